This is an optimization exercise on Yosys and OpenROAD, whose aim is small area, a short achievable clock period and few clock cycles per item, not a production implementation.
RTL that was checked went through simulation tests only; none was proved equivalent to the original.
Runs are listed by start time; runs that overlapped did not see each other's results, and the first one shown may already differ from the original design.
Some runs may be left out. An edit can pass the tests and still lose a function that they never use.
For runs 5 to 8 and 14 to 23, only the layout was checked, not whether the RTL still works.
No activity file was given, so power comes from the tool's default toggle rates.

[design/flow/run.sh]
#!/bin/bash
# synth_recipe.tcl (not shown) runs the flow's synth.tcl, then flattens the netlist and writes it again
# the make line also repeats each setting of config.mk as NAME=value (left out here)
make -C /OpenROAD-flow-scripts/flow DESIGN_CONFIG=/design/flow/config.mk WORK_HOME=/design/flow/orfs CLKGATE_MAP_FILE= SYNTH_SCRIPT=/design/flow/synth_recipe.tcl finish
[design/flow/config.mk]
export PLATFORM = sky130hd
export DESIGN_NAME = MyDesign
export DESIGN_NICKNAME = MyDesign
export VERILOG_FILES = /design/flow/design.v
export SDC_FILE = /design/flow/constraint.sdc
export NUM_CORES = 4
export LEC_CHECK = 0
export CAP_MARGIN = 20
export CORE_MARGIN = 2
export CORE_UTILIZATION = 40
export SLEW_MARGIN = 20
[design/flow/design.v]
module MyDesign(
    input logic reset_n,
    input logic clk,
    input logic dut_valid,
    output logic dut_ready,
    output logic dut__tb__sram_input_write_enable,
    output logic [16-1 : 0] dut__tb__sram_input_write_address,
    output logic [32-1 : 0] dut__tb__sram_input_write_data,
    output logic [16-1 : 0] dut__tb__sram_input_read_address,
    input logic [32-1 : 0] tb__dut__sram_input_read_data,     
    output logic dut__tb__sram_weight_write_enable,
    output logic [16-1 : 0] dut__tb__sram_weight_write_address,
    output logic [32-1 : 0] dut__tb__sram_weight_write_data,
    output logic [16-1 : 0] dut__tb__sram_weight_read_address,
    input logic [32-1 : 0] tb__dut__sram_weight_read_data,     
    output logic dut__tb__sram_result_write_enable,
    output logic [16-1 : 0] dut__tb__sram_result_write_address,
    output logic [32-1 : 0] dut__tb__sram_result_write_data,
    output logic [16-1 : 0] dut__tb__sram_result_read_address,
    input logic [32-1 : 0] tb__dut__sram_result_read_data,
    output logic dut__tb__sram_scratchpad_write_enable,
    output logic [16-1 : 0] dut__tb__sram_scratchpad_write_address,
    output logic [32-1 : 0] dut__tb__sram_scratchpad_write_data,
    output logic [16-1 : 0] dut__tb__sram_scratchpad_read_address,
    input logic [32-1 : 0] tb__dut__sram_scratchpad_read_data
);
typedef enum logic [2:0] {
    IDLE,
    READ_DIM,
    READ_INPUT,
    ACCUMULATE,
    WRITE_DATA,
    DONE
} state_t;
state_t current_state, next_state;
logic [31:0]  accum_result;
logic [31:0]  temp_result;
logic [31:0]  input_data;
logic [14:0] input_address;			 
logic [31:0]  weight_data;
logic [15:0] weight_address;
logic [13:0] matrix_a_rows;			 
logic [15:0] matrix_a_cols;
logic [13:0] matrix_b_cols;
logic [14:0] total_elements_b;			 
logic [13:0] total_writes;
logic [13:0] row_counter;
logic [15:0] a_column_counter;
logic [13:0] b_element_counter;
logic [13:0] b_column_counter;			 
logic [13:0] write_count;			 
logic [15:0] result_addr;
logic [13:0] scratchpad_addr;			 
logic first_write;				 
logic [15:0] col_dims;
logic set_dut_ready;
logic compute_complete;
logic read_addr_sel ;
logic write_enable_sel;
logic [2:0]done_count;
always @(posedge clk) begin : proc_current_state_fsm
  if(!reset_n) begin  
    current_state <= IDLE;
  end else begin
    current_state <= next_state;
  end
end
always @(posedge clk) begin : proc_compute_complete
  if(!reset_n) begin
    compute_complete <= 0;
  end else begin
    compute_complete <= (set_dut_ready) ? 1'b1 : 1'b0;
  end
end
assign dut_ready = compute_complete;
always @(posedge clk) begin : proc_matrix_size
  if(!reset_n) begin
    matrix_a_rows <= 0;
    matrix_a_cols <= 0;
    matrix_b_cols <= 0;
    dut__tb__sram_input_write_enable <= 0;
    dut__tb__sram_weight_write_enable <= 0;
  end else begin
   if (current_state==READ_DIM) begin
    matrix_a_rows <= tb__dut__sram_input_read_data[31:16];
    matrix_a_cols <= tb__dut__sram_input_read_data[15:0];
    matrix_b_cols <= tb__dut__sram_weight_read_data[15:0];
    total_elements_b <= tb__dut__sram_input_read_data[15:0] * tb__dut__sram_weight_read_data[15:0];
    total_writes <=tb__dut__sram_input_read_data[31:16]*tb__dut__sram_weight_read_data[15:0]; 
   end
  end
end
always @(posedge clk) begin
  if (!reset_n || current_state == IDLE) begin
    done_count <= 3'b000;
  end else if (current_state == DONE ) begin 
    done_count <= done_count + 1;
  end
end
assign col_dims = (done_count<3) ? matrix_a_cols : 
                  (done_count==3) ? matrix_b_cols : 
                  (done_count==4)  ? matrix_a_rows : 
                   0;
always @(posedge clk) begin  
  if(!reset_n) begin  
    first_write <= 0;
  end else begin
    if (current_state==DONE)
    	first_write <= 0;
    else if (current_state==WRITE_DATA)
    	first_write <= 1;
  end
end
always @(posedge clk) begin
    if (!reset_n|| current_state == IDLE) begin
      input_address  <= 1'b0;
      weight_address <= 1'b0;
      row_counter <= 1'b0;
      a_column_counter <= 1'b0;
      b_element_counter <= 1'b0;
      b_column_counter <= 1'b1;
      write_count <= 1'b0;
    end
    else begin
     if (done_count<3) begin
      if (read_addr_sel == 1'b0) begin
        input_address <= 1'b0;
	weight_address <= 1'b0;
        a_column_counter <= 1'b0;
        row_counter <= 1'b0;
        b_element_counter <= 1'b0;
      end
      else if (read_addr_sel == 1'b1) begin
      	input_address <= 12'h001  + (row_counter * matrix_a_cols) + a_column_counter;
        weight_address <= 12'h001 + b_element_counter + done_count * total_elements_b;
	if (a_column_counter == matrix_a_cols -1 && b_element_counter != total_elements_b -1) begin
                    a_column_counter <= 0;  
	            b_element_counter <= b_element_counter + 1;
        end else if (b_element_counter == total_elements_b-1) begin
	        row_counter <= row_counter + 1;  		 
	        a_column_counter <= 0;
		b_element_counter <= 0;
	    end 
            else if (a_column_counter < matrix_a_cols-1 && b_element_counter != total_elements_b -1 ) begin
	        a_column_counter <= a_column_counter + 1;
	        b_element_counter <= b_element_counter + 1; 
	    end 
     end	
    end
	else if (done_count==3) begin
      if (read_addr_sel == 1'b0) begin
        input_address <= 1'b0;
	weight_address <= 1'b0;
        a_column_counter <= 1'b0;
        row_counter <= 1'b0;
        b_element_counter <= 1'b0;
      end
      else if (read_addr_sel == 1'b1) begin
      	input_address <=  (row_counter * matrix_b_cols) + a_column_counter;
        weight_address <=  b_element_counter;
	if (a_column_counter == matrix_b_cols -1 && b_element_counter != total_writes -1) begin
                    a_column_counter <= 0;  
	            b_element_counter <= b_element_counter + 1;
        end else if (b_element_counter == total_writes-1) begin
	        row_counter <= row_counter + 1;  		 
	        a_column_counter <= 0;
		b_element_counter <= 0;
	    end 
            else if (a_column_counter < matrix_b_cols-1 && b_element_counter != total_writes -1 ) begin
	        a_column_counter <= a_column_counter + 1;
	        b_element_counter <= b_element_counter + 1; 
	    end 
     end	
    end
	else if (done_count ==4) begin
      if (read_addr_sel == 1'b0) begin
        input_address <= 1'b0;
	weight_address <= 1'b0;
        a_column_counter <= 1'b0;
        row_counter <= 1'b0;
        b_element_counter <= 1'b0;
	b_column_counter <= 1'b1;
      end
      else if (read_addr_sel == 1'b1) begin
      	input_address <=  (row_counter * matrix_a_rows) + a_column_counter + total_writes + total_writes +total_writes; 	 
        weight_address <=  b_element_counter + total_writes;
	if (a_column_counter == matrix_a_rows -1 && b_element_counter != total_writes -1) begin
                    a_column_counter <= 0;  
	            b_element_counter <= b_column_counter;
		    b_column_counter <= b_column_counter +1;
		    write_count <= write_count +1;
        end else if (b_element_counter == total_writes-1) begin
	        row_counter <= row_counter + 1;  		 
	        a_column_counter <= 0;
		b_element_counter <= 0;
		b_column_counter <= 1;
	    end 
            else if (a_column_counter < matrix_a_rows-1 && b_element_counter != total_writes -1 ) begin
	        a_column_counter <= a_column_counter + 1;
	        b_element_counter <= b_element_counter + matrix_b_cols; 
	    end 
     end	
end
    end
 end
assign dut__tb__sram_input_write_address = 0;
assign dut__tb__sram_input_write_data = 0;
assign dut__tb__sram_weight_write_address = 0;
assign dut__tb__sram_weight_write_data = 0;
assign dut__tb__sram_input_read_address = (done_count<3)? input_address : 0;
assign dut__tb__sram_weight_read_address = (done_count<3)? weight_address : 0;
assign dut__tb__sram_result_read_address = (done_count>2)? input_address : 0;
assign dut__tb__sram_scratchpad_read_address = (done_count>2)? weight_address : 0;
always @(posedge clk) begin : proc_accumulation
  if(!reset_n|| current_state == IDLE) begin
    input_data   <= 1'b0;
    weight_data  <= 1'b0;
    accum_result <= 1'b0;
  end else begin
    accum_result <= accum_result;
    if (done_count <3) begin
    	input_data <= tb__dut__sram_input_read_data;
    	weight_data <= tb__dut__sram_weight_read_data;
    end else if(done_count >2) begin
    	input_data <= tb__dut__sram_result_read_data;
    	weight_data <= tb__dut__sram_scratchpad_read_data;
    end
	if (current_state == WRITE_DATA) 
		accum_result <= 0;
	else 
		accum_result <= accum_result + temp_result;
   end
end
assign temp_result = input_data*weight_data;
always @(posedge clk) begin : proc_sram_write_address_r
  if(!reset_n || current_state == IDLE) begin
    result_addr <= 0;
    scratchpad_addr <= 0;
  end else begin
    result_addr <= write_enable_sel ? result_addr + 1 : result_addr; 
    if (done_count)	
	scratchpad_addr <= write_enable_sel ? scratchpad_addr + 1 : scratchpad_addr;
  end
end
 assign dut__tb__sram_result_write_enable = write_enable_sel;
 assign dut__tb__sram_result_write_address = result_addr;
 assign dut__tb__sram_result_write_data = write_enable_sel ? (accum_result + temp_result) : 0;
 assign dut__tb__sram_scratchpad_write_enable = write_enable_sel && (done_count==2 ||done_count ==1);
 assign dut__tb__sram_scratchpad_write_address = scratchpad_addr;
 assign	dut__tb__sram_scratchpad_write_data = write_enable_sel ? (accum_result + temp_result) : 0;
always @(*) begin : proc_next_state_fsm
  next_state          = IDLE;
  case (current_state)
    IDLE                    : begin
	if (dut_valid) begin
		set_dut_ready       = 1'b0;
        	read_addr_sel       = 1'b0;
        	write_enable_sel    = 1'b0;
        	next_state          = READ_DIM;
      	end
      	else begin
        	set_dut_ready       = 1'b1;
        	read_addr_sel       = 1'b0;
        	write_enable_sel    = 1'b0;
        	next_state          = IDLE;
      	end
    end
    READ_DIM  : begin
      set_dut_ready         = 1'b0;
      read_addr_sel         = 1'b0;  
      write_enable_sel      = 1'b0;
      next_state            = READ_INPUT;
    end 
    READ_INPUT: begin
      set_dut_ready         = 1'b0;
      read_addr_sel         = 1'b1;   
      write_enable_sel      = 1'b0;
      next_state            = ACCUMULATE;    
    end
    ACCUMULATE: begin
      set_dut_ready         = 1'b0;
      read_addr_sel         = 1'b1;   
      write_enable_sel      = 1'b0;
      if (a_column_counter !=1 && col_dims>1 )
      	next_state            = ACCUMULATE; 
      else 
	next_state = WRITE_DATA;   
    end
    WRITE_DATA: begin
      set_dut_ready         = 1'b0;
      read_addr_sel         = 1'b1;  
      write_enable_sel      = first_write? 1'b1: 1'b0;
      if (col_dims<2 ) begin
	if (write_count<total_writes+1)
		next_state = WRITE_DATA;
	else 
		next_state = DONE;
      end
      else begin
	if (done_count !=4) begin
      if (row_counter == matrix_a_rows && b_element_counter==2)			 
      	next_state = DONE;
      else 
		next_state = ACCUMULATE; 
      end
      else if (done_count ==4) begin
	if (write_count > total_writes)			 
      	next_state = DONE;
      else 
		next_state = ACCUMULATE; 
      end
	end
    end
    DONE: begin
      set_dut_ready         = 1'b0;
      read_addr_sel         = 1'b0;  
      write_enable_sel      = 1'b0;
      if (done_count ==4)
	next_state = IDLE;
      else   
	next_state = READ_INPUT;   
    end
    default                 :  begin
      set_dut_ready         = 1'b1;
      read_addr_sel         = 1'b0;  
      write_enable_sel      = 1'b0;
      next_state = IDLE;    
    end
endcase
end
endmodule
[design/flow/constraint.sdc]
create_clock -name core_clock -period 11.0 [get_ports {clk}]
set_input_delay 2.2000 -clock core_clock [delete_from_list [all_inputs] [get_ports {clk}]]
set_output_delay 2.2000 -clock core_clock [all_outputs]
set_load 0.01 [all_outputs]
==> summary.txt, run 1 <==
Status
  – Status: complete, no violations

Die
  – Die Span X: 378 um
  – Ports: 392
  – Die Area: 0.143 mm2
  – Initial core utilization: 40.2%
  – Die Y: 378 um
  – Core Rows: 137
  – Area of the core: 0.139 mm2

STA
  – Final number of max-transition violations: 0
  – Slew headroom: 27.1%
  – # setup viols final: 0
  – Setup Skew: 0.0406 ns
  – Tmin final: 10.61 ns
  – Fmax: 94.2 MHz
  – RSZ-0062 raised after global routing: no
  – Crit share post-route: 96.5%
  – Slew @ Worst Pin: 1.09 ns
  – Final hold violations: 0
  – TNS Setup: 0 ns

Route
  – Via-to-Cell Ratio: 5.23
  – DRT iter0 DRCs: 3597
  – Routed WL per cell: 20.8 um
  – Post-DRT Antenna Nets: 0
  – Pre-antenna DRT Iters: 7
  – Final WL: 181 mm
  – DRC viols: 0
  – Via count: 45500

Placed design
  – Final GP Congestion: 0.936
  – Port bufs: 289
  – DP HPWL: 142 mm

Setup path
  – Crit path launch: input_data[11]
  – WP data required: 8.80 ns
  – Worst Setup EP: dut__tb__sram_result_write_data[30]
  – Reg2Reg Depth: 25
  – Crit Path Category: reg -> out
  – Reg2reg start: input_data[11]
  – Arrival @ worst endpoint: 8.41 ns
  – Reg2reg end: accum_result[30]
  – Critical path capture point type: output pin
  – Crit path launch type: register
  – Setup slack, reg-to-reg: 3.61 ns
  – Worst-path fanout max: 13

Synthesis
  – Unique masters post-synth: 92
  – Post-synthesis adder-cell area fraction: 41.7%
  – Syn_area_per_cell: 8.35 um2
  – Post-synth ARST share: 0%
  – Seq/Total Area, Yosys: 11.6%
  – Ys Warns: 1
  – XOR/XNOR Fraction of Synth Area: 7.25%
  – Mux cell area share after synthesis: 0.288%
  – Largest family of logic cells by synthesized area: adder cells
  – Post-synth top flop: dfxtp_1
  – Syn Std Cell Area: 0.0560 mm2
  – Number of synthesized register bits: 310
  – Number of synthesized flops with an enable pin: 29
  – Cell count after synthesis: 6700
  – Compound-cell area share of the yosys netlist: 7.26%
  – Synth Area in Simple Gates: 20.3%

GRT
  – Global-route wire length before repair: 278 mm
  – GR Util All Layers: 25.5%
  – Global route total overflow: 0
  – Number of global-route vias before repair: 46000
  – Largest net degree at the start of global routing: 70
  – Antenna violations before repair: 8

Layout
  – Layout area overhead: 10.6%
  – Commonest non-fill, non-tap cell in the layout: inv_1
  – Final core utilization: 44.4%
  – # fillers: 13800
  – Layout Nets: 8254
  – Most frequent cells in the layout: 1080 x inv_1, 941 x nand2_1, 860 x fa_1
  – Layout cells sized above 1: 4.02%

CTS
  – Clock latency (worst-skew pair): 0.65 ns
  – Clock-pin slew on the worst setup and hold paths: 0.06 ns
  – Root buf cell: clkbuf_16
  – Clk buf depth: 3
  – TritonCTS clock tree: yes
  – TritonCTS Sinks: 310
  – Post-CTS setup repair buffer count: 0
  – CTS buffer count: 44
  – Htree depth: 2

Worst hold path
  – Worst hold path class: reg -> reg

Run
  – Max Cap Violations: 0

Pwr
  – Peak supply drop: 0.134 mV
  – Leak: 0.0288 uW
  – P per Cell Area: 123 mW/mm2
[synthesized netlist by cell type (45+ instances only)]
master    number  share of area, %
nand2_1      941               6.3
clkbuf_1     326               2.2
ha_1         488                11
and3_1        45              0.50
dfxtp_1      281                10
nor2_1       320               2.1
nor3_1        73              0.65
nand3_1      131               1.2
a21o_1        47              0.63
nor2b_1       57              0.64
and2_1       597               6.7
a21oi_1      209               1.9
buf_4        136               1.8
fa_1         860                31
inv_1       1080               7.2
o21ai_0      167               1.5
xnor2_1      332               5.2
xor2_1       131               2.1
[worst max-delay path, stage by stage (launching register included)]
cell	delay, ns
dfxtp_1	0.72
buf_4	0.31
and2_1	0.18
fa_1	0.39
inv_1	0.07
fa_1	0.44
fa_1	0.56
inv_1	0.06
fa_1	0.40
fa_1	0.47
fa_1	0.52
fa_1	0.50
inv_1	0.05
fa_1	0.47
inv_1	0.04
ha_1	0.33
a21o_1	0.19
a21o_1	0.18
a21o_1	0.19
a21oi_1	0.14
nor2b_1	0.06
a311o_1	0.35
a21o_1	0.19
a21oi_1	0.17
xor2_1	0.10
nor2_1	0.13
clkdlybuf4s50_1	0.56
[where the power goes]
part,internal [uW],switching [uW],leakage [uW]
logic,1770,2570,0.0255
clock network,972,636,0.000764
registers,1340,341,0.00255
[worst min path at each step]
| stage | start | end | slack [ns] | cells after the start |
|---|---|---|---|---|
| final | weight_address[1] | weight_address[1] | 0.46 | 2 |
| after global routing | matrix_a_cols[1] | matrix_a_cols[1] | 0.49 | 2 |
| after CTS | matrix_b_cols[2] | matrix_b_cols[2] | 0.46 | 2 |
| after detailed placement | matrix_b_cols[2] | matrix_b_cols[2] | 0.45 | 2 |
| after global placement | matrix_b_cols[2] | matrix_b_cols[2] | 0.45 | 2 |
| after floorplan | weight_address[15] | weight_address[15] | 0.44 | 2 |
[what timing repair did]
action / CTS / global route
hold buffers: 0 / 0
gates resized for setup: 0 / 20
setup endpoints to repair: 0 / 12
[registers in the layout, indices dropped and copies added (netlist names), 3 cells and up]
signal	cells
a_column_counter	16
matrix_a_rows	14
input_address	15
b_column_counter	14
current_state	3
weight_address	16
accum_result	32
b_element_counter	14
done_count	3
row_counter	14
write_count	14
result_addr	16
matrix_b_cols	14
weight_data	32
matrix_a_cols	16
scratchpad_addr	14
input_data	32
total_elements_b	15
total_writes	14
[layer usage]
layer | part of all wire (%) | up-vias | global-route usage (%)
li1 | - | 20600 | -
met1 | 43 | 22700 | 34.8
met2 | 45 | 1830 | 41.0
met3 | 8.5 | 290 | 4.44
met4 | 3.3 | 4 | 8.31
met5 | 0.013 | - | 0
[through the flow]
stage	instance area, um2	std cells	worst slack, ns	power [uW]	hold WS (ns)
5_1_grt	61900	8687	0.0278	8210	0.486
3_5_place_dp	60200	8605	0.834	5980	0.453
6_report	61900	8688	0.386	7630	0.461
4_1_cts	61800	8687	0.139	7620	0.462
2_1_floorplan	56300	6801	1.75	4630	0.436
3_3_place_gp	60200	8605	0.918	5910	0.447
[kinds of logic after synthesis]
family / count (synthesis)
simple gates: 2343
buf+inv: 1573
fa+ha+maj: 1348
compound gates: 646
xor+xnor: 463
flops: 310
mux: 16
other cells: 1
[layout make-up]
class | instances | area [um2] | area share [%]
Clock inverter | 30 | 407 | 0.657
Inverter | 1082 | 4060 | 6.57
Timing Repair Buffer | 419 | 3880 | 6.27
Clock buffer | 52 | 1190 | 1.93
Tap cell | 1876 | 2350 | 3.79
Multi-Input combinational cell | 4918 | 43400 | 70.2
Antenna cell | 1 | 2.50 | 0.00405
Sequential cell | 310 | 6530 | 10.5
Testbench counts, summed over its fixed seeds: cycles 312,606, items 48.
==> inputs of run 2 (changes only) <==
==> design/flow/design.v (replaced) <==
module MyDesign(
    input logic reset_n,
    input logic clk,
    input logic dut_valid,
    output logic dut_ready,
    output logic dut__tb__sram_input_write_enable,
    output logic [16-1 : 0] dut__tb__sram_input_write_address,
    output logic [32-1 : 0] dut__tb__sram_input_write_data,
    output logic [16-1 : 0] dut__tb__sram_input_read_address,
    input logic [32-1 : 0] tb__dut__sram_input_read_data,
    output logic dut__tb__sram_weight_write_enable,
    output logic [16-1 : 0] dut__tb__sram_weight_write_address,
    output logic [32-1 : 0] dut__tb__sram_weight_write_data,
    output logic [16-1 : 0] dut__tb__sram_weight_read_address,
    input logic [32-1 : 0] tb__dut__sram_weight_read_data,
    output logic dut__tb__sram_result_write_enable,
    output logic [16-1 : 0] dut__tb__sram_result_write_address,
    output logic [32-1 : 0] dut__tb__sram_result_write_data,
    output logic [16-1 : 0] dut__tb__sram_result_read_address,
    input logic [32-1 : 0] tb__dut__sram_result_read_data,
    output logic dut__tb__sram_scratchpad_write_enable,
    output logic [16-1 : 0] dut__tb__sram_scratchpad_write_address,
    output logic [32-1 : 0] dut__tb__sram_scratchpad_write_data,
    output logic [16-1 : 0] dut__tb__sram_scratchpad_read_address,
    input logic [32-1 : 0] tb__dut__sram_scratchpad_read_data
);
  logic        res_we, sp_we, w_spv, w_rowend, w_final;
  logic [11:0] res_wa;
  logic [9:0]  sp_wa, vt_row;
  logic        ready_r;
  logic        st_wait;       
  logic        st_dims;       
  logic        issuing;       
  logic [2:0]  ph;            
  logic [4:0]  k, c;
  logic [3:0]  r;
  logic [4:0]  kmax, cmax;
  logic [4:0]  dm1, em1;
  logic [3:0]  nm1;
  logic [10:0] a_addr, a_row;
  logic [11:0] b_addr, b_base;
  wire end_k  = (k == kmax);
  wire end_c  = (c == cmax);
  wire end_r  = (r == nm1);
  wire end_ph = end_k & end_c & end_r;
  wire [10:0] a_inc = a_addr + 11'd1;
  wire [11:0] b_inc = b_addr + 12'd1;
  always_ff @(posedge clk) begin
    if (!reset_n) begin
      ready_r <= 1'b1;
      st_wait <= 1'b0;
      st_dims <= 1'b0;
      issuing <= 1'b0;
    end else begin
      st_wait <= 1'b0;
      st_dims <= st_wait;
      if (ready_r && dut_valid) begin
        ready_r <= 1'b0;
        st_wait <= 1'b1;
      end
      if (st_dims)
        issuing <= 1'b1;
      else if (issuing && end_ph && ph == 3'd4)
        issuing <= 1'b0;
      if (w_final)
        ready_r <= 1'b1;
    end
  end
  always_ff @(posedge clk) begin
    if (ready_r) begin
      a_addr <= '0;
      b_addr <= '0;
    end else if (st_dims) begin
      nm1    <= tb__dut__sram_input_read_data[19:16] - 4'd1;
      dm1    <= tb__dut__sram_input_read_data[4:0] - 5'd1;
      em1    <= tb__dut__sram_weight_read_data[4:0] - 5'd1;
      kmax   <= tb__dut__sram_input_read_data[4:0] - 5'd1;
      cmax   <= tb__dut__sram_weight_read_data[4:0] - 5'd1;
      ph     <= 3'd0;
      k      <= '0;
      c      <= '0;
      r      <= '0;
      a_addr <= 11'd1;
      a_row  <= 11'd1;
      b_addr <= 12'd1;
      b_base <= 12'd1;
    end else if (issuing) begin
      if (!end_k) begin
        k      <= k + 5'd1;
        a_addr <= a_inc;
        b_addr <= b_inc;
      end else begin
        k <= '0;
        if (!end_c) begin
          c      <= c + 5'd1;
          a_addr <= a_row;
          b_addr <= b_inc;
        end else begin
          c <= '0;
          if (!end_r) begin
            r      <= r + 4'd1;
            a_addr <= a_inc;
            a_row  <= a_inc;
            b_addr <= b_base;
          end else begin
            r  <= '0;
            ph <= ph + 3'd1;
            case (ph)
              3'd0, 3'd1: begin             
                a_addr <= 11'd1;
                a_row  <= 11'd1;
                b_addr <= b_inc;
                b_base <= b_inc;
              end
              3'd2: begin                   
                a_addr <= '0;
                a_row  <= '0;
                b_addr <= '0;
                b_base <= '0;
                kmax   <= em1;
                cmax   <= {1'b0, nm1};
              end
              default: begin                
                a_addr <= a_inc + {a_inc[9:0], 1'b0};
                a_row  <= a_inc + {a_inc[9:0], 1'b0};
                b_addr <= b_inc;
                b_base <= b_inc;
                kmax   <= {1'b0, nm1};
                cmax   <= em1;
              end
            endcase
          end
        end
      end
    end
  end
  logic       t1_v, t2_v, t3_v;
  logic       t1_src;
  logic       t1_first, t2_first, t3_first;
  logic       t1_last, t2_last, t3_last;
  logic       t1_rowend, t2_rowend, t3_rowend;
  logic       t1_spk, t2_spk, t3_spk;        
  logic       t1_spv, t2_spv, t3_spv;        
  logic       t1_fin, t2_fin, t3_fin;
  always_ff @(posedge clk) begin
    if (!reset_n) begin
      t1_v <= 1'b0; t2_v <= 1'b0; t3_v <= 1'b0;
    end else begin
      t1_v <= issuing; t2_v <= t1_v; t3_v <= t2_v;
    end
  end
  always_ff @(posedge clk) begin
    t1_src    <= (ph == 3'd3) || (ph == 3'd4);
    t1_first  <= (k == 5'd0);
    t1_last   <= end_k;
    t1_rowend <= end_c;
    t1_spk    <= (ph == 3'd1);
    t1_spv    <= (ph == 3'd2);
    t1_fin    <= end_ph && (ph == 3'd4);
    t2_first  <= t1_first;  t3_first  <= t2_first;
    t2_last   <= t1_last;   t3_last   <= t2_last;
    t2_rowend <= t1_rowend; t3_rowend <= t2_rowend;
    t2_spk    <= t1_spk;    t3_spk    <= t2_spk;
    t2_spv    <= t1_spv;    t3_spv    <= t2_spv;
    t2_fin    <= t1_fin;    t3_fin    <= t2_fin;
  end
  logic [31:0] op_a, op_b;
  always_ff @(posedge clk) begin
    op_a <= t1_src ? tb__dut__sram_result_read_data     : tb__dut__sram_input_read_data;
    op_b <= t1_src ? tb__dut__sram_scratchpad_read_data : tb__dut__sram_weight_read_data;
  end
  logic [31:0] pp [0:16];
  logic [15:0] neg;
  always_comb begin
    logic [2:0]  bits;
    logic        one, two;
    logic [31:0] m;
    for (int i = 0; i < 16; i++) begin
      bits   = {op_b[2*i+1], op_b[2*i], (i == 0) ? 1'b0 : op_b[2*i-1]};
      one    = bits[1] ^ bits[0];
      two    = (bits == 3'b100) || (bits == 3'b011);
      neg[i] = bits[2];
      m      = ({32{one}} & op_a) | ({32{two}} & {op_a[30:0], 1'b0});
      if (bits[2]) m = ~m;
      pp[i]  = m << (2*i);
      if (i > 0) pp[i][2*i-2] = neg[i-1];
    end
    pp[16] = {1'b0, neg[15], 30'b0};
  end
  function automatic logic [63:0] csa(input logic [31:0] x, input logic [31:0] y, input logic [31:0] z);
    logic [31:0] s, cy;
    s  = x ^ y ^ z;
    cy = (x & y) | (x & z) | (y & z);
    csa = {cy[30:0], 1'b0, s};
  endfunction
  logic [31:0] l1 [0:11];
  logic [31:0] l2 [0:7];
  logic [31:0] l3 [0:5];
  logic [31:0] l4 [0:3];
  logic [31:0] l5 [0:2];
  always_comb begin
    logic [63:0] t;
    for (int i = 0; i < 5; i++) begin t = csa(pp[3*i], pp[3*i+1], pp[3*i+2]); l1[2*i] = t[31:0]; l1[2*i+1] = t[63:32]; end
    l1[10] = pp[15];
    l1[11] = pp[16];
    for (int i = 0; i < 4; i++) begin t = csa(l1[3*i], l1[3*i+1], l1[3*i+2]); l2[2*i] = t[31:0]; l2[2*i+1] = t[63:32]; end
    for (int i = 0; i < 2; i++) begin t = csa(l2[3*i], l2[3*i+1], l2[3*i+2]); l3[2*i] = t[31:0]; l3[2*i+1] = t[63:32]; end
    l3[4] = l2[6];
    l3[5] = l2[7];
    for (int i = 0; i < 2; i++) begin t = csa(l3[3*i], l3[3*i+1], l3[3*i+2]); l4[2*i] = t[31:0]; l4[2*i+1] = t[63:32]; end
    begin t = csa(l4[0], l4[1], l4[2]); l5[0] = t[31:0]; l5[1] = t[63:32]; end
    l5[2] = l4[3];
  end
  logic [31:0] p0, p1, p2;
  always_ff @(posedge clk) begin
    p0 <= l5[0];
    p1 <= l5[1];
    p2 <= l5[2];
  end
  logic [31:0] acc;
  always_ff @(posedge clk)
    acc <= (t3_first ? 32'd0 : acc) + p0 + p1 + p2;
  always_ff @(posedge clk) begin
    if (!reset_n) begin
      res_we  <= 1'b0;
      sp_we   <= 1'b0;
      w_final <= 1'b0;
    end else begin
      res_we  <= t3_v & t3_last;
      sp_we   <= t3_v & t3_last & (t3_spk | t3_spv);
      w_final <= t3_v & t3_last & t3_fin;
    end
  end
  always_ff @(posedge clk) begin
    w_spv    <= t3_spv;
    w_rowend <= t3_rowend;
  end
  always_ff @(posedge clk) begin
    if (st_dims) begin
      res_wa <= '0;
      sp_wa  <= '0;
    end else if (res_we) begin
      res_wa <= res_wa + 12'd1;
      if (sp_we) begin
        if (!w_spv) begin
          sp_wa  <= sp_wa + 10'd1;
          vt_row <= sp_wa + 10'd1;
        end else if (w_rowend) begin
          sp_wa  <= vt_row + 10'd1;
          vt_row <= vt_row + 10'd1;
        end else begin
          sp_wa  <= sp_wa + {6'd0, nm1} + 10'd1;
        end
      end
    end
  end
  assign dut_ready = ready_r;
  assign dut__tb__sram_input_write_enable   = 1'b0;
  assign dut__tb__sram_input_write_address  = '0;
  assign dut__tb__sram_input_write_data     = '0;
  assign dut__tb__sram_weight_write_enable  = 1'b0;
  assign dut__tb__sram_weight_write_address = '0;
  assign dut__tb__sram_weight_write_data    = '0;
  assign dut__tb__sram_input_read_address      = {5'd0, a_addr};
  assign dut__tb__sram_result_read_address     = {5'd0, a_addr};
  assign dut__tb__sram_weight_read_address     = {4'd0, b_addr};
  assign dut__tb__sram_scratchpad_read_address = {4'd0, b_addr};
  assign dut__tb__sram_result_write_enable      = res_we;
  assign dut__tb__sram_result_write_address     = {4'd0, res_wa};
  assign dut__tb__sram_result_write_data        = acc;
  assign dut__tb__sram_scratchpad_write_enable  = sp_we;
  assign dut__tb__sram_scratchpad_write_address = {6'd0, sp_wa};
  assign dut__tb__sram_scratchpad_write_data    = acc;
endmodule
==> summary.txt, run 2 <==
Status
  – Status: complete, no violations

STA
  – Final number of max-transition violations: 0 (unchanged)
  – Post-route setup slack: 4.33 ns (+3.94 ns)
  – Slew @ Worst Pin: 1.14 ns (+0.0490 ns)
  – Slew headroom: 24.2% (-2.9 points)
  – Final hold violations: 0 (unchanged)
  – Setup Skew: 0.0365 ns (-0.00408 ns)
  – TNS Setup: 0 ns (unchanged)
  – # setup viols final: 0 (unchanged)
  – Tmin final: 6.67 ns (-3.94 ns)
  – Fmax: 150 MHz (+59%)
  – RSZ-0062 raised after global routing: no
  – Crit share post-route: 60.6% (-36 points)

CTS
  – Post-CTS setup repair buffer count: 0 (unchanged)
  – Clock latency (worst-skew pair): 0.59 ns (-0.06 ns)
  – Post-CTS Resized: 0 (unchanged)
  – TritonCTS clock tree: yes
  – Clock-pin slew on the worst setup and hold paths: 0.06 ns (about the same)
  – Root buf cell: clkbuf_16
  – Clk buf depth: 3 (unchanged)
  – CTS buffer count: 38 (-14%)
  – TritonCTS Sinks: 304 (-1.9%)
  – Hold_buf cts: 0 (unchanged)
  – Htree depth: 2 (unchanged)

Synthesis
  – Largest cells by area after synthesis: dfxtp_1 17%, fa_1 17%, xnor2_1 10%
  – Number of synthesized flops with an enable pin: 69 (+140%)
  – Post-synth ARST share: 0% (unchanged)
  – Seq/Total Area, Yosys: 25.2% (+14 points)
  – Number of synthesized register bits: 304 (-1.9%)
  – Count leader, synth: xnor2_1
  – Ys Warns: 7 (+6)
  – Unique masters post-synth: 72 (-22%)
  – Syn_area_per_cell: 9.61 um2 (+15%)
  – Cell count after synthesis: 2800 (-58%)
  – Syn Std Cell Area: 0.0269 mm2 (-52%)
  – Area leader, netlist: dfxtp_1
  – Post-synth top cells: 316 x xnor2_1, 240 x inv_1, 235 x dfxtp_1, 234 x a22oi_1, 223 x fa_1
  – Post-synth top flop: dfxtp_1
  – Synth top area share: 17.5% (-13 points)

Layout
  – Layout cells sized above 1: 6.65% (+2.6 points)
  – Final core utilization: 45.7% (+1.3 points)
  – Final instance area: 0.0306 mm2 (-51%)
  – Most frequent cells in the layout: 316 x xnor2_1, 265 x clkdlybuf4s50_1, 240 x inv_1
  – Commonest non-fill, non-tap cell in the layout: xnor2_1
  – Layout Nets: 3415 (-59%)
  – Layout area overhead: 13.6%
  – Ant diodes: 0 (-1)

Route
  – Pre-antenna DRT Iters: 7 (unchanged)
  – DRT iter0 DRCs: 1606 (-55%)
  – DRC viols: 0 (unchanged)
  – Final WL: 72.1 mm (-60%)
  – Post-DRT Antenna Nets: 0 (unchanged)
  – Via-to-Cell Ratio: 5.26 (+0.59%)
  – Via count: 19900 (-56%)
  – Routed WL per cell: 19.0 um (-8.7%)

Setup path
  – Crit Path Category: reg -> reg
  – Critical path capture point type: register
  – CP Cell Sequence: inv_1, ha_1, a22oi_1, xnor2_1, fa_1, fa_1, inv_1, fa_1, fa_1, xnor2_1, xnor2_1, xnor2_1, xnor2_1, xnor2_1, xnor2_1, xnor2_1, xnor2_1
  – Crit path largest cell delay: 1.24 ns (+0.52 ns)
  – Crit path launch type: register
  – Top delay family on crit path: adder cells
  – Slowest stage cell, crit path: ha_1
  – Worst path most repeated cell: xnor2_1
  – Crit path buf inv count: 2 (-4)
  – WP data required: 11.52 ns (+2.72 ns)
  – Worst-path fanout max: 36 (+23)
  – Arrival @ worst endpoint: 7.19 ns (-1.22 ns)

Die
  – Die Area: 0.0694 mm2 (-51%)
  – Ports: 392 (unchanged)
  – Die Span X: 263 um (-30%)
  – Area of the core: 0.0669 mm2 (-52%)
  – Core Rows: 95 (-31%)
  – Die Y: 263 um (-30%)
  – Initial core utilization: 40.2% (about the same)

GRT
  – Global-route wire length before repair: 114 mm (-59%)
  – Largest net degree at the start of global routing: 71 (+1.4%)
  – Antenna violations before repair: 0 (-8)
  – Global route total overflow: 0 (unchanged)
  – GR Util All Layers: 20.4% (-5.1 points)
  – Number of global-route vias before repair: 20300 (-56%)

Pwr
  – Peak supply drop: 0.241 mV (+80%)
  – Overall power: 8770 uW (+15%)
  – Leak: 0.0125 uW (-57%)
  – P per Cell Area: 287 mW/mm2 (+130%)

Placed design
  – DP HPWL: 52.8 mm (-63%)
  – Port bufs: 265 (-8.3%)
  – Final GP Congestion: 0.845 (-9.7%)
  – Post-place setup slack: 4.34 ns (+3.51 ns)
  – Cell Area, Placed: 0.0293 mm2 (-51%)

Worst hold path
  – Worst hold path class: reg -> reg

Run
  – Max Cap Violations: 0 (unchanged)
-- run 2: cell families (layout without fill, tap and decap cells) --
group	Yosys count	after routing	share of synthesized area, %
AOI/OAI and AO/OA	533	533	13.9
xor gates and xnor gates	401	401	13.0
adders and majority gates	397	397	24.7
buffers and inverters	620	612	11.2
DFF	304	304	25.2
muxes	94	94	3.85
other	1	126	0.0139
and+or+nand+nor	450	450	8.11
-- run 2: cell type report --
cell class,count,area (um2)
clock buffers,52,1130
well taps,873,1090
repair buffers,290,2840
flip-flops and latches,304,6780
inverters,252,946
fillers,6311,36300
multi-input cells,2001,17600
clock inverters,18,200
-- run 2: final timing paths --
path / from / to / slack (ns) / depth (start not counted)
setup / recovery: op_b[1] / p0[31] / 4.33 / 17
hold / removal: t2_rowend / t3_rowend / 0.30 / 0
setup reg to reg: op_b[1] / p0[31] / 4.33 / 17
hold reg to reg: t2_rowend / t3_rowend / 0.30 / 0
-- run 2: per-stage QoR --
| step | std cells | hold WS, ns |
|---|---|---|
| after global placement | 3720 | 0.310 |
| after detailed placement | 3720 | 0.312 |
| after floorplan | 2925 | 0.310 |
| final | 3790 | 0.302 |
| after global routing | 3790 | 0.314 |
| after CTS | 3790 | 0.304 |
-- run 2: worst reg2reg max path: cells and delay by family (launching register included) --
kind            cells  cell delay, ns
compound gates      1            0.25
flops               1            0.97
xor+xnor            9            1.53
fa+ha+maj           5            3.05
buf+inv             2            0.81
-- run 2: per-layer routing --
layer	track usage, %	vias to the layer above	wire length [um]
li1	-	9318	-
met4	5.90	0	1710
met2	34.8	707	34800
met3	2.89	109	4340
met5	0	-	0
met1	27.0	9811	31300
-- run 2: power breakdown --
group,internal (uW),leakage (uW),switching [uW]
combinational,2690,0.00925,3150
sequential,1460,0.00258,162
clock,758,0.000644,542
total,4920,0.0125,3850
Testbench counts for the RTL of run 2, summed over its fixed seeds: cycles 307,764, items 48.
==> inputs of run 3 (changes only) <==
--- a/design/flow/design.v
+++ b/design/flow/design.v
@@ -164,28 +164,29 @@
     t2_spv    <= t1_spv;    t3_spv    <= t2_spv;
     t2_fin    <= t1_fin;    t3_fin    <= t2_fin;
   end
-  logic [31:0] op_a, op_b;
-  always_ff @(posedge clk) begin
-    op_a <= t1_src ? tb__dut__sram_result_read_data     : tb__dut__sram_input_read_data;
-    op_b <= t1_src ? tb__dut__sram_scratchpad_read_data : tb__dut__sram_weight_read_data;
+  logic [31:0] op_a;
+  logic [15:0] bt_one, bt_two, bt_neg;
+  wire  [31:0] in_b = t1_src ? tb__dut__sram_scratchpad_read_data : tb__dut__sram_weight_read_data;
+  always_ff @(posedge clk) begin
+    op_a <= t1_src ? tb__dut__sram_result_read_data : tb__dut__sram_input_read_data;
+    for (int i = 0; i < 16; i++) begin
+      logic [2:0] bits;
+      bits      = {in_b[2*i+1], in_b[2*i], (i == 0) ? 1'b0 : in_b[2*i-1]};
+      bt_one[i] <= bits[1] ^ bits[0];
+      bt_two[i] <= (bits == 3'b100) || (bits == 3'b011);
+      bt_neg[i] <= bits[2];
+    end
   end
   logic [31:0] pp [0:16];
-  logic [15:0] neg;
   always_comb begin
-    logic [2:0]  bits;
-    logic        one, two;
     logic [31:0] m;
     for (int i = 0; i < 16; i++) begin
-      bits   = {op_b[2*i+1], op_b[2*i], (i == 0) ? 1'b0 : op_b[2*i-1]};
-      one    = bits[1] ^ bits[0];
-      two    = (bits == 3'b100) || (bits == 3'b011);
-      neg[i] = bits[2];
-      m      = ({32{one}} & op_a) | ({32{two}} & {op_a[30:0], 1'b0});
-      if (bits[2]) m = ~m;
+      m      = ({32{bt_one[i]}} & op_a) | ({32{bt_two[i]}} & {op_a[30:0], 1'b0});
+      if (bt_neg[i]) m = ~m;
       pp[i]  = m << (2*i);
-      if (i > 0) pp[i][2*i-2] = neg[i-1];
-    end
-    pp[16] = {1'b0, neg[15], 30'b0};
+      if (i > 0) pp[i][2*i-2] = bt_neg[i-1];
+    end
+    pp[16] = {1'b0, bt_neg[15], 30'b0};
   end
   function automatic logic [63:0] csa(input logic [31:0] x, input logic [31:0] y, input logic [31:0] z);
     logic [31:0] s, cy;
@@ -197,7 +198,6 @@
   logic [31:0] l2 [0:7];
   logic [31:0] l3 [0:5];
   logic [31:0] l4 [0:3];
-  logic [31:0] l5 [0:2];
   always_comb begin
     logic [63:0] t;
     for (int i = 0; i < 5; i++) begin t = csa(pp[3*i], pp[3*i+1], pp[3*i+2]); l1[2*i] = t[31:0]; l1[2*i+1] = t[63:32]; end
@@ -208,18 +208,17 @@
     l3[4] = l2[6];
     l3[5] = l2[7];
     for (int i = 0; i < 2; i++) begin t = csa(l3[3*i], l3[3*i+1], l3[3*i+2]); l4[2*i] = t[31:0]; l4[2*i+1] = t[63:32]; end
-    begin t = csa(l4[0], l4[1], l4[2]); l5[0] = t[31:0]; l5[1] = t[63:32]; end
-    l5[2] = l4[3];
-  end
-  logic [31:0] p0, p1, p2;
-  always_ff @(posedge clk) begin
-    p0 <= l5[0];
-    p1 <= l5[1];
-    p2 <= l5[2];
+  end
+  logic [31:0] p0, p1, p2, p3;
+  always_ff @(posedge clk) begin
+    p0 <= l4[0];
+    p1 <= l4[1];
+    p2 <= l4[2];
+    p3 <= l4[3];
   end
   logic [31:0] acc;
   always_ff @(posedge clk)
-    acc <= (t3_first ? 32'd0 : acc) + p0 + p1 + p2;
+    acc <= (t3_first ? 32'd0 : acc) + p0 + p1 + p2 + p3;
   always_ff @(posedge clk) begin
     if (!reset_n) begin
       res_we  <= 1'b0;
==> summary.txt, run 3 <==
Layout
  – Most frequent cells in the layout: 308 x inv_1, 270 x a22oi_1, 265 x clkdlybuf4s50_1
  – Layout cells sized above 1: 5.69% (-0.96 points)
  – Register area: 0.00740 mm2 (+9.1%)
  – Commonest non-fill, non-tap cell in the layout: inv_1
  – # fillers: 6291 (-0.32%)
  – Area of the multi-input gates: 0.0173 mm2 (-1.9%)
  – Layout area overhead: 13.8%
  – Final instance area: 0.0312 mm2 (+2.0%)
  – Registers with the most flip-flops: acc: 32 flops, op_a: 32 flops, p0: 32 flops
  – Layout Nets: 3436 (+0.61%)

Synthesis
  – Number of synthesized register bits: 335 (+10%)
  – Post-synth top cells: 308 x inv_1, 270 x a22oi_1, 266 x dfxtp_1, 256 x xnor2_1, 225 x fa_1
  – Largest cells by area after synthesis: dfxtp_1 19%, fa_1 16%, xnor2_1 8.2%
  – Post-synth ARST share: 0% (unchanged)
  – Number of synthesized flops with an enable pin: 69 (unchanged)
  – Cell count after synthesis: 2812 (+0.43%)
  – Count leader, synth: inv_1
  – Ys Warns: 6 (-1)
  – Seq/Total Area, Yosys: 27.0% (+1.8 points)
  – Synth top area share: 19.4% (+2.0 points)
  – Syn_area_per_cell: 9.74 um2 (+1.3%)
  – Unique masters post-synth: 67 (-6.9%)
  – Post-synth top flop: dfxtp_1
  – Syn Std Cell Area: 0.0274 mm2 (+1.8%)
  – Area leader, netlist: dfxtp_1

Pwr
  – P per Cell Area: 311 mW/mm2 (+8.4%)
  – Peak supply drop: 0.374 mV (+55%)
  – Leak: 0.0131 uW (+4.7%)

Die
  – Ports: 392 (unchanged)
  – Area of the core: 0.0675 mm2 (+0.89%)
  – Die Y: 266 um (+0.87%)
  – Die Span X: 266 um (+0.87%)
  – Die Area: 0.0706 mm2 (+1.7%)
  – Initial core utilization: 40.6% (+0.35 points)
  – Core Rows: 95 (unchanged)

Route
  – Post-DRT Antenna Nets: 0 (unchanged)
  – Via-to-Cell Ratio: 5.17 (-1.8%)
  – DRT iter0 DRCs: 1415 (-12%)
  – Final WL: 68.5 mm (-5.1%)
  – Via count: 19700 (-1.2%)
  – Pre-antenna DRT Iters: 6 (-1)
  – Routed WL per cell: 18.0 um (-5.6%)
  – DRC viols: 0 (unchanged)

STA
  – Final number of max-transition violations: 0 (unchanged)
  – Fmax: 241 MHz (+61%)
  – Slew headroom: 25.0% (+0.87 points)
  – Crit share post-route: 37.7% (-23 points)
  – Setup Skew: 0.0284 ns (-0.00812 ns)
  – Final hold violations: 0 (unchanged)
  – Slew @ Worst Pin: 1.12 ns (-0.0130 ns)
  – RSZ-0062 raised after global routing: no
  – Post-route setup slack: 6.85 ns (+2.52 ns)
  – # setup viols final: 0 (unchanged)
  – TNS Setup: 0 ns (unchanged)
  – Tmin final: 4.15 ns (-2.52 ns)
  – Hold slack: 0.322 ns (+0.0199 ns)

CTS
  – TritonCTS clock tree: yes
  – CTS buffer count: 41 (+7.9%)
  – Hold_buf cts: 0 (unchanged)
  – Clk buf depth: 3 (unchanged)
  – Clock latency (worst-skew pair): 0.59 ns (about the same)
  – Clock-pin slew on the worst setup and hold paths: 0.06 ns (about the same)
  – Htree depth: 2 (unchanged)
  – Post-CTS Resized: 0 (unchanged)
  – Root buf cell: clkbuf_16
  – Post-CTS setup repair buffer count: 0 (unchanged)
  – TritonCTS Sinks: 335 (+10%)

Worst hold path
  – Worst Min Path Start: t1_first
  – Hold path endpoint: t2_first
  – Hold path cells: 0 (unchanged)
  – Worst hold path class: reg -> reg

GRT
  – Global-route wire length before repair: 110 mm (-3.2%)
  – Number of global-route vias before repair: 20200 (-0.54%)
  – Antenna violations before repair: 3 (+3)
  – Global route total overflow: 0 (unchanged)
  – GR Util All Layers: 19.3% (-1.1 points)
  – Largest net degree at the start of global routing: 80 (+13%)

Setup path
  – Crit path launch type: register
  – CP Cell Sequence: buf_4, nor2b_1, fa_1, ha_1, ha_1, ha_1, nand3_1, or3_1, o22ai_1, a211oi_2, o311ai_0, a21oi_1, xnor2_1
  – Slowest stage cell, crit path: o22ai_1
  – WP data required: 11.46 ns (-0.06 ns)
  – Reg2Reg Depth: 13 (-4)
  – Crit path launch: t3_first
  – Worst-path fanout max: 32 (-11%)
  – Critical path capture point type: register
  – Crit Path Category: reg -> reg
  – Reg2reg end: acc[28]
  – Crit path largest cell delay: 0.48 ns (-0.76 ns)
  – Worst path most repeated cell: ha_1
  – Reg2reg start: t3_first
  – Setup slack, reg-to-reg: 6.85 ns (+2.52 ns)
  – Arrival @ worst endpoint: 4.60 ns (-2.59 ns)

Placed design
  – Final GP Congestion: 0.838 (-0.89%)
  – Port bufs: 265 (unchanged)
  – Cell Area, Placed: 0.0298 mm2 (+1.7%)
  – Post-place setup slack: 6.86 ns (+2.51 ns)
  – DP HPWL: 52.3 mm (-1.0%)

Run
  – Max Cap Violations: 0 (unchanged)

Status
  – Status: complete, no violations
run 3: worst max-delay path by stage:
stage	end	depth (start not counted)
after floorplan	acc[30]	14
after global placement	acc[30]	13
after detailed placement	acc[28]	13
after CTS	acc[28]	13
after global routing	acc[30]	13
final	acc[28]	13
run 3: cells by family after synthesis:
kind of cell	share of synthesized area [%]
buffers and inverters	11.7
multiplexers	3.78
adder cells (fa/ha/maj)	24.4
AO/OA/AOI/OAI	12.7
XOR/XNOR	13.3
AND/OR/NAND/NOR	7.06
other	0.0137
flip-flops	27.0
run 3: where the power goes:
part	switching, uW	leakage (uW)	internal (uW)
sequential	222	0.00284	1620
clock	572	0.000696	814
combinational	3550	0.00953	2920
run 3: cell type report:
class	instances	share of cell area [%]
repair buffers	289	9.08
diodes	2	0.0160
flip-flops and latches	335	23.7
clock buffers	60	3.94
well taps	873	3.50
clock inverters	15	0.626
multi-input cells	1928	55.4
inverters	310	3.73
run 3: critical path: cells and delay by family (launching register included):
family,cells,cell delay [ns]
xor+xnor,1,0.13
buf+inv,1,0.31
simple gates,3,0.63
fa+ha+maj,4,1.40
compound gates,4,1.22
flops,1,0.31
run 3: per-layer routing:
metal	wire [um]	vias to the layer above	part of all wire (%)	GRT usage, %
li1	-	9234	-	-
met1	30600	9698	45	26.3
met2	33000	699	48	32.5
met3	3800	70	5.5	2.52
met4	1110	2	1.6	4.69
met5	13	-	0.019	0
run 3: through the flow:
| step | total power (uW) | utilization, % | cells |
|---|---|---|---|
| global placement | 8150 | 44.1 | 3735 |
| detailed placement | 8310 | 44.1 | 3735 |
| floorplan | 6640 | - | 2937 |
| CTS | 9770 | 46.2 | 3810 |
| finish | 9690 | 46.2 | 3812 |
| global route | 10700 | 46.2 | 3811 |
Testbench counts for the RTL of run 3, summed over its fixed seeds: cycles 307,764, items 48.
==> inputs of run 4 (changes only) <==
==> design/flow/flow/run.sh (new file) <==
#!/bin/bash
bash standard.sh SETUP_SLACK_MARGIN=7.5 ABC_CLOCK_PERIOD_IN_PS=3500 finish > standard.log 2>&1
==> design/flow/standard.sh (new file) <==
#!/bin/bash
# synth_recipe.tcl (not shown) runs the flow's synth.tcl, then flattens the netlist and writes it again
# the make line also repeats each setting of config.mk as NAME=value (left out here)
make -C /OpenROAD-flow-scripts/flow DESIGN_CONFIG=/design/flow/config.mk WORK_HOME=/design/flow/orfs CLKGATE_MAP_FILE= SYNTH_SCRIPT=/design/flow/synth_recipe.tcl "${@:-finish}"
removed: design/flow/run.sh
==> summary.txt, run 4 <==
Status
  – Status: complete, no violations

STA
  – Post-route setup slack: 7.24 ns (+0.391 ns)
  – Tmin final: 3.76 ns (-0.391 ns)
  – # setup viols final: 0 (unchanged)
  – RSZ-0062 raised after global routing: yes
  – Crit share post-route: 34.2% (-3.6 points)
  – Slew @ Worst Pin: 1.03 ns (-0.0884 ns)
  – Final hold violations: 0 (unchanged)
  – Setup Skew: 0.0436 ns (+0.0151 ns)
  – Final number of max-transition violations: 0 (unchanged)
  – Fmax: 266 MHz (+10%)
  – Hold slack: 0.326 ns (+0.00383 ns)
  – Slew headroom: 30.8% (+5.8 points)
  – TNS Setup: 0 ns (unchanged)

Placed design
  – Post-place setup slack: 6.74 ns (-0.115 ns)
  – DP HPWL: 51.9 mm (-0.76%)
  – Port bufs: 265 (unchanged)
  – Final GP Congestion: 0.849 (+1.4%)

GRT
  – Global-route wire length before repair: 112 mm (+1.3%)
  – Global route total overflow: 0 (unchanged)
  – GR Util All Layers: 19.6% (+0.28 points)
  – Largest net degree at the start of global routing: 80 (unchanged)
  – Number of global-route vias before repair: 20200 (+0.19%)
  – Antenna violations before repair: 1 (-2)

Layout
  – Final core utilization: 47.8% (+1.6 points)
  – # fillers: 6233 (-0.92%)
  – Most frequent cells in the layout: 307 x inv_1, 264 x a22oi_1, 254 x xnor2_1
  – Registers with the most flip-flops: acc: 32 flops, op_a: 32 flops, p0: 32 flops
  – Commonest non-fill, non-tap cell in the layout: inv_1
  – Area of the multi-input gates: 0.0179 mm2 (+3.6%)
  – Layout area overhead: 17.7%
  – Layout cells sized above 1: 12.9% (+7.2 points)
  – Register area: 0.00766 mm2 (+3.5%)
  – Layout Nets: 3469 (+0.96%)

Synthesis
  – Seq/Total Area, Yosys: 27.0% (unchanged)
  – Number of synthesized register bits: 335 (unchanged)
  – Post-synth top flop: dfxtp_1
  – Ys Warns: 6 (unchanged)
  – Unique masters post-synth: 67 (unchanged)
  – Largest cells by area after synthesis: dfxtp_1 19%, fa_1 16%, xnor2_1 8.2%
  – Synth top area share: 19.4% (unchanged)
  – Syn Std Cell Area: 0.0274 mm2 (unchanged)
  – Syn_area_per_cell: 9.74 um2 (unchanged)
  – Number of synthesized flops with an enable pin: 69 (unchanged)
  – Cell count after synthesis: 2812 (unchanged)
  – Area leader, netlist: dfxtp_1
  – Post-synth ARST share: 0% (unchanged)
  – Count leader, synth: inv_1
  – Post-synth top cells: 308 x inv_1, 270 x a22oi_1, 266 x dfxtp_1, 256 x xnor2_1, 225 x fa_1

Route
  – Routed WL per cell: 18.5 um (+2.9%)
  – DRT iter0 DRCs: 1350 (-4.6%)
  – Highest Signal Layer: met4
  – Via-to-Cell Ratio: 5.23 (+1.2%)
  – Met1 wire length: 31.0 mm (+1.3%)
  – Post-DRT Antenna Nets: 0 (unchanged)
  – Final WL: 71.0 mm (+3.7%)
  – Met3 wire length: 4.33 mm (+14%)
  – Pre-antenna DRT Iters: 6 (unchanged)
  – Met2 wire len: 34.2 mm (+3.7%)
  – Via count: 20100 (+2.0%)
  – DRC viols: 0 (unchanged)

Die
  – Initial core utilization: 40.6% (unchanged)
  – Die Area: 0.0706 mm2 (unchanged)
  – Ports: 392 (unchanged)
  – Die Span X: 266 um (unchanged)
  – Area of the core: 0.0675 mm2 (unchanged)
  – Core Rows: 95 (unchanged)
  – Die Y: 266 um (unchanged)

Setup path
  – Critical path capture point type: register
  – Worst-path fanout max: 6 (-81%)
  – Crit path launch type: register
  – WP data required: 11.49 ns (+0.03 ns)
  – Crit Path Category: reg -> reg
  – Worst path most repeated cell: ha_4
  – Arrival @ worst endpoint: 4.24 ns (-0.36 ns)
  – Slowest stage cell, crit path: fa_1
  – Crit path largest cell delay: 0.51 ns (+0.03 ns)
  – CP Cell Sequence: buf_6, nor2b_2, fa_2, fa_1, ha_4, ha_4, and3_4, a221o_1, o211ai_1, o21ai_2, a211oi_2, buf_4, o31ai_4, a311oi_2, xnor2_1

CTS
  – Clock-pin slew on the worst setup and hold paths: 0.06 ns (about the same)
  – TritonCTS Sinks: 335 (unchanged)
  – TritonCTS clock tree: yes
  – Hold_buf cts: 0 (unchanged)
  – CTS buffer count: 39 (-4.9%)
  – Clk buf depth: 3 (unchanged)
  – Htree depth: 2 (unchanged)
  – Clock latency (worst-skew pair): 0.60 ns (about the same)
  – Root buf cell: clkbuf_16

Run
  – Max Cap Violations: 0 (unchanged)

Worst hold path
  – Worst hold path class: reg -> reg
## run 4: cell counts after synthesis
Identical to the previous run, type by type.
## run 4: path summary, 6_finish.rpt
path / start / end / slack, ns / cells past startpoint
hold / removal: t2_last / t3_last / 0.33 / 0
hold reg to reg: t2_last / t3_last / 0.33 / 0
setup / recovery: t3_first / acc[30] / 7.24 / 15
setup reg to reg: t3_first / acc[30] / 7.24 / 15
## run 4: worst max-delay path: cells and delay by family, from the launching register on
family / cells / cell delay (ns)
AND/OR/NAND/NOR: 2 / 0.21
AO/OA/AOI/OAI: 6 / 1.23
adder cells (fa/ha/maj): 4 / 1.35
flip-flops: 1 / 0.42
XOR/XNOR: 1 / 0.14
buffers and inverters: 2 / 0.30
## run 4: cell families after synthesis
kind of cell    after synthesis  synth area share (%)
flops                       335                  27.0
simple gates                393                  7.06
other cells                   1                0.0137
mux                          97                  3.78
compound gates              497                  12.7
xor+xnor                    415                  13.3
fa+ha+maj                   400                  24.4
buf+inv                     674                  11.7
## run 4: layer usage
layer / vias to the layer above / global-route usage [%]
li1: 9318 / -
met1: 9875 / 26.9
met2: 778 / 32.6
met3: 118 / 2.50
met4: 0 / 5.16
met5: - / 0
## run 4: stage by stage
step / instances / instance area [um2]
CTS: 3821 / 31700
global placement: 3731 / 29800
floorplan: 2937 / 27900
global route: 3842 / 32300
detailed placement: 3732 / 29800
finish: 3842 / 32300
## run 4: cell type report
class | count | share of cell area [%]
multi-input cells | 1928 | 55.5
diodes | 1 | 0.00776
well taps | 873 | 3.39
clock inverters | 21 | 0.799
flip-flops and latches | 335 | 23.8
inverters | 310 | 3.61
clock buffers | 50 | 3.31
repair buffers | 324 | 9.67
## run 4: repair_timing
action	CTS	global route
pin swaps	22	26
endpoints found under the setup margin	203	43
buffers inserted	18	19
resized for setup	360	98
cloned	0	1
Power of run 4 is not shown: the default activity estimate is doubtful for this run.
==> inputs of run 5 (changes only) <==
--- a/design/flow/design.v
+++ b/design/flow/design.v
@@ -177,48 +177,24 @@
       bt_neg[i] <= bits[2];
     end
   end
-  logic [31:0] pp [0:16];
-  always_comb begin
-    logic [31:0] m;
-    for (int i = 0; i < 16; i++) begin
-      m      = ({32{bt_one[i]}} & op_a) | ({32{bt_two[i]}} & {op_a[30:0], 1'b0});
-      if (bt_neg[i]) m = ~m;
-      pp[i]  = m << (2*i);
-      if (i > 0) pp[i][2*i-2] = bt_neg[i-1];
-    end
-    pp[16] = {1'b0, bt_neg[15], 30'b0};
-  end
-  function automatic logic [63:0] csa(input logic [31:0] x, input logic [31:0] y, input logic [31:0] z);
-    logic [31:0] s, cy;
-    s  = x ^ y ^ z;
-    cy = (x & y) | (x & z) | (y & z);
-    csa = {cy[30:0], 1'b0, s};
-  endfunction
-  logic [31:0] l1 [0:11];
-  logic [31:0] l2 [0:7];
-  logic [31:0] l3 [0:5];
-  logic [31:0] l4 [0:3];
-  always_comb begin
-    logic [63:0] t;
-    for (int i = 0; i < 5; i++) begin t = csa(pp[3*i], pp[3*i+1], pp[3*i+2]); l1[2*i] = t[31:0]; l1[2*i+1] = t[63:32]; end
-    l1[10] = pp[15];
-    l1[11] = pp[16];
-    for (int i = 0; i < 4; i++) begin t = csa(l1[3*i], l1[3*i+1], l1[3*i+2]); l2[2*i] = t[31:0]; l2[2*i+1] = t[63:32]; end
-    for (int i = 0; i < 2; i++) begin t = csa(l2[3*i], l2[3*i+1], l2[3*i+2]); l3[2*i] = t[31:0]; l3[2*i+1] = t[63:32]; end
-    l3[4] = l2[6];
-    l3[5] = l2[7];
-    for (int i = 0; i < 2; i++) begin t = csa(l3[3*i], l3[3*i+1], l3[3*i+2]); l4[2*i] = t[31:0]; l4[2*i+1] = t[63:32]; end
-  end
-  logic [31:0] p0, p1, p2, p3;
+  logic [31:0] r0, r1, r2;
+  booth_tree u_booth (
+    .op_a(op_a), .one(bt_one), .two(bt_two), .neg(bt_neg),
+    .r0(r0), .r1(r1), .r2(r2)
+  );
+  logic [31:0] p0, p1, p2;
   always_ff @(posedge clk) begin
-    p0 <= l4[0];
-    p1 <= l4[1];
-    p2 <= l4[2];
-    p3 <= l4[3];
+    p0 <= r0;
+    p1 <= r1;
+    p2 <= r2;
   end
-  logic [31:0] acc;
+  logic [31:0] acc, y0, y1;
+  csa_tree u_csa (
+    .x0(p0), .x1(p1), .x2(p2), .x3(t3_first ? 32'd0 : acc),
+    .y0(y0), .y1(y1)
+  );
   always_ff @(posedge clk)
-    acc <= (t3_first ? 32'd0 : acc) + p0 + p1 + p2 + p3;
+    acc <= y0 + y1;
   always_ff @(posedge clk) begin
     if (!reset_n) begin
       res_we  <= 1'b0;
@@ -271,3 +247,829 @@
   assign dut__tb__sram_scratchpad_write_address = {6'd0, sp_wa};
   assign dut__tb__sram_scratchpad_write_data    = acc;
 endmodule
+module booth_tree (
+  input  logic [31:0] op_a,
+  input  logic [15:0] one, two, neg,
+  output logic [31:0] r0,
+  output logic [31:0] r1,
+  output logic [31:0] r2
+);
+  wire pp_0_0 = (one[0] & op_a[0]) ^ neg[0];
+  wire pp_0_1 = ((one[0] & op_a[1]) | (two[0] & op_a[0])) ^ neg[0];
+  wire pp_0_2 = ((one[0] & op_a[2]) | (two[0] & op_a[1])) ^ neg[0];
+  wire pp_0_3 = ((one[0] & op_a[3]) | (two[0] & op_a[2])) ^ neg[0];
+  wire pp_0_4 = ((one[0] & op_a[4]) | (two[0] & op_a[3])) ^ neg[0];
+  wire pp_0_5 = ((one[0] & op_a[5]) | (two[0] & op_a[4])) ^ neg[0];
+  wire pp_0_6 = ((one[0] & op_a[6]) | (two[0] & op_a[5])) ^ neg[0];
+  wire pp_0_7 = ((one[0] & op_a[7]) | (two[0] & op_a[6])) ^ neg[0];
+  wire pp_0_8 = ((one[0] & op_a[8]) | (two[0] & op_a[7])) ^ neg[0];
+  wire pp_0_9 = ((one[0] & op_a[9]) | (two[0] & op_a[8])) ^ neg[0];
+  wire pp_0_10 = ((one[0] & op_a[10]) | (two[0] & op_a[9])) ^ neg[0];
+  wire pp_0_11 = ((one[0] & op_a[11]) | (two[0] & op_a[10])) ^ neg[0];
+  wire pp_0_12 = ((one[0] & op_a[12]) | (two[0] & op_a[11])) ^ neg[0];
+  wire pp_0_13 = ((one[0] & op_a[13]) | (two[0] & op_a[12])) ^ neg[0];
+  wire pp_0_14 = ((one[0] & op_a[14]) | (two[0] & op_a[13])) ^ neg[0];
+  wire pp_0_15 = ((one[0] & op_a[15]) | (two[0] & op_a[14])) ^ neg[0];
+  wire pp_0_16 = ((one[0] & op_a[16]) | (two[0] & op_a[15])) ^ neg[0];
+  wire pp_0_17 = ((one[0] & op_a[17]) | (two[0] & op_a[16])) ^ neg[0];
+  wire pp_0_18 = ((one[0] & op_a[18]) | (two[0] & op_a[17])) ^ neg[0];
+  wire pp_0_19 = ((one[0] & op_a[19]) | (two[0] & op_a[18])) ^ neg[0];
+  wire pp_0_20 = ((one[0] & op_a[20]) | (two[0] & op_a[19])) ^ neg[0];
+  wire pp_0_21 = ((one[0] & op_a[21]) | (two[0] & op_a[20])) ^ neg[0];
+  wire pp_0_22 = ((one[0] & op_a[22]) | (two[0] & op_a[21])) ^ neg[0];
+  wire pp_0_23 = ((one[0] & op_a[23]) | (two[0] & op_a[22])) ^ neg[0];
+  wire pp_0_24 = ((one[0] & op_a[24]) | (two[0] & op_a[23])) ^ neg[0];
+  wire pp_0_25 = ((one[0] & op_a[25]) | (two[0] & op_a[24])) ^ neg[0];
+  wire pp_0_26 = ((one[0] & op_a[26]) | (two[0] & op_a[25])) ^ neg[0];
+  wire pp_0_27 = ((one[0] & op_a[27]) | (two[0] & op_a[26])) ^ neg[0];
+  wire pp_0_28 = ((one[0] & op_a[28]) | (two[0] & op_a[27])) ^ neg[0];
+  wire pp_0_29 = ((one[0] & op_a[29]) | (two[0] & op_a[28])) ^ neg[0];
+  wire pp_0_30 = ((one[0] & op_a[30]) | (two[0] & op_a[29])) ^ neg[0];
+  wire pp_0_31 = ((one[0] & op_a[31]) | (two[0] & op_a[30])) ^ neg[0];
+  wire pp_1_0 = (one[1] & op_a[0]) ^ neg[1];
+  wire pp_1_1 = ((one[1] & op_a[1]) | (two[1] & op_a[0])) ^ neg[1];
+  wire pp_1_2 = ((one[1] & op_a[2]) | (two[1] & op_a[1])) ^ neg[1];
+  wire pp_1_3 = ((one[1] & op_a[3]) | (two[1] & op_a[2])) ^ neg[1];
+  wire pp_1_4 = ((one[1] & op_a[4]) | (two[1] & op_a[3])) ^ neg[1];
+  wire pp_1_5 = ((one[1] & op_a[5]) | (two[1] & op_a[4])) ^ neg[1];
+  wire pp_1_6 = ((one[1] & op_a[6]) | (two[1] & op_a[5])) ^ neg[1];
+  wire pp_1_7 = ((one[1] & op_a[7]) | (two[1] & op_a[6])) ^ neg[1];
+  wire pp_1_8 = ((one[1] & op_a[8]) | (two[1] & op_a[7])) ^ neg[1];
+  wire pp_1_9 = ((one[1] & op_a[9]) | (two[1] & op_a[8])) ^ neg[1];
+  wire pp_1_10 = ((one[1] & op_a[10]) | (two[1] & op_a[9])) ^ neg[1];
+  wire pp_1_11 = ((one[1] & op_a[11]) | (two[1] & op_a[10])) ^ neg[1];
+  wire pp_1_12 = ((one[1] & op_a[12]) | (two[1] & op_a[11])) ^ neg[1];
+  wire pp_1_13 = ((one[1] & op_a[13]) | (two[1] & op_a[12])) ^ neg[1];
+  wire pp_1_14 = ((one[1] & op_a[14]) | (two[1] & op_a[13])) ^ neg[1];
+  wire pp_1_15 = ((one[1] & op_a[15]) | (two[1] & op_a[14])) ^ neg[1];
+  wire pp_1_16 = ((one[1] & op_a[16]) | (two[1] & op_a[15])) ^ neg[1];
+  wire pp_1_17 = ((one[1] & op_a[17]) | (two[1] & op_a[16])) ^ neg[1];
+  wire pp_1_18 = ((one[1] & op_a[18]) | (two[1] & op_a[17])) ^ neg[1];
+  wire pp_1_19 = ((one[1] & op_a[19]) | (two[1] & op_a[18])) ^ neg[1];
+  wire pp_1_20 = ((one[1] & op_a[20]) | (two[1] & op_a[19])) ^ neg[1];
+  wire pp_1_21 = ((one[1] & op_a[21]) | (two[1] & op_a[20])) ^ neg[1];
+  wire pp_1_22 = ((one[1] & op_a[22]) | (two[1] & op_a[21])) ^ neg[1];
+  wire pp_1_23 = ((one[1] & op_a[23]) | (two[1] & op_a[22])) ^ neg[1];
+  wire pp_1_24 = ((one[1] & op_a[24]) | (two[1] & op_a[23])) ^ neg[1];
+  wire pp_1_25 = ((one[1] & op_a[25]) | (two[1] & op_a[24])) ^ neg[1];
+  wire pp_1_26 = ((one[1] & op_a[26]) | (two[1] & op_a[25])) ^ neg[1];
+  wire pp_1_27 = ((one[1] & op_a[27]) | (two[1] & op_a[26])) ^ neg[1];
+  wire pp_1_28 = ((one[1] & op_a[28]) | (two[1] & op_a[27])) ^ neg[1];
+  wire pp_1_29 = ((one[1] & op_a[29]) | (two[1] & op_a[28])) ^ neg[1];
+  wire pp_2_0 = (one[2] & op_a[0]) ^ neg[2];
+  wire pp_2_1 = ((one[2] & op_a[1]) | (two[2] & op_a[0])) ^ neg[2];
+  wire pp_2_2 = ((one[2] & op_a[2]) | (two[2] & op_a[1])) ^ neg[2];
+  wire pp_2_3 = ((one[2] & op_a[3]) | (two[2] & op_a[2])) ^ neg[2];
+  wire pp_2_4 = ((one[2] & op_a[4]) | (two[2] & op_a[3])) ^ neg[2];
+  wire pp_2_5 = ((one[2] & op_a[5]) | (two[2] & op_a[4])) ^ neg[2];
+  wire pp_2_6 = ((one[2] & op_a[6]) | (two[2] & op_a[5])) ^ neg[2];
+  wire pp_2_7 = ((one[2] & op_a[7]) | (two[2] & op_a[6])) ^ neg[2];
+  wire pp_2_8 = ((one[2] & op_a[8]) | (two[2] & op_a[7])) ^ neg[2];
+  wire pp_2_9 = ((one[2] & op_a[9]) | (two[2] & op_a[8])) ^ neg[2];
+  wire pp_2_10 = ((one[2] & op_a[10]) | (two[2] & op_a[9])) ^ neg[2];
+  wire pp_2_11 = ((one[2] & op_a[11]) | (two[2] & op_a[10])) ^ neg[2];
+  wire pp_2_12 = ((one[2] & op_a[12]) | (two[2] & op_a[11])) ^ neg[2];
+  wire pp_2_13 = ((one[2] & op_a[13]) | (two[2] & op_a[12])) ^ neg[2];
+  wire pp_2_14 = ((one[2] & op_a[14]) | (two[2] & op_a[13])) ^ neg[2];
+  wire pp_2_15 = ((one[2] & op_a[15]) | (two[2] & op_a[14])) ^ neg[2];
+  wire pp_2_16 = ((one[2] & op_a[16]) | (two[2] & op_a[15])) ^ neg[2];
+  wire pp_2_17 = ((one[2] & op_a[17]) | (two[2] & op_a[16])) ^ neg[2];
+  wire pp_2_18 = ((one[2] & op_a[18]) | (two[2] & op_a[17])) ^ neg[2];
+  wire pp_2_19 = ((one[2] & op_a[19]) | (two[2] & op_a[18])) ^ neg[2];
+  wire pp_2_20 = ((one[2] & op_a[20]) | (two[2] & op_a[19])) ^ neg[2];
+  wire pp_2_21 = ((one[2] & op_a[21]) | (two[2] & op_a[20])) ^ neg[2];
+  wire pp_2_22 = ((one[2] & op_a[22]) | (two[2] & op_a[21])) ^ neg[2];
+  wire pp_2_23 = ((one[2] & op_a[23]) | (two[2] & op_a[22])) ^ neg[2];
+  wire pp_2_24 = ((one[2] & op_a[24]) | (two[2] & op_a[23])) ^ neg[2];
+  wire pp_2_25 = ((one[2] & op_a[25]) | (two[2] & op_a[24])) ^ neg[2];
+  wire pp_2_26 = ((one[2] & op_a[26]) | (two[2] & op_a[25])) ^ neg[2];
+  wire pp_2_27 = ((one[2] & op_a[27]) | (two[2] & op_a[26])) ^ neg[2];
+  wire pp_3_0 = (one[3] & op_a[0]) ^ neg[3];
+  wire pp_3_1 = ((one[3] & op_a[1]) | (two[3] & op_a[0])) ^ neg[3];
+  wire pp_3_2 = ((one[3] & op_a[2]) | (two[3] & op_a[1])) ^ neg[3];
+  wire pp_3_3 = ((one[3] & op_a[3]) | (two[3] & op_a[2])) ^ neg[3];
+  wire pp_3_4 = ((one[3] & op_a[4]) | (two[3] & op_a[3])) ^ neg[3];
+  wire pp_3_5 = ((one[3] & op_a[5]) | (two[3] & op_a[4])) ^ neg[3];
+  wire pp_3_6 = ((one[3] & op_a[6]) | (two[3] & op_a[5])) ^ neg[3];
+  wire pp_3_7 = ((one[3] & op_a[7]) | (two[3] & op_a[6])) ^ neg[3];
+  wire pp_3_8 = ((one[3] & op_a[8]) | (two[3] & op_a[7])) ^ neg[3];
+  wire pp_3_9 = ((one[3] & op_a[9]) | (two[3] & op_a[8])) ^ neg[3];
+  wire pp_3_10 = ((one[3] & op_a[10]) | (two[3] & op_a[9])) ^ neg[3];
+  wire pp_3_11 = ((one[3] & op_a[11]) | (two[3] & op_a[10])) ^ neg[3];
+  wire pp_3_12 = ((one[3] & op_a[12]) | (two[3] & op_a[11])) ^ neg[3];
+  wire pp_3_13 = ((one[3] & op_a[13]) | (two[3] & op_a[12])) ^ neg[3];
+  wire pp_3_14 = ((one[3] & op_a[14]) | (two[3] & op_a[13])) ^ neg[3];
+  wire pp_3_15 = ((one[3] & op_a[15]) | (two[3] & op_a[14])) ^ neg[3];
+  wire pp_3_16 = ((one[3] & op_a[16]) | (two[3] & op_a[15])) ^ neg[3];
+  wire pp_3_17 = ((one[3] & op_a[17]) | (two[3] & op_a[16])) ^ neg[3];
+  wire pp_3_18 = ((one[3] & op_a[18]) | (two[3] & op_a[17])) ^ neg[3];
+  wire pp_3_19 = ((one[3] & op_a[19]) | (two[3] & op_a[18])) ^ neg[3];
+  wire pp_3_20 = ((one[3] & op_a[20]) | (two[3] & op_a[19])) ^ neg[3];
+  wire pp_3_21 = ((one[3] & op_a[21]) | (two[3] & op_a[20])) ^ neg[3];
+  wire pp_3_22 = ((one[3] & op_a[22]) | (two[3] & op_a[21])) ^ neg[3];
+  wire pp_3_23 = ((one[3] & op_a[23]) | (two[3] & op_a[22])) ^ neg[3];
+  wire pp_3_24 = ((one[3] & op_a[24]) | (two[3] & op_a[23])) ^ neg[3];
+  wire pp_3_25 = ((one[3] & op_a[25]) | (two[3] & op_a[24])) ^ neg[3];
+  wire pp_4_0 = (one[4] & op_a[0]) ^ neg[4];
+  wire pp_4_1 = ((one[4] & op_a[1]) | (two[4] & op_a[0])) ^ neg[4];
+  wire pp_4_2 = ((one[4] & op_a[2]) | (two[4] & op_a[1])) ^ neg[4];
+  wire pp_4_3 = ((one[4] & op_a[3]) | (two[4] & op_a[2])) ^ neg[4];
+  wire pp_4_4 = ((one[4] & op_a[4]) | (two[4] & op_a[3])) ^ neg[4];
+  wire pp_4_5 = ((one[4] & op_a[5]) | (two[4] & op_a[4])) ^ neg[4];
+  wire pp_4_6 = ((one[4] & op_a[6]) | (two[4] & op_a[5])) ^ neg[4];
+  wire pp_4_7 = ((one[4] & op_a[7]) | (two[4] & op_a[6])) ^ neg[4];
+  wire pp_4_8 = ((one[4] & op_a[8]) | (two[4] & op_a[7])) ^ neg[4];
+  wire pp_4_9 = ((one[4] & op_a[9]) | (two[4] & op_a[8])) ^ neg[4];
+  wire pp_4_10 = ((one[4] & op_a[10]) | (two[4] & op_a[9])) ^ neg[4];
+  wire pp_4_11 = ((one[4] & op_a[11]) | (two[4] & op_a[10])) ^ neg[4];
+  wire pp_4_12 = ((one[4] & op_a[12]) | (two[4] & op_a[11])) ^ neg[4];
+  wire pp_4_13 = ((one[4] & op_a[13]) | (two[4] & op_a[12])) ^ neg[4];
+  wire pp_4_14 = ((one[4] & op_a[14]) | (two[4] & op_a[13])) ^ neg[4];
+  wire pp_4_15 = ((one[4] & op_a[15]) | (two[4] & op_a[14])) ^ neg[4];
+  wire pp_4_16 = ((one[4] & op_a[16]) | (two[4] & op_a[15])) ^ neg[4];
+  wire pp_4_17 = ((one[4] & op_a[17]) | (two[4] & op_a[16])) ^ neg[4];
+  wire pp_4_18 = ((one[4] & op_a[18]) | (two[4] & op_a[17])) ^ neg[4];
+  wire pp_4_19 = ((one[4] & op_a[19]) | (two[4] & op_a[18])) ^ neg[4];
+  wire pp_4_20 = ((one[4] & op_a[20]) | (two[4] & op_a[19])) ^ neg[4];
+  wire pp_4_21 = ((one[4] & op_a[21]) | (two[4] & op_a[20])) ^ neg[4];
+  wire pp_4_22 = ((one[4] & op_a[22]) | (two[4] & op_a[21])) ^ neg[4];
+  wire pp_4_23 = ((one[4] & op_a[23]) | (two[4] & op_a[22])) ^ neg[4];
+  wire pp_5_0 = (one[5] & op_a[0]) ^ neg[5];
+  wire pp_5_1 = ((one[5] & op_a[1]) | (two[5] & op_a[0])) ^ neg[5];
+  wire pp_5_2 = ((one[5] & op_a[2]) | (two[5] & op_a[1])) ^ neg[5];
+  wire pp_5_3 = ((one[5] & op_a[3]) | (two[5] & op_a[2])) ^ neg[5];
+  wire pp_5_4 = ((one[5] & op_a[4]) | (two[5] & op_a[3])) ^ neg[5];
+  wire pp_5_5 = ((one[5] & op_a[5]) | (two[5] & op_a[4])) ^ neg[5];
+  wire pp_5_6 = ((one[5] & op_a[6]) | (two[5] & op_a[5])) ^ neg[5];
+  wire pp_5_7 = ((one[5] & op_a[7]) | (two[5] & op_a[6])) ^ neg[5];
+  wire pp_5_8 = ((one[5] & op_a[8]) | (two[5] & op_a[7])) ^ neg[5];
+  wire pp_5_9 = ((one[5] & op_a[9]) | (two[5] & op_a[8])) ^ neg[5];
+  wire pp_5_10 = ((one[5] & op_a[10]) | (two[5] & op_a[9])) ^ neg[5];
+  wire pp_5_11 = ((one[5] & op_a[11]) | (two[5] & op_a[10])) ^ neg[5];
+  wire pp_5_12 = ((one[5] & op_a[12]) | (two[5] & op_a[11])) ^ neg[5];
+  wire pp_5_13 = ((one[5] & op_a[13]) | (two[5] & op_a[12])) ^ neg[5];
+  wire pp_5_14 = ((one[5] & op_a[14]) | (two[5] & op_a[13])) ^ neg[5];
+  wire pp_5_15 = ((one[5] & op_a[15]) | (two[5] & op_a[14])) ^ neg[5];
+  wire pp_5_16 = ((one[5] & op_a[16]) | (two[5] & op_a[15])) ^ neg[5];
+  wire pp_5_17 = ((one[5] & op_a[17]) | (two[5] & op_a[16])) ^ neg[5];
+  wire pp_5_18 = ((one[5] & op_a[18]) | (two[5] & op_a[17])) ^ neg[5];
+  wire pp_5_19 = ((one[5] & op_a[19]) | (two[5] & op_a[18])) ^ neg[5];
+  wire pp_5_20 = ((one[5] & op_a[20]) | (two[5] & op_a[19])) ^ neg[5];
+  wire pp_5_21 = ((one[5] & op_a[21]) | (two[5] & op_a[20])) ^ neg[5];
+  wire pp_6_0 = (one[6] & op_a[0]) ^ neg[6];
+  wire pp_6_1 = ((one[6] & op_a[1]) | (two[6] & op_a[0])) ^ neg[6];
+  wire pp_6_2 = ((one[6] & op_a[2]) | (two[6] & op_a[1])) ^ neg[6];
+  wire pp_6_3 = ((one[6] & op_a[3]) | (two[6] & op_a[2])) ^ neg[6];
+  wire pp_6_4 = ((one[6] & op_a[4]) | (two[6] & op_a[3])) ^ neg[6];
+  wire pp_6_5 = ((one[6] & op_a[5]) | (two[6] & op_a[4])) ^ neg[6];
+  wire pp_6_6 = ((one[6] & op_a[6]) | (two[6] & op_a[5])) ^ neg[6];
+  wire pp_6_7 = ((one[6] & op_a[7]) | (two[6] & op_a[6])) ^ neg[6];
+  wire pp_6_8 = ((one[6] & op_a[8]) | (two[6] & op_a[7])) ^ neg[6];
+  wire pp_6_9 = ((one[6] & op_a[9]) | (two[6] & op_a[8])) ^ neg[6];
+  wire pp_6_10 = ((one[6] & op_a[10]) | (two[6] & op_a[9])) ^ neg[6];
+  wire pp_6_11 = ((one[6] & op_a[11]) | (two[6] & op_a[10])) ^ neg[6];
+  wire pp_6_12 = ((one[6] & op_a[12]) | (two[6] & op_a[11])) ^ neg[6];
+  wire pp_6_13 = ((one[6] & op_a[13]) | (two[6] & op_a[12])) ^ neg[6];
+  wire pp_6_14 = ((one[6] & op_a[14]) | (two[6] & op_a[13])) ^ neg[6];
+  wire pp_6_15 = ((one[6] & op_a[15]) | (two[6] & op_a[14])) ^ neg[6];
+  wire pp_6_16 = ((one[6] & op_a[16]) | (two[6] & op_a[15])) ^ neg[6];
+  wire pp_6_17 = ((one[6] & op_a[17]) | (two[6] & op_a[16])) ^ neg[6];
+  wire pp_6_18 = ((one[6] & op_a[18]) | (two[6] & op_a[17])) ^ neg[6];
+  wire pp_6_19 = ((one[6] & op_a[19]) | (two[6] & op_a[18])) ^ neg[6];
+  wire pp_7_0 = (one[7] & op_a[0]) ^ neg[7];
+  wire pp_7_1 = ((one[7] & op_a[1]) | (two[7] & op_a[0])) ^ neg[7];
+  wire pp_7_2 = ((one[7] & op_a[2]) | (two[7] & op_a[1])) ^ neg[7];
+  wire pp_7_3 = ((one[7] & op_a[3]) | (two[7] & op_a[2])) ^ neg[7];
+  wire pp_7_4 = ((one[7] & op_a[4]) | (two[7] & op_a[3])) ^ neg[7];
+  wire pp_7_5 = ((one[7] & op_a[5]) | (two[7] & op_a[4])) ^ neg[7];
+  wire pp_7_6 = ((one[7] & op_a[6]) | (two[7] & op_a[5])) ^ neg[7];
+  wire pp_7_7 = ((one[7] & op_a[7]) | (two[7] & op_a[6])) ^ neg[7];
+  wire pp_7_8 = ((one[7] & op_a[8]) | (two[7] & op_a[7])) ^ neg[7];
+  wire pp_7_9 = ((one[7] & op_a[9]) | (two[7] & op_a[8])) ^ neg[7];
+  wire pp_7_10 = ((one[7] & op_a[10]) | (two[7] & op_a[9])) ^ neg[7];
+  wire pp_7_11 = ((one[7] & op_a[11]) | (two[7] & op_a[10])) ^ neg[7];
+  wire pp_7_12 = ((one[7] & op_a[12]) | (two[7] & op_a[11])) ^ neg[7];
+  wire pp_7_13 = ((one[7] & op_a[13]) | (two[7] & op_a[12])) ^ neg[7];
+  wire pp_7_14 = ((one[7] & op_a[14]) | (two[7] & op_a[13])) ^ neg[7];
+  wire pp_7_15 = ((one[7] & op_a[15]) | (two[7] & op_a[14])) ^ neg[7];
+  wire pp_7_16 = ((one[7] & op_a[16]) | (two[7] & op_a[15])) ^ neg[7];
+  wire pp_7_17 = ((one[7] & op_a[17]) | (two[7] & op_a[16])) ^ neg[7];
+  wire pp_8_0 = (one[8] & op_a[0]) ^ neg[8];
+  wire pp_8_1 = ((one[8] & op_a[1]) | (two[8] & op_a[0])) ^ neg[8];
+  wire pp_8_2 = ((one[8] & op_a[2]) | (two[8] & op_a[1])) ^ neg[8];
+  wire pp_8_3 = ((one[8] & op_a[3]) | (two[8] & op_a[2])) ^ neg[8];
+  wire pp_8_4 = ((one[8] & op_a[4]) | (two[8] & op_a[3])) ^ neg[8];
+  wire pp_8_5 = ((one[8] & op_a[5]) | (two[8] & op_a[4])) ^ neg[8];
+  wire pp_8_6 = ((one[8] & op_a[6]) | (two[8] & op_a[5])) ^ neg[8];
+  wire pp_8_7 = ((one[8] & op_a[7]) | (two[8] & op_a[6])) ^ neg[8];
+  wire pp_8_8 = ((one[8] & op_a[8]) | (two[8] & op_a[7])) ^ neg[8];
+  wire pp_8_9 = ((one[8] & op_a[9]) | (two[8] & op_a[8])) ^ neg[8];
+  wire pp_8_10 = ((one[8] & op_a[10]) | (two[8] & op_a[9])) ^ neg[8];
+  wire pp_8_11 = ((one[8] & op_a[11]) | (two[8] & op_a[10])) ^ neg[8];
+  wire pp_8_12 = ((one[8] & op_a[12]) | (two[8] & op_a[11])) ^ neg[8];
+  wire pp_8_13 = ((one[8] & op_a[13]) | (two[8] & op_a[12])) ^ neg[8];
+  wire pp_8_14 = ((one[8] & op_a[14]) | (two[8] & op_a[13])) ^ neg[8];
+  wire pp_8_15 = ((one[8] & op_a[15]) | (two[8] & op_a[14])) ^ neg[8];
+  wire pp_9_0 = (one[9] & op_a[0]) ^ neg[9];
+  wire pp_9_1 = ((one[9] & op_a[1]) | (two[9] & op_a[0])) ^ neg[9];
+  wire pp_9_2 = ((one[9] & op_a[2]) | (two[9] & op_a[1])) ^ neg[9];
+  wire pp_9_3 = ((one[9] & op_a[3]) | (two[9] & op_a[2])) ^ neg[9];
+  wire pp_9_4 = ((one[9] & op_a[4]) | (two[9] & op_a[3])) ^ neg[9];
+  wire pp_9_5 = ((one[9] & op_a[5]) | (two[9] & op_a[4])) ^ neg[9];
+  wire pp_9_6 = ((one[9] & op_a[6]) | (two[9] & op_a[5])) ^ neg[9];
+  wire pp_9_7 = ((one[9] & op_a[7]) | (two[9] & op_a[6])) ^ neg[9];
+  wire pp_9_8 = ((one[9] & op_a[8]) | (two[9] & op_a[7])) ^ neg[9];
+  wire pp_9_9 = ((one[9] & op_a[9]) | (two[9] & op_a[8])) ^ neg[9];
+  wire pp_9_10 = ((one[9] & op_a[10]) | (two[9] & op_a[9])) ^ neg[9];
+  wire pp_9_11 = ((one[9] & op_a[11]) | (two[9] & op_a[10])) ^ neg[9];
+  wire pp_9_12 = ((one[9] & op_a[12]) | (two[9] & op_a[11])) ^ neg[9];
+  wire pp_9_13 = ((one[9] & op_a[13]) | (two[9] & op_a[12])) ^ neg[9];
+  wire pp_10_0 = (one[10] & op_a[0]) ^ neg[10];
+  wire pp_10_1 = ((one[10] & op_a[1]) | (two[10] & op_a[0])) ^ neg[10];
+  wire pp_10_2 = ((one[10] & op_a[2]) | (two[10] & op_a[1])) ^ neg[10];
+  wire pp_10_3 = ((one[10] & op_a[3]) | (two[10] & op_a[2])) ^ neg[10];
+  wire pp_10_4 = ((one[10] & op_a[4]) | (two[10] & op_a[3])) ^ neg[10];
+  wire pp_10_5 = ((one[10] & op_a[5]) | (two[10] & op_a[4])) ^ neg[10];
+  wire pp_10_6 = ((one[10] & op_a[6]) | (two[10] & op_a[5])) ^ neg[10];
+  wire pp_10_7 = ((one[10] & op_a[7]) | (two[10] & op_a[6])) ^ neg[10];
+  wire pp_10_8 = ((one[10] & op_a[8]) | (two[10] & op_a[7])) ^ neg[10];
+  wire pp_10_9 = ((one[10] & op_a[9]) | (two[10] & op_a[8])) ^ neg[10];
+  wire pp_10_10 = ((one[10] & op_a[10]) | (two[10] & op_a[9])) ^ neg[10];
+  wire pp_10_11 = ((one[10] & op_a[11]) | (two[10] & op_a[10])) ^ neg[10];
+  wire pp_11_0 = (one[11] & op_a[0]) ^ neg[11];
+  wire pp_11_1 = ((one[11] & op_a[1]) | (two[11] & op_a[0])) ^ neg[11];
+  wire pp_11_2 = ((one[11] & op_a[2]) | (two[11] & op_a[1])) ^ neg[11];
+  wire pp_11_3 = ((one[11] & op_a[3]) | (two[11] & op_a[2])) ^ neg[11];
+  wire pp_11_4 = ((one[11] & op_a[4]) | (two[11] & op_a[3])) ^ neg[11];
+  wire pp_11_5 = ((one[11] & op_a[5]) | (two[11] & op_a[4])) ^ neg[11];
+  wire pp_11_6 = ((one[11] & op_a[6]) | (two[11] & op_a[5])) ^ neg[11];
+  wire pp_11_7 = ((one[11] & op_a[7]) | (two[11] & op_a[6])) ^ neg[11];
+  wire pp_11_8 = ((one[11] & op_a[8]) | (two[11] & op_a[7])) ^ neg[11];
+  wire pp_11_9 = ((one[11] & op_a[9]) | (two[11] & op_a[8])) ^ neg[11];
+  wire pp_12_0 = (one[12] & op_a[0]) ^ neg[12];
+  wire pp_12_1 = ((one[12] & op_a[1]) | (two[12] & op_a[0])) ^ neg[12];
+  wire pp_12_2 = ((one[12] & op_a[2]) | (two[12] & op_a[1])) ^ neg[12];
+  wire pp_12_3 = ((one[12] & op_a[3]) | (two[12] & op_a[2])) ^ neg[12];
+  wire pp_12_4 = ((one[12] & op_a[4]) | (two[12] & op_a[3])) ^ neg[12];
+  wire pp_12_5 = ((one[12] & op_a[5]) | (two[12] & op_a[4])) ^ neg[12];
+  wire pp_12_6 = ((one[12] & op_a[6]) | (two[12] & op_a[5])) ^ neg[12];
+  wire pp_12_7 = ((one[12] & op_a[7]) | (two[12] & op_a[6])) ^ neg[12];
+  wire pp_13_0 = (one[13] & op_a[0]) ^ neg[13];
+  wire pp_13_1 = ((one[13] & op_a[1]) | (two[13] & op_a[0])) ^ neg[13];
+  wire pp_13_2 = ((one[13] & op_a[2]) | (two[13] & op_a[1])) ^ neg[13];
+  wire pp_13_3 = ((one[13] & op_a[3]) | (two[13] & op_a[2])) ^ neg[13];
+  wire pp_13_4 = ((one[13] & op_a[4]) | (two[13] & op_a[3])) ^ neg[13];
+  wire pp_13_5 = ((one[13] & op_a[5]) | (two[13] & op_a[4])) ^ neg[13];
+  wire pp_14_0 = (one[14] & op_a[0]) ^ neg[14];
+  wire pp_14_1 = ((one[14] & op_a[1]) | (two[14] & op_a[0])) ^ neg[14];
+  wire pp_14_2 = ((one[14] & op_a[2]) | (two[14] & op_a[1])) ^ neg[14];
+  wire pp_14_3 = ((one[14] & op_a[3]) | (two[14] & op_a[2])) ^ neg[14];
+  wire pp_15_0 = (one[15] & op_a[0]) ^ neg[15];
+  wire pp_15_1 = ((one[15] & op_a[1]) | (two[15] & op_a[0])) ^ neg[15];
+  wire s0 = pp_0_24 ^ pp_1_22;
+  wire c0 = pp_0_24 & pp_1_22;
+  wire s1 = pp_0_25 ^ pp_1_23;
+  wire c1 = pp_0_25 & pp_1_23;
+  wire s2 = pp_0_26 ^ pp_1_24 ^ pp_2_22;
+  wire c2 = (pp_0_26 & pp_1_24) | (pp_0_26 & pp_2_22) | (pp_1_24 & pp_2_22);
+  wire s3 = pp_3_20 ^ pp_4_18;
+  wire c3 = pp_3_20 & pp_4_18;
+  wire s4 = pp_0_27 ^ pp_1_25 ^ pp_2_23;
+  wire c4 = (pp_0_27 & pp_1_25) | (pp_0_27 & pp_2_23) | (pp_1_25 & pp_2_23);
+  wire s5 = pp_3_21 ^ pp_4_19;
+  wire c5 = pp_3_21 & pp_4_19;
+  wire s6 = pp_0_28 ^ pp_1_26 ^ pp_2_24;
+  wire c6 = (pp_0_28 & pp_1_26) | (pp_0_28 & pp_2_24) | (pp_1_26 & pp_2_24);
+  wire s7 = pp_3_22 ^ pp_4_20 ^ pp_5_18;
+  wire c7 = (pp_3_22 & pp_4_20) | (pp_3_22 & pp_5_18) | (pp_4_20 & pp_5_18);
+  wire s8 = pp_6_16 ^ pp_7_14;
+  wire c8 = pp_6_16 & pp_7_14;
+  wire s9 = pp_0_29 ^ pp_1_27 ^ pp_2_25;
+  wire c9 = (pp_0_29 & pp_1_27) | (pp_0_29 & pp_2_25) | (pp_1_27 & pp_2_25);
+  wire s10 = pp_3_23 ^ pp_4_21 ^ pp_5_19;
+  wire c10 = (pp_3_23 & pp_4_21) | (pp_3_23 & pp_5_19) | (pp_4_21 & pp_5_19);
+  wire s11 = pp_6_17 ^ pp_7_15;
+  wire c11 = pp_6_17 & pp_7_15;
+  wire s12 = pp_0_30 ^ pp_1_28 ^ pp_2_26;
+  wire c12 = (pp_0_30 & pp_1_28) | (pp_0_30 & pp_2_26) | (pp_1_28 & pp_2_26);
+  wire s13 = pp_3_24 ^ pp_4_22 ^ pp_5_20;
+  wire c13 = (pp_3_24 & pp_4_22) | (pp_3_24 & pp_5_20) | (pp_4_22 & pp_5_20);
+  wire s14 = pp_6_18 ^ pp_7_16 ^ pp_8_14;
+  wire c14 = (pp_6_18 & pp_7_16) | (pp_6_18 & pp_8_14) | (pp_7_16 & pp_8_14);
+  wire s15 = pp_9_12 ^ pp_10_10;
+  wire c15 = pp_9_12 & pp_10_10;
+  wire s16 = pp_0_31 ^ pp_1_29 ^ pp_2_27;
+  wire s17 = pp_3_25 ^ pp_4_23 ^ pp_5_21;
+  wire s18 = pp_6_19 ^ pp_7_17 ^ pp_8_15;
+  wire s19 = pp_9_13 ^ pp_10_11;
+  wire s20 = pp_0_16 ^ pp_1_14;
+  wire c20 = pp_0_16 & pp_1_14;
+  wire s21 = pp_0_17 ^ pp_1_15;
+  wire c21 = pp_0_17 & pp_1_15;
+  wire s22 = pp_0_18 ^ pp_1_16 ^ pp_2_14;
+  wire c22 = (pp_0_18 & pp_1_16) | (pp_0_18 & pp_2_14) | (pp_1_16 & pp_2_14);
+  wire s23 = pp_3_12 ^ pp_4_10;
+  wire c23 = pp_3_12 & pp_4_10;
+  wire s24 = pp_0_19 ^ pp_1_17 ^ pp_2_15;
+  wire c24 = (pp_0_19 & pp_1_17) | (pp_0_19 & pp_2_15) | (pp_1_17 & pp_2_15);
+  wire s25 = pp_3_13 ^ pp_4_11;
+  wire c25 = pp_3_13 & pp_4_11;
+  wire s26 = pp_0_20 ^ pp_1_18 ^ pp_2_16;
+  wire c26 = (pp_0_20 & pp_1_18) | (pp_0_20 & pp_2_16) | (pp_1_18 & pp_2_16);
+  wire s27 = pp_3_14 ^ pp_4_12 ^ pp_5_10;
+  wire c27 = (pp_3_14 & pp_4_12) | (pp_3_14 & pp_5_10) | (pp_4_12 & pp_5_10);
+  wire s28 = pp_6_8 ^ pp_7_6;
+  wire c28 = pp_6_8 & pp_7_6;
+  wire s29 = pp_0_21 ^ pp_1_19 ^ pp_2_17;
+  wire c29 = (pp_0_21 & pp_1_19) | (pp_0_21 & pp_2_17) | (pp_1_19 & pp_2_17);
+  wire s30 = pp_3_15 ^ pp_4_13 ^ pp_5_11;
+  wire c30 = (pp_3_15 & pp_4_13) | (pp_3_15 & pp_5_11) | (pp_4_13 & pp_5_11);
+  wire s31 = pp_6_9 ^ pp_7_7;
+  wire c31 = pp_6_9 & pp_7_7;
+  wire s32 = pp_0_22 ^ pp_1_20 ^ pp_2_18;
+  wire c32 = (pp_0_22 & pp_1_20) | (pp_0_22 & pp_2_18) | (pp_1_20 & pp_2_18);
+  wire s33 = pp_3_16 ^ pp_4_14 ^ pp_5_12;
+  wire c33 = (pp_3_16 & pp_4_14) | (pp_3_16 & pp_5_12) | (pp_4_14 & pp_5_12);
+  wire s34 = pp_6_10 ^ pp_7_8 ^ pp_8_6;
+  wire c34 = (pp_6_10 & pp_7_8) | (pp_6_10 & pp_8_6) | (pp_7_8 & pp_8_6);
+  wire s35 = pp_9_4 ^ pp_10_2;
+  wire c35 = pp_9_4 & pp_10_2;
+  wire s36 = pp_0_23 ^ pp_1_21 ^ pp_2_19;
+  wire c36 = (pp_0_23 & pp_1_21) | (pp_0_23 & pp_2_19) | (pp_1_21 & pp_2_19);
+  wire s37 = pp_3_17 ^ pp_4_15 ^ pp_5_13;
+  wire c37 = (pp_3_17 & pp_4_15) | (pp_3_17 & pp_5_13) | (pp_4_15 & pp_5_13);
+  wire s38 = pp_6_11 ^ pp_7_9 ^ pp_8_7;
+  wire c38 = (pp_6_11 & pp_7_9) | (pp_6_11 & pp_8_7) | (pp_7_9 & pp_8_7);
+  wire s39 = pp_9_5 ^ pp_10_3;
+  wire c39 = pp_9_5 & pp_10_3;
+  wire s40 = s0 ^ pp_2_20 ^ pp_3_18;
+  wire c40 = (s0 & pp_2_20) | (s0 & pp_3_18) | (pp_2_20 & pp_3_18);
+  wire s41 = pp_4_16 ^ pp_5_14 ^ pp_6_12;
+  wire c41 = (pp_4_16 & pp_5_14) | (pp_4_16 & pp_6_12) | (pp_5_14 & pp_6_12);
+  wire s42 = pp_7_10 ^ pp_8_8 ^ pp_9_6;
+  wire c42 = (pp_7_10 & pp_8_8) | (pp_7_10 & pp_9_6) | (pp_8_8 & pp_9_6);
+  wire s43 = pp_10_4 ^ pp_11_2 ^ pp_12_0;
+  wire c43 = (pp_10_4 & pp_11_2) | (pp_10_4 & pp_12_0) | (pp_11_2 & pp_12_0);
+  wire s44 = s1 ^ pp_2_21 ^ pp_3_19;
+  wire c44 = (s1 & pp_2_21) | (s1 & pp_3_19) | (pp_2_21 & pp_3_19);
+  wire s45 = pp_4_17 ^ pp_5_15 ^ pp_6_13;
+  wire c45 = (pp_4_17 & pp_5_15) | (pp_4_17 & pp_6_13) | (pp_5_15 & pp_6_13);
+  wire s46 = pp_7_11 ^ pp_8_9 ^ pp_9_7;
+  wire c46 = (pp_7_11 & pp_8_9) | (pp_7_11 & pp_9_7) | (pp_8_9 & pp_9_7);
+  wire s47 = pp_10_5 ^ pp_11_3 ^ pp_12_1;
+  wire c47 = (pp_10_5 & pp_11_3) | (pp_10_5 & pp_12_1) | (pp_11_3 & pp_12_1);
+  wire s48 = s2 ^ s3 ^ pp_5_16;
+  wire c48 = (s2 & s3) | (s2 & pp_5_16) | (s3 & pp_5_16);
+  wire s49 = pp_6_14 ^ pp_7_12 ^ pp_8_10;
+  wire c49 = (pp_6_14 & pp_7_12) | (pp_6_14 & pp_8_10) | (pp_7_12 & pp_8_10);
+  wire s50 = pp_9_8 ^ pp_10_6 ^ pp_11_4;
+  wire c50 = (pp_9_8 & pp_10_6) | (pp_9_8 & pp_11_4) | (pp_10_6 & pp_11_4);
+  wire s51 = pp_12_2 ^ pp_13_0 ^ neg[13];
+  wire c51 = (pp_12_2 & pp_13_0) | (pp_12_2 & neg[13]) | (pp_13_0 & neg[13]);
+  wire s52 = s4 ^ s5 ^ pp_5_17;
+  wire c52 = (s4 & s5) | (s4 & pp_5_17) | (s5 & pp_5_17);
+  wire s53 = pp_6_15 ^ pp_7_13 ^ pp_8_11;
+  wire c53 = (pp_6_15 & pp_7_13) | (pp_6_15 & pp_8_11) | (pp_7_13 & pp_8_11);
+  wire s54 = pp_9_9 ^ pp_10_7 ^ pp_11_5;
+  wire c54 = (pp_9_9 & pp_10_7) | (pp_9_9 & pp_11_5) | (pp_10_7 & pp_11_5);
+  wire s55 = pp_12_3 ^ pp_13_1 ^ c2;
+  wire c55 = (pp_12_3 & pp_13_1) | (pp_12_3 & c2) | (pp_13_1 & c2);
+  wire s56 = s6 ^ s7 ^ s8;
+  wire c56 = (s6 & s7) | (s6 & s8) | (s7 & s8);
+  wire s57 = pp_8_12 ^ pp_9_10 ^ pp_10_8;
+  wire c57 = (pp_8_12 & pp_9_10) | (pp_8_12 & pp_10_8) | (pp_9_10 & pp_10_8);
+  wire s58 = pp_11_6 ^ pp_12_4 ^ pp_13_2;
+  wire c58 = (pp_11_6 & pp_12_4) | (pp_11_6 & pp_13_2) | (pp_12_4 & pp_13_2);
+  wire s59 = pp_14_0 ^ neg[14] ^ c4;
+  wire c59 = (pp_14_0 & neg[14]) | (pp_14_0 & c4) | (neg[14] & c4);
+  wire s60 = s9 ^ s10 ^ s11;
+  wire c60 = (s9 & s10) | (s9 & s11) | (s10 & s11);
+  wire s61 = pp_8_13 ^ pp_9_11 ^ pp_10_9;
+  wire c61 = (pp_8_13 & pp_9_11) | (pp_8_13 & pp_10_9) | (pp_9_11 & pp_10_9);
+  wire s62 = pp_11_7 ^ pp_12_5 ^ pp_13_3;
+  wire c62 = (pp_11_7 & pp_12_5) | (pp_11_7 & pp_13_3) | (pp_12_5 & pp_13_3);
+  wire s63 = pp_14_1 ^ c6 ^ c7;
+  wire c63 = (pp_14_1 & c6) | (pp_14_1 & c7) | (c6 & c7);
+  wire s64 = s12 ^ s13 ^ s14;
+  wire c64 = (s12 & s13) | (s12 & s14) | (s13 & s14);
+  wire s65 = s15 ^ pp_11_8 ^ pp_12_6;
+  wire c65 = (s15 & pp_11_8) | (s15 & pp_12_6) | (pp_11_8 & pp_12_6);
+  wire s66 = pp_13_4 ^ pp_14_2 ^ pp_15_0;
+  wire c66 = (pp_13_4 & pp_14_2) | (pp_13_4 & pp_15_0) | (pp_14_2 & pp_15_0);
+  wire s67 = neg[15] ^ c9 ^ c10;
+  wire c67 = (neg[15] & c9) | (neg[15] & c10) | (c9 & c10);
+  wire s68 = s16 ^ s17 ^ s18;
+  wire s69 = s19 ^ pp_11_9 ^ pp_12_7;
+  wire s70 = pp_13_5 ^ pp_14_3 ^ pp_15_1;
+  wire s71 = c12 ^ c13 ^ c14;
+  wire s72 = pp_0_10 ^ pp_1_8;
+  wire c72 = pp_0_10 & pp_1_8;
+  wire s73 = pp_0_11 ^ pp_1_9;
+  wire c73 = pp_0_11 & pp_1_9;
+  wire s74 = pp_0_12 ^ pp_1_10 ^ pp_2_8;
+  wire c74 = (pp_0_12 & pp_1_10) | (pp_0_12 & pp_2_8) | (pp_1_10 & pp_2_8);
+  wire s75 = pp_3_6 ^ pp_4_4;
+  wire c75 = pp_3_6 & pp_4_4;
+  wire s76 = pp_0_13 ^ pp_1_11 ^ pp_2_9;
+  wire c76 = (pp_0_13 & pp_1_11) | (pp_0_13 & pp_2_9) | (pp_1_11 & pp_2_9);
+  wire s77 = pp_3_7 ^ pp_4_5;
+  wire c77 = pp_3_7 & pp_4_5;
+  wire s78 = pp_0_14 ^ pp_1_12 ^ pp_2_10;
+  wire c78 = (pp_0_14 & pp_1_12) | (pp_0_14 & pp_2_10) | (pp_1_12 & pp_2_10);
+  wire s79 = pp_3_8 ^ pp_4_6 ^ pp_5_4;
+  wire c79 = (pp_3_8 & pp_4_6) | (pp_3_8 & pp_5_4) | (pp_4_6 & pp_5_4);
+  wire s80 = pp_6_2 ^ pp_7_0;
+  wire c80 = pp_6_2 & pp_7_0;
+  wire s81 = pp_0_15 ^ pp_1_13 ^ pp_2_11;
+  wire c81 = (pp_0_15 & pp_1_13) | (pp_0_15 & pp_2_11) | (pp_1_13 & pp_2_11);
+  wire s82 = pp_3_9 ^ pp_4_7 ^ pp_5_5;
+  wire c82 = (pp_3_9 & pp_4_7) | (pp_3_9 & pp_5_5) | (pp_4_7 & pp_5_5);
+  wire s83 = pp_6_3 ^ pp_7_1;
+  wire c83 = pp_6_3 & pp_7_1;
+  wire s84 = s20 ^ pp_2_12 ^ pp_3_10;
+  wire c84 = (s20 & pp_2_12) | (s20 & pp_3_10) | (pp_2_12 & pp_3_10);
+  wire s85 = pp_4_8 ^ pp_5_6 ^ pp_6_4;
+  wire c85 = (pp_4_8 & pp_5_6) | (pp_4_8 & pp_6_4) | (pp_5_6 & pp_6_4);
+  wire s86 = pp_7_2 ^ pp_8_0 ^ neg[8];
+  wire c86 = (pp_7_2 & pp_8_0) | (pp_7_2 & neg[8]) | (pp_8_0 & neg[8]);
+  wire s87 = s21 ^ pp_2_13 ^ pp_3_11;
+  wire c87 = (s21 & pp_2_13) | (s21 & pp_3_11) | (pp_2_13 & pp_3_11);
+  wire s88 = pp_4_9 ^ pp_5_7 ^ pp_6_5;
+  wire c88 = (pp_4_9 & pp_5_7) | (pp_4_9 & pp_6_5) | (pp_5_7 & pp_6_5);
+  wire s89 = pp_7_3 ^ pp_8_1 ^ c20;
+  wire c89 = (pp_7_3 & pp_8_1) | (pp_7_3 & c20) | (pp_8_1 & c20);
+  wire s90 = s22 ^ s23 ^ pp_5_8;
+  wire c90 = (s22 & s23) | (s22 & pp_5_8) | (s23 & pp_5_8);
+  wire s91 = pp_6_6 ^ pp_7_4 ^ pp_8_2;
+  wire c91 = (pp_6_6 & pp_7_4) | (pp_6_6 & pp_8_2) | (pp_7_4 & pp_8_2);
+  wire s92 = pp_9_0 ^ neg[9] ^ c21;
+  wire c92 = (pp_9_0 & neg[9]) | (pp_9_0 & c21) | (neg[9] & c21);
+  wire s93 = s24 ^ s25 ^ pp_5_9;
+  wire c93 = (s24 & s25) | (s24 & pp_5_9) | (s25 & pp_5_9);
+  wire s94 = pp_6_7 ^ pp_7_5 ^ pp_8_3;
+  wire c94 = (pp_6_7 & pp_7_5) | (pp_6_7 & pp_8_3) | (pp_7_5 & pp_8_3);
+  wire s95 = pp_9_1 ^ c22 ^ c23;
+  wire c95 = (pp_9_1 & c22) | (pp_9_1 & c23) | (c22 & c23);
+  wire s96 = s26 ^ s27 ^ s28;
+  wire c96 = (s26 & s27) | (s26 & s28) | (s27 & s28);
+  wire s97 = pp_8_4 ^ pp_9_2 ^ pp_10_0;
+  wire c97 = (pp_8_4 & pp_9_2) | (pp_8_4 & pp_10_0) | (pp_9_2 & pp_10_0);
+  wire s98 = neg[10] ^ c24 ^ c25;
+  wire c98 = (neg[10] & c24) | (neg[10] & c25) | (c24 & c25);
+  wire s99 = s29 ^ s30 ^ s31;
+  wire c99 = (s29 & s30) | (s29 & s31) | (s30 & s31);
+  wire s100 = pp_8_5 ^ pp_9_3 ^ pp_10_1;
+  wire c100 = (pp_8_5 & pp_9_3) | (pp_8_5 & pp_10_1) | (pp_9_3 & pp_10_1);
+  wire s101 = c26 ^ c27 ^ c28;
+  wire c101 = (c26 & c27) | (c26 & c28) | (c27 & c28);
+  wire s102 = s32 ^ s33 ^ s34;
+  wire c102 = (s32 & s33) | (s32 & s34) | (s33 & s34);
+  wire s103 = s35 ^ pp_11_0 ^ neg[11];
+  wire c103 = (s35 & pp_11_0) | (s35 & neg[11]) | (pp_11_0 & neg[11]);
+  wire s104 = c29 ^ c30 ^ c31;
+  wire c104 = (c29 & c30) | (c29 & c31) | (c30 & c31);
+  wire s105 = s36 ^ s37 ^ s38;
+  wire c105 = (s36 & s37) | (s36 & s38) | (s37 & s38);
+  wire s106 = s39 ^ pp_11_1 ^ c32;
+  wire c106 = (s39 & pp_11_1) | (s39 & c32) | (pp_11_1 & c32);
+  wire s107 = c33 ^ c34 ^ c35;
+  wire c107 = (c33 & c34) | (c33 & c35) | (c34 & c35);
+  wire s108 = s40 ^ s41 ^ s42;
+  wire c108 = (s40 & s41) | (s40 & s42) | (s41 & s42);
+  wire s109 = s43 ^ neg[12] ^ c36;
+  wire c109 = (s43 & neg[12]) | (s43 & c36) | (neg[12] & c36);
+  wire s110 = c37 ^ c38 ^ c39;
+  wire c110 = (c37 & c38) | (c37 & c39) | (c38 & c39);
+  wire s111 = s44 ^ s45 ^ s46;
+  wire c111 = (s44 & s45) | (s44 & s46) | (s45 & s46);
+  wire s112 = s47 ^ c0 ^ c40;
+  wire c112 = (s47 & c0) | (s47 & c40) | (c0 & c40);
+  wire s113 = c41 ^ c42 ^ c43;
+  wire c113 = (c41 & c42) | (c41 & c43) | (c42 & c43);
+  wire s114 = s48 ^ s49 ^ s50;
+  wire c114 = (s48 & s49) | (s48 & s50) | (s49 & s50);
+  wire s115 = s51 ^ c1 ^ c44;
+  wire c115 = (s51 & c1) | (s51 & c44) | (c1 & c44);
+  wire s116 = c45 ^ c46 ^ c47;
+  wire c116 = (c45 & c46) | (c45 & c47) | (c46 & c47);
+  wire s117 = s52 ^ s53 ^ s54;
+  wire c117 = (s52 & s53) | (s52 & s54) | (s53 & s54);
+  wire s118 = s55 ^ c3 ^ c48;
+  wire c118 = (s55 & c3) | (s55 & c48) | (c3 & c48);
+  wire s119 = c49 ^ c50 ^ c51;
+  wire c119 = (c49 & c50) | (c49 & c51) | (c50 & c51);
+  wire s120 = s56 ^ s57 ^ s58;
+  wire c120 = (s56 & s57) | (s56 & s58) | (s57 & s58);
+  wire s121 = s59 ^ c5 ^ c52;
+  wire c121 = (s59 & c5) | (s59 & c52) | (c5 & c52);
+  wire s122 = c53 ^ c54 ^ c55;
+  wire c122 = (c53 & c54) | (c53 & c55) | (c54 & c55);
+  wire s123 = s60 ^ s61 ^ s62;
+  wire c123 = (s60 & s61) | (s60 & s62) | (s61 & s62);
+  wire s124 = s63 ^ c8 ^ c56;
+  wire c124 = (s63 & c8) | (s63 & c56) | (c8 & c56);
+  wire s125 = c57 ^ c58 ^ c59;
+  wire c125 = (c57 & c58) | (c57 & c59) | (c58 & c59);
+  wire s126 = s64 ^ s65 ^ s66;
+  wire c126 = (s64 & s65) | (s64 & s66) | (s65 & s66);
+  wire s127 = s67 ^ c11 ^ c60;
+  wire c127 = (s67 & c11) | (s67 & c60) | (c11 & c60);
+  wire s128 = c61 ^ c62 ^ c63;
+  wire c128 = (c61 & c62) | (c61 & c63) | (c62 & c63);
+  wire s129 = s68 ^ s69 ^ s70;
+  wire s130 = s71 ^ c15 ^ c64;
+  wire s131 = c65 ^ c66 ^ c67;
+  wire s132 = pp_0_6 ^ pp_1_4;
+  wire c132 = pp_0_6 & pp_1_4;
+  wire s133 = pp_0_7 ^ pp_1_5;
+  wire c133 = pp_0_7 & pp_1_5;
+  wire s134 = pp_0_8 ^ pp_1_6 ^ pp_2_4;
+  wire c134 = (pp_0_8 & pp_1_6) | (pp_0_8 & pp_2_4) | (pp_1_6 & pp_2_4);
+  wire s135 = pp_3_2 ^ pp_4_0;
+  wire c135 = pp_3_2 & pp_4_0;
+  wire s136 = pp_0_9 ^ pp_1_7 ^ pp_2_5;
+  wire c136 = (pp_0_9 & pp_1_7) | (pp_0_9 & pp_2_5) | (pp_1_7 & pp_2_5);
+  wire s137 = pp_3_3 ^ pp_4_1;
+  wire c137 = pp_3_3 & pp_4_1;
+  wire s138 = s72 ^ pp_2_6 ^ pp_3_4;
+  wire c138 = (s72 & pp_2_6) | (s72 & pp_3_4) | (pp_2_6 & pp_3_4);
+  wire s139 = pp_4_2 ^ pp_5_0 ^ neg[5];
+  wire c139 = (pp_4_2 & pp_5_0) | (pp_4_2 & neg[5]) | (pp_5_0 & neg[5]);
+  wire s140 = s73 ^ pp_2_7 ^ pp_3_5;
+  wire c140 = (s73 & pp_2_7) | (s73 & pp_3_5) | (pp_2_7 & pp_3_5);
+  wire s141 = pp_4_3 ^ pp_5_1 ^ c72;
+  wire c141 = (pp_4_3 & pp_5_1) | (pp_4_3 & c72) | (pp_5_1 & c72);
+  wire s142 = s74 ^ s75 ^ pp_5_2;
+  wire c142 = (s74 & s75) | (s74 & pp_5_2) | (s75 & pp_5_2);
+  wire s143 = pp_6_0 ^ neg[6] ^ c73;
+  wire c143 = (pp_6_0 & neg[6]) | (pp_6_0 & c73) | (neg[6] & c73);
+  wire s144 = s76 ^ s77 ^ pp_5_3;
+  wire c144 = (s76 & s77) | (s76 & pp_5_3) | (s77 & pp_5_3);
+  wire s145 = pp_6_1 ^ c74 ^ c75;
+  wire c145 = (pp_6_1 & c74) | (pp_6_1 & c75) | (c74 & c75);
+  wire s146 = s78 ^ s79 ^ s80;
+  wire c146 = (s78 & s79) | (s78 & s80) | (s79 & s80);
+  wire s147 = neg[7] ^ c76 ^ c77;
+  wire c147 = (neg[7] & c76) | (neg[7] & c77) | (c76 & c77);
+  wire s148 = s81 ^ s82 ^ s83;
+  wire c148 = (s81 & s82) | (s81 & s83) | (s82 & s83);
+  wire s149 = c78 ^ c79 ^ c80;
+  wire c149 = (c78 & c79) | (c78 & c80) | (c79 & c80);
+  wire s150 = s84 ^ s85 ^ s86;
+  wire c150 = (s84 & s85) | (s84 & s86) | (s85 & s86);
+  wire s151 = c81 ^ c82 ^ c83;
+  wire c151 = (c81 & c82) | (c81 & c83) | (c82 & c83);
+  wire s152 = s87 ^ s88 ^ s89;
+  wire c152 = (s87 & s88) | (s87 & s89) | (s88 & s89);
+  wire s153 = c84 ^ c85 ^ c86;
+  wire c153 = (c84 & c85) | (c84 & c86) | (c85 & c86);
+  wire s154 = s90 ^ s91 ^ s92;
+  wire c154 = (s90 & s91) | (s90 & s92) | (s91 & s92);
+  wire s155 = c87 ^ c88 ^ c89;
+  wire c155 = (c87 & c88) | (c87 & c89) | (c88 & c89);
+  wire s156 = s93 ^ s94 ^ s95;
+  wire c156 = (s93 & s94) | (s93 & s95) | (s94 & s95);
+  wire s157 = c90 ^ c91 ^ c92;
+  wire c157 = (c90 & c91) | (c90 & c92) | (c91 & c92);
+  wire s158 = s96 ^ s97 ^ s98;
+  wire c158 = (s96 & s97) | (s96 & s98) | (s97 & s98);
+  wire s159 = c93 ^ c94 ^ c95;
+  wire c159 = (c93 & c94) | (c93 & c95) | (c94 & c95);
+  wire s160 = s99 ^ s100 ^ s101;
+  wire c160 = (s99 & s100) | (s99 & s101) | (s100 & s101);
+  wire s161 = c96 ^ c97 ^ c98;
+  wire c161 = (c96 & c97) | (c96 & c98) | (c97 & c98);
+  wire s162 = s102 ^ s103 ^ s104;
+  wire c162 = (s102 & s103) | (s102 & s104) | (s103 & s104);
+  wire s163 = c99 ^ c100 ^ c101;
+  wire c163 = (c99 & c100) | (c99 & c101) | (c100 & c101);
+  wire s164 = s105 ^ s106 ^ s107;
+  wire c164 = (s105 & s106) | (s105 & s107) | (s106 & s107);
+  wire s165 = c102 ^ c103 ^ c104;
+  wire c165 = (c102 & c103) | (c102 & c104) | (c103 & c104);
+  wire s166 = s108 ^ s109 ^ s110;
+  wire c166 = (s108 & s109) | (s108 & s110) | (s109 & s110);
+  wire s167 = c105 ^ c106 ^ c107;
+  wire c167 = (c105 & c106) | (c105 & c107) | (c106 & c107);
+  wire s168 = s111 ^ s112 ^ s113;
+  wire c168 = (s111 & s112) | (s111 & s113) | (s112 & s113);
+  wire s169 = c108 ^ c109 ^ c110;
+  wire c169 = (c108 & c109) | (c108 & c110) | (c109 & c110);
+  wire s170 = s114 ^ s115 ^ s116;
+  wire c170 = (s114 & s115) | (s114 & s116) | (s115 & s116);
+  wire s171 = c111 ^ c112 ^ c113;
+  wire c171 = (c111 & c112) | (c111 & c113) | (c112 & c113);
+  wire s172 = s117 ^ s118 ^ s119;
+  wire c172 = (s117 & s118) | (s117 & s119) | (s118 & s119);
+  wire s173 = c114 ^ c115 ^ c116;
+  wire c173 = (c114 & c115) | (c114 & c116) | (c115 & c116);
+  wire s174 = s120 ^ s121 ^ s122;
+  wire c174 = (s120 & s121) | (s120 & s122) | (s121 & s122);
+  wire s175 = c117 ^ c118 ^ c119;
+  wire c175 = (c117 & c118) | (c117 & c119) | (c118 & c119);
+  wire s176 = s123 ^ s124 ^ s125;
+  wire c176 = (s123 & s124) | (s123 & s125) | (s124 & s125);
+  wire s177 = c120 ^ c121 ^ c122;
+  wire c177 = (c120 & c121) | (c120 & c122) | (c121 & c122);
+  wire s178 = s126 ^ s127 ^ s128;
+  wire c178 = (s126 & s127) | (s126 & s128) | (s127 & s128);
+  wire s179 = c123 ^ c124 ^ c125;
+  wire c179 = (c123 & c124) | (c123 & c125) | (c124 & c125);
+  wire s180 = s129 ^ s130 ^ s131;
+  wire s181 = c126 ^ c127 ^ c128;
+  wire s182 = pp_0_4 ^ pp_1_2;
+  wire c182 = pp_0_4 & pp_1_2;
+  wire s183 = pp_0_5 ^ pp_1_3;
+  wire c183 = pp_0_5 & pp_1_3;
+  wire s184 = s132 ^ pp_2_2 ^ pp_3_0;
+  wire c184 = (s132 & pp_2_2) | (s132 & pp_3_0) | (pp_2_2 & pp_3_0);
+  wire s185 = s133 ^ pp_2_3 ^ pp_3_1;
+  wire c185 = (s133 & pp_2_3) | (s133 & pp_3_1) | (pp_2_3 & pp_3_1);
+  wire s186 = s134 ^ s135 ^ neg[4];
+  wire c186 = (s134 & s135) | (s134 & neg[4]) | (s135 & neg[4]);
+  wire s187 = s136 ^ s137 ^ c134;
+  wire c187 = (s136 & s137) | (s136 & c134) | (s137 & c134);
+  wire s188 = s138 ^ s139 ^ c136;
+  wire c188 = (s138 & s139) | (s138 & c136) | (s139 & c136);
+  wire s189 = s140 ^ s141 ^ c138;
+  wire c189 = (s140 & s141) | (s140 & c138) | (s141 & c138);
+  wire s190 = s142 ^ s143 ^ c140;
+  wire c190 = (s142 & s143) | (s142 & c140) | (s143 & c140);
+  wire s191 = s144 ^ s145 ^ c142;
+  wire c191 = (s144 & s145) | (s144 & c142) | (s145 & c142);
+  wire s192 = s146 ^ s147 ^ c144;
+  wire c192 = (s146 & s147) | (s146 & c144) | (s147 & c144);
+  wire s193 = s148 ^ s149 ^ c146;
+  wire c193 = (s148 & s149) | (s148 & c146) | (s149 & c146);
+  wire s194 = s150 ^ s151 ^ c148;
+  wire c194 = (s150 & s151) | (s150 & c148) | (s151 & c148);
+  wire s195 = s152 ^ s153 ^ c150;
+  wire c195 = (s152 & s153) | (s152 & c150) | (s153 & c150);
+  wire s196 = s154 ^ s155 ^ c152;
+  wire c196 = (s154 & s155) | (s154 & c152) | (s155 & c152);
+  wire s197 = s156 ^ s157 ^ c154;
+  wire c197 = (s156 & s157) | (s156 & c154) | (s157 & c154);
+  wire s198 = s158 ^ s159 ^ c156;
+  wire c198 = (s158 & s159) | (s158 & c156) | (s159 & c156);
+  wire s199 = s160 ^ s161 ^ c158;
+  wire c199 = (s160 & s161) | (s160 & c158) | (s161 & c158);
+  wire s200 = s162 ^ s163 ^ c160;
+  wire c200 = (s162 & s163) | (s162 & c160) | (s163 & c160);
+  wire s201 = s164 ^ s165 ^ c162;
+  wire c201 = (s164 & s165) | (s164 & c162) | (s165 & c162);
+  wire s202 = s166 ^ s167 ^ c164;
+  wire c202 = (s166 & s167) | (s166 & c164) | (s167 & c164);
+  wire s203 = s168 ^ s169 ^ c166;
+  wire c203 = (s168 & s169) | (s168 & c166) | (s169 & c166);
+  wire s204 = s170 ^ s171 ^ c168;
+  wire c204 = (s170 & s171) | (s170 & c168) | (s171 & c168);
+  wire s205 = s172 ^ s173 ^ c170;
+  wire c205 = (s172 & s173) | (s172 & c170) | (s173 & c170);
+  wire s206 = s174 ^ s175 ^ c172;
+  wire c206 = (s174 & s175) | (s174 & c172) | (s175 & c172);
+  wire s207 = s176 ^ s177 ^ c174;
+  wire c207 = (s176 & s177) | (s176 & c174) | (s177 & c174);
+  wire s208 = s178 ^ s179 ^ c176;
+  wire c208 = (s178 & s179) | (s178 & c176) | (s179 & c176);
+  wire s209 = s180 ^ s181 ^ c178;
+  assign r0 = {s209, s208, s207, s206, s205, s204, s203, s202, s201, s200, s199, s198, s197, s196, s195, s194, s193, s192, s191, s190, s189, s188, s187, s186, s185, s184, s183, s182, pp_0_3, pp_0_2, pp_0_1, pp_0_0};
+  assign r1 = {c179, c177, c175, c173, c171, c169, c167, c165, c163, c161, c159, c157, c155, c153, c151, c149, c147, c145, c143, c141, c139, c137, c135, c133, c132, neg[3], pp_2_1, pp_2_0, pp_1_1, pp_1_0, 1'b0, neg[0]};
+  assign r2 = {c208, c207, c206, c205, c204, c203, c202, c201, c200, c199, c198, c197, c196, c195, c194, c193, c192, c191, c190, c189, c188, c187, c186, c185, c184, c183, c182, neg[2], 1'b0, neg[1], 1'b0, 1'b0};
+endmodule
+module csa_tree (
+  input  logic [31:0] x0,
+  input  logic [31:0] x1,
+  input  logic [31:0] x2,
+  input  logic [31:0] x3,
+  output logic [31:0] y0,
+  output logic [31:0] y1
+);
+  wire s0 = x0[0] ^ x1[0];
+  wire c0 = x0[0] & x1[0];
+  wire s1 = x0[1] ^ x1[1] ^ x2[1];
+  wire c1 = (x0[1] & x1[1]) | (x0[1] & x2[1]) | (x1[1] & x2[1]);
+  wire s2 = x0[2] ^ x1[2] ^ x2[2];
+  wire c2 = (x0[2] & x1[2]) | (x0[2] & x2[2]) | (x1[2] & x2[2]);
+  wire s3 = x0[3] ^ x1[3] ^ x2[3];
+  wire c3 = (x0[3] & x1[3]) | (x0[3] & x2[3]) | (x1[3] & x2[3]);
+  wire s4 = x0[4] ^ x1[4] ^ x2[4];
+  wire c4 = (x0[4] & x1[4]) | (x0[4] & x2[4]) | (x1[4] & x2[4]);
+  wire s5 = x0[5] ^ x1[5] ^ x2[5];
+  wire c5 = (x0[5] & x1[5]) | (x0[5] & x2[5]) | (x1[5] & x2[5]);
+  wire s6 = x0[6] ^ x1[6] ^ x2[6];
+  wire c6 = (x0[6] & x1[6]) | (x0[6] & x2[6]) | (x1[6] & x2[6]);
+  wire s7 = x0[7] ^ x1[7] ^ x2[7];
+  wire c7 = (x0[7] & x1[7]) | (x0[7] & x2[7]) | (x1[7] & x2[7]);
+  wire s8 = x0[8] ^ x1[8] ^ x2[8];
+  wire c8 = (x0[8] & x1[8]) | (x0[8] & x2[8]) | (x1[8] & x2[8]);
+  wire s9 = x0[9] ^ x1[9] ^ x2[9];
+  wire c9 = (x0[9] & x1[9]) | (x0[9] & x2[9]) | (x1[9] & x2[9]);
+  wire s10 = x0[10] ^ x1[10] ^ x2[10];
+  wire c10 = (x0[10] & x1[10]) | (x0[10] & x2[10]) | (x1[10] & x2[10]);
+  wire s11 = x0[11] ^ x1[11] ^ x2[11];
+  wire c11 = (x0[11] & x1[11]) | (x0[11] & x2[11]) | (x1[11] & x2[11]);
+  wire s12 = x0[12] ^ x1[12] ^ x2[12];
+  wire c12 = (x0[12] & x1[12]) | (x0[12] & x2[12]) | (x1[12] & x2[12]);
+  wire s13 = x0[13] ^ x1[13] ^ x2[13];
+  wire c13 = (x0[13] & x1[13]) | (x0[13] & x2[13]) | (x1[13] & x2[13]);
+  wire s14 = x0[14] ^ x1[14] ^ x2[14];
+  wire c14 = (x0[14] & x1[14]) | (x0[14] & x2[14]) | (x1[14] & x2[14]);
+  wire s15 = x0[15] ^ x1[15] ^ x2[15];
+  wire c15 = (x0[15] & x1[15]) | (x0[15] & x2[15]) | (x1[15] & x2[15]);
+  wire s16 = x0[16] ^ x1[16] ^ x2[16];
+  wire c16 = (x0[16] & x1[16]) | (x0[16] & x2[16]) | (x1[16] & x2[16]);
+  wire s17 = x0[17] ^ x1[17] ^ x2[17];
+  wire c17 = (x0[17] & x1[17]) | (x0[17] & x2[17]) | (x1[17] & x2[17]);
+  wire s18 = x0[18] ^ x1[18] ^ x2[18];
+  wire c18 = (x0[18] & x1[18]) | (x0[18] & x2[18]) | (x1[18] & x2[18]);
+  wire s19 = x0[19] ^ x1[19] ^ x2[19];
+  wire c19 = (x0[19] & x1[19]) | (x0[19] & x2[19]) | (x1[19] & x2[19]);
+  wire s20 = x0[20] ^ x1[20] ^ x2[20];
+  wire c20 = (x0[20] & x1[20]) | (x0[20] & x2[20]) | (x1[20] & x2[20]);
+  wire s21 = x0[21] ^ x1[21] ^ x2[21];
+  wire c21 = (x0[21] & x1[21]) | (x0[21] & x2[21]) | (x1[21] & x2[21]);
+  wire s22 = x0[22] ^ x1[22] ^ x2[22];
+  wire c22 = (x0[22] & x1[22]) | (x0[22] & x2[22]) | (x1[22] & x2[22]);
+  wire s23 = x0[23] ^ x1[23] ^ x2[23];
+  wire c23 = (x0[23] & x1[23]) | (x0[23] & x2[23]) | (x1[23] & x2[23]);
+  wire s24 = x0[24] ^ x1[24] ^ x2[24];
+  wire c24 = (x0[24] & x1[24]) | (x0[24] & x2[24]) | (x1[24] & x2[24]);
+  wire s25 = x0[25] ^ x1[25] ^ x2[25];
+  wire c25 = (x0[25] & x1[25]) | (x0[25] & x2[25]) | (x1[25] & x2[25]);
+  wire s26 = x0[26] ^ x1[26] ^ x2[26];
+  wire c26 = (x0[26] & x1[26]) | (x0[26] & x2[26]) | (x1[26] & x2[26]);
+  wire s27 = x0[27] ^ x1[27] ^ x2[27];
+  wire c27 = (x0[27] & x1[27]) | (x0[27] & x2[27]) | (x1[27] & x2[27]);
+  wire s28 = x0[28] ^ x1[28] ^ x2[28];
+  wire c28 = (x0[28] & x1[28]) | (x0[28] & x2[28]) | (x1[28] & x2[28]);
+  wire s29 = x0[29] ^ x1[29] ^ x2[29];
+  wire c29 = (x0[29] & x1[29]) | (x0[29] & x2[29]) | (x1[29] & x2[29]);
+  wire s30 = x0[30] ^ x1[30] ^ x2[30];
+  wire c30 = (x0[30] & x1[30]) | (x0[30] & x2[30]) | (x1[30] & x2[30]);
+  wire s31 = x0[31] ^ x1[31] ^ x2[31];
+  wire s32 = s0 ^ x2[0];
+  wire c32 = s0 & x2[0];
+  wire s33 = s1 ^ x3[1] ^ c0;
+  wire c33 = (s1 & x3[1]) | (s1 & c0) | (x3[1] & c0);
+  wire s34 = s2 ^ x3[2] ^ c1;
+  wire c34 = (s2 & x3[2]) | (s2 & c1) | (x3[2] & c1);
+  wire s35 = s3 ^ x3[3] ^ c2;
+  wire c35 = (s3 & x3[3]) | (s3 & c2) | (x3[3] & c2);
+  wire s36 = s4 ^ x3[4] ^ c3;
+  wire c36 = (s4 & x3[4]) | (s4 & c3) | (x3[4] & c3);
+  wire s37 = s5 ^ x3[5] ^ c4;
+  wire c37 = (s5 & x3[5]) | (s5 & c4) | (x3[5] & c4);
+  wire s38 = s6 ^ x3[6] ^ c5;
+  wire c38 = (s6 & x3[6]) | (s6 & c5) | (x3[6] & c5);
+  wire s39 = s7 ^ x3[7] ^ c6;
+  wire c39 = (s7 & x3[7]) | (s7 & c6) | (x3[7] & c6);
+  wire s40 = s8 ^ x3[8] ^ c7;
+  wire c40 = (s8 & x3[8]) | (s8 & c7) | (x3[8] & c7);
+  wire s41 = s9 ^ x3[9] ^ c8;
+  wire c41 = (s9 & x3[9]) | (s9 & c8) | (x3[9] & c8);
+  wire s42 = s10 ^ x3[10] ^ c9;
+  wire c42 = (s10 & x3[10]) | (s10 & c9) | (x3[10] & c9);
+  wire s43 = s11 ^ x3[11] ^ c10;
+  wire c43 = (s11 & x3[11]) | (s11 & c10) | (x3[11] & c10);
+  wire s44 = s12 ^ x3[12] ^ c11;
+  wire c44 = (s12 & x3[12]) | (s12 & c11) | (x3[12] & c11);
+  wire s45 = s13 ^ x3[13] ^ c12;
+  wire c45 = (s13 & x3[13]) | (s13 & c12) | (x3[13] & c12);
+  wire s46 = s14 ^ x3[14] ^ c13;
+  wire c46 = (s14 & x3[14]) | (s14 & c13) | (x3[14] & c13);
+  wire s47 = s15 ^ x3[15] ^ c14;
+  wire c47 = (s15 & x3[15]) | (s15 & c14) | (x3[15] & c14);
+  wire s48 = s16 ^ x3[16] ^ c15;
+  wire c48 = (s16 & x3[16]) | (s16 & c15) | (x3[16] & c15);
+  wire s49 = s17 ^ x3[17] ^ c16;
+  wire c49 = (s17 & x3[17]) | (s17 & c16) | (x3[17] & c16);
+  wire s50 = s18 ^ x3[18] ^ c17;
+  wire c50 = (s18 & x3[18]) | (s18 & c17) | (x3[18] & c17);
+  wire s51 = s19 ^ x3[19] ^ c18;
+  wire c51 = (s19 & x3[19]) | (s19 & c18) | (x3[19] & c18);
+  wire s52 = s20 ^ x3[20] ^ c19;
+  wire c52 = (s20 & x3[20]) | (s20 & c19) | (x3[20] & c19);
+  wire s53 = s21 ^ x3[21] ^ c20;
+  wire c53 = (s21 & x3[21]) | (s21 & c20) | (x3[21] & c20);
+  wire s54 = s22 ^ x3[22] ^ c21;
+  wire c54 = (s22 & x3[22]) | (s22 & c21) | (x3[22] & c21);
+  wire s55 = s23 ^ x3[23] ^ c22;
+  wire c55 = (s23 & x3[23]) | (s23 & c22) | (x3[23] & c22);
+  wire s56 = s24 ^ x3[24] ^ c23;
+  wire c56 = (s24 & x3[24]) | (s24 & c23) | (x3[24] & c23);
+  wire s57 = s25 ^ x3[25] ^ c24;
+  wire c57 = (s25 & x3[25]) | (s25 & c24) | (x3[25] & c24);
+  wire s58 = s26 ^ x3[26] ^ c25;
+  wire c58 = (s26 & x3[26]) | (s26 & c25) | (x3[26] & c25);
+  wire s59 = s27 ^ x3[27] ^ c26;
+  wire c59 = (s27 & x3[27]) | (s27 & c26) | (x3[27] & c26);
+  wire s60 = s28 ^ x3[28] ^ c27;
+  wire c60 = (s28 & x3[28]) | (s28 & c27) | (x3[28] & c27);
+  wire s61 = s29 ^ x3[29] ^ c28;
+  wire c61 = (s29 & x3[29]) | (s29 & c28) | (x3[29] & c28);
+  wire s62 = s30 ^ x3[30] ^ c29;
+  wire c62 = (s30 & x3[30]) | (s30 & c29) | (x3[30] & c29);
+  wire s63 = s31 ^ x3[31] ^ c30;
+  assign y0 = {s63, s62, s61, s60, s59, s58, s57, s56, s55, s54, s53, s52, s51, s50, s49, s48, s47, s46, s45, s44, s43, s42, s41, s40, s39, s38, s37, s36, s35, s34, s33, s32};
+  assign y1 = {c62, c61, c60, c59, c58, c57, c56, c55, c54, c53, c52, c51, c50, c49, c48, c47, c46, c45, c44, c43, c42, c41, c40, c39, c38, c37, c36, c35, c34, c33, c32, x3[0]};
+endmodule
==> design/flow/flow/run.sh (replaced) <==
#!/bin/bash
set -euo pipefail
bash standard.sh SETUP_SLACK_MARGIN=7.5 finish > standard.log 2>&1
--- a/design/flow/config.mk
+++ b/design/flow/config.mk
@@ -5,6 +5,7 @@
 export SDC_FILE = /design/flow/constraint.sdc
 export NUM_CORES = 4
 export LEC_CHECK = 0
+export ABC_CLOCK_PERIOD_IN_PS = 3500
 export CAP_MARGIN = 20
 export CORE_MARGIN = 2
 export CORE_UTILIZATION = 40
==> summary.txt, run 5 <==
Status
  – Status: complete, no violations

Pwr
  – P per Cell Area: 317 mW/mm2
  – Peak supply drop: 0.317 mV
  – Int Pwr: 5810 uW
  – Clock Power Share: 14.2%
  – Leak: 0.0139 uW
  – Combinational power share: 67.9%
  – Sw Share: 44.3%
  – Seq pwr share: 17.9%
  – P_sw: 4620 uW

Layout
  – Final core utilization: 49.0% (+1.2 points)
  – # fillers: 6144 (-1.4%)
  – Layout cells sized above 1: 17.5% (+4.6 points)
  – Registers with the most flip-flops: acc: 32 flops, op_a: 32 flops, p0: 32 flops
  – Most frequent cells in the layout: 277 x inv_1, 236 x xnor2_1, 234 x a22oi_1
  – Commonest non-fill, non-tap cell in the layout: inv_1
  – Non-filler cells, final: 3899 (+1.5%)
  – Layout Nets: 3463 (-0.17%)
  – Layout area overhead: 21.3%
  – Final instance area: 0.0329 mm2 (+2.0%)

Placed design
  – Post-place setup slack: 6.53 ns (-0.216 ns)
  – Port bufs: 265 (unchanged)
  – Cell Area, Placed: 0.0296 mm2 (-0.47%)
  – Dpl cells: 3737 (+0.13%)
  – DP HPWL: 54.7 mm (+5.4%)
  – Final GP Congestion: 0.877 (+3.3%)

Synthesis
  – Count leader, synth: inv_1
  – Post-synth ARST share: 0% (unchanged)
  – Cell count after synthesis: 2808 (-0.14%)
  – Seq/Total Area, Yosys: 28.3% (+1.3 points)
  – Post-synth top flop: dfxtp_1
  – Largest cells by area after synthesis: dfxtp_1 21%, fa_1 16%, xnor2_1 8.0%
  – Ys Warns: 1 (-5)
  – Syn_area_per_cell: 9.66 um2 (-0.88%)
  – Synth top area share: 20.7% (+1.2 points)
  – Area leader, netlist: dfxtp_1
  – Number of synthesized flops with an enable pin: 69 (unchanged)
  – Unique masters post-synth: 74 (+10%)
  – Post-synth top cells: 306 x inv_1, 280 x dfxtp_1, 267 x a22oi_1, 249 x xnor2_1, 221 x fa_1
  – Syn Std Cell Area: 0.0271 mm2 (-1.0%)
  – Number of synthesized register bits: 349 (+4.2%)

Setup path
  – Critical path capture point type: register
  – Worst-path fanout max: 6 (unchanged)
  – Reg2reg start: bt_two[2]
  – WP data required: 11.51 ns (+0.02 ns)
  – Setup slack, reg-to-reg: 7.19 ns (-0.05 ns)
  – Arrival @ worst endpoint: 4.32 ns (+0.08 ns)
  – Crit path launch type: register
  – Crit Path Category: reg -> reg
  – Crit path launch: bt_two[2]

STA
  – Slew headroom: 33.0% (+2.2 points)
  – Final hold violations: 0 (unchanged)
  – Setup Skew: 0.0312 ns (-0.0124 ns)
  – Post-route setup slack: 7.19 ns (-0.0483 ns)
  – Fmax: 263 MHz (-1.3%)
  – # setup viols final: 0 (unchanged)
  – Slew @ Worst Pin: 0.996 ns (-0.0390 ns)
  – Crit share post-route: 34.6% (+0.44 points)
  – Tmin final: 3.81 ns (+0.0483 ns)
  – Final number of max-transition violations: 0 (unchanged)
  – TNS Setup: 0 ns (unchanged)
  – RSZ-0062 raised after global routing: yes

CTS
  – Clk buf depth: 3 (unchanged)
  – CTS buffer count: 40 (+2.6%)
  – Root buf cell: clkbuf_16
  – TritonCTS Sinks: 349 (+4.2%)
  – Hold_buf cts: 0 (unchanged)
  – Clock latency (worst-skew pair): 0.60 ns (about the same)
  – Clock-pin slew on the worst setup and hold paths: 0.07 ns (about the same)
  – Htree depth: 2 (unchanged)
  – TritonCTS clock tree: yes

Route
  – Final WL: 75.7 mm (+6.6%)
  – DRT iter0 DRCs: 1400 (+3.7%)
  – DRC viols: 0 (unchanged)
  – Routed WL per cell: 19.4 um (+5.1%)
  – Via-to-Cell Ratio: 5.22 (-0.23%)
  – Via count: 20300 (+1.3%)
  – Post-DRT Antenna Nets: 0 (unchanged)
  – Pre-antenna DRT Iters: 6 (unchanged)

Worst hold path
  – Worst Min Path Start: t1_first
  – Worst hold path class: reg -> reg

Die
  – Die Y: 264 um (-0.50%)
  – Die Span X: 264 um (-0.50%)
  – Initial core utilization: 40.4% (-0.20 points)
  – Die Area: 0.0699 mm2 (-1.0%)
  – Core Rows: 95 (unchanged)
  – Ports: 392 (unchanged)
  – Area of the core: 0.0672 mm2 (-0.53%)

GRT
  – Largest net degree at the start of global routing: 59 (-26%)
  – Global-route wire length before repair: 117 mm (+4.7%)
  – Number of global-route vias before repair: 20500 (+1.4%)
  – Global route total overflow: 0 (unchanged)
  – GR Util All Layers: 21.1% (+1.5 points)
  – Antenna violations before repair: 4 (+3)

Run
  – Max Cap Violations: 0 (unchanged)
==> run 5: changes by cell type after synthesis, sizes merged, moves of 8 or more <==
cell / change
ha: -56
o21ai: +20
dfxtp: +14
nand2: +12
o211ai: -10
nor2: +8
==> run 5: critical path, stage by stage (launching register included) <==
cell	delay, ns
dfxtp_4	0.35
buf_12	0.13
buf_4	0.12
buf_6	0.11
a22oi_2	0.21
xnor2_2	0.10
fa_1	0.56
inv_2	0.05
fa_1	0.51
inv_2	0.05
fa_1	0.49
inv_2	0.04
fa_1	0.48
inv_2	0.04
fa_2	0.50
==> run 5: power by group through the flow <==
stage	registers, uW	logic (uW)	clock network, uW
after floorplan	1830	4750	0
after global placement	1910	5920	0
after detailed placement	1920	6120	0
after CTS	1880	6560	1510
after global routing	1900	7940	1570
final	1860	7080	1480
==> run 5: what timing repair did <==
action,in CTS,in global routing
gates resized for setup,412,143
pin swaps,48,78
cloned,5,4
setup buffers,37,40
hold endpoints to repair,0,0
setup endpoints to repair,188,98
==> run 5: cell type report <==
type	count	area [um2]	area share, %
antenna	3	7.51	0.0228
clock buffer	44	1070	3.25
clock inverter	29	405	1.23
inverter	309	1160	3.54
multi-input combinational	1909	17400	52.9
sequential	349	7960	24.2
tap	873	1090	3.32
timing repair buffer	383	3810	11.6
==> run 5: path summary, 6_finish.rpt <==
kind	to	depth (start not counted)
setup / recovery	p0[26]	14
hold / removal	t2_first	0
setup reg to reg	p0[26]	14
hold reg to reg	t2_first	0
==> run 5: cell families (layout without fill, tap and decap cells) <==
kind of cell | Yosys count | after routing | synth area share, %
compound gates | 522 | 522 | 13.6
xor+xnor | 411 | 411 | 13.3
mux | 97 | 97 | 3.81
buf+inv | 675 | 765 | 11.9
fa+ha+maj | 340 | 340 | 21.8
flops | 349 | 349 | 28.3
other cells | 1 | 129 | 0.0138
simple gates | 413 | 413 | 7.36
==> run 5: through the flow <==
stage	hold WS (ns)	total power [uW]
CTS	0.321	9950
detailed placement	0.312	8030
global route	0.330	11400
finish	0.324	10400
global placement	0.310	7830
floorplan	0.310	6580
==> run 5: layer usage <==
metal  GRT usage, %  vias up  wire (um)
met5              0        -         13
met1           28.5    10000      32800
li1               -     9394          -
met4           7.68        2       2450
met3           3.37      137       4760
met2           34.2      806      35700
==> inputs of run 6 (changes only) <==
==> design/flow/flow/run.sh (replaced) <==
#!/bin/bash
set -euo pipefail
bash standard.sh SETUP_SLACK_MARGIN=7.5 "BUFFER_PORTS_ARGS=-buffer_cell sky130_fd_sc_hd__buf_1" finish > standard.log 2>&1
==> summary.txt, run 6 <==
GRT
  – GR Util All Layers: 20.1% (-0.96 points)
  – Antenna violations before repair: 5 (+1)
  – Global route total overflow: 0 (unchanged)
  – Global-route wire length before repair: 112 mm (-4.1%)
  – Number of global-route vias before repair: 19400 (-5.6%)
  – Largest net degree at the start of global routing: 57 (-3.4%)

CTS
  – Clock-pin slew on the worst setup and hold paths: 0.06 ns (about the same)
  – CTS buffer count: 42 (+5.0%)
  – Root buf cell: clkbuf_16
  – Htree depth: 2 (unchanged)
  – Clock latency (worst-skew pair): 0.62 ns (+0.02 ns)
  – Clk buf depth: 3 (unchanged)
  – Hold_buf cts: 0 (unchanged)
  – TritonCTS clock tree: yes
  – TritonCTS Sinks: 349 (unchanged)

Placed design
  – Cell Area, Placed: 0.0280 mm2 (-5.6%)
  – Final GP Congestion: 0.859 (-2.1%)
  – Dpl cells: 3736 (-0.027%)
  – DP HPWL: 51.9 mm (-5.0%)
  – Port bufs: 265 (unchanged)

Worst hold path
  – Hold path endpoint: t3_spk
  – Hold path cells: 0 (unchanged)
  – Worst Min Path Start: t2_spk
  – Worst hold path class: reg -> reg

Synthesis
  – Number of synthesized flops with an enable pin: 69 (unchanged)
  – Largest cells by area after synthesis: dfxtp_1 21%, fa_1 16%, xnor2_1 8.0%
  – Syn Std Cell Area: 0.0271 mm2 (unchanged)
  – Number of synthesized register bits: 349 (unchanged)
  – Seq/Total Area, Yosys: 28.3% (unchanged)
  – Synth top area share: 20.7% (unchanged)
  – Cell count after synthesis: 2808 (unchanged)
  – Area leader, netlist: dfxtp_1
  – Unique masters post-synth: 74 (unchanged)
  – Post-synth top cells: 306 x inv_1, 280 x dfxtp_1, 267 x a22oi_1, 249 x xnor2_1, 221 x fa_1
  – Post-synth ARST share: 0% (unchanged)
  – Ys Warns: 1 (unchanged)
  – Count leader, synth: inv_1
  – Post-synth top flop: dfxtp_1
  – Syn_area_per_cell: 9.66 um2 (unchanged)

Die
  – Ports: 392 (unchanged)
  – Area of the core: 0.0672 mm2 (unchanged)
  – Die Y: 264 um (unchanged)
  – Die Area: 0.0699 mm2 (unchanged)
  – Die Span X: 264 um (unchanged)
  – Initial core utilization: 40.4% (unchanged)
  – Core Rows: 95 (unchanged)

Layout
  – # fillers: 6326 (+3.0%)
  – Layout Nets: 3426 (-1.1%)
  – Final instance area: 0.0309 mm2 (-6.0%)
  – Most frequent cells in the layout: 281 x inv_1, 263 x buf_1, 236 x xnor2_1
  – Final core utilization: 46.0% (-2.9 points)
  – Registers with the most flip-flops: acc: 32 flops, op_a: 32 flops, p0: 32 flops
  – Non-filler cells, final: 3864 (-0.90%)
  – Layout area overhead: 14.0%
  – Commonest non-fill, non-tap cell in the layout: inv_1
  – Layout cells sized above 1: 14.4% (-3.0 points)

Setup path
  – Reg2Reg Depth: 14 (unchanged)
  – Reg2reg start: bt_one[1]
  – WP data required: 11.51 ns (about the same)
  – Arrival @ worst endpoint: 4.43 ns (+0.11 ns)
  – Reg2reg end: p0[26]
  – Crit path launch type: register
  – Critical path capture point type: register
  – Worst-path fanout max: 5 (-1)
  – Crit Path Category: reg -> reg
  – Setup slack, reg-to-reg: 7.09 ns (-0.11 ns)

Route
  – Via-to-Cell Ratio: 5.07 (-2.9%)
  – Pre-antenna DRT Iters: 6 (unchanged)
  – DRC viols: 0 (unchanged)
  – Via count: 19600 (-3.8%)
  – DRT iter0 DRCs: 1368 (-2.3%)
  – Post-DRT Antenna Nets: 0 (unchanged)
  – Routed WL per cell: 18.4 um (-5.2%)
  – Final WL: 71.1 mm (-6.1%)

Pwr
  – Sw Share: 44.4% (+0.11 points)
  – Peak supply drop: 0.274 mV (-14%)
  – Clock Power Share: 15.0% (+0.8 points)
  – P per Cell Area: 319 mW/mm2 (+0.66%)
  – Leak: 0.0127 uW (-8.1%)
  – Seq pwr share: 19.1% (+1.2 points)
  – Overall power: 9860 uW (-5.4%)
  – P_sw: 4380 uW (-5.2%)
  – Combinational power share: 65.9% (-2.0 points)
  – Int Pwr: 5490 uW (-5.6%)

STA
  – Slew headroom: 31.5% (-1.5 points)
  – RSZ-0062 raised after global routing: yes
  – Tmin final: 3.91 ns (+0.108 ns)
  – Final hold violations: 0 (unchanged)
  – Final number of max-transition violations: 0 (unchanged)
  – Setup Skew: 0.0565 ns (+0.0253 ns)
  – Slew @ Worst Pin: 1.02 ns (+0.0229 ns)
  – # setup viols final: 0 (unchanged)
  – Fmax: 256 MHz (-2.8%)
  – TNS Setup: 0 ns (unchanged)
  – Crit share post-route: 35.6% (+0.98 points)

Run
  – Max Cap Violations: 0 (unchanged)

Status
  – Status: complete, no violations
-- run 6: critical path, stage by stage (launching register included) --
cell     delay (ns)
dfxtp_4        0.35
buf_12         0.12
buf_12         0.12
buf_8          0.12
a22oi_2        0.20
xnor2_2        0.10
fa_1           0.58
inv_2          0.05
fa_1           0.58
inv_2          0.05
fa_1           0.47
inv_1          0.05
fa_1           0.47
inv_1          0.05
fa_2           0.50
-- run 6: power by group through the flow --
stage               sequential (uW)  clock, uW  combinational [uW]
floorplan                      1830          0                4750
global placement               1920          0                5750
detailed placement             1920          0                5880
CTS                            1890       1510                6270
global route                   1920       1570                7400
finish                         1880       1480                6500
-- run 6: worst max-delay path by stage --
stage | startpoint | end | slack [ns] | cells past startpoint
after global routing | bt_one[1] | p0[31] | 6.92 | 15
after CTS | p0[4] | acc[29] | 7.17 | 12
after detailed placement | bt_one[0] | p0[31] | 6.55 | 15
after global placement | bt_one[0] | p0[31] | 6.57 | 15
final | bt_one[1] | p0[26] | 7.09 | 14
after floorplan | op_a[14] | p0[31] | 7.23 | 16
-- run 6: layout make-up --
class | instances | area [um2] | area share (%)
Clock inverter | 21 | 283 | 0.915
Multi-Input combinational cell | 1909 | 17300 | 55.9
Timing Repair Buffer | 344 | 1990 | 6.43
Tap cell | 873 | 1090 | 3.53
Sequential cell | 349 | 7860 | 25.4
Antenna cell | 3 | 7.51 | 0.0243
Inverter | 309 | 1160 | 3.76
Clock buffer | 56 | 1230 | 3.97
-- run 6: cells by family (layout without fill, tap and decap cells) --
group | count (synthesis) | after routing | share of synthesized area, %
other cells | 1 | 129 | 0.0138
simple gates | 413 | 413 | 7.36
buf+inv | 675 | 730 | 11.9
xor+xnor | 411 | 411 | 13.3
flops | 349 | 349 | 28.3
mux | 97 | 97 | 3.81
compound gates | 522 | 522 | 13.6
fa+ha+maj | 340 | 340 | 21.8
-- run 6: stage by stage --
stage	setup slack [ns]	hold WS, ns
global route	6.92	0.325
CTS	7.17	0.321
detailed placement	6.55	0.312
finish	7.09	0.321
floorplan	7.23	0.310
global placement	6.57	0.310
-- run 6: per-layer routing --
layer / track usage, % / vias to the layer above / wire, um
li1: - / 9330 / -
met4: 5.99 / 4 / 1890
met5: 0 / - / 28
met2: 32.6 / 672 / 33100
met1: 28.0 / 9461 / 32000
met3: 2.81 / 110 / 4130
-- run 6: timing repair --
action,4_1_cts,5_1_grt
setup endpoints to repair,98,68
pin swaps,42,58
gates cloned,5,2
setup buffers,21,20
endpoints found under the hold margin,0,0
gates resized for setup,170,111
==> inputs of run 7 (changes only) <==
--- a/design/flow/design.v
+++ b/design/flow/design.v
@@ -177,20 +177,21 @@
       bt_neg[i] <= bits[2];
     end
   end
-  logic [31:0] r0, r1, r2;
+  logic [31:0] r0, r1, r2, r3;
   booth_tree u_booth (
     .op_a(op_a), .one(bt_one), .two(bt_two), .neg(bt_neg),
-    .r0(r0), .r1(r1), .r2(r2)
+    .r0(r0), .r1(r1), .r2(r2), .r3(r3)
   );
-  logic [31:0] p0, p1, p2;
+  logic [31:0] p0, p1, p2, p3;
   always_ff @(posedge clk) begin
     p0 <= r0;
     p1 <= r1;
     p2 <= r2;
+    p3 <= r3;
   end
   logic [31:0] acc, y0, y1;
   csa_tree u_csa (
-    .x0(p0), .x1(p1), .x2(p2), .x3(t3_first ? 32'd0 : acc),
+    .x0(p0), .x1(p1), .x2(p2), .x3(p3), .x4(t3_first ? 32'd0 : acc),
     .y0(y0), .y1(y1)
   );
   always_ff @(posedge clk)
@@ -252,7 +253,8 @@
   input  logic [15:0] one, two, neg,
   output logic [31:0] r0,
   output logic [31:0] r1,
-  output logic [31:0] r2
+  output logic [31:0] r2,
+  output logic [31:0] r3
 );
   wire pp_0_0 = (one[0] & op_a[0]) ^ neg[0];
   wire pp_0_1 = ((one[0] & op_a[1]) | (two[0] & op_a[0])) ^ neg[0];
@@ -877,70 +879,17 @@
   wire c179 = (c123 & c124) | (c123 & c125) | (c124 & c125);
   wire s180 = s129 ^ s130 ^ s131;
   wire s181 = c126 ^ c127 ^ c128;
-  wire s182 = pp_0_4 ^ pp_1_2;
-  wire c182 = pp_0_4 & pp_1_2;
-  wire s183 = pp_0_5 ^ pp_1_3;
-  wire c183 = pp_0_5 & pp_1_3;
-  wire s184 = s132 ^ pp_2_2 ^ pp_3_0;
-  wire c184 = (s132 & pp_2_2) | (s132 & pp_3_0) | (pp_2_2 & pp_3_0);
-  wire s185 = s133 ^ pp_2_3 ^ pp_3_1;
-  wire c185 = (s133 & pp_2_3) | (s133 & pp_3_1) | (pp_2_3 & pp_3_1);
-  wire s186 = s134 ^ s135 ^ neg[4];
-  wire c186 = (s134 & s135) | (s134 & neg[4]) | (s135 & neg[4]);
-  wire s187 = s136 ^ s137 ^ c134;
-  wire c187 = (s136 & s137) | (s136 & c134) | (s137 & c134);
-  wire s188 = s138 ^ s139 ^ c136;
-  wire c188 = (s138 & s139) | (s138 & c136) | (s139 & c136);
-  wire s189 = s140 ^ s141 ^ c138;
-  wire c189 = (s140 & s141) | (s140 & c138) | (s141 & c138);
-  wire s190 = s142 ^ s143 ^ c140;
-  wire c190 = (s142 & s143) | (s142 & c140) | (s143 & c140);
-  wire s191 = s144 ^ s145 ^ c142;
-  wire c191 = (s144 & s145) | (s144 & c142) | (s145 & c142);
-  wire s192 = s146 ^ s147 ^ c144;
-  wire c192 = (s146 & s147) | (s146 & c144) | (s147 & c144);
-  wire s193 = s148 ^ s149 ^ c146;
-  wire c193 = (s148 & s149) | (s148 & c146) | (s149 & c146);
-  wire s194 = s150 ^ s151 ^ c148;
-  wire c194 = (s150 & s151) | (s150 & c148) | (s151 & c148);
-  wire s195 = s152 ^ s153 ^ c150;
-  wire c195 = (s152 & s153) | (s152 & c150) | (s153 & c150);
-  wire s196 = s154 ^ s155 ^ c152;
-  wire c196 = (s154 & s155) | (s154 & c152) | (s155 & c152);
-  wire s197 = s156 ^ s157 ^ c154;
-  wire c197 = (s156 & s157) | (s156 & c154) | (s157 & c154);
-  wire s198 = s158 ^ s159 ^ c156;
-  wire c198 = (s158 & s159) | (s158 & c156) | (s159 & c156);
-  wire s199 = s160 ^ s161 ^ c158;
-  wire c199 = (s160 & s161) | (s160 & c158) | (s161 & c158);
-  wire s200 = s162 ^ s163 ^ c160;
-  wire c200 = (s162 & s163) | (s162 & c160) | (s163 & c160);
-  wire s201 = s164 ^ s165 ^ c162;
-  wire c201 = (s164 & s165) | (s164 & c162) | (s165 & c162);
-  wire s202 = s166 ^ s167 ^ c164;
-  wire c202 = (s166 & s167) | (s166 & c164) | (s167 & c164);
-  wire s203 = s168 ^ s169 ^ c166;
-  wire c203 = (s168 & s169) | (s168 & c166) | (s169 & c166);
-  wire s204 = s170 ^ s171 ^ c168;
-  wire c204 = (s170 & s171) | (s170 & c168) | (s171 & c168);
-  wire s205 = s172 ^ s173 ^ c170;
-  wire c205 = (s172 & s173) | (s172 & c170) | (s173 & c170);
-  wire s206 = s174 ^ s175 ^ c172;
-  wire c206 = (s174 & s175) | (s174 & c172) | (s175 & c172);
-  wire s207 = s176 ^ s177 ^ c174;
-  wire c207 = (s176 & s177) | (s176 & c174) | (s177 & c174);
-  wire s208 = s178 ^ s179 ^ c176;
-  wire c208 = (s178 & s179) | (s178 & c176) | (s179 & c176);
-  wire s209 = s180 ^ s181 ^ c178;
-  assign r0 = {s209, s208, s207, s206, s205, s204, s203, s202, s201, s200, s199, s198, s197, s196, s195, s194, s193, s192, s191, s190, s189, s188, s187, s186, s185, s184, s183, s182, pp_0_3, pp_0_2, pp_0_1, pp_0_0};
-  assign r1 = {c179, c177, c175, c173, c171, c169, c167, c165, c163, c161, c159, c157, c155, c153, c151, c149, c147, c145, c143, c141, c139, c137, c135, c133, c132, neg[3], pp_2_1, pp_2_0, pp_1_1, pp_1_0, 1'b0, neg[0]};
-  assign r2 = {c208, c207, c206, c205, c204, c203, c202, c201, c200, c199, c198, c197, c196, c195, c194, c193, c192, c191, c190, c189, c188, c187, c186, c185, c184, c183, c182, neg[2], 1'b0, neg[1], 1'b0, 1'b0};
+  assign r0 = {s180, s178, s176, s174, s172, s170, s168, s166, s164, s162, s160, s158, s156, s154, s152, s150, s148, s146, s144, s142, s140, s138, s136, s134, s133, s132, pp_0_5, pp_0_4, pp_0_3, pp_0_2, pp_0_1, pp_0_0};
+  assign r1 = {s181, s179, s177, s175, s173, s171, s169, s167, s165, s163, s161, s159, s157, s155, s153, s151, s149, s147, s145, s143, s141, s139, s137, s135, pp_2_3, pp_2_2, pp_1_3, pp_1_2, pp_1_1, pp_1_0, 1'b0, neg[0]};
+  assign r2 = {c178, c176, c174, c172, c170, c168, c166, c164, c162, c160, c158, c156, c154, c152, c150, c148, c146, c144, c142, c140, c138, c136, c134, neg[4], pp_3_1, pp_3_0, pp_2_1, pp_2_0, 1'b0, neg[1], 1'b0, 1'b0};
+  assign r3 = {c179, c177, c175, c173, c171, c169, c167, c165, c163, c161, c159, c157, c155, c153, c151, c149, c147, c145, c143, c141, c139, c137, c135, c133, c132, neg[3], 1'b0, neg[2], 1'b0, 1'b0, 1'b0, 1'b0};
 endmodule
 module csa_tree (
   input  logic [31:0] x0,
   input  logic [31:0] x1,
   input  logic [31:0] x2,
   input  logic [31:0] x3,
+  input  logic [31:0] x4,
   output logic [31:0] y0,
   output logic [31:0] y1
 );
@@ -1009,67 +958,130 @@
   wire s31 = x0[31] ^ x1[31] ^ x2[31];
   wire s32 = s0 ^ x2[0];
   wire c32 = s0 & x2[0];
-  wire s33 = s1 ^ x3[1] ^ c0;
-  wire c33 = (s1 & x3[1]) | (s1 & c0) | (x3[1] & c0);
-  wire s34 = s2 ^ x3[2] ^ c1;
-  wire c34 = (s2 & x3[2]) | (s2 & c1) | (x3[2] & c1);
-  wire s35 = s3 ^ x3[3] ^ c2;
-  wire c35 = (s3 & x3[3]) | (s3 & c2) | (x3[3] & c2);
-  wire s36 = s4 ^ x3[4] ^ c3;
-  wire c36 = (s4 & x3[4]) | (s4 & c3) | (x3[4] & c3);
-  wire s37 = s5 ^ x3[5] ^ c4;
-  wire c37 = (s5 & x3[5]) | (s5 & c4) | (x3[5] & c4);
-  wire s38 = s6 ^ x3[6] ^ c5;
-  wire c38 = (s6 & x3[6]) | (s6 & c5) | (x3[6] & c5);
-  wire s39 = s7 ^ x3[7] ^ c6;
-  wire c39 = (s7 & x3[7]) | (s7 & c6) | (x3[7] & c6);
-  wire s40 = s8 ^ x3[8] ^ c7;
-  wire c40 = (s8 & x3[8]) | (s8 & c7) | (x3[8] & c7);
-  wire s41 = s9 ^ x3[9] ^ c8;
-  wire c41 = (s9 & x3[9]) | (s9 & c8) | (x3[9] & c8);
-  wire s42 = s10 ^ x3[10] ^ c9;
-  wire c42 = (s10 & x3[10]) | (s10 & c9) | (x3[10] & c9);
-  wire s43 = s11 ^ x3[11] ^ c10;
-  wire c43 = (s11 & x3[11]) | (s11 & c10) | (x3[11] & c10);
-  wire s44 = s12 ^ x3[12] ^ c11;
-  wire c44 = (s12 & x3[12]) | (s12 & c11) | (x3[12] & c11);
-  wire s45 = s13 ^ x3[13] ^ c12;
-  wire c45 = (s13 & x3[13]) | (s13 & c12) | (x3[13] & c12);
-  wire s46 = s14 ^ x3[14] ^ c13;
-  wire c46 = (s14 & x3[14]) | (s14 & c13) | (x3[14] & c13);
-  wire s47 = s15 ^ x3[15] ^ c14;
-  wire c47 = (s15 & x3[15]) | (s15 & c14) | (x3[15] & c14);
-  wire s48 = s16 ^ x3[16] ^ c15;
-  wire c48 = (s16 & x3[16]) | (s16 & c15) | (x3[16] & c15);
-  wire s49 = s17 ^ x3[17] ^ c16;
-  wire c49 = (s17 & x3[17]) | (s17 & c16) | (x3[17] & c16);
-  wire s50 = s18 ^ x3[18] ^ c17;
-  wire c50 = (s18 & x3[18]) | (s18 & c17) | (x3[18] & c17);
-  wire s51 = s19 ^ x3[19] ^ c18;
-  wire c51 = (s19 & x3[19]) | (s19 & c18) | (x3[19] & c18);
-  wire s52 = s20 ^ x3[20] ^ c19;
-  wire c52 = (s20 & x3[20]) | (s20 & c19) | (x3[20] & c19);
-  wire s53 = s21 ^ x3[21] ^ c20;
-  wire c53 = (s21 & x3[21]) | (s21 & c20) | (x3[21] & c20);
-  wire s54 = s22 ^ x3[22] ^ c21;
-  wire c54 = (s22 & x3[22]) | (s22 & c21) | (x3[22] & c21);
-  wire s55 = s23 ^ x3[23] ^ c22;
-  wire c55 = (s23 & x3[23]) | (s23 & c22) | (x3[23] & c22);
-  wire s56 = s24 ^ x3[24] ^ c23;
-  wire c56 = (s24 & x3[24]) | (s24 & c23) | (x3[24] & c23);
-  wire s57 = s25 ^ x3[25] ^ c24;
-  wire c57 = (s25 & x3[25]) | (s25 & c24) | (x3[25] & c24);
-  wire s58 = s26 ^ x3[26] ^ c25;
-  wire c58 = (s26 & x3[26]) | (s26 & c25) | (x3[26] & c25);
-  wire s59 = s27 ^ x3[27] ^ c26;
-  wire c59 = (s27 & x3[27]) | (s27 & c26) | (x3[27] & c26);
-  wire s60 = s28 ^ x3[28] ^ c27;
-  wire c60 = (s28 & x3[28]) | (s28 & c27) | (x3[28] & c27);
-  wire s61 = s29 ^ x3[29] ^ c28;
-  wire c61 = (s29 & x3[29]) | (s29 & c28) | (x3[29] & c28);
-  wire s62 = s30 ^ x3[30] ^ c29;
-  wire c62 = (s30 & x3[30]) | (s30 & c29) | (x3[30] & c29);
-  wire s63 = s31 ^ x3[31] ^ c30;
-  assign y0 = {s63, s62, s61, s60, s59, s58, s57, s56, s55, s54, s53, s52, s51, s50, s49, s48, s47, s46, s45, s44, s43, s42, s41, s40, s39, s38, s37, s36, s35, s34, s33, s32};
-  assign y1 = {c62, c61, c60, c59, c58, c57, c56, c55, c54, c53, c52, c51, c50, c49, c48, c47, c46, c45, c44, c43, c42, c41, c40, c39, c38, c37, c36, c35, c34, c33, c32, x3[0]};
+  wire s33 = s1 ^ x3[1] ^ x4[1];
+  wire c33 = (s1 & x3[1]) | (s1 & x4[1]) | (x3[1] & x4[1]);
+  wire s34 = s2 ^ x3[2] ^ x4[2];
+  wire c34 = (s2 & x3[2]) | (s2 & x4[2]) | (x3[2] & x4[2]);
+  wire s35 = s3 ^ x3[3] ^ x4[3];
+  wire c35 = (s3 & x3[3]) | (s3 & x4[3]) | (x3[3] & x4[3]);
+  wire s36 = s4 ^ x3[4] ^ x4[4];
+  wire c36 = (s4 & x3[4]) | (s4 & x4[4]) | (x3[4] & x4[4]);
+  wire s37 = s5 ^ x3[5] ^ x4[5];
+  wire c37 = (s5 & x3[5]) | (s5 & x4[5]) | (x3[5] & x4[5]);
+  wire s38 = s6 ^ x3[6] ^ x4[6];
+  wire c38 = (s6 & x3[6]) | (s6 & x4[6]) | (x3[6] & x4[6]);
+  wire s39 = s7 ^ x3[7] ^ x4[7];
+  wire c39 = (s7 & x3[7]) | (s7 & x4[7]) | (x3[7] & x4[7]);
+  wire s40 = s8 ^ x3[8] ^ x4[8];
+  wire c40 = (s8 & x3[8]) | (s8 & x4[8]) | (x3[8] & x4[8]);
+  wire s41 = s9 ^ x3[9] ^ x4[9];
+  wire c41 = (s9 & x3[9]) | (s9 & x4[9]) | (x3[9] & x4[9]);
+  wire s42 = s10 ^ x3[10] ^ x4[10];
+  wire c42 = (s10 & x3[10]) | (s10 & x4[10]) | (x3[10] & x4[10]);
+  wire s43 = s11 ^ x3[11] ^ x4[11];
+  wire c43 = (s11 & x3[11]) | (s11 & x4[11]) | (x3[11] & x4[11]);
+  wire s44 = s12 ^ x3[12] ^ x4[12];
+  wire c44 = (s12 & x3[12]) | (s12 & x4[12]) | (x3[12] & x4[12]);
+  wire s45 = s13 ^ x3[13] ^ x4[13];
+  wire c45 = (s13 & x3[13]) | (s13 & x4[13]) | (x3[13] & x4[13]);
+  wire s46 = s14 ^ x3[14] ^ x4[14];
+  wire c46 = (s14 & x3[14]) | (s14 & x4[14]) | (x3[14] & x4[14]);
+  wire s47 = s15 ^ x3[15] ^ x4[15];
+  wire c47 = (s15 & x3[15]) | (s15 & x4[15]) | (x3[15] & x4[15]);
+  wire s48 = s16 ^ x3[16] ^ x4[16];
+  wire c48 = (s16 & x3[16]) | (s16 & x4[16]) | (x3[16] & x4[16]);
+  wire s49 = s17 ^ x3[17] ^ x4[17];
+  wire c49 = (s17 & x3[17]) | (s17 & x4[17]) | (x3[17] & x4[17]);
+  wire s50 = s18 ^ x3[18] ^ x4[18];
+  wire c50 = (s18 & x3[18]) | (s18 & x4[18]) | (x3[18] & x4[18]);
+  wire s51 = s19 ^ x3[19] ^ x4[19];
+  wire c51 = (s19 & x3[19]) | (s19 & x4[19]) | (x3[19] & x4[19]);
+  wire s52 = s20 ^ x3[20] ^ x4[20];
+  wire c52 = (s20 & x3[20]) | (s20 & x4[20]) | (x3[20] & x4[20]);
+  wire s53 = s21 ^ x3[21] ^ x4[21];
+  wire c53 = (s21 & x3[21]) | (s21 & x4[21]) | (x3[21] & x4[21]);
+  wire s54 = s22 ^ x3[22] ^ x4[22];
+  wire c54 = (s22 & x3[22]) | (s22 & x4[22]) | (x3[22] & x4[22]);
+  wire s55 = s23 ^ x3[23] ^ x4[23];
+  wire c55 = (s23 & x3[23]) | (s23 & x4[23]) | (x3[23] & x4[23]);
+  wire s56 = s24 ^ x3[24] ^ x4[24];
+  wire c56 = (s24 & x3[24]) | (s24 & x4[24]) | (x3[24] & x4[24]);
+  wire s57 = s25 ^ x3[25] ^ x4[25];
+  wire c57 = (s25 & x3[25]) | (s25 & x4[25]) | (x3[25] & x4[25]);
+  wire s58 = s26 ^ x3[26] ^ x4[26];
+  wire c58 = (s26 & x3[26]) | (s26 & x4[26]) | (x3[26] & x4[26]);
+  wire s59 = s27 ^ x3[27] ^ x4[27];
+  wire c59 = (s27 & x3[27]) | (s27 & x4[27]) | (x3[27] & x4[27]);
+  wire s60 = s28 ^ x3[28] ^ x4[28];
+  wire c60 = (s28 & x3[28]) | (s28 & x4[28]) | (x3[28] & x4[28]);
+  wire s61 = s29 ^ x3[29] ^ x4[29];
+  wire c61 = (s29 & x3[29]) | (s29 & x4[29]) | (x3[29] & x4[29]);
+  wire s62 = s30 ^ x3[30] ^ x4[30];
+  wire c62 = (s30 & x3[30]) | (s30 & x4[30]) | (x3[30] & x4[30]);
+  wire s63 = s31 ^ x3[31] ^ x4[31];
+  wire s64 = s32 ^ x3[0];
+  wire c64 = s32 & x3[0];
+  wire s65 = s33 ^ c0 ^ c32;
+  wire c65 = (s33 & c0) | (s33 & c32) | (c0 & c32);
+  wire s66 = s34 ^ c1 ^ c33;
+  wire c66 = (s34 & c1) | (s34 & c33) | (c1 & c33);
+  wire s67 = s35 ^ c2 ^ c34;
+  wire c67 = (s35 & c2) | (s35 & c34) | (c2 & c34);
+  wire s68 = s36 ^ c3 ^ c35;
+  wire c68 = (s36 & c3) | (s36 & c35) | (c3 & c35);
+  wire s69 = s37 ^ c4 ^ c36;
+  wire c69 = (s37 & c4) | (s37 & c36) | (c4 & c36);
+  wire s70 = s38 ^ c5 ^ c37;
+  wire c70 = (s38 & c5) | (s38 & c37) | (c5 & c37);
+  wire s71 = s39 ^ c6 ^ c38;
+  wire c71 = (s39 & c6) | (s39 & c38) | (c6 & c38);
+  wire s72 = s40 ^ c7 ^ c39;
+  wire c72 = (s40 & c7) | (s40 & c39) | (c7 & c39);
+  wire s73 = s41 ^ c8 ^ c40;
+  wire c73 = (s41 & c8) | (s41 & c40) | (c8 & c40);
+  wire s74 = s42 ^ c9 ^ c41;
+  wire c74 = (s42 & c9) | (s42 & c41) | (c9 & c41);
+  wire s75 = s43 ^ c10 ^ c42;
+  wire c75 = (s43 & c10) | (s43 & c42) | (c10 & c42);
+  wire s76 = s44 ^ c11 ^ c43;
+  wire c76 = (s44 & c11) | (s44 & c43) | (c11 & c43);
+  wire s77 = s45 ^ c12 ^ c44;
+  wire c77 = (s45 & c12) | (s45 & c44) | (c12 & c44);
+  wire s78 = s46 ^ c13 ^ c45;
+  wire c78 = (s46 & c13) | (s46 & c45) | (c13 & c45);
+  wire s79 = s47 ^ c14 ^ c46;
+  wire c79 = (s47 & c14) | (s47 & c46) | (c14 & c46);
+  wire s80 = s48 ^ c15 ^ c47;
+  wire c80 = (s48 & c15) | (s48 & c47) | (c15 & c47);
+  wire s81 = s49 ^ c16 ^ c48;
+  wire c81 = (s49 & c16) | (s49 & c48) | (c16 & c48);
+  wire s82 = s50 ^ c17 ^ c49;
+  wire c82 = (s50 & c17) | (s50 & c49) | (c17 & c49);
+  wire s83 = s51 ^ c18 ^ c50;
+  wire c83 = (s51 & c18) | (s51 & c50) | (c18 & c50);
+  wire s84 = s52 ^ c19 ^ c51;
+  wire c84 = (s52 & c19) | (s52 & c51) | (c19 & c51);
+  wire s85 = s53 ^ c20 ^ c52;
+  wire c85 = (s53 & c20) | (s53 & c52) | (c20 & c52);
+  wire s86 = s54 ^ c21 ^ c53;
+  wire c86 = (s54 & c21) | (s54 & c53) | (c21 & c53);
+  wire s87 = s55 ^ c22 ^ c54;
+  wire c87 = (s55 & c22) | (s55 & c54) | (c22 & c54);
+  wire s88 = s56 ^ c23 ^ c55;
+  wire c88 = (s56 & c23) | (s56 & c55) | (c23 & c55);
+  wire s89 = s57 ^ c24 ^ c56;
+  wire c89 = (s57 & c24) | (s57 & c56) | (c24 & c56);
+  wire s90 = s58 ^ c25 ^ c57;
+  wire c90 = (s58 & c25) | (s58 & c57) | (c25 & c57);
+  wire s91 = s59 ^ c26 ^ c58;
+  wire c91 = (s59 & c26) | (s59 & c58) | (c26 & c58);
+  wire s92 = s60 ^ c27 ^ c59;
+  wire c92 = (s60 & c27) | (s60 & c59) | (c27 & c59);
+  wire s93 = s61 ^ c28 ^ c60;
+  wire c93 = (s61 & c28) | (s61 & c60) | (c28 & c60);
+  wire s94 = s62 ^ c29 ^ c61;
+  wire c94 = (s62 & c29) | (s62 & c61) | (c29 & c61);
+  wire s95 = s63 ^ c30 ^ c62;
+  assign y0 = {s95, s94, s93, s92, s91, s90, s89, s88, s87, s86, s85, s84, s83, s82, s81, s80, s79, s78, s77, s76, s75, s74, s73, s72, s71, s70, s69, s68, s67, s66, s65, s64};
+  assign y1 = {c94, c93, c92, c91, c90, c89, c88, c87, c86, c85, c84, c83, c82, c81, c80, c79, c78, c77, c76, c75, c74, c73, c72, c71, c70, c69, c68, c67, c66, c65, c64, x4[0]};
 endmodule
--- a/design/flow/config.mk
+++ b/design/flow/config.mk
@@ -9,4 +9,5 @@
 export CAP_MARGIN = 20
 export CORE_MARGIN = 2
 export CORE_UTILIZATION = 40
+export CTS_BUF_LIST = sky130_fd_sc_hd__clkbuf_4 sky130_fd_sc_hd__clkbuf_8
 export SLEW_MARGIN = 20
==> summary.txt, run 7 <==
Status
  – Status: complete, no violations

Setup path
  – Critical path capture point type: register
  – Crit path launch type: register
  – Crit path largest cell delay: 0.54 ns (-0.04 ns)
  – Worst-path fanout max: 3 (-2)
  – CP Cell Sequence: inv_2, fa_1, inv_2, fa_1, inv_1, fa_1, inv_2, ha_4, nand2_4, nor3_4, o21a_1, o311ai_4, a211oi_4, buf_6, o21bai_4, and3_4, or3_1
  – Slowest stage cell, crit path: fa_1
  – Crit Path Category: reg -> reg
  – WP data required: 11.54 ns (+0.03 ns)
  – Arrival @ worst endpoint: 4.47 ns (+0.04 ns)

STA
  – Setup Skew: 0.0560 ns (-0.000515 ns)
  – Slew @ Worst Pin: 0.961 ns (-0.0571 ns)
  – TNS Setup: 0 ns (unchanged)
  – Final hold violations: 0 (unchanged)
  – RSZ-0062 raised after global routing: yes
  – Tmin final: 3.93 ns (+0.0118 ns)
  – # setup viols final: 0 (unchanged)
  – Final number of max-transition violations: 0 (unchanged)
  – Crit share post-route: 35.7% (+0.11 points)
  – Slew headroom: 35.8% (+4.3 points)
  – Fmax: 255 MHz (-0.30%)

Placed design
  – Port bufs: 265 (unchanged)
  – Final GP Congestion: 0.866 (+0.77%)
  – DP HPWL: 52.2 mm (+0.51%)

CTS
  – TritonCTS clock tree: yes
  – Htree depth: 3 (+1)
  – Hold_buf cts: 0 (unchanged)
  – TritonCTS Sinks: 376 (+7.7%)
  – Clock-pin slew on the worst setup and hold paths: 0.06 ns (about the same)
  – Clk buf depth: 3 (unchanged)
  – Clock latency (worst-skew pair): 0.70 ns (+0.08 ns)
  – Root buf cell: clkbuf_8
  – CTS buffer count: 66 (+57%)

Synthesis
  – Syn Std Cell Area: 0.0277 mm2 (+2.1%)
  – Unique masters post-synth: 77 (+4.1%)
  – Cell count after synthesis: 2825 (+0.61%)
  – Area leader, netlist: dfxtp_1
  – Count leader, synth: dfxtp_1
  – Post-synth top cells: 307 x dfxtp_1, 297 x inv_1, 273 x a22oi_1, 242 x xnor2_1, 221 x fa_1
  – Post-synth top flop: dfxtp_1
  – Largest cells by area after synthesis: dfxtp_1 22%, fa_1 16%, xnor2_1 7.7%
  – Post-synth ARST share: 0% (unchanged)
  – Ys Warns: 1 (unchanged)
  – Seq/Total Area, Yosys: 29.7% (+1.4 points)
  – Syn_area_per_cell: 9.80 um2 (+1.5%)
  – Synth top area share: 22.2% (+1.5 points)
  – Number of synthesized register bits: 376 (+7.7%)
  – Number of synthesized flops with an enable pin: 69 (unchanged)

Route
  – DRT iter0 DRCs: 1333 (-2.6%)
  – Via count: 19800 (+0.91%)
  – Via-to-Cell Ratio: 4.99 (-1.5%)
  – DRC viols: 0 (unchanged)
  – Post-DRT Antenna Nets: 0 (unchanged)
  – Routed WL per cell: 18.1 um (-1.5%)
  – Pre-antenna DRT Iters: 6 (unchanged)
  – Final WL: 71.8 mm (+1.0%)

GRT
  – GR Util All Layers: 20.1% (-0.022 points)
  – Antenna violations before repair: 1 (-4)
  – Largest net degree at the start of global routing: 62 (+8.8%)
  – Global-route wire length before repair: 112 mm (about the same)
  – Number of global-route vias before repair: 19400 (+0.12%)
  – Global route total overflow: 0 (unchanged)

Layout
  – Layout cells sized above 1: 14.6% (+0.21 points)
  – Layout Nets: 3453 (+0.79%)
  – Register area: 0.00840 mm2 (+6.9%)
  – Commonest non-fill, non-tap cell in the layout: inv_1
  – Most frequent cells in the layout: 287 x inv_1, 273 x a22oi_1, 241 x xnor2_1
  – Area of the multi-input gates: 0.0171 mm2 (-1.2%)
  – Registers with the most flip-flops: acc: 32 flops, op_a: 32 flops, p0: 32 flops
  – Layout area overhead: 11.3%
  – # fillers: 6617 (+4.6%)

Worst hold path
  – Worst hold path class: reg -> reg

Die
  – Area of the core: 0.0686 mm2 (+2.1%)
  – Core Rows: 96 (+1.1%)
  – Ports: 392 (unchanged)
  – Die Y: 267 um (+1.0%)
  – Die Span X: 267 um (+1.0%)
  – Die Area: 0.0713 mm2 (+2.1%)
  – Initial core utilization: 40.4% (about the same)

Run
  – Max Cap Violations: 0 (unchanged)
run 7: cell count changes after synthesis, sizes merged, moves of 9 or more:
| cell | before | now |
|---|---|---|
| clkbuf | 141 | 129 |
| nand2b | 20 | 36 |
| inv | 307 | 298 |
| a211oi | 16 | 25 |
| nand2 | 86 | 103 |
| buf | 225 | 238 |
| nor2b | 30 | 17 |
| dfxtp | 280 | 307 |
| o21ai | 77 | 59 |
| a21o | 17 | 29 |
run 7: kinds of logic (layout without fill, tap and decap cells):
kind of cell	Yosys count	in the layout	share of synthesized area, %
other	1	127	0.0135
buffers and inverters	665	743	11.6
xor gates and xnor gates	413	413	13.1
DFF	376	376	29.7
AOI/OAI and AO/OA	513	513	13.1
adders and majority gates	344	344	21.5
and+or+nand+nor	416	416	7.33
muxes	97	97	3.74
run 7: area by class of cell:
class / count / area share (%)
multi-input combinational: 1909 / 55.4
sequential: 376 / 27.2
timing repair buffer: 327 / 5.08
tap: 931 / 3.78
clock buffer: 92 / 3.74
inverter: 298 / 3.63
clock inverter: 26 / 1.10
antenna: 1 / 0.00812
run 7: worst paths after layout:
kind	startpoint	slack [ns]	cells past startpoint	endpoint
worst max-delay path	p2[4]	7.07	17	acc[28]
worst min-delay path	t1_fin	0.33	0	t2_fin
worst max register to register	p2[4]	7.07	17	acc[28]
worst min register to register	t1_fin	0.33	0	t2_fin
run 7: what timing repair did:
item                                    in CTS  in global routing
endpoints found under the setup margin     144                 51
pin swaps                                   45                 16
hold endpoints to repair                     0                  0
resized for setup                          169                 43
buffers inserted                            22                  5
run 7: metrics by stage:
step | utilization, % | std cells | hold slack (ns) | setup WS (ns) | instance area, um2
after global placement | 41.8 | 3814 | 0.310 | 6.57 | 28700
after CTS | 44.8 | 3954 | 0.326 | 6.92 | 30700
final | 44.9 | 3960 | 0.326 | 7.07 | 30800
after floorplan | - | 2950 | 0.310 | 7.28 | 28300
after detailed placement | 41.8 | 3814 | 0.312 | 6.49 | 28700
after global routing | 44.9 | 3960 | 0.331 | 6.92 | 30800
run 7: critical path, delay by kind of cell (launching register included):
| kind | cells | cell delay, ns |
|---|---|---|
| AND/OR/NAND/NOR | 4 | 0.70 |
| adder cells (fa/ha/maj) | 4 | 1.82 |
| AO/OA/AOI/OAI | 4 | 0.64 |
| flip-flops | 1 | 0.32 |
| buffers and inverters | 5 | 0.32 |
run 7: per-layer routing:
| layer | share of wire, % | track usage, % |
|---|---|---|
| met1 | 45 | 28.2 |
| met2 | 46 | 31.6 |
| met3 | 6.6 | 3.20 |
| met4 | 2.5 | 6.74 |
| met5 | 0 | 0 |
Power of run 7 is not shown: the default activity estimate is doubtful for this run.
==> inputs of run 8 (changes only) <==
--- a/design/flow/config.mk
+++ b/design/flow/config.mk
@@ -9,5 +9,4 @@
 export CAP_MARGIN = 20
 export CORE_MARGIN = 2
 export CORE_UTILIZATION = 40
-export CTS_BUF_LIST = sky130_fd_sc_hd__clkbuf_4 sky130_fd_sc_hd__clkbuf_8
 export SLEW_MARGIN = 20
==> summary.txt, run 8 <==
STA
  – # setup viols final: 0 (unchanged)
  – Final number of max-transition violations: 0 (unchanged)
  – Crit share post-route: 35.5% (-0.19 points)
  – Tmin final: 3.90 ns (-0.0207 ns)
  – Fmax: 256 MHz (+0.53%)
  – Final hold violations: 0 (unchanged)
  – Setup Skew: 0.0243 ns (-0.0317 ns)
  – RSZ-0062 raised after global routing: yes
  – TNS Setup: 0 ns (unchanged)
  – Slew headroom: 33.8% (-2.0 points)
  – Slew @ Worst Pin: 0.993 ns (+0.0320 ns)

Route
  – DRT iter0 DRCs: 1307 (-2.0%)
  – Final WL: 71.6 mm (-0.34%)
  – Pre-antenna DRT Iters: 7 (+1)
  – DRC viols: 0 (unchanged)
  – Via-to-Cell Ratio: 5.01 (+0.48%)
  – Post-DRT Antenna Nets: 0 (unchanged)
  – Via count: 19600 (-0.63%)
  – Routed WL per cell: 18.3 um (+0.78%)

Layout
  – Final core utilization: 44.7% (-0.23 points)
  – Non-filler cells, final: 3916 (-1.1%)
  – Most frequent cells in the layout: 287 x inv_1, 273 x a22oi_1, 265 x buf_1
  – Commonest non-fill, non-tap cell in the layout: inv_1
  – Registers with the most flip-flops: acc: 32 flops, op_a: 32 flops, p0: 32 flops
  – Layout Nets: 3427 (-0.75%)
  – Layout cells sized above 1: 10.9% (-3.8 points)
  – Layout area overhead: 10.8%
  – Ant diodes: 0 (-1)

Setup path
  – Crit Path Category: reg -> reg
  – Arrival @ worst endpoint: 4.37 ns (-0.10 ns)
  – Worst Setup EP: acc[28]
  – WP data required: 11.47 ns (-0.07 ns)
  – Reg2reg start: p2[4]
  – Setup slack, reg-to-reg: 7.10 ns (+0.02 ns)
  – Reg2reg end: acc[28]
  – Reg2Reg Depth: 17 (unchanged)
  – Critical path capture point type: register
  – Crit path launch type: register
  – Worst-path fanout max: 3 (unchanged)
  – Crit path launch: p2[4]

Placed design
  – Dpl cells: 3814 (unchanged)
  – Port bufs: 265 (unchanged)
  – Final GP Congestion: 0.866 (unchanged)
  – DP HPWL: 52.2 mm (unchanged)

Synthesis
  – Syn Std Cell Area: 0.0277 mm2 (unchanged)
  – Cell count after synthesis: 2825 (unchanged)
  – Post-synth top cells: 307 x dfxtp_1, 297 x inv_1, 273 x a22oi_1, 242 x xnor2_1, 221 x fa_1
  – Seq/Total Area, Yosys: 29.7% (unchanged)
  – Ys Warns: 1 (unchanged)
  – Area leader, netlist: dfxtp_1
  – Synth top area share: 22.2% (unchanged)
  – Unique masters post-synth: 77 (unchanged)
  – Syn_area_per_cell: 9.80 um2 (unchanged)
  – Number of synthesized register bits: 376 (unchanged)
  – Post-synth top flop: dfxtp_1
  – Count leader, synth: dfxtp_1
  – Post-synth ARST share: 0% (unchanged)
  – Number of synthesized flops with an enable pin: 69 (unchanged)
  – Largest cells by area after synthesis: dfxtp_1 22%, fa_1 16%, xnor2_1 7.7%

Die
  – Die Area: 0.0713 mm2 (unchanged)
  – Ports: 392 (unchanged)
  – Area of the core: 0.0686 mm2 (unchanged)
  – Core Rows: 96 (unchanged)
  – Initial core utilization: 40.4% (unchanged)
  – Die Y: 267 um (unchanged)
  – Die Span X: 267 um (unchanged)

GRT
  – M3 GR Usage: 3.20% (unchanged)
  – GR Util met1: 28.0% (-0.20 points)
  – GR Util All Layers: 20.0% (-0.16 points)
  – Largest net degree at the start of global routing: 62 (unchanged)
  – GR Util met2: 31.8% (+0.19 points)
  – Global-route wire length before repair: 111 mm (-0.44%)
  – Antenna violations before repair: 0 (-1)
  – Busiest grt layer: met2
  – Global route total overflow: 0 (unchanged)
  – Number of global-route vias before repair: 19200 (-0.96%)

CTS
  – Clock latency (worst-skew pair): 0.60 ns (-0.10 ns)
  – CTS buffer count: 43 (-35%)
  – TritonCTS clock tree: yes
  – Clk buf depth: 3 (unchanged)
  – Hold_buf cts: 0 (unchanged)
  – Htree depth: 2 (-1)
  – Clock-pin slew on the worst setup and hold paths: 0.06 ns (about the same)
  – TritonCTS Sinks: 376 (unchanged)
  – Root buf cell: clkbuf_16

Status
  – Status: complete, no violations

Worst hold path
  – Worst hold path class: reg -> reg

Run
  – Max Cap Violations: 0 (unchanged)
==> run 8: cell counts after synthesis <==
No cell type changed its count.
==> run 8: worst min path at each step <==
stage                    from         to  slack, ns  cells past startpoint
global placement    t2_rowend  t3_rowend       0.31                      0
finish              t2_rowend  t3_rowend       0.33                      0
detailed placement  t2_rowend  t3_rowend       0.31                      0
CTS                 t2_rowend  t3_rowend       0.33                      0
global route           t1_fin     t2_fin       0.33                      0
floorplan              t1_fin     t2_fin       0.31                      0
==> run 8: kinds of logic after synthesis <==
| group | Yosys count | share of synthesized area [%] |
|---|---|---|
| AO/OA/AOI/OAI | 513 | 13.1 |
| XOR/XNOR | 413 | 13.1 |
| adder cells (fa/ha/maj) | 344 | 21.5 |
| buffers and inverters | 665 | 11.6 |
| flip-flops | 376 | 29.7 |
| multiplexers | 97 | 3.74 |
| other | 1 | 0.0135 |
| AND/OR/NAND/NOR | 416 | 7.33 |
==> run 8: worst max-delay path, cell delays in order, from the launching register on <==
cell and delay, ns:
dfxtp_2 0.32, inv_2 0.03, fa_1 0.54, inv_2 0.04, fa_1 0.49, inv_1 0.05, fa_1 0.48, inv_2 0.05
ha_4 0.29, nand2_4 0.06, nor3_4 0.13, o21a_1 0.21, o311ai_4 0.13, a211oi_4 0.23, buf_6 0.15, o21bai_4 0.07
and3_1 0.18, or3_1 0.35
==> run 8: area by class of cell <==
cell class | count | area (um2)
sequential | 376 | 8300
clock buffer | 54 | 1180
tap | 931 | 1160
multi-input combinational | 1909 | 17100
clock inverter | 24 | 317
inverter | 298 | 1120
fill | 6632 | 37900
timing repair buffer | 324 | 1480
==> run 8: what timing repair did <==
item / in CTS / in global routing
pin swaps: 39 / 31
buffers inserted: 14 / 10
resized for setup: 68 / 51
setup endpoints to repair: 65 / 46
==> run 8: routing by layer <==
layer | share of wire [%] | vias up
met2 | 46 | 670
met1 | 46 | 9537
met3 | 6.2 | 108
li1 | - | 9315
met5 | 0 | -
met4 | 2.5 | 0
==> run 8: stage by stage <==
step / hold WS (ns) / worst slack [ns] / instance area [um2]
6_report: 0.325 / 7.10 / 30700
5_1_grt: 0.330 / 6.95 / 30700
4_1_cts: 0.326 / 6.92 / 30500
3_5_place_dp: 0.312 / 6.49 / 28700
3_3_place_gp: 0.310 / 6.57 / 28700
2_1_floorplan: 0.310 / 7.28 / 28300
Power of run 8 is not shown: the default activity estimate is doubtful for this run.
==> inputs of run 9 (changes only) <==
--- a/design/flow/design.v
+++ b/design/flow/design.v
@@ -24,6 +24,7 @@
     output logic [16-1 : 0] dut__tb__sram_scratchpad_read_address,
     input logic [32-1 : 0] tb__dut__sram_scratchpad_read_data
 );
+  logic        w4_we, w4_sp, w4_fin, w4_spv, w4_rowend;
   logic        res_we, sp_we, w_spv, w_rowend, w_final;
   logic [11:0] res_wa;
   logic [9:0]  sp_wa, vt_row;
@@ -189,27 +190,41 @@
     p2 <= r2;
     p3 <= r3;
   end
-  logic [31:0] acc, y0, y1;
+  logic [31:0] acc_s, acc_c, y0, y1;
   csa_tree u_csa (
-    .x0(p0), .x1(p1), .x2(p2), .x3(p3), .x4(t3_first ? 32'd0 : acc),
+    .x0(p0), .x1(p1), .x2(p2), .x3(p3),
+    .x4(t3_first ? 32'd0 : acc_s), .x5(t3_first ? 32'd0 : acc_c),
     .y0(y0), .y1(y1)
   );
+  always_ff @(posedge clk) begin
+    acc_s <= y0;
+    acc_c <= y1;
+  end
+  logic [31:0] wdata;
   always_ff @(posedge clk)
-    acc <= y0 + y1;
+    wdata <= acc_s + acc_c;
   always_ff @(posedge clk) begin
     if (!reset_n) begin
+      w4_we   <= 1'b0;
+      w4_sp   <= 1'b0;
+      w4_fin  <= 1'b0;
       res_we  <= 1'b0;
       sp_we   <= 1'b0;
       w_final <= 1'b0;
     end else begin
-      res_we  <= t3_v & t3_last;
-      sp_we   <= t3_v & t3_last & (t3_spk | t3_spv);
-      w_final <= t3_v & t3_last & t3_fin;
+      w4_we   <= t3_v & t3_last;
+      w4_sp   <= t3_v & t3_last & (t3_spk | t3_spv);
+      w4_fin  <= t3_v & t3_last & t3_fin;
+      res_we  <= w4_we;
+      sp_we   <= w4_sp;
+      w_final <= w4_fin;
     end
   end
   always_ff @(posedge clk) begin
-    w_spv    <= t3_spv;
-    w_rowend <= t3_rowend;
+    w4_spv    <= t3_spv;
+    w4_rowend <= t3_rowend;
+    w_spv     <= w4_spv;
+    w_rowend  <= w4_rowend;
   end
   always_ff @(posedge clk) begin
     if (st_dims) begin
@@ -243,10 +258,10 @@
   assign dut__tb__sram_scratchpad_read_address = {4'd0, b_addr};
   assign dut__tb__sram_result_write_enable      = res_we;
   assign dut__tb__sram_result_write_address     = {4'd0, res_wa};
-  assign dut__tb__sram_result_write_data        = acc;
+  assign dut__tb__sram_result_write_data        = wdata;
   assign dut__tb__sram_scratchpad_write_enable  = sp_we;
   assign dut__tb__sram_scratchpad_write_address = {6'd0, sp_wa};
-  assign dut__tb__sram_scratchpad_write_data    = acc;
+  assign dut__tb__sram_scratchpad_write_data    = wdata;
 endmodule
 module booth_tree (
   input  logic [31:0] op_a,
@@ -890,198 +905,260 @@
   input  logic [31:0] x2,
   input  logic [31:0] x3,
   input  logic [31:0] x4,
+  input  logic [31:0] x5,
   output logic [31:0] y0,
   output logic [31:0] y1
 );
-  wire s0 = x0[0] ^ x1[0];
-  wire c0 = x0[0] & x1[0];
+  wire s0 = x0[0] ^ x1[0] ^ x2[0];
+  wire c0 = (x0[0] & x1[0]) | (x0[0] & x2[0]) | (x1[0] & x2[0]);
   wire s1 = x0[1] ^ x1[1] ^ x2[1];
   wire c1 = (x0[1] & x1[1]) | (x0[1] & x2[1]) | (x1[1] & x2[1]);
-  wire s2 = x0[2] ^ x1[2] ^ x2[2];
-  wire c2 = (x0[2] & x1[2]) | (x0[2] & x2[2]) | (x1[2] & x2[2]);
-  wire s3 = x0[3] ^ x1[3] ^ x2[3];
-  wire c3 = (x0[3] & x1[3]) | (x0[3] & x2[3]) | (x1[3] & x2[3]);
-  wire s4 = x0[4] ^ x1[4] ^ x2[4];
-  wire c4 = (x0[4] & x1[4]) | (x0[4] & x2[4]) | (x1[4] & x2[4]);
-  wire s5 = x0[5] ^ x1[5] ^ x2[5];
-  wire c5 = (x0[5] & x1[5]) | (x0[5] & x2[5]) | (x1[5] & x2[5]);
-  wire s6 = x0[6] ^ x1[6] ^ x2[6];
-  wire c6 = (x0[6] & x1[6]) | (x0[6] & x2[6]) | (x1[6] & x2[6]);
-  wire s7 = x0[7] ^ x1[7] ^ x2[7];
-  wire c7 = (x0[7] & x1[7]) | (x0[7] & x2[7]) | (x1[7] & x2[7]);
-  wire s8 = x0[8] ^ x1[8] ^ x2[8];
-  wire c8 = (x0[8] & x1[8]) | (x0[8] & x2[8]) | (x1[8] & x2[8]);
-  wire s9 = x0[9] ^ x1[9] ^ x2[9];
-  wire c9 = (x0[9] & x1[9]) | (x0[9] & x2[9]) | (x1[9] & x2[9]);
-  wire s10 = x0[10] ^ x1[10] ^ x2[10];
-  wire c10 = (x0[10] & x1[10]) | (x0[10] & x2[10]) | (x1[10] & x2[10]);
-  wire s11 = x0[11] ^ x1[11] ^ x2[11];
-  wire c11 = (x0[11] & x1[11]) | (x0[11] & x2[11]) | (x1[11] & x2[11]);
-  wire s12 = x0[12] ^ x1[12] ^ x2[12];
-  wire c12 = (x0[12] & x1[12]) | (x0[12] & x2[12]) | (x1[12] & x2[12]);
-  wire s13 = x0[13] ^ x1[13] ^ x2[13];
-  wire c13 = (x0[13] & x1[13]) | (x0[13] & x2[13]) | (x1[13] & x2[13]);
-  wire s14 = x0[14] ^ x1[14] ^ x2[14];
-  wire c14 = (x0[14] & x1[14]) | (x0[14] & x2[14]) | (x1[14] & x2[14]);
-  wire s15 = x0[15] ^ x1[15] ^ x2[15];
-  wire c15 = (x0[15] & x1[15]) | (x0[15] & x2[15]) | (x1[15] & x2[15]);
-  wire s16 = x0[16] ^ x1[16] ^ x2[16];
-  wire c16 = (x0[16] & x1[16]) | (x0[16] & x2[16]) | (x1[16] & x2[16]);
-  wire s17 = x0[17] ^ x1[17] ^ x2[17];
-  wire c17 = (x0[17] & x1[17]) | (x0[17] & x2[17]) | (x1[17] & x2[17]);
-  wire s18 = x0[18] ^ x1[18] ^ x2[18];
-  wire c18 = (x0[18] & x1[18]) | (x0[18] & x2[18]) | (x1[18] & x2[18]);
-  wire s19 = x0[19] ^ x1[19] ^ x2[19];
-  wire c19 = (x0[19] & x1[19]) | (x0[19] & x2[19]) | (x1[19] & x2[19]);
-  wire s20 = x0[20] ^ x1[20] ^ x2[20];
-  wire c20 = (x0[20] & x1[20]) | (x0[20] & x2[20]) | (x1[20] & x2[20]);
-  wire s21 = x0[21] ^ x1[21] ^ x2[21];
-  wire c21 = (x0[21] & x1[21]) | (x0[21] & x2[21]) | (x1[21] & x2[21]);
-  wire s22 = x0[22] ^ x1[22] ^ x2[22];
-  wire c22 = (x0[22] & x1[22]) | (x0[22] & x2[22]) | (x1[22] & x2[22]);
-  wire s23 = x0[23] ^ x1[23] ^ x2[23];
-  wire c23 = (x0[23] & x1[23]) | (x0[23] & x2[23]) | (x1[23] & x2[23]);
-  wire s24 = x0[24] ^ x1[24] ^ x2[24];
-  wire c24 = (x0[24] & x1[24]) | (x0[24] & x2[24]) | (x1[24] & x2[24]);
-  wire s25 = x0[25] ^ x1[25] ^ x2[25];
-  wire c25 = (x0[25] & x1[25]) | (x0[25] & x2[25]) | (x1[25] & x2[25]);
-  wire s26 = x0[26] ^ x1[26] ^ x2[26];
-  wire c26 = (x0[26] & x1[26]) | (x0[26] & x2[26]) | (x1[26] & x2[26]);
-  wire s27 = x0[27] ^ x1[27] ^ x2[27];
-  wire c27 = (x0[27] & x1[27]) | (x0[27] & x2[27]) | (x1[27] & x2[27]);
-  wire s28 = x0[28] ^ x1[28] ^ x2[28];
-  wire c28 = (x0[28] & x1[28]) | (x0[28] & x2[28]) | (x1[28] & x2[28]);
-  wire s29 = x0[29] ^ x1[29] ^ x2[29];
-  wire c29 = (x0[29] & x1[29]) | (x0[29] & x2[29]) | (x1[29] & x2[29]);
-  wire s30 = x0[30] ^ x1[30] ^ x2[30];
-  wire c30 = (x0[30] & x1[30]) | (x0[30] & x2[30]) | (x1[30] & x2[30]);
-  wire s31 = x0[31] ^ x1[31] ^ x2[31];
-  wire s32 = s0 ^ x2[0];
-  wire c32 = s0 & x2[0];
-  wire s33 = s1 ^ x3[1] ^ x4[1];
-  wire c33 = (s1 & x3[1]) | (s1 & x4[1]) | (x3[1] & x4[1]);
-  wire s34 = s2 ^ x3[2] ^ x4[2];
-  wire c34 = (s2 & x3[2]) | (s2 & x4[2]) | (x3[2] & x4[2]);
-  wire s35 = s3 ^ x3[3] ^ x4[3];
-  wire c35 = (s3 & x3[3]) | (s3 & x4[3]) | (x3[3] & x4[3]);
-  wire s36 = s4 ^ x3[4] ^ x4[4];
-  wire c36 = (s4 & x3[4]) | (s4 & x4[4]) | (x3[4] & x4[4]);
-  wire s37 = s5 ^ x3[5] ^ x4[5];
-  wire c37 = (s5 & x3[5]) | (s5 & x4[5]) | (x3[5] & x4[5]);
-  wire s38 = s6 ^ x3[6] ^ x4[6];
-  wire c38 = (s6 & x3[6]) | (s6 & x4[6]) | (x3[6] & x4[6]);
-  wire s39 = s7 ^ x3[7] ^ x4[7];
-  wire c39 = (s7 & x3[7]) | (s7 & x4[7]) | (x3[7] & x4[7]);
-  wire s40 = s8 ^ x3[8] ^ x4[8];
-  wire c40 = (s8 & x3[8]) | (s8 & x4[8]) | (x3[8] & x4[8]);
-  wire s41 = s9 ^ x3[9] ^ x4[9];
-  wire c41 = (s9 & x3[9]) | (s9 & x4[9]) | (x3[9] & x4[9]);
-  wire s42 = s10 ^ x3[10] ^ x4[10];
-  wire c42 = (s10 & x3[10]) | (s10 & x4[10]) | (x3[10] & x4[10]);
-  wire s43 = s11 ^ x3[11] ^ x4[11];
-  wire c43 = (s11 & x3[11]) | (s11 & x4[11]) | (x3[11] & x4[11]);
-  wire s44 = s12 ^ x3[12] ^ x4[12];
-  wire c44 = (s12 & x3[12]) | (s12 & x4[12]) | (x3[12] & x4[12]);
-  wire s45 = s13 ^ x3[13] ^ x4[13];
-  wire c45 = (s13 & x3[13]) | (s13 & x4[13]) | (x3[13] & x4[13]);
-  wire s46 = s14 ^ x3[14] ^ x4[14];
-  wire c46 = (s14 & x3[14]) | (s14 & x4[14]) | (x3[14] & x4[14]);
-  wire s47 = s15 ^ x3[15] ^ x4[15];
-  wire c47 = (s15 & x3[15]) | (s15 & x4[15]) | (x3[15] & x4[15]);
-  wire s48 = s16 ^ x3[16] ^ x4[16];
-  wire c48 = (s16 & x3[16]) | (s16 & x4[16]) | (x3[16] & x4[16]);
-  wire s49 = s17 ^ x3[17] ^ x4[17];
-  wire c49 = (s17 & x3[17]) | (s17 & x4[17]) | (x3[17] & x4[17]);
-  wire s50 = s18 ^ x3[18] ^ x4[18];
-  wire c50 = (s18 & x3[18]) | (s18 & x4[18]) | (x3[18] & x4[18]);
-  wire s51 = s19 ^ x3[19] ^ x4[19];
-  wire c51 = (s19 & x3[19]) | (s19 & x4[19]) | (x3[19] & x4[19]);
-  wire s52 = s20 ^ x3[20] ^ x4[20];
-  wire c52 = (s20 & x3[20]) | (s20 & x4[20]) | (x3[20] & x4[20]);
-  wire s53 = s21 ^ x3[21] ^ x4[21];
-  wire c53 = (s21 & x3[21]) | (s21 & x4[21]) | (x3[21] & x4[21]);
-  wire s54 = s22 ^ x3[22] ^ x4[22];
-  wire c54 = (s22 & x3[22]) | (s22 & x4[22]) | (x3[22] & x4[22]);
-  wire s55 = s23 ^ x3[23] ^ x4[23];
-  wire c55 = (s23 & x3[23]) | (s23 & x4[23]) | (x3[23] & x4[23]);
-  wire s56 = s24 ^ x3[24] ^ x4[24];
-  wire c56 = (s24 & x3[24]) | (s24 & x4[24]) | (x3[24] & x4[24]);
-  wire s57 = s25 ^ x3[25] ^ x4[25];
-  wire c57 = (s25 & x3[25]) | (s25 & x4[25]) | (x3[25] & x4[25]);
-  wire s58 = s26 ^ x3[26] ^ x4[26];
-  wire c58 = (s26 & x3[26]) | (s26 & x4[26]) | (x3[26] & x4[26]);
-  wire s59 = s27 ^ x3[27] ^ x4[27];
-  wire c59 = (s27 & x3[27]) | (s27 & x4[27]) | (x3[27] & x4[27]);
-  wire s60 = s28 ^ x3[28] ^ x4[28];
-  wire c60 = (s28 & x3[28]) | (s28 & x4[28]) | (x3[28] & x4[28]);
-  wire s61 = s29 ^ x3[29] ^ x4[29];
-  wire c61 = (s29 & x3[29]) | (s29 & x4[29]) | (x3[29] & x4[29]);
-  wire s62 = s30 ^ x3[30] ^ x4[30];
-  wire c62 = (s30 & x3[30]) | (s30 & x4[30]) | (x3[30] & x4[30]);
-  wire s63 = s31 ^ x3[31] ^ x4[31];
-  wire s64 = s32 ^ x3[0];
-  wire c64 = s32 & x3[0];
-  wire s65 = s33 ^ c0 ^ c32;
-  wire c65 = (s33 & c0) | (s33 & c32) | (c0 & c32);
-  wire s66 = s34 ^ c1 ^ c33;
-  wire c66 = (s34 & c1) | (s34 & c33) | (c1 & c33);
-  wire s67 = s35 ^ c2 ^ c34;
-  wire c67 = (s35 & c2) | (s35 & c34) | (c2 & c34);
-  wire s68 = s36 ^ c3 ^ c35;
-  wire c68 = (s36 & c3) | (s36 & c35) | (c3 & c35);
-  wire s69 = s37 ^ c4 ^ c36;
-  wire c69 = (s37 & c4) | (s37 & c36) | (c4 & c36);
-  wire s70 = s38 ^ c5 ^ c37;
-  wire c70 = (s38 & c5) | (s38 & c37) | (c5 & c37);
-  wire s71 = s39 ^ c6 ^ c38;
-  wire c71 = (s39 & c6) | (s39 & c38) | (c6 & c38);
-  wire s72 = s40 ^ c7 ^ c39;
-  wire c72 = (s40 & c7) | (s40 & c39) | (c7 & c39);
-  wire s73 = s41 ^ c8 ^ c40;
-  wire c73 = (s41 & c8) | (s41 & c40) | (c8 & c40);
-  wire s74 = s42 ^ c9 ^ c41;
-  wire c74 = (s42 & c9) | (s42 & c41) | (c9 & c41);
-  wire s75 = s43 ^ c10 ^ c42;
-  wire c75 = (s43 & c10) | (s43 & c42) | (c10 & c42);
-  wire s76 = s44 ^ c11 ^ c43;
-  wire c76 = (s44 & c11) | (s44 & c43) | (c11 & c43);
-  wire s77 = s45 ^ c12 ^ c44;
-  wire c77 = (s45 & c12) | (s45 & c44) | (c12 & c44);
-  wire s78 = s46 ^ c13 ^ c45;
-  wire c78 = (s46 & c13) | (s46 & c45) | (c13 & c45);
-  wire s79 = s47 ^ c14 ^ c46;
-  wire c79 = (s47 & c14) | (s47 & c46) | (c14 & c46);
-  wire s80 = s48 ^ c15 ^ c47;
-  wire c80 = (s48 & c15) | (s48 & c47) | (c15 & c47);
-  wire s81 = s49 ^ c16 ^ c48;
-  wire c81 = (s49 & c16) | (s49 & c48) | (c16 & c48);
-  wire s82 = s50 ^ c17 ^ c49;
-  wire c82 = (s50 & c17) | (s50 & c49) | (c17 & c49);
-  wire s83 = s51 ^ c18 ^ c50;
-  wire c83 = (s51 & c18) | (s51 & c50) | (c18 & c50);
-  wire s84 = s52 ^ c19 ^ c51;
-  wire c84 = (s52 & c19) | (s52 & c51) | (c19 & c51);
-  wire s85 = s53 ^ c20 ^ c52;
-  wire c85 = (s53 & c20) | (s53 & c52) | (c20 & c52);
-  wire s86 = s54 ^ c21 ^ c53;
-  wire c86 = (s54 & c21) | (s54 & c53) | (c21 & c53);
-  wire s87 = s55 ^ c22 ^ c54;
-  wire c87 = (s55 & c22) | (s55 & c54) | (c22 & c54);
-  wire s88 = s56 ^ c23 ^ c55;
-  wire c88 = (s56 & c23) | (s56 & c55) | (c23 & c55);
-  wire s89 = s57 ^ c24 ^ c56;
-  wire c89 = (s57 & c24) | (s57 & c56) | (c24 & c56);
-  wire s90 = s58 ^ c25 ^ c57;
-  wire c90 = (s58 & c25) | (s58 & c57) | (c25 & c57);
-  wire s91 = s59 ^ c26 ^ c58;
-  wire c91 = (s59 & c26) | (s59 & c58) | (c26 & c58);
-  wire s92 = s60 ^ c27 ^ c59;
-  wire c92 = (s60 & c27) | (s60 & c59) | (c27 & c59);
-  wire s93 = s61 ^ c28 ^ c60;
-  wire c93 = (s61 & c28) | (s61 & c60) | (c28 & c60);
-  wire s94 = s62 ^ c29 ^ c61;
-  wire c94 = (s62 & c29) | (s62 & c61) | (c29 & c61);
-  wire s95 = s63 ^ c30 ^ c62;
-  assign y0 = {s95, s94, s93, s92, s91, s90, s89, s88, s87, s86, s85, s84, s83, s82, s81, s80, s79, s78, s77, s76, s75, s74, s73, s72, s71, s70, s69, s68, s67, s66, s65, s64};
-  assign y1 = {c94, c93, c92, c91, c90, c89, c88, c87, c86, c85, c84, c83, c82, c81, c80, c79, c78, c77, c76, c75, c74, c73, c72, c71, c70, c69, c68, c67, c66, c65, c64, x4[0]};
+  wire s2 = x3[1] ^ x4[1];
+  wire c2 = x3[1] & x4[1];
+  wire s3 = x0[2] ^ x1[2] ^ x2[2];
+  wire c3 = (x0[2] & x1[2]) | (x0[2] & x2[2]) | (x1[2] & x2[2]);
+  wire s4 = x3[2] ^ x4[2] ^ x5[2];
+  wire c4 = (x3[2] & x4[2]) | (x3[2] & x5[2]) | (x4[2] & x5[2]);
+  wire s5 = x0[3] ^ x1[3] ^ x2[3];
+  wire c5 = (x0[3] & x1[3]) | (x0[3] & x2[3]) | (x1[3] & x2[3]);
+  wire s6 = x3[3] ^ x4[3] ^ x5[3];
+  wire c6 = (x3[3] & x4[3]) | (x3[3] & x5[3]) | (x4[3] & x5[3]);
+  wire s7 = x0[4] ^ x1[4] ^ x2[4];
+  wire c7 = (x0[4] & x1[4]) | (x0[4] & x2[4]) | (x1[4] & x2[4]);
+  wire s8 = x3[4] ^ x4[4] ^ x5[4];
+  wire c8 = (x3[4] & x4[4]) | (x3[4] & x5[4]) | (x4[4] & x5[4]);
+  wire s9 = x0[5] ^ x1[5] ^ x2[5];
+  wire c9 = (x0[5] & x1[5]) | (x0[5] & x2[5]) | (x1[5] & x2[5]);
+  wire s10 = x3[5] ^ x4[5] ^ x5[5];
+  wire c10 = (x3[5] & x4[5]) | (x3[5] & x5[5]) | (x4[5] & x5[5]);
+  wire s11 = x0[6] ^ x1[6] ^ x2[6];
+  wire c11 = (x0[6] & x1[6]) | (x0[6] & x2[6]) | (x1[6] & x2[6]);
+  wire s12 = x3[6] ^ x4[6] ^ x5[6];
+  wire c12 = (x3[6] & x4[6]) | (x3[6] & x5[6]) | (x4[6] & x5[6]);
+  wire s13 = x0[7] ^ x1[7] ^ x2[7];
+  wire c13 = (x0[7] & x1[7]) | (x0[7] & x2[7]) | (x1[7] & x2[7]);
+  wire s14 = x3[7] ^ x4[7] ^ x5[7];
+  wire c14 = (x3[7] & x4[7]) | (x3[7] & x5[7]) | (x4[7] & x5[7]);
+  wire s15 = x0[8] ^ x1[8] ^ x2[8];
+  wire c15 = (x0[8] & x1[8]) | (x0[8] & x2[8]) | (x1[8] & x2[8]);
+  wire s16 = x3[8] ^ x4[8] ^ x5[8];
+  wire c16 = (x3[8] & x4[8]) | (x3[8] & x5[8]) | (x4[8] & x5[8]);
+  wire s17 = x0[9] ^ x1[9] ^ x2[9];
+  wire c17 = (x0[9] & x1[9]) | (x0[9] & x2[9]) | (x1[9] & x2[9]);
+  wire s18 = x3[9] ^ x4[9] ^ x5[9];
+  wire c18 = (x3[9] & x4[9]) | (x3[9] & x5[9]) | (x4[9] & x5[9]);
+  wire s19 = x0[10] ^ x1[10] ^ x2[10];
+  wire c19 = (x0[10] & x1[10]) | (x0[10] & x2[10]) | (x1[10] & x2[10]);
+  wire s20 = x3[10] ^ x4[10] ^ x5[10];
+  wire c20 = (x3[10] & x4[10]) | (x3[10] & x5[10]) | (x4[10] & x5[10]);
+  wire s21 = x0[11] ^ x1[11] ^ x2[11];
+  wire c21 = (x0[11] & x1[11]) | (x0[11] & x2[11]) | (x1[11] & x2[11]);
+  wire s22 = x3[11] ^ x4[11] ^ x5[11];
+  wire c22 = (x3[11] & x4[11]) | (x3[11] & x5[11]) | (x4[11] & x5[11]);
+  wire s23 = x0[12] ^ x1[12] ^ x2[12];
+  wire c23 = (x0[12] & x1[12]) | (x0[12] & x2[12]) | (x1[12] & x2[12]);
+  wire s24 = x3[12] ^ x4[12] ^ x5[12];
+  wire c24 = (x3[12] & x4[12]) | (x3[12] & x5[12]) | (x4[12] & x5[12]);
+  wire s25 = x0[13] ^ x1[13] ^ x2[13];
+  wire c25 = (x0[13] & x1[13]) | (x0[13] & x2[13]) | (x1[13] & x2[13]);
+  wire s26 = x3[13] ^ x4[13] ^ x5[13];
+  wire c26 = (x3[13] & x4[13]) | (x3[13] & x5[13]) | (x4[13] & x5[13]);
+  wire s27 = x0[14] ^ x1[14] ^ x2[14];
+  wire c27 = (x0[14] & x1[14]) | (x0[14] & x2[14]) | (x1[14] & x2[14]);
+  wire s28 = x3[14] ^ x4[14] ^ x5[14];
+  wire c28 = (x3[14] & x4[14]) | (x3[14] & x5[14]) | (x4[14] & x5[14]);
+  wire s29 = x0[15] ^ x1[15] ^ x2[15];
+  wire c29 = (x0[15] & x1[15]) | (x0[15] & x2[15]) | (x1[15] & x2[15]);
+  wire s30 = x3[15] ^ x4[15] ^ x5[15];
+  wire c30 = (x3[15] & x4[15]) | (x3[15] & x5[15]) | (x4[15] & x5[15]);
+  wire s31 = x0[16] ^ x1[16] ^ x2[16];
+  wire c31 = (x0[16] & x1[16]) | (x0[16] & x2[16]) | (x1[16] & x2[16]);
+  wire s32 = x3[16] ^ x4[16] ^ x5[16];
+  wire c32 = (x3[16] & x4[16]) | (x3[16] & x5[16]) | (x4[16] & x5[16]);
+  wire s33 = x0[17] ^ x1[17] ^ x2[17];
+  wire c33 = (x0[17] & x1[17]) | (x0[17] & x2[17]) | (x1[17] & x2[17]);
+  wire s34 = x3[17] ^ x4[17] ^ x5[17];
+  wire c34 = (x3[17] & x4[17]) | (x3[17] & x5[17]) | (x4[17] & x5[17]);
+  wire s35 = x0[18] ^ x1[18] ^ x2[18];
+  wire c35 = (x0[18] & x1[18]) | (x0[18] & x2[18]) | (x1[18] & x2[18]);
+  wire s36 = x3[18] ^ x4[18] ^ x5[18];
+  wire c36 = (x3[18] & x4[18]) | (x3[18] & x5[18]) | (x4[18] & x5[18]);
+  wire s37 = x0[19] ^ x1[19] ^ x2[19];
+  wire c37 = (x0[19] & x1[19]) | (x0[19] & x2[19]) | (x1[19] & x2[19]);
+  wire s38 = x3[19] ^ x4[19] ^ x5[19];
+  wire c38 = (x3[19] & x4[19]) | (x3[19] & x5[19]) | (x4[19] & x5[19]);
+  wire s39 = x0[20] ^ x1[20] ^ x2[20];
+  wire c39 = (x0[20] & x1[20]) | (x0[20] & x2[20]) | (x1[20] & x2[20]);
+  wire s40 = x3[20] ^ x4[20] ^ x5[20];
+  wire c40 = (x3[20] & x4[20]) | (x3[20] & x5[20]) | (x4[20] & x5[20]);
+  wire s41 = x0[21] ^ x1[21] ^ x2[21];
+  wire c41 = (x0[21] & x1[21]) | (x0[21] & x2[21]) | (x1[21] & x2[21]);
+  wire s42 = x3[21] ^ x4[21] ^ x5[21];
+  wire c42 = (x3[21] & x4[21]) | (x3[21] & x5[21]) | (x4[21] & x5[21]);
+  wire s43 = x0[22] ^ x1[22] ^ x2[22];
+  wire c43 = (x0[22] & x1[22]) | (x0[22] & x2[22]) | (x1[22] & x2[22]);
+  wire s44 = x3[22] ^ x4[22] ^ x5[22];
+  wire c44 = (x3[22] & x4[22]) | (x3[22] & x5[22]) | (x4[22] & x5[22]);
+  wire s45 = x0[23] ^ x1[23] ^ x2[23];
+  wire c45 = (x0[23] & x1[23]) | (x0[23] & x2[23]) | (x1[23] & x2[23]);
+  wire s46 = x3[23] ^ x4[23] ^ x5[23];
+  wire c46 = (x3[23] & x4[23]) | (x3[23] & x5[23]) | (x4[23] & x5[23]);
+  wire s47 = x0[24] ^ x1[24] ^ x2[24];
+  wire c47 = (x0[24] & x1[24]) | (x0[24] & x2[24]) | (x1[24] & x2[24]);
+  wire s48 = x3[24] ^ x4[24] ^ x5[24];
+  wire c48 = (x3[24] & x4[24]) | (x3[24] & x5[24]) | (x4[24] & x5[24]);
+  wire s49 = x0[25] ^ x1[25] ^ x2[25];
+  wire c49 = (x0[25] & x1[25]) | (x0[25] & x2[25]) | (x1[25] & x2[25]);
+  wire s50 = x3[25] ^ x4[25] ^ x5[25];
+  wire c50 = (x3[25] & x4[25]) | (x3[25] & x5[25]) | (x4[25] & x5[25]);
+  wire s51 = x0[26] ^ x1[26] ^ x2[26];
+  wire c51 = (x0[26] & x1[26]) | (x0[26] & x2[26]) | (x1[26] & x2[26]);
+  wire s52 = x3[26] ^ x4[26] ^ x5[26];
+  wire c52 = (x3[26] & x4[26]) | (x3[26] & x5[26]) | (x4[26] & x5[26]);
+  wire s53 = x0[27] ^ x1[27] ^ x2[27];
+  wire c53 = (x0[27] & x1[27]) | (x0[27] & x2[27]) | (x1[27] & x2[27]);
+  wire s54 = x3[27] ^ x4[27] ^ x5[27];
+  wire c54 = (x3[27] & x4[27]) | (x3[27] & x5[27]) | (x4[27] & x5[27]);
+  wire s55 = x0[28] ^ x1[28] ^ x2[28];
+  wire c55 = (x0[28] & x1[28]) | (x0[28] & x2[28]) | (x1[28] & x2[28]);
+  wire s56 = x3[28] ^ x4[28] ^ x5[28];
+  wire c56 = (x3[28] & x4[28]) | (x3[28] & x5[28]) | (x4[28] & x5[28]);
+  wire s57 = x0[29] ^ x1[29] ^ x2[29];
+  wire c57 = (x0[29] & x1[29]) | (x0[29] & x2[29]) | (x1[29] & x2[29]);
+  wire s58 = x3[29] ^ x4[29] ^ x5[29];
+  wire c58 = (x3[29] & x4[29]) | (x3[29] & x5[29]) | (x4[29] & x5[29]);
+  wire s59 = x0[30] ^ x1[30] ^ x2[30];
+  wire c59 = (x0[30] & x1[30]) | (x0[30] & x2[30]) | (x1[30] & x2[30]);
+  wire s60 = x3[30] ^ x4[30] ^ x5[30];
+  wire c60 = (x3[30] & x4[30]) | (x3[30] & x5[30]) | (x4[30] & x5[30]);
+  wire s61 = x0[31] ^ x1[31] ^ x2[31];
+  wire s62 = x3[31] ^ x4[31] ^ x5[31];
+  wire s63 = s0 ^ x3[0];
+  wire c63 = s0 & x3[0];
+  wire s64 = s1 ^ s2 ^ x5[1];
+  wire c64 = (s1 & s2) | (s1 & x5[1]) | (s2 & x5[1]);
+  wire s65 = s3 ^ s4 ^ c1;
+  wire c65 = (s3 & s4) | (s3 & c1) | (s4 & c1);
+  wire s66 = s5 ^ s6 ^ c3;
+  wire c66 = (s5 & s6) | (s5 & c3) | (s6 & c3);
+  wire s67 = s7 ^ s8 ^ c5;
+  wire c67 = (s7 & s8) | (s7 & c5) | (s8 & c5);
+  wire s68 = s9 ^ s10 ^ c7;
+  wire c68 = (s9 & s10) | (s9 & c7) | (s10 & c7);
+  wire s69 = s11 ^ s12 ^ c9;
+  wire c69 = (s11 & s12) | (s11 & c9) | (s12 & c9);
+  wire s70 = s13 ^ s14 ^ c11;
+  wire c70 = (s13 & s14) | (s13 & c11) | (s14 & c11);
+  wire s71 = s15 ^ s16 ^ c13;
+  wire c71 = (s15 & s16) | (s15 & c13) | (s16 & c13);
+  wire s72 = s17 ^ s18 ^ c15;
+  wire c72 = (s17 & s18) | (s17 & c15) | (s18 & c15);
+  wire s73 = s19 ^ s20 ^ c17;
+  wire c73 = (s19 & s20) | (s19 & c17) | (s20 & c17);
+  wire s74 = s21 ^ s22 ^ c19;
+  wire c74 = (s21 & s22) | (s21 & c19) | (s22 & c19);
+  wire s75 = s23 ^ s24 ^ c21;
+  wire c75 = (s23 & s24) | (s23 & c21) | (s24 & c21);
+  wire s76 = s25 ^ s26 ^ c23;
+  wire c76 = (s25 & s26) | (s25 & c23) | (s26 & c23);
+  wire s77 = s27 ^ s28 ^ c25;
+  wire c77 = (s27 & s28) | (s27 & c25) | (s28 & c25);
+  wire s78 = s29 ^ s30 ^ c27;
+  wire c78 = (s29 & s30) | (s29 & c27) | (s30 & c27);
+  wire s79 = s31 ^ s32 ^ c29;
+  wire c79 = (s31 & s32) | (s31 & c29) | (s32 & c29);
+  wire s80 = s33 ^ s34 ^ c31;
+  wire c80 = (s33 & s34) | (s33 & c31) | (s34 & c31);
+  wire s81 = s35 ^ s36 ^ c33;
+  wire c81 = (s35 & s36) | (s35 & c33) | (s36 & c33);
+  wire s82 = s37 ^ s38 ^ c35;
+  wire c82 = (s37 & s38) | (s37 & c35) | (s38 & c35);
+  wire s83 = s39 ^ s40 ^ c37;
+  wire c83 = (s39 & s40) | (s39 & c37) | (s40 & c37);
+  wire s84 = s41 ^ s42 ^ c39;
+  wire c84 = (s41 & s42) | (s41 & c39) | (s42 & c39);
+  wire s85 = s43 ^ s44 ^ c41;
+  wire c85 = (s43 & s44) | (s43 & c41) | (s44 & c41);
+  wire s86 = s45 ^ s46 ^ c43;
+  wire c86 = (s45 & s46) | (s45 & c43) | (s46 & c43);
+  wire s87 = s47 ^ s48 ^ c45;
+  wire c87 = (s47 & s48) | (s47 & c45) | (s48 & c45);
+  wire s88 = s49 ^ s50 ^ c47;
+  wire c88 = (s49 & s50) | (s49 & c47) | (s50 & c47);
+  wire s89 = s51 ^ s52 ^ c49;
+  wire c89 = (s51 & s52) | (s51 & c49) | (s52 & c49);
+  wire s90 = s53 ^ s54 ^ c51;
+  wire c90 = (s53 & s54) | (s53 & c51) | (s54 & c51);
+  wire s91 = s55 ^ s56 ^ c53;
+  wire c91 = (s55 & s56) | (s55 & c53) | (s56 & c53);
+  wire s92 = s57 ^ s58 ^ c55;
+  wire c92 = (s57 & s58) | (s57 & c55) | (s58 & c55);
+  wire s93 = s59 ^ s60 ^ c57;
+  wire c93 = (s59 & s60) | (s59 & c57) | (s60 & c57);
+  wire s94 = s61 ^ s62 ^ c59;
+  wire s95 = s63 ^ x4[0];
+  wire c95 = s63 & x4[0];
+  wire s96 = s64 ^ c0 ^ c63;
+  wire c96 = (s64 & c0) | (s64 & c63) | (c0 & c63);
+  wire s97 = s65 ^ c2 ^ c64;
+  wire c97 = (s65 & c2) | (s65 & c64) | (c2 & c64);
+  wire s98 = s66 ^ c4 ^ c65;
+  wire c98 = (s66 & c4) | (s66 & c65) | (c4 & c65);
+  wire s99 = s67 ^ c6 ^ c66;
+  wire c99 = (s67 & c6) | (s67 & c66) | (c6 & c66);
+  wire s100 = s68 ^ c8 ^ c67;
+  wire c100 = (s68 & c8) | (s68 & c67) | (c8 & c67);
+  wire s101 = s69 ^ c10 ^ c68;
+  wire c101 = (s69 & c10) | (s69 & c68) | (c10 & c68);
+  wire s102 = s70 ^ c12 ^ c69;
+  wire c102 = (s70 & c12) | (s70 & c69) | (c12 & c69);
+  wire s103 = s71 ^ c14 ^ c70;
+  wire c103 = (s71 & c14) | (s71 & c70) | (c14 & c70);
+  wire s104 = s72 ^ c16 ^ c71;
+  wire c104 = (s72 & c16) | (s72 & c71) | (c16 & c71);
+  wire s105 = s73 ^ c18 ^ c72;
+  wire c105 = (s73 & c18) | (s73 & c72) | (c18 & c72);
+  wire s106 = s74 ^ c20 ^ c73;
+  wire c106 = (s74 & c20) | (s74 & c73) | (c20 & c73);
+  wire s107 = s75 ^ c22 ^ c74;
+  wire c107 = (s75 & c22) | (s75 & c74) | (c22 & c74);
+  wire s108 = s76 ^ c24 ^ c75;
+  wire c108 = (s76 & c24) | (s76 & c75) | (c24 & c75);
+  wire s109 = s77 ^ c26 ^ c76;
+  wire c109 = (s77 & c26) | (s77 & c76) | (c26 & c76);
+  wire s110 = s78 ^ c28 ^ c77;
+  wire c110 = (s78 & c28) | (s78 & c77) | (c28 & c77);
+  wire s111 = s79 ^ c30 ^ c78;
+  wire c111 = (s79 & c30) | (s79 & c78) | (c30 & c78);
+  wire s112 = s80 ^ c32 ^ c79;
+  wire c112 = (s80 & c32) | (s80 & c79) | (c32 & c79);
+  wire s113 = s81 ^ c34 ^ c80;
+  wire c113 = (s81 & c34) | (s81 & c80) | (c34 & c80);
+  wire s114 = s82 ^ c36 ^ c81;
+  wire c114 = (s82 & c36) | (s82 & c81) | (c36 & c81);
+  wire s115 = s83 ^ c38 ^ c82;
+  wire c115 = (s83 & c38) | (s83 & c82) | (c38 & c82);
+  wire s116 = s84 ^ c40 ^ c83;
+  wire c116 = (s84 & c40) | (s84 & c83) | (c40 & c83);
+  wire s117 = s85 ^ c42 ^ c84;
+  wire c117 = (s85 & c42) | (s85 & c84) | (c42 & c84);
+  wire s118 = s86 ^ c44 ^ c85;
+  wire c118 = (s86 & c44) | (s86 & c85) | (c44 & c85);
+  wire s119 = s87 ^ c46 ^ c86;
+  wire c119 = (s87 & c46) | (s87 & c86) | (c46 & c86);
+  wire s120 = s88 ^ c48 ^ c87;
+  wire c120 = (s88 & c48) | (s88 & c87) | (c48 & c87);
+  wire s121 = s89 ^ c50 ^ c88;
+  wire c121 = (s89 & c50) | (s89 & c88) | (c50 & c88);
+  wire s122 = s90 ^ c52 ^ c89;
+  wire c122 = (s90 & c52) | (s90 & c89) | (c52 & c89);
+  wire s123 = s91 ^ c54 ^ c90;
+  wire c123 = (s91 & c54) | (s91 & c90) | (c54 & c90);
+  wire s124 = s92 ^ c56 ^ c91;
+  wire c124 = (s92 & c56) | (s92 & c91) | (c56 & c91);
+  wire s125 = s93 ^ c58 ^ c92;
+  wire c125 = (s93 & c58) | (s93 & c92) | (c58 & c92);
+  wire s126 = s94 ^ c60 ^ c93;
+  assign y0 = {s126, s125, s124, s123, s122, s121, s120, s119, s118, s117, s116, s115, s114, s113, s112, s111, s110, s109, s108, s107, s106, s105, s104, s103, s102, s101, s100, s99, s98, s97, s96, s95};
+  assign y1 = {c125, c124, c123, c122, c121, c120, c119, c118, c117, c116, c115, c114, c113, c112, c111, c110, c109, c108, c107, c106, c105, c104, c103, c102, c101, c100, c99, c98, c97, c96, c95, x5[0]};
 endmodule
==> summary.txt, run 9 <==
Status
  – Status: complete, no violations

Die
  – Die Span X: 275 um (+3.1%)
  – Ports: 392 (unchanged)
  – Core Rows: 99 (+3.1%)
  – Die Y: 275 um (+3.1%)
  – Die Area: 0.0759 mm2 (+6.3%)
  – Area of the core: 0.0730 mm2 (+6.4%)
  – Initial core utilization: 40.4% (about the same)

Route
  – Via-to-Cell Ratio: 5.04 (+0.60%)
  – Pre-antenna DRT Iters: 5 (-2)
  – Met2 wire len: 33.0 mm (+0.96%)
  – DRT iter0 DRCs: 1408 (+7.7%)
  – Via count: 20100 (+2.4%)
  – Final WL: 71.6 mm (about the same)
  – Highest Signal Layer: met4
  – Met3 wire length: 4.47 mm (+0.52%)
  – Post-DRT Antenna Nets: 0 (unchanged)
  – DRC viols: 0 (unchanged)
  – Routed WL per cell: 18.0 um (-1.7%)
  – Met1 wire length: 31.6 mm (-3.0%)

CTS
  – Clock-pin slew on the worst setup and hold paths: 0.07 ns (about the same)
  – Htree depth: 2 (unchanged)
  – Clk buf depth: 3 (unchanged)
  – Hold_buf cts: 0 (unchanged)
  – TritonCTS clock tree: yes
  – Root buf cell: clkbuf_16
  – TritonCTS Sinks: 444 (+18%)
  – Clock latency (worst-skew pair): 0.62 ns (+0.02 ns)
  – CTS buffer count: 50 (+16%)

Setup path
  – Crit path largest cell delay: 0.45 ns (-0.09 ns)
  – Arrival @ worst endpoint: 1.26 ns (-3.11 ns)
  – Slowest stage cell, crit path: dfxtp_4
  – WP data required: 8.80 ns (-2.67 ns)
  – Crit Path Category: reg -> out
  – Worst-path fanout max: 16 (+13)
  – Top delay family on crit path: flip-flops
  – Reg2Reg Depth: 7 (-10)
  – Reg2reg start: bt_one[7]
  – Critical path capture point type: output pin
  – Setup slack, reg-to-reg: 7.57 ns (+0.47 ns)
  – Crit path launch type: register
  – CP Cell Sequence: buf_2
  – Crit path buf inv count: 1 (-4)
  – Reg2reg end: p0[30]

Pwr
  – P per Cell Area: 248 mW/mm2
  – Leak: 0.0130 uW
  – Peak supply drop: 0.129 mV

STA
  – Final number of max-transition violations: 0 (unchanged)
  – Final hold violations: 0 (unchanged)
  – RSZ-0062 raised after global routing: no
  – Slew headroom: 34.3% (+0.57 points)
  – TNS Setup: 0 ns (unchanged)
  – Crit share post-route: 31.5% (-4.0 points)
  – Setup Skew: 0.0456 ns (+0.0213 ns)
  – Hold slack: 0.320 ns (-0.00494 ns)
  – Fmax: 289 MHz (+13%)
  – # setup viols final: 0 (unchanged)
  – Tmin final: 3.46 ns (-0.442 ns)
  – Slew @ Worst Pin: 0.984 ns (-0.00996 ns)

Worst hold path
  – Hold path cells: 0 (unchanged)
  – Hold path endpoint: t3_fin
  – Worst hold path class: reg -> reg
  – Worst Min Path Start: t2_fin

Synthesis
  – Largest cells by area after synthesis: dfxtp_1 25%, fa_1 17%, xnor2_1 8.0%
  – Compound-cell area share of the yosys netlist: 12.2% (-0.82 points)
  – Mux cell area share after synthesis: 3.41% (-0.33 points)
  – Cell count after synthesis: 2879 (+1.9%)
  – Area leader, netlist: dfxtp_1
  – Synth Area in Simple Gates: 7.69% (+0.36 points)
  – Unique masters post-synth: 75 (-2.6%)
  – Syn_area_per_cell: 10.2 um2 (+4.4%)
  – Seq/Total Area, Yosys: 32.5% (+2.8 points)
  – Synth top area share: 25.5% (+3.3 points)
  – Post-synth top flop: dfxtp_1
  – Largest family of logic cells by synthesized area: adder cells
  – Syn Std Cell Area: 0.0295 mm2 (+6.4%)
  – Post-synth top cells: 375 x dfxtp_1, 271 x a22oi_1, 268 x xnor2_1, 250 x fa_1, 202 x inv_1
  – Number of synthesized register bits: 444 (+18%)
  – Number of synthesized flops with an enable pin: 69 (unchanged)
  – XOR/XNOR Fraction of Synth Area: 12.2% (-0.88 points)
  – Ys Warns: 1 (unchanged)
  – Count leader, synth: dfxtp_1
  – Post-synthesis adder-cell area fraction: 22.2% (+0.62 points)
  – Post-synth ARST share: 0% (unchanged)

Layout
  – # fillers: 6896 (+4.0%)
  – Commonest non-fill, non-tap cell in the layout: dfxtp_1
  – Register area: 0.00966 mm2 (+16%)
  – Layout area overhead: 9.26%
  – Area of the multi-input gates: 0.0175 mm2 (+2.5%)
  – Final instance area: 0.0322 mm2 (+5.0%)
  – Layout Nets: 3485 (+1.7%)
  – Layout cells sized above 1: 8.20% (-2.7 points)
  – Most frequent cells in the layout: 326 x dfxtp_1, 271 x a22oi_1, 267 x xnor2_1

GRT
  – GR Util All Layers: 19.0% (-1.0 points)
  – Global-route wire length before repair: 113 mm (+1.5%)
  – Global route total overflow: 0 (unchanged)
  – Largest net degree at the start of global routing: 68 (+9.7%)
  – Antenna violations before repair: 2 (+2)
  – Number of global-route vias before repair: 19600 (+2.3%)

Placed design
  – Port bufs: 265 (unchanged)
  – DP HPWL: 52.4 mm (+0.47%)
  – Cell Area, Placed: 0.0303 mm2 (+5.8%)
  – Final GP Congestion: 0.874 (+0.96%)

Run
  – Max Cap Violations: 0 (unchanged)
==> run 9: cell types whose count changed in the layout (fill, tap and decap cells not counted), sizes merged, moves of 16 or more <==
cell / change
fa: +29
clkbuf: +16
dfxtp: +68
buf: -22
nor2b: +49
inv: -94
xor2: -27
nand2b: -25
xnor2: +25
==> run 9: what timing repair did <==
item	4_1_cts	5_1_grt
gates resized for setup	34	28
endpoints found under the setup margin	63	34
setup buffers	2	0
pin swaps	1	0
==> run 9: worst max-delay path by stage <==
| stage | from | to | slack, ns | depth (start not counted) |
|---|---|---|---|---|
| finish | a_addr[0] | dut__tb__sram_input_read_address[0] | 7.54 | 1 |
| CTS | a_addr[9] | dut__tb__sram_result_read_address[9] | 7.50 | 1 |
| global placement | k[0] | kmax[0] | 7.01 | 9 |
| detailed placement | k[0] | kmax[0] | 7.04 | 9 |
| global route | a_addr[0] | dut__tb__sram_input_read_address[0] | 7.50 | 1 |
| floorplan | bt_neg[3] | p0[28] | 7.59 | 8 |
==> run 9: area by class of cell <==
type / instances / area share (%)
clock inverters: 23 / 0.890
inverters: 206 / 2.41
multi-input cells: 1979 / 54.5
well taps: 959 / 3.73
repair buffers: 302 / 3.99
clock buffers: 70 / 4.49
flip-flops and latches: 444 / 30.0
diodes: 2 / 0.0155
==> run 9: power by group <==
| part | internal (uW) | switching (uW) | total, uW |
|---|---|---|---|
| sequential | 2160 | 269 | 2430 |
| combinational | 1760 | 2060 | 3830 |
| clock | 1020 | 713 | 1730 |
==> run 9: layer usage <==
layer | GRT usage (%) | vias to the layer above
li1 | - | 9575
met1 | 26.0 | 9685
met2 | 30.3 | 711
met3 | 2.85 | 124
met4 | 6.93 | 0
met5 | 0 | -
==> run 9: logic make-up (layout without fill, tap and decap cells) <==
kind of cell | after synthesis | count (layout)
muxes | 94 | 94
and+or+nand+nor | 457 | 457
xor gates and xnor gates | 411 | 411
DFF | 444 | 444
other | 1 | 128
adders and majority gates | 372 | 372
buffers and inverters | 581 | 601
AOI/OAI and AO/OA | 519 | 519
==> run 9: per-stage QoR <==
step | total power (uW) | utilization [%] | instances | setup WS [ns]
floorplan | 5440 | - | 3004 | 7.59
CTS | 8160 | 44.0 | 3983 | 7.50
global placement | 6280 | 41.6 | 3888 | 7.01
global route | 8880 | 44.1 | 3984 | 7.50
finish | 7990 | 44.1 | 3985 | 7.54
detailed placement | 6390 | 41.6 | 3888 | 7.04
Testbench counts for the RTL of run 9, summed over its fixed seeds: cycles 307,812, items 48.
==> inputs of run 10 (changes only) <==
--- a/design/flow/config.mk
+++ b/design/flow/config.mk
@@ -9,4 +9,6 @@
 export CAP_MARGIN = 20
 export CORE_MARGIN = 2
 export CORE_UTILIZATION = 40
+export CTS_CLUSTER_DIAMETER = 150
+export CTS_CLUSTER_SIZE = 30
 export SLEW_MARGIN = 20
==> summary.txt, run 10 <==
Status
  – Status: complete, no violations

Setup path
  – Arrival @ worst endpoint: 1.27 ns (about the same)
  – Crit path launch: a_addr[0]
  – Slowest stage cell, crit path: dfxtp_4
  – Worst-path fanout max: 16 (unchanged)
  – Top delay family on crit path: flip-flops
  – Reg2reg start: bt_one[7]
  – Crit path largest cell delay: 0.47 ns (+0.02 ns)
  – Crit path launch type: register
  – Crit Path Category: reg -> out
  – Critical path capture point type: output pin
  – Crit path buf inv count: 1 (unchanged)
  – WP data required: 8.80 ns (about the same)
  – CP Cell Sequence: buf_1

Layout
  – Layout area overhead: 5.01%
  – Final instance area: 0.0309 mm2 (-3.9%)
  – Most frequent cells in the layout: 332 x dfxtp_1, 271 x a22oi_1, 267 x xnor2_1
  – Commonest non-fill, non-tap cell in the layout: dfxtp_1
  – Layout Nets: 3452 (-0.95%)
  – # fillers: 6996 (+1.5%)
  – Layout cells sized above 1: 6.09% (-2.1 points)
  – Non-filler cells, final: 3918 (-1.7%)

Synthesis
  – Largest cells by area after synthesis: dfxtp_1 25%, fa_1 17%, xnor2_1 8.0%
  – Syn_area_per_cell: 10.2 um2 (unchanged)
  – Cell count after synthesis: 2879 (unchanged)
  – Synth top area share: 25.5% (unchanged)
  – Number of synthesized flops with an enable pin: 69 (unchanged)
  – Post-synth top flop: dfxtp_1
  – Seq/Total Area, Yosys: 32.5% (unchanged)
  – Count leader, synth: dfxtp_1
  – Ys Warns: 1 (unchanged)
  – Syn Std Cell Area: 0.0295 mm2 (unchanged)
  – Post-synth top cells: 375 x dfxtp_1, 271 x a22oi_1, 268 x xnor2_1, 250 x fa_1, 202 x inv_1
  – Post-synth ARST share: 0% (unchanged)
  – Unique masters post-synth: 75 (unchanged)
  – Number of synthesized register bits: 444 (unchanged)
  – Area leader, netlist: dfxtp_1

STA
  – Fmax: 288 MHz (-0.31%)
  – TNS Setup: 0 ns (unchanged)
  – Tmin final: 3.47 ns (+0.0107 ns)
  – Slew headroom: 34.0% (-0.30 points)
  – Slew @ Worst Pin: 0.988 ns (+0.00456 ns)
  – RSZ-0062 raised after global routing: yes
  – Post-route setup slack: 7.53 ns (-0.0107 ns)
  – Setup Skew: 0.0171 ns (-0.0285 ns)
  – Final number of max-transition violations: 0 (unchanged)
  – Final hold violations: 0 (unchanged)
  – Crit share post-route: 31.6% (+0.098 points)
  – # setup viols final: 0 (unchanged)

Placed design
  – Dpl cells: 3888 (unchanged)
  – Cell Area, Placed: 0.0303 mm2 (unchanged)
  – Post-place setup slack: 7.04 ns (unchanged)
  – Port bufs: 265 (unchanged)
  – Final GP Congestion: 0.874 (unchanged)
  – DP HPWL: 52.4 mm (unchanged)

Worst hold path
  – Worst Min Path Start: w4_rowend
  – Worst hold path class: reg -> reg

Die
  – Area of the core: 0.0730 mm2 (unchanged)
  – Die Span X: 275 um (unchanged)
  – Die Area: 0.0759 mm2 (unchanged)
  – Die Y: 275 um (unchanged)
  – Core Rows: 99 (unchanged)
  – Initial core utilization: 40.4% (unchanged)
  – Ports: 392 (unchanged)

CTS
  – TritonCTS Sinks: 444 (unchanged)
  – TritonCTS clock tree: yes
  – Root buf cell: clkbuf_16
  – Clock-pin slew on the worst setup and hold paths: 0.12 ns (+0.05 ns)
  – CTS buffer count: 18 (-64%)
  – Htree depth: 1 (-1)
  – Clk buf depth: 3 (unchanged)
  – Clock latency (worst-skew pair): 0.57 ns (-0.05 ns)

Route
  – Via-to-Cell Ratio: 5.06 (+0.33%)
  – Final WL: 70.5 mm (-1.5%)
  – Routed WL per cell: 18.0 um (+0.19%)
  – DRT iter0 DRCs: 1406 (-0.14%)
  – Pre-antenna DRT Iters: 6 (+1)
  – DRC viols: 0 (unchanged)
  – Via count: 19800 (-1.4%)
  – Post-DRT Antenna Nets: 0 (unchanged)

GRT
  – Global route total overflow: 0 (unchanged)
  – GR Util All Layers: 18.6% (-0.41 points)
  – Antenna violations before repair: 2 (unchanged)
  – Largest net degree at the start of global routing: 68 (unchanged)
  – Number of global-route vias before repair: 19200 (-2.0%)
  – Global-route wire length before repair: 111 mm (-1.6%)

Pwr
  – P per Cell Area: 229 mW/mm2 (-7.8%)
  – Peak supply drop: 0.162 mV (+26%)
  – Leak: 0.0124 uW (-4.7%)

Run
  – Max Cap Violations: 0 (unchanged)
run 10: cell count changes in the layout (fill, tap and decap cells not counted), sizes merged:
cell and delta:
inv -3, clkinv -10, buf -1, bufinv -4, clkinvlp -4, clkbuf -45
run 10: cell families after synthesis:
logic type	count (synthesis)	share of synthesized area, %
buffers and inverters	581	9.77
AOI/OAI and AO/OA	519	12.2
and+or+nand+nor	457	7.69
DFF	444	32.5
xor gates and xnor gates	411	12.2
adders and majority gates	372	22.2
muxes	94	3.41
other	1	0.0127
run 10: worst paths after layout:
check | slack (ns) | end | cells past startpoint
worst max-delay path | 7.53 | dut__tb__sram_input_read_address[0] | 1
worst min-delay path | 0.33 | w_rowend | 0
worst max register to register | 7.57 | p0[30] | 7
worst min register to register | 0.33 | w_rowend | 0
run 10: routing by layer:
layer,GRT usage [%],routed length (um),up-vias
li1,-,-,9459
met1,26.1,31700,9634
met2,30.2,32800,649
met3,2.05,3990,81
met4,5.41,1940,0
met5,0,0,-
run 10: what timing repair did:
action | in CTS | in global routing
setup endpoints to repair | 49 | 36
setup buffers | 1 | 0
hold endpoints to repair | 0 | 0
pin swaps | 1 | 0
resized for setup | 23 | 30
gates cloned | 0 | 0
hold buffers | 0 | 0
run 10: layout make-up:
class / instances / area (um2) / share of cell area (%)
diodes: 2 / 5.00 / 0.0162
clock buffers: 25 / 498 / 1.61
clock inverters: 2 / 10.0 / 0.0323
inverters: 206 / 777 / 2.51
multi-input cells: 1979 / 17500 / 56.7
flip-flops and latches: 444 / 9650 / 31.2
well taps: 959 / 1200 / 3.88
repair buffers: 301 / 1270 / 4.10
run 10: report_power, final:
group | switching [uW] | total, uW | internal [uW]
Clock | 515 | 838 | 323
Combinational | 2060 | 3810 | 1760
Sequential | 269 | 2430 | 2160
Total | 2840 | 7080 | 4240
run 10: stage by stage:
step                      hold slack [ns]  power, uW  util (%)
final                               0.328       7080      42.4
after global routing                0.329       7950      42.4
after CTS                           0.327       7240      42.3
after detailed placement            0.312       6390      41.6
after global placement              0.310       6280      41.6
after floorplan                     0.310       5440         -
==> inputs of run 11 (changes only) <==
--- a/design/flow/config.mk
+++ b/design/flow/config.mk
@@ -8,7 +8,5 @@
 export ABC_CLOCK_PERIOD_IN_PS = 3500
 export CAP_MARGIN = 20
 export CORE_MARGIN = 2
-export CORE_UTILIZATION = 40
-export CTS_CLUSTER_DIAMETER = 150
-export CTS_CLUSTER_SIZE = 30
+export CORE_UTILIZATION = 65
 export SLEW_MARGIN = 20
==> summary.txt, run 11 <==
Pwr
  – Leak: 0.0130 uW (+5.0%)
  – Peak supply drop: 0.205 mV (+26%)
  – P_sw: 3100 uW (+9.1%)
  – P per Cell Area: 256 mW/mm2 (+12%)
  – Int Pwr: 5030 uW (+19%)
  – Clock Power Share: 21.8% (+10 points)
  – Seq pwr share: 30.0% (-4.3 points)
  – Combinational power share: 48.2% (-5.7 points)
  – Sw Share: 38.1% (-2.0 points)

Setup path
  – Slowest stage cell, crit path: dfxtp_4
  – Crit path launch type: register
  – Crit path buf inv count: 1 (unchanged)
  – Worst-path fanout max: 16 (unchanged)
  – Top delay family on crit path: flip-flops
  – Arrival @ worst endpoint: 1.27 ns (about the same)
  – Critical path capture point type: output pin
  – Crit Path Category: reg -> out
  – WP data required: 8.80 ns (about the same)
  – CP Cell Sequence: buf_2
  – Crit path largest cell delay: 0.46 ns (about the same)

Synthesis
  – Area leader, netlist: dfxtp_1
  – Seq/Total Area, Yosys: 32.5% (unchanged)
  – Post-synth top flop: dfxtp_1
  – Compound-cell area share of the yosys netlist: 12.2% (unchanged)
  – Syn_area_per_cell: 10.2 um2 (unchanged)
  – Number of synthesized register bits: 444 (unchanged)
  – Post-synth top cells: 375 x dfxtp_1, 271 x a22oi_1, 268 x xnor2_1, 250 x fa_1, 202 x inv_1
  – Mux cell area share after synthesis: 3.41% (unchanged)
  – Syn Std Cell Area: 0.0295 mm2 (unchanged)
  – Ys Warns: 1 (unchanged)
  – Count leader, synth: dfxtp_1
  – Synth Area in Simple Gates: 7.69% (unchanged)
  – Post-synth ARST share: 0% (unchanged)
  – Unique masters post-synth: 75 (unchanged)
  – Synth top area share: 25.5% (unchanged)
  – Cell count after synthesis: 2879 (unchanged)
  – Largest cells by area after synthesis: dfxtp_1 25%, fa_1 17%, xnor2_1 8.0%
  – Number of synthesized flops with an enable pin: 69 (unchanged)
  – Largest family of logic cells by synthesized area: adder cells
  – XOR/XNOR Fraction of Synth Area: 12.2% (unchanged)
  – Post-synthesis adder-cell area fraction: 22.2% (unchanged)

STA
  – Setup Skew: 0.0337 ns (+0.0166 ns)
  – TNS Setup: 0 ns (unchanged)
  – Final number of max-transition violations: 0 (unchanged)
  – Slew @ Worst Pin: 1.02 ns (+0.0295 ns)
  – Tmin final: 3.47 ns (-0.00392 ns)
  – Fmax: 288 MHz (+0.11%)
  – RSZ-0062 raised after global routing: yes
  – Slew headroom: 32.1% (-2.0 points)
  – Crit share post-route: 31.5% (-0.036 points)
  – # setup viols final: 0 (unchanged)
  – Hold slack: 0.325 ns (-0.00256 ns)
  – Final hold violations: 0 (unchanged)

Route
  – DRC viols: 0 (unchanged)
  – Final WL: 72.3 mm (+2.5%)
  – Routed WL per cell: 20.0 um (+11%)
  – Via count: 21000 (+6.0%)
  – Post-DRT Antenna Nets: 0 (unchanged)
  – Pre-antenna DRT Iters: 7 (+1)
  – Via-to-Cell Ratio: 5.81 (+15%)
  – DRT iter0 DRCs: 1967 (+40%)

CTS
  – Hold_buf cts: 0 (unchanged)
  – CTS buffer count: 49 (+31)
  – TritonCTS Sinks: 444 (unchanged)
  – Clock-pin slew on the worst setup and hold paths: 0.07 ns (-0.05 ns)
  – TritonCTS clock tree: yes
  – Htree depth: 2 (+1)
  – Root buf cell: clkbuf_16
  – Clock latency (worst-skew pair): 0.61 ns (+0.04 ns)
  – Clk buf depth: 3 (unchanged)

Placed design
  – Cell Area, Placed: 0.0298 mm2 (-1.6%)
  – Final GP Congestion: 0.929 (+6.3%)
  – DP HPWL: 52.0 mm (-0.91%)
  – Port bufs: 265 (unchanged)

GRT
  – Number of global-route vias before repair: 21100 (+9.5%)
  – GR Util All Layers: 30.8% (+12 points)
  – Antenna violations before repair: 0 (-2)
  – Largest net degree at the start of global routing: 67 (-1.5%)
  – Global route total overflow: 0 (unchanged)
  – Global-route wire length before repair: 114 mm (+2.7%)

Die
  – Ports: 392 (unchanged)
  – Area of the core: 0.0451 mm2 (-38%)
  – Core Rows: 78 (-21%)
  – Die Span X: 217 um (-21%)
  – Initial core utilization: 65.4% (+25 points)
  – Die Area: 0.0471 mm2 (-38%)
  – Die Y: 217 um (-21%)

Layout
  – Final core utilization: 70.5% (+28 points)
  – Layout cells sized above 1: 8.03% (+1.9 points)
  – Final instance area: 0.0318 mm2 (+2.6%)
  – Layout Nets: 3477 (+0.72%)
  – Layout area overhead: 7.79%
  – Ant diodes: 0 (-2)
  – Commonest non-fill, non-tap cell in the layout: dfxtp_1
  – Most frequent cells in the layout: 325 x dfxtp_1, 271 x a22oi_1, 267 x xnor2_1
  – # fillers: 3491 (-50%)

Run
  – Max Cap Violations: 0 (unchanged)

Status
  – Status: complete, no violations

Worst hold path
  – Worst hold path class: reg -> reg
## run 11: cell counts after synthesis
Identical to the previous run, type by type.
## run 11: layer usage
layer | track usage [%] | routed length, um | vias to the layer above
li1 | - | - | 9547
met1 | 42.3 | 30500 | 10300
met2 | 49.1 | 33200 | 1003
met3 | 5.70 | 5910 | 158
met4 | 11.4 | 2640 | 0
met5 | 0 | 0 | -
## run 11: power by group through the flow
stage                     clock network (uW)  registers [uW]  logic (uW)
after floorplan                            0            2390        3050
final                                   1770            2440        3920
after global routing                    1870            2490        4530
after CTS                               1800            2440        3960
after detailed placement                   0            2470        3900
after global placement                     0            2460        3720
## run 11: final timing paths
path                  start                             endpoint  slack [ns]  cells after the start
hold / removal       t2_spk                               t3_spk        0.33                      0
setup / recovery  a_addr[0]  dut__tb__sram_input_read_address[0]        7.53                      1
hold reg to reg      t2_spk                               t3_spk        0.33                      0
setup reg to reg  a_addr[0]                            a_row[10]        7.62                     12
## run 11: cell type report
class                   instances  area, um2  share of cell area (%)
multi-input cells            1979      17600                    55.3
flip-flops and latches        444       9660                    30.4
clock buffers                  71       1480                    4.67
repair buffers                295       1260                    3.95
inverters                     206        773                    2.43
well taps                     600        751                    2.36
clock inverters                19        274                   0.863
## run 11: what timing repair did
item | in CTS | in global routing
resized for setup | 29 | 37
setup endpoints to repair | 73 | 35
pin swaps | 1 | 0
setup buffers | 1 | 1
cloned | 0 | 0
## run 11: cell families after synthesis
kind of cell,Yosys count
flops,444
buf+inv,581
compound gates,519
xor+xnor,411
mux,94
fa+ha+maj,372
other cells,1
simple gates,457
## run 11: through the flow
stage	setup WS (ns)	cells	total power, uW
finish	7.53	3614	8130
global route	7.47	3614	8880
CTS	7.50	3613	8200
detailed placement	6.91	3522	6380
global placement	7.08	3522	6180
floorplan	7.59	3004	5440
==> inputs of run 12 (changes only) <==
==> design/flow/config.mk (replaced) <==
export PLATFORM = sky130hd
export DESIGN_NAME = MyDesign
export DESIGN_NICKNAME = MyDesign
export VERILOG_FILES = /design/flow/design.v
export SDC_FILE = /design/flow/constraint.sdc
export NUM_CORES = 4
export LEC_CHECK = 0
export ABC_AREA = 1
export CAP_MARGIN = 20
export CORE_MARGIN = 2
export CORE_UTILIZATION = 40
export CTS_CLUSTER_DIAMETER = 100
export CTS_CLUSTER_SIZE = 20
export SLEW_MARGIN = 20
==> summary.txt, run 12 <==
Synthesis
  – Ys Warns: 1 (unchanged)
  – Area leader, netlist: dfxtp_1
  – Syn Std Cell Area: 0.0295 mm2 (+0.26%)
  – Syn_area_per_cell: 9.09 um2 (-11%)
  – Largest cells by area after synthesis: dfxtp_1 25%, fa_1 17%, xor2_1 9.9%
  – Post-synth top flop: dfxtp_1
  – Post-synth ARST share: 0% (unchanged)
  – Synth top area share: 25.4% (-0.067 points)
  – Number of synthesized flops with an enable pin: 69 (unchanged)
  – Cell count after synthesis: 3251 (+13%)
  – Count leader, synth: inv_1
  – Unique masters post-synth: 59 (-21%)
  – Seq/Total Area, Yosys: 32.4% (-0.085 points)
  – Number of synthesized register bits: 444 (unchanged)
  – Post-synth top cells: 439 x inv_1, 375 x dfxtp_1, 362 x nand2_1, 335 x xor2_1, 259 x o22ai_1

Route
  – Post-DRT Antenna Nets: 0 (unchanged)
  – Met2 wire len: 36.0 mm (+8.4%)
  – Met1 wire length: 32.2 mm (+5.5%)
  – Via count: 21200 (+1.1%)
  – Met3 wire length: 4.05 mm (-31%)
  – DRC viols: 0 (unchanged)
  – Pre-antenna DRT Iters: 16 (+9)
  – DRT iter0 DRCs: 1483 (-25%)
  – Final WL: 74.7 mm (+3.4%)
  – Routed WL per cell: 17.1 um (-14%)
  – Highest Signal Layer: met5
  – Via-to-Cell Ratio: 4.87 (-16%)

STA
  – TNS Setup: 0 ns (unchanged)
  – Final hold violations: 0 (unchanged)
  – Slew @ Worst Pin: 0.990 ns (-0.0273 ns)
  – Tmin final: 3.45 ns (-0.0169 ns)
  – Post-route setup slack: 7.55 ns (+0.0169 ns)
  – RSZ-0062 raised after global routing: yes
  – Crit share post-route: 31.4% (-0.15 points)
  – Fmax: 290 MHz (+0.49%)
  – Final number of max-transition violations: 0 (unchanged)
  – # setup viols final: 0 (unchanged)
  – Setup Skew: 0.0502 ns (+0.0165 ns)
  – Slew headroom: 33.6% (+1.5 points)

Die
  – Ports: 392 (unchanged)
  – Core Rows: 99 (+27%)
  – Initial core utilization: 40.4% (-25 points)
  – Die Y: 276 um (+27%)
  – Area of the core: 0.0731 mm2 (+62%)
  – Die Span X: 276 um (+27%)
  – Die Area: 0.0761 mm2 (+62%)

Placed design
  – Final GP Congestion: 0.882 (-5.0%)
  – Post-place setup slack: 7.22 ns (+0.306 ns)
  – Cell Area, Placed: 0.0304 mm2 (+2.0%)
  – Port bufs: 265 (unchanged)
  – DP HPWL: 57.1 mm (+10%)

GRT
  – Number of global-route vias before repair: 20700 (-1.7%)
  – Global route total overflow: 0 (unchanged)
  – GR Util All Layers: 19.4% (-11 points)
  – Largest net degree at the start of global routing: 66 (-1.5%)
  – Antenna violations before repair: 5 (+5)
  – Global-route wire length before repair: 116 mm (+1.8%)

CTS
  – Clock latency (worst-skew pair): 0.63 ns (+0.02 ns)
  – Htree depth: 1 (-1)
  – TritonCTS Sinks: 444 (unchanged)
  – Hold_buf cts: 0 (unchanged)
  – TritonCTS clock tree: yes
  – Clk buf depth: 3 (unchanged)
  – Clock-pin slew on the worst setup and hold paths: 0.09 ns (+0.02 ns)
  – Root buf cell: clkbuf_16
  – CTS buffer count: 28 (-43%)

Layout
  – Commonest non-fill, non-tap cell in the layout: inv_1
  – Most frequent cells in the layout: 428 x inv_1, 362 x nand2_1, 344 x dfxtp_1
  – Layout cells sized above 1: 6.73% (-1.3 points)
  – Layout area overhead: 6.97%
  – Final instance area: 0.0316 mm2 (-0.50%)
  – Layout Nets: 3889 (+12%)

Setup path
  – Crit path largest cell delay: 0.45 ns (about the same)
  – Top delay family on crit path: flip-flops
  – Slowest stage cell, crit path: dfxtp_4
  – Worst-path fanout max: 9 (-7)
  – Crit path buf inv count: 1 (unchanged)
  – Crit Path Category: reg -> out
  – CP Cell Sequence: buf_1
  – WP data required: 8.80 ns (about the same)
  – Arrival @ worst endpoint: 1.25 ns (-0.02 ns)
  – Critical path capture point type: output pin
  – Crit path launch type: register

Run
  – Max Cap Violations: 0 (unchanged)

Pwr
  – Overall power: 7100 uW (-13%)
  – Leak: 0.0140 uW (+7.8%)
  – Peak supply drop: 0.132 mV (-36%)
  – P per Cell Area: 225 mW/mm2 (-12%)

Worst hold path
  – Worst hold path class: reg -> reg

Status
  – Status: complete, no violations
==> run 12: through the flow <==
step / std cells / utilization, % / hold slack, ns
2_1_floorplan: 3376 / - / 0.310
3_3_place_gp: 4292 / 41.6 / 0.310
3_5_place_dp: 4292 / 41.6 / 0.312
4_1_cts: 4350 / 43.0 / 0.319
5_1_grt: 4365 / 43.2 / 0.319
6_report: 4365 / 43.2 / 0.318
==> run 12: worst register-to-register path: stages, from the launching register on <==
cell and delay (ns):
dfxtp_1 0.51, inv_1 0.40, xor2_1 0.29, fa_1 0.51
fa_1 0.53, inv_1 0.07, fa_1 0.50, fa_1 0.49
==> run 12: metal layers <==
| metal | vias up | GRT usage, % |
|---|---|---|
| li1 | 10400 | - |
| met1 | 10100 | 25.8 |
| met2 | 661 | 33.1 |
| met3 | 123 | 2.05 |
| met4 | 2 | 6.40 |
| met5 | - | 0 |
==> run 12: repair_timing <==
action / 4_1_cts / 5_1_grt
cloned: 5 / 2
pin swaps: 0 / 0
buffers inserted: 7 / 9
gates resized for setup: 42 / 25
hold endpoints to repair: 0 / 0
setup endpoints to repair: 58 / 23
==> run 12: report_power, final <==
group / switching, uW / internal (uW) / total [uW]
clock network: 594 / 502 / 1100
registers: 224 / 2140 / 2360
logic: 2100 / 1550 / 3640
==> run 12: path summary, 6_finish.rpt <==
path	startpoint	end	slack [ns]	cells past startpoint
worst max-delay path	a_addr[0]	dut__tb__sram_result_read_address[0]	7.55	1
worst min-delay path	t2_rowend	t3_rowend	0.32	0
worst max register to register	bt_neg[8]	p0[30]	7.62	7
worst min register to register	t2_rowend	t3_rowend	0.32	0
==> run 12: cell families (layout without fill, tap and decap cells) <==
| family | Yosys count | count (layout) | synth area share (%) |
|---|---|---|---|
| buffers and inverters | 808 | 835 | 12.7 |
| and+or+nand+nor | 666 | 666 | 9.52 |
| AOI/OAI and AO/OA | 551 | 551 | 10.9 |
| DFF | 444 | 444 | 32.4 |
| xor gates and xnor gates | 382 | 382 | 11.3 |
| adders and majority gates | 371 | 371 | 22.1 |
| muxes | 28 | 28 | 1.07 |
| other | 1 | 129 | 0.0127 |
==> run 12: layout make-up <==
| type | count | area [um2] |
|---|---|---|
| fillers | 7272 | 41500 |
| multi-input cells | 2124 | 16700 |
| flip-flops and latches | 444 | 9640 |
| inverters | 480 | 1870 |
| repair buffers | 302 | 1280 |
| well taps | 959 | 1200 |
| clock buffers | 38 | 769 |
| clock inverters | 8 | 98.8 |
| repair inverters | 7 | 35.0 |
| diodes | 3 | 7.51 |
==> inputs of run 13 (changes only) <==
--- a/design/flow/config.mk
+++ b/design/flow/config.mk
@@ -5,7 +5,7 @@
 export SDC_FILE = /design/flow/constraint.sdc
 export NUM_CORES = 4
 export LEC_CHECK = 0
-export ABC_AREA = 1
+export ABC_CLOCK_PERIOD_IN_PS = 3500
 export CAP_MARGIN = 20
 export CORE_MARGIN = 2
 export CORE_UTILIZATION = 40
==> summary.txt, run 13 <==
Synthesis
  – Synth top area share: 25.5% (+0.067 points)
  – Post-synth top cells: 375 x dfxtp_1, 271 x a22oi_1, 268 x xnor2_1, 250 x fa_1, 202 x inv_1
  – Ys Warns: 1 (unchanged)
  – Post-synth ARST share: 0% (unchanged)
  – Area leader, netlist: dfxtp_1
  – Syn_area_per_cell: 10.2 um2 (+13%)
  – Syn Std Cell Area: 0.0295 mm2 (-0.26%)
  – Number of synthesized flops with an enable pin: 69 (unchanged)
  – Post-synth top flop: dfxtp_1
  – Unique masters post-synth: 75 (+27%)
  – Largest cells by area after synthesis: dfxtp_1 25%, fa_1 17%, xnor2_1 8.0%
  – Seq/Total Area, Yosys: 32.5% (+0.085 points)
  – Count leader, synth: dfxtp_1
  – Number of synthesized register bits: 444 (unchanged)
  – Cell count after synthesis: 2879 (-11%)

Route
  – Post-DRT Antenna Nets: 0 (unchanged)
  – Via-to-Cell Ratio: 5.06 (+4.0%)
  – DRT iter0 DRCs: 1275 (-14%)
  – Via count: 19900 (-6.2%)
  – Routed WL per cell: 18.0 um (+5.1%)
  – DRC viols: 0 (unchanged)
  – Final WL: 70.8 mm (-5.2%)
  – Pre-antenna DRT Iters: 7 (-9)

CTS
  – CTS buffer count: 28 (unchanged)
  – Htree depth: 1 (unchanged)
  – Clock latency (worst-skew pair): 0.61 ns (-0.02 ns)
  – Root buf cell: clkbuf_16
  – Clock-pin slew on the worst setup and hold paths: 0.09 ns (about the same)
  – Clk buf depth: 3 (unchanged)
  – TritonCTS Sinks: 444 (unchanged)
  – TritonCTS clock tree: yes

Setup path
  – Setup slack, reg-to-reg: 7.61 ns (about the same)
  – Crit path buf inv count: 1 (unchanged)
  – Crit path launch: a_addr[0]
  – Worst-path fanout max: 16 (+7)
  – Reg2Reg Depth: 7 (unchanged)
  – Worst Setup EP: dut__tb__sram_input_read_address[0]
  – Crit Path Category: reg -> out
  – CP Cell Sequence: buf_2
  – WP data required: 8.80 ns (about the same)
  – Reg2reg end: p0[30]
  – Slowest stage cell, crit path: dfxtp_4
  – CP Depth: 1 (unchanged)
  – Critical path capture point type: output pin
  – Top delay family on crit path: flip-flops
  – Reg2reg start: bt_one[7]
  – Crit path largest cell delay: 0.46 ns (about the same)
  – Arrival @ worst endpoint: 1.26 ns (about the same)
  – Crit path launch type: register

STA
  – RSZ-0062 raised after global routing: yes
  – Final hold violations: 0 (unchanged)
  – Slew headroom: 33.2% (-0.37 points)
  – Setup Skew: 0.0301 ns (-0.0201 ns)
  – Fmax: 289 MHz (-0.29%)
  – Slew @ Worst Pin: 1.00 ns (+0.0103 ns)
  – Final number of max-transition violations: 0 (unchanged)
  – Hold slack: 0.330 ns (+0.0128 ns)
  – TNS Setup: 0 ns (unchanged)
  – Crit share post-route: 31.5% (+0.090 points)
  – Tmin final: 3.46 ns (+0.00994 ns)
  – # setup viols final: 0 (unchanged)

GRT
  – Global-route wire length before repair: 112 mm (-4.0%)
  – GR Util All Layers: 18.6% (-0.82 points)
  – Number of global-route vias before repair: 19300 (-6.6%)
  – Antenna violations before repair: 2 (-3)
  – Global route total overflow: 0 (unchanged)
  – Largest net degree at the start of global routing: 68 (+3.0%)

Placed design
  – Final GP Congestion: 0.874 (-0.94%)
  – DP HPWL: 52.4 mm (-8.2%)
  – Port bufs: 265 (unchanged)

Layout
  – Commonest non-fill, non-tap cell in the layout: dfxtp_1
  – # fillers: 6966 (-4.2%)
  – Most frequent cells in the layout: 325 x dfxtp_1, 271 x a22oi_1, 268 x xnor2_1
  – Layout area overhead: 6.16%
  – Area of the multi-input gates: 0.0175 mm2 (+5.0%)
  – Register area: 0.00966 mm2 (+0.25%)
  – Layout cells sized above 1: 6.86% (+0.13 points)
  – Layout Nets: 3463 (-11%)
  – Final core utilization: 42.9% (-0.37 points)

Status
  – Status: complete, no violations

Die
  – Die Area: 0.0759 mm2 (-0.26%)
  – Initial core utilization: 40.4% (about the same)
  – Area of the core: 0.0730 mm2 (-0.17%)
  – Die Span X: 275 um (-0.13%)
  – Ports: 392 (unchanged)
  – Core Rows: 99 (unchanged)
  – Die Y: 275 um (-0.13%)

Worst hold path
  – Worst Min Path Start: t2_first
  – Worst hold path class: reg -> reg

Pwr
  – Leak: 0.0125 uW (-10%)
  – Int Pwr: 4400 uW (+5.1%)
  – Sw Share: 39.8% (-1.2 points)
  – Overall power: 7310 uW (+2.9%)
  – Peak supply drop: 0.143 mV (+8.5%)
  – Seq pwr share: 33.2% (about the same)
  – Combinational power share: 52.2% (+0.9 points)
  – Clock Power Share: 14.6% (-0.8 points)
  – P_sw: 2910 uW (-0.22%)
  – P per Cell Area: 234 mW/mm2 (+4.0%)

Run
  – Max Cap Violations: 0 (unchanged)
run 13: changes by cell type after synthesis, sizes merged, moves of 193 or more:
cell and delta:
a22oi +268, inv -252, o22ai -255, xnor2 +222, nand2 -287, xor2 -193
run 13: metrics by stage:
step,setup slack [ns],area (um2),cells
CTS,7.50,31200,3934
floorplan,7.59,30000,3004
detailed placement,7.04,30300,3888
global route,7.49,31300,3935
global placement,7.01,30300,3888
finish,7.54,31300,3936
run 13: kinds of logic (layout without fill, tap and decap cells):
logic type	count (synthesis)	count (layout)	synth area share, %
buffers and inverters	581	552	9.77
AOI/OAI and AO/OA	519	519	12.2
and+or+nand+nor	457	457	7.69
DFF	444	444	32.5
xor gates and xnor gates	411	411	12.2
adders and majority gates	372	372	22.2
muxes	94	94	3.41
other	1	128	0.0127
run 13: worst min-delay path by stage:
| stage | end | cells after the start | slack [ns] |
|---|---|---|---|
| 6_report | t3_first | 0 | 0.33 |
| 5_1_grt | t3_first | 0 | 0.33 |
| 4_1_cts | t3_first | 0 | 0.33 |
| 3_5_place_dp | t3_rowend | 0 | 0.31 |
| 3_3_place_gp | w_spv | 0 | 0.31 |
| 2_1_floorplan | t2_fin | 0 | 0.31 |
run 13: area by class of cell:
cell class                 instances  area share (%)
clock inverter                     6           0.264
timing repair buffer             302            4.12
sequential                       444            30.9
clock buffer                      38            2.36
multi-input combinational       1979            56.0
inverter                         206            2.48
tap                              959            3.84
antenna                            2          0.0160
run 13: power by group through the flow:
stage | sequential [uW] | combinational, uW | clock, uW
final | 2430 | 3810 | 1070
after floorplan | 2390 | 3050 | 0
after detailed placement | 2470 | 3920 | 0
after global placement | 2470 | 3820 | 0
after CTS | 2430 | 3940 | 1100
after global routing | 2480 | 4550 | 1160
run 13: per-layer routing:
layer | up-vias | global-route usage, % | routed length, um
met3 | 98 | 2.25 | 4170
met2 | 669 | 30.1 | 32800
met4 | 0 | 5.95 | 2200
met1 | 9650 | 26.0 | 31600
met5 | - | 0 | 0
li1 | 9504 | - | -
run 13: timing repair:
item / CTS / global route
hold endpoints to repair: 0 / 0
gates resized for setup: 39 / 27
setup buffers: 2 / 0
setup endpoints to repair: 66 / 29
pin swaps: 1 / 0
hold buffers: 0 / 0
==> inputs of run 14 (changes only) <==
--- a/design/flow/design.v
+++ b/design/flow/design.v
@@ -68,7 +68,7 @@
     end
   end
   always_ff @(posedge clk) begin
-    if (ready_r) begin
+    if (ready_r || st_wait) begin
       a_addr <= '0;
       b_addr <= '0;
     end else if (st_dims) begin
@@ -85,7 +85,7 @@
       a_row  <= 11'd1;
       b_addr <= 12'd1;
       b_base <= 12'd1;
-    end else if (issuing) begin
+    end else begin
       if (!end_k) begin
         k      <= k + 5'd1;
         a_addr <= a_inc;
==> summary.txt, run 14 <==
Route
  – Final WL: 70.0 mm (-1.2%)
  – DRC viols: 0 (unchanged)
  – DRT iter0 DRCs: 1353 (+6.1%)
  – Post-DRT Antenna Nets: 0 (unchanged)
  – Via count: 19400 (-2.4%)
  – Pre-antenna DRT Iters: 6 (-1)
  – Routed WL per cell: 18.0 um (-0.11%)
  – Via-to-Cell Ratio: 4.99 (-1.4%)

STA
  – Final hold violations: 0 (unchanged)
  – Slew @ Worst Pin: 1.15 ns (+0.145 ns)
  – Tmin final: 3.44 ns (-0.0200 ns)
  – RSZ-0062 raised after global routing: yes
  – Fmax: 291 MHz (+0.58%)
  – TNS Setup: 0 ns (unchanged)
  – # setup viols final: 0 (unchanged)
  – Slew headroom: 23.5% (-9.7 points)
  – Final number of max-transition violations: 0 (unchanged)
  – Setup Skew: 0.0194 ns (-0.0107 ns)
  – Crit share post-route: 31.3% (-0.18 points)

Layout
  – Commonest non-fill, non-tap cell in the layout: dfxtp_1
  – Layout area overhead: 6.71%
  – Most frequent cells in the layout: 318 x dfxtp_1, 275 x a22oi_1, 262 x xnor2_1
  – Layout cells sized above 1: 6.92% (+0.059 points)
  – Layout Nets: 3420 (-1.2%)

Die
  – Ports: 392 (unchanged)
  – Initial core utilization: 40.3% (-0.14 points)
  – Die Y: 275 um (-0.33%)
  – Core Rows: 99 (unchanged)
  – Die Area: 0.0754 mm2 (-0.67%)
  – Die Span X: 275 um (-0.33%)
  – Area of the core: 0.0727 mm2 (-0.34%)

CTS
  – TritonCTS clock tree: yes
  – TritonCTS Sinks: 444 (unchanged)
  – CTS buffer count: 29 (+3.6%)
  – Htree depth: 1 (unchanged)
  – Root buf cell: clkbuf_16
  – Clk buf depth: 3 (unchanged)
  – Hold_buf cts: 0 (unchanged)
  – Clock-pin slew on the worst setup and hold paths: 0.10 ns (about the same)
  – Clock latency (worst-skew pair): 0.63 ns (+0.02 ns)

Setup path
  – Crit Path Category: reg -> out
  – WP data required: 8.80 ns (about the same)
  – Arrival @ worst endpoint: 1.24 ns (-0.02 ns)
  – Reg2reg start: bt_two[8]
  – Crit path launch type: register
  – Crit path largest cell delay: 0.44 ns (-0.02 ns)
  – Setup slack, reg-to-reg: 7.57 ns (-0.04 ns)
  – Reg2reg end: p0[30]
  – CP Depth: 1 (unchanged)
  – Reg2Reg Depth: 7 (unchanged)
  – Slowest stage cell, crit path: dfxtp_4
  – Crit path buf inv count: 1 (unchanged)
  – Critical path capture point type: output pin
  – CP Cell Sequence: buf_1
  – Worst-path fanout max: 13 (-3)
  – Top delay family on crit path: flip-flops

Synthesis
  – Syn_area_per_cell: 10.3 um2 (+0.87%)
  – Synth top area share: 25.6% (+0.17 points)
  – Post-synth ARST share: 0% (unchanged)
  – Ys Warns: 1 (unchanged)
  – Count leader, synth: dfxtp_1
  – Largest cells by area after synthesis: dfxtp_1 26%, fa_1 17%, xnor2_1 8.0%
  – Seq/Total Area, Yosys: 32.7% (+0.22 points)
  – Cell count after synthesis: 2835 (-1.5%)
  – Syn Std Cell Area: 0.0293 mm2 (-0.68%)
  – Area leader, netlist: dfxtp_1
  – Number of synthesized flops with an enable pin: 69 (unchanged)
  – Number of synthesized register bits: 444 (unchanged)
  – Post-synth top flop: dfxtp_1
  – Post-synth top cells: 375 x dfxtp_1, 275 x a22oi_1, 266 x xnor2_1, 250 x fa_1, 184 x inv_1
  – Unique masters post-synth: 81 (+8.0%)

Worst hold path
  – Hold path endpoint: t3_last
  – Hold path cells: 0 (unchanged)
  – Worst hold path class: reg -> reg
  – Worst Min Path Start: t2_last

Placed design
  – Port bufs: 265 (unchanged)
  – Final GP Congestion: 0.833 (-4.7%)
  – DP HPWL: 51.6 mm (-1.5%)

GRT
  – GR Util All Layers: 18.5% (-0.12 points)
  – Number of global-route vias before repair: 19100 (-1.2%)
  – Antenna violations before repair: 0 (-2)
  – Global route total overflow: 0 (unchanged)
  – Global-route wire length before repair: 111 mm (-0.96%)
  – Largest net degree at the start of global routing: 63 (-7.4%)

Status
  – Status: complete, no violations

Pwr
  – Overall power: 7450 uW (+2.0%)
  – P per Cell Area: 239 mW/mm2 (+2.2%)
  – Peak supply drop: 0.139 mV (-2.7%)
  – Leak: 0.0125 uW (-0.51%)

Run
  – Max Cap Violations: 0 (unchanged)
[run 14: timing repair]
item	in CTS	in global routing
setup buffers	0	13
resized for setup	44	35
pin swaps	1	8
endpoints found under the setup margin	66	35
[run 14: worst register-to-register path, stage by stage (launching register included)]
cell and delay, ns:
dfxtp_1 0.86, a22oi_1 0.18, xor2_1 0.25, fa_1 0.48, fa_1 0.49, inv_1 0.05
fa_1 0.51, fa_1 0.48
[run 14: how the worst max path moves through the flow]
stage                                           endpoint  slack, ns      start
2_1_floorplan                                     p0[28]       7.59  bt_neg[3]
3_3_place_gp                                      p0[26]       7.22  bt_two[0]
3_5_place_dp                                      p0[26]       7.15  bt_two[0]
4_1_cts        dut__tb__sram_scratchpad_write_address[7]       7.50   sp_wa[7]
5_1_grt                                        wdata[31]       7.45   acc_s[1]
6_report             dut__tb__sram_input_read_address[3]       7.56  a_addr[3]
[run 14: power breakdown]
group / switching [uW] / internal, uW / leakage, uW
Sequential: 290 / 2160 / 0.00378
Combinational: 2070 / 1810 / 0.00827
Clock: 610 / 515 / 0.000434
[run 14: routing by layer]
| metal | track usage (%) | up-vias | wire length [um] |
|---|---|---|---|
| met5 | 0 | - | 0 |
| met4 | 5.51 | 0 | 1830 |
| met3 | 2.14 | 101 | 3570 |
| met2 | 30.2 | 577 | 33000 |
| met1 | 25.8 | 9431 | 31600 |
| li1 | - | 9325 | - |
[run 14: per-stage QoR]
stage                     setup WS, ns  instances  util, %  area (um2)  hold WS, ns
after floorplan                   7.59       2960        -       29700        0.310
after global placement            7.22       3833     41.3       30100        0.310
after detailed placement          7.15       3833     41.3       30100        0.312
after CTS                         7.50       3881     42.7       31000        0.331
after global routing              7.45       3894     43.0       31200        0.338
final                             7.56       3895     43.0       31200        0.331
[run 14: logic make-up (layout without fill, tap and decap cells)]
logic type	after synthesis	count (layout)	share of synthesized area, %
AOI/OAI and AO/OA	502	502	12.0
adders and majority gates	372	372	22.3
buffers and inverters	565	540	9.58
other	1	127	0.0128
DFF	444	444	32.7
and+or+nand+nor	439	439	7.47
muxes	93	93	3.39
xor gates and xnor gates	419	419	12.5
[run 14: cell type report]
class,instances,area (um2)
Multi-Input combinational cell,1951,17400
Antenna cell,1,2.50
Inverter,188,707
Clock buffer,39,783
Tap cell,959,1200
Fill cell,7065,41500
Timing Repair Buffer,304,1290
Clock inverter,9,115
Sequential cell,444,9690
==> inputs of run 15 (changes only) <==
--- a/design/flow/config.mk
+++ b/design/flow/config.mk
@@ -5,7 +5,7 @@
 export SDC_FILE = /design/flow/constraint.sdc
 export NUM_CORES = 4
 export LEC_CHECK = 0
-export ABC_CLOCK_PERIOD_IN_PS = 3500
+export ABC_CLOCK_PERIOD_IN_PS = 2800
 export CAP_MARGIN = 20
 export CORE_MARGIN = 2
 export CORE_UTILIZATION = 40
==> summary.txt, run 15 <==
STA
  – Slew headroom: 23.5% (unchanged)
  – Hold slack: 0.331 ns (unchanged)
  – # setup viols final: 0 (unchanged)
  – Crit share post-route: 31.3% (unchanged)
  – Tmin final: 3.44 ns (unchanged)
  – RSZ-0062 raised after global routing: yes
  – TNS Setup: 0 ns (unchanged)
  – Fmax: 291 MHz (unchanged)
  – Final hold violations: 0 (unchanged)
  – Setup Skew: 0.0194 ns (unchanged)
  – Slew @ Worst Pin: 1.15 ns (unchanged)
  – Final number of max-transition violations: 0 (unchanged)

Setup path
  – Crit path buf inv count: 1 (unchanged)
  – Arrival @ worst endpoint: 1.24 ns (about the same)
  – Slowest stage cell, crit path: dfxtp_4
  – Reg2Reg Depth: 7 (unchanged)
  – Worst-path fanout max: 13 (unchanged)
  – Crit path launch type: register
  – CP Cell Sequence: buf_1
  – Crit path largest cell delay: 0.44 ns (about the same)
  – Critical path capture point type: output pin
  – Crit Path Category: reg -> out
  – Top delay family on crit path: flip-flops
  – WP data required: 8.80 ns (about the same)
  – CP Depth: 1 (unchanged)

Placed design
  – Dpl cells: 3833 (unchanged)
  – DP HPWL: 51.6 mm (unchanged)
  – Final GP Congestion: 0.833 (unchanged)
  – Port bufs: 265 (unchanged)

Synthesis
  – Syn_area_per_cell: 10.3 um2 (unchanged)
  – Count leader, synth: dfxtp_1
  – Largest cells by area after synthesis: dfxtp_1 26%, fa_1 17%, xnor2_1 8.0%
  – Cell count after synthesis: 2835 (unchanged)
  – Post-synth top cells: 375 x dfxtp_1, 275 x a22oi_1, 266 x xnor2_1, 250 x fa_1, 184 x inv_1
  – Seq/Total Area, Yosys: 32.7% (unchanged)
  – Syn Std Cell Area: 0.0293 mm2 (unchanged)
  – Number of synthesized register bits: 444 (unchanged)
  – Post-synth ARST share: 0% (unchanged)
  – Area leader, netlist: dfxtp_1
  – Ys Warns: 1 (unchanged)
  – Post-synth top flop: dfxtp_1
  – Synth top area share: 25.6% (unchanged)
  – Number of synthesized flops with an enable pin: 69 (unchanged)
  – Unique masters post-synth: 81 (unchanged)

Die
  – Die Area: 0.0754 mm2 (unchanged)
  – Initial core utilization: 40.3% (unchanged)
  – Die Y: 275 um (unchanged)
  – Ports: 392 (unchanged)
  – Die Span X: 275 um (unchanged)
  – Area of the core: 0.0727 mm2 (unchanged)
  – Core Rows: 99 (unchanged)

Route
  – DRT iter0 DRCs: 1353 (unchanged)
  – Via count: 19400 (unchanged)
  – Routed WL per cell: 18.0 um (unchanged)
  – Post-DRT Antenna Nets: 0 (unchanged)
  – Via-to-Cell Ratio: 4.99 (unchanged)
  – Pre-antenna DRT Iters: 6 (unchanged)
  – Final WL: 70.0 mm (unchanged)
  – DRC viols: 0 (unchanged)

GRT
  – GR Util All Layers: 18.5% (unchanged)
  – Number of global-route vias before repair: 19100 (unchanged)
  – Global route total overflow: 0 (unchanged)
  – Global-route wire length before repair: 111 mm (unchanged)
  – Largest net degree at the start of global routing: 63 (unchanged)
  – Antenna violations before repair: 0 (unchanged)

Layout
  – Most frequent cells in the layout: 318 x dfxtp_1, 275 x a22oi_1, 262 x xnor2_1
  – Non-filler cells, final: 3895 (unchanged)
  – Layout area overhead: 6.71% (unchanged)
  – Layout cells sized above 1: 6.92% (unchanged)
  – Layout Nets: 3420 (unchanged)
  – Final core utilization: 43.0% (unchanged)
  – Commonest non-fill, non-tap cell in the layout: dfxtp_1

Pwr
  – Leak: 0.0125 uW (unchanged)
  – Peak supply drop: 0.139 mV (unchanged)
  – P per Cell Area: 239 mW/mm2 (unchanged)

CTS
  – CTS buffer count: 29 (unchanged)
  – TritonCTS Sinks: 444 (unchanged)
  – Hold_buf cts: 0 (unchanged)
  – TritonCTS clock tree: yes
  – Clock-pin slew on the worst setup and hold paths: 0.10 ns (about the same)
  – Clk buf depth: 3 (unchanged)
  – Clock latency (worst-skew pair): 0.63 ns (about the same)
  – Root buf cell: clkbuf_16
  – Htree depth: 1 (unchanged)

Worst hold path
  – Worst hold path class: reg -> reg
  – Hold path cells: 0 (unchanged)

Status
  – Status: complete, no violations

Run
  – Max Cap Violations: 0 (unchanged)
## run 15: cell counts in the layout (fill, tap and decap cells not counted)
Identical to the previous run, type by type.
## run 15: cells by family after synthesis
group	count (synthesis)	synth area share [%]
simple gates	439	7.47
buf+inv	565	9.58
xor+xnor	419	12.5
flops	444	32.7
fa+ha+maj	372	22.3
compound gates	502	12.0
other cells	1	0.0128
mux	93	3.39
## run 15: final cells by class
cell class / count / area (um2)
Antenna cell: 1 / 2.50
Timing Repair Buffer: 304 / 1290
Fill cell: 7065 / 41500
Inverter: 188 / 707
Tap cell: 959 / 1200
Multi-Input combinational cell: 1951 / 17400
Clock buffer: 39 / 783
Sequential cell: 444 / 9690
Clock inverter: 9 / 115
## run 15: worst paths after layout
kind | endpoint | from | slack (ns)
max | dut__tb__sram_input_read_address[3] | a_addr[3] | 7.56
min | t3_last | t2_last | 0.33
max reg2reg | p0[30] | bt_two[8] | 7.57
min reg2reg | t3_last | t2_last | 0.33
## run 15: power by group
group	switching [uW]	internal [uW]	total [uW]	leakage, uW
clock	610	515	1120	0.000434
combinational	2070	1810	3880	0.00827
sequential	290	2160	2450	0.00378
total	2970	4480	7450	0.0125
## run 15: per-stage QoR
stage | setup WS [ns] | cell area, um2 | power [uW]
global route | 7.45 | 31200 | 8300
finish | 7.56 | 31200 | 7450
floorplan | 7.59 | 29700 | 5470
global placement | 7.22 | 30100 | 6290
CTS | 7.50 | 31000 | 7590
detailed placement | 7.15 | 30100 | 6450
## run 15: worst reg2reg max path: stages (launching register included)
cell     delay (ns)
dfxtp_1        0.86
a22oi_1        0.18
xor2_1         0.25
fa_1           0.48
fa_1           0.49
inv_1          0.05
fa_1           0.51
fa_1           0.48
## run 15: per-layer routing
| metal | routed length (um) | share of wire [%] | vias up | track usage, % |
|---|---|---|---|---|
| met4 | 1830 | 2.6 | 0 | 5.51 |
| met3 | 3570 | 5.1 | 101 | 2.14 |
| met5 | 0 | 0 | - | 0 |
| met2 | 33000 | 47 | 577 | 30.2 |
| met1 | 31600 | 45 | 9431 | 25.8 |
| li1 | - | - | 9325 | - |
## run 15: repair_timing
item / CTS / global route
endpoints found under the setup margin: 66 / 35
gates resized for setup: 44 / 35
setup buffers: 0 / 13
pin swaps: 1 / 8
==> inputs of run 16 (changes only) <==
==> design/flow/flow/run.sh (replaced) <==
#!/bin/bash
set -euo pipefail
bash standard.sh SETUP_SLACK_MARGIN=7.3 "BUFFER_PORTS_ARGS=-buffer_cell sky130_fd_sc_hd__buf_1" finish > standard.log 2>&1
--- a/design/flow/config.mk
+++ b/design/flow/config.mk
@@ -5,7 +5,7 @@
 export SDC_FILE = /design/flow/constraint.sdc
 export NUM_CORES = 4
 export LEC_CHECK = 0
-export ABC_CLOCK_PERIOD_IN_PS = 2800
+export ABC_CLOCK_PERIOD_IN_PS = 3500
 export CAP_MARGIN = 20
 export CORE_MARGIN = 2
 export CORE_UTILIZATION = 40
==> summary.txt, run 16 <==
Route
  – DRT iter0 DRCs: 1328 (-1.8%)
  – Via count: 19300 (-0.48%)
  – Pre-antenna DRT Iters: 6 (unchanged)
  – Final WL: 69.5 mm (-0.78%)
  – Via-to-Cell Ratio: 4.98 (-0.17%)
  – Routed WL per cell: 17.9 um (-0.48%)
  – DRC viols: 0 (unchanged)
  – Post-DRT Antenna Nets: 0 (unchanged)

Setup path
  – Crit Path Category: reg -> out
  – Worst Setup EP: dut__tb__sram_input_read_address[3]
  – Crit path launch: a_addr[3]
  – WP data required: 8.80 ns (about the same)
  – Setup slack, reg-to-reg: 7.44 ns (-0.13 ns)
  – Arrival @ worst endpoint: 1.44 ns (+0.20 ns)
  – Worst-path fanout max: 13 (unchanged)
  – Reg2Reg Depth: 7 (unchanged)
  – Critical path capture point type: output pin
  – Crit path launch type: register
  – CP Depth: 1 (unchanged)
  – Crit path buf inv count: 1 (unchanged)
  – Crit path largest cell delay: 0.61 ns (+0.17 ns)
  – CP Cell Sequence: buf_1
  – Reg2reg end: p0[30]
  – Reg2reg start: bt_two[6]
  – Slowest stage cell, crit path: dfxtp_1
  – Top delay family on crit path: flip-flops

Placed design
  – DP HPWL: 51.4 mm (-0.48%)
  – Final GP Congestion: 0.821 (-1.4%)
  – Port bufs: 265 (unchanged)

Synthesis
  – Syn_area_per_cell: 10.3 um2 (unchanged)
  – Post-synth ARST share: 0% (unchanged)
  – Seq/Total Area, Yosys: 32.7% (unchanged)
  – Ys Warns: 1 (unchanged)
  – Syn Std Cell Area: 0.0293 mm2 (unchanged)
  – Area leader, netlist: dfxtp_1
  – Number of synthesized flops with an enable pin: 69 (unchanged)
  – Post-synth top cells: 375 x dfxtp_1, 275 x a22oi_1, 266 x xnor2_1, 250 x fa_1, 184 x inv_1
  – Largest cells by area after synthesis: dfxtp_1 26%, fa_1 17%, xnor2_1 8.0%
  – Synth top area share: 25.6% (unchanged)
  – Unique masters post-synth: 81 (unchanged)
  – Post-synth top flop: dfxtp_1
  – Cell count after synthesis: 2835 (unchanged)
  – Number of synthesized register bits: 444 (unchanged)
  – Count leader, synth: dfxtp_1

Layout
  – Layout area overhead: 5.88%
  – Layout cells sized above 1: 4.79% (-2.1 points)
  – # fillers: 6987 (-1.1%)
  – Commonest non-fill, non-tap cell in the layout: dfxtp_1
  – Final core utilization: 42.6% (-0.34 points)
  – Most frequent cells in the layout: 357 x dfxtp_1, 275 x a22oi_1, 265 x buf_1
  – Layout Nets: 3408 (-0.35%)

Pwr
  – Peak supply drop: 0.134 mV (-3.5%)
  – P per Cell Area: 238 mW/mm2 (-0.36%)
  – Leak: 0.0124 uW (-0.99%)

CTS
  – Htree depth: 1 (unchanged)
  – Post-CTS setup repair buffer count: 0 (unchanged)
  – Clk buf depth: 3 (unchanged)
  – Root buf cell: clkbuf_16
  – CTS buffer count: 29 (unchanged)
  – Clock latency (worst-skew pair): 0.62 ns (about the same)
  – TritonCTS Sinks: 444 (unchanged)
  – Clock-pin slew on the worst setup and hold paths: 0.10 ns (about the same)
  – Hold_buf cts: 0 (unchanged)
  – TritonCTS clock tree: yes

STA
  – Crit share post-route: 33.1% (+1.8 points)
  – Final hold violations: 0 (unchanged)
  – TNS Setup: 0 ns (unchanged)
  – Slew @ Worst Pin: 1.06 ns (-0.0873 ns)
  – Slew headroom: 29.3% (+5.8 points)
  – Setup Skew: 0.0367 ns (+0.0173 ns)
  – Final number of max-transition violations: 0 (unchanged)
  – RSZ-0062 raised after global routing: yes
  – Tmin final: 3.64 ns (+0.203 ns)
  – # setup viols final: 0 (unchanged)
  – Fmax: 274 MHz (-5.6%)

Die
  – Ports: 392 (unchanged)
  – Die Y: 275 um (unchanged)
  – Die Span X: 275 um (unchanged)
  – Core Rows: 99 (unchanged)
  – Die Area: 0.0754 mm2 (unchanged)
  – Initial core utilization: 40.3% (unchanged)
  – Area of the core: 0.0727 mm2 (unchanged)

GRT
  – Global route total overflow: 0 (unchanged)
  – GR Util All Layers: 18.4% (-0.14 points)
  – Largest net degree at the start of global routing: 63 (unchanged)
  – Antenna violations before repair: 2 (+2)
  – Global-route wire length before repair: 109 mm (-1.2%)
  – Number of global-route vias before repair: 18900 (-1.3%)

Status
  – Status: complete, no violations

Worst hold path
  – Hold path cells: 0 (unchanged)
  – Worst hold path class: reg -> reg

Run
  – Max Cap Violations: 0 (unchanged)
-- run 16: per-layer routing --
layer / global-route usage (%) / up-vias / part of all wire [%]
li1: - / 9316 / -
met1: 25.3 / 9336 / 45
met2: 29.6 / 595 / 46
met3: 2.58 / 94 / 5.7
met4: 6.06 / 0 / 3.0
met5: 0 / - / 0
-- run 16: cell families after synthesis --
| logic type | share of synthesized area (%) |
|---|---|
| buf+inv | 9.58 |
| fa+ha+maj | 22.3 |
| flops | 32.7 |
| xor+xnor | 12.5 |
| other cells | 0.0128 |
| compound gates | 12.0 |
| simple gates | 7.47 |
| mux | 3.39 |
-- run 16: cell type report --
| class | count | area (um2) | share of cell area (%) |
|---|---|---|---|
| multi-input cells | 1951 | 17400 | 56.1 |
| diodes | 3 | 7.51 | 0.0242 |
| clock buffers | 37 | 756 | 2.44 |
| repair buffers | 292 | 1200 | 3.86 |
| flip-flops and latches | 444 | 9610 | 31.0 |
| clock inverters | 9 | 115 | 0.371 |
| well taps | 959 | 1200 | 3.87 |
| inverters | 188 | 707 | 2.28 |
-- run 16: repair_timing --
action / 4_1_cts / 5_1_grt
setup endpoints to repair: 24 / 15
resized for setup: 4 / 10
hold endpoints to repair: 0 / 0
-- run 16: worst min path at each step --
stage                     startpoint        to  slack (ns)
after global placement        t2_fin    t3_fin        0.31
final                        t1_last   t2_last        0.33
after global routing        t2_first  t3_first        0.34
after CTS                   t2_first  t3_first        0.33
after detailed placement      t2_spv    t3_spv        0.31
after floorplan               t1_fin    t2_fin        0.31
-- run 16: through the flow --
stage          setup WS, ns  instance area, um2  instances  hold slack [ns]  power [uW]
2_1_floorplan          7.44               29700       2960            0.310        5470
3_3_place_gp           7.19               30100       3834            0.310        6300
3_5_place_dp           7.14               30100       3834            0.312        6410
4_1_cts                7.34               30900       3880            0.330        7530
5_1_grt                7.25               31000       3882            0.335        8220
6_report               7.36               31000       3883            0.327        7370
-- run 16: power breakdown --
part / switching [uW] / total (uW) / internal, uW
clock: 605 / 1110 / 501
combinational: 2050 / 3810 / 1770
sequential: 290 / 2450 / 2160
total: 2940 / 7370 / 4430
==> inputs of run 17 (changes only) <==
--- a/design/flow/design.v
+++ b/design/flow/design.v
@@ -548,31 +548,31 @@
   wire s1 = pp_0_25 ^ pp_1_23;
   wire c1 = pp_0_25 & pp_1_23;
   wire s2 = pp_0_26 ^ pp_1_24 ^ pp_2_22;
-  wire c2 = (pp_0_26 & pp_1_24) | (pp_0_26 & pp_2_22) | (pp_1_24 & pp_2_22);
+  wire c2 = (pp_0_26 ^ pp_1_24) ? pp_2_22 : pp_0_26;
   wire s3 = pp_3_20 ^ pp_4_18;
   wire c3 = pp_3_20 & pp_4_18;
   wire s4 = pp_0_27 ^ pp_1_25 ^ pp_2_23;
-  wire c4 = (pp_0_27 & pp_1_25) | (pp_0_27 & pp_2_23) | (pp_1_25 & pp_2_23);
+  wire c4 = (pp_0_27 ^ pp_1_25) ? pp_2_23 : pp_0_27;
   wire s5 = pp_3_21 ^ pp_4_19;
   wire c5 = pp_3_21 & pp_4_19;
   wire s6 = pp_0_28 ^ pp_1_26 ^ pp_2_24;
-  wire c6 = (pp_0_28 & pp_1_26) | (pp_0_28 & pp_2_24) | (pp_1_26 & pp_2_24);
+  wire c6 = (pp_0_28 ^ pp_1_26) ? pp_2_24 : pp_0_28;
   wire s7 = pp_3_22 ^ pp_4_20 ^ pp_5_18;
-  wire c7 = (pp_3_22 & pp_4_20) | (pp_3_22 & pp_5_18) | (pp_4_20 & pp_5_18);
+  wire c7 = (pp_3_22 ^ pp_4_20) ? pp_5_18 : pp_3_22;
   wire s8 = pp_6_16 ^ pp_7_14;
   wire c8 = pp_6_16 & pp_7_14;
   wire s9 = pp_0_29 ^ pp_1_27 ^ pp_2_25;
-  wire c9 = (pp_0_29 & pp_1_27) | (pp_0_29 & pp_2_25) | (pp_1_27 & pp_2_25);
+  wire c9 = (pp_0_29 ^ pp_1_27) ? pp_2_25 : pp_0_29;
   wire s10 = pp_3_23 ^ pp_4_21 ^ pp_5_19;
-  wire c10 = (pp_3_23 & pp_4_21) | (pp_3_23 & pp_5_19) | (pp_4_21 & pp_5_19);
+  wire c10 = (pp_3_23 ^ pp_4_21) ? pp_5_19 : pp_3_23;
   wire s11 = pp_6_17 ^ pp_7_15;
   wire c11 = pp_6_17 & pp_7_15;
   wire s12 = pp_0_30 ^ pp_1_28 ^ pp_2_26;
-  wire c12 = (pp_0_30 & pp_1_28) | (pp_0_30 & pp_2_26) | (pp_1_28 & pp_2_26);
+  wire c12 = (pp_0_30 ^ pp_1_28) ? pp_2_26 : pp_0_30;
   wire s13 = pp_3_24 ^ pp_4_22 ^ pp_5_20;
-  wire c13 = (pp_3_24 & pp_4_22) | (pp_3_24 & pp_5_20) | (pp_4_22 & pp_5_20);
+  wire c13 = (pp_3_24 ^ pp_4_22) ? pp_5_20 : pp_3_24;
   wire s14 = pp_6_18 ^ pp_7_16 ^ pp_8_14;
-  wire c14 = (pp_6_18 & pp_7_16) | (pp_6_18 & pp_8_14) | (pp_7_16 & pp_8_14);
+  wire c14 = (pp_6_18 ^ pp_7_16) ? pp_8_14 : pp_6_18;
   wire s15 = pp_9_12 ^ pp_10_10;
   wire c15 = pp_9_12 & pp_10_10;
   wire s16 = pp_0_31 ^ pp_1_29 ^ pp_2_27;
@@ -584,97 +584,97 @@
   wire s21 = pp_0_17 ^ pp_1_15;
   wire c21 = pp_0_17 & pp_1_15;
   wire s22 = pp_0_18 ^ pp_1_16 ^ pp_2_14;
-  wire c22 = (pp_0_18 & pp_1_16) | (pp_0_18 & pp_2_14) | (pp_1_16 & pp_2_14);
+  wire c22 = (pp_0_18 ^ pp_1_16) ? pp_2_14 : pp_0_18;
   wire s23 = pp_3_12 ^ pp_4_10;
   wire c23 = pp_3_12 & pp_4_10;
   wire s24 = pp_0_19 ^ pp_1_17 ^ pp_2_15;
-  wire c24 = (pp_0_19 & pp_1_17) | (pp_0_19 & pp_2_15) | (pp_1_17 & pp_2_15);
+  wire c24 = (pp_0_19 ^ pp_1_17) ? pp_2_15 : pp_0_19;
   wire s25 = pp_3_13 ^ pp_4_11;
   wire c25 = pp_3_13 & pp_4_11;
   wire s26 = pp_0_20 ^ pp_1_18 ^ pp_2_16;
-  wire c26 = (pp_0_20 & pp_1_18) | (pp_0_20 & pp_2_16) | (pp_1_18 & pp_2_16);
+  wire c26 = (pp_0_20 ^ pp_1_18) ? pp_2_16 : pp_0_20;
   wire s27 = pp_3_14 ^ pp_4_12 ^ pp_5_10;
-  wire c27 = (pp_3_14 & pp_4_12) | (pp_3_14 & pp_5_10) | (pp_4_12 & pp_5_10);
+  wire c27 = (pp_3_14 ^ pp_4_12) ? pp_5_10 : pp_3_14;
   wire s28 = pp_6_8 ^ pp_7_6;
   wire c28 = pp_6_8 & pp_7_6;
   wire s29 = pp_0_21 ^ pp_1_19 ^ pp_2_17;
-  wire c29 = (pp_0_21 & pp_1_19) | (pp_0_21 & pp_2_17) | (pp_1_19 & pp_2_17);
+  wire c29 = (pp_0_21 ^ pp_1_19) ? pp_2_17 : pp_0_21;
   wire s30 = pp_3_15 ^ pp_4_13 ^ pp_5_11;
-  wire c30 = (pp_3_15 & pp_4_13) | (pp_3_15 & pp_5_11) | (pp_4_13 & pp_5_11);
+  wire c30 = (pp_3_15 ^ pp_4_13) ? pp_5_11 : pp_3_15;
   wire s31 = pp_6_9 ^ pp_7_7;
   wire c31 = pp_6_9 & pp_7_7;
   wire s32 = pp_0_22 ^ pp_1_20 ^ pp_2_18;
-  wire c32 = (pp_0_22 & pp_1_20) | (pp_0_22 & pp_2_18) | (pp_1_20 & pp_2_18);
+  wire c32 = (pp_0_22 ^ pp_1_20) ? pp_2_18 : pp_0_22;
   wire s33 = pp_3_16 ^ pp_4_14 ^ pp_5_12;
-  wire c33 = (pp_3_16 & pp_4_14) | (pp_3_16 & pp_5_12) | (pp_4_14 & pp_5_12);
+  wire c33 = (pp_3_16 ^ pp_4_14) ? pp_5_12 : pp_3_16;
   wire s34 = pp_6_10 ^ pp_7_8 ^ pp_8_6;
-  wire c34 = (pp_6_10 & pp_7_8) | (pp_6_10 & pp_8_6) | (pp_7_8 & pp_8_6);
+  wire c34 = (pp_6_10 ^ pp_7_8) ? pp_8_6 : pp_6_10;
   wire s35 = pp_9_4 ^ pp_10_2;
   wire c35 = pp_9_4 & pp_10_2;
   wire s36 = pp_0_23 ^ pp_1_21 ^ pp_2_19;
-  wire c36 = (pp_0_23 & pp_1_21) | (pp_0_23 & pp_2_19) | (pp_1_21 & pp_2_19);
+  wire c36 = (pp_0_23 ^ pp_1_21) ? pp_2_19 : pp_0_23;
   wire s37 = pp_3_17 ^ pp_4_15 ^ pp_5_13;
-  wire c37 = (pp_3_17 & pp_4_15) | (pp_3_17 & pp_5_13) | (pp_4_15 & pp_5_13);
+  wire c37 = (pp_3_17 ^ pp_4_15) ? pp_5_13 : pp_3_17;
   wire s38 = pp_6_11 ^ pp_7_9 ^ pp_8_7;
-  wire c38 = (pp_6_11 & pp_7_9) | (pp_6_11 & pp_8_7) | (pp_7_9 & pp_8_7);
+  wire c38 = (pp_6_11 ^ pp_7_9) ? pp_8_7 : pp_6_11;
   wire s39 = pp_9_5 ^ pp_10_3;
   wire c39 = pp_9_5 & pp_10_3;
   wire s40 = s0 ^ pp_2_20 ^ pp_3_18;
-  wire c40 = (s0 & pp_2_20) | (s0 & pp_3_18) | (pp_2_20 & pp_3_18);
+  wire c40 = (s0 ^ pp_2_20) ? pp_3_18 : s0;
   wire s41 = pp_4_16 ^ pp_5_14 ^ pp_6_12;
-  wire c41 = (pp_4_16 & pp_5_14) | (pp_4_16 & pp_6_12) | (pp_5_14 & pp_6_12);
+  wire c41 = (pp_4_16 ^ pp_5_14) ? pp_6_12 : pp_4_16;
   wire s42 = pp_7_10 ^ pp_8_8 ^ pp_9_6;
-  wire c42 = (pp_7_10 & pp_8_8) | (pp_7_10 & pp_9_6) | (pp_8_8 & pp_9_6);
+  wire c42 = (pp_7_10 ^ pp_8_8) ? pp_9_6 : pp_7_10;
   wire s43 = pp_10_4 ^ pp_11_2 ^ pp_12_0;
-  wire c43 = (pp_10_4 & pp_11_2) | (pp_10_4 & pp_12_0) | (pp_11_2 & pp_12_0);
+  wire c43 = (pp_10_4 ^ pp_11_2) ? pp_12_0 : pp_10_4;
   wire s44 = s1 ^ pp_2_21 ^ pp_3_19;
-  wire c44 = (s1 & pp_2_21) | (s1 & pp_3_19) | (pp_2_21 & pp_3_19);
+  wire c44 = (s1 ^ pp_2_21) ? pp_3_19 : s1;
   wire s45 = pp_4_17 ^ pp_5_15 ^ pp_6_13;
-  wire c45 = (pp_4_17 & pp_5_15) | (pp_4_17 & pp_6_13) | (pp_5_15 & pp_6_13);
+  wire c45 = (pp_4_17 ^ pp_5_15) ? pp_6_13 : pp_4_17;
   wire s46 = pp_7_11 ^ pp_8_9 ^ pp_9_7;
-  wire c46 = (pp_7_11 & pp_8_9) | (pp_7_11 & pp_9_7) | (pp_8_9 & pp_9_7);
+  wire c46 = (pp_7_11 ^ pp_8_9) ? pp_9_7 : pp_7_11;
   wire s47 = pp_10_5 ^ pp_11_3 ^ pp_12_1;
-  wire c47 = (pp_10_5 & pp_11_3) | (pp_10_5 & pp_12_1) | (pp_11_3 & pp_12_1);
+  wire c47 = (pp_10_5 ^ pp_11_3) ? pp_12_1 : pp_10_5;
   wire s48 = s2 ^ s3 ^ pp_5_16;
-  wire c48 = (s2 & s3) | (s2 & pp_5_16) | (s3 & pp_5_16);
+  wire c48 = (s2 ^ s3) ? pp_5_16 : s2;
   wire s49 = pp_6_14 ^ pp_7_12 ^ pp_8_10;
-  wire c49 = (pp_6_14 & pp_7_12) | (pp_6_14 & pp_8_10) | (pp_7_12 & pp_8_10);
+  wire c49 = (pp_6_14 ^ pp_7_12) ? pp_8_10 : pp_6_14;
   wire s50 = pp_9_8 ^ pp_10_6 ^ pp_11_4;
-  wire c50 = (pp_9_8 & pp_10_6) | (pp_9_8 & pp_11_4) | (pp_10_6 & pp_11_4);
+  wire c50 = (pp_9_8 ^ pp_10_6) ? pp_11_4 : pp_9_8;
   wire s51 = pp_12_2 ^ pp_13_0 ^ neg[13];
-  wire c51 = (pp_12_2 & pp_13_0) | (pp_12_2 & neg[13]) | (pp_13_0 & neg[13]);
+  wire c51 = (pp_12_2 ^ pp_13_0) ? neg[13] : pp_12_2;
   wire s52 = s4 ^ s5 ^ pp_5_17;
-  wire c52 = (s4 & s5) | (s4 & pp_5_17) | (s5 & pp_5_17);
+  wire c52 = (s4 ^ s5) ? pp_5_17 : s4;
   wire s53 = pp_6_15 ^ pp_7_13 ^ pp_8_11;
-  wire c53 = (pp_6_15 & pp_7_13) | (pp_6_15 & pp_8_11) | (pp_7_13 & pp_8_11);
+  wire c53 = (pp_6_15 ^ pp_7_13) ? pp_8_11 : pp_6_15;
   wire s54 = pp_9_9 ^ pp_10_7 ^ pp_11_5;
-  wire c54 = (pp_9_9 & pp_10_7) | (pp_9_9 & pp_11_5) | (pp_10_7 & pp_11_5);
+  wire c54 = (pp_9_9 ^ pp_10_7) ? pp_11_5 : pp_9_9;
   wire s55 = pp_12_3 ^ pp_13_1 ^ c2;
-  wire c55 = (pp_12_3 & pp_13_1) | (pp_12_3 & c2) | (pp_13_1 & c2);
+  wire c55 = (pp_12_3 ^ pp_13_1) ? c2 : pp_12_3;
   wire s56 = s6 ^ s7 ^ s8;
-  wire c56 = (s6 & s7) | (s6 & s8) | (s7 & s8);
+  wire c56 = (s6 ^ s7) ? s8 : s6;
   wire s57 = pp_8_12 ^ pp_9_10 ^ pp_10_8;
-  wire c57 = (pp_8_12 & pp_9_10) | (pp_8_12 & pp_10_8) | (pp_9_10 & pp_10_8);
+  wire c57 = (pp_8_12 ^ pp_9_10) ? pp_10_8 : pp_8_12;
   wire s58 = pp_11_6 ^ pp_12_4 ^ pp_13_2;
-  wire c58 = (pp_11_6 & pp_12_4) | (pp_11_6 & pp_13_2) | (pp_12_4 & pp_13_2);
+  wire c58 = (pp_11_6 ^ pp_12_4) ? pp_13_2 : pp_11_6;
   wire s59 = pp_14_0 ^ neg[14] ^ c4;
-  wire c59 = (pp_14_0 & neg[14]) | (pp_14_0 & c4) | (neg[14] & c4);
+  wire c59 = (pp_14_0 ^ neg[14]) ? c4 : pp_14_0;
   wire s60 = s9 ^ s10 ^ s11;
-  wire c60 = (s9 & s10) | (s9 & s11) | (s10 & s11);
+  wire c60 = (s9 ^ s10) ? s11 : s9;
   wire s61 = pp_8_13 ^ pp_9_11 ^ pp_10_9;
-  wire c61 = (pp_8_13 & pp_9_11) | (pp_8_13 & pp_10_9) | (pp_9_11 & pp_10_9);
+  wire c61 = (pp_8_13 ^ pp_9_11) ? pp_10_9 : pp_8_13;
   wire s62 = pp_11_7 ^ pp_12_5 ^ pp_13_3;
-  wire c62 = (pp_11_7 & pp_12_5) | (pp_11_7 & pp_13_3) | (pp_12_5 & pp_13_3);
+  wire c62 = (pp_11_7 ^ pp_12_5) ? pp_13_3 : pp_11_7;
   wire s63 = pp_14_1 ^ c6 ^ c7;
-  wire c63 = (pp_14_1 & c6) | (pp_14_1 & c7) | (c6 & c7);
+  wire c63 = (pp_14_1 ^ c6) ? c7 : pp_14_1;
   wire s64 = s12 ^ s13 ^ s14;
-  wire c64 = (s12 & s13) | (s12 & s14) | (s13 & s14);
+  wire c64 = (s12 ^ s13) ? s14 : s12;
   wire s65 = s15 ^ pp_11_8 ^ pp_12_6;
-  wire c65 = (s15 & pp_11_8) | (s15 & pp_12_6) | (pp_11_8 & pp_12_6);
+  wire c65 = (s15 ^ pp_11_8) ? pp_12_6 : s15;
   wire s66 = pp_13_4 ^ pp_14_2 ^ pp_15_0;
-  wire c66 = (pp_13_4 & pp_14_2) | (pp_13_4 & pp_15_0) | (pp_14_2 & pp_15_0);
+  wire c66 = (pp_13_4 ^ pp_14_2) ? pp_15_0 : pp_13_4;
   wire s67 = neg[15] ^ c9 ^ c10;
-  wire c67 = (neg[15] & c9) | (neg[15] & c10) | (c9 & c10);
+  wire c67 = (neg[15] ^ c9) ? c10 : neg[15];
   wire s68 = s16 ^ s17 ^ s18;
   wire s69 = s19 ^ pp_11_9 ^ pp_12_7;
   wire s70 = pp_13_5 ^ pp_14_3 ^ pp_15_1;
@@ -684,115 +684,115 @@
   wire s73 = pp_0_11 ^ pp_1_9;
   wire c73 = pp_0_11 & pp_1_9;
   wire s74 = pp_0_12 ^ pp_1_10 ^ pp_2_8;
-  wire c74 = (pp_0_12 & pp_1_10) | (pp_0_12 & pp_2_8) | (pp_1_10 & pp_2_8);
+  wire c74 = (pp_0_12 ^ pp_1_10) ? pp_2_8 : pp_0_12;
   wire s75 = pp_3_6 ^ pp_4_4;
   wire c75 = pp_3_6 & pp_4_4;
   wire s76 = pp_0_13 ^ pp_1_11 ^ pp_2_9;
-  wire c76 = (pp_0_13 & pp_1_11) | (pp_0_13 & pp_2_9) | (pp_1_11 & pp_2_9);
+  wire c76 = (pp_0_13 ^ pp_1_11) ? pp_2_9 : pp_0_13;
   wire s77 = pp_3_7 ^ pp_4_5;
   wire c77 = pp_3_7 & pp_4_5;
   wire s78 = pp_0_14 ^ pp_1_12 ^ pp_2_10;
-  wire c78 = (pp_0_14 & pp_1_12) | (pp_0_14 & pp_2_10) | (pp_1_12 & pp_2_10);
+  wire c78 = (pp_0_14 ^ pp_1_12) ? pp_2_10 : pp_0_14;
   wire s79 = pp_3_8 ^ pp_4_6 ^ pp_5_4;
-  wire c79 = (pp_3_8 & pp_4_6) | (pp_3_8 & pp_5_4) | (pp_4_6 & pp_5_4);
+  wire c79 = (pp_3_8 ^ pp_4_6) ? pp_5_4 : pp_3_8;
   wire s80 = pp_6_2 ^ pp_7_0;
   wire c80 = pp_6_2 & pp_7_0;
   wire s81 = pp_0_15 ^ pp_1_13 ^ pp_2_11;
-  wire c81 = (pp_0_15 & pp_1_13) | (pp_0_15 & pp_2_11) | (pp_1_13 & pp_2_11);
+  wire c81 = (pp_0_15 ^ pp_1_13) ? pp_2_11 : pp_0_15;
   wire s82 = pp_3_9 ^ pp_4_7 ^ pp_5_5;
-  wire c82 = (pp_3_9 & pp_4_7) | (pp_3_9 & pp_5_5) | (pp_4_7 & pp_5_5);
+  wire c82 = (pp_3_9 ^ pp_4_7) ? pp_5_5 : pp_3_9;
   wire s83 = pp_6_3 ^ pp_7_1;
   wire c83 = pp_6_3 & pp_7_1;
   wire s84 = s20 ^ pp_2_12 ^ pp_3_10;
-  wire c84 = (s20 & pp_2_12) | (s20 & pp_3_10) | (pp_2_12 & pp_3_10);
+  wire c84 = (s20 ^ pp_2_12) ? pp_3_10 : s20;
   wire s85 = pp_4_8 ^ pp_5_6 ^ pp_6_4;
-  wire c85 = (pp_4_8 & pp_5_6) | (pp_4_8 & pp_6_4) | (pp_5_6 & pp_6_4);
+  wire c85 = (pp_4_8 ^ pp_5_6) ? pp_6_4 : pp_4_8;
   wire s86 = pp_7_2 ^ pp_8_0 ^ neg[8];
-  wire c86 = (pp_7_2 & pp_8_0) | (pp_7_2 & neg[8]) | (pp_8_0 & neg[8]);
+  wire c86 = (pp_7_2 ^ pp_8_0) ? neg[8] : pp_7_2;
   wire s87 = s21 ^ pp_2_13 ^ pp_3_11;
-  wire c87 = (s21 & pp_2_13) | (s21 & pp_3_11) | (pp_2_13 & pp_3_11);
+  wire c87 = (s21 ^ pp_2_13) ? pp_3_11 : s21;
   wire s88 = pp_4_9 ^ pp_5_7 ^ pp_6_5;
-  wire c88 = (pp_4_9 & pp_5_7) | (pp_4_9 & pp_6_5) | (pp_5_7 & pp_6_5);
+  wire c88 = (pp_4_9 ^ pp_5_7) ? pp_6_5 : pp_4_9;
   wire s89 = pp_7_3 ^ pp_8_1 ^ c20;
-  wire c89 = (pp_7_3 & pp_8_1) | (pp_7_3 & c20) | (pp_8_1 & c20);
+  wire c89 = (pp_7_3 ^ pp_8_1) ? c20 : pp_7_3;
   wire s90 = s22 ^ s23 ^ pp_5_8;
-  wire c90 = (s22 & s23) | (s22 & pp_5_8) | (s23 & pp_5_8);
+  wire c90 = (s22 ^ s23) ? pp_5_8 : s22;
   wire s91 = pp_6_6 ^ pp_7_4 ^ pp_8_2;
-  wire c91 = (pp_6_6 & pp_7_4) | (pp_6_6 & pp_8_2) | (pp_7_4 & pp_8_2);
+  wire c91 = (pp_6_6 ^ pp_7_4) ? pp_8_2 : pp_6_6;
   wire s92 = pp_9_0 ^ neg[9] ^ c21;
-  wire c92 = (pp_9_0 & neg[9]) | (pp_9_0 & c21) | (neg[9] & c21);
+  wire c92 = (pp_9_0 ^ neg[9]) ? c21 : pp_9_0;
   wire s93 = s24 ^ s25 ^ pp_5_9;
-  wire c93 = (s24 & s25) | (s24 & pp_5_9) | (s25 & pp_5_9);
+  wire c93 = (s24 ^ s25) ? pp_5_9 : s24;
   wire s94 = pp_6_7 ^ pp_7_5 ^ pp_8_3;
-  wire c94 = (pp_6_7 & pp_7_5) | (pp_6_7 & pp_8_3) | (pp_7_5 & pp_8_3);
+  wire c94 = (pp_6_7 ^ pp_7_5) ? pp_8_3 : pp_6_7;
   wire s95 = pp_9_1 ^ c22 ^ c23;
-  wire c95 = (pp_9_1 & c22) | (pp_9_1 & c23) | (c22 & c23);
+  wire c95 = (pp_9_1 ^ c22) ? c23 : pp_9_1;
   wire s96 = s26 ^ s27 ^ s28;
-  wire c96 = (s26 & s27) | (s26 & s28) | (s27 & s28);
+  wire c96 = (s26 ^ s27) ? s28 : s26;
   wire s97 = pp_8_4 ^ pp_9_2 ^ pp_10_0;
-  wire c97 = (pp_8_4 & pp_9_2) | (pp_8_4 & pp_10_0) | (pp_9_2 & pp_10_0);
+  wire c97 = (pp_8_4 ^ pp_9_2) ? pp_10_0 : pp_8_4;
   wire s98 = neg[10] ^ c24 ^ c25;
-  wire c98 = (neg[10] & c24) | (neg[10] & c25) | (c24 & c25);
+  wire c98 = (neg[10] ^ c24) ? c25 : neg[10];
   wire s99 = s29 ^ s30 ^ s31;
-  wire c99 = (s29 & s30) | (s29 & s31) | (s30 & s31);
+  wire c99 = (s29 ^ s30) ? s31 : s29;
   wire s100 = pp_8_5 ^ pp_9_3 ^ pp_10_1;
-  wire c100 = (pp_8_5 & pp_9_3) | (pp_8_5 & pp_10_1) | (pp_9_3 & pp_10_1);
+  wire c100 = (pp_8_5 ^ pp_9_3) ? pp_10_1 : pp_8_5;
   wire s101 = c26 ^ c27 ^ c28;
-  wire c101 = (c26 & c27) | (c26 & c28) | (c27 & c28);
+  wire c101 = (c26 ^ c27) ? c28 : c26;
   wire s102 = s32 ^ s33 ^ s34;
-  wire c102 = (s32 & s33) | (s32 & s34) | (s33 & s34);
+  wire c102 = (s32 ^ s33) ? s34 : s32;
   wire s103 = s35 ^ pp_11_0 ^ neg[11];
-  wire c103 = (s35 & pp_11_0) | (s35 & neg[11]) | (pp_11_0 & neg[11]);
+  wire c103 = (s35 ^ pp_11_0) ? neg[11] : s35;
   wire s104 = c29 ^ c30 ^ c31;
-  wire c104 = (c29 & c30) | (c29 & c31) | (c30 & c31);
+  wire c104 = (c29 ^ c30) ? c31 : c29;
   wire s105 = s36 ^ s37 ^ s38;
-  wire c105 = (s36 & s37) | (s36 & s38) | (s37 & s38);
+  wire c105 = (s36 ^ s37) ? s38 : s36;
   wire s106 = s39 ^ pp_11_1 ^ c32;
-  wire c106 = (s39 & pp_11_1) | (s39 & c32) | (pp_11_1 & c32);
+  wire c106 = (s39 ^ pp_11_1) ? c32 : s39;
   wire s107 = c33 ^ c34 ^ c35;
-  wire c107 = (c33 & c34) | (c33 & c35) | (c34 & c35);
+  wire c107 = (c33 ^ c34) ? c35 : c33;
   wire s108 = s40 ^ s41 ^ s42;
-  wire c108 = (s40 & s41) | (s40 & s42) | (s41 & s42);
+  wire c108 = (s40 ^ s41) ? s42 : s40;
   wire s109 = s43 ^ neg[12] ^ c36;
-  wire c109 = (s43 & neg[12]) | (s43 & c36) | (neg[12] & c36);
+  wire c109 = (s43 ^ neg[12]) ? c36 : s43;
   wire s110 = c37 ^ c38 ^ c39;
-  wire c110 = (c37 & c38) | (c37 & c39) | (c38 & c39);
+  wire c110 = (c37 ^ c38) ? c39 : c37;
   wire s111 = s44 ^ s45 ^ s46;
-  wire c111 = (s44 & s45) | (s44 & s46) | (s45 & s46);
+  wire c111 = (s44 ^ s45) ? s46 : s44;
   wire s112 = s47 ^ c0 ^ c40;
-  wire c112 = (s47 & c0) | (s47 & c40) | (c0 & c40);
+  wire c112 = (s47 ^ c0) ? c40 : s47;
   wire s113 = c41 ^ c42 ^ c43;
-  wire c113 = (c41 & c42) | (c41 & c43) | (c42 & c43);
+  wire c113 = (c41 ^ c42) ? c43 : c41;
   wire s114 = s48 ^ s49 ^ s50;
-  wire c114 = (s48 & s49) | (s48 & s50) | (s49 & s50);
+  wire c114 = (s48 ^ s49) ? s50 : s48;
   wire s115 = s51 ^ c1 ^ c44;
-  wire c115 = (s51 & c1) | (s51 & c44) | (c1 & c44);
+  wire c115 = (s51 ^ c1) ? c44 : s51;
   wire s116 = c45 ^ c46 ^ c47;
-  wire c116 = (c45 & c46) | (c45 & c47) | (c46 & c47);
+  wire c116 = (c45 ^ c46) ? c47 : c45;
   wire s117 = s52 ^ s53 ^ s54;
-  wire c117 = (s52 & s53) | (s52 & s54) | (s53 & s54);
+  wire c117 = (s52 ^ s53) ? s54 : s52;
   wire s118 = s55 ^ c3 ^ c48;
-  wire c118 = (s55 & c3) | (s55 & c48) | (c3 & c48);
+  wire c118 = (s55 ^ c3) ? c48 : s55;
   wire s119 = c49 ^ c50 ^ c51;
-  wire c119 = (c49 & c50) | (c49 & c51) | (c50 & c51);
+  wire c119 = (c49 ^ c50) ? c51 : c49;
   wire s120 = s56 ^ s57 ^ s58;
-  wire c120 = (s56 & s57) | (s56 & s58) | (s57 & s58);
+  wire c120 = (s56 ^ s57) ? s58 : s56;
   wire s121 = s59 ^ c5 ^ c52;
-  wire c121 = (s59 & c5) | (s59 & c52) | (c5 & c52);
+  wire c121 = (s59 ^ c5) ? c52 : s59;
   wire s122 = c53 ^ c54 ^ c55;
-  wire c122 = (c53 & c54) | (c53 & c55) | (c54 & c55);
+  wire c122 = (c53 ^ c54) ? c55 : c53;
   wire s123 = s60 ^ s61 ^ s62;
-  wire c123 = (s60 & s61) | (s60 & s62) | (s61 & s62);
+  wire c123 = (s60 ^ s61) ? s62 : s60;
   wire s124 = s63 ^ c8 ^ c56;
-  wire c124 = (s63 & c8) | (s63 & c56) | (c8 & c56);
+  wire c124 = (s63 ^ c8) ? c56 : s63;
   wire s125 = c57 ^ c58 ^ c59;
-  wire c125 = (c57 & c58) | (c57 & c59) | (c58 & c59);
+  wire c125 = (c57 ^ c58) ? c59 : c57;
   wire s126 = s64 ^ s65 ^ s66;
-  wire c126 = (s64 & s65) | (s64 & s66) | (s65 & s66);
+  wire c126 = (s64 ^ s65) ? s66 : s64;
   wire s127 = s67 ^ c11 ^ c60;
-  wire c127 = (s67 & c11) | (s67 & c60) | (c11 & c60);
+  wire c127 = (s67 ^ c11) ? c60 : s67;
   wire s128 = c61 ^ c62 ^ c63;
-  wire c128 = (c61 & c62) | (c61 & c63) | (c62 & c63);
+  wire c128 = (c61 ^ c62) ? c63 : c61;
   wire s129 = s68 ^ s69 ^ s70;
   wire s130 = s71 ^ c15 ^ c64;
   wire s131 = c65 ^ c66 ^ c67;
@@ -801,97 +801,97 @@
   wire s133 = pp_0_7 ^ pp_1_5;
   wire c133 = pp_0_7 & pp_1_5;
   wire s134 = pp_0_8 ^ pp_1_6 ^ pp_2_4;
-  wire c134 = (pp_0_8 & pp_1_6) | (pp_0_8 & pp_2_4) | (pp_1_6 & pp_2_4);
+  wire c134 = (pp_0_8 ^ pp_1_6) ? pp_2_4 : pp_0_8;
   wire s135 = pp_3_2 ^ pp_4_0;
   wire c135 = pp_3_2 & pp_4_0;
   wire s136 = pp_0_9 ^ pp_1_7 ^ pp_2_5;
-  wire c136 = (pp_0_9 & pp_1_7) | (pp_0_9 & pp_2_5) | (pp_1_7 & pp_2_5);
+  wire c136 = (pp_0_9 ^ pp_1_7) ? pp_2_5 : pp_0_9;
   wire s137 = pp_3_3 ^ pp_4_1;
   wire c137 = pp_3_3 & pp_4_1;
   wire s138 = s72 ^ pp_2_6 ^ pp_3_4;
-  wire c138 = (s72 & pp_2_6) | (s72 & pp_3_4) | (pp_2_6 & pp_3_4);
+  wire c138 = (s72 ^ pp_2_6) ? pp_3_4 : s72;
   wire s139 = pp_4_2 ^ pp_5_0 ^ neg[5];
-  wire c139 = (pp_4_2 & pp_5_0) | (pp_4_2 & neg[5]) | (pp_5_0 & neg[5]);
+  wire c139 = (pp_4_2 ^ pp_5_0) ? neg[5] : pp_4_2;
   wire s140 = s73 ^ pp_2_7 ^ pp_3_5;
-  wire c140 = (s73 & pp_2_7) | (s73 & pp_3_5) | (pp_2_7 & pp_3_5);
+  wire c140 = (s73 ^ pp_2_7) ? pp_3_5 : s73;
   wire s141 = pp_4_3 ^ pp_5_1 ^ c72;
-  wire c141 = (pp_4_3 & pp_5_1) | (pp_4_3 & c72) | (pp_5_1 & c72);
+  wire c141 = (pp_4_3 ^ pp_5_1) ? c72 : pp_4_3;
   wire s142 = s74 ^ s75 ^ pp_5_2;
-  wire c142 = (s74 & s75) | (s74 & pp_5_2) | (s75 & pp_5_2);
+  wire c142 = (s74 ^ s75) ? pp_5_2 : s74;
   wire s143 = pp_6_0 ^ neg[6] ^ c73;
-  wire c143 = (pp_6_0 & neg[6]) | (pp_6_0 & c73) | (neg[6] & c73);
+  wire c143 = (pp_6_0 ^ neg[6]) ? c73 : pp_6_0;
   wire s144 = s76 ^ s77 ^ pp_5_3;
-  wire c144 = (s76 & s77) | (s76 & pp_5_3) | (s77 & pp_5_3);
+  wire c144 = (s76 ^ s77) ? pp_5_3 : s76;
   wire s145 = pp_6_1 ^ c74 ^ c75;
-  wire c145 = (pp_6_1 & c74) | (pp_6_1 & c75) | (c74 & c75);
+  wire c145 = (pp_6_1 ^ c74) ? c75 : pp_6_1;
   wire s146 = s78 ^ s79 ^ s80;
-  wire c146 = (s78 & s79) | (s78 & s80) | (s79 & s80);
+  wire c146 = (s78 ^ s79) ? s80 : s78;
   wire s147 = neg[7] ^ c76 ^ c77;
-  wire c147 = (neg[7] & c76) | (neg[7] & c77) | (c76 & c77);
+  wire c147 = (neg[7] ^ c76) ? c77 : neg[7];
   wire s148 = s81 ^ s82 ^ s83;
-  wire c148 = (s81 & s82) | (s81 & s83) | (s82 & s83);
+  wire c148 = (s81 ^ s82) ? s83 : s81;
   wire s149 = c78 ^ c79 ^ c80;
-  wire c149 = (c78 & c79) | (c78 & c80) | (c79 & c80);
+  wire c149 = (c78 ^ c79) ? c80 : c78;
   wire s150 = s84 ^ s85 ^ s86;
-  wire c150 = (s84 & s85) | (s84 & s86) | (s85 & s86);
+  wire c150 = (s84 ^ s85) ? s86 : s84;
   wire s151 = c81 ^ c82 ^ c83;
-  wire c151 = (c81 & c82) | (c81 & c83) | (c82 & c83);
+  wire c151 = (c81 ^ c82) ? c83 : c81;
   wire s152 = s87 ^ s88 ^ s89;
-  wire c152 = (s87 & s88) | (s87 & s89) | (s88 & s89);
+  wire c152 = (s87 ^ s88) ? s89 : s87;
   wire s153 = c84 ^ c85 ^ c86;
-  wire c153 = (c84 & c85) | (c84 & c86) | (c85 & c86);
+  wire c153 = (c84 ^ c85) ? c86 : c84;
   wire s154 = s90 ^ s91 ^ s92;
-  wire c154 = (s90 & s91) | (s90 & s92) | (s91 & s92);
+  wire c154 = (s90 ^ s91) ? s92 : s90;
   wire s155 = c87 ^ c88 ^ c89;
-  wire c155 = (c87 & c88) | (c87 & c89) | (c88 & c89);
+  wire c155 = (c87 ^ c88) ? c89 : c87;
   wire s156 = s93 ^ s94 ^ s95;
-  wire c156 = (s93 & s94) | (s93 & s95) | (s94 & s95);
+  wire c156 = (s93 ^ s94) ? s95 : s93;
   wire s157 = c90 ^ c91 ^ c92;
-  wire c157 = (c90 & c91) | (c90 & c92) | (c91 & c92);
+  wire c157 = (c90 ^ c91) ? c92 : c90;
   wire s158 = s96 ^ s97 ^ s98;
-  wire c158 = (s96 & s97) | (s96 & s98) | (s97 & s98);
+  wire c158 = (s96 ^ s97) ? s98 : s96;
   wire s159 = c93 ^ c94 ^ c95;
-  wire c159 = (c93 & c94) | (c93 & c95) | (c94 & c95);
+  wire c159 = (c93 ^ c94) ? c95 : c93;
   wire s160 = s99 ^ s100 ^ s101;
-  wire c160 = (s99 & s100) | (s99 & s101) | (s100 & s101);
+  wire c160 = (s99 ^ s100) ? s101 : s99;
   wire s161 = c96 ^ c97 ^ c98;
-  wire c161 = (c96 & c97) | (c96 & c98) | (c97 & c98);
+  wire c161 = (c96 ^ c97) ? c98 : c96;
   wire s162 = s102 ^ s103 ^ s104;
-  wire c162 = (s102 & s103) | (s102 & s104) | (s103 & s104);
+  wire c162 = (s102 ^ s103) ? s104 : s102;
   wire s163 = c99 ^ c100 ^ c101;
-  wire c163 = (c99 & c100) | (c99 & c101) | (c100 & c101);
+  wire c163 = (c99 ^ c100) ? c101 : c99;
   wire s164 = s105 ^ s106 ^ s107;
-  wire c164 = (s105 & s106) | (s105 & s107) | (s106 & s107);
+  wire c164 = (s105 ^ s106) ? s107 : s105;
   wire s165 = c102 ^ c103 ^ c104;
-  wire c165 = (c102 & c103) | (c102 & c104) | (c103 & c104);
+  wire c165 = (c102 ^ c103) ? c104 : c102;
   wire s166 = s108 ^ s109 ^ s110;
-  wire c166 = (s108 & s109) | (s108 & s110) | (s109 & s110);
+  wire c166 = (s108 ^ s109) ? s110 : s108;
   wire s167 = c105 ^ c106 ^ c107;
-  wire c167 = (c105 & c106) | (c105 & c107) | (c106 & c107);
+  wire c167 = (c105 ^ c106) ? c107 : c105;
   wire s168 = s111 ^ s112 ^ s113;
-  wire c168 = (s111 & s112) | (s111 & s113) | (s112 & s113);
+  wire c168 = (s111 ^ s112) ? s113 : s111;
   wire s169 = c108 ^ c109 ^ c110;
-  wire c169 = (c108 & c109) | (c108 & c110) | (c109 & c110);
+  wire c169 = (c108 ^ c109) ? c110 : c108;
   wire s170 = s114 ^ s115 ^ s116;
-  wire c170 = (s114 & s115) | (s114 & s116) | (s115 & s116);
+  wire c170 = (s114 ^ s115) ? s116 : s114;
   wire s171 = c111 ^ c112 ^ c113;
-  wire c171 = (c111 & c112) | (c111 & c113) | (c112 & c113);
+  wire c171 = (c111 ^ c112) ? c113 : c111;
   wire s172 = s117 ^ s118 ^ s119;
-  wire c172 = (s117 & s118) | (s117 & s119) | (s118 & s119);
+  wire c172 = (s117 ^ s118) ? s119 : s117;
   wire s173 = c114 ^ c115 ^ c116;
-  wire c173 = (c114 & c115) | (c114 & c116) | (c115 & c116);
+  wire c173 = (c114 ^ c115) ? c116 : c114;
   wire s174 = s120 ^ s121 ^ s122;
-  wire c174 = (s120 & s121) | (s120 & s122) | (s121 & s122);
+  wire c174 = (s120 ^ s121) ? s122 : s120;
   wire s175 = c117 ^ c118 ^ c119;
-  wire c175 = (c117 & c118) | (c117 & c119) | (c118 & c119);
+  wire c175 = (c117 ^ c118) ? c119 : c117;
   wire s176 = s123 ^ s124 ^ s125;
-  wire c176 = (s123 & s124) | (s123 & s125) | (s124 & s125);
+  wire c176 = (s123 ^ s124) ? s125 : s123;
   wire s177 = c120 ^ c121 ^ c122;
-  wire c177 = (c120 & c121) | (c120 & c122) | (c121 & c122);
+  wire c177 = (c120 ^ c121) ? c122 : c120;
   wire s178 = s126 ^ s127 ^ s128;
-  wire c178 = (s126 & s127) | (s126 & s128) | (s127 & s128);
+  wire c178 = (s126 ^ s127) ? s128 : s126;
   wire s179 = c123 ^ c124 ^ c125;
-  wire c179 = (c123 & c124) | (c123 & c125) | (c124 & c125);
+  wire c179 = (c123 ^ c124) ? c125 : c123;
   wire s180 = s129 ^ s130 ^ s131;
   wire s181 = c126 ^ c127 ^ c128;
   assign r0 = {s180, s178, s176, s174, s172, s170, s168, s166, s164, s162, s160, s158, s156, s154, s152, s150, s148, s146, s144, s142, s140, s138, s136, s134, s133, s132, pp_0_5, pp_0_4, pp_0_3, pp_0_2, pp_0_1, pp_0_0};
==> design/flow/flow/run.sh (replaced) <==
#!/bin/bash
set -euo pipefail
bash standard.sh SETUP_SLACK_MARGIN=7.5 "BUFFER_PORTS_ARGS=-buffer_cell sky130_fd_sc_hd__buf_1" finish > standard.log 2>&1
==> summary.txt, run 17 <==
STA
  – Crit share post-route: 31.3% (-1.8 points)
  – # setup viols final: 0 (unchanged)
  – Final number of max-transition violations: 0 (unchanged)
  – Setup Skew: 0.0210 ns (-0.0157 ns)
  – Tmin final: 3.45 ns (-0.198 ns)
  – Slew @ Worst Pin: 1.12 ns (+0.0589 ns)
  – Slew headroom: 25.4% (-3.9 points)
  – Final hold violations: 0 (unchanged)
  – TNS Setup: 0 ns (unchanged)
  – RSZ-0062 raised after global routing: yes
  – Fmax: 290 MHz (+5.8%)

Setup path
  – Arrival @ worst endpoint: 1.25 ns (-0.19 ns)
  – Critical path capture point type: output pin
  – Worst-path fanout max: 8 (-5)
  – Top delay family on crit path: flip-flops
  – Crit Path Category: reg -> out
  – Crit path buf inv count: 1 (unchanged)
  – CP Cell Sequence: buf_1
  – Crit path launch type: register
  – Crit path largest cell delay: 0.43 ns (-0.18 ns)
  – WP data required: 8.80 ns (about the same)
  – Slowest stage cell, crit path: dfxtp_2

CTS
  – Htree depth: 1 (unchanged)
  – Root buf cell: clkbuf_16
  – TritonCTS Sinks: 444 (unchanged)
  – TritonCTS clock tree: yes
  – Clk buf depth: 3 (unchanged)
  – Clock-pin slew on the worst setup and hold paths: 0.09 ns (about the same)
  – CTS buffer count: 28 (-3.4%)
  – Post-CTS setup repair buffer count: 0 (unchanged)
  – Clock latency (worst-skew pair): 0.60 ns (-0.02 ns)

Placed design
  – Final GP Congestion: 0.832 (+1.3%)
  – DP HPWL: 53.0 mm (+3.2%)
  – Dpl cells: 4075 (+6.3%)
  – Cell Area, Placed: 0.0309 mm2 (+2.6%)
  – Port bufs: 265 (unchanged)

Layout
  – Most frequent cells in the layout: 563 x xnor2_1, 344 x dfxtp_1, 271 x a22oi_1
  – Layout area overhead: 6.02%
  – Layout Nets: 3502 (+2.8%)
  – # fillers: 7182 (+2.8%)
  – Area of the multi-input gates: 0.0185 mm2 (+6.2%)
  – Register area: 0.00964 mm2 (+0.27%)
  – Commonest non-fill, non-tap cell in the layout: xnor2_1
  – Final core utilization: 42.8% (+0.15 points)
  – Final instance area: 0.0318 mm2 (+2.7%)
  – Ant diodes: 0 (-3)
  – Non-filler cells, final: 4121 (+6.1%)
  – Layout cells sized above 1: 6.00% (+1.2 points)

Pwr
  – P per Cell Area: 248 mW/mm2 (+4.2%)
  – Clock Power Share: 14.3% (-0.7 points)
  – Int Pwr: 4770 uW (+7.8%)
  – Sw Share: 39.5% (-0.46 points)
  – Seq pwr share: 30.9% (-2.3 points)
  – Leak: 0.0120 uW (-3.3%)
  – Overall power: 7890 uW (+7.0%)
  – Peak supply drop: 0.126 mV (-6.3%)
  – Combinational power share: 54.8% (+3.1 points)
  – P_sw: 3110 uW (+5.8%)

Synthesis
  – Post-synth top cells: 564 x xnor2_1, 375 x dfxtp_1, 271 x a22oi_1, 185 x buf_4, 148 x nor2_1
  – Syn_area_per_cell: 9.85 um2 (-4.6%)
  – Ys Warns: 1 (unchanged)
  – Post-synth ARST share: 0% (unchanged)
  – Seq/Total Area, Yosys: 31.9% (-0.83 points)
  – Area leader, netlist: dfxtp_1
  – Count leader, synth: xnor2_1
  – Largest cells by area after synthesis: dfxtp_1 25%, xnor2_1 16%, fa_1 7.6%
  – Cell count after synthesis: 3050 (+7.6%)
  – Unique masters post-synth: 75 (-7.4%)
  – Number of synthesized flops with an enable pin: 69 (unchanged)
  – Syn Std Cell Area: 0.0300 mm2 (+2.6%)
  – Post-synth top flop: dfxtp_1
  – Synth top area share: 25.0% (-0.65 points)
  – Number of synthesized register bits: 444 (unchanged)

Die
  – Initial core utilization: 40.3% (+0.083 points)
  – Core Rows: 100 (+1.0%)
  – Die Area: 0.0773 mm2 (+2.6%)
  – Die Y: 278 um (+1.3%)
  – Area of the core: 0.0744 mm2 (+2.4%)
  – Die Span X: 278 um (+1.3%)
  – Ports: 392 (unchanged)

GRT
  – Antenna violations before repair: 1 (-1)
  – Number of global-route vias before repair: 20100 (+6.5%)
  – Global route total overflow: 0 (unchanged)
  – Largest net degree at the start of global routing: 79 (+25%)
  – GR Util All Layers: 18.3% (-0.053 points)
  – Global-route wire length before repair: 114 mm (+4.3%)

Route
  – Final WL: 71.5 mm (+3.0%)
  – Pre-antenna DRT Iters: 6 (unchanged)
  – Via-to-Cell Ratio: 5.04 (+1.1%)
  – Routed WL per cell: 17.4 um (-3.0%)
  – Via count: 20800 (+7.3%)
  – DRC viols: 0 (unchanged)
  – Post-DRT Antenna Nets: 0 (unchanged)
  – DRT iter0 DRCs: 1209 (-9.0%)

Run
  – Max Cap Violations: 0 (unchanged)

Worst hold path
  – Worst hold path class: reg -> reg

Status
  – Status: complete, no violations
[run 17: changes by cell type after synthesis, sizes merged, moves of 30 or more]
cell / before / now
maj3: 1 / 106
nor2: 118 / 148
xnor2: 266 / 566
xor2: 153 / 116
buf: 218 / 263
clkbuf: 159 / 105
nand2: 90 / 129
inv: 187 / 96
fa: 250 / 114
[run 17: cells by family after synthesis]
| kind of cell | Yosys count | share of synthesized area (%) |
|---|---|---|
| AOI/OAI and AO/OA | 525 | 12.0 |
| xor gates and xnor gates | 686 | 20.3 |
| adders and majority gates | 341 | 16.2 |
| buffers and inverters | 464 | 8.33 |
| DFF | 444 | 31.9 |
| muxes | 93 | 3.31 |
| other | 1 | 0.0125 |
| and+or+nand+nor | 496 | 7.96 |
[run 17: layout make-up]
type,instances,share of cell area [%]
clock buffers,39,2.40
clock inverters,7,0.405
repair buffers,299,3.94
well taps,969,3.81
inverters,96,1.13
multi-input cells,2267,58.1
flip-flops and latches,444,30.3
[run 17: per-layer routing]
metal / GRT usage [%] / wire length [um] / up-vias
li1: - / - / 10200
met1: 25.7 / 33100 / 9904
met2: 29.8 / 33000 / 557
met3: 2.16 / 3730 / 82
met4: 4.78 / 1660 / 2
met5: 0 / 8 / -
[run 17: per-stage QoR]
stage | setup slack [ns] | hold WS, ns
CTS | 7.50 | 0.329
global route | 7.49 | 0.338
floorplan | 7.56 | 0.310
global placement | 7.50 | 0.310
detailed placement | 7.43 | 0.312
finish | 7.55 | 0.326
[run 17: power by group through the flow]
stage | sequential (uW) | combinational (uW) | clock [uW]
global route | 2490 | 5000 | 1230
finish | 2440 | 4320 | 1130
global placement | 2480 | 4330 | 0
floorplan | 2390 | 3570 | 0
CTS | 2450 | 4420 | 1170
detailed placement | 2480 | 4400 | 0
[run 17: final timing paths]
check,start,endpoint,slack [ns],cells after the start
worst max-delay path,sp_wa[2],dut__tb__sram_scratchpad_write_address[2],7.55,1
worst min-delay path,t2_first,t3_first,0.33,0
worst max register to register,k[3],b_base[0],7.76,8
worst min register to register,t2_first,t3_first,0.33,0
[run 17: repair_timing]
action,CTS,global route
hold buffers,0,0
resized for setup,21,15
pin swaps,0,0
endpoints found under the setup margin,29,29
hold endpoints to repair,0,0
==> inputs of run 18 (changes only) <==
--- a/design/flow/config.mk
+++ b/design/flow/config.mk
@@ -9,6 +9,6 @@
 export CAP_MARGIN = 20
 export CORE_MARGIN = 2
 export CORE_UTILIZATION = 40
-export CTS_CLUSTER_DIAMETER = 100
-export CTS_CLUSTER_SIZE = 20
+export CTS_CLUSTER_DIAMETER = 60
+export CTS_CLUSTER_SIZE = 40
 export SLEW_MARGIN = 20
==> summary.txt, run 18 <==
Setup path
  – Reg2reg start: k[3]
  – Reg2Reg Depth: 8 (unchanged)
  – Slowest stage cell, crit path: dfxtp_2
  – Crit path buf inv count: 1 (unchanged)
  – WP data required: 8.80 ns (about the same)
  – Worst-path fanout max: 8 (unchanged)
  – CP Cell Sequence: buf_1
  – Critical path capture point type: output pin
  – Crit path largest cell delay: 0.44 ns (about the same)
  – Crit path launch: sp_wa[2]
  – Top delay family on crit path: flip-flops
  – Setup slack, reg-to-reg: 7.78 ns (+0.02 ns)
  – Worst Setup EP: dut__tb__sram_scratchpad_write_address[2]
  – Reg2reg end: b_base[1]
  – Crit Path Category: reg -> out
  – Arrival @ worst endpoint: 1.27 ns (+0.02 ns)
  – Crit path launch type: register
  – CP Depth: 1 (unchanged)

Layout
  – Final core utilization: 43.5% (+0.74 points)
  – Layout Nets: 3512 (+0.29%)
  – Layout cells sized above 1: 6.93% (+0.93 points)
  – Commonest non-fill, non-tap cell in the layout: xnor2_1
  – Ant diodes: 0 (unchanged)
  – Layout area overhead: 7.86%
  – Most frequent cells in the layout: 563 x xnor2_1, 345 x dfxtp_1, 271 x a22oi_1
  – # fillers: 7144 (-0.53%)

STA
  – Tmin final: 3.47 ns (+0.0186 ns)
  – Final hold violations: 0 (unchanged)
  – RSZ-0062 raised after global routing: yes
  – TNS Setup: 0 ns (unchanged)
  – Fmax: 289 MHz (-0.54%)
  – Slew @ Worst Pin: 1.09 ns (-0.0299 ns)
  – # setup viols final: 0 (unchanged)
  – Final number of max-transition violations: 0 (unchanged)
  – Crit share post-route: 31.5% (+0.17 points)
  – Setup Skew: 0.0494 ns (+0.0284 ns)
  – Slew headroom: 27.5% (+2.1 points)

CTS
  – Root buf cell: clkbuf_16
  – CTS buffer count: 38 (+36%)
  – Clk buf depth: 3 (unchanged)
  – TritonCTS clock tree: yes
  – Clock latency (worst-skew pair): 0.60 ns (about the same)
  – TritonCTS Sinks: 444 (unchanged)
  – Htree depth: 2 (+1)
  – Clock-pin slew on the worst setup and hold paths: 0.10 ns (about the same)
  – Post-CTS setup repair buffer count: 0 (unchanged)

Route
  – DRT iter0 DRCs: 1294 (+7.0%)
  – Met2 wire len: 32.6 mm (-1.1%)
  – DRC viols: 0 (unchanged)
  – Post-DRT Antenna Nets: 0 (unchanged)
  – Pre-antenna DRT Iters: 5 (-1)
  – Via count: 20900 (+0.52%)
  – Final WL: 71.4 mm (-0.18%)
  – Met3 wire length: 3.95 mm (+6.0%)
  – Routed WL per cell: 17.2 um (-0.73%)
  – Highest Signal Layer: met5
  – Via-to-Cell Ratio: 5.03 (about the same)
  – Met1 wire length: 32.9 mm (-0.69%)

Die
  – Core Rows: 100 (unchanged)
  – Die Span X: 278 um (unchanged)
  – Area of the core: 0.0744 mm2 (unchanged)
  – Initial core utilization: 40.3% (unchanged)
  – Die Area: 0.0773 mm2 (unchanged)
  – Ports: 392 (unchanged)
  – Die Y: 278 um (unchanged)

Synthesis
  – Unique masters post-synth: 75 (unchanged)
  – Post-synth ARST share: 0% (unchanged)
  – Syn_area_per_cell: 9.85 um2 (unchanged)
  – Seq/Total Area, Yosys: 31.9% (unchanged)
  – Count leader, synth: xnor2_1
  – Syn Std Cell Area: 0.0300 mm2 (unchanged)
  – Cell count after synthesis: 3050 (unchanged)
  – Number of synthesized flops with an enable pin: 69 (unchanged)
  – Area leader, netlist: dfxtp_1
  – Ys Warns: 1 (unchanged)
  – Synth top area share: 25.0% (unchanged)
  – Largest cells by area after synthesis: dfxtp_1 25%, xnor2_1 16%, fa_1 7.6%
  – Number of synthesized register bits: 444 (unchanged)
  – Post-synth top cells: 564 x xnor2_1, 375 x dfxtp_1, 271 x a22oi_1, 185 x buf_4, 148 x nor2_1
  – Post-synth top flop: dfxtp_1

Pwr
  – Leak: 0.0122 uW (+2.2%)
  – P per Cell Area: 255 mW/mm2 (+3.1%)
  – Peak supply drop: 0.147 mV (+16%)
  – Overall power: 8280 uW (+4.9%)

Placed design
  – Port bufs: 265 (unchanged)
  – DP HPWL: 53.0 mm (unchanged)
  – Final GP Congestion: 0.832 (unchanged)

Worst hold path
  – Worst Min Path Start: t1_last
  – Hold path cells: 0 (unchanged)
  – Worst hold path class: reg -> reg

GRT
  – Global-route wire length before repair: 114 mm (-0.25%)
  – Global route total overflow: 0 (unchanged)
  – Largest net degree at the start of global routing: 79 (unchanged)
  – GR Util All Layers: 18.4% (+0.056 points)
  – Number of global-route vias before repair: 20100 (-0.035%)
  – Antenna violations before repair: 1 (unchanged)

Status
  – Status: complete, no violations

Run
  – Max Cap Violations: 0 (unchanged)
run 18: worst min path at each step:
stage                     slack, ns        to
after global placement         0.31  t3_first
after floorplan                0.31    t2_fin
after global routing           0.32   t2_last
final                          0.33   t2_last
after CTS                      0.32   t2_last
after detailed placement       0.31  t3_first
run 18: kinds of logic after synthesis:
| kind of cell | synth area share [%] |
|---|---|
| other | 0.0125 |
| muxes | 3.31 |
| xor gates and xnor gates | 20.3 |
| adders and majority gates | 16.2 |
| buffers and inverters | 8.33 |
| DFF | 31.9 |
| AOI/OAI and AO/OA | 12.0 |
| and+or+nand+nor | 7.96 |
run 18: final cells by class:
class	count	area (um2)	share of cell area, %
timing repair buffer	299	1250	3.87
multi-input combinational	2267	18500	57.1
inverter	96	360	1.11
clock buffer	39	955	2.95
tap	969	1210	3.74
clock inverter	30	494	1.53
sequential	444	9630	29.7
run 18: through the flow:
stage | setup slack [ns] | instance area, um2 | hold slack, ns | instances
4_1_cts | 7.50 | 32300 | 0.324 | 4144
3_3_place_gp | 7.50 | 30900 | 0.310 | 4075
5_1_grt | 7.47 | 32400 | 0.324 | 4144
6_report | 7.53 | 32400 | 0.325 | 4144
3_5_place_dp | 7.43 | 30900 | 0.312 | 4075
2_1_floorplan | 7.56 | 30500 | 0.310 | 3175
run 18: per-layer routing:
| metal | vias up | GRT usage [%] |
|---|---|---|
| met5 | - | 0 |
| met4 | 2 | 5.39 |
| met3 | 98 | 2.75 |
| met2 | 559 | 29.5 |
| met1 | 9952 | 25.5 |
| li1 | 10200 | - |
run 18: repair_timing:
item,CTS,global route
endpoints found under the setup margin,26,33
hold buffers,0,0
hold endpoints to repair,0,0
resized for setup,18,16
run 18: report_power, final:
| group | switching (uW) | internal (uW) |
|---|---|---|
| Clock | 777 | 744 |
| Sequential | 278 | 2160 |
| Combinational | 2240 | 2070 |
==> inputs of run 19 (changes only) <==
==> design/flow/flow/run.sh (replaced) <==
#!/bin/bash
set -euo pipefail
bash standard.sh SETUP_SLACK_MARGIN=7.5 "BUFFER_PORTS_ARGS=-buffer_cell sky130_fd_sc_hd__buf_1" \
  "CTS_ARGS=-sink_clustering_enable -repair_clock_nets -sink_clustering_size 20 -sink_clustering_max_diameter 100 -dont_use_dummy_load" \
  finish > standard.log 2>&1
--- a/design/flow/config.mk
+++ b/design/flow/config.mk
@@ -9,6 +9,6 @@
 export CAP_MARGIN = 20
 export CORE_MARGIN = 2
 export CORE_UTILIZATION = 40
-export CTS_CLUSTER_DIAMETER = 60
-export CTS_CLUSTER_SIZE = 40
+export CTS_CLUSTER_DIAMETER = 100
+export CTS_CLUSTER_SIZE = 20
 export SLEW_MARGIN = 20
==> summary.txt, run 19 <==
Setup path
  – Crit path buf inv count: 1 (unchanged)
  – Critical path capture point type: output pin
  – Crit path largest cell delay: 0.43 ns (about the same)
  – Reg2reg end: b_base[9]
  – Setup slack, reg-to-reg: 7.79 ns (about the same)
  – Crit Path Category: reg -> out
  – Crit path launch type: register
  – Arrival @ worst endpoint: 1.24 ns (-0.03 ns)
  – Crit path launch: sp_wa[2]
  – Top delay family on crit path: flip-flops
  – Reg2reg start: k[3]
  – WP data required: 8.80 ns (about the same)
  – CP Cell Sequence: buf_1
  – CP Depth: 1 (unchanged)
  – Worst Setup EP: dut__tb__sram_scratchpad_write_address[2]
  – Worst-path fanout max: 8 (unchanged)
  – Slowest stage cell, crit path: dfxtp_2
  – Reg2Reg Depth: 8 (unchanged)

CTS
  – Post-CTS Resized: 18 (unchanged)
  – Clock-pin slew on the worst setup and hold paths: 0.08 ns (-0.02 ns)
  – Post-CTS setup repair buffer count: 0 (unchanged)
  – CTS buffer count: 28 (-26%)
  – TritonCTS clock tree: yes
  – TritonCTS Sinks: 444 (unchanged)
  – Htree depth: 1 (-1)
  – Clock latency (worst-skew pair): 0.59 ns (about the same)
  – Root buf cell: clkbuf_16
  – Hold_buf cts: 0 (unchanged)
  – Clk buf depth: 3 (unchanged)

Route
  – DRT iter0 DRCs: 1213 (-6.3%)
  – DRC viols: 0 (unchanged)
  – Via count: 20700 (-0.74%)
  – Via-to-Cell Ratio: 5.05 (+0.25%)
  – Routed WL per cell: 17.4 um (+1.0%)
  – Post-DRT Antenna Nets: 0 (unchanged)
  – Pre-antenna DRT Iters: 6 (+1)
  – Final WL: 71.4 mm (about the same)

Layout
  – Layout Nets: 3502 (-0.28%)
  – Ant diodes: 0 (unchanged)
  – Non-filler cells, final: 4103 (-0.99%)
  – Commonest non-fill, non-tap cell in the layout: xnor2_1
  – Layout cells sized above 1: 5.74% (-1.2 points)
  – Layout area overhead: 5.38%
  – Most frequent cells in the layout: 563 x xnor2_1, 345 x dfxtp_1, 271 x a22oi_1

Placed design
  – DP HPWL: 53.0 mm (unchanged)
  – Final GP Congestion: 0.832 (unchanged)
  – Dpl cells: 4075 (unchanged)
  – Port bufs: 265 (unchanged)

Pwr
  – Seq pwr share: 31.5% (+2.0 points)
  – Leak: 0.0119 uW (-2.9%)
  – Combinational power share: 55.8% (+3.6 points)
  – Int Pwr: 4680 uW (-5.9%)
  – Sw Share: 39.6% (-0.31 points)
  – Clock Power Share: 12.7% (-5.7 points)
  – Peak supply drop: 0.116 mV (-21%)
  – P per Cell Area: 245 mW/mm2 (-4.2%)
  – P_sw: 3060 uW (-7.2%)

Synthesis
  – Unique masters post-synth: 75 (unchanged)
  – Number of synthesized flops with an enable pin: 69 (unchanged)
  – Count leader, synth: xnor2_1
  – Ys Warns: 1 (unchanged)
  – Post-synth ARST share: 0% (unchanged)
  – Synth top area share: 25.0% (unchanged)
  – Number of synthesized register bits: 444 (unchanged)
  – Syn_area_per_cell: 9.85 um2 (unchanged)
  – Area leader, netlist: dfxtp_1
  – Post-synth top cells: 564 x xnor2_1, 375 x dfxtp_1, 271 x a22oi_1, 185 x buf_4, 148 x nor2_1
  – Seq/Total Area, Yosys: 31.9% (unchanged)
  – Largest cells by area after synthesis: dfxtp_1 25%, xnor2_1 16%, fa_1 7.6%
  – Syn Std Cell Area: 0.0300 mm2 (unchanged)
  – Cell count after synthesis: 3050 (unchanged)
  – Post-synth top flop: dfxtp_1

GRT
  – Largest net degree at the start of global routing: 79 (unchanged)
  – Global-route wire length before repair: 114 mm (about the same)
  – Number of global-route vias before repair: 20100 (-0.14%)
  – Global route total overflow: 0 (unchanged)
  – GR Util All Layers: 18.3% (-0.082 points)
  – Antenna violations before repair: 1 (unchanged)

Run
  – Max Cap Violations: 0 (unchanged)

STA
  – RSZ-0062 raised after global routing: yes
  – Tmin final: 3.44 ns (-0.0206 ns)
  – Crit share post-route: 31.3% (-0.19 points)
  – Setup Skew: 0.0581 ns (+0.00866 ns)
  – Final number of max-transition violations: 0 (unchanged)
  – Slew @ Worst Pin: 1.13 ns (+0.0444 ns)
  – Fmax: 290 MHz (+0.60%)
  – Final hold violations: 0 (unchanged)
  – # setup viols final: 0 (unchanged)
  – Slew headroom: 24.4% (-3.1 points)
  – TNS Setup: 0 ns (unchanged)

Die
  – Die Span X: 278 um (unchanged)
  – Initial core utilization: 40.3% (unchanged)
  – Area of the core: 0.0744 mm2 (unchanged)
  – Die Y: 278 um (unchanged)
  – Die Area: 0.0773 mm2 (unchanged)
  – Ports: 392 (unchanged)
  – Core Rows: 100 (unchanged)

Worst hold path
  – Worst hold path class: reg -> reg

Status
  – Status: complete, no violations
[run 19: changes by cell type in the layout (fill, tap and decap cells not counted), moves of 2 or more]
| cell | change |
|---|---|
| inv_8 | -5 |
| clkinv_8 | -5 |
| clkinv_16 | -3 |
| clkinv_2 | -2 |
| inv_16 | -6 |
| clkbuf_16 | -10 |
| inv_12 | -5 |
| inv_6 | -2 |
[run 19: how the worst min path moves through the flow]
| stage | from | end | slack, ns | cells after the start |
|---|---|---|---|---|
| finish | t1_last | t2_last | 0.33 | 0 |
| global route | t2_spk | t3_spk | 0.33 | 0 |
| CTS | t1_last | t2_last | 0.33 | 0 |
| detailed placement | t2_first | t3_first | 0.31 | 0 |
| global placement | t2_first | t3_first | 0.31 | 0 |
| floorplan | t1_fin | t2_fin | 0.31 | 0 |
[run 19: area by class of cell]
| type | count | area (um2) |
|---|---|---|
| inverter | 96 | 360 |
| timing repair buffer | 299 | 1250 |
| fill | 7200 | 42800 |
| multi-input combinational | 2267 | 18500 |
| clock buffer | 28 | 701 |
| sequential | 444 | 9630 |
| tap | 969 | 1210 |
[run 19: cells by family after synthesis]
group,synth area share (%)
AO/OA/AOI/OAI,12.0
XOR/XNOR,20.3
adder cells (fa/ha/maj),16.2
buffers and inverters,8.33
flip-flops,31.9
multiplexers,3.31
other,0.0125
AND/OR/NAND/NOR,7.96
[run 19: routing by layer]
| layer | part of all wire (%) | wire (um) | track usage (%) |
|---|---|---|---|
| met1 | 46 | 32900 | 25.6 |
| met2 | 46 | 33100 | 29.8 |
| met3 | 5.2 | 3700 | 2.11 |
| met4 | 2.4 | 1710 | 4.75 |
| met5 | 0.011 | 8 | 0 |
[run 19: power by group through the flow]
| stage | logic (uW) | registers, uW | clock network (uW) |
|---|---|---|---|
| after floorplan | 3570 | 2390 | 0 |
| after global placement | 4330 | 2480 | 0 |
| after detailed placement | 4400 | 2480 | 0 |
| final | 4320 | 2440 | 985 |
| after global routing | 5000 | 2490 | 1080 |
| after CTS | 4420 | 2450 | 1030 |
[run 19: through the flow]
step                setup WS, ns  hold WS, ns  power (uW)  cell area [um2]  utilization [%]
floorplan                   7.56        0.310        5970            30500                -
global placement            7.50        0.310        6810            30900             41.5
detailed placement          7.43        0.312        6880            30900             41.5
CTS                         7.50        0.332        7900            31600             42.4
global route                7.49        0.333        8580            31600             42.5
finish                      7.56        0.329        7740            31600             42.5
==> inputs of run 20 (changes only) <==
--- a/design/flow/design.v
+++ b/design/flow/design.v
@@ -40,12 +40,15 @@
   logic [3:0]  nm1;
   logic [10:0] a_addr, a_row;
   logic [11:0] b_addr, b_base;
+  logic [10:0] a_out;         
+  logic [11:0] b_out;         
   wire end_k  = (k == kmax);
   wire end_c  = (c == cmax);
   wire end_r  = (r == nm1);
   wire end_ph = end_k & end_c & end_r;
   wire [10:0] a_inc = a_addr + 11'd1;
   wire [11:0] b_inc = b_addr + 12'd1;
+  wire [10:0] z_base = a_inc + {a_inc[9:0], 1'b0};
   always_ff @(posedge clk) begin
     if (!reset_n) begin
       ready_r <= 1'b1;
@@ -71,7 +74,11 @@
     if (ready_r || st_wait) begin
       a_addr <= '0;
       b_addr <= '0;
+      a_out  <= '0;
+      b_out  <= '0;
     end else if (st_dims) begin
+      a_out  <= 11'd1;
+      b_out  <= 12'd1;
       nm1    <= tb__dut__sram_input_read_data[19:16] - 4'd1;
       dm1    <= tb__dut__sram_input_read_data[4:0] - 5'd1;
       em1    <= tb__dut__sram_weight_read_data[4:0] - 5'd1;
@@ -90,12 +97,16 @@
         k      <= k + 5'd1;
         a_addr <= a_inc;
         b_addr <= b_inc;
+        a_out  <= a_out + 11'd1;
+        b_out  <= b_out + 12'd1;
       end else begin
         k <= '0;
         if (!end_c) begin
           c      <= c + 5'd1;
           a_addr <= a_row;
           b_addr <= b_inc;
+          a_out  <= a_row;
+          b_out  <= b_out + 12'd1;
         end else begin
           c <= '0;
           if (!end_r) begin
@@ -103,6 +114,8 @@
             a_addr <= a_inc;
             a_row  <= a_inc;
             b_addr <= b_base;
+            a_out  <= a_out + 11'd1;
+            b_out  <= b_base;
           end else begin
             r  <= '0;
             ph <= ph + 3'd1;
@@ -112,20 +125,26 @@
                 a_row  <= 11'd1;
                 b_addr <= b_inc;
                 b_base <= b_inc;
+                a_out  <= 11'd1;
+                b_out  <= b_out + 12'd1;
               end
               3'd2: begin                   
                 a_addr <= '0;
                 a_row  <= '0;
                 b_addr <= '0;
                 b_base <= '0;
+                a_out  <= '0;
+                b_out  <= '0;
                 kmax   <= em1;
                 cmax   <= {1'b0, nm1};
               end
               default: begin                
-                a_addr <= a_inc + {a_inc[9:0], 1'b0};
-                a_row  <= a_inc + {a_inc[9:0], 1'b0};
+                a_addr <= z_base;
+                a_row  <= z_base;
                 b_addr <= b_inc;
                 b_base <= b_inc;
+                a_out  <= z_base;
+                b_out  <= b_out + 12'd1;
                 kmax   <= {1'b0, nm1};
                 cmax   <= em1;
               end
@@ -252,10 +271,10 @@
   assign dut__tb__sram_weight_write_enable  = 1'b0;
   assign dut__tb__sram_weight_write_address = '0;
   assign dut__tb__sram_weight_write_data    = '0;
-  assign dut__tb__sram_input_read_address      = {5'd0, a_addr};
-  assign dut__tb__sram_result_read_address     = {5'd0, a_addr};
-  assign dut__tb__sram_weight_read_address     = {4'd0, b_addr};
-  assign dut__tb__sram_scratchpad_read_address = {4'd0, b_addr};
+  assign dut__tb__sram_input_read_address      = {5'd0, a_out};
+  assign dut__tb__sram_result_read_address     = {5'd0, a_out};
+  assign dut__tb__sram_weight_read_address     = {4'd0, b_out};
+  assign dut__tb__sram_scratchpad_read_address = {4'd0, b_out};
   assign dut__tb__sram_result_write_enable      = res_we;
   assign dut__tb__sram_result_write_address     = {4'd0, res_wa};
   assign dut__tb__sram_result_write_data        = wdata;
==> design/flow/flow/run.sh (replaced) <==
#!/bin/bash
set -euo pipefail
bash standard.sh SETUP_SLACK_MARGIN=7.5 "BUFFER_PORTS_ARGS=-buffer_cell sky130_fd_sc_hd__buf_1" finish > standard.log 2>&1
==> summary.txt, run 20 <==
Pwr
  – P per Cell Area: 242 mW/mm2 (-1.3%)
  – Peak supply drop: 0.123 mV (+5.8%)
  – Leak: 0.0123 uW (+3.7%)

Route
  – Pre-antenna DRT Iters: 5 (-1)
  – Final WL: 74.9 mm (+4.9%)
  – DRC viols: 0 (unchanged)
  – Post-DRT Antenna Nets: 0 (unchanged)
  – Via count: 21700 (+4.6%)
  – DRT iter0 DRCs: 1341 (+11%)
  – Routed WL per cell: 17.3 um (-0.49%)
  – Via-to-Cell Ratio: 5.01 (-0.76%)

Die
  – Die Area: 0.0797 mm2 (+3.1%)
  – Area of the core: 0.0771 mm2 (+3.5%)
  – Die Span X: 282 um (+1.5%)
  – Die Y: 282 um (+1.5%)
  – Core Rows: 102 (+2.0%)
  – Ports: 392 (unchanged)
  – Initial core utilization: 40.2% (-0.15 points)

STA
  – Final number of max-transition violations: 0 (unchanged)
  – Crit share post-route: 31.3% (-0.054 points)
  – Tmin final: 3.44 ns (-0.00598 ns)
  – Slew @ Worst Pin: 1.04 ns (-0.0882 ns)
  – RSZ-0062 raised after global routing: yes
  – # setup viols final: 0 (unchanged)
  – Fmax: 291 MHz (+0.17%)
  – Setup Skew: 0.0304 ns (-0.0277 ns)
  – TNS Setup: 0 ns (unchanged)
  – Final hold violations: 0 (unchanged)
  – Slew headroom: 30.3% (+5.9 points)

Placed design
  – Port bufs: 265 (unchanged)
  – Final GP Congestion: 0.852 (+2.3%)
  – DP HPWL: 55.6 mm (+4.8%)

Synthesis
  – Synth top area share: 25.7% (+0.72 points)
  – Mux cell area share after synthesis: 3.14% (-0.17 points)
  – Post-synth ARST share: 0% (unchanged)
  – Synth Area in Simple Gates: 8.36% (+0.40 points)
  – Number of synthesized register bits: 467 (+5.2%)
  – Syn_area_per_cell: 9.74 um2 (-1.1%)
  – Seq/Total Area, Yosys: 32.4% (+0.51 points)
  – Post-synth top flop: dfxtp_1
  – Largest family of logic cells by synthesized area: XOR/XNOR gates
  – Unique masters post-synth: 70 (-6.7%)
  – Post-synth top cells: 576 x xnor2_1, 398 x dfxtp_1, 268 x a22oi_1, 183 x buf_4, 167 x nand2_1
  – Ys Warns: 1 (unchanged)
  – XOR/XNOR Fraction of Synth Area: 20.2% (-0.065 points)
  – Syn Std Cell Area: 0.0310 mm2 (+3.2%)
  – Post-synthesis adder-cell area fraction: 15.8% (-0.40 points)
  – Count leader, synth: xnor2_1
  – Largest cells by area after synthesis: dfxtp_1 26%, xnor2_1 16%, fa_1 7.4%
  – Cell count after synthesis: 3180 (+4.3%)
  – Number of synthesized flops with an enable pin: 69 (unchanged)
  – Area leader, netlist: dfxtp_1
  – Compound-cell area share of the yosys netlist: 12.0% (-0.062 points)

Setup path
  – Top delay family on crit path: flip-flops
  – Crit path largest cell delay: 0.41 ns (-0.02 ns)
  – Reg2reg end: a_out[9]
  – CP Cell Sequence: buf_1
  – Critical path capture point type: output pin
  – Slowest stage cell, crit path: dfxtp_2
  – Setup slack, reg-to-reg: 7.65 ns (-0.14 ns)
  – Crit Path Category: reg -> out
  – Arrival @ worst endpoint: 1.24 ns (about the same)
  – Reg2Reg Depth: 13 (+5)
  – Crit path launch type: register
  – Reg2reg start: a_addr[1]
  – WP data required: 8.80 ns (about the same)
  – Worst-path fanout max: 7 (-1)
  – Crit path buf inv count: 1 (unchanged)

Run
  – Max Cap Violations: 0 (unchanged)

GRT
  – GR Util All Layers: 18.6% (+0.30 points)
  – Largest net degree at the start of global routing: 63 (-20%)
  – Antenna violations before repair: 2 (+1)
  – Global-route wire length before repair: 117 mm (+3.2%)
  – Number of global-route vias before repair: 20700 (+3.3%)
  – Global route total overflow: 0 (unchanged)

CTS
  – Hold_buf cts: 0 (unchanged)
  – CTS buffer count: 29 (+3.6%)
  – Clock latency (worst-skew pair): 0.62 ns (+0.03 ns)
  – Root buf cell: clkbuf_16
  – TritonCTS clock tree: yes
  – Clk buf depth: 3 (unchanged)
  – Clock-pin slew on the worst setup and hold paths: 0.09 ns (about the same)
  – TritonCTS Sinks: 467 (+5.2%)
  – Htree depth: 1 (unchanged)

Layout
  – Layout Nets: 3637 (+3.9%)
  – Layout cells sized above 1: 5.75% (+0.010 points)
  – Layout area overhead: 6.11%
  – Final core utilization: 42.7% (+0.14 points)
  – Most frequent cells in the layout: 575 x xnor2_1, 369 x dfxtp_1, 268 x a22oi_1
  – Ant diodes: 0 (unchanged)
  – Commonest non-fill, non-tap cell in the layout: xnor2_1

Worst hold path
  – Worst Min Path Start: t1_last
  – Worst hold path class: reg -> reg
  – Hold path cells: 0 (unchanged)
  – Hold path endpoint: t2_last

Status
  – Status: complete, no violations
-- run 20: cell count changes in the layout (fill, tap and decap cells not counted), moves of 5 or more --
cell	change
nor2_1	+7
dfxtp_1	+24
nand2_1	+38
buf_4	+8
a21oi_1	+38
xnor2_1	+12
clkbuf_1	+11
xor2_1	+6
a211oi_1	+6
dfxtp_4	-5
nand3_1	+10
-- run 20: per-stage QoR --
stage / worst slack (ns) / std cells / area [um2] / power (uW) / hold slack [ns]
after CTS: 7.51 / 4323 / 32800 / 8090 / 0.329
after global routing: 7.45 / 4325 / 32900 / 8780 / 0.335
after global placement: 7.02 / 4276 / 31900 / 6840 / 0.310
final: 7.56 / 4325 / 32900 / 7940 / 0.324
after detailed placement: 7.00 / 4276 / 31900 / 6940 / 0.312
after floorplan: 7.87 / 3305 / 31500 / 6030 / 0.310
-- run 20: worst max-delay path by stage --
| stage | depth (start not counted) | endpoint | from | slack (ns) |
|---|---|---|---|---|
| 2_1_floorplan | 6 | cmax[4] | tb__dut__sram_weight_read_data[0] | 7.87 |
| 3_3_place_gp | 7 | kmax[1] | c[0] | 7.02 |
| 3_5_place_dp | 7 | kmax[1] | c[0] | 7.00 |
| 4_1_cts | 1 | dut__tb__sram_result_read_address[7] | a_out[7] | 7.51 |
| 5_1_grt | 11 | a_row[10] | ph[0] | 7.45 |
| 6_report | 1 | dut__tb__sram_scratchpad_write_address[0] | sp_wa[0] | 7.56 |
-- run 20: routing by layer --
metal | up-vias | share of wire (%) | GRT usage, % | wire length, um
met2 | 578 | 47 | 30.9 | 35200
li1 | 10600 | - | - | -
met1 | 10300 | 45 | 25.2 | 34000
met4 | 4 | 2.8 | 5.58 | 2060
met5 | - | 0.035 | 0 | 26
met3 | 103 | 4.8 | 2.27 | 3620
-- run 20: cell type report --
type | instances | area (um2)
timing repair buffer | 306 | 1300
clock buffer | 41 | 781
tap | 1040 | 1300
clock inverter | 6 | 78.8
inverter | 96 | 360
multi-input combinational | 2369 | 19000
sequential | 467 | 10100
fill | 7564 | 44200
-- run 20: power by group --
group | internal (uW) | switching [uW]
Combinational | 2080 | 2230
Sequential | 2240 | 269
Clock | 507 | 611
-- run 20: kinds of logic (layout without fill, tap and decap cells) --
logic type                 Yosys count  after routing
buffers and inverters              469            449
xor gates and xnor gates           705            705
muxes                               91             91
AOI/OAI and AO/OA                  551            551
DFF                                467            467
and+or+nand+nor                    553            553
adders and majority gates          343            343
other                                1            126
-- run 20: repair_timing --
action	4_1_cts	5_1_grt
gates cloned	0	0
hold endpoints to repair	0	0
gates resized for setup	24	8
setup buffers	0	2
pin swaps	0	1
setup endpoints to repair	34	27
==> inputs of run 21 (changes only) <==
==> design/flow/design.v: back to that of run 14 <==
==> design/flow/flow/run.sh (replaced) <==
#!/bin/bash
set -euo pipefail
bash standard.sh SETUP_SLACK_MARGIN=7.5 "BUFFER_PORTS_ARGS=-buffer_cell sky130_fd_sc_hd__buf_1" \
  "CTS_ARGS=-sink_clustering_enable -repair_clock_nets -sink_clustering_size 20 -sink_clustering_max_diameter 100 -dont_use_dummy_load" \
  finish > standard.log 2>&1
==> summary.txt, run 21 <==
CTS
  – Htree depth: 1 (unchanged)
  – Clock latency (worst-skew pair): 0.62 ns (about the same)
  – TritonCTS Sinks: 444 (-4.9%)
  – Root buf cell: clkbuf_16
  – Hold_buf cts: 0 (unchanged)
  – Clock-pin slew on the worst setup and hold paths: 0.10 ns (about the same)
  – CTS buffer count: 29 (unchanged)
  – TritonCTS clock tree: yes
  – Clk buf depth: 3 (unchanged)

Layout
  – Layout Nets: 3420 (-6.0%)
  – Commonest non-fill, non-tap cell in the layout: dfxtp_1
  – Final core utilization: 42.7% (+0.082 points)
  – Layout cells sized above 1: 6.58% (+0.83 points)
  – Most frequent cells in the layout: 318 x dfxtp_1, 275 x a22oi_1, 262 x xnor2_1
  – Layout area overhead: 6.15% (about the same)

Route
  – Pre-antenna DRT Iters: 5 (unchanged)
  – Via count: 19400 (-10%)
  – DRT iter0 DRCs: 1394 (+4.0%)
  – Post-DRT Antenna Nets: 0 (unchanged)
  – Via-to-Cell Ratio: 5.00 (-0.11%)
  – Final WL: 70.0 mm (-6.5%)
  – DRC viols: 0 (unchanged)
  – Routed WL per cell: 18.1 um (+4.3%)

Pwr
  – P per Cell Area: 236 mW/mm2 (-2.1%)
  – Peak supply drop: 0.132 mV (+7.4%)
  – Leak: 0.0124 uW (+0.86%)

Setup path
  – Critical path capture point type: output pin
  – Crit Path Category: reg -> out
  – Worst-path fanout max: 13 (+6)
  – Crit path launch type: register
  – WP data required: 8.80 ns (about the same)
  – Crit path buf inv count: 1 (unchanged)
  – CP Cell Sequence: buf_1
  – Setup slack, reg-to-reg: 7.57 ns (-0.08 ns)
  – Arrival @ worst endpoint: 1.24 ns (about the same)
  – Slowest stage cell, crit path: dfxtp_4
  – Top delay family on crit path: flip-flops
  – Crit path largest cell delay: 0.44 ns (+0.03 ns)

Synthesis
  – Area leader, netlist: dfxtp_1
  – Largest family of logic cells by synthesized area: adder cells
  – Compound-cell area share of the yosys netlist: 12.0% (+0.016 points)
  – Count leader, synth: dfxtp_1
  – Post-synth ARST share: 0% (unchanged)
  – Largest cells by area after synthesis: dfxtp_1 26%, fa_1 17%, xnor2_1 8.0%
  – Number of synthesized flops with an enable pin: 69 (unchanged)
  – Synth Area in Simple Gates: 7.47% (-0.89 points)
  – Unique masters post-synth: 81 (+16%)
  – Cell count after synthesis: 2835 (-11%)
  – Seq/Total Area, Yosys: 32.7% (+0.32 points)
  – Post-synthesis adder-cell area fraction: 22.3% (+6.5 points)
  – Syn_area_per_cell: 10.3 um2 (+6.0%)
  – Synth top area share: 25.6% (-0.069 points)
  – XOR/XNOR Fraction of Synth Area: 12.5% (-7.7 points)
  – Post-synth top cells: 375 x dfxtp_1, 275 x a22oi_1, 266 x xnor2_1, 250 x fa_1, 184 x inv_1
  – Syn Std Cell Area: 0.0293 mm2 (-5.5%)
  – Ys Warns: 1 (unchanged)
  – Number of synthesized register bits: 444 (-4.9%)
  – Mux cell area share after synthesis: 3.39% (+0.25 points)
  – Post-synth top flop: dfxtp_1

Die
  – Die Area: 0.0754 mm2 (-5.4%)
  – Ports: 392 (unchanged)
  – Core Rows: 99 (-2.9%)
  – Die Span X: 275 um (-2.8%)
  – Area of the core: 0.0727 mm2 (-5.7%)
  – Initial core utilization: 40.3% (+0.063 points)
  – Die Y: 275 um (-2.8%)

STA
  – Hold slack: 0.330 ns (+0.00587 ns)
  – Final hold violations: 0 (unchanged)
  – Fmax: 291 MHz (about the same)
  – Setup Skew: 0.0581 ns (+0.0277 ns)
  – Final number of max-transition violations: 0 (unchanged)
  – RSZ-0062 raised after global routing: yes
  – TNS Setup: 0 ns (unchanged)
  – # setup viols final: 0 (unchanged)
  – Slew headroom: 24.4% (-5.9 points)
  – Slew @ Worst Pin: 1.13 ns (+0.0886 ns)
  – Tmin final: 3.44 ns (+0.000550 ns)
  – Crit share post-route: 31.3% (about the same)

Status
  – Status: complete, no violations

GRT
  – GR Util All Layers: 18.5% (-0.063 points)
  – Largest net degree at the start of global routing: 63 (unchanged)
  – Global route total overflow: 0 (unchanged)
  – Antenna violations before repair: 0 (-2)
  – Number of global-route vias before repair: 19100 (-7.9%)
  – Global-route wire length before repair: 110 mm (-5.9%)

Placed design
  – DP HPWL: 51.6 mm (-7.1%)
  – Port bufs: 265 (unchanged)
  – Final GP Congestion: 0.833 (-2.2%)

Worst hold path
  – Worst hold path class: reg -> reg

Run
  – Max Cap Violations: 0 (unchanged)
run 21: logic make-up after synthesis:
logic type | Yosys count
buf+inv | 565
compound gates | 502
flops | 444
simple gates | 439
xor+xnor | 419
fa+ha+maj | 372
mux | 93
other cells | 1
run 21: layout make-up:
class	instances	area [um2]
Clock buffer	29	726
Sequential cell	444	9680
Fill cell	7070	41600
Multi-Input combinational cell	1951	17400
Inverter	188	707
Tap cell	959	1200
Antenna cell	1	2.50
Timing Repair Buffer	304	1310
run 21: through the flow:
step | setup WS [ns] | instances | area, um2 | power (uW)
6_report | 7.56 | 3876 | 31100 | 7350
5_1_grt | 7.48 | 3875 | 31100 | 8190
4_1_cts | 7.50 | 3863 | 30900 | 7480
3_5_place_dp | 7.15 | 3833 | 30100 | 6450
3_3_place_gp | 7.22 | 3833 | 30100 | 6290
2_1_floorplan | 7.59 | 2960 | 29700 | 5470
run 21: what timing repair did:
action | 4_1_cts | 5_1_grt
gates resized for setup | 41 | 39
setup endpoints to repair | 60 | 33
buffers inserted | 1 | 12
pin swaps | 1 | 8
run 21: final timing paths:
check,from,end,cells past startpoint
max,a_addr[3],dut__tb__sram_input_read_address[3],1
min reg2reg,t2_last,t3_last,0
min,t2_last,t3_last,0
max reg2reg,bt_two[8],p0[30],7
run 21: report_power, final:
| group | leakage, uW | internal (uW) | switching, uW |
|---|---|---|---|
| clock network | 0.000357 | 464 | 549 |
| registers | 0.00378 | 2160 | 289 |
| logic | 0.00827 | 1810 | 2080 |
run 21: per-layer routing:
metal / global-route usage (%) / up-vias / part of all wire (%)
met5: 0 / - / 0
met4: 5.68 / 0 / 2.8
met3: 2.11 / 97 / 4.8
met2: 30.2 / 569 / 47
met1: 25.8 / 9416 / 45
li1: - / 9306 / -
==> inputs of run 22 (changes only) <==
==> design/flow/flow/run.sh (replaced) <==
#!/bin/bash
set -euo pipefail
bash standard.sh SETUP_SLACK_MARGIN=7.7 "BUFFER_PORTS_ARGS=-buffer_cell sky130_fd_sc_hd__buf_1" \
  "CTS_ARGS=-sink_clustering_enable -repair_clock_nets -sink_clustering_size 20 -sink_clustering_max_diameter 100 -dont_use_dummy_load" \
  finish > standard.log 2>&1
==> summary.txt, run 22 <==
Status
  – Status: complete, no violations

CTS
  – Hold_buf cts: 0 (unchanged)
  – Clk buf depth: 3 (unchanged)
  – Clock latency (worst-skew pair): 0.61 ns (about the same)
  – Root buf cell: clkbuf_16
  – TritonCTS Sinks: 444 (unchanged)
  – Clock-pin slew on the worst setup and hold paths: 0.09 ns (about the same)
  – CTS buffer count: 29 (unchanged)
  – TritonCTS clock tree: yes
  – Htree depth: 1 (unchanged)

Setup path
  – CP Cell Sequence: buf_6
  – Crit path buf inv count: 1 (unchanged)
  – Slowest stage cell, crit path: dfxtp_4
  – Top delay family on crit path: flip-flops
  – Crit Path Category: reg -> out
  – Critical path capture point type: output pin
  – Arrival @ worst endpoint: 1.14 ns (-0.10 ns)
  – CP Depth: 1 (unchanged)
  – Crit path largest cell delay: 0.41 ns (-0.03 ns)
  – Crit path launch type: register
  – Worst-path fanout max: 6 (-7)
  – Reg2Reg Depth: 12 (+5)
  – WP data required: 8.80 ns (about the same)

Route
  – Pre-antenna DRT Iters: 6 (+1)
  – Routed WL per cell: 18.2 um (+0.72%)
  – Final WL: 71.6 mm (+2.3%)
  – Post-DRT Antenna Nets: 0 (unchanged)
  – DRT iter0 DRCs: 1233 (-12%)
  – Via-to-Cell Ratio: 5.03 (+0.62%)
  – DRC viols: 0 (unchanged)
  – Via count: 19800 (+2.2%)

Synthesis
  – Post-synth ARST share: 0% (unchanged)
  – Syn_area_per_cell: 10.3 um2 (unchanged)
  – XOR/XNOR Fraction of Synth Area: 12.5% (unchanged)
  – Largest family of logic cells by synthesized area: adder cells
  – Syn Std Cell Area: 0.0293 mm2 (unchanged)
  – Area leader, netlist: dfxtp_1
  – Largest cells by area after synthesis: dfxtp_1 26%, fa_1 17%, xnor2_1 8.0%
  – Unique masters post-synth: 81 (unchanged)
  – Count leader, synth: dfxtp_1
  – Post-synth top flop: dfxtp_1
  – Number of synthesized flops with an enable pin: 69 (unchanged)
  – Seq/Total Area, Yosys: 32.7% (unchanged)
  – Post-synth top cells: 375 x dfxtp_1, 275 x a22oi_1, 266 x xnor2_1, 250 x fa_1, 184 x inv_1
  – Post-synthesis adder-cell area fraction: 22.3% (unchanged)
  – Ys Warns: 1 (unchanged)
  – Mux cell area share after synthesis: 3.39% (unchanged)
  – Synth Area in Simple Gates: 7.47% (unchanged)
  – Compound-cell area share of the yosys netlist: 12.0% (unchanged)
  – Number of synthesized register bits: 444 (unchanged)
  – Synth top area share: 25.6% (unchanged)
  – Cell count after synthesis: 2835 (unchanged)

Die
  – Area of the core: 0.0727 mm2 (unchanged)
  – Die Span X: 275 um (unchanged)
  – Initial core utilization: 40.3% (unchanged)
  – Die Y: 275 um (unchanged)
  – Die Area: 0.0754 mm2 (unchanged)
  – Core Rows: 99 (unchanged)
  – Ports: 392 (unchanged)

Run
  – Max Cap Violations: 0 (unchanged)

Placed design
  – Final GP Congestion: 0.826 (-0.79%)
  – DP HPWL: 51.5 mm (-0.35%)
  – Port bufs: 265 (unchanged)
  – Cell Area, Placed: 0.0301 mm2 (about the same)

STA
  – Slew @ Worst Pin: 1.06 ns (-0.0737 ns)
  – Final number of max-transition violations: 0 (unchanged)
  – Slew headroom: 29.4% (+5.0 points)
  – TNS Setup: 0 ns (unchanged)
  – Crit share post-route: 30.4% (-0.91 points)
  – Final hold violations: 0 (unchanged)
  – Setup Skew: 0.0944 ns (+0.0363 ns)
  – Tmin final: 3.34 ns (-0.0997 ns)
  – # setup viols final: 0 (unchanged)
  – RSZ-0062 raised after global routing: yes
  – Fmax: 299 MHz (+3.0%)

Layout
  – Commonest non-fill, non-tap cell in the layout: a22oi_1
  – Layout Nets: 3481 (+1.8%)
  – Most frequent cells in the layout: 270 x a22oi_1, 268 x dfxtp_1, 261 x xnor2_1
  – Final core utilization: 44.7% (+1.9 points)
  – Layout cells sized above 1: 14.6% (+8.1 points)
  – Layout area overhead: 11.0%
  – Final instance area: 0.0325 mm2 (+4.6%)
  – Ant diodes: 0 (-1)
  – # fillers: 6903 (-2.4%)

Pwr
  – Peak supply drop: 0.159 mV (+20%)
  – Overall power: 7410 uW (+0.86%)
  – P per Cell Area: 228 mW/mm2 (-3.5%)
  – Leak: 0.0133 uW (+7.2%)

GRT
  – Largest net degree at the start of global routing: 70 (+11%)
  – Global route total overflow: 0 (unchanged)
  – GR Util All Layers: 18.9% (+0.41 points)
  – Global-route wire length before repair: 113 mm (+2.2%)
  – Number of global-route vias before repair: 19800 (+4.0%)
  – Antenna violations before repair: 1 (+1)

Worst hold path
  – Worst hold path class: reg -> reg
  – Hold path cells: 0 (unchanged)
run 22: cell counts after synthesis:
Identical to the previous run, type by type.
run 22: stage by stage:
stage                     hold WS [ns]  std cells  setup WS [ns]
after detailed placement         0.312       3833           7.15
final                            0.328       3936           7.66
after floorplan                  0.310       2960           7.70
after global placement           0.310       3833           7.19
after global routing             0.334       3936           7.57
after CTS                        0.331       3924           7.64
run 22: kinds of logic after synthesis:
| logic type | count (synthesis) |
|---|---|
| adders and majority gates | 372 |
| AOI/OAI and AO/OA | 502 |
| and+or+nand+nor | 439 |
| other | 1 |
| muxes | 93 |
| buffers and inverters | 565 |
| DFF | 444 |
| xor gates and xnor gates | 419 |
run 22: worst reg2reg max path, stage by stage (launching register included):
cell and delay (ns):
dfxtp_2 0.34, ha_4 0.16, inv_2 0.05, fa_2 0.21, nor2b_2 0.05, o31a_1 0.27
o22a_2 0.28, a21oi_4 0.21, a21oi_2 0.10, o31a_1 0.38, a311o_1 0.39, or4b_1 0.50
and3_1 0.16
run 22: layout make-up:
type	instances	area (um2)	share of cell area [%]
Clock buffer	29	726	2.23
Inverter	188	707	2.18
Multi-Input combinational cell	1951	17500	53.9
Sequential cell	444	9840	30.3
Tap cell	959	1200	3.69
Timing Repair Buffer	365	2510	7.73
run 22: metal layers:
layer / up-vias / GRT usage, % / share of wire (%)
li1: 9445 / - / -
met1: 9612 / 25.5 / 44
met2: 643 / 31.5 / 48
met3: 110 / 2.43 / 5.3
met4: 0 / 6.05 / 3.0
met5: - / 0 / 0
run 22: worst paths after layout:
path / end / from / slack, ns
min reg2reg: w_spv / w4_spv / 0.33
max reg2reg: wdata[31] / acc_s[1] / 7.74
min: w_spv / w4_spv / 0.33
max: dut__tb__sram_result_read_address[0] / a_addr[0] / 7.66
run 22: timing repair:
item / in CTS / in global routing
buffers inserted: 62 / 10
cloned: 0 / 2
endpoints found under the setup margin: 180 / 136
endpoints found under the hold margin: 0 / 0
gates resized for setup: 317 / 81
pin swaps: 7 / 15
run 22: report_power, final:
part           total [uW]  internal, uW  switching (uW)
sequential           2450          2160             289
clock                1010           464             542
combinational        3950          1870            2080
==> inputs of run 23 (changes only) <==
==> design/flow/flow/run.sh (replaced) <==
#!/bin/bash
set -euo pipefail
bash standard.sh SETUP_SLACK_MARGIN=8.0 "BUFFER_PORTS_ARGS=-buffer_cell sky130_fd_sc_hd__buf_1" \
  "CTS_ARGS=-sink_clustering_enable -repair_clock_nets -sink_clustering_size 20 -sink_clustering_max_diameter 100 -dont_use_dummy_load" \
  finish > standard.log 2>&1
==> summary.txt, run 23 <==
Status
  – Status: complete, no violations

GRT
  – Antenna violations before repair: 0 (-1)
  – GR Util All Layers: 19.3% (+0.33 points)
  – Global route total overflow: 0 (unchanged)
  – Largest net degree at the start of global routing: 63 (-10%)
  – Number of global-route vias before repair: 20000 (+0.89%)
  – Global-route wire length before repair: 115 mm (+1.8%)

STA
  – Final number of max-transition violations: 0 (unchanged)
  – RSZ-0062 raised after global routing: yes
  – Slew @ Worst Pin: 0.898 ns (-0.160 ns)
  – Setup Skew: 0.0723 ns (-0.0221 ns)
  – Final hold violations: 0 (unchanged)
  – Fmax: 299 MHz (about the same)
  – TNS Setup: 0 ns (unchanged)
  – # setup viols final: 0 (unchanged)
  – Crit share post-route: 30.4% (about the same)
  – Slew headroom: 40.1% (+11 points)
  – Tmin final: 3.34 ns (+0.00323 ns)

Placed design
  – DP HPWL: 50.8 mm (-1.3%)
  – Port bufs: 265 (unchanged)
  – Final GP Congestion: 0.824 (-0.35%)

Synthesis
  – Syn_area_per_cell: 10.3 um2 (unchanged)
  – Syn Std Cell Area: 0.0293 mm2 (unchanged)
  – Cell count after synthesis: 2835 (unchanged)
  – Largest cells by area after synthesis: dfxtp_1 26%, fa_1 17%, xnor2_1 8.0%
  – Count leader, synth: dfxtp_1
  – Post-synth top cells: 375 x dfxtp_1, 275 x a22oi_1, 266 x xnor2_1, 250 x fa_1, 184 x inv_1
  – Number of synthesized register bits: 444 (unchanged)
  – Synth top area share: 25.6% (unchanged)
  – Post-synth top flop: dfxtp_1
  – Area leader, netlist: dfxtp_1
  – Post-synth ARST share: 0% (unchanged)
  – Unique masters post-synth: 81 (unchanged)
  – Number of synthesized flops with an enable pin: 69 (unchanged)
  – Ys Warns: 1 (unchanged)
  – Seq/Total Area, Yosys: 32.7% (unchanged)

Layout
  – Register area: 0.00987 mm2 (+0.34%)
  – Layout Nets: 3529 (+1.4%)
  – Commonest non-fill, non-tap cell in the layout: xnor2_1
  – # fillers: 6723 (-2.6%)
  – Area of the multi-input gates: 0.0180 mm2 (+3.1%)
  – Final core utilization: 46.9% (+2.2 points)
  – Most frequent cells in the layout: 251 x xnor2_1, 249 x a22oi_1, 249 x dfxtp_1
  – Layout cells sized above 1: 20.1% (+5.5 points)
  – Layout area overhead: 16.5%

Setup path
  – CP Cell Sequence: buf_6
  – WP data required: 8.80 ns (about the same)
  – Crit Path Category: reg -> out
  – Reg2reg start: a_addr[3]
  – Top delay family on crit path: flip-flops
  – Arrival @ worst endpoint: 1.14 ns (about the same)
  – Crit path launch type: register
  – Worst-path fanout max: 5 (-1)
  – Worst Setup EP: dut__tb__sram_result_read_address[0]
  – Crit path largest cell delay: 0.41 ns (about the same)
  – Slowest stage cell, crit path: dfxtp_4
  – Reg2Reg Depth: 13 (+1)
  – Crit path launch: a_addr[0]
  – Setup slack, reg-to-reg: 7.76 ns (+0.02 ns)
  – Critical path capture point type: output pin
  – Crit path buf inv count: 1 (unchanged)
  – Reg2reg end: a_row[9]
  – CP Depth: 1 (unchanged)

Die
  – Initial core utilization: 40.3% (unchanged)
  – Die Y: 275 um (unchanged)
  – Ports: 392 (unchanged)
  – Die Span X: 275 um (unchanged)
  – Area of the core: 0.0727 mm2 (unchanged)
  – Core Rows: 99 (unchanged)
  – Die Area: 0.0754 mm2 (unchanged)

CTS
  – TritonCTS Sinks: 444 (unchanged)
  – CTS buffer count: 29 (unchanged)
  – Clk buf depth: 3 (unchanged)
  – Htree depth: 1 (unchanged)
  – Clock-pin slew on the worst setup and hold paths: 0.09 ns (about the same)
  – Clock latency (worst-skew pair): 0.62 ns (about the same)
  – TritonCTS clock tree: yes
  – Root buf cell: clkbuf_16
  – Hold_buf cts: 0 (unchanged)

Route
  – Pre-antenna DRT Iters: 6 (unchanged)
  – Via-to-Cell Ratio: 5.08 (+0.94%)
  – DRC viols: 0 (unchanged)
  – Post-DRT Antenna Nets: 0 (unchanged)
  – DRT iter0 DRCs: 1322 (+7.2%)
  – Routed WL per cell: 18.3 um (+0.87%)
  – Final WL: 73.1 mm (+2.1%)
  – Via count: 20200 (+2.2%)

Pwr
  – Peak supply drop: 0.138 mV (-13%)
  – Leak: 0.0139 uW (+4.4%)
  – P per Cell Area: 225 mW/mm2 (-1.4%)
  – Overall power: 7670 uW (+3.5%)

Run
  – Max Cap Violations: 0 (unchanged)

Worst hold path
  – Worst hold path class: reg -> reg
  – Worst Min Path Start: t2_spk
[run 23: changes by cell type in the layout (fill, tap and decap cells not counted), sizes merged]
cell / change
diode: +1
buf: +60
bufbuf: +6
clkbuf: -18
[run 23: how the worst min path moves through the flow]
stage	end	depth (start not counted)
floorplan	t2_fin	0
global placement	w4_rowend	0
detailed placement	t2_fin	0
CTS	t3_spk	0
global route	t3_spk	0
finish	t3_spk	0
[run 23: metrics by stage]
| step | std cells | setup slack (ns) | cell area (um2) | hold WS (ns) |
|---|---|---|---|---|
| finish | 3985 | 7.66 | 34100 | 0.329 |
| global route | 3984 | 7.60 | 34100 | 0.335 |
| CTS | 3949 | 7.63 | 33300 | 0.327 |
| detailed placement | 3840 | 7.21 | 30300 | 0.312 |
| global placement | 3840 | 7.28 | 30300 | 0.310 |
| floorplan | 2960 | 7.96 | 30200 | 0.310 |
[run 23: layer usage]
layer / vias to the layer above / track usage [%] / wire, um
met5: - / 0 / 0
met4: 0 / 5.96 / 2170
met3: 114 / 1.89 / 3690
met2: 657 / 31.7 / 34800
met1: 9919 / 26.7 / 32400
li1: 9556 / - / -
[run 23: final cells by class]
class / count / area share [%]
Sequential cell: 444 / 29.0
Clock buffer: 29 / 2.13
Timing Repair Buffer: 413 / 10.3
Multi-Input combinational cell: 1951 / 52.9
Inverter: 188 / 2.15
Tap cell: 959 / 3.52
Antenna cell: 1 / 0.00734
[run 23: cell families (layout without fill, tap and decap cells)]
group	after synthesis	after routing	synth area share (%)
buf+inv	565	630	9.58
compound gates	502	502	12.0
flops	444	444	32.7
simple gates	439	439	7.47
xor+xnor	419	419	12.5
fa+ha+maj	372	372	22.3
mux	93	93	3.39
other cells	1	127	0.0128
[run 23: repair_timing]
action	CTS	global route
pin swaps	28	51
endpoints found under the setup margin	214	200
resized for setup	493	98
setup buffers	74	34
gates cloned	6	1
[run 23: power breakdown]
part / internal (uW) / switching (uW) / total (uW)
registers: 2170 / 301 / 2470
logic: 2060 / 2120 / 4180
clock network: 464 / 556 / 1020

-- afterwards: timing with drivers on the ports --
In the flow no input, the clock included, has a driving cell. The finished layouts below were timed again as built, in two steps.
Step 1 (the two cells are an assumption about what drives the block):
set clk [get_ports {clk}]
set_driving_cell -lib_cell sky130_fd_sc_hd__clkbuf_16 $clk
set_driving_cell -lib_cell sky130_fd_sc_hd__buf_2 [delete_from_list [all_inputs] $clk]
Step 2, shift: input delay + t, output delay - t, t = (earliest + latest rising clock arrival at the registers) / 2. This alone moves slack from input paths to output paths.
Three values: ideal, step 1, step 2; two values: the first two.
run	t, ns	setup WS [ns]	worst register clock-pin slew, ns
run 1	0.703	0.386 / 0.313 / 1.015	0.08 / 0.08
run 2	0.639	4.330 / 4.330 / 4.330	0.07 / 0.07
run 3	0.641	6.851 / 6.851 / 6.851	0.06 / 0.06
run 4	0.635	7.243 / 7.243 / 7.094	0.06 / 0.06
run 5	0.647	7.195 / 7.195 / 7.039	0.07 / 0.07
run 6	0.653	7.087 / 7.087 / 7.087	0.07 / 0.07
run 7	0.733	7.075 / 7.075 / 7.075	0.07 / 0.07
run 8	0.651	7.096 / 7.096 / 7.096	0.07 / 0.07
run 9	0.667	7.538 / 7.472 / 7.452	0.07 / 0.07
run 10	0.627	7.527 / 7.461 / 7.469	0.12 / 0.12
run 11	0.659	7.531 / 7.470 / 7.380	0.07 / 0.07
run 12	0.668	7.548 / 7.485 / 7.329	0.09 / 0.09
run 13	0.663	7.538 / 7.472 / 7.460	0.09 / 0.09
run 14	0.683	7.558 / 7.492 / 7.461	0.10 / 0.10
run 15	0.683	7.558 / 7.492 / 7.461	0.10 / 0.10
run 16	0.676	7.355 / 7.289 / 7.432	0.10 / 0.10
run 17	0.657	7.553 / 7.490 / 7.494	0.09 / 0.09
run 18	0.639	7.535 / 7.469 / 7.492	0.10 / 0.10
run 19	0.631	7.555 / 7.490 / 7.480	0.09 / 0.09
run 20	0.667	7.561 / 7.494 / 7.424	0.09 / 0.09
run 21	0.656	7.561 / 7.497 / 7.482	0.10 / 0.10
run 22	0.633	7.660 / 7.595 / 7.452	0.10 / 0.10
run 23	0.651	7.657 / 7.594 / 7.492	0.10 / 0.10
After both steps setup and hold are still met in every run listed. For run 12, which loses most, drivers alone change the setup slack by -0.063 ns; drivers and shift together by -0.219 ns.
